Context: an optimization exercise on an open-source flow, tuned for small area and a short achievable clock period. The choices shown serve that exercise and are no tape-out recipe. RTL that was checked went through simulation tests only; none was proved equivalent to the original. The runs stand in the order in which they began. Some may have run side by side, so a run need not build on the results above it, and the first need not be the original design. Not every run is shown, and edits may drop behaviour that the tests do not exercise. Function not checked in runs 2 to 6, 11, 14, 22 and 27: the RTL went through the layout flow alone.

===== constraint.sdc =====
create_clock -name core_clock -period 8.5 [get_ports {clk}]
set_input_delay 1.7000 -clock core_clock [delete_from_list [all_inputs] [get_ports {clk}]]
set_output_delay 1.7000 -clock core_clock [all_outputs]
set_load 0.01 [all_outputs]

===== run.sh =====
#!/bin/bash
# synth_recipe.tcl (not shown) runs the flow's synth.tcl, then flattens the netlist and writes it again
# the make line also repeats each setting of config.mk as NAME=value (left out here)
make -C /OpenROAD-flow-scripts/flow DESIGN_CONFIG=/design/flow/config.mk WORK_HOME=/design/flow/orfs CLKGATE_MAP_FILE= SYNTH_SCRIPT=/design/flow/synth_recipe.tcl finish

===== design.v =====
`timescale 1ns / 1ps
module decode(instr,opcode,rd_index,rs_index,rt_index,constant,shamt,address);
input [15:0] instr;
output [3:0] opcode;
output [2:0] rd_index,rs_index,rt_index,shamt;
output [5:0] constant;
output [8:0] address;
assign opcode   = instr[15:12];
assign rd_index = instr[11:9];
assign rs_index = instr[8:6];
assign rt_index = instr[5:3];
assign shamt    = instr[2:0];
assign constant = instr[5:0];
assign address  = instr[11:3];
endmodule
`timescale 1ns / 1ps
module control_unit(instr,opcode,rd_index,rs_index,rt_index,shamt,constant,address);
input [15:0] instr;
output  [3:0] opcode;
output  [2:0] rd_index,rs_index,rt_index,shamt;
output [5:0] constant;
output [8:0] address;
decode call(instr,opcode,rd_index,rs_index,rt_index,constant,shamt,address);
endmodule
`timescale 1ns / 1ps
module ALU(clk,reset,op_code,rd,rs,rt,rd_store,shamt,constant,hi,lo);
input clk,reset;
input [3:0] op_code;                   				  
input [15:0]rs,rt;  								        	  
input [15:0]rd_store;                                
input [5:0] constant;										  
input [2:0] shamt;                				        
reg [31:0] TEMP;                                      
wire [15:0] mem_addr;
output reg[15:0] rd;  							            
output reg[15:0] hi,lo;                             
reg [15:0] RAM [0:7];
assign mem_addr = rs + constant;
always @ (*)
	begin
		TEMP = rs * rt;  
		if(op_code== 0)					 
			begin                    
			rd = rs + rt; 
			end
		else if (op_code==1)				 
			begin               
			rd = rs << shamt;
			end
		else if (op_code==2)				 
			begin           
			rd = rs >> shamt; 
			end
		else if (op_code==4) 			 
			begin           
			rd = lo; 
			end
		else if (op_code==5) 			 
			begin           
			rd = hi;   
			end
		else if (op_code==6) 			 
			begin           
			rd = rs | rt; 
			end
		else if (op_code==7) 			 
			begin 
			rd = rs & rt; 
			end
		else if (op_code==8) 			 
			begin 
			rd = rs + constant; 
			end
		else if (op_code==9) 			 
			begin          
			rd = constant; 
			end         
		else if (op_code==10) 			 
			begin             
			rd = (mem_addr < 8) ? RAM [mem_addr[2:0]] : 16'd0;  
			end
		else   							 
			begin 
			rd = 0; 
			end
	end
always @ (posedge clk, posedge reset)
	begin
	if (reset)
		begin
		hi <= 0;
		lo <= 0;
		RAM[0] <= 16'b 0000000000000001;
		RAM[1] <= 16'b 0000000000000101;                      
		RAM[2] <= 16'b 0000000000000000;
		RAM[3] <= 16'b 0000000000000000;
		RAM[4] <= 16'b 0000000000000011;
		RAM[5] <= 16'b 0000000000000001;
		RAM[6] <= 16'b 0000000000000001;
		RAM[7] <= 16'b 0000000000000001;
		end
	else
		begin
		if (op_code == 3)
			begin
			hi <= TEMP[31:16];     			  
			lo <= TEMP[15:0];					 
			end
		if (op_code == 11 && mem_addr < 8)
			RAM[mem_addr[2:0]] <= rd_store;
		end
	end
endmodule
`timescale 1ns / 1ps
module data_path(clk,reset,op_code,rd_index,rs_index,rt_index,shamt,constant,rd_value,rs_value,rt_value,low,high,SR);
input clk,reset;
input [3:0] op_code;
input [2:0] rd_index, rs_index, rt_index, shamt;
input [5:0] constant;
output [15:0] rd_value;
output reg [15:0] rs_value,rt_value;
output [15:0] low,high;
output reg [15:0] SR;	
wire [15:0] hi,lo;
reg [3:0] flags;
reg wr_en;
reg [15:0] regfile[0:7];
always@(*)
	begin
     if (op_code>=0 && op_code<=7)		 
			begin
			rs_value=regfile[rs_index];
			rt_value=regfile[rt_index];
			end
    else if (op_code>=8 && op_code<=11)  
			begin
			rs_value=regfile[rs_index]; 
			rt_value=0;
			end
    else 
			begin 								 
			rs_value=0;
			rt_value=0; 
			end
	end
always @(*)
	begin	
	flags = 4'b0000;
	if(rs_value==rt_value)
			flags[3]=1;                                	    
	else if(rs_value<rt_value)
			flags[2]=1;                           		   	 
	else if(rs_value[15]==1 && rt_value[15]==1)
			flags[0]=1;                          			   
	else if(rs_value[15]==0 && rt_value[15]==0)
			flags[0]=1;                                 	  
	else if(rs_value[15:0] || rt_value[15:0])
			flags[1]=1;                          			  
	end
always @(*)
	begin
	wr_en = !(op_code == 3 || op_code >= 11);
	end
always @(posedge clk, posedge reset)
	begin
	if (reset)
		begin
		regfile[0] <= 7;
		regfile[1] <= 6;
		regfile[2] <= 5;
		regfile[3] <= 4;
		regfile[4] <= 3;
		regfile[5] <= 2;
		regfile[6] <= 1;
		regfile[7] <= 0;
		SR <= 16'b0000000000000000;
		end
	else
		begin
		if (wr_en)
			regfile[rd_index] <= rd_value;
		SR <= {12'b000000000000, flags};
		end
	end
assign low = lo;
assign high = hi;
ALU call(clk,reset,op_code,rd_value,rs_value,rt_value,regfile[rd_index],shamt,constant,hi,lo);
endmodule
`timescale 1ns / 1ps
module processor(clk,reset,instr,PC,opcode,rd_index,rs_index,rt_index,shamt,constant,address,rd_value,rs_value,rt_value,low_out,high_out,SR);
input clk,reset;
input [15:0] instr;							 
reg [7:0] pc;
output [7:0] PC;
output [3:0] opcode;
output [2:0] rd_index, rs_index, rt_index, shamt;
output [5:0] constant;
output [8:0] address;
output [15:0] rd_value,rs_value,rt_value,low_out,high_out,SR;
always @ (posedge clk,posedge reset)
begin
	if(reset==1)
		begin
		pc<=0;
		end
	else if (pc>14)								 
		begin
		pc <= 0;
		end
	else if(opcode>=12 && opcode<=14) 		 
		begin
		pc <= pc + address; 
		end
	else 
		begin
		pc <= pc + 1; 								 
		end
end
assign PC = pc;
wire [3:0] opcode;
wire [2:0] rd_index,rs_index,rt_index,shamt;
wire [5:0] constant;
wire [8:0] address;
control_unit cal1(instr,opcode,rd_index,rs_index,rt_index,shamt,constant,address);
data_path cal2(clk,reset,opcode,rd_index,rs_index,rt_index,shamt,constant,rd_value,rs_value,rt_value,low_out,high_out,SR);
endmodule 

===== config.mk =====
export PLATFORM = sky130hd
export DESIGN_NAME = processor
export DESIGN_NICKNAME = processor
export VERILOG_FILES = /design/flow/design.v
export SDC_FILE = /design/flow/constraint.sdc
export NUM_CORES = 4
export LEC_CHECK = 0
export CAP_MARGIN = 20
export CORE_MARGIN = 2
export CORE_UTILIZATION = 40
export SLEW_MARGIN = 20

==> summary.md, run 1 <==
| Metric | Value |
|---|---|
| Hold path endpoint | cal2.call.RAM[7][15] |
| Max-cap violations | 0 |
| DP Wirelength | 92.85 mm |
| DRC | 0 |
| Fmax | 119.9 MHz |
| R2R cell count | 26 |
| # hold bufs at CTS | 0 |
| Final hold violation count | 0 |
| Layout cells sized above 1 | 29.93% |
| Pins Over Slew Limit | 0 |
| Distinct cell type count after synthesis | 92 |
| Met1 GRT Util | 43.50% |
| Final Setup Violations | 0 |
| Synth warnings | 6 |
| Drt via density | 5.879 |
| Detailed Route WL | 118.1 mm |
| Worst Setup SP | instr[7] |
| Worst-skew pair later-pin latency | 0.59 ns |
| Number of synthesized register bits | 300 |
| Layout Cells excl Fill | 4,416 |
| Layout Nets | 3,828 |
| Die area | 73,020 um2 |
| Area Growth Syn to Fin | 26.28% |
| # IOs | 153 |
| Wire length per cell | 26.75 um |
| Final Cycle Share | 98.13% |
| Initial drt markers | 2,741 |
| Worst Setup Path Type | primary input to output port |
| GPL Wtd Cong | 1.037 |
| First-pass GRT wire length | 175.9 mm |
| RSZ-0062 raised after global routing | no |
| CTS clk-pin slew, worst paths | 0.05 ns |
| TritonRoute pass-1 iters | 7 |
| CTS tree | built |
| R2R setup slack | 1.37 ns |
| CORE AREA | 70,150 um2 |
| Pre-CTS WS | -0.6676 ns |
| CTS H-tree depth | 2 |
| Final WS setup | 0.1589 ns |
| DIE HEIGHT | 270.2 um |
| Period minus WS final | 8.341 ns |
| Largest net degree at the start of global routing | 168 |
| Mapped cell area | 28,350 um2 |
| Row Count | 97 |
| Fraction of registers with async set/reset | 100.0% |
| Slew Limit Headroom | 30.28% |
| Final setup TNS | 0 ns |
| Root Driver | clkbuf_16 |
| Syn_area_per_cell | 9.546 um2 |
| Register area share after synthesis | 26.57% |
| Vias | 25,960 |
| Post-route ant nets | 0 |
| Initial Utilization | 40.41% |
| Top_reg_cell synth | dfrtp_1 |
| Crit Path Max Fanout | 19 |
| Clock net sink count | 300 |
| CP Capture Type | output port |
| TritonCTS Buffers | 36 |
| Crit path required time | 6.80 ns |
| Placed Cells | 4,328 |
| FF-to-FF Start | cal2.regfile[0][9] |
| Chip Width | 270.2 um |
| Critical path arrival | 6.64 ns |
| Worst Max-Slew Pin Slew | 1.019 ns |
| Mapped Cells | 2,970 |
| Routing usage on met2 | 48.87% |
| Total track usage | 32.04% |
| Vias in the first global route | 26,534 |
| Initial antenna violation count | 2 |
| Clk buf depth | 3 |
| Top Usage Layer GRT | met2 |
| Outcome | no timing/DRC/antenna violations |
| Total grt overflow | 0 |
| Skew final | 0.01623 ns |
| Tightest Hold Check Type | flop to flop |
| Crit path launch type | primary input |
| Met3 Use GR | 6.908% |
| Port Buffers | 140 |
| Worst reg2reg endpoint | cal2.call.hi[10] |
| Hold Startpoint | cal2.call.RAM[7][15] |
| Post-synth EDFFs | 0 |
| Hold path depth | 1 |
-- kinds of logic after synthesis --
logic type | share of synthesized area, %
XOR/XNOR | 1.761
AO/OA/AOI/OAI | 13.56
multiplexers | 17.32
flip-flops | 26.57
adder cells (fa/ha/maj) | 21.24
buffers and inverters | 7.432
AND/OR/NAND/NOR | 12.11
other | 0.01323
-- how the worst max path moves through the flow --
stage / to / slack, ns / depth (start not counted)
after CTS: rd_value[9] / 0.004 / 21
after global routing: cal2.call.hi[10] / 0.006 / 31
final: rd_value[1] / 0.16 / 20
after detailed placement: cal2.call.hi[15] / -0.67 / 29
after floorplan: cal2.call.hi[12] / 0.0005 / 27
after global placement: cal2.call.hi[15] / -0.55 / 29
-- critical path: stages --
cell and delay (ns):
buf_2 0.18, buf_6 0.20, buf_12 0.18, or4bb_1 0.49, nand4_1 0.13, o221a_4 0.23
inv_1 0.09, buf_4 0.16, fa_2 0.35, nor2b_2 0.14, o31a_1 0.15, o21ai_0 0.11
a21o_1 0.25, or4_1 0.51, o211ai_1 0.29, nand2_2 0.14, buf_4 0.17, o31a_1 0.32
o21ai_4 0.23, clkdlybuf4s50_1 0.59
-- through the flow --
step	hold slack (ns)	instance area [um2]	utilization (%)
after floorplan	0.4533	28540	-
after global placement	0.4691	33960	48.42
after detailed placement	0.4800	33980	48.44
after CTS	0.4928	35470	50.56
after global routing	0.5153	35800	51.03
final	0.4893	35800	51.04
-- cell type report --
type	count	area, um2
inverter	274	1040
clock inverter	13	267.8
clock buffer	53	1005
timing repair buffer	648	5509
tap	940	1176
multi-input combinational	2187	19270
fill	6531	34350
antenna	1	2.502
sequential	300	7532
-- per-layer routing --
metal	wire (um)	share of wire, %
met1	49110	42
met2	51730	44
met3	10690	9.0
met4	6570	5.6
met5	12	0.010
-- layout by cell type, fill, tap and decap left out, types with 31 or more instances in the layout --
master / instances
buf_4: 473
nand2_1: 288
mux2_2: 282
dfrtp_1: 280
nor2_1: 267
inv_1: 254
fa_1: 192
ha_1: 161
a21oi_1: 130
clkdlybuf4s50_1: 121
o21ai_0: 111
mux2i_1: 74
mux4_2: 36
clkbuf_16: 36
a221oi_1: 34
nand3_1: 34
nor3_1: 33
xnor2_1: 31
-- synth_stat cells (48+ instances only) --
cell / instances / share of area [%]
clkbuf_1: 125 / 1.7
mux2_2: 282 / 11
mux2i_1: 75 / 2.6
fa_1: 197 / 14
inv_1: 260 / 3.4
nand2_1: 295 / 3.9
nor2_1: 270 / 3.6
dfrtp_1: 280 / 25
buf_4: 48 / 1.3
o21ai_0: 118 / 2.1
ha_1: 166 / 7.3
a21oi_1: 134 / 2.4
-- sequential cells by signal, summed over array words and instances, names as in the netlist --
| register | count |
|---|---|
| cal2.call.RAM | 128 |
| cal2.regfile | 128 |
| cal2.call.hi | 16 |
| cal2.call.lo | 16 |
| pc | 8 |
| cal2.SR | 4 |
-- timing repair --
item / 4_1_cts / 5_1_grt
gates resized for setup: 38 / 62
buffers inserted: 9 / 12
endpoints found under the setup margin: 19 / 27
pin swaps: 15 / 26
Power of run 1 is not shown: the default activity estimate is doubtful for this run.
==> run 2, diff against run 1 <==
==> design.v (replaced) <==
`timescale 1ns / 1ps
module decode(instr,opcode,rd_index,rs_index,rt_index,constant,shamt,address);
input [15:0] instr;
output [3:0] opcode;
output [2:0] rd_index,rs_index,rt_index,shamt;
output [5:0] constant;
output [8:0] address;
assign opcode   = instr[15:12];
assign rd_index = instr[11:9];
assign rs_index = instr[8:6];
assign rt_index = instr[5:3];
assign shamt    = instr[2:0];
assign constant = instr[5:0];
assign address  = instr[11:3];
endmodule
`timescale 1ns / 1ps
module control_unit(instr,opcode,rd_index,rs_index,rt_index,shamt,constant,address);
input [15:0] instr;
output  [3:0] opcode;
output  [2:0] rd_index,rs_index,rt_index,shamt;
output [5:0] constant;
output [8:0] address;
decode call(instr,opcode,rd_index,rs_index,rt_index,constant,shamt,address);
endmodule
module mul16(a, b, p);
input [15:0] a, b;
output [31:0] p;
  wire [15:0] pp [0:15];
  genvar gi;
  generate for (gi = 0; gi < 16; gi = gi + 1) begin : g_pp
    assign pp[gi] = b & {16{a[gi]}};
  end endgenerate
  wire t1 = pp[0][13] ^ pp[1][12];
  wire t2 = pp[0][13] & pp[1][12];
  wire t3 = pp[0][14] ^ pp[1][13] ^ pp[2][12];
  wire t4 = (pp[0][14] & pp[1][13]) | (pp[0][14] & pp[2][12]) | (pp[1][13] & pp[2][12]);
  wire t5 = pp[3][11] ^ pp[4][10];
  wire t6 = pp[3][11] & pp[4][10];
  wire t7 = pp[0][15] ^ pp[1][14] ^ pp[2][13];
  wire t8 = (pp[0][15] & pp[1][14]) | (pp[0][15] & pp[2][13]) | (pp[1][14] & pp[2][13]);
  wire t9 = pp[3][12] ^ pp[4][11] ^ pp[5][10];
  wire t10 = (pp[3][12] & pp[4][11]) | (pp[3][12] & pp[5][10]) | (pp[4][11] & pp[5][10]);
  wire t11 = pp[6][9] ^ pp[7][8];
  wire t12 = pp[6][9] & pp[7][8];
  wire t13 = pp[1][15] ^ pp[2][14] ^ pp[3][13];
  wire t14 = (pp[1][15] & pp[2][14]) | (pp[1][15] & pp[3][13]) | (pp[2][14] & pp[3][13]);
  wire t15 = pp[4][12] ^ pp[5][11] ^ pp[6][10];
  wire t16 = (pp[4][12] & pp[5][11]) | (pp[4][12] & pp[6][10]) | (pp[5][11] & pp[6][10]);
  wire t17 = pp[7][9] ^ pp[8][8];
  wire t18 = pp[7][9] & pp[8][8];
  wire t19 = pp[2][15] ^ pp[3][14] ^ pp[4][13];
  wire t20 = (pp[2][15] & pp[3][14]) | (pp[2][15] & pp[4][13]) | (pp[3][14] & pp[4][13]);
  wire t21 = pp[5][12] ^ pp[6][11] ^ pp[7][10];
  wire t22 = (pp[5][12] & pp[6][11]) | (pp[5][12] & pp[7][10]) | (pp[6][11] & pp[7][10]);
  wire t23 = pp[3][15] ^ pp[4][14] ^ pp[5][13];
  wire t24 = (pp[3][15] & pp[4][14]) | (pp[3][15] & pp[5][13]) | (pp[4][14] & pp[5][13]);
  wire t25 = pp[0][9] ^ pp[1][8];
  wire t26 = pp[0][9] & pp[1][8];
  wire t27 = pp[0][10] ^ pp[1][9] ^ pp[2][8];
  wire t28 = (pp[0][10] & pp[1][9]) | (pp[0][10] & pp[2][8]) | (pp[1][9] & pp[2][8]);
  wire t29 = pp[3][7] ^ pp[4][6];
  wire t30 = pp[3][7] & pp[4][6];
  wire t31 = pp[0][11] ^ pp[1][10] ^ pp[2][9];
  wire t32 = (pp[0][11] & pp[1][10]) | (pp[0][11] & pp[2][9]) | (pp[1][10] & pp[2][9]);
  wire t33 = pp[3][8] ^ pp[4][7] ^ pp[5][6];
  wire t34 = (pp[3][8] & pp[4][7]) | (pp[3][8] & pp[5][6]) | (pp[4][7] & pp[5][6]);
  wire t35 = pp[6][5] ^ pp[7][4];
  wire t36 = pp[6][5] & pp[7][4];
  wire t37 = pp[0][12] ^ pp[1][11] ^ pp[2][10];
  wire t38 = (pp[0][12] & pp[1][11]) | (pp[0][12] & pp[2][10]) | (pp[1][11] & pp[2][10]);
  wire t39 = pp[3][9] ^ pp[4][8] ^ pp[5][7];
  wire t40 = (pp[3][9] & pp[4][8]) | (pp[3][9] & pp[5][7]) | (pp[4][8] & pp[5][7]);
  wire t41 = pp[6][6] ^ pp[7][5] ^ pp[8][4];
  wire t42 = (pp[6][6] & pp[7][5]) | (pp[6][6] & pp[8][4]) | (pp[7][5] & pp[8][4]);
  wire t43 = pp[9][3] ^ pp[10][2];
  wire t44 = pp[9][3] & pp[10][2];
  wire t45 = t1 ^ pp[2][11] ^ pp[3][10];
  wire t46 = (t1 & pp[2][11]) | (t1 & pp[3][10]) | (pp[2][11] & pp[3][10]);
  wire t47 = pp[4][9] ^ pp[5][8] ^ pp[6][7];
  wire t48 = (pp[4][9] & pp[5][8]) | (pp[4][9] & pp[6][7]) | (pp[5][8] & pp[6][7]);
  wire t49 = pp[7][6] ^ pp[8][5] ^ pp[9][4];
  wire t50 = (pp[7][6] & pp[8][5]) | (pp[7][6] & pp[9][4]) | (pp[8][5] & pp[9][4]);
  wire t51 = pp[10][3] ^ pp[11][2] ^ pp[12][1];
  wire t52 = (pp[10][3] & pp[11][2]) | (pp[10][3] & pp[12][1]) | (pp[11][2] & pp[12][1]);
  wire t53 = t2 ^ t3 ^ t5;
  wire t54 = (t2 & t3) | (t2 & t5) | (t3 & t5);
  wire t55 = pp[5][9] ^ pp[6][8] ^ pp[7][7];
  wire t56 = (pp[5][9] & pp[6][8]) | (pp[5][9] & pp[7][7]) | (pp[6][8] & pp[7][7]);
  wire t57 = pp[8][6] ^ pp[9][5] ^ pp[10][4];
  wire t58 = (pp[8][6] & pp[9][5]) | (pp[8][6] & pp[10][4]) | (pp[9][5] & pp[10][4]);
  wire t59 = pp[11][3] ^ pp[12][2] ^ pp[13][1];
  wire t60 = (pp[11][3] & pp[12][2]) | (pp[11][3] & pp[13][1]) | (pp[12][2] & pp[13][1]);
  wire t61 = t4 ^ t6 ^ t7;
  wire t62 = (t4 & t6) | (t4 & t7) | (t6 & t7);
  wire t63 = t9 ^ t11 ^ pp[8][7];
  wire t64 = (t9 & t11) | (t9 & pp[8][7]) | (t11 & pp[8][7]);
  wire t65 = pp[9][6] ^ pp[10][5] ^ pp[11][4];
  wire t66 = (pp[9][6] & pp[10][5]) | (pp[9][6] & pp[11][4]) | (pp[10][5] & pp[11][4]);
  wire t67 = pp[12][3] ^ pp[13][2] ^ pp[14][1];
  wire t68 = (pp[12][3] & pp[13][2]) | (pp[12][3] & pp[14][1]) | (pp[13][2] & pp[14][1]);
  wire t69 = t8 ^ t10 ^ t12;
  wire t70 = (t8 & t10) | (t8 & t12) | (t10 & t12);
  wire t71 = t13 ^ t15 ^ t17;
  wire t72 = (t13 & t15) | (t13 & t17) | (t15 & t17);
  wire t73 = pp[9][7] ^ pp[10][6] ^ pp[11][5];
  wire t74 = (pp[9][7] & pp[10][6]) | (pp[9][7] & pp[11][5]) | (pp[10][6] & pp[11][5]);
  wire t75 = pp[12][4] ^ pp[13][3] ^ pp[14][2];
  wire t76 = (pp[12][4] & pp[13][3]) | (pp[12][4] & pp[14][2]) | (pp[13][3] & pp[14][2]);
  wire t77 = t14 ^ t16 ^ t18;
  wire t78 = (t14 & t16) | (t14 & t18) | (t16 & t18);
  wire t79 = t19 ^ t21 ^ pp[8][9];
  wire t80 = (t19 & t21) | (t19 & pp[8][9]) | (t21 & pp[8][9]);
  wire t81 = pp[9][8] ^ pp[10][7] ^ pp[11][6];
  wire t82 = (pp[9][8] & pp[10][7]) | (pp[9][8] & pp[11][6]) | (pp[10][7] & pp[11][6]);
  wire t83 = pp[12][5] ^ pp[13][4] ^ pp[14][3];
  wire t84 = (pp[12][5] & pp[13][4]) | (pp[12][5] & pp[14][3]) | (pp[13][4] & pp[14][3]);
  wire t85 = t20 ^ t22 ^ t23;
  wire t86 = (t20 & t22) | (t20 & t23) | (t22 & t23);
  wire t87 = pp[6][12] ^ pp[7][11] ^ pp[8][10];
  wire t88 = (pp[6][12] & pp[7][11]) | (pp[6][12] & pp[8][10]) | (pp[7][11] & pp[8][10]);
  wire t89 = pp[9][9] ^ pp[10][8] ^ pp[11][7];
  wire t90 = (pp[9][9] & pp[10][8]) | (pp[9][9] & pp[11][7]) | (pp[10][8] & pp[11][7]);
  wire t91 = pp[12][6] ^ pp[13][5] ^ pp[14][4];
  wire t92 = (pp[12][6] & pp[13][5]) | (pp[12][6] & pp[14][4]) | (pp[13][5] & pp[14][4]);
  wire t93 = t24 ^ pp[4][15] ^ pp[5][14];
  wire t94 = (t24 & pp[4][15]) | (t24 & pp[5][14]) | (pp[4][15] & pp[5][14]);
  wire t95 = pp[6][13] ^ pp[7][12] ^ pp[8][11];
  wire t96 = (pp[6][13] & pp[7][12]) | (pp[6][13] & pp[8][11]) | (pp[7][12] & pp[8][11]);
  wire t97 = pp[9][10] ^ pp[10][9] ^ pp[11][8];
  wire t98 = (pp[9][10] & pp[10][9]) | (pp[9][10] & pp[11][8]) | (pp[10][9] & pp[11][8]);
  wire t99 = pp[12][7] ^ pp[13][6] ^ pp[14][5];
  wire t100 = (pp[12][7] & pp[13][6]) | (pp[12][7] & pp[14][5]) | (pp[13][6] & pp[14][5]);
  wire t101 = pp[5][15] ^ pp[6][14] ^ pp[7][13];
  wire t102 = (pp[5][15] & pp[6][14]) | (pp[5][15] & pp[7][13]) | (pp[6][14] & pp[7][13]);
  wire t103 = pp[8][12] ^ pp[9][11] ^ pp[10][10];
  wire t104 = (pp[8][12] & pp[9][11]) | (pp[8][12] & pp[10][10]) | (pp[9][11] & pp[10][10]);
  wire t105 = pp[11][9] ^ pp[12][8] ^ pp[13][7];
  wire t106 = (pp[11][9] & pp[12][8]) | (pp[11][9] & pp[13][7]) | (pp[12][8] & pp[13][7]);
  wire t107 = pp[6][15] ^ pp[7][14] ^ pp[8][13];
  wire t108 = (pp[6][15] & pp[7][14]) | (pp[6][15] & pp[8][13]) | (pp[7][14] & pp[8][13]);
  wire t109 = pp[9][12] ^ pp[10][11] ^ pp[11][10];
  wire t110 = (pp[9][12] & pp[10][11]) | (pp[9][12] & pp[11][10]) | (pp[10][11] & pp[11][10]);
  wire t111 = pp[7][15] ^ pp[8][14] ^ pp[9][13];
  wire t112 = (pp[7][15] & pp[8][14]) | (pp[7][15] & pp[9][13]) | (pp[8][14] & pp[9][13]);
  wire t113 = pp[0][6] ^ pp[1][5];
  wire t114 = pp[0][6] & pp[1][5];
  wire t115 = pp[0][7] ^ pp[1][6] ^ pp[2][5];
  wire t116 = (pp[0][7] & pp[1][6]) | (pp[0][7] & pp[2][5]) | (pp[1][6] & pp[2][5]);
  wire t117 = pp[3][4] ^ pp[4][3];
  wire t118 = pp[3][4] & pp[4][3];
  wire t119 = pp[0][8] ^ pp[1][7] ^ pp[2][6];
  wire t120 = (pp[0][8] & pp[1][7]) | (pp[0][8] & pp[2][6]) | (pp[1][7] & pp[2][6]);
  wire t121 = pp[3][5] ^ pp[4][4] ^ pp[5][3];
  wire t122 = (pp[3][5] & pp[4][4]) | (pp[3][5] & pp[5][3]) | (pp[4][4] & pp[5][3]);
  wire t123 = pp[6][2] ^ pp[7][1];
  wire t124 = pp[6][2] & pp[7][1];
  wire t125 = t25 ^ pp[2][7] ^ pp[3][6];
  wire t126 = (t25 & pp[2][7]) | (t25 & pp[3][6]) | (pp[2][7] & pp[3][6]);
  wire t127 = pp[4][5] ^ pp[5][4] ^ pp[6][3];
  wire t128 = (pp[4][5] & pp[5][4]) | (pp[4][5] & pp[6][3]) | (pp[5][4] & pp[6][3]);
  wire t129 = pp[7][2] ^ pp[8][1] ^ pp[9][0];
  wire t130 = (pp[7][2] & pp[8][1]) | (pp[7][2] & pp[9][0]) | (pp[8][1] & pp[9][0]);
  wire t131 = t26 ^ t27 ^ t29;
  wire t132 = (t26 & t27) | (t26 & t29) | (t27 & t29);
  wire t133 = pp[5][5] ^ pp[6][4] ^ pp[7][3];
  wire t134 = (pp[5][5] & pp[6][4]) | (pp[5][5] & pp[7][3]) | (pp[6][4] & pp[7][3]);
  wire t135 = pp[8][2] ^ pp[9][1] ^ pp[10][0];
  wire t136 = (pp[8][2] & pp[9][1]) | (pp[8][2] & pp[10][0]) | (pp[9][1] & pp[10][0]);
  wire t137 = t28 ^ t30 ^ t31;
  wire t138 = (t28 & t30) | (t28 & t31) | (t30 & t31);
  wire t139 = t33 ^ t35 ^ pp[8][3];
  wire t140 = (t33 & t35) | (t33 & pp[8][3]) | (t35 & pp[8][3]);
  wire t141 = pp[9][2] ^ pp[10][1] ^ pp[11][0];
  wire t142 = (pp[9][2] & pp[10][1]) | (pp[9][2] & pp[11][0]) | (pp[10][1] & pp[11][0]);
  wire t143 = t32 ^ t34 ^ t36;
  wire t144 = (t32 & t34) | (t32 & t36) | (t34 & t36);
  wire t145 = t37 ^ t39 ^ t41;
  wire t146 = (t37 & t39) | (t37 & t41) | (t39 & t41);
  wire t147 = t43 ^ pp[11][1] ^ pp[12][0];
  wire t148 = (t43 & pp[11][1]) | (t43 & pp[12][0]) | (pp[11][1] & pp[12][0]);
  wire t149 = t38 ^ t40 ^ t42;
  wire t150 = (t38 & t40) | (t38 & t42) | (t40 & t42);
  wire t151 = t44 ^ t45 ^ t47;
  wire t152 = (t44 & t45) | (t44 & t47) | (t45 & t47);
  wire t153 = t49 ^ t51 ^ pp[13][0];
  wire t154 = (t49 & t51) | (t49 & pp[13][0]) | (t51 & pp[13][0]);
  wire t155 = t46 ^ t48 ^ t50;
  wire t156 = (t46 & t48) | (t46 & t50) | (t48 & t50);
  wire t157 = t52 ^ t53 ^ t55;
  wire t158 = (t52 & t53) | (t52 & t55) | (t53 & t55);
  wire t159 = t57 ^ t59 ^ pp[14][0];
  wire t160 = (t57 & t59) | (t57 & pp[14][0]) | (t59 & pp[14][0]);
  wire t161 = t54 ^ t56 ^ t58;
  wire t162 = (t54 & t56) | (t54 & t58) | (t56 & t58);
  wire t163 = t60 ^ t61 ^ t63;
  wire t164 = (t60 & t61) | (t60 & t63) | (t61 & t63);
  wire t165 = t65 ^ t67 ^ pp[15][0];
  wire t166 = (t65 & t67) | (t65 & pp[15][0]) | (t67 & pp[15][0]);
  wire t167 = t62 ^ t64 ^ t66;
  wire t168 = (t62 & t64) | (t62 & t66) | (t64 & t66);
  wire t169 = t68 ^ t69 ^ t71;
  wire t170 = (t68 & t69) | (t68 & t71) | (t69 & t71);
  wire t171 = t73 ^ t75 ^ pp[15][1];
  wire t172 = (t73 & t75) | (t73 & pp[15][1]) | (t75 & pp[15][1]);
  wire t173 = t70 ^ t72 ^ t74;
  wire t174 = (t70 & t72) | (t70 & t74) | (t72 & t74);
  wire t175 = t76 ^ t77 ^ t79;
  wire t176 = (t76 & t77) | (t76 & t79) | (t77 & t79);
  wire t177 = t81 ^ t83 ^ pp[15][2];
  wire t178 = (t81 & t83) | (t81 & pp[15][2]) | (t83 & pp[15][2]);
  wire t179 = t78 ^ t80 ^ t82;
  wire t180 = (t78 & t80) | (t78 & t82) | (t80 & t82);
  wire t181 = t84 ^ t85 ^ t87;
  wire t182 = (t84 & t85) | (t84 & t87) | (t85 & t87);
  wire t183 = t89 ^ t91 ^ pp[15][3];
  wire t184 = (t89 & t91) | (t89 & pp[15][3]) | (t91 & pp[15][3]);
  wire t185 = t86 ^ t88 ^ t90;
  wire t186 = (t86 & t88) | (t86 & t90) | (t88 & t90);
  wire t187 = t92 ^ t93 ^ t95;
  wire t188 = (t92 & t93) | (t92 & t95) | (t93 & t95);
  wire t189 = t97 ^ t99 ^ pp[15][4];
  wire t190 = (t97 & t99) | (t97 & pp[15][4]) | (t99 & pp[15][4]);
  wire t191 = t94 ^ t96 ^ t98;
  wire t192 = (t94 & t96) | (t94 & t98) | (t96 & t98);
  wire t193 = t100 ^ t101 ^ t103;
  wire t194 = (t100 & t101) | (t100 & t103) | (t101 & t103);
  wire t195 = t105 ^ pp[14][6] ^ pp[15][5];
  wire t196 = (t105 & pp[14][6]) | (t105 & pp[15][5]) | (pp[14][6] & pp[15][5]);
  wire t197 = t102 ^ t104 ^ t106;
  wire t198 = (t102 & t104) | (t102 & t106) | (t104 & t106);
  wire t199 = t107 ^ t109 ^ pp[12][9];
  wire t200 = (t107 & t109) | (t107 & pp[12][9]) | (t109 & pp[12][9]);
  wire t201 = pp[13][8] ^ pp[14][7] ^ pp[15][6];
  wire t202 = (pp[13][8] & pp[14][7]) | (pp[13][8] & pp[15][6]) | (pp[14][7] & pp[15][6]);
  wire t203 = t108 ^ t110 ^ t111;
  wire t204 = (t108 & t110) | (t108 & t111) | (t110 & t111);
  wire t205 = pp[10][12] ^ pp[11][11] ^ pp[12][10];
  wire t206 = (pp[10][12] & pp[11][11]) | (pp[10][12] & pp[12][10]) | (pp[11][11] & pp[12][10]);
  wire t207 = pp[13][9] ^ pp[14][8] ^ pp[15][7];
  wire t208 = (pp[13][9] & pp[14][8]) | (pp[13][9] & pp[15][7]) | (pp[14][8] & pp[15][7]);
  wire t209 = t112 ^ pp[8][15] ^ pp[9][14];
  wire t210 = (t112 & pp[8][15]) | (t112 & pp[9][14]) | (pp[8][15] & pp[9][14]);
  wire t211 = pp[10][13] ^ pp[11][12] ^ pp[12][11];
  wire t212 = (pp[10][13] & pp[11][12]) | (pp[10][13] & pp[12][11]) | (pp[11][12] & pp[12][11]);
  wire t213 = pp[13][10] ^ pp[14][9] ^ pp[15][8];
  wire t214 = (pp[13][10] & pp[14][9]) | (pp[13][10] & pp[15][8]) | (pp[14][9] & pp[15][8]);
  wire t215 = pp[9][15] ^ pp[10][14] ^ pp[11][13];
  wire t216 = (pp[9][15] & pp[10][14]) | (pp[9][15] & pp[11][13]) | (pp[10][14] & pp[11][13]);
  wire t217 = pp[12][12] ^ pp[13][11] ^ pp[14][10];
  wire t218 = (pp[12][12] & pp[13][11]) | (pp[12][12] & pp[14][10]) | (pp[13][11] & pp[14][10]);
  wire t219 = pp[10][15] ^ pp[11][14] ^ pp[12][13];
  wire t220 = (pp[10][15] & pp[11][14]) | (pp[10][15] & pp[12][13]) | (pp[11][14] & pp[12][13]);
  wire t221 = pp[0][4] ^ pp[1][3];
  wire t222 = pp[0][4] & pp[1][3];
  wire t223 = pp[0][5] ^ pp[1][4] ^ pp[2][3];
  wire t224 = (pp[0][5] & pp[1][4]) | (pp[0][5] & pp[2][3]) | (pp[1][4] & pp[2][3]);
  wire t225 = pp[3][2] ^ pp[4][1];
  wire t226 = pp[3][2] & pp[4][1];
  wire t227 = t113 ^ pp[2][4] ^ pp[3][3];
  wire t228 = (t113 & pp[2][4]) | (t113 & pp[3][3]) | (pp[2][4] & pp[3][3]);
  wire t229 = pp[4][2] ^ pp[5][1] ^ pp[6][0];
  wire t230 = (pp[4][2] & pp[5][1]) | (pp[4][2] & pp[6][0]) | (pp[5][1] & pp[6][0]);
  wire t231 = t114 ^ t115 ^ t117;
  wire t232 = (t114 & t115) | (t114 & t117) | (t115 & t117);
  wire t233 = pp[5][2] ^ pp[6][1] ^ pp[7][0];
  wire t234 = (pp[5][2] & pp[6][1]) | (pp[5][2] & pp[7][0]) | (pp[6][1] & pp[7][0]);
  wire t235 = t116 ^ t118 ^ t119;
  wire t236 = (t116 & t118) | (t116 & t119) | (t118 & t119);
  wire t237 = t121 ^ t123 ^ pp[8][0];
  wire t238 = (t121 & t123) | (t121 & pp[8][0]) | (t123 & pp[8][0]);
  wire t239 = t120 ^ t122 ^ t124;
  wire t240 = (t120 & t122) | (t120 & t124) | (t122 & t124);
  wire t241 = t125 ^ t127 ^ t129;
  wire t242 = (t125 & t127) | (t125 & t129) | (t127 & t129);
  wire t243 = t126 ^ t128 ^ t130;
  wire t244 = (t126 & t128) | (t126 & t130) | (t128 & t130);
  wire t245 = t131 ^ t133 ^ t135;
  wire t246 = (t131 & t133) | (t131 & t135) | (t133 & t135);
  wire t247 = t132 ^ t134 ^ t136;
  wire t248 = (t132 & t134) | (t132 & t136) | (t134 & t136);
  wire t249 = t137 ^ t139 ^ t141;
  wire t250 = (t137 & t139) | (t137 & t141) | (t139 & t141);
  wire t251 = t138 ^ t140 ^ t142;
  wire t252 = (t138 & t140) | (t138 & t142) | (t140 & t142);
  wire t253 = t143 ^ t145 ^ t147;
  wire t254 = (t143 & t145) | (t143 & t147) | (t145 & t147);
  wire t255 = t144 ^ t146 ^ t148;
  wire t256 = (t144 & t146) | (t144 & t148) | (t146 & t148);
  wire t257 = t149 ^ t151 ^ t153;
  wire t258 = (t149 & t151) | (t149 & t153) | (t151 & t153);
  wire t259 = t150 ^ t152 ^ t154;
  wire t260 = (t150 & t152) | (t150 & t154) | (t152 & t154);
  wire t261 = t155 ^ t157 ^ t159;
  wire t262 = (t155 & t157) | (t155 & t159) | (t157 & t159);
  wire t263 = t156 ^ t158 ^ t160;
  wire t264 = (t156 & t158) | (t156 & t160) | (t158 & t160);
  wire t265 = t161 ^ t163 ^ t165;
  wire t266 = (t161 & t163) | (t161 & t165) | (t163 & t165);
  wire t267 = t162 ^ t164 ^ t166;
  wire t268 = (t162 & t164) | (t162 & t166) | (t164 & t166);
  wire t269 = t167 ^ t169 ^ t171;
  wire t270 = (t167 & t169) | (t167 & t171) | (t169 & t171);
  wire t271 = t168 ^ t170 ^ t172;
  wire t272 = (t168 & t170) | (t168 & t172) | (t170 & t172);
  wire t273 = t173 ^ t175 ^ t177;
  wire t274 = (t173 & t175) | (t173 & t177) | (t175 & t177);
  wire t275 = t174 ^ t176 ^ t178;
  wire t276 = (t174 & t176) | (t174 & t178) | (t176 & t178);
  wire t277 = t179 ^ t181 ^ t183;
  wire t278 = (t179 & t181) | (t179 & t183) | (t181 & t183);
  wire t279 = t180 ^ t182 ^ t184;
  wire t280 = (t180 & t182) | (t180 & t184) | (t182 & t184);
  wire t281 = t185 ^ t187 ^ t189;
  wire t282 = (t185 & t187) | (t185 & t189) | (t187 & t189);
  wire t283 = t186 ^ t188 ^ t190;
  wire t284 = (t186 & t188) | (t186 & t190) | (t188 & t190);
  wire t285 = t191 ^ t193 ^ t195;
  wire t286 = (t191 & t193) | (t191 & t195) | (t193 & t195);
  wire t287 = t192 ^ t194 ^ t196;
  wire t288 = (t192 & t194) | (t192 & t196) | (t194 & t196);
  wire t289 = t197 ^ t199 ^ t201;
  wire t290 = (t197 & t199) | (t197 & t201) | (t199 & t201);
  wire t291 = t198 ^ t200 ^ t202;
  wire t292 = (t198 & t200) | (t198 & t202) | (t200 & t202);
  wire t293 = t203 ^ t205 ^ t207;
  wire t294 = (t203 & t205) | (t203 & t207) | (t205 & t207);
  wire t295 = t204 ^ t206 ^ t208;
  wire t296 = (t204 & t206) | (t204 & t208) | (t206 & t208);
  wire t297 = t209 ^ t211 ^ t213;
  wire t298 = (t209 & t211) | (t209 & t213) | (t211 & t213);
  wire t299 = t210 ^ t212 ^ t214;
  wire t300 = (t210 & t212) | (t210 & t214) | (t212 & t214);
  wire t301 = t215 ^ t217 ^ pp[15][9];
  wire t302 = (t215 & t217) | (t215 & pp[15][9]) | (t217 & pp[15][9]);
  wire t303 = t216 ^ t218 ^ t219;
  wire t304 = (t216 & t218) | (t216 & t219) | (t218 & t219);
  wire t305 = pp[13][12] ^ pp[14][11] ^ pp[15][10];
  wire t306 = (pp[13][12] & pp[14][11]) | (pp[13][12] & pp[15][10]) | (pp[14][11] & pp[15][10]);
  wire t307 = t220 ^ pp[11][15] ^ pp[12][14];
  wire t308 = (t220 & pp[11][15]) | (t220 & pp[12][14]) | (pp[11][15] & pp[12][14]);
  wire t309 = pp[13][13] ^ pp[14][12] ^ pp[15][11];
  wire t310 = (pp[13][13] & pp[14][12]) | (pp[13][13] & pp[15][11]) | (pp[14][12] & pp[15][11]);
  wire t311 = pp[12][15] ^ pp[13][14] ^ pp[14][13];
  wire t312 = (pp[12][15] & pp[13][14]) | (pp[12][15] & pp[14][13]) | (pp[13][14] & pp[14][13]);
  wire t313 = pp[0][3] ^ pp[1][2];
  wire t314 = pp[0][3] & pp[1][2];
  wire t315 = t221 ^ pp[2][2] ^ pp[3][1];
  wire t316 = (t221 & pp[2][2]) | (t221 & pp[3][1]) | (pp[2][2] & pp[3][1]);
  wire t317 = t222 ^ t223 ^ t225;
  wire t318 = (t222 & t223) | (t222 & t225) | (t223 & t225);
  wire t319 = t224 ^ t226 ^ t227;
  wire t320 = (t224 & t226) | (t224 & t227) | (t226 & t227);
  wire t321 = t228 ^ t230 ^ t231;
  wire t322 = (t228 & t230) | (t228 & t231) | (t230 & t231);
  wire t323 = t232 ^ t234 ^ t235;
  wire t324 = (t232 & t234) | (t232 & t235) | (t234 & t235);
  wire t325 = t236 ^ t238 ^ t239;
  wire t326 = (t236 & t238) | (t236 & t239) | (t238 & t239);
  wire t327 = t240 ^ t242 ^ t243;
  wire t328 = (t240 & t242) | (t240 & t243) | (t242 & t243);
  wire t329 = t244 ^ t246 ^ t247;
  wire t330 = (t244 & t246) | (t244 & t247) | (t246 & t247);
  wire t331 = t248 ^ t250 ^ t251;
  wire t332 = (t248 & t250) | (t248 & t251) | (t250 & t251);
  wire t333 = t252 ^ t254 ^ t255;
  wire t334 = (t252 & t254) | (t252 & t255) | (t254 & t255);
  wire t335 = t256 ^ t258 ^ t259;
  wire t336 = (t256 & t258) | (t256 & t259) | (t258 & t259);
  wire t337 = t260 ^ t262 ^ t263;
  wire t338 = (t260 & t262) | (t260 & t263) | (t262 & t263);
  wire t339 = t264 ^ t266 ^ t267;
  wire t340 = (t264 & t266) | (t264 & t267) | (t266 & t267);
  wire t341 = t268 ^ t270 ^ t271;
  wire t342 = (t268 & t270) | (t268 & t271) | (t270 & t271);
  wire t343 = t272 ^ t274 ^ t275;
  wire t344 = (t272 & t274) | (t272 & t275) | (t274 & t275);
  wire t345 = t276 ^ t278 ^ t279;
  wire t346 = (t276 & t278) | (t276 & t279) | (t278 & t279);
  wire t347 = t280 ^ t282 ^ t283;
  wire t348 = (t280 & t282) | (t280 & t283) | (t282 & t283);
  wire t349 = t284 ^ t286 ^ t287;
  wire t350 = (t284 & t286) | (t284 & t287) | (t286 & t287);
  wire t351 = t288 ^ t290 ^ t291;
  wire t352 = (t288 & t290) | (t288 & t291) | (t290 & t291);
  wire t353 = t292 ^ t294 ^ t295;
  wire t354 = (t292 & t294) | (t292 & t295) | (t294 & t295);
  wire t355 = t296 ^ t298 ^ t299;
  wire t356 = (t296 & t298) | (t296 & t299) | (t298 & t299);
  wire t357 = t300 ^ t302 ^ t303;
  wire t358 = (t300 & t302) | (t300 & t303) | (t302 & t303);
  wire t359 = t304 ^ t306 ^ t307;
  wire t360 = (t304 & t306) | (t304 & t307) | (t306 & t307);
  wire t361 = t308 ^ t310 ^ t311;
  wire t362 = (t308 & t310) | (t308 & t311) | (t310 & t311);
  wire t363 = t312 ^ pp[13][15] ^ pp[14][14];
  wire t364 = (t312 & pp[13][15]) | (t312 & pp[14][14]) | (pp[13][15] & pp[14][14]);
  wire t365 = pp[0][2] ^ pp[1][1];
  wire t366 = pp[0][2] & pp[1][1];
  wire t367 = t313 ^ pp[2][1] ^ pp[3][0];
  wire t368 = (t313 & pp[2][1]) | (t313 & pp[3][0]) | (pp[2][1] & pp[3][0]);
  wire t369 = t314 ^ t315 ^ pp[4][0];
  wire t370 = (t314 & t315) | (t314 & pp[4][0]) | (t315 & pp[4][0]);
  wire t371 = t316 ^ t317 ^ pp[5][0];
  wire t372 = (t316 & t317) | (t316 & pp[5][0]) | (t317 & pp[5][0]);
  wire t373 = t318 ^ t319 ^ t229;
  wire t374 = (t318 & t319) | (t318 & t229) | (t319 & t229);
  wire t375 = t320 ^ t321 ^ t233;
  wire t376 = (t320 & t321) | (t320 & t233) | (t321 & t233);
  wire t377 = t322 ^ t323 ^ t237;
  wire t378 = (t322 & t323) | (t322 & t237) | (t323 & t237);
  wire t379 = t324 ^ t325 ^ t241;
  wire t380 = (t324 & t325) | (t324 & t241) | (t325 & t241);
  wire t381 = t326 ^ t327 ^ t245;
  wire t382 = (t326 & t327) | (t326 & t245) | (t327 & t245);
  wire t383 = t328 ^ t329 ^ t249;
  wire t384 = (t328 & t329) | (t328 & t249) | (t329 & t249);
  wire t385 = t330 ^ t331 ^ t253;
  wire t386 = (t330 & t331) | (t330 & t253) | (t331 & t253);
  wire t387 = t332 ^ t333 ^ t257;
  wire t388 = (t332 & t333) | (t332 & t257) | (t333 & t257);
  wire t389 = t334 ^ t335 ^ t261;
  wire t390 = (t334 & t335) | (t334 & t261) | (t335 & t261);
  wire t391 = t336 ^ t337 ^ t265;
  wire t392 = (t336 & t337) | (t336 & t265) | (t337 & t265);
  wire t393 = t338 ^ t339 ^ t269;
  wire t394 = (t338 & t339) | (t338 & t269) | (t339 & t269);
  wire t395 = t340 ^ t341 ^ t273;
  wire t396 = (t340 & t341) | (t340 & t273) | (t341 & t273);
  wire t397 = t342 ^ t343 ^ t277;
  wire t398 = (t342 & t343) | (t342 & t277) | (t343 & t277);
  wire t399 = t344 ^ t345 ^ t281;
  wire t400 = (t344 & t345) | (t344 & t281) | (t345 & t281);
  wire t401 = t346 ^ t347 ^ t285;
  wire t402 = (t346 & t347) | (t346 & t285) | (t347 & t285);
  wire t403 = t348 ^ t349 ^ t289;
  wire t404 = (t348 & t349) | (t348 & t289) | (t349 & t289);
  wire t405 = t350 ^ t351 ^ t293;
  wire t406 = (t350 & t351) | (t350 & t293) | (t351 & t293);
  wire t407 = t352 ^ t353 ^ t297;
  wire t408 = (t352 & t353) | (t352 & t297) | (t353 & t297);
  wire t409 = t354 ^ t355 ^ t301;
  wire t410 = (t354 & t355) | (t354 & t301) | (t355 & t301);
  wire t411 = t356 ^ t357 ^ t305;
  wire t412 = (t356 & t357) | (t356 & t305) | (t357 & t305);
  wire t413 = t358 ^ t359 ^ t309;
  wire t414 = (t358 & t359) | (t358 & t309) | (t359 & t309);
  wire t415 = t360 ^ t361 ^ pp[15][12];
  wire t416 = (t360 & t361) | (t360 & pp[15][12]) | (t361 & pp[15][12]);
  wire t417 = t362 ^ t363 ^ pp[15][13];
  wire t418 = (t362 & t363) | (t362 & pp[15][13]) | (t363 & pp[15][13]);
  wire t419 = t364 ^ pp[14][15] ^ pp[15][14];
  wire t420 = (t364 & pp[14][15]) | (t364 & pp[15][14]) | (pp[14][15] & pp[15][14]);
  wire [31:0] ra = {1'b0, t420, t418, t416, t414, t412, t410, t408, t406, t404, t402, t400, t398, t396, t394, t392, t390, t388, t386, t384, t382, t380, t378, t376, t374, t372, t370, t368, t366, t365, pp[0][1], pp[0][0]};
  wire [31:0] rb = {1'b0, pp[15][15], t419, t417, t415, t413, t411, t409, t407, t405, t403, t401, t399, t397, t395, t393, t391, t389, t387, t385, t383, t381, t379, t377, t375, t373, t371, t369, t367, pp[2][0], pp[1][0], 1'b0};
  assign p = ra + rb;
endmodule
`timescale 1ns / 1ps
`timescale 1ns / 1ps
module processor(clk,reset,instr,PC,opcode,rd_index,rs_index,rt_index,shamt,constant,address,rd_value,rs_value,rt_value,low_out,high_out,SR);
input clk,reset;
input [15:0] instr;
output [7:0] PC;
output [3:0] opcode;
output [2:0] rd_index, rs_index, rt_index, shamt;
output [5:0] constant;
output [8:0] address;
output [15:0] rd_value,rs_value,rt_value,low_out,high_out,SR;
control_unit cal1(instr,opcode,rd_index,rs_index,rt_index,shamt,constant,address);
wire [3:0] op = opcode;
reg [7:0] pc;
reg [15:0] R [0:7];
reg [15:0] RAM [0:7];
reg [15:0] hi, lo;
reg [3:0] flags_q;
wire op_r    = ~op[3];                  
wire op_rs   = ~(op[3] & op[2]);        
wire is_sw   = (op == 4'd11);
wire is_lw   = (op == 4'd10);
wire is_mul  = (op == 4'd3);
wire wr_en   = ~(is_mul | (op[3] & (op[2] | (op[1] & op[0]))));
wire [15:0] rs_v = op_rs ? R[rs_index] : 16'd0;
wire [2:0]  t_idx = is_sw ? rd_index : rt_index;
wire [15:0] t_raw = R[t_idx];
wire [15:0] rt_v = op_r ? t_raw : 16'd0;
assign rs_value = rs_v;
assign rt_value = rt_v;
wire use_c = op[3] & ~op[0] | is_sw;    
wire [15:0] addb = rt_v | (use_c ? {10'd0, constant} : 16'd0);
wire [15:0] sum = rs_v + addb;
wire [6:0] lo_sum = {1'b0, rs_v[5:0]} + {1'b0, constant};
wire ma_ok = (lo_sum[5:3] == 3'd0) & (lo_sum[6] ? (&rs_v[15:6]) : ~(|rs_v[15:6]));
wire [2:0] ma = sum[2:0];
wire [15:0] ram_rd = RAM[ma];
reg [15:0] rdv;
always @(*) begin
	case (op)
	4'd0, 4'd8: rdv = sum;
	4'd1: rdv = rs_v << shamt;
	4'd2: rdv = rs_v >> shamt;
	4'd4: rdv = lo;
	4'd5: rdv = hi;
	4'd6: rdv = rs_v | rt_v;
	4'd7: rdv = rs_v & rt_v;
	4'd9: rdv = {10'd0, constant};
	4'd10: rdv = ma_ok ? ram_rd : 16'd0;
	default: rdv = 16'd0;
	endcase
end
assign rd_value = rdv;
wire [31:0] prod;
mul16 mul(rs_v, rt_v, prod);
wire eq = (rs_v == rt_v);
wire lt = (rs_v < rt_v);
wire sgn_eq = (rs_v[15] == rt_v[15]);
wire [3:0] flags = {eq, ~eq & lt, ~eq & ~lt & ~sgn_eq, ~eq & ~lt & sgn_eq};
assign SR = {12'd0, flags_q};
assign low_out = lo;
assign high_out = hi;
assign PC = pc;
integer k;
always @(posedge clk, posedge reset) begin
	if (reset) begin
		pc <= 8'd0;
		hi <= 16'd0;
		lo <= 16'd0;
		flags_q <= 4'd0;
		for (k = 0; k < 8; k = k + 1) R[k] <= 7 - k;
		RAM[0] <= 16'd1;
		RAM[1] <= 16'd5;
		RAM[2] <= 16'd0;
		RAM[3] <= 16'd0;
		RAM[4] <= 16'd3;
		RAM[5] <= 16'd1;
		RAM[6] <= 16'd1;
		RAM[7] <= 16'd1;
	end else begin
		if (pc > 8'd14) pc <= 8'd0;
		else if (op[3] & op[2] & ~(op[1] & op[0])) pc <= pc + address[7:0];
		else pc <= pc + 8'd1;
		if (is_mul) begin
			hi <= prod[31:16];
			lo <= prod[15:0];
		end
		flags_q <= flags;
		if (wr_en) R[rd_index] <= rdv;
		if (is_sw & ma_ok) RAM[ma] <= t_raw;
	end
end
endmodule
==> run 2 against run 1 <==
Against the previous run:
- synthesized cell count is 0.37% higher
- worst setup slack got worse by 0.060 ns
- core utilization increased by 1.6 points
- sequential cell count is the same
==> summary.md, run 2 <==
| Metric | Value |
|---|---|
| Syn_area_per_cell | 8.751 um2 |
| # IOs | 153 |
| Skew final | 0.03436 ns |
| Synth top area share | 26.86% |
| Vias in the first global route | 25,105 |
| Most common cell after layout, fill and taps aside | nand2_1 |
| CP Capture Type | output port |
| Synth area leader | dfrtp_1 |
| Worst Setup SP | instr[14] |
| R2R setup slack | 1.73 ns |
| # hold bufs at CTS | 0 |
| Row Count | 93 |
| Worst-skew pair later-pin latency | 0.59 ns |
| Total track usage | 30.41% |
| Clk buf depth | 3 |
| Post-route ant nets | 0 |
| Distinct cell type count after synthesis | 87 |
| Crit Path Max Fanout | 7 |
| Initial Utilization | 40.47% |
| Synth warnings | 4 |
| Post-synth EDFFs | 0 |
| Initial drt markers | 2,564 |
| CTS H-tree depth | 2 |
| Layout Nets | 3,796 |
| Mapped Cells | 2,981 |
| CP Buf/Inv Count | 14 |
| DIE HEIGHT | 259.4 um |
| Initial antenna violation count | 0 |
| Crit path launch type | primary input |
| Layout Cells excl Fill | 4,351 |
| Most numerous cell in the Yosys netlist | nand2_1 |
| Commonest cells in the netlist | 489 x nand2_1, 290 x inv_1, 280 x dfrtp_1 |
| Delay of the slowest critical-path stage | 0.53 ns |
| Worst Setup Path Type | primary input to output port |
| Period minus WS final | 8.401 ns |
| Drt via density | 5.710 |
| CORE AREA | 64,460 um2 |
| Area contributors post-synth | dfrtp_1 27%, fa_1 15%, nand2_1 7.0%, ha_1 5.3%, mux2_2 4.5% |
| Placed Cells | 4,219 |
| Slew Limit Headroom | 33.47% |
| TritonCTS Buffers | 36 |
| Regs by FF count | RAM x128, R x128 |
| DP Wirelength | 78.67 mm |
| Critical Path Sink | rd_value[1] |
| Critical path arrival | 6.70 ns |
| Chip Width | 259.4 um |
| Fmax | 119.0 MHz |
| DRC | 0 |
| Hold Startpoint | RAM[7][0] |
| Outcome | no timing/DRC/antenna violations |
| Area Growth Syn to Fin | 30.06% |
| Register area share after synthesis | 28.87% |
| TritonRoute pass-1 iters | 8 |
| Util after Layout | 52.63% |
| Worst reg2reg endpoint | hi[14] |
| RSZ-0062 raised after global routing | yes |
| CP Depth | 29 |
| Die area | 67,280 um2 |
| Number of synthesized register bits | 300 |
| Clock net sink count | 300 |
| Most Frequent Cell on Critical Path | buf_4 |
| Final Setup Violations | 0 |
| Commonest non-fill, non-tap cells in the layout | 486 x nand2_1, 482 x buf_4, 285 x inv_1, 280 x dfrtp_1, 214 x nor2_1 |
| Layout cells sized above 1 | 26.58% |
| First-pass GRT wire length | 154.7 mm |
| Detailed Route WL | 102.2 mm |
| Hold Worst Slack | 0.4640 ns |
| Mapped cell area | 26,090 um2 |
| Max-cap violations | 0 |
| Worst Max-Slew Pin Slew | 0.9980 ns |
| Root Driver | clkbuf_16 |
| Largest net degree at the start of global routing | 167 |
| CP delay by family, top | buffers and inverters |
| Vias | 24,844 |
| Crit path required time | 6.80 ns |
| CTS clk-pin slew, worst paths | 0.06 ns |
| Final hold violation count | 0 |
| CTS tree | built |
| Wire length per cell | 23.49 um |
| Final Cycle Share | 98.83% |
| Top_reg_cell synth | dfrtp_1 |
| Pins Over Slew Limit | 0 |
| GPL Wtd Cong | 1.020 |
| Fraction of registers with async set/reset | 100.0% |
| R2R cell count | 27 |
| FF-to-FF Start | R[2][2] |
| Port Buffers | 140 |
| Critical-path top delay cell | clkdlybuf4s50_1 |
| Tightest Hold Check Type | flop to flop |
| Total grt overflow | 0 |
-- run 2: cell count changes after synthesis, sizes merged, moves of 13 or more --
| cell | before | now |
|---|---|---|
| mux2 | 294 | 104 |
| o21ai | 122 | 238 |
| inv | 269 | 295 |
| a22oi | 26 | 9 |
| a21oi | 134 | 151 |
| nor3 | 49 | 36 |
| ha | 166 | 111 |
| mux4 | 36 | 23 |
| nor2 | 274 | 254 |
| nand2 | 296 | 489 |
-- run 2: logic make-up (layout without fill, tap and decap cells) --
group,after synthesis,in the layout,share of synthesized area (%)
adders and majority gates,309,309,20.52
AOI/OAI and AO/OA,672,672,16.32
xor gates and xnor gates,46,46,1.544
muxes,191,191,8.931
buffers and inverters,529,1032,8.562
other,1,13,0.01438
and+or+nand+nor,933,933,15.23
DFF,300,300,28.87
-- run 2: cell type report --
| class | count | area, um2 |
|---|---|---|
| diodes | 1 | 2.502 |
| clock buffers | 49 | 1020 |
| clock inverters | 15 | 211.5 |
| fillers | 5960 | 30540 |
| inverters | 306 | 1167 |
| multi-input cells | 2163 | 17260 |
| flip-flops and latches | 300 | 7532 |
| well taps | 855 | 1070 |
| repair buffers | 662 | 5665 |
-- run 2: worst min path at each step --
stage,to,slack (ns),cells past startpoint
floorplan,RAM[5][14],0.44,2
global placement,RAM[1][2],0.45,2
detailed placement,RAM[1][2],0.46,2
CTS,RAM[1][2],0.47,2
global route,RAM[7][0],0.48,2
finish,RAM[7][0],0.46,2
-- run 2: timing repair --
action | CTS | global route
pin swaps | 60 | 49
gates resized for setup | 85 | 69
cloned | 3 | 0
buffers inserted | 51 | 14
setup endpoints to repair | 27 | 24
-- run 2: per-stage QoR --
step | TNS, ns | cell area (um2) | setup slack (ns)
2_1_floorplan | -0.09590 | 26580 | -0.05981
3_3_place_gp | -18.73 | 31580 | -0.8405
3_5_place_dp | -22.06 | 31600 | -0.8374
4_1_cts | 0 | 33590 | 0.02899
5_1_grt | -0.05533 | 33930 | -0.02347
6_report | 0 | 33930 | 0.09916
-- run 2: layer usage --
layer	GRT usage (%)	wire, um	up-vias
li1	-	-	11022
met1	41.42	42850	12469
met2	49.13	47650	1100
met3	4.101	7328	253
met4	11.93	4375	0
met5	0	0	-
-- run 2: worst register-to-register path: stages, from the launching register on --
cell	delay [ns]
dfstp_2	0.55
inv_1	0.04
a221oi_1	0.26
a211oi_1	0.12
buf_4	0.15
nor2_1	0.13
inv_1	0.21
buf_4	0.22
buf_4	0.13
nor2_4	0.09
fa_1	0.44
fa_1	0.55
inv_2	0.05
fa_2	0.34
fa_1	0.48
fa_1	0.52
inv_1	0.05
fa_1	0.48
ha_4	0.31
and4_1	0.19
and2_4	0.16
a21oi_1	0.08
a221oi_2	0.23
buf_4	0.18
a21oi_1	0.07
o2111a_1	0.24
a41o_1	0.20
o22a_1	0.17
Power of run 2 is not shown: the default activity estimate is doubtful for this run.
==> run 3, diff against run 2 <==
--- a/config.mk
+++ b/config.mk
@@ -8,4 +8,5 @@
 export CAP_MARGIN = 20
 export CORE_MARGIN = 2
 export CORE_UTILIZATION = 40
+export SETUP_SLACK_MARGIN = 2
 export SLEW_MARGIN = 20
==> run 3 against run 2 <==
Against the previous run:
- still clean
- non-clock buffer count increased by 22
- sequential share of layout area decreased by 0.91 points
- cell count increased by 0.60%
- routed wire length increased by 4.0%
- die area unchanged
- critical endpoint is now hi[11]
==> summary.md, run 3 <==
| Metric | Value |
|---|---|
| Mapped cell area | 26,090 um2 |
| # hold bufs at CTS | 0 |
| GPL Wtd Cong | 0.9799 |
| Port Buffers | 140 |
| Post-route ant nets | 0 |
| Worst-skew pair later-pin latency | 0.58 ns |
| Post-synth EDFFs | 0 |
| Synth Area in XOR/XNOR | 1.544% |
| Wire length per cell | 24.29 um |
| FF-to-FF Start | R[7][0] |
| Vias in the first global route | 25,409 |
| Root Driver | clkbuf_16 |
| Mapped Cells | 2,981 |
| Most common cell after layout, fill and taps aside | nand2_1 |
| DRC | 0 |
| Initial Utilization | 40.47% |
| Crit path launch type | primary input |
| CP Capture Type | flop |
| Distinct cell type count after synthesis | 87 |
| Layout Nets | 3,819 |
| Mux share of post-synthesis cell area | 8.931% |
| CTS H-tree depth | 2 |
| Critical-path top delay cell | fa_1 |
| Pins Over Slew Limit | 0 |
| Post-Synth Adder-Cell Area | 20.52% |
| DIE HEIGHT | 259.4 um |
| Register area share after synthesis | 28.87% |
| Area contributors post-synth | dfrtp_1 27%, fa_1 15%, nand2_1 7.0%, ha_1 5.3%, mux2_2 4.5% |
| Max-cap violations | 0 |
| CTS tree | built |
| Skew final | 0.03441 ns |
| Commonest cells in the netlist | 489 x nand2_1, 290 x inv_1, 280 x dfrtp_1 |
| R2R setup slack | 1.72 ns |
| Final Cycle Share | 96.93% |
| Post-Synth Simple-Gate Area | 15.23% |
| Worst Max-Slew Pin Slew | 1.016 ns |
| Hold path depth | 2 |
| Crit path required time | 8.92 ns |
| # IOs | 153 |
| Clk buf depth | 3 |
| Regs by FF count | RAM x128, R x128 |
| Vias | 24,884 |
| Final WS setup | 0.2613 ns |
| Largest net degree at the start of global routing | 160 |
| Tightest Hold Check Type | flop to flop |
| Layout cells sized above 1 | 31.39% |
| Compound-gate portion of the synthesized area | 16.32% |
| Hold Startpoint | RAM[4][1] |
| Syn_area_per_cell | 8.751 um2 |
| Main combinational cell family by area after synthesis | adder cells |
| Clock net sink count | 300 |
| Hold path endpoint | RAM[4][1] |
| Most numerous cell in the Yosys netlist | nand2_1 |
| RSZ-0062 raised after global routing | yes |
| Row Count | 93 |
| Initial drt markers | 2,209 |
| Fmax | 121.4 MHz |
| Detailed Route WL | 106.3 mm |
| Pre-CTS WS | -0.9667 ns |
| TritonRoute pass-1 iters | 6 |
| Delay of the slowest critical-path stage | 0.55 ns |
| R2R cell count | 22 |
| Drt via density | 5.685 |
| Worst reg2reg endpoint | hi[11] |
| Synth top area share | 26.86% |
| TritonCTS Buffers | 37 |
| Worst Setup Path Type | primary input to flop |
| Number of synthesized register bits | 300 |
| DP Wirelength | 81.06 mm |
| Top_reg_cell synth | dfrtp_1 |
| Final hold violation count | 0 |
| Commonest non-fill, non-tap cells in the layout | 471 x nand2_1, 434 x buf_4, 280 x dfrtp_1, 268 x inv_1, 195 x nor2_1 |
| CTS clk-pin slew, worst paths | 0.05 ns |
| Synth warnings | 4 |
| First-pass GRT wire length | 159.3 mm |
| Die area | 67,280 um2 |
| Total track usage | 31.48% |
| Final Setup Violations | 0 |
| Critical path arrival | 8.66 ns |
| Initial antenna violation count | 2 |
| Most Frequent Cell on Critical Path | fa_1 |
| Total grt overflow | 0 |
| Area Growth Syn to Fin | 35.62% |
| Slew Limit Headroom | 31.76% |
| Outcome | no timing/DRC/antenna violations |
| Synth area leader | dfrtp_1 |
| Period minus WS final | 8.239 ns |
| Chip Width | 259.4 um |
| Crit Path Max Fanout | 8 |
| CORE AREA | 64,460 um2 |
| Fraction of registers with async set/reset | 100.0% |
| Hold Worst Slack | 0.4630 ns |
-- run 3: cell counts after synthesis --
No cell type changed its count.
-- run 3: cells by family after synthesis --
kind of cell | Yosys count
adder cells (fa/ha/maj) | 309
multiplexers | 191
AO/OA/AOI/OAI | 672
AND/OR/NAND/NOR | 933
buffers and inverters | 529
flip-flops | 300
XOR/XNOR | 46
other | 1
-- run 3: per-stage QoR --
step	utilization (%)	setup TNS [ns]	cell area, um2	instances
final	54.88	0	35380	4377
after global routing	54.87	0	35370	4375
after CTS	53.02	0	34180	4325
after detailed placement	49.36	-18.63	31820	4197
after global placement	49.36	-16.80	31820	4197
after floorplan	-	-0.09672	27080	2992
-- run 3: how the worst max path moves through the flow --
stage / startpoint / to / slack (ns)
floorplan: instr[14] / hi[11] / -0.06
global placement: instr[14] / rd_value[15] / -0.95
detailed placement: instr[14] / rd_value[15] / -0.97
CTS: instr[12] / rd_value[15] / 0.33
global route: instr[14] / hi[9] / 0.04
finish: instr[14] / hi[11] / 0.26
-- run 3: routing by layer --
layer	share of wire [%]	global-route usage, %	vias to the layer above
met3	7.1	4.657	196
met1	44	44.81	12622
met5	0	0	-
li1	-	-	11059
met4	3.4	10.30	0
met2	45	49.20	1007
-- run 3: worst max-delay path: cells and delay by family --
family / cells / cell delay (ns)
buffers and inverters: 8 / 0.96
AND/OR/NAND/NOR: 6 / 0.92
XOR/XNOR: 1 / 0.15
multiplexers: 1 / 0.19
AO/OA/AOI/OAI: 8 / 1.69
adder cells (fa/ha/maj): 7 / 3.02
-- run 3: layout make-up --
| cell class | count | area (um2) |
|---|---|---|
| fillers | 5862 | 29090 |
| multi-input cells | 2163 | 18130 |
| flip-flops and latches | 300 | 7532 |
| repair buffers | 684 | 6211 |
| inverters | 306 | 1196 |
| clock buffers | 54 | 1111 |
| well taps | 855 | 1070 |
| clock inverters | 13 | 118.9 |
| diodes | 2 | 5.005 |
-- run 3: timing repair --
item / in CTS / in global routing
setup endpoints to repair: 164 / 61
cloned: 0 / 2
pin swaps: 93 / 98
setup buffers: 61 / 48
resized for setup: 247 / 182
Power of run 3 is not shown: the default activity estimate is doubtful for this run.
==> run 4, diff against run 3 <==
--- a/config.mk
+++ b/config.mk
@@ -5,6 +5,7 @@
 export SDC_FILE = /design/flow/constraint.sdc
 export NUM_CORES = 4
 export LEC_CHECK = 0
+export ABC_CLOCK_PERIOD_IN_PS = 4000
 export CAP_MARGIN = 20
 export CORE_MARGIN = 2
 export CORE_UTILIZATION = 40
==> run 4 against run 3 <==
Against the previous run:
- synthesized cell count did not move
- critical endpoint unchanged
- largest cell class unchanged
- worst hold slack unchanged
- non-clock buffer count did not move
==> summary.md, run 4 <==
| Metric | Value |
|---|---|
| Outcome | no timing/DRC/antenna violations |
| Worst Max-Slew Pin Slew | 1.016 ns |
| DRC | 0 |
| # IOs | 153 |
| Chip Width | 259.4 um |
| CORE AREA | 64,460 um2 |
| Fraction of registers with async set/reset | 100.0% |
| Main combinational cell family by area after synthesis | adder cells |
| Total track usage | 31.48% |
| Worst Setup Path Type | primary input to flop |
| Top_reg_cell synth | dfrtp_1 |
| Register area share after synthesis | 28.87% |
| Slew Limit Headroom | 31.76% |
| Layout Nets | 3,819 |
| GPL Wtd Cong | 0.9799 |
| Total grt overflow | 0 |
| Syn_area_per_cell | 8.751 um2 |
| Final hold violation count | 0 |
| Post-Synth Simple-Gate Area | 15.23% |
| Vias in the first global route | 25,409 |
| Post-synth EDFFs | 0 |
| Tightest Hold Check Type | flop to flop |
| Regs by FF count | RAM x128, R x128 |
| Mapped Cells | 2,981 |
| Area Growth Syn to Fin | 35.62% |
| Fmax | 121.4 MHz |
| Most Frequent Cell on Critical Path | fa_1 |
| Worst-skew pair later-pin latency | 0.58 ns |
| DP Wirelength | 81.06 mm |
| Max Used Layer | met4 |
| Crit Path Max Fanout | 8 |
| Skew final | 0.03441 ns |
| Max-cap violations | 0 |
| Critical path arrival | 8.66 ns |
| Most numerous cell in the Yosys netlist | nand2_1 |
| Synth area leader | dfrtp_1 |
| Period minus WS final | 8.239 ns |
| Distinct cell type count after synthesis | 87 |
| Clk buf depth | 3 |
| Post-route ant nets | 0 |
| Post-Synth Adder-Cell Area | 20.52% |
| Critical-path top delay cell | fa_1 |
| # hold bufs at CTS | 0 |
| CTS tree | built |
| Drt via density | 5.685 |
| Area contributors post-synth | dfrtp_1 27%, fa_1 15%, nand2_1 7.0%, ha_1 5.3%, mux2_2 4.5% |
| Metal2 WL | 48.27 mm |
| Compound-gate portion of the synthesized area | 16.32% |
| Most common cell after layout, fill and taps aside | nand2_1 |
| Synth top area share | 26.86% |
| Number of synthesized register bits | 300 |
| Util after Layout | 54.88% |
| Final Cycle Share | 96.93% |
| Initial Utilization | 40.47% |
| Crit path required time | 8.92 ns |
| Mux share of post-synthesis cell area | 8.931% |
| CP Capture Type | flop |
| RSZ-0062 raised after global routing | yes |
| TritonCTS Buffers | 37 |
| Final Setup Violations | 0 |
| Mapped cell area | 26,090 um2 |
| CTS clk-pin slew, worst paths | 0.05 ns |
| Metal-1 WL | 46.91 mm |
| Dpl cell area | 31,820 um2 |
| Initial drt markers | 2,209 |
| Initial antenna violation count | 2 |
| Die area | 67,280 um2 |
| Layout cells sized above 1 | 31.39% |
| DIE HEIGHT | 259.4 um |
| Hold Worst Slack | 0.4630 ns |
| First-pass GRT wire length | 159.3 mm |
| Wire length per cell | 24.29 um |
| Pins Over Slew Limit | 0 |
| Detailed Route WL | 106.3 mm |
| Placed Cells | 4,197 |
| Crit path launch type | primary input |
| CTS H-tree depth | 2 |
| Root Driver | clkbuf_16 |
| Port Buffers | 140 |
| Delay of the slowest critical-path stage | 0.55 ns |
| Synth Area in XOR/XNOR | 1.544% |
| Clock net sink count | 300 |
| Layout Cells excl Fill | 4,377 |
| Fin area | 35,380 um2 |
| Vias | 24,884 |
| Commonest non-fill, non-tap cells in the layout | 471 x nand2_1, 434 x buf_4, 280 x dfrtp_1, 268 x inv_1, 195 x nor2_1 |
| Synth warnings | 4 |
| Row Count | 93 |
| TritonRoute pass-1 iters | 6 |
| Commonest cells in the netlist | 489 x nand2_1, 290 x inv_1, 280 x dfrtp_1 |
| Detail Route met3 WL | 7.551 mm |
| Largest net degree at the start of global routing | 160 |
## run 4: cell counts after synthesis
No cell type changed its count.
## run 4: kinds of logic after synthesis
| logic type | count (synthesis) |
|---|---|
| mux | 191 |
| fa+ha+maj | 309 |
| buf+inv | 529 |
| compound gates | 672 |
| simple gates | 933 |
| other cells | 1 |
| xor+xnor | 46 |
| flops | 300 |
## run 4: through the flow
stage          worst slack (ns)  setup TNS (ns)
3_5_place_dp            -0.9667          -18.63
6_report                 0.2613               0
2_1_floorplan          -0.05829        -0.09672
4_1_cts                  0.3343               0
5_1_grt                 0.04392               0
3_3_place_gp            -0.9487          -16.80
## run 4: metal layers
metal,GRT usage (%),up-vias
met5,0,-
met4,10.30,0
met3,4.657,196
met2,49.20,1007
met1,44.81,12622
li1,-,11059
## run 4: final timing paths
check / startpoint / endpoint / slack (ns) / depth (start not counted)
setup / recovery: instr[14] / hi[11] / 0.26 / 31
hold / removal: RAM[4][1] / RAM[4][1] / 0.46 / 2
setup reg to reg: R[7][0] / hi[11] / 1.72 / 22
hold reg to reg: RAM[4][1] / RAM[4][1] / 0.46 / 2
max in group asynchronous: reset / hi[9] / 4.97 / 4
min in group asynchronous: reset / RAM[6][6] / 1.54 / 2
## run 4: timing repair
action	CTS	global route
gates resized for setup	247	182
gates cloned	0	2
endpoints found under the setup margin	164	61
buffers inserted	61	48
pin swaps	93	98
## run 4: layout make-up
type	instances	area, um2
Sequential cell	300	7532
Tap cell	855	1070
Clock inverter	13	118.9
Inverter	306	1196
Multi-Input combinational cell	2163	18130
Timing Repair Buffer	684	6211
Fill cell	5862	29090
Antenna cell	2	5.005
Clock buffer	54	1111
## run 4: worst max-delay path: cells and delay by family
family | cells | cell delay, ns
and+or+nand+nor | 6 | 0.92
buffers and inverters | 8 | 0.96
xor gates and xnor gates | 1 | 0.15
AOI/OAI and AO/OA | 8 | 1.69
adders and majority gates | 7 | 3.02
muxes | 1 | 0.19
Power of run 4 is not shown: the default activity estimate is doubtful for this run.
==> run 5, diff against run 4 <==
==> design.v (replaced) <==
`timescale 1ns / 1ps
module decode(instr,opcode,rd_index,rs_index,rt_index,constant,shamt,address);
input [15:0] instr;
output [3:0] opcode;
output [2:0] rd_index,rs_index,rt_index,shamt;
output [5:0] constant;
output [8:0] address;
assign opcode   = instr[15:12];
assign rd_index = instr[11:9];
assign rs_index = instr[8:6];
assign rt_index = instr[5:3];
assign shamt    = instr[2:0];
assign constant = instr[5:0];
assign address  = instr[11:3];
endmodule
`timescale 1ns / 1ps
module control_unit(instr,opcode,rd_index,rs_index,rt_index,shamt,constant,address);
input [15:0] instr;
output  [3:0] opcode;
output  [2:0] rd_index,rs_index,rt_index,shamt;
output [5:0] constant;
output [8:0] address;
decode call(instr,opcode,rd_index,rs_index,rt_index,constant,shamt,address);
endmodule
`timescale 1ns / 1ps
module mul16(a, b, p);
input [15:0] a, b;
output [31:0] p;
  wire [17:0] bx = {2'b00, b};
  wire [18:0] be = {bx, 1'b0};
  wire [16:0] ax = {1'b0, a};
  wire [17:0] ax2 = {1'b0, a, 1'b0};
  wire [7:0] neg, one, two;
  wire [16:0] pp0;
  wire [16:0] pp1;
  wire [16:0] pp2;
  wire [16:0] pp3;
  wire [16:0] pp4;
  wire [16:0] pp5;
  wire [16:0] pp6;
  wire [16:0] pp7;
  genvar gi;
  generate for (gi = 0; gi < 8; gi = gi + 1) begin : g_booth
    wire b0 = be[2*gi], b1 = be[2*gi+1], b2 = be[2*gi+2];
    assign neg[gi] = b2;
    assign one[gi] = b1 ^ b0;
    assign two[gi] = (b2 & ~b1 & ~b0) | (~b2 & b1 & b0);
  end endgenerate
  assign pp0 = (({17{one[0]}} & ax) | ({17{two[0]}} & ax2[16:0])) ^ {17{neg[0]}};
  assign pp1 = (({17{one[1]}} & ax) | ({17{two[1]}} & ax2[16:0])) ^ {17{neg[1]}};
  assign pp2 = (({17{one[2]}} & ax) | ({17{two[2]}} & ax2[16:0])) ^ {17{neg[2]}};
  assign pp3 = (({17{one[3]}} & ax) | ({17{two[3]}} & ax2[16:0])) ^ {17{neg[3]}};
  assign pp4 = (({17{one[4]}} & ax) | ({17{two[4]}} & ax2[16:0])) ^ {17{neg[4]}};
  assign pp5 = (({17{one[5]}} & ax) | ({17{two[5]}} & ax2[16:0])) ^ {17{neg[5]}};
  assign pp6 = (({17{one[6]}} & ax) | ({17{two[6]}} & ax2[16:0])) ^ {17{neg[6]}};
  assign pp7 = (({17{one[7]}} & ax) | ({17{two[7]}} & ax2[16:0])) ^ {17{neg[7]}};
  wire [15:0] pp8 = a & {16{b[15]}};
  wire t1 = pp0[10] ^ pp1[8];
  wire t2 = pp0[10] & pp1[8];
  wire t3 = pp0[11] ^ pp1[9];
  wire t4 = pp0[11] & pp1[9];
  wire t5 = pp0[12] ^ pp1[10] ^ pp2[8];
  wire t6 = (pp0[12] & pp1[10]) | (pp0[12] & pp2[8]) | (pp1[10] & pp2[8]);
  wire t7 = pp3[6] ^ pp4[4];
  wire t8 = pp3[6] & pp4[4];
  wire t9 = pp0[13] ^ pp1[11] ^ pp2[9];
  wire t10 = (pp0[13] & pp1[11]) | (pp0[13] & pp2[9]) | (pp1[11] & pp2[9]);
  wire t11 = pp3[7] ^ pp4[5];
  wire t12 = pp3[7] & pp4[5];
  wire t13 = pp0[14] ^ pp1[12] ^ pp2[10];
  wire t14 = (pp0[14] & pp1[12]) | (pp0[14] & pp2[10]) | (pp1[12] & pp2[10]);
  wire t15 = pp3[8] ^ pp4[6] ^ pp5[4];
  wire t16 = (pp3[8] & pp4[6]) | (pp3[8] & pp5[4]) | (pp4[6] & pp5[4]);
  wire t17 = pp6[2] ^ pp7[0];
  wire t18 = pp6[2] & pp7[0];
  wire t19 = pp0[15] ^ pp1[13] ^ pp2[11];
  wire t20 = (pp0[15] & pp1[13]) | (pp0[15] & pp2[11]) | (pp1[13] & pp2[11]);
  wire t21 = pp3[9] ^ pp4[7] ^ pp5[5];
  wire t22 = (pp3[9] & pp4[7]) | (pp3[9] & pp5[5]) | (pp4[7] & pp5[5]);
  wire t23 = pp6[3] ^ pp7[1];
  wire t24 = pp6[3] & pp7[1];
  wire t25 = pp0[16] ^ pp1[14] ^ pp2[12];
  wire t26 = (pp0[16] & pp1[14]) | (pp0[16] & pp2[12]) | (pp1[14] & pp2[12]);
  wire t27 = pp3[10] ^ pp4[8] ^ pp5[6];
  wire t28 = (pp3[10] & pp4[8]) | (pp3[10] & pp5[6]) | (pp4[8] & pp5[6]);
  wire t29 = pp6[4] ^ pp7[2] ^ pp8[0];
  wire t30 = (pp6[4] & pp7[2]) | (pp6[4] & pp8[0]) | (pp7[2] & pp8[0]);
  wire t31 = neg[0] ^ pp1[15] ^ pp2[13];
  wire t32 = (neg[0] & pp1[15]) | (neg[0] & pp2[13]) | (pp1[15] & pp2[13]);
  wire t33 = pp3[11] ^ pp4[9] ^ pp5[7];
  wire t34 = (pp3[11] & pp4[9]) | (pp3[11] & pp5[7]) | (pp4[9] & pp5[7]);
  wire t35 = pp6[5] ^ pp7[3] ^ pp8[1];
  wire t36 = (pp6[5] & pp7[3]) | (pp6[5] & pp8[1]) | (pp7[3] & pp8[1]);
  wire t37 = neg[0] ^ pp1[16] ^ pp2[14];
  wire t38 = (neg[0] & pp1[16]) | (neg[0] & pp2[14]) | (pp1[16] & pp2[14]);
  wire t39 = pp3[12] ^ pp4[10] ^ pp5[8];
  wire t40 = (pp3[12] & pp4[10]) | (pp3[12] & pp5[8]) | (pp4[10] & pp5[8]);
  wire t41 = pp6[6] ^ pp7[4] ^ pp8[2];
  wire t42 = (pp6[6] & pp7[4]) | (pp6[6] & pp8[2]) | (pp7[4] & pp8[2]);
  wire t43 = ~neg[0] ^ ~neg[1] ^ pp2[15];
  wire t44 = (~neg[0] & ~neg[1]) | (~neg[0] & pp2[15]) | (~neg[1] & pp2[15]);
  wire t45 = pp3[13] ^ pp4[11] ^ pp5[9];
  wire t46 = (pp3[13] & pp4[11]) | (pp3[13] & pp5[9]) | (pp4[11] & pp5[9]);
  wire t47 = pp6[7] ^ pp7[5] ^ pp8[3];
  wire t48 = (pp6[7] & pp7[5]) | (pp6[7] & pp8[3]) | (pp7[5] & pp8[3]);
  wire t49 = pp2[16] ^ pp3[14] ^ pp4[12];
  wire t50 = (pp2[16] & pp3[14]) | (pp2[16] & pp4[12]) | (pp3[14] & pp4[12]);
  wire t51 = pp5[10] ^ pp6[8] ^ pp7[6];
  wire t52 = (pp5[10] & pp6[8]) | (pp5[10] & pp7[6]) | (pp6[8] & pp7[6]);
  wire t53 = pp8[4] ^ 1'b1;
  wire t54 = pp8[4] & 1'b1;
  wire t55 = ~neg[2] ^ pp3[15] ^ pp4[13];
  wire t56 = (~neg[2] & pp3[15]) | (~neg[2] & pp4[13]) | (pp3[15] & pp4[13]);
  wire t57 = pp5[11] ^ pp6[9] ^ pp7[7];
  wire t58 = (pp5[11] & pp6[9]) | (pp5[11] & pp7[7]) | (pp6[9] & pp7[7]);
  wire t59 = pp3[16] ^ pp4[14] ^ pp5[12];
  wire t60 = (pp3[16] & pp4[14]) | (pp3[16] & pp5[12]) | (pp4[14] & pp5[12]);
  wire t61 = pp6[10] ^ pp7[8];
  wire t62 = pp6[10] & pp7[8];
  wire t63 = ~neg[3] ^ pp4[15] ^ pp5[13];
  wire t64 = (~neg[3] & pp4[15]) | (~neg[3] & pp5[13]) | (pp4[15] & pp5[13]);
  wire t65 = pp4[16] ^ pp5[14];
  wire t66 = pp4[16] & pp5[14];
  wire t67 = pp0[6] ^ pp1[4];
  wire t68 = pp0[6] & pp1[4];
  wire t69 = pp0[7] ^ pp1[5];
  wire t70 = pp0[7] & pp1[5];
  wire t71 = pp0[8] ^ pp1[6] ^ pp2[4];
  wire t72 = (pp0[8] & pp1[6]) | (pp0[8] & pp2[4]) | (pp1[6] & pp2[4]);
  wire t73 = pp3[2] ^ pp4[0];
  wire t74 = pp3[2] & pp4[0];
  wire t75 = pp0[9] ^ pp1[7] ^ pp2[5];
  wire t76 = (pp0[9] & pp1[7]) | (pp0[9] & pp2[5]) | (pp1[7] & pp2[5]);
  wire t77 = pp3[3] ^ pp4[1];
  wire t78 = pp3[3] & pp4[1];
  wire t79 = t1 ^ pp2[6] ^ pp3[4];
  wire t80 = (t1 & pp2[6]) | (t1 & pp3[4]) | (pp2[6] & pp3[4]);
  wire t81 = pp4[2] ^ pp5[0] ^ neg[5];
  wire t82 = (pp4[2] & pp5[0]) | (pp4[2] & neg[5]) | (pp5[0] & neg[5]);
  wire t83 = t2 ^ t3 ^ pp2[7];
  wire t84 = (t2 & t3) | (t2 & pp2[7]) | (t3 & pp2[7]);
  wire t85 = pp3[5] ^ pp4[3] ^ pp5[1];
  wire t86 = (pp3[5] & pp4[3]) | (pp3[5] & pp5[1]) | (pp4[3] & pp5[1]);
  wire t87 = t4 ^ t5 ^ t7;
  wire t88 = (t4 & t5) | (t4 & t7) | (t5 & t7);
  wire t89 = pp5[2] ^ pp6[0] ^ neg[6];
  wire t90 = (pp5[2] & pp6[0]) | (pp5[2] & neg[6]) | (pp6[0] & neg[6]);
  wire t91 = t6 ^ t8 ^ t9;
  wire t92 = (t6 & t8) | (t6 & t9) | (t8 & t9);
  wire t93 = t11 ^ pp5[3] ^ pp6[1];
  wire t94 = (t11 & pp5[3]) | (t11 & pp6[1]) | (pp5[3] & pp6[1]);
  wire t95 = t10 ^ t12 ^ t13;
  wire t96 = (t10 & t12) | (t10 & t13) | (t12 & t13);
  wire t97 = t15 ^ t17 ^ neg[7];
  wire t98 = (t15 & t17) | (t15 & neg[7]) | (t17 & neg[7]);
  wire t99 = t14 ^ t16 ^ t18;
  wire t100 = (t14 & t16) | (t14 & t18) | (t16 & t18);
  wire t101 = t19 ^ t21 ^ t23;
  wire t102 = (t19 & t21) | (t19 & t23) | (t21 & t23);
  wire t103 = t20 ^ t22 ^ t24;
  wire t104 = (t20 & t22) | (t20 & t24) | (t22 & t24);
  wire t105 = t25 ^ t27 ^ t29;
  wire t106 = (t25 & t27) | (t25 & t29) | (t27 & t29);
  wire t107 = t26 ^ t28 ^ t30;
  wire t108 = (t26 & t28) | (t26 & t30) | (t28 & t30);
  wire t109 = t31 ^ t33 ^ t35;
  wire t110 = (t31 & t33) | (t31 & t35) | (t33 & t35);
  wire t111 = t32 ^ t34 ^ t36;
  wire t112 = (t32 & t34) | (t32 & t36) | (t34 & t36);
  wire t113 = t37 ^ t39 ^ t41;
  wire t114 = (t37 & t39) | (t37 & t41) | (t39 & t41);
  wire t115 = t38 ^ t40 ^ t42;
  wire t116 = (t38 & t40) | (t38 & t42) | (t40 & t42);
  wire t117 = t43 ^ t45 ^ t47;
  wire t118 = (t43 & t45) | (t43 & t47) | (t45 & t47);
  wire t119 = t44 ^ t46 ^ t48;
  wire t120 = (t44 & t46) | (t44 & t48) | (t46 & t48);
  wire t121 = t49 ^ t51 ^ t53;
  wire t122 = (t49 & t51) | (t49 & t53) | (t51 & t53);
  wire t123 = t50 ^ t52 ^ t54;
  wire t124 = (t50 & t52) | (t50 & t54) | (t52 & t54);
  wire t125 = t55 ^ t57 ^ pp8[5];
  wire t126 = (t55 & t57) | (t55 & pp8[5]) | (t57 & pp8[5]);
  wire t127 = t56 ^ t58 ^ t59;
  wire t128 = (t56 & t58) | (t56 & t59) | (t58 & t59);
  wire t129 = t61 ^ pp8[6] ^ 1'b1;
  wire t130 = (t61 & pp8[6]) | (t61 & 1'b1) | (pp8[6] & 1'b1);
  wire t131 = t60 ^ t62 ^ t63;
  wire t132 = (t60 & t62) | (t60 & t63) | (t62 & t63);
  wire t133 = pp6[11] ^ pp7[9] ^ pp8[7];
  wire t134 = (pp6[11] & pp7[9]) | (pp6[11] & pp8[7]) | (pp7[9] & pp8[7]);
  wire t135 = t64 ^ t65 ^ pp6[12];
  wire t136 = (t64 & t65) | (t64 & pp6[12]) | (t65 & pp6[12]);
  wire t137 = pp7[10] ^ pp8[8] ^ 1'b1;
  wire t138 = (pp7[10] & pp8[8]) | (pp7[10] & 1'b1) | (pp8[8] & 1'b1);
  wire t139 = t66 ^ ~neg[4] ^ pp5[15];
  wire t140 = (t66 & ~neg[4]) | (t66 & pp5[15]) | (~neg[4] & pp5[15]);
  wire t141 = pp6[13] ^ pp7[11] ^ pp8[9];
  wire t142 = (pp6[13] & pp7[11]) | (pp6[13] & pp8[9]) | (pp7[11] & pp8[9]);
  wire t143 = pp5[16] ^ pp6[14] ^ pp7[12];
  wire t144 = (pp5[16] & pp6[14]) | (pp5[16] & pp7[12]) | (pp6[14] & pp7[12]);
  wire t145 = pp8[10] ^ 1'b1;
  wire t146 = pp8[10] & 1'b1;
  wire t147 = ~neg[5] ^ pp6[15] ^ pp7[13];
  wire t148 = (~neg[5] & pp6[15]) | (~neg[5] & pp7[13]) | (pp6[15] & pp7[13]);
  wire t149 = pp6[16] ^ pp7[14];
  wire t150 = pp6[16] & pp7[14];
  wire t151 = pp0[4] ^ pp1[2];
  wire t152 = pp0[4] & pp1[2];
  wire t153 = pp0[5] ^ pp1[3];
  wire t154 = pp0[5] & pp1[3];
  wire t155 = t67 ^ pp2[2] ^ pp3[0];
  wire t156 = (t67 & pp2[2]) | (t67 & pp3[0]) | (pp2[2] & pp3[0]);
  wire t157 = t68 ^ t69 ^ pp2[3];
  wire t158 = (t68 & t69) | (t68 & pp2[3]) | (t69 & pp2[3]);
  wire t159 = t70 ^ t71 ^ t73;
  wire t160 = (t70 & t71) | (t70 & t73) | (t71 & t73);
  wire t161 = t72 ^ t74 ^ t75;
  wire t162 = (t72 & t74) | (t72 & t75) | (t74 & t75);
  wire t163 = t76 ^ t78 ^ t79;
  wire t164 = (t76 & t78) | (t76 & t79) | (t78 & t79);
  wire t165 = t80 ^ t82 ^ t83;
  wire t166 = (t80 & t82) | (t80 & t83) | (t82 & t83);
  wire t167 = t84 ^ t86 ^ t87;
  wire t168 = (t84 & t86) | (t84 & t87) | (t86 & t87);
  wire t169 = t88 ^ t90 ^ t91;
  wire t170 = (t88 & t90) | (t88 & t91) | (t90 & t91);
  wire t171 = t92 ^ t94 ^ t95;
  wire t172 = (t92 & t94) | (t92 & t95) | (t94 & t95);
  wire t173 = t96 ^ t98 ^ t99;
  wire t174 = (t96 & t98) | (t96 & t99) | (t98 & t99);
  wire t175 = t100 ^ t102 ^ t103;
  wire t176 = (t100 & t102) | (t100 & t103) | (t102 & t103);
  wire t177 = t104 ^ t106 ^ t107;
  wire t178 = (t104 & t106) | (t104 & t107) | (t106 & t107);
  wire t179 = t108 ^ t110 ^ t111;
  wire t180 = (t108 & t110) | (t108 & t111) | (t110 & t111);
  wire t181 = t112 ^ t114 ^ t115;
  wire t182 = (t112 & t114) | (t112 & t115) | (t114 & t115);
  wire t183 = t116 ^ t118 ^ t119;
  wire t184 = (t116 & t118) | (t116 & t119) | (t118 & t119);
  wire t185 = t120 ^ t122 ^ t123;
  wire t186 = (t120 & t122) | (t120 & t123) | (t122 & t123);
  wire t187 = t124 ^ t126 ^ t127;
  wire t188 = (t124 & t126) | (t124 & t127) | (t126 & t127);
  wire t189 = t128 ^ t130 ^ t131;
  wire t190 = (t128 & t130) | (t128 & t131) | (t130 & t131);
  wire t191 = t132 ^ t134 ^ t135;
  wire t192 = (t132 & t134) | (t132 & t135) | (t134 & t135);
  wire t193 = t136 ^ t138 ^ t139;
  wire t194 = (t136 & t138) | (t136 & t139) | (t138 & t139);
  wire t195 = t140 ^ t142 ^ t143;
  wire t196 = (t140 & t142) | (t140 & t143) | (t142 & t143);
  wire t197 = t144 ^ t146 ^ t147;
  wire t198 = (t144 & t146) | (t144 & t147) | (t146 & t147);
  wire t199 = t148 ^ t149 ^ pp8[12];
  wire t200 = (t148 & t149) | (t148 & pp8[12]) | (t149 & pp8[12]);
  wire t201 = t150 ^ ~neg[6] ^ pp7[15];
  wire t202 = (t150 & ~neg[6]) | (t150 & pp7[15]) | (~neg[6] & pp7[15]);
  wire t203 = pp7[16] ^ pp8[14];
  wire t204 = pp7[16] & pp8[14];
  wire t205 = pp0[2] ^ pp1[0];
  wire t206 = pp0[2] & pp1[0];
  wire t207 = pp0[3] ^ pp1[1];
  wire t208 = pp0[3] & pp1[1];
  wire t209 = t151 ^ pp2[0] ^ neg[2];
  wire t210 = (t151 & pp2[0]) | (t151 & neg[2]) | (pp2[0] & neg[2]);
  wire t211 = t152 ^ t153 ^ pp2[1];
  wire t212 = (t152 & t153) | (t152 & pp2[1]) | (t153 & pp2[1]);
  wire t213 = t154 ^ t155 ^ neg[3];
  wire t214 = (t154 & t155) | (t154 & neg[3]) | (t155 & neg[3]);
  wire t215 = t156 ^ t157 ^ pp3[1];
  wire t216 = (t156 & t157) | (t156 & pp3[1]) | (t157 & pp3[1]);
  wire t217 = t158 ^ t159 ^ neg[4];
  wire t218 = (t158 & t159) | (t158 & neg[4]) | (t159 & neg[4]);
  wire t219 = t160 ^ t161 ^ t77;
  wire t220 = (t160 & t161) | (t160 & t77) | (t161 & t77);
  wire t221 = t162 ^ t163 ^ t81;
  wire t222 = (t162 & t163) | (t162 & t81) | (t163 & t81);
  wire t223 = t164 ^ t165 ^ t85;
  wire t224 = (t164 & t165) | (t164 & t85) | (t165 & t85);
  wire t225 = t166 ^ t167 ^ t89;
  wire t226 = (t166 & t167) | (t166 & t89) | (t167 & t89);
  wire t227 = t168 ^ t169 ^ t93;
  wire t228 = (t168 & t169) | (t168 & t93) | (t169 & t93);
  wire t229 = t170 ^ t171 ^ t97;
  wire t230 = (t170 & t171) | (t170 & t97) | (t171 & t97);
  wire t231 = t172 ^ t173 ^ t101;
  wire t232 = (t172 & t173) | (t172 & t101) | (t173 & t101);
  wire t233 = t174 ^ t175 ^ t105;
  wire t234 = (t174 & t175) | (t174 & t105) | (t175 & t105);
  wire t235 = t176 ^ t177 ^ t109;
  wire t236 = (t176 & t177) | (t176 & t109) | (t177 & t109);
  wire t237 = t178 ^ t179 ^ t113;
  wire t238 = (t178 & t179) | (t178 & t113) | (t179 & t113);
  wire t239 = t180 ^ t181 ^ t117;
  wire t240 = (t180 & t181) | (t180 & t117) | (t181 & t117);
  wire t241 = t182 ^ t183 ^ t121;
  wire t242 = (t182 & t183) | (t182 & t121) | (t183 & t121);
  wire t243 = t184 ^ t185 ^ t125;
  wire t244 = (t184 & t185) | (t184 & t125) | (t185 & t125);
  wire t245 = t186 ^ t187 ^ t129;
  wire t246 = (t186 & t187) | (t186 & t129) | (t187 & t129);
  wire t247 = t188 ^ t189 ^ t133;
  wire t248 = (t188 & t189) | (t188 & t133) | (t189 & t133);
  wire t249 = t190 ^ t191 ^ t137;
  wire t250 = (t190 & t191) | (t190 & t137) | (t191 & t137);
  wire t251 = t192 ^ t193 ^ t141;
  wire t252 = (t192 & t193) | (t192 & t141) | (t193 & t141);
  wire t253 = t194 ^ t195 ^ t145;
  wire t254 = (t194 & t195) | (t194 & t145) | (t195 & t145);
  wire t255 = t196 ^ t197 ^ pp8[11];
  wire t256 = (t196 & t197) | (t196 & pp8[11]) | (t197 & pp8[11]);
  wire t257 = t198 ^ t199 ^ 1'b1;
  wire t258 = (t198 & t199) | (t198 & 1'b1) | (t199 & 1'b1);
  wire t259 = t200 ^ t201 ^ pp8[13];
  wire t260 = (t200 & t201) | (t200 & pp8[13]) | (t201 & pp8[13]);
  wire t261 = t202 ^ t203 ^ 1'b1;
  wire t262 = (t202 & t203) | (t202 & 1'b1) | (t203 & 1'b1);
  wire t263 = t204 ^ ~neg[7] ^ pp8[15];
  wire t264 = (t204 & ~neg[7]) | (t204 & pp8[15]) | (~neg[7] & pp8[15]);
  wire [31:0] ra = {t262, t260, t258, t256, t254, t252, t250, t248, t246, t244, t242, t240, t238, t236, t234, t232, t230, t228, t226, t224, t222, t220, t218, t216, t214, t212, t210, t208, t206, t205, pp0[1], pp0[0]};
  wire [31:0] rb = {t263, t261, t259, t257, t255, t253, t251, t249, t247, t245, t243, t241, t239, t237, t235, t233, t231, t229, t227, t225, t223, t221, t219, t217, t215, t213, t211, t209, t207, neg[1], 1'b0, neg[0]};
  assign p = ra + rb;
endmodule
`timescale 1ns / 1ps
`timescale 1ns / 1ps
module processor(clk,reset,instr,PC,opcode,rd_index,rs_index,rt_index,shamt,constant,address,rd_value,rs_value,rt_value,low_out,high_out,SR);
input clk,reset;
input [15:0] instr;
output [7:0] PC;
output [3:0] opcode;
output [2:0] rd_index, rs_index, rt_index, shamt;
output [5:0] constant;
output [8:0] address;
output [15:0] rd_value,rs_value,rt_value,low_out,high_out,SR;
control_unit cal1(instr,opcode,rd_index,rs_index,rt_index,shamt,constant,address);
wire [3:0] op = opcode;
reg [7:0] pc;
reg [15:0] R [0:7];
reg [15:0] RAM [0:7];
reg [15:0] hi, lo;
reg [3:0] flags_q;
wire op_r    = ~op[3];                  
wire op_rs   = ~(op[3] & op[2]);        
wire is_sw   = (op == 4'd11);
wire is_lw   = (op == 4'd10);
wire is_mul  = (op == 4'd3);
wire wr_en   = ~(is_mul | (op[3] & (op[2] | (op[1] & op[0]))));
wire [15:0] rs_v = op_rs ? R[rs_index] : 16'd0;
wire [15:0] rt_v = op_r ? R[rt_index] : 16'd0;
wire [15:0] st_v = R[rd_index];
assign rs_value = rs_v;
assign rt_value = rt_v;
wire use_c = op[3] & ~op[0] | is_sw;    
wire [15:0] addb = rt_v | (use_c ? {10'd0, constant} : 16'd0);
wire [15:0] sum = rs_v + addb;
wire [6:0] lo_sum = {1'b0, rs_v[5:0]} + {1'b0, constant};
wire ma_ok = (lo_sum[5:3] == 3'd0) & (lo_sum[6] ? (&rs_v[15:6]) : ~(|rs_v[15:6]));
wire [2:0] ma = sum[2:0];
wire [15:0] ram_rd = RAM[ma];
reg [15:0] rdv;
always @(*) begin
	case (op)
	4'd0, 4'd8: rdv = sum;
	4'd1: rdv = rs_v << shamt;
	4'd2: rdv = rs_v >> shamt;
	4'd4: rdv = lo;
	4'd5: rdv = hi;
	4'd6: rdv = rs_v | rt_v;
	4'd7: rdv = rs_v & rt_v;
	4'd9: rdv = {10'd0, constant};
	4'd10: rdv = ma_ok ? ram_rd : 16'd0;
	default: rdv = 16'd0;
	endcase
end
assign rd_value = rdv;
wire [31:0] prod;
mul16 mul(rs_v, rt_v, prod);
wire eq = (rs_v == rt_v);
wire lt = (rs_v < rt_v);
wire sgn_eq = (rs_v[15] == rt_v[15]);
wire [3:0] flags = {eq, ~eq & lt, ~eq & ~lt & ~sgn_eq, ~eq & ~lt & sgn_eq};
assign SR = {12'd0, flags_q};
assign low_out = lo;
assign high_out = hi;
assign PC = pc;
integer k;
always @(posedge clk, posedge reset) begin
	if (reset) begin
		pc <= 8'd0;
		hi <= 16'd0;
		lo <= 16'd0;
		flags_q <= 4'd0;
		for (k = 0; k < 8; k = k + 1) R[k] <= 7 - k;
		RAM[0] <= 16'd1;
		RAM[1] <= 16'd5;
		RAM[2] <= 16'd0;
		RAM[3] <= 16'd0;
		RAM[4] <= 16'd3;
		RAM[5] <= 16'd1;
		RAM[6] <= 16'd1;
		RAM[7] <= 16'd1;
	end else begin
		if (pc > 8'd14) pc <= 8'd0;
		else if (op[3] & op[2] & ~(op[1] & op[0])) pc <= pc + address[7:0];
		else pc <= pc + 8'd1;
		if (is_mul) begin
			hi <= prod[31:16];
			lo <= prod[15:0];
		end
		flags_q <= flags;
		if (wr_en) R[rd_index] <= rdv;
		if (is_sw & ma_ok) RAM[ma] <= st_v;
	end
end
endmodule
--- a/config.mk
+++ b/config.mk
@@ -5,9 +5,8 @@
 export SDC_FILE = /design/flow/constraint.sdc
 export NUM_CORES = 4
 export LEC_CHECK = 0
-export ABC_CLOCK_PERIOD_IN_PS = 4000
 export CAP_MARGIN = 20
 export CORE_MARGIN = 2
 export CORE_UTILIZATION = 40
-export SETUP_SLACK_MARGIN = 2
+export GPL_TIMING_DRIVEN = 0
 export SLEW_MARGIN = 20
==> run 5 against run 4 <==
Against the previous run:
- routed wire length rose by 34%
- clock skew grew 0.0037 ns
- core utilization is 4.7 points lower
- critical path type is now primary input to output port
- count of clock-buffer cells in the layout fell by 2
- now fails the layout checks on setup timing
- global-route usage up 7.8 points
==> summary.md, run 5 <==
| Metric | Value |
|---|---|
| Worst-skew pair later-pin latency | 0.61 ns |
| Critical path arrival | 6.83 ns |
| Initial antenna violation count | 3 |
| Post-route ant nets | 0 |
| Worst Setup SP | instr[15] |
| DIE HEIGHT | 267.2 um |
| Commonest cells in the netlist | 379 x nand2_1, 350 x o21ai_0, 288 x a21oi_1 |
| Row Count | 96 |
| Outcome | complete, but fails checks |
| Chip Width | 267.2 um |
| Main combinational cell family by area after synthesis | compound AO/OA/AOI/OAI gates |
| Layout Nets | 3,873 |
| R2R setup slack | 1.13 ns |
| Detailed Route WL | 142.2 mm |
| Final Cycle Share | 100.3% |
| Mapped cell area | 27,710 um2 |
| FF/Latch Area | 7532 um2 |
| Final Setup Violations | 6 |
| Worst Setup Path Type | primary input to output port |
| Distinct cell type count after synthesis | 86 |
| Synth Area in XOR/XNOR | 1.833% |
| Total track usage | 39.23% |
| Max-cap violations | 0 |
| Hold Startpoint | RAM[1][6] |
| Synth area leader | dfrtp_1 |
| CP cell instances | clkdlybuf4s50_1 > nand2_2 > clkbuf_4 > buf_4 > o221a_2 > clkbuf_8 > buf_8 > ha_1 > a211oi_1 > a311oi_1 > nand4_1 > or4_4 > o31ai_4 > buf_6 > and2_1 > buf_6 > a311oi_4 > buf_4 > inv_1 > clkdlybuf4s50_1 |
| Commonest non-fill, non-tap cells in the layout | 374 x nand2_1, 330 x o21ai_0, 280 x dfrtp_1, 273 x a21oi_1, 237 x inv_1 |
| DP Wirelength | 104.4 mm |
| CP Capture Type | output port |
| Final setup TNS | -0.08129 ns |
| Mux share of post-synthesis cell area | 10.64% |
| Post-Synth Adder-Cell Area | 12.84% |
| Crit Path Max Fanout | 14 |
| Critical-path top delay cell | or4_4 |
| Initial drt markers | 4,250 |
| Drt via density | 6.458 |
| Vias | 29,667 |
| Multi-input logic area | 18,880 um2 |
| Util after Layout | 50.19% |
| DRC | 0 |
| Post-synth EDFFs | 0 |
| TritonRoute pass-1 iters | 6 |
| Die area | 71,390 um2 |
| Pins Over Slew Limit | 0 |
| Slew Limit Headroom | 23.97% |
| Wire length per cell | 30.95 um |
| Number of synthesized register bits | 300 |
| Worst Max-Slew Pin Slew | 1.132 ns |
| # hold bufs at CTS | 0 |
| Post-Synth Simple-Gate Area | 14.07% |
| Final hold violation count | 0 |
| Period minus WS final | 8.528 ns |
| CTS tree | built |
| Syn_area_per_cell | 8.294 um2 |
| Crit path launch type | primary input |
| Port Buffers | 137 |
| # IOs | 153 |
| Clk buf depth | 3 |
| Skew final | 0.03814 ns |
| Ant. Diodes | 0 |
| Top_reg_cell synth | dfrtp_1 |
| Area contributors post-synth | dfrtp_1 25%, fa_1 7.5%, o21ai_0 6.3%, ha_1 5.3%, a21oi_1 5.2% |
| Initial Utilization | 40.40% |
| Delay of the slowest critical-path stage | 0.59 ns |
| Vias in the first global route | 28,025 |
| Largest net degree at the start of global routing | 35 |
| Root Driver | clkbuf_16 |
| Synth warnings | 3 |
| Fraction of registers with async set/reset | 100.0% |
| Synth top area share | 25.29% |
| Compound-gate portion of the synthesized area | 24.87% |
| Clock net sink count | 300 |
| CTS clk-pin slew, worst paths | 0.06 ns |
| Area Growth Syn to Fin | 24.22% |
| Mapped Cells | 3,341 |
| Tightest Hold Check Type | flop to flop |
| Most numerous cell in the Yosys netlist | nand2_1 |
| Total grt overflow | 0 |
| TritonCTS Buffers | 38 |
| Layout cells sized above 1 | 20.39% |
| FF-to-FF Start | R[7][14] |
| GPL Wtd Cong | 1.022 |
| Register area share after synthesis | 27.18% |
| Regs by FF count | RAM x128, R x128 |
| Final WS setup | -0.02763 ns |
| CORE AREA | 68,590 um2 |
| CTS H-tree depth | 2 |
| Crit path required time | 6.80 ns |
| First-pass GRT wire length | 202.4 mm |
| Layout check faults | setup timing |
| Filler cell count | 6,693 |
| Fmax | 117.3 MHz |
| Most common cell after layout, fill and taps aside | nand2_1 |
[run 5: cell types whose count changed in the layout (fill, tap and decap cells not counted), sizes merged, moves of 24 or more]
cell and change:
buf -307, clkbuf +150, a21oi +138, o21ai +135, nand2 -110, fa -94, inv -48, a221oi +38
a22oi +37, mux2i +27, mux4 +25, clkdlybuf4s50 +24, o22ai +24
[run 5: per-layer routing]
| layer | up-vias | share of wire (%) | GRT usage (%) |
|---|---|---|---|
| li1 | 12457 | - | - |
| met1 | 14542 | 41 | 54.72 |
| met5 | - | 0.047 | 0.4158 |
| met2 | 2150 | 40 | 55.24 |
| met4 | 6 | 5.9 | 19.31 |
| met3 | 512 | 13 | 11.15 |
[run 5: path summary, 6_finish.rpt]
check	endpoint	cells after the start
max	rd_value[12]	20
max reg2reg	hi[12]	23
min in group asynchronous	R[5][8]	2
min	RAM[1][6]	2
max in group asynchronous	hi[1]	7
min reg2reg	RAM[1][6]	2
[run 5: logic make-up (layout without fill, tap and decap cells)]
kind of cell,count (synthesis),in the layout
AOI/OAI and AO/OA,1099,1099
buffers and inverters,562,873
adders and majority gates,222,222
and+or+nand+nor,875,875
xor gates and xnor gates,58,58
other,1,12
DFF,300,300
muxes,224,224
[run 5: worst max-delay path, delay by kind of cell]
| kind | cells | cell delay (ns) |
|---|---|---|
| buffers and inverters | 10 | 2.75 |
| and+or+nand+nor | 4 | 1.08 |
| AOI/OAI and AO/OA | 5 | 1.06 |
| adders and majority gates | 1 | 0.20 |
[run 5: per-stage QoR]
step                cell area, um2  hold WS, ns  instances  setup WS [ns]
floorplan                    27800       0.4422       3352        0.04656
global placement             30340       0.4552       4420         -3.787
detailed placement           30710       0.4573       4439         -3.757
CTS                          33570       0.4770       4553       -0.02532
global route                 34420       0.4896       4594       -0.01159
finish                       34420       0.4758       4594       -0.02763
[run 5: repair_timing]
action | 4_1_cts | 5_1_grt
pin swaps | 32 | 32
gates resized for setup | 355 | 206
endpoints found under the setup margin | 217 | 33
setup buffers | 60 | 44
[run 5: layout make-up]
| class | count | share of cell area (%) |
|---|---|---|
| flip-flops and latches | 300 | 21.88 |
| inverters | 257 | 2.930 |
| well taps | 931 | 3.384 |
| clock inverters | 18 | 0.7961 |
| repair buffers | 261 | 7.386 |
| plain buffers | 285 | 5.580 |
| clock buffers | 52 | 3.177 |
| multi-input cells | 2490 | 54.86 |
Power of run 5 is not shown: the default activity estimate is doubtful for this run.
==> run 6, diff against run 5 <==
--- a/design.v
+++ b/design.v
@@ -23,9 +23,9 @@
 decode call(instr,opcode,rd_index,rs_index,rt_index,constant,shamt,address);
 endmodule
 `timescale 1ns / 1ps
-module mul16(a, b, p);
+module mul16(a, b, s, c);
 input [15:0] a, b;
-output [31:0] p;
+output [31:0] s, c;
   wire [17:0] bx = {2'b00, b};
   wire [18:0] be = {bx, 1'b0};
   wire [16:0] ax = {1'b0, a};
@@ -319,9 +319,8 @@
   wire t262 = (t202 & t203) | (t202 & 1'b1) | (t203 & 1'b1);
   wire t263 = t204 ^ ~neg[7] ^ pp8[15];
   wire t264 = (t204 & ~neg[7]) | (t204 & pp8[15]) | (~neg[7] & pp8[15]);
-  wire [31:0] ra = {t262, t260, t258, t256, t254, t252, t250, t248, t246, t244, t242, t240, t238, t236, t234, t232, t230, t228, t226, t224, t222, t220, t218, t216, t214, t212, t210, t208, t206, t205, pp0[1], pp0[0]};
-  wire [31:0] rb = {t263, t261, t259, t257, t255, t253, t251, t249, t247, t245, t243, t241, t239, t237, t235, t233, t231, t229, t227, t225, t223, t221, t219, t217, t215, t213, t211, t209, t207, neg[1], 1'b0, neg[0]};
-  assign p = ra + rb;
+  assign s = {t262, t260, t258, t256, t254, t252, t250, t248, t246, t244, t242, t240, t238, t236, t234, t232, t230, t228, t226, t224, t222, t220, t218, t216, t214, t212, t210, t208, t206, t205, pp0[1], pp0[0]};
+  assign c = {t263, t261, t259, t257, t255, t253, t251, t249, t247, t245, t243, t241, t239, t237, t235, t233, t231, t229, t227, t225, t223, t221, t219, t217, t215, t213, t211, t209, t207, neg[1], 1'b0, neg[0]};
 endmodule
 `timescale 1ns / 1ps
 `timescale 1ns / 1ps
@@ -339,7 +338,8 @@
 reg [7:0] pc;
 reg [15:0] R [0:7];
 reg [15:0] RAM [0:7];
-reg [15:0] hi, lo;
+reg [31:0] ps, pc2;    
+wire [15:0] hi, lo;
 reg [3:0] flags_q;
 wire op_r    = ~op[3];                  
 wire op_rs   = ~(op[3] & op[2]);        
@@ -375,8 +375,11 @@
 	endcase
 end
 assign rd_value = rdv;
-wire [31:0] prod;
-mul16 mul(rs_v, rt_v, prod);
+wire [31:0] mul_s, mul_c;
+mul16 mul(rs_v, rt_v, mul_s, mul_c);
+wire [31:0] prod = ps + pc2;
+assign lo = prod[15:0];
+assign hi = prod[31:16];
 wire eq = (rs_v == rt_v);
 wire lt = (rs_v < rt_v);
 wire sgn_eq = (rs_v[15] == rt_v[15]);
@@ -389,8 +392,8 @@
 always @(posedge clk, posedge reset) begin
 	if (reset) begin
 		pc <= 8'd0;
-		hi <= 16'd0;
-		lo <= 16'd0;
+		ps <= 32'd0;
+		pc2 <= 32'd0;
 		flags_q <= 4'd0;
 		for (k = 0; k < 8; k = k + 1) R[k] <= 7 - k;
 		RAM[0] <= 16'd1;
@@ -406,8 +409,8 @@
 		else if (op[3] & op[2] & ~(op[1] & op[0])) pc <= pc + address[7:0];
 		else pc <= pc + 8'd1;
 		if (is_mul) begin
-			hi <= prod[31:16];
-			lo <= prod[15:0];
+			ps <= mul_s;
+			pc2 <= mul_c;
 		end
 		flags_q <= flags;
 		if (wr_en) R[rd_index] <= rdv;
--- a/config.mk
+++ b/config.mk
@@ -8,5 +8,4 @@
 export CAP_MARGIN = 20
 export CORE_MARGIN = 2
 export CORE_UTILIZATION = 40
-export GPL_TIMING_DRIVEN = 0
 export SLEW_MARGIN = 20
==> run 6 against run 5 <==
Against the previous run:
- the run now finishes clean
- synthesized cell count grew 8.3%
- first-iteration DRC count shrank 6.9%
- fmax grew 2.0%
- critical path depth shrank 3
- area after synthesis grew 6.2%
- clock skew grew 0.033 ns
- count of clock-buffer cells in the layout grew 1
- via count shrank 0.36%
- cell area shrank 2.6%
- die area grew 6.1%
- sequential share of layout area grew 2.9 points
- critical path type unchanged
- highest routed layer unchanged
==> summary.md, run 6 <==
| Metric | Value |
|---|---|
| Layout Nets | 3,909 |
| Total grt overflow | 0 |
| First-pass GRT wire length | 192.8 mm |
| Regs by FF count | RAM x128, R x128, ps x32 |
| Final Setup Violations | 0 |
| Worst Setup SP | instr[8] |
| TritonRoute pass-1 iters | 6 |
| R2R setup slack | 2.75 ns |
| Fin area | 33,510 um2 |
| CP Capture Type | output port |
| Number of synthesized register bits | 331 |
| Fmax | 119.7 MHz |
| Mapped Cells | 3,617 |
| Drt via density | 6.342 |
| Delay of the slowest critical-path stage | 0.61 ns |
| Pins Over Slew Limit | 0 |
| Post-route ant nets | 0 |
| Most Frequent Cell on Critical Path | buf_4 |
| Chip Width | 275.3 um |
| # IOs | 153 |
| Initial antenna violation count | 6 |
| Syn_area_per_cell | 8.137 um2 |
| CP cell instances | clkdlybuf4s50_1 > buf_12 > nand2_1 > o22ai_1 > o31a_1 > buf_4 > ha_1 > nand3_1 > o31ai_1 > mux2i_1 > nor2_1 > buf_4 > a31o_2 > a211oi_1 > buf_4 > inv_1 > clkdlybuf4s50_1 |
| Clock net sink count | 331 |
| Critical-path top delay cell | mux2i_1 |
| DIE HEIGHT | 275.3 um |
| Post-synth EDFFs | 0 |
| Most numerous cell in the Yosys netlist | nand2_1 |
| Crit path required time | 6.80 ns |
| Critical path arrival | 6.66 ns |
| Total track usage | 34.31% |
| Period minus WS final | 8.357 ns |
| CORE AREA | 72,960 um2 |
| Critical Path Sink | rd_value[13] |
| CP delay by family, top | buffers and inverters |
| Row Count | 99 |
| Distinct cell type count after synthesis | 92 |
| Commonest cells in the netlist | 489 x nand2_1, 327 x nor2_1, 311 x dfrtp_1 |
| Root Driver | clkbuf_16 |
| Tightest Hold Check Type | flop to flop |
| R2R cell count | 19 |
| Register area share after synthesis | 28.23% |
| Mapped cell area | 29,430 um2 |
| Postcts setup bufs | 0 |
| RSZ-0062 raised after global routing | no |
| Filler cell count | 7,255 |
| Vias in the first global route | 27,756 |
| Worst-skew pair later-pin latency | 0.62 ns |
| Hold path depth | 2 |
| Final WS setup | 0.1425 ns |
| TritonCTS Buffers | 39 |
| Final hold violation count | 0 |
| Final setup TNS | 0 ns |
| Outcome | no timing/DRC/antenna violations |
| Synth warnings | 3 |
| Crit path launch type | primary input |
| CP Buf/Inv Count | 7 |
| Max-cap violations | 0 |
| Commonest non-fill, non-tap cells in the layout | 488 x nand2_1, 324 x nor2_1, 311 x dfrtp_1, 302 x o21ai_0, 278 x a21oi_1 |
| Wire length per cell | 28.36 um |
| FF-to-FF Start | R[7][5] |
| Initial Utilization | 40.34% |
| Dpl cell area | 32,130 um2 |
| Final Cycle Share | 98.32% |
| Clk buf depth | 3 |
| Synth area leader | dfrtp_1 |
| Initial drt markers | 3,957 |
| Worst Max-Slew Pin Slew | 1.220 ns |
| Area Growth Syn to Fin | 13.86% |
| GPL Wtd Cong | 1.034 |
| Port Buffers | 140 |
| Skew final | 0.07070 ns |
| DP Wirelength | 97.62 mm |
| Largest net degree at the start of global routing | 169 |
| CP Depth | 17 |
| Vias | 29,559 |
| Area contributors post-synth | dfrtp_1 26%, fa_1 7.1%, nand2_1 6.2%, o21ai_0 5.1%, ha_1 5.0% |
| CTS H-tree depth | 2 |
| CTS clk-pin slew, worst paths | 0.06 ns |
| Die area | 75,770 um2 |
| Slew Limit Headroom | 18.11% |
| Synth top area share | 26.44% |
| Crit Path Max Fanout | 38 |
| Top_reg_cell synth | dfrtp_1 |
| Worst Setup Path Type | primary input to output port |
| Layout cells sized above 1 | 12.41% |
| CTS tree | built |
| Pre-CTS WS | 0.3055 ns |
| DRC | 0 |
| Most common cell after layout, fill and taps aside | nand2_1 |
| Detailed Route WL | 132.2 mm |
| Worst reg2reg endpoint | pc2[19] |
| Fraction of registers with async set/reset | 100.0% |
==> run 6: cell types whose count changed after synthesis, moves of 31 or more <==
cell	before	now
a21o_1	20	95
dfrtp_1	280	311
inv_1	247	175
nand2_1	379	489
nor2_1	246	327
o21ai_0	350	302
==> run 6: per-layer routing <==
metal | routed length, um | GRT usage [%]
met1 | 57670 | 50.50
met2 | 54610 | 49.28
met3 | 14280 | 7.168
met4 | 5580 | 12.63
met5 | 28 | 0
==> run 6: per-stage QoR <==
stage | utilization (%) | cells | hold slack, ns
after floorplan | - | 3628 | 0.4411
after global placement | 44.04 | 4586 | 0.4520
final | 45.93 | 4661 | 0.4654
after global routing | 45.93 | 4660 | 0.4800
after detailed placement | 44.04 | 4586 | 0.4590
after CTS | 45.90 | 4658 | 0.4685
==> run 6: worst min-delay path by stage <==
stage	from	slack, ns	endpoint
after floorplan	RAM[2][3]	0.44	RAM[2][3]
after global placement	RAM[6][7]	0.45	RAM[6][7]
after detailed placement	RAM[6][7]	0.46	RAM[6][7]
after CTS	RAM[5][0]	0.47	RAM[5][0]
after global routing	RAM[1][0]	0.48	RAM[1][0]
final	RAM[1][0]	0.47	RAM[1][0]
==> run 6: final cells by class <==
class | instances | area [um2] | share of cell area [%]
antenna | 2 | 5.005 | 0.01493
multi-input combinational | 2769 | 19040 | 56.81
sequential | 331 | 8308 | 24.79
inverter | 192 | 724.4 | 2.162
tap | 959 | 1200 | 3.580
clock buffer | 53 | 1089 | 3.248
timing repair buffer | 336 | 2883 | 8.602
clock inverter | 19 | 266.5 | 0.7953
==> run 6: cell families (layout without fill, tap and decap cells) <==
family | after synthesis | count (layout) | synth area share [%]
other | 1 | 14 | 0.01274
XOR/XNOR | 68 | 68 | 2.023
flip-flops | 331 | 331 | 28.23
adder cells (fa/ha/maj) | 222 | 222 | 12.09
AND/OR/NAND/NOR | 1096 | 1096 | 16.37
buffers and inverters | 528 | 600 | 7.677
AO/OA/AOI/OAI | 1167 | 1167 | 25.23
multiplexers | 204 | 204 | 8.379
==> run 6: worst register-to-register path, cell delays in order (launching register included) <==
cell	delay [ns]
dfrtp_1	0.41
mux4_2	0.48
a21oi_1	0.28
or3_1	0.22
buf_4	0.21
inv_1	0.14
buf_4	0.23
nor2_1	0.57
buf_4	0.31
nor2_1	0.05
o21ai_0	0.14
o221ai_1	0.14
fa_1	0.53
fa_1	0.54
inv_1	0.06
fa_1	0.54
inv_1	0.05
fa_1	0.62
nand2_1	0.08
nand2_1	0.07
==> run 6: timing repair <==
action | 4_1_cts | 5_1_grt
resized for setup | 0 | 2
endpoints found under the hold margin | 0 | 0
hold buffers | 0 | 0
endpoints found under the setup margin | 0 | 1
Power of run 6 is not shown: the default activity estimate is doubtful for this run.
==> run 7, diff against run 6 <==
==> design.v (replaced) <==
`timescale 1ns / 1ps
module decode(instr,opcode,rd_index,rs_index,rt_index,constant,shamt,address);
input [15:0] instr;
output [3:0] opcode;
output [2:0] rd_index,rs_index,rt_index,shamt;
output [5:0] constant;
output [8:0] address;
assign opcode   = instr[15:12];
assign rd_index = instr[11:9];
assign rs_index = instr[8:6];
assign rt_index = instr[5:3];
assign shamt    = instr[2:0];
assign constant = instr[5:0];
assign address  = instr[11:3];
endmodule
`timescale 1ns / 1ps
module control_unit(instr,opcode,rd_index,rs_index,rt_index,shamt,constant,address);
input [15:0] instr;
output  [3:0] opcode;
output  [2:0] rd_index,rs_index,rt_index,shamt;
output [5:0] constant;
output [8:0] address;
decode call(instr,opcode,rd_index,rs_index,rt_index,constant,shamt,address);
endmodule
`timescale 1ns / 1ps
module mul16(a, b, s, c);
input [15:0] a, b;
output [31:0] s, c;
  wire [15:0] pp [0:15];
  genvar gi;
  generate for (gi = 0; gi < 16; gi = gi + 1) begin : g_pp
    assign pp[gi] = b & {16{a[gi]}};
  end endgenerate
  wire t1 = pp[0][13] ^ pp[1][12];
  wire t2 = pp[0][13] & pp[1][12];
  wire t3 = pp[0][14] ^ pp[1][13] ^ pp[2][12];
  wire t4 = (pp[0][14] & pp[1][13]) | (pp[0][14] & pp[2][12]) | (pp[1][13] & pp[2][12]);
  wire t5 = pp[3][11] ^ pp[4][10];
  wire t6 = pp[3][11] & pp[4][10];
  wire t7 = pp[0][15] ^ pp[1][14] ^ pp[2][13];
  wire t8 = (pp[0][15] & pp[1][14]) | (pp[0][15] & pp[2][13]) | (pp[1][14] & pp[2][13]);
  wire t9 = pp[3][12] ^ pp[4][11] ^ pp[5][10];
  wire t10 = (pp[3][12] & pp[4][11]) | (pp[3][12] & pp[5][10]) | (pp[4][11] & pp[5][10]);
  wire t11 = pp[6][9] ^ pp[7][8];
  wire t12 = pp[6][9] & pp[7][8];
  wire t13 = pp[1][15] ^ pp[2][14] ^ pp[3][13];
  wire t14 = (pp[1][15] & pp[2][14]) | (pp[1][15] & pp[3][13]) | (pp[2][14] & pp[3][13]);
  wire t15 = pp[4][12] ^ pp[5][11] ^ pp[6][10];
  wire t16 = (pp[4][12] & pp[5][11]) | (pp[4][12] & pp[6][10]) | (pp[5][11] & pp[6][10]);
  wire t17 = pp[7][9] ^ pp[8][8];
  wire t18 = pp[7][9] & pp[8][8];
  wire t19 = pp[2][15] ^ pp[3][14] ^ pp[4][13];
  wire t20 = (pp[2][15] & pp[3][14]) | (pp[2][15] & pp[4][13]) | (pp[3][14] & pp[4][13]);
  wire t21 = pp[5][12] ^ pp[6][11] ^ pp[7][10];
  wire t22 = (pp[5][12] & pp[6][11]) | (pp[5][12] & pp[7][10]) | (pp[6][11] & pp[7][10]);
  wire t23 = pp[3][15] ^ pp[4][14] ^ pp[5][13];
  wire t24 = (pp[3][15] & pp[4][14]) | (pp[3][15] & pp[5][13]) | (pp[4][14] & pp[5][13]);
  wire t25 = pp[0][9] ^ pp[1][8];
  wire t26 = pp[0][9] & pp[1][8];
  wire t27 = pp[0][10] ^ pp[1][9] ^ pp[2][8];
  wire t28 = (pp[0][10] & pp[1][9]) | (pp[0][10] & pp[2][8]) | (pp[1][9] & pp[2][8]);
  wire t29 = pp[3][7] ^ pp[4][6];
  wire t30 = pp[3][7] & pp[4][6];
  wire t31 = pp[0][11] ^ pp[1][10] ^ pp[2][9];
  wire t32 = (pp[0][11] & pp[1][10]) | (pp[0][11] & pp[2][9]) | (pp[1][10] & pp[2][9]);
  wire t33 = pp[3][8] ^ pp[4][7] ^ pp[5][6];
  wire t34 = (pp[3][8] & pp[4][7]) | (pp[3][8] & pp[5][6]) | (pp[4][7] & pp[5][6]);
  wire t35 = pp[6][5] ^ pp[7][4];
  wire t36 = pp[6][5] & pp[7][4];
  wire t37 = pp[0][12] ^ pp[1][11] ^ pp[2][10];
  wire t38 = (pp[0][12] & pp[1][11]) | (pp[0][12] & pp[2][10]) | (pp[1][11] & pp[2][10]);
  wire t39 = pp[3][9] ^ pp[4][8] ^ pp[5][7];
  wire t40 = (pp[3][9] & pp[4][8]) | (pp[3][9] & pp[5][7]) | (pp[4][8] & pp[5][7]);
  wire t41 = pp[6][6] ^ pp[7][5] ^ pp[8][4];
  wire t42 = (pp[6][6] & pp[7][5]) | (pp[6][6] & pp[8][4]) | (pp[7][5] & pp[8][4]);
  wire t43 = pp[9][3] ^ pp[10][2];
  wire t44 = pp[9][3] & pp[10][2];
  wire t45 = t1 ^ pp[2][11] ^ pp[3][10];
  wire t46 = (t1 & pp[2][11]) | (t1 & pp[3][10]) | (pp[2][11] & pp[3][10]);
  wire t47 = pp[4][9] ^ pp[5][8] ^ pp[6][7];
  wire t48 = (pp[4][9] & pp[5][8]) | (pp[4][9] & pp[6][7]) | (pp[5][8] & pp[6][7]);
  wire t49 = pp[7][6] ^ pp[8][5] ^ pp[9][4];
  wire t50 = (pp[7][6] & pp[8][5]) | (pp[7][6] & pp[9][4]) | (pp[8][5] & pp[9][4]);
  wire t51 = pp[10][3] ^ pp[11][2] ^ pp[12][1];
  wire t52 = (pp[10][3] & pp[11][2]) | (pp[10][3] & pp[12][1]) | (pp[11][2] & pp[12][1]);
  wire t53 = t2 ^ t3 ^ t5;
  wire t54 = (t2 & t3) | (t2 & t5) | (t3 & t5);
  wire t55 = pp[5][9] ^ pp[6][8] ^ pp[7][7];
  wire t56 = (pp[5][9] & pp[6][8]) | (pp[5][9] & pp[7][7]) | (pp[6][8] & pp[7][7]);
  wire t57 = pp[8][6] ^ pp[9][5] ^ pp[10][4];
  wire t58 = (pp[8][6] & pp[9][5]) | (pp[8][6] & pp[10][4]) | (pp[9][5] & pp[10][4]);
  wire t59 = pp[11][3] ^ pp[12][2] ^ pp[13][1];
  wire t60 = (pp[11][3] & pp[12][2]) | (pp[11][3] & pp[13][1]) | (pp[12][2] & pp[13][1]);
  wire t61 = t4 ^ t6 ^ t7;
  wire t62 = (t4 & t6) | (t4 & t7) | (t6 & t7);
  wire t63 = t9 ^ t11 ^ pp[8][7];
  wire t64 = (t9 & t11) | (t9 & pp[8][7]) | (t11 & pp[8][7]);
  wire t65 = pp[9][6] ^ pp[10][5] ^ pp[11][4];
  wire t66 = (pp[9][6] & pp[10][5]) | (pp[9][6] & pp[11][4]) | (pp[10][5] & pp[11][4]);
  wire t67 = pp[12][3] ^ pp[13][2] ^ pp[14][1];
  wire t68 = (pp[12][3] & pp[13][2]) | (pp[12][3] & pp[14][1]) | (pp[13][2] & pp[14][1]);
  wire t69 = t8 ^ t10 ^ t12;
  wire t70 = (t8 & t10) | (t8 & t12) | (t10 & t12);
  wire t71 = t13 ^ t15 ^ t17;
  wire t72 = (t13 & t15) | (t13 & t17) | (t15 & t17);
  wire t73 = pp[9][7] ^ pp[10][6] ^ pp[11][5];
  wire t74 = (pp[9][7] & pp[10][6]) | (pp[9][7] & pp[11][5]) | (pp[10][6] & pp[11][5]);
  wire t75 = pp[12][4] ^ pp[13][3] ^ pp[14][2];
  wire t76 = (pp[12][4] & pp[13][3]) | (pp[12][4] & pp[14][2]) | (pp[13][3] & pp[14][2]);
  wire t77 = t14 ^ t16 ^ t18;
  wire t78 = (t14 & t16) | (t14 & t18) | (t16 & t18);
  wire t79 = t19 ^ t21 ^ pp[8][9];
  wire t80 = (t19 & t21) | (t19 & pp[8][9]) | (t21 & pp[8][9]);
  wire t81 = pp[9][8] ^ pp[10][7] ^ pp[11][6];
  wire t82 = (pp[9][8] & pp[10][7]) | (pp[9][8] & pp[11][6]) | (pp[10][7] & pp[11][6]);
  wire t83 = pp[12][5] ^ pp[13][4] ^ pp[14][3];
  wire t84 = (pp[12][5] & pp[13][4]) | (pp[12][5] & pp[14][3]) | (pp[13][4] & pp[14][3]);
  wire t85 = t20 ^ t22 ^ t23;
  wire t86 = (t20 & t22) | (t20 & t23) | (t22 & t23);
  wire t87 = pp[6][12] ^ pp[7][11] ^ pp[8][10];
  wire t88 = (pp[6][12] & pp[7][11]) | (pp[6][12] & pp[8][10]) | (pp[7][11] & pp[8][10]);
  wire t89 = pp[9][9] ^ pp[10][8] ^ pp[11][7];
  wire t90 = (pp[9][9] & pp[10][8]) | (pp[9][9] & pp[11][7]) | (pp[10][8] & pp[11][7]);
  wire t91 = pp[12][6] ^ pp[13][5] ^ pp[14][4];
  wire t92 = (pp[12][6] & pp[13][5]) | (pp[12][6] & pp[14][4]) | (pp[13][5] & pp[14][4]);
  wire t93 = t24 ^ pp[4][15] ^ pp[5][14];
  wire t94 = (t24 & pp[4][15]) | (t24 & pp[5][14]) | (pp[4][15] & pp[5][14]);
  wire t95 = pp[6][13] ^ pp[7][12] ^ pp[8][11];
  wire t96 = (pp[6][13] & pp[7][12]) | (pp[6][13] & pp[8][11]) | (pp[7][12] & pp[8][11]);
  wire t97 = pp[9][10] ^ pp[10][9] ^ pp[11][8];
  wire t98 = (pp[9][10] & pp[10][9]) | (pp[9][10] & pp[11][8]) | (pp[10][9] & pp[11][8]);
  wire t99 = pp[12][7] ^ pp[13][6] ^ pp[14][5];
  wire t100 = (pp[12][7] & pp[13][6]) | (pp[12][7] & pp[14][5]) | (pp[13][6] & pp[14][5]);
  wire t101 = pp[5][15] ^ pp[6][14] ^ pp[7][13];
  wire t102 = (pp[5][15] & pp[6][14]) | (pp[5][15] & pp[7][13]) | (pp[6][14] & pp[7][13]);
  wire t103 = pp[8][12] ^ pp[9][11] ^ pp[10][10];
  wire t104 = (pp[8][12] & pp[9][11]) | (pp[8][12] & pp[10][10]) | (pp[9][11] & pp[10][10]);
  wire t105 = pp[11][9] ^ pp[12][8] ^ pp[13][7];
  wire t106 = (pp[11][9] & pp[12][8]) | (pp[11][9] & pp[13][7]) | (pp[12][8] & pp[13][7]);
  wire t107 = pp[6][15] ^ pp[7][14] ^ pp[8][13];
  wire t108 = (pp[6][15] & pp[7][14]) | (pp[6][15] & pp[8][13]) | (pp[7][14] & pp[8][13]);
  wire t109 = pp[9][12] ^ pp[10][11] ^ pp[11][10];
  wire t110 = (pp[9][12] & pp[10][11]) | (pp[9][12] & pp[11][10]) | (pp[10][11] & pp[11][10]);
  wire t111 = pp[7][15] ^ pp[8][14] ^ pp[9][13];
  wire t112 = (pp[7][15] & pp[8][14]) | (pp[7][15] & pp[9][13]) | (pp[8][14] & pp[9][13]);
  wire t113 = pp[0][6] ^ pp[1][5];
  wire t114 = pp[0][6] & pp[1][5];
  wire t115 = pp[0][7] ^ pp[1][6] ^ pp[2][5];
  wire t116 = (pp[0][7] & pp[1][6]) | (pp[0][7] & pp[2][5]) | (pp[1][6] & pp[2][5]);
  wire t117 = pp[3][4] ^ pp[4][3];
  wire t118 = pp[3][4] & pp[4][3];
  wire t119 = pp[0][8] ^ pp[1][7] ^ pp[2][6];
  wire t120 = (pp[0][8] & pp[1][7]) | (pp[0][8] & pp[2][6]) | (pp[1][7] & pp[2][6]);
  wire t121 = pp[3][5] ^ pp[4][4] ^ pp[5][3];
  wire t122 = (pp[3][5] & pp[4][4]) | (pp[3][5] & pp[5][3]) | (pp[4][4] & pp[5][3]);
  wire t123 = pp[6][2] ^ pp[7][1];
  wire t124 = pp[6][2] & pp[7][1];
  wire t125 = t25 ^ pp[2][7] ^ pp[3][6];
  wire t126 = (t25 & pp[2][7]) | (t25 & pp[3][6]) | (pp[2][7] & pp[3][6]);
  wire t127 = pp[4][5] ^ pp[5][4] ^ pp[6][3];
  wire t128 = (pp[4][5] & pp[5][4]) | (pp[4][5] & pp[6][3]) | (pp[5][4] & pp[6][3]);
  wire t129 = pp[7][2] ^ pp[8][1] ^ pp[9][0];
  wire t130 = (pp[7][2] & pp[8][1]) | (pp[7][2] & pp[9][0]) | (pp[8][1] & pp[9][0]);
  wire t131 = t26 ^ t27 ^ t29;
  wire t132 = (t26 & t27) | (t26 & t29) | (t27 & t29);
  wire t133 = pp[5][5] ^ pp[6][4] ^ pp[7][3];
  wire t134 = (pp[5][5] & pp[6][4]) | (pp[5][5] & pp[7][3]) | (pp[6][4] & pp[7][3]);
  wire t135 = pp[8][2] ^ pp[9][1] ^ pp[10][0];
  wire t136 = (pp[8][2] & pp[9][1]) | (pp[8][2] & pp[10][0]) | (pp[9][1] & pp[10][0]);
  wire t137 = t28 ^ t30 ^ t31;
  wire t138 = (t28 & t30) | (t28 & t31) | (t30 & t31);
  wire t139 = t33 ^ t35 ^ pp[8][3];
  wire t140 = (t33 & t35) | (t33 & pp[8][3]) | (t35 & pp[8][3]);
  wire t141 = pp[9][2] ^ pp[10][1] ^ pp[11][0];
  wire t142 = (pp[9][2] & pp[10][1]) | (pp[9][2] & pp[11][0]) | (pp[10][1] & pp[11][0]);
  wire t143 = t32 ^ t34 ^ t36;
  wire t144 = (t32 & t34) | (t32 & t36) | (t34 & t36);
  wire t145 = t37 ^ t39 ^ t41;
  wire t146 = (t37 & t39) | (t37 & t41) | (t39 & t41);
  wire t147 = t43 ^ pp[11][1] ^ pp[12][0];
  wire t148 = (t43 & pp[11][1]) | (t43 & pp[12][0]) | (pp[11][1] & pp[12][0]);
  wire t149 = t38 ^ t40 ^ t42;
  wire t150 = (t38 & t40) | (t38 & t42) | (t40 & t42);
  wire t151 = t44 ^ t45 ^ t47;
  wire t152 = (t44 & t45) | (t44 & t47) | (t45 & t47);
  wire t153 = t49 ^ t51 ^ pp[13][0];
  wire t154 = (t49 & t51) | (t49 & pp[13][0]) | (t51 & pp[13][0]);
  wire t155 = t46 ^ t48 ^ t50;
  wire t156 = (t46 & t48) | (t46 & t50) | (t48 & t50);
  wire t157 = t52 ^ t53 ^ t55;
  wire t158 = (t52 & t53) | (t52 & t55) | (t53 & t55);
  wire t159 = t57 ^ t59 ^ pp[14][0];
  wire t160 = (t57 & t59) | (t57 & pp[14][0]) | (t59 & pp[14][0]);
  wire t161 = t54 ^ t56 ^ t58;
  wire t162 = (t54 & t56) | (t54 & t58) | (t56 & t58);
  wire t163 = t60 ^ t61 ^ t63;
  wire t164 = (t60 & t61) | (t60 & t63) | (t61 & t63);
  wire t165 = t65 ^ t67 ^ pp[15][0];
  wire t166 = (t65 & t67) | (t65 & pp[15][0]) | (t67 & pp[15][0]);
  wire t167 = t62 ^ t64 ^ t66;
  wire t168 = (t62 & t64) | (t62 & t66) | (t64 & t66);
  wire t169 = t68 ^ t69 ^ t71;
  wire t170 = (t68 & t69) | (t68 & t71) | (t69 & t71);
  wire t171 = t73 ^ t75 ^ pp[15][1];
  wire t172 = (t73 & t75) | (t73 & pp[15][1]) | (t75 & pp[15][1]);
  wire t173 = t70 ^ t72 ^ t74;
  wire t174 = (t70 & t72) | (t70 & t74) | (t72 & t74);
  wire t175 = t76 ^ t77 ^ t79;
  wire t176 = (t76 & t77) | (t76 & t79) | (t77 & t79);
  wire t177 = t81 ^ t83 ^ pp[15][2];
  wire t178 = (t81 & t83) | (t81 & pp[15][2]) | (t83 & pp[15][2]);
  wire t179 = t78 ^ t80 ^ t82;
  wire t180 = (t78 & t80) | (t78 & t82) | (t80 & t82);
  wire t181 = t84 ^ t85 ^ t87;
  wire t182 = (t84 & t85) | (t84 & t87) | (t85 & t87);
  wire t183 = t89 ^ t91 ^ pp[15][3];
  wire t184 = (t89 & t91) | (t89 & pp[15][3]) | (t91 & pp[15][3]);
  wire t185 = t86 ^ t88 ^ t90;
  wire t186 = (t86 & t88) | (t86 & t90) | (t88 & t90);
  wire t187 = t92 ^ t93 ^ t95;
  wire t188 = (t92 & t93) | (t92 & t95) | (t93 & t95);
  wire t189 = t97 ^ t99 ^ pp[15][4];
  wire t190 = (t97 & t99) | (t97 & pp[15][4]) | (t99 & pp[15][4]);
  wire t191 = t94 ^ t96 ^ t98;
  wire t192 = (t94 & t96) | (t94 & t98) | (t96 & t98);
  wire t193 = t100 ^ t101 ^ t103;
  wire t194 = (t100 & t101) | (t100 & t103) | (t101 & t103);
  wire t195 = t105 ^ pp[14][6] ^ pp[15][5];
  wire t196 = (t105 & pp[14][6]) | (t105 & pp[15][5]) | (pp[14][6] & pp[15][5]);
  wire t197 = t102 ^ t104 ^ t106;
  wire t198 = (t102 & t104) | (t102 & t106) | (t104 & t106);
  wire t199 = t107 ^ t109 ^ pp[12][9];
  wire t200 = (t107 & t109) | (t107 & pp[12][9]) | (t109 & pp[12][9]);
  wire t201 = pp[13][8] ^ pp[14][7] ^ pp[15][6];
  wire t202 = (pp[13][8] & pp[14][7]) | (pp[13][8] & pp[15][6]) | (pp[14][7] & pp[15][6]);
  wire t203 = t108 ^ t110 ^ t111;
  wire t204 = (t108 & t110) | (t108 & t111) | (t110 & t111);
  wire t205 = pp[10][12] ^ pp[11][11] ^ pp[12][10];
  wire t206 = (pp[10][12] & pp[11][11]) | (pp[10][12] & pp[12][10]) | (pp[11][11] & pp[12][10]);
  wire t207 = pp[13][9] ^ pp[14][8] ^ pp[15][7];
  wire t208 = (pp[13][9] & pp[14][8]) | (pp[13][9] & pp[15][7]) | (pp[14][8] & pp[15][7]);
  wire t209 = t112 ^ pp[8][15] ^ pp[9][14];
  wire t210 = (t112 & pp[8][15]) | (t112 & pp[9][14]) | (pp[8][15] & pp[9][14]);
  wire t211 = pp[10][13] ^ pp[11][12] ^ pp[12][11];
  wire t212 = (pp[10][13] & pp[11][12]) | (pp[10][13] & pp[12][11]) | (pp[11][12] & pp[12][11]);
  wire t213 = pp[13][10] ^ pp[14][9] ^ pp[15][8];
  wire t214 = (pp[13][10] & pp[14][9]) | (pp[13][10] & pp[15][8]) | (pp[14][9] & pp[15][8]);
  wire t215 = pp[9][15] ^ pp[10][14] ^ pp[11][13];
  wire t216 = (pp[9][15] & pp[10][14]) | (pp[9][15] & pp[11][13]) | (pp[10][14] & pp[11][13]);
  wire t217 = pp[12][12] ^ pp[13][11] ^ pp[14][10];
  wire t218 = (pp[12][12] & pp[13][11]) | (pp[12][12] & pp[14][10]) | (pp[13][11] & pp[14][10]);
  wire t219 = pp[10][15] ^ pp[11][14] ^ pp[12][13];
  wire t220 = (pp[10][15] & pp[11][14]) | (pp[10][15] & pp[12][13]) | (pp[11][14] & pp[12][13]);
  wire t221 = pp[0][4] ^ pp[1][3];
  wire t222 = pp[0][4] & pp[1][3];
  wire t223 = pp[0][5] ^ pp[1][4] ^ pp[2][3];
  wire t224 = (pp[0][5] & pp[1][4]) | (pp[0][5] & pp[2][3]) | (pp[1][4] & pp[2][3]);
  wire t225 = pp[3][2] ^ pp[4][1];
  wire t226 = pp[3][2] & pp[4][1];
  wire t227 = t113 ^ pp[2][4] ^ pp[3][3];
  wire t228 = (t113 & pp[2][4]) | (t113 & pp[3][3]) | (pp[2][4] & pp[3][3]);
  wire t229 = pp[4][2] ^ pp[5][1] ^ pp[6][0];
  wire t230 = (pp[4][2] & pp[5][1]) | (pp[4][2] & pp[6][0]) | (pp[5][1] & pp[6][0]);
  wire t231 = t114 ^ t115 ^ t117;
  wire t232 = (t114 & t115) | (t114 & t117) | (t115 & t117);
  wire t233 = pp[5][2] ^ pp[6][1] ^ pp[7][0];
  wire t234 = (pp[5][2] & pp[6][1]) | (pp[5][2] & pp[7][0]) | (pp[6][1] & pp[7][0]);
  wire t235 = t116 ^ t118 ^ t119;
  wire t236 = (t116 & t118) | (t116 & t119) | (t118 & t119);
  wire t237 = t121 ^ t123 ^ pp[8][0];
  wire t238 = (t121 & t123) | (t121 & pp[8][0]) | (t123 & pp[8][0]);
  wire t239 = t120 ^ t122 ^ t124;
  wire t240 = (t120 & t122) | (t120 & t124) | (t122 & t124);
  wire t241 = t125 ^ t127 ^ t129;
  wire t242 = (t125 & t127) | (t125 & t129) | (t127 & t129);
  wire t243 = t126 ^ t128 ^ t130;
  wire t244 = (t126 & t128) | (t126 & t130) | (t128 & t130);
  wire t245 = t131 ^ t133 ^ t135;
  wire t246 = (t131 & t133) | (t131 & t135) | (t133 & t135);
  wire t247 = t132 ^ t134 ^ t136;
  wire t248 = (t132 & t134) | (t132 & t136) | (t134 & t136);
  wire t249 = t137 ^ t139 ^ t141;
  wire t250 = (t137 & t139) | (t137 & t141) | (t139 & t141);
  wire t251 = t138 ^ t140 ^ t142;
  wire t252 = (t138 & t140) | (t138 & t142) | (t140 & t142);
  wire t253 = t143 ^ t145 ^ t147;
  wire t254 = (t143 & t145) | (t143 & t147) | (t145 & t147);
  wire t255 = t144 ^ t146 ^ t148;
  wire t256 = (t144 & t146) | (t144 & t148) | (t146 & t148);
  wire t257 = t149 ^ t151 ^ t153;
  wire t258 = (t149 & t151) | (t149 & t153) | (t151 & t153);
  wire t259 = t150 ^ t152 ^ t154;
  wire t260 = (t150 & t152) | (t150 & t154) | (t152 & t154);
  wire t261 = t155 ^ t157 ^ t159;
  wire t262 = (t155 & t157) | (t155 & t159) | (t157 & t159);
  wire t263 = t156 ^ t158 ^ t160;
  wire t264 = (t156 & t158) | (t156 & t160) | (t158 & t160);
  wire t265 = t161 ^ t163 ^ t165;
  wire t266 = (t161 & t163) | (t161 & t165) | (t163 & t165);
  wire t267 = t162 ^ t164 ^ t166;
  wire t268 = (t162 & t164) | (t162 & t166) | (t164 & t166);
  wire t269 = t167 ^ t169 ^ t171;
  wire t270 = (t167 & t169) | (t167 & t171) | (t169 & t171);
  wire t271 = t168 ^ t170 ^ t172;
  wire t272 = (t168 & t170) | (t168 & t172) | (t170 & t172);
  wire t273 = t173 ^ t175 ^ t177;
  wire t274 = (t173 & t175) | (t173 & t177) | (t175 & t177);
  wire t275 = t174 ^ t176 ^ t178;
  wire t276 = (t174 & t176) | (t174 & t178) | (t176 & t178);
  wire t277 = t179 ^ t181 ^ t183;
  wire t278 = (t179 & t181) | (t179 & t183) | (t181 & t183);
  wire t279 = t180 ^ t182 ^ t184;
  wire t280 = (t180 & t182) | (t180 & t184) | (t182 & t184);
  wire t281 = t185 ^ t187 ^ t189;
  wire t282 = (t185 & t187) | (t185 & t189) | (t187 & t189);
  wire t283 = t186 ^ t188 ^ t190;
  wire t284 = (t186 & t188) | (t186 & t190) | (t188 & t190);
  wire t285 = t191 ^ t193 ^ t195;
  wire t286 = (t191 & t193) | (t191 & t195) | (t193 & t195);
  wire t287 = t192 ^ t194 ^ t196;
  wire t288 = (t192 & t194) | (t192 & t196) | (t194 & t196);
  wire t289 = t197 ^ t199 ^ t201;
  wire t290 = (t197 & t199) | (t197 & t201) | (t199 & t201);
  wire t291 = t198 ^ t200 ^ t202;
  wire t292 = (t198 & t200) | (t198 & t202) | (t200 & t202);
  wire t293 = t203 ^ t205 ^ t207;
  wire t294 = (t203 & t205) | (t203 & t207) | (t205 & t207);
  wire t295 = t204 ^ t206 ^ t208;
  wire t296 = (t204 & t206) | (t204 & t208) | (t206 & t208);
  wire t297 = t209 ^ t211 ^ t213;
  wire t298 = (t209 & t211) | (t209 & t213) | (t211 & t213);
  wire t299 = t210 ^ t212 ^ t214;
  wire t300 = (t210 & t212) | (t210 & t214) | (t212 & t214);
  wire t301 = t215 ^ t217 ^ pp[15][9];
  wire t302 = (t215 & t217) | (t215 & pp[15][9]) | (t217 & pp[15][9]);
  wire t303 = t216 ^ t218 ^ t219;
  wire t304 = (t216 & t218) | (t216 & t219) | (t218 & t219);
  wire t305 = pp[13][12] ^ pp[14][11] ^ pp[15][10];
  wire t306 = (pp[13][12] & pp[14][11]) | (pp[13][12] & pp[15][10]) | (pp[14][11] & pp[15][10]);
  wire t307 = t220 ^ pp[11][15] ^ pp[12][14];
  wire t308 = (t220 & pp[11][15]) | (t220 & pp[12][14]) | (pp[11][15] & pp[12][14]);
  wire t309 = pp[13][13] ^ pp[14][12] ^ pp[15][11];
  wire t310 = (pp[13][13] & pp[14][12]) | (pp[13][13] & pp[15][11]) | (pp[14][12] & pp[15][11]);
  wire t311 = pp[12][15] ^ pp[13][14] ^ pp[14][13];
  wire t312 = (pp[12][15] & pp[13][14]) | (pp[12][15] & pp[14][13]) | (pp[13][14] & pp[14][13]);
  wire t313 = pp[0][3] ^ pp[1][2];
  wire t314 = pp[0][3] & pp[1][2];
  wire t315 = t221 ^ pp[2][2] ^ pp[3][1];
  wire t316 = (t221 & pp[2][2]) | (t221 & pp[3][1]) | (pp[2][2] & pp[3][1]);
  wire t317 = t222 ^ t223 ^ t225;
  wire t318 = (t222 & t223) | (t222 & t225) | (t223 & t225);
  wire t319 = t224 ^ t226 ^ t227;
  wire t320 = (t224 & t226) | (t224 & t227) | (t226 & t227);
  wire t321 = t228 ^ t230 ^ t231;
  wire t322 = (t228 & t230) | (t228 & t231) | (t230 & t231);
  wire t323 = t232 ^ t234 ^ t235;
  wire t324 = (t232 & t234) | (t232 & t235) | (t234 & t235);
  wire t325 = t236 ^ t238 ^ t239;
  wire t326 = (t236 & t238) | (t236 & t239) | (t238 & t239);
  wire t327 = t240 ^ t242 ^ t243;
  wire t328 = (t240 & t242) | (t240 & t243) | (t242 & t243);
  wire t329 = t244 ^ t246 ^ t247;
  wire t330 = (t244 & t246) | (t244 & t247) | (t246 & t247);
  wire t331 = t248 ^ t250 ^ t251;
  wire t332 = (t248 & t250) | (t248 & t251) | (t250 & t251);
  wire t333 = t252 ^ t254 ^ t255;
  wire t334 = (t252 & t254) | (t252 & t255) | (t254 & t255);
  wire t335 = t256 ^ t258 ^ t259;
  wire t336 = (t256 & t258) | (t256 & t259) | (t258 & t259);
  wire t337 = t260 ^ t262 ^ t263;
  wire t338 = (t260 & t262) | (t260 & t263) | (t262 & t263);
  wire t339 = t264 ^ t266 ^ t267;
  wire t340 = (t264 & t266) | (t264 & t267) | (t266 & t267);
  wire t341 = t268 ^ t270 ^ t271;
  wire t342 = (t268 & t270) | (t268 & t271) | (t270 & t271);
  wire t343 = t272 ^ t274 ^ t275;
  wire t344 = (t272 & t274) | (t272 & t275) | (t274 & t275);
  wire t345 = t276 ^ t278 ^ t279;
  wire t346 = (t276 & t278) | (t276 & t279) | (t278 & t279);
  wire t347 = t280 ^ t282 ^ t283;
  wire t348 = (t280 & t282) | (t280 & t283) | (t282 & t283);
  wire t349 = t284 ^ t286 ^ t287;
  wire t350 = (t284 & t286) | (t284 & t287) | (t286 & t287);
  wire t351 = t288 ^ t290 ^ t291;
  wire t352 = (t288 & t290) | (t288 & t291) | (t290 & t291);
  wire t353 = t292 ^ t294 ^ t295;
  wire t354 = (t292 & t294) | (t292 & t295) | (t294 & t295);
  wire t355 = t296 ^ t298 ^ t299;
  wire t356 = (t296 & t298) | (t296 & t299) | (t298 & t299);
  wire t357 = t300 ^ t302 ^ t303;
  wire t358 = (t300 & t302) | (t300 & t303) | (t302 & t303);
  wire t359 = t304 ^ t306 ^ t307;
  wire t360 = (t304 & t306) | (t304 & t307) | (t306 & t307);
  wire t361 = t308 ^ t310 ^ t311;
  wire t362 = (t308 & t310) | (t308 & t311) | (t310 & t311);
  wire t363 = t312 ^ pp[13][15] ^ pp[14][14];
  wire t364 = (t312 & pp[13][15]) | (t312 & pp[14][14]) | (pp[13][15] & pp[14][14]);
  wire t365 = pp[0][2] ^ pp[1][1];
  wire t366 = pp[0][2] & pp[1][1];
  wire t367 = t313 ^ pp[2][1] ^ pp[3][0];
  wire t368 = (t313 & pp[2][1]) | (t313 & pp[3][0]) | (pp[2][1] & pp[3][0]);
  wire t369 = t314 ^ t315 ^ pp[4][0];
  wire t370 = (t314 & t315) | (t314 & pp[4][0]) | (t315 & pp[4][0]);
  wire t371 = t316 ^ t317 ^ pp[5][0];
  wire t372 = (t316 & t317) | (t316 & pp[5][0]) | (t317 & pp[5][0]);
  wire t373 = t318 ^ t319 ^ t229;
  wire t374 = (t318 & t319) | (t318 & t229) | (t319 & t229);
  wire t375 = t320 ^ t321 ^ t233;
  wire t376 = (t320 & t321) | (t320 & t233) | (t321 & t233);
  wire t377 = t322 ^ t323 ^ t237;
  wire t378 = (t322 & t323) | (t322 & t237) | (t323 & t237);
  wire t379 = t324 ^ t325 ^ t241;
  wire t380 = (t324 & t325) | (t324 & t241) | (t325 & t241);
  wire t381 = t326 ^ t327 ^ t245;
  wire t382 = (t326 & t327) | (t326 & t245) | (t327 & t245);
  wire t383 = t328 ^ t329 ^ t249;
  wire t384 = (t328 & t329) | (t328 & t249) | (t329 & t249);
  wire t385 = t330 ^ t331 ^ t253;
  wire t386 = (t330 & t331) | (t330 & t253) | (t331 & t253);
  wire t387 = t332 ^ t333 ^ t257;
  wire t388 = (t332 & t333) | (t332 & t257) | (t333 & t257);
  wire t389 = t334 ^ t335 ^ t261;
  wire t390 = (t334 & t335) | (t334 & t261) | (t335 & t261);
  wire t391 = t336 ^ t337 ^ t265;
  wire t392 = (t336 & t337) | (t336 & t265) | (t337 & t265);
  wire t393 = t338 ^ t339 ^ t269;
  wire t394 = (t338 & t339) | (t338 & t269) | (t339 & t269);
  wire t395 = t340 ^ t341 ^ t273;
  wire t396 = (t340 & t341) | (t340 & t273) | (t341 & t273);
  wire t397 = t342 ^ t343 ^ t277;
  wire t398 = (t342 & t343) | (t342 & t277) | (t343 & t277);
  wire t399 = t344 ^ t345 ^ t281;
  wire t400 = (t344 & t345) | (t344 & t281) | (t345 & t281);
  wire t401 = t346 ^ t347 ^ t285;
  wire t402 = (t346 & t347) | (t346 & t285) | (t347 & t285);
  wire t403 = t348 ^ t349 ^ t289;
  wire t404 = (t348 & t349) | (t348 & t289) | (t349 & t289);
  wire t405 = t350 ^ t351 ^ t293;
  wire t406 = (t350 & t351) | (t350 & t293) | (t351 & t293);
  wire t407 = t352 ^ t353 ^ t297;
  wire t408 = (t352 & t353) | (t352 & t297) | (t353 & t297);
  wire t409 = t354 ^ t355 ^ t301;
  wire t410 = (t354 & t355) | (t354 & t301) | (t355 & t301);
  wire t411 = t356 ^ t357 ^ t305;
  wire t412 = (t356 & t357) | (t356 & t305) | (t357 & t305);
  wire t413 = t358 ^ t359 ^ t309;
  wire t414 = (t358 & t359) | (t358 & t309) | (t359 & t309);
  wire t415 = t360 ^ t361 ^ pp[15][12];
  wire t416 = (t360 & t361) | (t360 & pp[15][12]) | (t361 & pp[15][12]);
  wire t417 = t362 ^ t363 ^ pp[15][13];
  wire t418 = (t362 & t363) | (t362 & pp[15][13]) | (t363 & pp[15][13]);
  wire t419 = t364 ^ pp[14][15] ^ pp[15][14];
  wire t420 = (t364 & pp[14][15]) | (t364 & pp[15][14]) | (pp[14][15] & pp[15][14]);
  assign s = {1'b0, t420, t418, t416, t414, t412, t410, t408, t406, t404, t402, t400, t398, t396, t394, t392, t390, t388, t386, t384, t382, t380, t378, t376, t374, t372, t370, t368, t366, t365, pp[0][1], pp[0][0]};
  assign c = {1'b0, pp[15][15], t419, t417, t415, t413, t411, t409, t407, t405, t403, t401, t399, t397, t395, t393, t391, t389, t387, t385, t383, t381, t379, t377, t375, t373, t371, t369, t367, pp[2][0], pp[1][0], 1'b0};
endmodule
`timescale 1ns / 1ps
`timescale 1ns / 1ps
module processor(clk,reset,instr,PC,opcode,rd_index,rs_index,rt_index,shamt,constant,address,rd_value,rs_value,rt_value,low_out,high_out,SR);
input clk,reset;
input [15:0] instr;
output [7:0] PC;
output [3:0] opcode;
output [2:0] rd_index, rs_index, rt_index, shamt;
output [5:0] constant;
output [8:0] address;
output [15:0] rd_value,rs_value,rt_value,low_out,high_out,SR;
control_unit cal1(instr,opcode,rd_index,rs_index,rt_index,shamt,constant,address);
wire [3:0] op = opcode;
reg [7:0] pc;
reg [15:0] R [0:7];
reg [15:0] RAM [0:7];
reg [31:0] ps, pc2;    
reg [3:0] flags_q;
wire op_r    = ~op[3];                  
wire op_rs   = ~(op[3] & op[2]);        
wire is_sw   = (op == 4'd11);
wire is_mul  = (op == 4'd3);
wire wr_en   = ~(is_mul | (op[3] & (op[2] | (op[1] & op[0]))));
reg [15:0] rs_v, rt_v, st_v;
integer i;
always @(*) begin
	rs_v = 16'd0;
	rt_v = 16'd0;
	st_v = 16'd0;
	for (i = 0; i < 8; i = i + 1) begin
		rs_v = rs_v | (R[i] & {16{op_rs & (rs_index == i)}});
		rt_v = rt_v | (R[i] & {16{op_r & (rt_index == i)}});
		st_v = st_v | (R[i] & {16{rd_index == i}});
	end
end
assign rs_value = rs_v;
assign rt_value = rt_v;
wire [15:0] sum = rs_v + (rt_v | (op[3] ? {10'd0, constant} : 16'd0));
reg [7:0] cl, ch, r02, r35;
reg carry3, eq_n1, eq_n0x;
reg [15:0] ram_rd;
reg [7:0] ma_hot;
integer v, j;
always @(*) begin
	for (v = 0; v < 8; v = v + 1) begin
		cl[v]  = (constant[2:0] == v);
		ch[v]  = (constant[5:3] == v);
		r02[v] = (rs_v[2:0] == v);
		r35[v] = (rs_v[5:3] == v);
	end
	carry3 = 1'b0;
	eq_n1 = 1'b0;
	eq_n0x = 1'b0;
	for (v = 0; v < 8; v = v + 1) begin
		carry3 = carry3 | (cl[v] & (rs_v[2:0] > 7 - v));
		eq_n1 = eq_n1 | (r35[v] & ch[7 - v]);
		if (v != 0) eq_n0x = eq_n0x | (r35[v] & ch[8 - v]);
	end
	ram_rd = 16'd0;
	for (j = 0; j < 8; j = j + 1) begin
		ma_hot[j] = 1'b0;
		for (v = 0; v < 8; v = v + 1)
			ma_hot[j] = ma_hot[j] | (cl[v] & r02[(j - v) & 7]);
		ram_rd = ram_rd | (RAM[j] & {16{ma_hot[j]}});
	end
end
wire ones_hi = &rs_v[15:6];
wire ma_ok = carry3 ? (ones_hi & eq_n1)
                    : (ch[0] ? ~(|rs_v[15:3]) : (ones_hi & eq_n0x));
wire [31:0] mul_s, mul_c;
mul16 mul(rs_v, rt_v, mul_s, mul_c);
wire [31:0] prod = ps + pc2;
wire [15:0] lo = prod[15:0];
wire [15:0] hi = prod[31:16];
reg [15:0] rdv;
always @(*) begin
	case (op)
	4'd0, 4'd8: rdv = sum;
	4'd1: rdv = rs_v << shamt;
	4'd2: rdv = rs_v >> shamt;
	4'd4: rdv = lo;
	4'd5: rdv = hi;
	4'd6: rdv = rs_v | rt_v;
	4'd7: rdv = rs_v & rt_v;
	4'd9: rdv = {10'd0, constant};
	4'd10: rdv = ma_ok ? ram_rd : 16'd0;
	default: rdv = 16'd0;
	endcase
end
assign rd_value = rdv;
wire eq = (rs_v == rt_v);
wire lt = (rs_v < rt_v);
wire sgn_eq = (rs_v[15] == rt_v[15]);
wire [3:0] flags = {eq, ~eq & lt, ~eq & ~lt & ~sgn_eq, ~eq & ~lt & sgn_eq};
assign SR = {12'd0, flags_q};
assign low_out = lo;
assign high_out = hi;
assign PC = pc;
integer k;
always @(posedge clk, posedge reset) begin
	if (reset) begin
		pc <= 8'd0;
		ps <= 32'd0;
		pc2 <= 32'd0;
		flags_q <= 4'd0;
		for (k = 0; k < 8; k = k + 1) R[k] <= 7 - k;
		RAM[0] <= 16'd1;
		RAM[1] <= 16'd5;
		RAM[2] <= 16'd0;
		RAM[3] <= 16'd0;
		RAM[4] <= 16'd3;
		RAM[5] <= 16'd1;
		RAM[6] <= 16'd1;
		RAM[7] <= 16'd1;
	end else begin
		if (pc > 8'd14) pc <= 8'd0;
		else if (op[3] & op[2] & ~(op[1] & op[0])) pc <= pc + address[7:0];
		else pc <= pc + 8'd1;
		if (is_mul) begin
			ps <= mul_s;
			pc2 <= mul_c;
		end
		flags_q <= flags;
		if (wr_en) R[rd_index] <= rdv;
		for (k = 0; k < 8; k = k + 1)
			if (is_sw & ma_ok & ma_hot[k]) RAM[k] <= st_v;
	end
end
endmodule
==> flow/run.sh (new file) <==
#!/bin/bash
# The standard layout (standard.sh), with two changes: buf_4 port buffers,
# and no adder-cell mapping (extract_fa) in synthesis, so ABC maps adders.
set -euo pipefail
export BUFFER_PORTS_ARGS="-buffer_cell sky130_fd_sc_hd__buf_4"
export ADDER_MAP_FILE=
bash standard.sh > standard.log 2>&1
==> standard.sh (new file) <==
#!/bin/bash
# synth_recipe.tcl (not shown) runs the flow's synth.tcl, then flattens the netlist and writes it again
# the make line also repeats each setting of config.mk as NAME=value (left out here)
make -C /OpenROAD-flow-scripts/flow DESIGN_CONFIG=/design/flow/config.mk WORK_HOME=/design/flow/orfs CLKGATE_MAP_FILE= SYNTH_SCRIPT=/design/flow/synth_recipe.tcl "${@:-finish}"
removed: run.sh
==> run 7 against run 6 <==
Against the previous run:
- non-clock buffer count fell by 74
- cell count fell by 4.7%
- die area fell by 1.7%
- via count fell by 8.9%
- synthesized cell count fell by 5.0%
- clock skew fell by 0.033 ns
- largest cell class unchanged
- still clean on timing, DRC and antenna
- area after synthesis fell by 1.8%
- critical path type unchanged
- cell area fell by 4.1%
- core utilization fell by 0.97 points
- worst setup slack improved by 0.21 ns
- worst hold slack improved by 0.013 ns
- routed wire length fell by 10%
==> summary.md, run 7 <==
| Metric | Value |
|---|---|
| Outcome | no timing/DRC/antenna violations |
| Metal-1 WL | 50.97 mm |
| Drt via density | 6.063 |
| Detailed Route WL | 118.9 mm |
| Die area | 74,450 um2 |
| Final setup TNS | 0 ns |
| Critical path arrival | 6.44 ns |
| # resized after CTS | 0 |
| DIE HEIGHT | 272.9 um |
| First-pass GRT wire length | 174.7 mm |
| Row Count | 98 |
| # hold bufs at CTS | 0 |
| Layout Nets | 3,480 |
| Initial Utilization | 40.45% |
| Max-cap violations | 0 |
| Top_reg_cell synth | dfrtp_1 |
| CP Capture Type | output port |
| Postcts setup bufs | 0 |
| Skew final | 0.03752 ns |
| Regs by FF count | RAM x128, R x128, ps x31 |
| Initial drt markers | 3,070 |
| Chip Width | 272.9 um |
| Tightest Hold Check Type | flop to flop |
| Commonest non-fill, non-tap cells in the layout | 523 x nand2_1, 328 x xnor2_1, 309 x dfrtp_1, 267 x nor2_1, 258 x buf_4 |
| GPL Wtd Cong | 1.083 |
| DRC | 0 |
| Post-synth EDFFs | 0 |
| Max Used Layer | met5 |
| Synth top area share | 26.74% |
| Crit Path Max Fanout | 36 |
| Final Cycle Share | 95.80% |
| Period minus WS final | 8.143 ns |
| Area Growth Syn to Fin | 11.17% |
| Worst Setup Path Type | primary input to output port |
| Number of synthesized register bits | 329 |
| CORE AREA | 71,490 um2 |
| Vias | 26,938 |
| RSZ-0062 raised after global routing | no |
| CTS H-tree depth | 2 |
| Area contributors post-synth | dfrtp_1 27%, xnor2_1 10%, nand2_1 6.8%, maj3_1 5.0%, o21ai_0 4.5% |
| Filler cell count | 7,074 |
| Final Setup Violations | 0 |
| Worst-skew pair later-pin latency | 0.59 ns |
| Crit path launch type | primary input |
| Distinct cell type count after synthesis | 117 |
| Hold path depth | 2 |
| Total grt overflow | 0 |
| Most common cell after layout, fill and taps aside | nand2_1 |
| Fmax | 122.8 MHz |
| Worst Max-Slew Pin Slew | 1.122 ns |
| Slew Limit Headroom | 24.67% |
| DP Wirelength | 88.89 mm |
| Pins Over Slew Limit | 0 |
| CTS tree | built |
| Vias in the first global route | 25,323 |
| Root Driver | clkbuf_16 |
| Wire length per cell | 26.76 um |
| Final hold violation count | 0 |
| R2R cell count | 16 |
| CTS clk-pin slew, worst paths | 0.06 ns |
| TritonRoute pass-1 iters | 6 |
| Synth warnings | 4 |
| Total track usage | 31.44% |
| Synth area leader | dfrtp_1 |
| Post-route ant nets | 0 |
| R2R setup slack | 3.10 ns |
| Initial antenna violation count | 5 |
| Clk buf depth | 3 |
| Most numerous cell in the Yosys netlist | nand2_1 |
| Metal2 WL | 50.49 mm |
| Syn_area_per_cell | 8.413 um2 |
| Fraction of registers with async set/reset | 100.0% |
| Mapped Cells | 3,437 |
| Crit path required time | 6.80 ns |
| Layout cells sized above 1 | 17.89% |
| Largest net degree at the start of global routing | 165 |
| Detail Route met3 WL | 11.27 mm |
| # IOs | 153 |
| Clock net sink count | 329 |
| Port Buffers | 140 |
| Ant. Diodes | 0 |
| Mapped cell area | 28,910 um2 |
| Register area share after synthesis | 28.56% |
| TritonCTS Buffers | 41 |
| Commonest cells in the netlist | 524 x nand2_1, 329 x xnor2_1, 309 x dfrtp_1 |
## run 7: cell types whose count changed in the layout (fill, tap and decap cells not counted), moves of 103 or more
cell,previous run,this run
clkdlybuf4s50_1,132,0
fa_1,103,0
ha_1,117,0
inv_1,174,52
maj3_1,0,143
xnor2_1,50,328
## run 7: kinds of logic (layout without fill, tap and decap cells)
kind of cell,count (synthesis),in the layout,synth area share (%)
compound gates,863,863,20.05
xor+xnor,465,465,15.35
fa+ha+maj,187,187,6.664
buf+inv,370,415,6.275
flops,329,329,28.56
mux,173,173,6.989
other cells,1,12,0.01297
simple gates,1049,1049,16.10
## run 7: worst max-delay path, cell delays in order
cell	delay, ns
buf_4	0.35
nor2b_1	0.55
and2_1	0.32
a221oi_4	0.12
and2_1	0.29
maj3_2	0.41
maj3_2	0.37
a21oi_1	0.39
o21ai_0	0.25
a22oi_1	0.31
nand2_1	0.16
nor4b_2	0.33
mux2i_1	0.26
nand3_2	0.31
buf_4	0.27
## run 7: final cells by class
type	instances	area (um2)	share of cell area, %
inverter	79	304.0	0.9459
clock inverter	15	234.0	0.7279
tap	950	1189	3.698
timing repair buffer	262	2014	6.267
sequential	329	8258	25.69
clock buffer	59	1174	3.651
multi-input combinational	2749	18970	59.02
## run 7: per-stage QoR
stage / worst slack, ns / std cells / util (%) / hold slack (ns) / cell area [um2]
floorplan: 1.741 / 3448 / - / 0.4422 / 28960
global placement: 0.5230 / 4366 / 42.91 / 0.4618 / 30680
detailed placement: 0.4496 / 4366 / 42.91 / 0.4698 / 30680
CTS: 0.4394 / 4440 / 44.88 / 0.4837 / 32080
global route: 0.2008 / 4443 / 44.97 / 0.5025 / 32140
finish: 0.3567 / 4443 / 44.97 / 0.4783 / 32140
## run 7: final timing paths
| path | startpoint | end |
|---|---|---|
| max | instr[7] | rd_value[15] |
| max in group asynchronous | reset | RAM[5][3] |
| min reg2reg | RAM[0][4] | RAM[0][4] |
| min in group asynchronous | reset | R[3][3] |
| min | RAM[0][4] | RAM[0][4] |
| max reg2reg | ps[2] | R[0][14] |
## run 7: per-layer routing
metal | global-route usage [%] | up-vias
li1 | - | 12138
met1 | 43.79 | 13132
met2 | 46.73 | 1340
met3 | 6.291 | 322
met4 | 14.53 | 6
met5 | 0 | -
Power of run 7 is not shown: the default activity estimate is doubtful for this run.
==> run 8, diff against run 7 <==
==> flow/run.sh (replaced) <==
#!/bin/bash
# The standard layout (standard.sh), with one change: the port buffers that
# global placement inserts on every input and output are buf_4 cells instead
# of the resizer's default pick (clkdlybuf4s50_1, a delay cell).
set -euo pipefail
export BUFFER_PORTS_ARGS="-buffer_cell sky130_fd_sc_hd__buf_4"
bash standard.sh > standard.log 2>&1
==> run 8 against run 7 <==
Against the previous run:
- still clean
- core utilization grew 0.81 points
- first-iteration DRC count shrank 11%
- register-to-register slack lost 0.50 ns
- sequential cell count is the same
- clock skew grew 0.0062 ns
- sequential share of layout area grew 1.2 points
- critical path type unchanged
- largest cell class unchanged
==> summary.md, run 8 <==
| Metric | Value |
|---|---|
| Fmax | 120.2 MHz |
| Total grt overflow | 0 |
| Root Driver | clkbuf_16 |
| Tightest Hold Check Type | flop to flop |
| Post-Synth Adder-Cell Area | 19.55% |
| Commonest non-fill, non-tap cells in the layout | 393 x nand2_1, 309 x dfrtp_1, 281 x nor2_1, 279 x buf_4, 265 x inv_1 |
| DP Wirelength | 83.62 mm |
| Initial drt markers | 2,724 |
| Worst reg2reg endpoint | pc2[16] |
| Regs by FF count | RAM x128, R x128, ps x31 |
| Crit path required time | 6.80 ns |
| Final setup TNS | 0 ns |
| Synth warnings | 4 |
| Post-route ant nets | 0 |
| Register area share after synthesis | 30.51% |
| Commonest cells in the netlist | 393 x nand2_1, 309 x dfrtp_1, 281 x nor2_1 |
| Critical Path Sink | rd_value[13] |
| Post-Synth Simple-Gate Area | 15.50% |
| Initial Utilization | 40.37% |
| Largest net degree at the start of global routing | 203 |
| Crit path launch type | primary input |
| CORE AREA | 67,040 um2 |
| Area Growth Syn to Fin | 13.40% |
| Synth area leader | dfrtp_1 |
| Vias | 24,648 |
| Compound-gate portion of the synthesized area | 18.53% |
| Detailed Route WL | 110.6 mm |
| R2R setup slack | 2.60 ns |
| Total track usage | 31.46% |
| Critical path arrival | 6.62 ns |
| Util after Layout | 45.78% |
| Final Cycle Share | 97.84% |
| Worst-skew pair later-pin latency | 0.61 ns |
| Distinct cell type count after synthesis | 106 |
| # IOs | 153 |
| Outcome | no timing/DRC/antenna violations |
| Final hold violation count | 0 |
| TritonCTS Buffers | 39 |
| Synth top area share | 28.57% |
| CTS clk-pin slew, worst paths | 0.06 ns |
| DIE HEIGHT | 264.1 um |
| FF-to-FF Start | R[0][3] |
| Mux share of post-synthesis cell area | 6.236% |
| Die area | 69,760 um2 |
| Mapped cell area | 27,060 um2 |
| Syn_area_per_cell | 8.956 um2 |
| Mapped Cells | 3,022 |
| Max-cap violations | 0 |
| Number of synthesized register bits | 329 |
| CTS tree | built |
| Area contributors post-synth | dfrtp_1 29%, fa_1 15%, nand2_1 5.5%, ha_1 4.9%, mux2_2 4.7% |
| Main combinational cell family by area after synthesis | adder cells |
| Row Count | 95 |
| Chip Width | 264.1 um |
| Metal-1 WL | 43.82 mm |
| Synth Area in XOR/XNOR | 1.489% |
| Postcts setup bufs | 0 |
| Layout Nets | 3,436 |
| Layout cells sized above 1 | 17.59% |
| Crit Path Max Fanout | 18 |
| Final Setup Violations | 0 |
| Metal2 WL | 49.63 mm |
| Port Buffers | 140 |
| Most common cell after layout, fill and taps aside | nand2_1 |
| DRC | 0 |
| Worst Setup SP | instr[14] |
| Clk buf depth | 3 |
| CTS H-tree depth | 2 |
| Max Used Layer | met4 |
| First-pass GRT wire length | 163.7 mm |
| R2R cell count | 17 |
| Clock net sink count | 329 |
| CP Capture Type | output port |
| Vias in the first global route | 24,794 |
| Period minus WS final | 8.317 ns |
| Top_reg_cell synth | dfrtp_1 |
| Post-synth EDFFs | 0 |
| Skew final | 0.04373 ns |
| Initial antenna violation count | 0 |
| Worst Max-Slew Pin Slew | 1.096 ns |
| Ant. Diodes | 0 |
| Fraction of registers with async set/reset | 100.0% |
| Slew Limit Headroom | 26.86% |
| Hold Startpoint | RAM[2][12] |
| Hold path depth | 2 |
| RSZ-0062 raised after global routing | no |
| GPL Wtd Cong | 1.040 |
| Drt via density | 6.136 |
| Pins Over Slew Limit | 0 |
| Most numerous cell in the Yosys netlist | nand2_1 |
| Worst Setup Path Type | primary input to output port |
| Detail Route met3 WL | 9.806 mm |
| TritonRoute pass-1 iters | 9 |
| Wire length per cell | 27.52 um |
[run 8: kinds of logic after synthesis]
family,Yosys count
multiplexers,146
other,1
buffers and inverters,518
AND/OR/NAND/NOR,931
XOR/XNOR,46
flip-flops,329
AO/OA/AOI/OAI,747
adder cells (fa/ha/maj),304
[run 8: how the worst min path moves through the flow]
stage | slack (ns) | endpoint
after global routing | 0.50 | RAM[2][6]
final | 0.48 | RAM[2][12]
after CTS | 0.48 | RAM[2][12]
after floorplan | 0.44 | RAM[2][15]
after global placement | 0.45 | RAM[2][15]
after detailed placement | 0.46 | RAM[2][12]
[run 8: worst max-delay path, cell delays in order]
cell and delay (ns):
buf_4 0.23, and2_1 0.41, nor3_1 0.15, nor4_2 0.41
nand2b_1 0.18, buf_4 0.26, ha_1 0.31, a211oi_1 0.37
o21ai_0 0.20, a2111oi_0 0.63, o31ai_1 0.24, a21o_1 0.24
a21oi_1 0.19, nand2_1 0.07, nor3b_1 0.16, a2111oi_4 0.56
inv_1 0.10, buf_4 0.16
[run 8: layer usage]
layer | global-route usage [%] | up-vias
met5 | 0 | -
met4 | 18.43 | 0
met2 | 49.05 | 1358
li1 | - | 10583
met1 | 40.45 | 12359
met3 | 6.646 | 348
[run 8: per-stage QoR]
| step | worst slack (ns) | instance area (um2) | hold slack, ns | std cells |
|---|---|---|---|---|
| after floorplan | 0.3374 | 27110 | 0.4418 | 3033 |
| after global placement | 0.04884 | 29240 | 0.4529 | 3944 |
| after detailed placement | 0.07073 | 29240 | 0.4637 | 3944 |
| after CTS | 0.06726 | 30610 | 0.4794 | 4015 |
| after global routing | 0.003736 | 30690 | 0.4977 | 4017 |
| final | 0.1835 | 30690 | 0.4755 | 4017 |
[run 8: final cells by class]
class | count | area, um2
clock inverters | 16 | 206.4
multi-input cells | 2186 | 16770
flip-flops and latches | 329 | 8258
clock buffers | 55 | 1156
fillers | 6500 | 36350
inverters | 276 | 1041
repair buffers | 282 | 2170
well taps | 873 | 1092
[run 8: what timing repair did]
action,4_1_cts,5_1_grt
hold endpoints to repair,0,0
gates resized for setup,0,5
hold buffers,0,0
setup endpoints to repair,0,4
Power of run 8 is not shown: the default activity estimate is doubtful for this run.
==> run 9, diff against run 8 <==
--- a/config.mk
+++ b/config.mk
@@ -5,6 +5,7 @@
 export SDC_FILE = /design/flow/constraint.sdc
 export NUM_CORES = 4
 export LEC_CHECK = 0
+export ABC_AREA = 1
 export CAP_MARGIN = 20
 export CORE_MARGIN = 2
 export CORE_UTILIZATION = 40
==> run 9 against run 8 <==
Against the previous run:
- sequential cell count stayed put
- cell count is 32% higher
- register-to-register slack better by 0.35 ns
- non-clock buffer count is 24 lower
- routed wire length is 6.6% higher
- critical path type unchanged
- critical endpoint is now rd_value[12]
- highest routed layer unchanged
==> summary.md, run 9 <==
| Metric | Value |
|---|---|
| Outcome | no timing/DRC/antenna violations |
| Hold path depth | 2 |
| Number of synthesized register bits | 329 |
| Detailed Route WL | 117.9 mm |
| Max-cap violations | 0 |
| Vias in the first global route | 27,694 |
| First-pass GRT wire length | 176.4 mm |
| Fmax | 124.5 MHz |
| CTS H-tree depth | 2 |
| Layout Nets | 4,661 |
| CTS tree | built |
| Crit path required time | 6.80 ns |
| Port Buffers | 140 |
| Vias | 28,573 |
| DRC | 0 |
| Register area share after synthesis | 28.43% |
| FF/Latch Area | 8258 um2 |
| Final hold violation count | 0 |
| Wire length per cell | 22.16 um |
| Slew Limit Headroom | 21.13% |
| Dpl cell area | 31,270 um2 |
| Row Count | 98 |
| Synth top area share | 26.62% |
| Initial Utilization | 40.50% |
| Fraction of registers with async set/reset | 100.0% |
| Drt via density | 5.371 |
| Clk buf depth | 3 |
| Commonest non-fill, non-tap cells in the layout | 1,720 x nand2_1, 627 x inv_1, 309 x dfrtp_1, 256 x buf_4, 243 x o21ai_0 |
| CORE AREA | 71,730 um2 |
| Post-route ant nets | 0 |
| Ant. Diodes | 0 |
| Mapped Cells | 4,222 |
| Filler cell count | 7,472 |
| Layout cells sized above 1 | 9.451% |
| TritonCTS Buffers | 41 |
| Synth area leader | dfrtp_1 |
| Worst Setup Path Type | primary input to output port |
| CTS clk-pin slew, worst paths | 0.05 ns |
| Final setup TNS | 0 ns |
| Synth warnings | 4 |
| Commonest cells in the netlist | 1,720 x nand2_1, 628 x inv_1, 309 x dfrtp_1 |
| Skew final | 0.02315 ns |
| Final Cycle Share | 94.49% |
| DIE HEIGHT | 273.5 um |
| Distinct cell type count after synthesis | 54 |
| DP Wirelength | 89.09 mm |
| GPL Wtd Cong | 1.025 |
| Area Growth Syn to Fin | 12.21% |
| Total track usage | 31.41% |
| Clock net sink count | 329 |
| # IOs | 153 |
| Pins Over Slew Limit | 0 |
| Chip Width | 273.5 um |
| TritonRoute pass-1 iters | 7 |
| Most common cell after layout, fill and taps aside | nand2_1 |
| Fin area | 32,600 um2 |
| Largest net degree at the start of global routing | 149 |
| Crit path launch type | primary input |
| Post-synth EDFFs | 0 |
| Syn_area_per_cell | 6.881 um2 |
| Area contributors post-synth | dfrtp_1 27%, nand2_1 22%, fa_1 14%, inv_1 8.1%, ha_1 4.6% |
| Worst Max-Slew Pin Slew | 1.179 ns |
| Critical path arrival | 6.33 ns |
| Initial drt markers | 3,140 |
| Multi-input logic area | 17,430 um2 |
| Crit Path Max Fanout | 11 |
| Worst-skew pair later-pin latency | 0.60 ns |
| Final Setup Violations | 0 |
| Period minus WS final | 8.032 ns |
| Top_reg_cell synth | dfrtp_1 |
| Initial antenna violation count | 0 |
| Tightest Hold Check Type | flop to flop |
| Hold Worst Slack | 0.4738 ns |
| Root Driver | clkbuf_16 |
| R2R cell count | 16 |
| RSZ-0062 raised after global routing | no |
| Total grt overflow | 0 |
| Mapped cell area | 29,050 um2 |
| Die area | 74,800 um2 |
| Regs by FF count | RAM x128, R x128, ps x31 |
| Most numerous cell in the Yosys netlist | nand2_1 |
| CP Capture Type | output port |
## run 9: final timing paths
kind,start,endpoint,slack (ns)
max,instr[15],rd_value[12],0.47
min,pc2[5],pc2[5],0.47
max reg2reg,R[0][13],pc2[15],2.95
min reg2reg,pc2[5],pc2[5],0.47
max in group asynchronous,reset,RAM[2][7],5.88
min in group asynchronous,reset,R[2][10],1.05
## run 9: worst max-delay path, cell delays in order
cell,delay (ns)
buf_4,0.16
clkinv_1,0.23
nand2_1,0.30
inv_1,0.31
a22o_1,0.29
nor4_1,0.27
buf_4,0.20
o21ai_0,0.09
ha_1,0.27
fa_1,0.47
nand3_1,0.12
a31oi_1,0.09
nor2_1,0.17
o21ai_0,0.14
a21oi_1,0.24
o21ai_0,0.13
or2_2,0.29
nand2_1,0.07
nand2_1,0.05
nor2_1,0.14
nand3_2,0.30
buf_4,0.27
## run 9: final cells by class
| type | instances | area share [%] |
|---|---|---|
| Multi-Input combinational cell | 3062 | 53.47 |
| Sequential cell | 329 | 25.33 |
| Inverter | 647 | 7.462 |
| Timing Repair Buffer | 258 | 6.019 |
| Clock buffer | 66 | 3.685 |
| Tap cell | 950 | 3.647 |
| Clock inverter | 8 | 0.3800 |
## run 9: cell families after synthesis
group                      after synthesis  synth area share, %
xor gates and xnor gates                31               0.9346
adders and majority gates              304                18.21
AOI/OAI and AO/OA                      517                10.30
buffers and inverters                  842                11.81
other                                    1              0.01291
and+or+nand+nor                       2198                30.31
DFF                                    329                28.43
## run 9: stage by stage
step / std cells / setup slack (ns) / utilization (%)
after global placement: 5246 / 0.6208 / 43.60
after CTS: 5320 / 0.5281 / 45.44
after floorplan: 4233 / 1.372 / -
after detailed placement: 5246 / 0.5420 / 43.60
final: 5320 / 0.4683 / 45.44
after global routing: 5320 / 0.004456 / 45.44
## run 9: layer usage
layer  share of wire (%)  wire length [um]  track usage (%)  vias to the layer above
li1                    -                 -                -                    13207
met1                  43             50170            42.44                    13863
met2                  45             52860            49.97                     1248
met3                 7.8              9253            5.026                      255
met4                 4.8              5620            13.33                        0
met5                   0                 0                0                        -
## run 9: timing repair
| item | 4_1_cts | 5_1_grt |
|---|---|---|
| endpoints found under the setup margin | 0 | 1 |
| hold buffers | 0 | 0 |
| setup buffers | 0 | 0 |
| resized for setup | 0 | 1 |
Power of run 9 is not shown: the default activity estimate is doubtful for this run.
==> run 10, diff against run 9 <==
--- a/config.mk
+++ b/config.mk
@@ -5,8 +5,8 @@
 export SDC_FILE = /design/flow/constraint.sdc
 export NUM_CORES = 4
 export LEC_CHECK = 0
-export ABC_AREA = 1
 export CAP_MARGIN = 20
 export CORE_MARGIN = 2
 export CORE_UTILIZATION = 40
+export CTS_BUF_LIST = sky130_fd_sc_hd__clkbuf_4 sky130_fd_sc_hd__clkbuf_8
 export SLEW_MARGIN = 20
==> run 10 against run 9 <==
Against the previous run:
- routed wire length down 6.1%
- area after synthesis down 6.8%
- critical path depth down 4
- synthesized cell count down 28%
- count of clock-buffer cells in the layout rose by 30
- core utilization increased by 0.34 points
- still clean on timing, DRC and antenna
- die area decreased by 6.7%
- critical endpoint is now rd_value[13]
- cell count shrank 24%
- sequential share of layout area up 1.6 points
- via count is 14% lower
- worst hold slack gained 0.0046 ns
==> summary.md, run 10 <==
| Metric | Value |
|---|---|
| Outcome | no timing/DRC/antenna violations |
| Slew Limit Headroom | 24.14% |
| Top_reg_cell synth | dfrtp_1 |
| Commonest cells in the netlist | 393 x nand2_1, 309 x dfrtp_1, 281 x nor2_1 |
| Crit Path Max Fanout | 18 |
| Post-Synth Adder-Cell Area | 19.55% |
| First-pass GRT wire length | 164.0 mm |
| Layout cells sized above 1 | 18.67% |
| TritonCTS Buffers | 58 |
| Max-cap violations | 0 |
| Chip Width | 264.1 um |
| Root Driver | clkbuf_8 |
| Most common cell after layout, fill and taps aside | nand2_1 |
| Regs by FF count | RAM x128, R x128, ps x31 |
| Final Cycle Share | 97.95% |
| Period minus WS final | 8.326 ns |
| Row Count | 95 |
| TritonRoute pass-1 iters | 6 |
| Fraction of registers with async set/reset | 100.0% |
| Filler cell count | 6,548 |
| Most numerous cell in the Yosys netlist | nand2_1 |
| Post-Synth Simple-Gate Area | 15.50% |
| CP Capture Type | output port |
| Compound-gate portion of the synthesized area | 18.53% |
| Port Buffers | 140 |
| Wire length per cell | 27.28 um |
| Crit path launch type | primary input |
| Mux share of post-synthesis cell area | 6.236% |
| Die area | 69,760 um2 |
| Clk buf depth | 3 |
| Critical path arrival | 6.63 ns |
| CORE AREA | 67,040 um2 |
| Synth top area share | 28.57% |
| Synth Area in XOR/XNOR | 1.489% |
| Commonest non-fill, non-tap cells in the layout | 393 x nand2_1, 309 x dfrtp_1, 281 x nor2_1, 279 x buf_4, 265 x inv_1 |
| RSZ-0062 raised after global routing | no |
| CTS tree | built |
| Mapped Cells | 3,022 |
| Vias | 24,686 |
| CTS H-tree depth | 2 |
| Initial drt markers | 2,728 |
| Crit path required time | 6.80 ns |
| Largest net degree at the start of global routing | 203 |
| Layout Nets | 3,455 |
| CTS clk-pin slew, worst paths | 0.06 ns |
| Post-route ant nets | 0 |
| Worst-skew pair later-pin latency | 0.73 ns |
| DRC | 0 |
| Final hold violation count | 0 |
| DP Wirelength | 83.62 mm |
| Worst Setup Path Type | primary input to output port |
| Final Setup Violations | 0 |
| Pins Over Slew Limit | 0 |
| Final setup TNS | 0 ns |
| Worst Max-Slew Pin Slew | 1.137 ns |
| # IOs | 153 |
| Number of synthesized register bits | 329 |
| Postcts setup bufs | 0 |
| Post-synth EDFFs | 0 |
| Total grt overflow | 0 |
| Main combinational cell family by area after synthesis | adder cells |
| Tightest Hold Check Type | flop to flop |
| Area contributors post-synth | dfrtp_1 29%, fa_1 15%, nand2_1 5.5%, ha_1 4.9%, mux2_2 4.7% |
| Syn_area_per_cell | 8.956 um2 |
| Distinct cell type count after synthesis | 106 |
| Drt via density | 6.086 |
| Synth area leader | dfrtp_1 |
| Area Growth Syn to Fin | 13.39% |
| # hold bufs at CTS | 0 |
| Synth warnings | 4 |
| GPL Wtd Cong | 1.040 |
| Mapped cell area | 27,060 um2 |
| Skew final | 0.04800 ns |
| Initial antenna violation count | 2 |
| Detailed Route WL | 110.7 mm |
| Fmax | 120.1 MHz |
| Total track usage | 31.46% |
| Clock net sink count | 329 |
| Register area share after synthesis | 30.51% |
| Initial Utilization | 40.37% |
| DIE HEIGHT | 264.1 um |
| Vias in the first global route | 25,043 |
==> run 10: logic make-up (layout without fill, tap and decap cells) <==
logic type	Yosys count	count (layout)
DFF	329	329
xor gates and xnor gates	46	46
adders and majority gates	304	304
muxes	146	146
and+or+nand+nor	931	931
AOI/OAI and AO/OA	747	747
buffers and inverters	518	666
other	1	14
==> run 10: final cells by class <==
class / count / area, um2 / area share (%)
clock buffers: 96 / 1196 / 3.898
repair buffers: 282 / 2170 / 7.069
multi-input cells: 2186 / 16770 / 54.64
well taps: 873 / 1092 / 3.559
clock inverters: 12 / 160.2 / 0.5219
diodes: 2 / 5.005 / 0.01631
inverters: 276 / 1041 / 3.392
flip-flops and latches: 329 / 8258 / 26.91
==> run 10: what timing repair did <==
action,CTS,global route
gates resized for setup,0,5
endpoints found under the setup margin,0,4
hold endpoints to repair,0,0
==> run 10: final timing paths <==
kind	depth (start not counted)	from	end	slack, ns
max	18	instr[14]	rd_value[13]	0.17
min reg2reg	2	RAM[7][11]	RAM[7][11]	0.48
min in group asynchronous	2	reset	R[3][3]	1.12
max in group asynchronous	5	reset	ps[25]	5.55
min	2	RAM[7][11]	RAM[7][11]	0.48
max reg2reg	17	R[0][3]	pc2[16]	2.62
==> run 10: layer usage <==
| metal | part of all wire, % | track usage [%] | up-vias |
|---|---|---|---|
| li1 | - | - | 10623 |
| met1 | 39 | 40.21 | 12317 |
| met5 | 0 | 0 | - |
| met2 | 45 | 49.25 | 1377 |
| met4 | 6.8 | 18.87 | 0 |
| met3 | 9.1 | 6.488 | 369 |
==> run 10: critical path, cell delays in order <==
cell	delay (ns)
buf_4	0.22
and2_1	0.40
nor3_1	0.15
nor4_2	0.41
nand2b_1	0.20
buf_4	0.26
ha_1	0.31
a211oi_1	0.38
o21ai_0	0.21
a2111oi_0	0.62
o31ai_1	0.24
a21o_1	0.24
a21oi_1	0.19
nand2_1	0.07
nor3b_1	0.17
a2111oi_4	0.57
inv_1	0.10
buf_4	0.16
==> run 10: stage by stage <==
stage,setup WS [ns],instance area [um2],instances,hold slack [ns],util (%)
after CTS,0.06729,30600,4052,0.4790,45.65
final,0.1740,30690,4056,0.4785,45.78
after floorplan,0.3374,27110,3033,0.4418,-
after detailed placement,0.07073,29240,3944,0.4637,43.62
after global routing,0.003134,30690,4055,0.4991,45.77
after global placement,0.04884,29240,3944,0.4529,43.62
Power of run 10 is not shown: the default activity estimate is doubtful for this run.
==> run 11, diff against run 10 <==
--- a/design.v
+++ b/design.v
@@ -23,9 +23,9 @@
 decode call(instr,opcode,rd_index,rs_index,rt_index,constant,shamt,address);
 endmodule
 `timescale 1ns / 1ps
-module mul16(a, b, s, c);
+module mul16(a, b, p);
 input [15:0] a, b;
-output [31:0] s, c;
+output [31:0] p;
   wire [15:0] pp [0:15];
   genvar gi;
   generate for (gi = 0; gi < 16; gi = gi + 1) begin : g_pp
@@ -451,8 +451,9 @@
   wire t418 = (t362 & t363) | (t362 & pp[15][13]) | (t363 & pp[15][13]);
   wire t419 = t364 ^ pp[14][15] ^ pp[15][14];
   wire t420 = (t364 & pp[14][15]) | (t364 & pp[15][14]) | (pp[14][15] & pp[15][14]);
-  assign s = {1'b0, t420, t418, t416, t414, t412, t410, t408, t406, t404, t402, t400, t398, t396, t394, t392, t390, t388, t386, t384, t382, t380, t378, t376, t374, t372, t370, t368, t366, t365, pp[0][1], pp[0][0]};
-  assign c = {1'b0, pp[15][15], t419, t417, t415, t413, t411, t409, t407, t405, t403, t401, t399, t397, t395, t393, t391, t389, t387, t385, t383, t381, t379, t377, t375, t373, t371, t369, t367, pp[2][0], pp[1][0], 1'b0};
+  wire [31:0] ra = {1'b0, t420, t418, t416, t414, t412, t410, t408, t406, t404, t402, t400, t398, t396, t394, t392, t390, t388, t386, t384, t382, t380, t378, t376, t374, t372, t370, t368, t366, t365, pp[0][1], pp[0][0]};
+  wire [31:0] rb = {1'b0, pp[15][15], t419, t417, t415, t413, t411, t409, t407, t405, t403, t401, t399, t397, t395, t393, t391, t389, t387, t385, t383, t381, t379, t377, t375, t373, t371, t369, t367, pp[2][0], pp[1][0], 1'b0};
+  assign p = ra + rb;
 endmodule
 `timescale 1ns / 1ps
 `timescale 1ns / 1ps
@@ -470,7 +471,7 @@
 reg [7:0] pc;
 reg [15:0] R [0:7];
 reg [15:0] RAM [0:7];
-reg [31:0] ps, pc2;    
+reg [15:0] mul_a, mul_b;    
 reg [3:0] flags_q;
 wire op_r    = ~op[3];                  
 wire op_rs   = ~(op[3] & op[2]);        
@@ -523,9 +524,8 @@
 wire ones_hi = &rs_v[15:6];
 wire ma_ok = carry3 ? (ones_hi & eq_n1)
                     : (ch[0] ? ~(|rs_v[15:3]) : (ones_hi & eq_n0x));
-wire [31:0] mul_s, mul_c;
-mul16 mul(rs_v, rt_v, mul_s, mul_c);
-wire [31:0] prod = ps + pc2;
+wire [31:0] prod;
+mul16 mul(mul_a, mul_b, prod);
 wire [15:0] lo = prod[15:0];
 wire [15:0] hi = prod[31:16];
 reg [15:0] rdv;
@@ -556,8 +556,8 @@
 always @(posedge clk, posedge reset) begin
 	if (reset) begin
 		pc <= 8'd0;
-		ps <= 32'd0;
-		pc2 <= 32'd0;
+		mul_a <= 16'd0;
+		mul_b <= 16'd0;
 		flags_q <= 4'd0;
 		for (k = 0; k < 8; k = k + 1) R[k] <= 7 - k;
 		RAM[0] <= 16'd1;
@@ -573,8 +573,8 @@
 		else if (op[3] & op[2] & ~(op[1] & op[0])) pc <= pc + address[7:0];
 		else pc <= pc + 8'd1;
 		if (is_mul) begin
-			ps <= mul_s;
-			pc2 <= mul_c;
+			mul_a <= rs_v;
+			mul_b <= rt_v;
 		end
 		flags_q <= flags;
 		if (wr_en) R[rd_index] <= rdv;
--- a/config.mk
+++ b/config.mk
@@ -8,5 +8,4 @@
 export CAP_MARGIN = 20
 export CORE_MARGIN = 2
 export CORE_UTILIZATION = 40
-export CTS_BUF_LIST = sky130_fd_sc_hd__clkbuf_4 sky130_fd_sc_hd__clkbuf_8
 export SLEW_MARGIN = 20
==> run 11 against run 10 <==
Against the previous run:
- highest routed layer is now met5
- core utilization rose by 1.2 points
- clock skew fell by 0.028 ns
- still clean
- cell count fell by 3.2%
- die area fell by 0.15%
- fmax fell by 0.46%
==> summary.md, run 11 <==
| Metric | Value |
|---|---|
| Syn_area_per_cell | 9.542 um2 |
| Initial Utilization | 40.31% |
| Fmax | 119.6 MHz |
| CP Buf/Inv Count | 5 |
| Initial antenna violation count | 5 |
| Post-synth EDFFs | 0 |
| Crit path launch type | flop |
| Drt via density | 6.101 |
| Compound-gate portion of the synthesized area | 15.96% |
| Most Frequent Cell on Critical Path | fa_1 |
| Max Used Layer | met5 |
| Slew Limit Headroom | 24.00% |
| Worst Max-Slew Pin Slew | 1.136 ns |
| Skew final | 0.01998 ns |
| Number of synthesized register bits | 300 |
| Pins Over Slew Limit | 0 |
| Mapped cell area | 27,020 um2 |
| Synth top area share | 25.93% |
| Hold Worst Slack | 0.4815 ns |
| Final Cycle Share | 98.40% |
| Main combinational cell family by area after synthesis | adder cells |
| First-pass GRT wire length | 159.9 mm |
| Commonest cells in the netlist | 313 x inv_1, 280 x dfrtp_1, 256 x nand2_1 |
| Tightest Hold Check Type | flop to flop |
| Chip Width | 263.9 um |
| CP Capture Type | output port |
| Fin area | 31,490 um2 |
| Vias in the first global route | 24,067 |
| Vias | 23,945 |
| TritonCTS Buffers | 37 |
| Final hold violation count | 0 |
| TritonRoute pass-1 iters | 7 |
| DIE HEIGHT | 263.9 um |
| Crit path required time | 6.80 ns |
| Regs by FF count | RAM x128, R x128 |
| Commonest non-fill, non-tap cells in the layout | 341 x buf_4, 309 x inv_1, 261 x dfrtp_1, 250 x nand2_1, 193 x fa_1 |
| Delay of the slowest critical-path stage | 0.56 ns |
| Synth area leader | dfrtp_1 |
| CTS tree | built |
| GPL Wtd Cong | 1.009 |
| Mux share of post-synthesis cell area | 11.85% |
| Layout cells sized above 1 | 25.66% |
| DP Wirelength | 82.29 mm |
| Final Setup Violations | 0 |
| CTS H-tree depth | 2 |
| Detail Route met3 WL | 10.81 mm |
| Area contributors post-synth | dfrtp_1 26%, fa_1 15%, mux2_2 7.0%, ha_1 4.9%, inv_1 4.3% |
| Worst Setup Path Type | flop to output port |
| Post-route ant nets | 0 |
| Final setup TNS | 0 ns |
| Total grt overflow | 0 |
| Register area share after synthesis | 27.87% |
| Period minus WS final | 8.364 ns |
| # hold bufs at CTS | 0 |
| Fraction of registers with async set/reset | 100.0% |
| Root Driver | clkbuf_16 |
| Ant. Diodes | 0 |
| Row Count | 95 |
| Crit Path Max Fanout | 5 |
| Total track usage | 30.72% |
| CTS clk-pin slew, worst paths | 0.06 ns |
| Wire length per cell | 27.74 um |
| Util after Layout | 46.97% |
| Top_reg_cell synth | dfrtp_1 |
| Distinct cell type count after synthesis | 97 |
| Port Buffers | 140 |
| Metal-1 WL | 43.51 mm |
| Filler cell count | 6,348 |
| Worst-skew pair later-pin latency | 0.56 ns |
| # IOs | 153 |
| DRC | 0 |
| Die area | 69,650 um2 |
| Area Growth Syn to Fin | 16.52% |
| Clk buf depth | 3 |
| Max-cap violations | 0 |
| Largest net degree at the start of global routing | 146 |
| Layout Nets | 3,349 |
| Post-Synth Adder-Cell Area | 19.58% |
| Dpl cell area | 29,630 um2 |
| CP delay by family, top | adder cells |
| Mapped Cells | 2,832 |
| Initial drt markers | 2,847 |
| Outcome | no timing/DRC/antenna violations |
| Synth Area in XOR/XNOR | 1.556% |
| Most numerous cell in the Yosys netlist | inv_1 |
| RSZ-0062 raised after global routing | yes |
| Critical-path top delay cell | fa_1 |
| Critical path arrival | 6.66 ns |
| Post-Synth Simple-Gate Area | 14.66% |
| Clock net sink count | 300 |
| Metal2 WL | 48.37 mm |
| CP cell instances | and2_1 > fa_1 > fa_1 > fa_1 > inv_1 > fa_1 > fa_1 > inv_1 > fa_1 > ha_4 > buf_4 > nand2_1 > o211ai_1 > a221oi_4 > a21oi_2 > o21ai_2 > a311oi_2 > buf_4 > a21oi_4 > mux2i_1 > o211ai_2 > buf_6 |
| Detailed Route WL | 108.9 mm |
| CORE AREA | 67,040 um2 |
| Most common cell after layout, fill and taps aside | buf_4 |
| Synth warnings | 4 |
==> run 11: worst register-to-register path, delay by kind of cell (launching register included) <==
family	cells	cell delay (ns)
DFF	1	0.45
muxes	2	0.52
adders and majority gates	7	3.15
and+or+nand+nor	2	0.30
AOI/OAI and AO/OA	7	1.34
buffers and inverters	5	0.66
==> run 11: final timing paths <==
path,from,cells past startpoint,slack (ns),endpoint
worst max-delay path,mul_a[2],22,0.14,rd_value[12]
worst min-delay path,RAM[3][5],1,0.48,RAM[3][5]
worst max register to register,mul_a[2],23,1.98,R[2][12]
worst min register to register,RAM[3][5],1,0.48,RAM[3][5]
max in group asynchronous,reset,4,5.53,pc[7]
min in group asynchronous,reset,3,1.37,RAM[3][5]
==> run 11: repair_timing <==
item                                    4_1_cts  5_1_grt
pin swaps                                     4       38
gates resized for setup                      29       75
endpoints found under the setup margin       21       23
buffers inserted                              6       19
==> run 11: cell type report <==
class                           count  area (um2)  share of cell area [%]
Clock buffer                       50        1087                   3.453
Clock inverter                     14       170.2                  0.5404
Inverter                          326        1227                   3.898
Multi-Input combinational cell   2009       17630                   56.00
Sequential cell                   300        7556                   24.00
Tap cell                          873        1092                   3.469
Timing Repair Buffer              353        2721                   8.642
==> run 11: metal layers <==
metal	track usage, %	vias to the layer above
li1	-	10173
met1	40.34	12111
met2	47.50	1338
met3	7.681	319
met4	14.63	4
met5	0	-
==> run 11: metrics by stage <==
stage                     worst slack [ns]  cells
after floorplan                     0.2570   2843
after global placement              0.3106   3836
after detailed placement            0.2051   3836
after CTS                         -0.01025   3906
after global routing              -0.09054   3925
final                               0.1360   3925
==> run 11: logic make-up (layout without fill, tap and decap cells) <==
| group | Yosys count | count (layout) |
|---|---|---|
| compound gates | 607 | 607 |
| simple gates | 782 | 782 |
| fa+ha+maj | 304 | 304 |
| mux | 256 | 256 |
| xor+xnor | 48 | 48 |
| other cells | 1 | 12 |
| buf+inv | 534 | 743 |
| flops | 300 | 300 |
Power of run 11 is left out: the tool's default activity adds up to more than one toggle a clock period on the data nets, which glitch-free logic cannot reach.
==> run 12, diff against run 11 <==
==> design.v: back to that of run 7 <==
==> flow/run.sh (replaced) <==
#!/bin/bash
# The standard layout (standard.sh), with one change: the port buffers that
# global placement inserts on every input and output are buf_2 cells instead
# of the resizer's default pick (clkdlybuf4s50_1, a delay cell).
set -euo pipefail
export BUFFER_PORTS_ARGS="-buffer_cell sky130_fd_sc_hd__buf_2"
bash standard.sh > standard.log 2>&1
--- a/config.mk
+++ b/config.mk
@@ -7,5 +7,5 @@
 export LEC_CHECK = 0
 export CAP_MARGIN = 20
 export CORE_MARGIN = 2
-export CORE_UTILIZATION = 40
+export CORE_UTILIZATION = 50
 export SLEW_MARGIN = 20
==> run 12 against run 11 <==
Against the previous run:
- sequential cell count rose by 29
- die area shrank 20%
- cell count is 2.1% lower
- clock skew rose by 0.0035 ns
- fmax up 0.52%
- synthesized cell count grew 6.7%
- core utilization rose by 9.0 points
- via count rose by 2.6%
- highest routed layer unchanged
- register-to-register slack better by 0.88 ns
- worst hold slack worse by 0.0056 ns
- count of clock-buffer cells in the layout increased by 5
- routed wire length shrank 2.1%
- still clean on timing, DRC and antenna
==> summary.md, run 12 <==
| Metric | Value |
|---|---|
| DRC | 0 |
| Most common cell after layout, fill and taps aside | nand2_1 |
| Most numerous cell in the Yosys netlist | nand2_1 |
| Filler cell count | 4,839 |
| Skew final | 0.02343 ns |
| GPL Wtd Cong | 1.009 |
| Worst Max-Slew Pin Slew | 1.094 ns |
| Chip Width | 236.7 um |
| # IOs | 153 |
| Clock net sink count | 329 |
| Worst Setup Path Type | primary input to output port |
| Mapped cell area | 27,060 um2 |
| Pre-CTS WS | 0.01255 ns |
| CORE AREA | 53,710 um2 |
| Crit path launch type | primary input |
| Util after Layout | 55.95% |
| Layout Nets | 3,441 |
| Vias | 24,565 |
| Slew Limit Headroom | 26.88% |
| CP Capture Type | output port |
| Layout cells sized above 1 | 17.47% |
| Port Buffers | 140 |
| Dpl cell area | 28,720 um2 |
| Period minus WS final | 8.321 ns |
| R2R setup slack | 2.86 ns |
| TritonRoute pass-1 iters | 6 |
| Final Setup Violations | 0 |
| Tightest Hold Check Type | flop to flop |
| Synth top area share | 28.57% |
| Hold Startpoint | RAM[2][14] |
| Worst-skew pair later-pin latency | 0.59 ns |
| Total grt overflow | 0 |
| Register area share after synthesis | 30.51% |
| Critical path arrival | 6.62 ns |
| Initial antenna violation count | 4 |
| Regs by FF count | RAM x128, R x128, ps x31 |
| Clk buf depth | 3 |
| Post-synth EDFFs | 0 |
| Final WS setup | 0.1790 ns |
| Area contributors post-synth | dfrtp_1 29%, fa_1 15%, nand2_1 5.5%, ha_1 4.9%, mux2_2 4.7% |
| Synth area leader | dfrtp_1 |
| TritonCTS Buffers | 39 |
| Worst Setup SP | instr[15] |
| Post-route ant nets | 0 |
| Synth warnings | 4 |
| Row Count | 85 |
| Largest net degree at the start of global routing | 135 |
| DIE HEIGHT | 236.7 um |
| RSZ-0062 raised after global routing | no |
| Pins Over Slew Limit | 0 |
| Outcome | no timing/DRC/antenna violations |
| Commonest non-fill, non-tap cells in the layout | 393 x nand2_1, 309 x dfrtp_1, 281 x nor2_1, 265 x inv_1, 219 x o21ai_0 |
| Final hold violation count | 0 |
| CTS clk-pin slew, worst paths | 0.06 ns |
| Syn_area_per_cell | 8.956 um2 |
| FF-to-FF Start | R[5][5] |
| Total track usage | 38.20% |
| Mapped Cells | 3,022 |
| Die area | 56,010 um2 |
| DP Wirelength | 81.27 mm |
| Initial drt markers | 2,732 |
| Distinct cell type count after synthesis | 106 |
| # hold bufs at CTS | 0 |
| Fraction of registers with async set/reset | 100.0% |
| Ant. Diodes | 0 |
| CTS tree | built |
| Final Cycle Share | 97.89% |
| Top_reg_cell synth | dfrtp_1 |
| Root Driver | clkbuf_16 |
| Commonest cells in the netlist | 393 x nand2_1, 309 x dfrtp_1, 281 x nor2_1 |
| Crit Path Max Fanout | 15 |
| Postcts setup bufs | 0 |
| Initial Utilization | 50.39% |
| Number of synthesized register bits | 329 |
| Drt via density | 6.390 |
| Hold path depth | 2 |
| Area Growth Syn to Fin | 11.03% |
| CTS H-tree depth | 2 |
| Wire length per cell | 27.72 um |
| Detailed Route WL | 106.6 mm |
| Vias in the first global route | 24,415 |
| Final setup TNS | 0 ns |
| Fin area | 30,050 um2 |
| Max-cap violations | 0 |
| Crit path required time | 6.80 ns |
| First-pass GRT wire length | 159.5 mm |
| Fmax | 120.2 MHz |
| R2R cell count | 18 |
==> run 12: final cells by class <==
cell class	count	area, um2	area share (%)
clock buffers	55	1086	3.614
clock inverters	15	230.2	0.7661
inverters	276	1041	3.464
multi-input cells	2186	16750	55.73
flip-flops and latches	329	8258	27.48
well taps	696	870.8	2.898
repair buffers	287	1817	6.046
==> run 12: final timing paths <==
path,end
hold reg to reg,RAM[2][14]
setup / recovery,rd_value[14]
hold / removal,RAM[2][14]
setup reg to reg,pc2[17]
max in group asynchronous,ps[22]
min in group asynchronous,R[4][4]
==> run 12: routing by layer <==
metal / vias to the layer above / share of wire, % / GRT usage, %
li1: 10593 / - / -
met1: 12424 / 41 / 50.86
met2: 1273 / 45 / 59.58
met3: 269 / 8.9 / 8.242
met4: 6 / 5.7 / 18.26
met5: - / 0.035 / 0
==> run 12: critical path, cell delays in order <==
cell       delay (ns)
buf_2            0.26
buf_4            0.28
a2111oi_2        0.11
a221o_1          0.37
or2_1            0.27
ha_1             0.24
fa_1             0.49
a211oi_1         0.32
o21bai_1         0.16
a2111oi_2        0.45
buf_4            0.18
nor4b_1          0.07
o21a_1           0.22
o41ai_2          0.29
o21ai_0          0.18
xnor2_1          0.17
nor2_1           0.05
or3b_1           0.57
buf_2            0.22
==> run 12: timing repair <==
| action | 4_1_cts | 5_1_grt |
|---|---|---|
| setup endpoints to repair | 1 | 1 |
| resized for setup | 1 | 2 |
| hold endpoints to repair | 0 | 0 |
==> run 12: logic make-up after synthesis <==
family / share of synthesized area [%]
fa+ha+maj: 19.55
xor+xnor: 1.489
buf+inv: 8.173
mux: 6.236
other cells: 0.01386
simple gates: 15.50
compound gates: 18.53
flops: 30.51
==> run 12: through the flow <==
stage | hold slack (ns) | cells
floorplan | 0.4418 | 3033
global placement | 0.4559 | 3774
detailed placement | 0.4642 | 3774
CTS | 0.4766 | 3844
global route | 0.4942 | 3844
finish | 0.4759 | 3844
Power of run 12 is not shown: the default activity estimate is doubtful for this run.
==> run 13, diff against run 12 <==
==> flow/run.sh (replaced) <==
#!/bin/bash
# The standard layout (standard.sh), with one change: the port buffers that
# global placement inserts on every input and output are buf_4 cells instead
# of the resizer's default pick (clkdlybuf4s50_1, a delay cell).
set -euo pipefail
export BUFFER_PORTS_ARGS="-buffer_cell sky130_fd_sc_hd__buf_4"
bash standard.sh > standard.log 2>&1
--- a/config.mk
+++ b/config.mk
@@ -7,5 +7,6 @@
 export LEC_CHECK = 0
 export CAP_MARGIN = 20
 export CORE_MARGIN = 2
-export CORE_UTILIZATION = 50
+export CORE_UTILIZATION = 40
+export CTS_BUF_LIST = sky130_fd_sc_hd__clkbuf_4
 export SLEW_MARGIN = 20
==> run 13 against run 12 <==
Against the previous run:
- synthesized cell count unchanged
- via count up 1.6%
- cell area up 1.6%
- fmax about the same
- highest routed layer is now met4
- critical path depth down 1
- count of clock-buffer cells in the layout up 85
- first-iteration DRC count down 4.8%
- non-clock buffer count down 6
- global-route usage down 6.6 points
==> summary.md, run 13 <==
| Metric | Value |
|---|---|
| Total grt overflow | 0 |
| Fraction of registers with async set/reset | 100.0% |
| Crit path launch type | primary input |
| Tightest Hold Check Type | flop to flop |
| Row Count | 95 |
| Layout cells sized above 1 | 19.64% |
| Final Cycle Share | 97.90% |
| Crit path required time | 6.80 ns |
| Critical-path top delay cell | nor3_2 |
| Worst Max-Slew Pin Slew | 1.125 ns |
| TritonCTS Buffers | 92 |
| Detailed Route WL | 110.9 mm |
| Synth top area share | 28.57% |
| Pins Over Slew Limit | 0 |
| Commonest cells in the netlist | 393 x nand2_1, 309 x dfrtp_1, 281 x nor2_1 |
| Vias in the first global route | 25,228 |
| Delay of the slowest critical-path stage | 0.76 ns |
| Drt via density | 6.067 |
| Hold path depth | 2 |
| Initial Utilization | 40.37% |
| Most numerous cell in the Yosys netlist | nand2_1 |
| Mux share of post-synthesis cell area | 6.236% |
| # IOs | 153 |
| Initial antenna violation count | 4 |
| TritonRoute pass-1 iters | 8 |
| Max-cap violations | 0 |
| Final hold violation count | 0 |
| CTS tree | built |
| Synth area leader | dfrtp_1 |
| Wire length per cell | 26.95 um |
| Period minus WS final | 8.322 ns |
| Fmax | 120.2 MHz |
| DIE HEIGHT | 264.1 um |
| Crit Path Max Fanout | 14 |
| CORE AREA | 67,040 um2 |
| Commonest non-fill, non-tap cells in the layout | 393 x nand2_1, 309 x dfrtp_1, 281 x nor2_1, 279 x buf_4, 265 x inv_1 |
| Synth warnings | 4 |
| CTS H-tree depth | 3 |
| Area contributors post-synth | dfrtp_1 29%, fa_1 15%, nand2_1 5.5%, ha_1 4.9%, mux2_2 4.7% |
| Post-Synth Simple-Gate Area | 15.50% |
| Regs by FF count | RAM x128, R x128, ps x31 |
| CP cell instances | buf_4 > buf_4 > nor3_2 > a22oi_1 > nand4_1 > inv_1 > nand2_1 > ha_1 > a211oi_1 > o21ai_0 > a2111oi_0 > o31ai_1 > a21o_1 > a21oi_1 > nor2_1 > a41o_1 > nand4bb_1 > buf_4 |
| First-pass GRT wire length | 164.3 mm |
| Most common cell after layout, fill and taps aside | nand2_1 |
| Compound-gate portion of the synthesized area | 18.53% |
| CTS clk-pin slew, worst paths | 0.07 ns |
| Number of synthesized register bits | 329 |
| CP Capture Type | output port |
| Initial drt markers | 2,600 |
| Root Driver | clkbuf_4 |
| Area Growth Syn to Fin | 12.76% |
| Worst Setup Path Type | primary input to output port |
| Post-synth EDFFs | 0 |
| Mapped Cells | 3,022 |
| Synth Area in XOR/XNOR | 1.489% |
| Final Setup Violations | 0 |
| Outcome | no timing/DRC/antenna violations |
| Die area | 69,760 um2 |
| Final setup TNS | 0 ns |
| RSZ-0062 raised after global routing | no |
| Total track usage | 31.64% |
| Most Frequent Cell on Critical Path | buf_4 |
| Register area share after synthesis | 30.51% |
| R2R cell count | 17 |
| DP Wirelength | 83.62 mm |
| Top_reg_cell synth | dfrtp_1 |
| Vias | 24,954 |
| Post-Synth Adder-Cell Area | 19.55% |
| Main combinational cell family by area after synthesis | adder cells |
| Mapped cell area | 27,060 um2 |
| Worst-skew pair later-pin latency | 0.93 ns |
| DRC | 0 |
| GPL Wtd Cong | 1.040 |
| Skew final | 0.08160 ns |
| Clk buf depth | 3 |
| Post-route ant nets | 0 |
| Slew Limit Headroom | 24.94% |
| Layout Nets | 3,488 |
| Distinct cell type count after synthesis | 106 |
| Clock net sink count | 329 |
| Largest net degree at the start of global routing | 203 |
| Critical path arrival | 6.62 ns |
| Port Buffers | 140 |
| Chip Width | 264.1 um |
| Syn_area_per_cell | 8.956 um2 |
==> run 13: per-stage QoR <==
stage	hold slack (ns)	instance area [um2]	worst slack, ns	util, %	std cells
4_1_cts	0.4798	30440	0.06175	45.41	4105
3_3_place_gp	0.4529	29240	0.04884	43.62	3944
2_1_floorplan	0.4418	27110	0.3374	-	3033
6_report	0.4807	30520	0.1782	45.52	4113
5_1_grt	0.5014	30510	0.03710	45.52	4111
3_5_place_dp	0.4637	29240	0.07073	43.62	3944
==> run 13: critical path: cells and delay by family <==
| kind | cells | cell delay, ns |
|---|---|---|
| and+or+nand+nor | 5 | 1.60 |
| adders and majority gates | 1 | 0.25 |
| buffers and inverters | 4 | 0.75 |
| AOI/OAI and AO/OA | 8 | 2.29 |
==> run 13: final timing paths <==
check                      startpoint      endpoint  slack [ns]
max                         instr[15]  rd_value[15]        0.18
min                        RAM[7][11]    RAM[7][11]        0.48
max reg2reg                   R[0][3]       pc2[16]        2.64
min reg2reg                RAM[7][11]    RAM[7][11]        0.48
max in group asynchronous       reset        ps[25]        5.65
min in group asynchronous       reset       R[7][1]        0.93
==> run 13: what timing repair did <==
action / 4_1_cts / 5_1_grt
hold buffers: 0 / 0
endpoints found under the setup margin: 0 / 4
gates resized for setup: 0 / 6
setup buffers: 0 / 0
==> run 13: per-layer routing <==
metal	GRT usage, %	wire length [um]	vias up
li1	-	-	10764
met1	40.55	43640	12428
met2	49.43	49880	1401
met3	6.516	10200	361
met4	18.86	7142	0
met5	0	0	-
==> run 13: cells by family after synthesis <==
family | after synthesis
xor+xnor | 46
fa+ha+maj | 304
compound gates | 747
flops | 329
simple gates | 931
mux | 146
other cells | 1
buf+inv | 518
==> run 13: area by class of cell <==
class / instances / area (um2)
timing repair buffer: 281 / 2142
multi-input combinational: 2186 / 16770
clock buffer: 140 / 1051
tap: 873 / 1092
fill: 6605 / 36520
sequential: 329 / 8258
clock inverter: 21 / 146.4
inverter: 276 / 1041
antenna: 7 / 17.52
Power of run 13 is not shown: the default activity estimate is doubtful for this run.
==> run 14, diff against run 13 <==
==> design.v: back to that of run 11 <==
==> flow/run.sh (replaced) <==
#!/bin/bash
# The standard layout (standard.sh), with one change: the port buffers that
# global placement inserts on every input and output are buf_2 cells instead
# of the resizer's default pick (clkdlybuf4s50_1, a delay cell).
set -euo pipefail
export BUFFER_PORTS_ARGS="-buffer_cell sky130_fd_sc_hd__buf_2"
bash standard.sh > standard.log 2>&1
--- a/config.mk
+++ b/config.mk
@@ -7,6 +7,5 @@
 export LEC_CHECK = 0
 export CAP_MARGIN = 20
 export CORE_MARGIN = 2
-export CORE_UTILIZATION = 40
-export CTS_BUF_LIST = sky130_fd_sc_hd__clkbuf_4
+export CORE_UTILIZATION = 50
 export SLEW_MARGIN = 20
==> run 14 against run 13 <==
Against the previous run:
- still clean on timing, DRC and antenna
- count of clock-buffer cells in the layout shrank 87
- synthesized cell count shrank 6.3%
- core utilization grew 12 points
- routed wire length shrank 8.4%
- sequential cell count shrank 29
- via count shrank 5.1%
- non-clock buffer count grew 70
- largest cell class unchanged
==> summary.md, run 14 <==
| Metric | Value |
|---|---|
| CORE AREA | 53,600 um2 |
| Post-Synth Adder-Cell Area | 19.58% |
| Layout Cells excl Fill | 3,744 |
| Synth warnings | 4 |
| Ant. Diodes | 0 |
| Largest net degree at the start of global routing | 128 |
| Crit Path Max Fanout | 7 |
| First-pass GRT wire length | 152.3 mm |
| Detailed Route WL | 101.5 mm |
| Row Count | 85 |
| CTS H-tree depth | 2 |
| Skew final | 0.02436 ns |
| CP Capture Type | output port |
| Mux share of post-synthesis cell area | 11.85% |
| Commonest non-fill, non-tap cells in the layout | 309 x inv_1, 262 x dfrtp_1, 248 x nand2_1, 195 x buf_4, 191 x fa_1 |
| Syn_area_per_cell | 9.542 um2 |
| Multi-input logic area | 17,620 um2 |
| Fraction of registers with async set/reset | 100.0% |
| Regs by FF count | RAM x128, R x128 |
| Outcome | no timing/DRC/antenna violations |
| Number of synthesized register bits | 300 |
| Wire length per cell | 27.11 um |
| Post-synth EDFFs | 0 |
| Post-Synth Simple-Gate Area | 14.66% |
| Port Buffers | 140 |
| Slew Limit Headroom | 19.99% |
| Layout cells sized above 1 | 25.13% |
| Mapped Cells | 2,832 |
| Initial drt markers | 2,255 |
| Pins Over Slew Limit | 0 |
| Commonest cells in the netlist | 313 x inv_1, 280 x dfrtp_1, 256 x nand2_1 |
| Top_reg_cell synth | dfrtp_1 |
| Mapped cell area | 27,020 um2 |
| # hold bufs at CTS | 0 |
| Area Growth Syn to Fin | 14.07% |
| Worst-skew pair later-pin latency | 0.57 ns |
| Vias | 23,685 |
| RSZ-0062 raised after global routing | yes |
| Most numerous cell in the Yosys netlist | inv_1 |
| Fmax | 119.7 MHz |
| FF/Latch Area | 7555 um2 |
| Clock net sink count | 300 |
| CTS tree | built |
| DP Wirelength | 75.89 mm |
| Register area share after synthesis | 27.87% |
| Tightest Hold Check Type | flop to flop |
| Crit path launch type | flop |
| Filler cell count | 4,796 |
| Distinct cell type count after synthesis | 97 |
| CTS clk-pin slew, worst paths | 0.06 ns |
| Die area | 55,920 um2 |
| DIE HEIGHT | 236.5 um |
| Initial antenna violation count | 0 |
| Final Cycle Share | 98.29% |
| Worst Setup Path Type | flop to output port |
| Chip Width | 236.5 um |
| Synth top area share | 25.93% |
| Root Driver | clkbuf_16 |
| DRC | 0 |
| TritonCTS Buffers | 35 |
| Total track usage | 36.32% |
| Compound-gate portion of the synthesized area | 15.96% |
| Final Setup Violations | 0 |
| Initial Utilization | 50.42% |
| Vias in the first global route | 23,750 |
| Most common cell after layout, fill and taps aside | inv_1 |
| Main combinational cell family by area after synthesis | adder cells |
| Final hold violation count | 0 |
| Area contributors post-synth | dfrtp_1 26%, fa_1 15%, mux2_2 7.0%, ha_1 4.9%, inv_1 4.3% |
| Synth Area in XOR/XNOR | 1.556% |
| Drt via density | 6.326 |
| Critical path arrival | 6.65 ns |
| Period minus WS final | 8.354 ns |
| Synth area leader | dfrtp_1 |
| # IOs | 153 |
| Max-cap violations | 0 |
| Layout Nets | 3,345 |
| Crit path required time | 6.80 ns |
| Placed Cells | 3,652 |
| Post-route ant nets | 0 |
| GPL Wtd Cong | 0.9892 |
| TritonRoute pass-1 iters | 8 |
| Total grt overflow | 0 |
| Util after Layout | 57.51% |
| Worst Max-Slew Pin Slew | 1.200 ns |
| Clk buf depth | 3 |
-- run 14: changes by cell type after synthesis, sizes merged, moves of 16 or more --
cell | before | now
a22o | 24 | 7
nand2 | 394 | 257
inv | 273 | 324
mux4 | 6 | 22
and2 | 9 | 173
o21ai | 236 | 106
nor2 | 282 | 127
mux2 | 115 | 216
dfrtp | 309 | 280
clkbuf | 142 | 113
-- run 14: worst max-delay path, stage by stage (launching register included) --
cell and delay (ns):
dfrtp_1 0.43, buf_4 0.19, and2_1 0.15, ha_1 0.27, inv_1 0.05, fa_1 0.54
inv_1 0.06, fa_1 0.38, inv_1 0.08, fa_1 0.47, fa_1 0.55, inv_1 0.05
fa_2 0.56, ha_4 0.22, and4_1 0.19, o2111a_2 0.18, a221oi_4 0.28, a21oi_2 0.11
o21ai_2 0.24, and2_4 0.21, a21oi_1 0.07, xnor2_1 0.18, a221oi_2 0.42, inv_1 0.07
buf_2 0.15
-- run 14: stage by stage --
| step | setup WS, ns | cell area, um2 | hold slack, ns | setup TNS (ns) |
|---|---|---|---|---|
| floorplan | 0.2570 | 27070 | 0.4503 | 0 |
| global placement | 0.1583 | 29040 | 0.4611 | 0 |
| detailed placement | 0.1250 | 29040 | 0.4692 | 0 |
| CTS | -0.007390 | 30310 | 0.4831 | -0.007390 |
| global route | -0.07698 | 30830 | 0.4922 | -0.2175 |
| finish | 0.1456 | 30830 | 0.4783 | 0 |
-- run 14: cells by family after synthesis --
| group | after synthesis |
|---|---|
| buf+inv | 534 |
| flops | 300 |
| compound gates | 607 |
| simple gates | 782 |
| other cells | 1 |
| xor+xnor | 48 |
| fa+ha+maj | 304 |
| mux | 256 |
-- run 14: path summary, 6_finish.rpt --
kind / start / endpoint / slack [ns] / cells after the start
max in group asynchronous: reset / mul_b[11] / 5.86 / 3
min in group asynchronous: reset / RAM[1][7] / 1.23 / 2
min reg2reg: RAM[3][8] / RAM[3][8] / 0.48 / 1
min: RAM[3][8] / RAM[3][8] / 0.48 / 1
max: mul_b[10] / rd_value[10] / 0.15 / 24
max reg2reg: mul_b[10] / R[2][14] / 1.93 / 25
-- run 14: layout make-up --
class	instances	area share [%]
multi-input cells	2009	57.16
flip-flops and latches	300	24.51
repair buffers	351	7.813
inverters	326	3.982
clock buffers	53	3.190
well taps	696	2.825
clock inverters	9	0.5195
-- run 14: metal layers --
layer / vias to the layer above / wire, um / GRT usage, %
li1: 10174 / - / -
met1: 11865 / 38730 / 45.85
met2: 1286 / 47080 / 58.50
met3: 360 / 9505 / 8.464
met4: 0 / 6188 / 18.62
met5: - / 0 / 0
-- run 14: what timing repair did --
item	in CTS	in global routing
endpoints found under the setup margin	18	22
cloned	0	0
setup buffers	3	24
pin swaps	9	34
endpoints found under the hold margin	0	0
gates resized for setup	27	78
Power of run 14 is not shown: default switching activity piles up to over one toggle a cycle in this logic, so the estimate is an artifact.
==> run 15, diff against run 14 <==
==> design.v: back to that of run 7 <==
==> flow/run.sh (replaced) <==
#!/bin/bash
# The standard layout (standard.sh), with one change: the port buffers that
# global placement inserts on every input and output are buf_1 cells instead
# of the resizer's default pick (clkdlybuf4s50_1, a delay cell).
set -euo pipefail
export BUFFER_PORTS_ARGS="-buffer_cell sky130_fd_sc_hd__buf_1"
bash standard.sh > standard.log 2>&1
--- a/config.mk
+++ b/config.mk
@@ -7,5 +7,5 @@
 export LEC_CHECK = 0
 export CAP_MARGIN = 20
 export CORE_MARGIN = 2
-export CORE_UTILIZATION = 50
+export CORE_UTILIZATION = 55
 export SLEW_MARGIN = 20
==> run 15 against run 14 <==
Against the previous run:
- highest routed layer unchanged
- clock skew increased by 0.026 ns
- sequential cell count up 29
- fmax is 2.2% higher
- synthesized cell count increased by 6.7%
- critical path depth fell by 4
- cell count up 1.7%
- routed wire length grew 1.2%
- first-iteration DRC count rose by 32%
- critical endpoint is now rd_value[14]
- global-route usage up 4.4 points
- non-clock buffer count down 67
==> summary.md, run 15 <==
| Metric | Value |
|---|---|
| Outcome | no timing/DRC/antenna violations |
| Dpl cell area | 28,520 um2 |
| # IOs | 153 |
| Worst Setup Path Type | primary input to output port |
| Crit Path Max Fanout | 7 |
| DRC | 0 |
| # hold bufs at CTS | 0 |
| Most Frequent Cell on Critical Path | buf_4 |
| CTS clk-pin slew, worst paths | 0.06 ns |
| CTS tree | built |
| Post-synth EDFFs | 0 |
| First-pass GRT wire length | 154.8 mm |
| Synth warnings | 4 |
| Drt via density | 6.518 |
| Most numerous cell in the Yosys netlist | nand2_1 |
| Pins Over Slew Limit | 0 |
| Top_reg_cell synth | dfrtp_1 |
| Mapped cell area | 27,060 um2 |
| Largest net degree at the start of global routing | 193 |
| Chip Width | 225.8 um |
| CP Capture Type | output port |
| Commonest cells in the netlist | 393 x nand2_1, 309 x dfrtp_1, 281 x nor2_1 |
| Synth area leader | dfrtp_1 |
| Hold Worst Slack | 0.4828 ns |
| Critical-path top delay cell | fa_1 |
| Initial Utilization | 55.52% |
| Initial antenna violation count | 2 |
| Total grt overflow | 0 |
| Skew final | 0.05001 ns |
| Wire length per cell | 26.96 um |
| Final Setup Violations | 0 |
| Postcts setup bufs | 0 |
| Clock net sink count | 329 |
| CTS H-tree depth | 2 |
| Layout cells sized above 1 | 13.20% |
| Tightest Hold Check Type | flop to flop |
| Crit path launch type | primary input |
| DIE HEIGHT | 225.8 um |
| Syn_area_per_cell | 8.956 um2 |
| Fin area | 29,820 um2 |
| Detailed Route WL | 102.7 mm |
| Max-cap violations | 0 |
| Critical path arrival | 6.48 ns |
| Final Cycle Share | 96.18% |
| RSZ-0062 raised after global routing | no |
| Final setup TNS | 0 ns |
| Row Count | 81 |
| CP Buf/Inv Count | 4 |
| Area Growth Syn to Fin | 10.19% |
| Worst-skew pair later-pin latency | 0.59 ns |
| Clk buf depth | 3 |
| CP cell instances | clkbuf_2 > mux2_4 > a32o_1 > a211o_1 > or2_1 > ha_1 > fa_1 > a211oi_2 > o21bai_1 > a2111oi_1 > buf_4 > nor4b_2 > o21a_1 > o41ai_1 > buf_4 > o21ai_0 > xnor2_1 > nor2_1 > or3b_4 > buf_1 |
| Port Buffers | 140 |
| TritonRoute pass-1 iters | 9 |
| Fraction of registers with async set/reset | 100.0% |
| Most common cell after layout, fill and taps aside | nand2_1 |
| Slew Limit Headroom | 27.85% |
| Total track usage | 40.72% |
| Mapped Cells | 3,022 |
| Area contributors post-synth | dfrtp_1 29%, fa_1 15%, nand2_1 5.5%, ha_1 4.9%, mux2_2 4.7% |
| Worst Max-Slew Pin Slew | 1.082 ns |
| Vias in the first global route | 24,841 |
| Regs by FF count | RAM x128, R x128, ps x31 |
| Number of synthesized register bits | 329 |
| DP Wirelength | 77.16 mm |
| CORE AREA | 48,750 um2 |
| Final hold violation count | 0 |
| Die area | 51,000 um2 |
| Layout Nets | 3,436 |
| Period minus WS final | 8.175 ns |
| Register area share after synthesis | 30.51% |
| Crit path required time | 6.80 ns |
| CP delay by family, top | compound AO/OA/AOI/OAI gates |
| Synth top area share | 28.57% |
| Initial drt markers | 2,987 |
| Vias | 24,819 |
| GPL Wtd Cong | 1.040 |
| Post-route ant nets | 0 |
| Delay of the slowest critical-path stage | 0.50 ns |
| Fmax | 122.3 MHz |
| Commonest non-fill, non-tap cells in the layout | 393 x nand2_1, 309 x dfrtp_1, 281 x nor2_1, 265 x inv_1, 219 x o21ai_0 |
| Root Driver | clkbuf_16 |
| Filler cell count | 4,271 |
| Distinct cell type count after synthesis | 106 |
| TritonCTS Buffers | 37 |
==> run 15: layer usage <==
metal	wire (um)	GRT usage, %	vias to the layer above
met1	39000	51.72	12292
met5	0	0	-
met4	7235	24.50	0
li1	-	-	10591
met3	10210	8.574	382
met2	46230	64.15	1554
==> run 15: path summary, 6_finish.rpt <==
| path | slack, ns | cells past startpoint | startpoint | endpoint |
|---|---|---|---|---|
| max in group asynchronous | 5.36 | 4 | reset | ps[24] |
| min in group asynchronous | 1.23 | 2 | reset | R[4][4] |
| min reg2reg | 0.48 | 2 | RAM[5][2] | RAM[5][2] |
| max | 0.32 | 20 | instr[6] | rd_value[14] |
| max reg2reg | 2.69 | 18 | R[5][5] | pc2[17] |
| min | 0.48 | 2 | RAM[5][2] | RAM[5][2] |
==> run 15: area by class of cell <==
| class | instances | area, um2 | share of cell area, % |
|---|---|---|---|
| Antenna cell | 1 | 2.502 | 0.008391 |
| Tap cell | 664 | 830.8 | 2.786 |
| Timing Repair Buffer | 284 | 1662 | 5.572 |
| Multi-Input combinational cell | 2186 | 16760 | 56.19 |
| Inverter | 276 | 1041 | 3.491 |
| Sequential cell | 329 | 8258 | 27.69 |
| Clock buffer | 51 | 1039 | 3.482 |
| Clock inverter | 17 | 231.5 | 0.7762 |
==> run 15: kinds of logic after synthesis <==
logic type,count (synthesis),synth area share [%]
DFF,329,30.51
other,1,0.01386
adders and majority gates,304,19.55
and+or+nand+nor,931,15.50
muxes,146,6.236
xor gates and xnor gates,46,1.489
AOI/OAI and AO/OA,747,18.53
buffers and inverters,518,8.173
==> run 15: metrics by stage <==
step	setup slack, ns	std cells	utilization [%]
3_5_place_dp	0.2344	3739	58.51
6_report	0.3250	3808	61.18
3_3_place_gp	0.1780	3739	58.51
2_1_floorplan	0.3374	3033	-
4_1_cts	0.2073	3807	61.12
5_1_grt	0.05998	3807	61.17
==> run 15: worst reg2reg max path, stage by stage (launching register included) <==
cell and delay [ns]:
dfrtp_1 0.43, mux2i_1 0.20, o32ai_1 0.09, or4_1 0.63, buf_4 0.28, inv_2 0.14, buf_4 0.28, nor2_1 0.10
fa_1 0.51, inv_1 0.05, fa_1 0.51, inv_1 0.06, fa_1 0.45, fa_1 0.53, inv_1 0.06, fa_1 0.54
inv_1 0.06, fa_1 0.47, mux2_2 0.27
==> run 15: timing repair <==
action,in CTS,in global routing
setup endpoints to repair,0,2
resized for setup,0,6
endpoints found under the hold margin,0,0
Power of run 15 is not shown: the default activity estimate is doubtful for this run.
==> run 16, diff against run 15 <==
--- a/config.mk
+++ b/config.mk
@@ -7,5 +7,5 @@
 export LEC_CHECK = 0
 export CAP_MARGIN = 20
 export CORE_MARGIN = 2
-export CORE_UTILIZATION = 55
+export CORE_UTILIZATION = 60
 export SLEW_MARGIN = 20
==> run 16 against run 15 <==
Against the previous run:
- routed wire length rose by 3.4%
- critical path type unchanged
- largest cell class unchanged
- still clean on timing, DRC and antenna
- synthesized cell count did not move
- worst setup slack got worse by 0.16 ns
==> summary.md, run 16 <==
| Metric | Value |
|---|---|
| Commonest cells in the netlist | 393 x nand2_1, 309 x dfrtp_1, 281 x nor2_1 |
| Top_reg_cell synth | dfrtp_1 |
| Fraction of registers with async set/reset | 100.0% |
| Port Buffers | 140 |
| Post-route ant nets | 0 |
| Commonest non-fill, non-tap cells in the layout | 391 x nand2_1, 309 x dfrtp_1, 281 x nor2_1, 265 x inv_1, 219 x o21ai_0 |
| Synth warnings | 4 |
| CTS tree | built |
| Slew Limit Headroom | 27.17% |
| Critical path arrival | 6.64 ns |
| Number of synthesized register bits | 329 |
| Worst Setup Path Type | primary input to output port |
| Initial Utilization | 60.94% |
| Register area share after synthesis | 30.51% |
| Delay of the slowest critical-path stage | 0.49 ns |
| Post-synth EDFFs | 0 |
| Most numerous cell in the Yosys netlist | nand2_1 |
| First-pass GRT wire length | 158.0 mm |
| Period minus WS final | 8.337 ns |
| Final Setup Violations | 0 |
| Filler cell count | 3,507 |
| Layout cells sized above 1 | 12.89% |
| Detailed Route WL | 106.1 mm |
| CTS clk-pin slew, worst paths | 0.06 ns |
| Critical Path Sink | rd_value[14] |
| Initial drt markers | 3,540 |
| Util after Layout | 66.77% |
| CP Capture Type | output port |
| Layout Nets | 3,421 |
| DP Wirelength | 76.92 mm |
| Worst reg2reg endpoint | pc2[16] |
| Total grt overflow | 0 |
| Top Usage Layer GRT | met2 |
| CP Buf/Inv Count | 2 |
| Row Count | 77 |
| TritonRoute pass-1 iters | 9 |
| Fmax | 119.9 MHz |
| Pins Over Slew Limit | 0 |
| Clock net sink count | 329 |
| # hold bufs at CTS | 0 |
| Met1 GRT Util | 56.68% |
| R2R setup slack | 2.70 ns |
| Area contributors post-synth | dfrtp_1 29%, fa_1 15%, nand2_1 5.5%, ha_1 4.9%, mux2_2 4.7% |
| Met3 Use GR | 12.56% |
| CP cell instances | clkbuf_2 > mux2_4 > a32o_1 > a211o_1 > or2_1 > ha_1 > fa_1 > a211oi_1 > o21bai_1 > a2111oi_4 > nor4b_1 > o21a_1 > o41ai_1 > o21ai_0 > xnor2_1 > nor2_1 > or3b_4 > buf_1 |
| Area Growth Syn to Fin | 9.574% |
| Total track usage | 45.18% |
| Wire length per cell | 28.52 um |
| Drt via density | 6.779 |
| Largest net degree at the start of global routing | 200 |
| DIE HEIGHT | 216.4 um |
| Worst Max-Slew Pin Slew | 1.092 ns |
| Worst Setup SP | instr[6] |
| CTS H-tree depth | 2 |
| Postcts setup bufs | 0 |
| RSZ-0062 raised after global routing | no |
| Outcome | no timing/DRC/antenna violations |
| Vias in the first global route | 25,233 |
| # IOs | 153 |
| CP delay by family, top | compound AO/OA/AOI/OAI gates |
| Skew final | 0.02023 ns |
| Crit path required time | 6.80 ns |
| CP Depth | 18 |
| Crit Path Max Fanout | 11 |
| TritonCTS Buffers | 37 |
| Worst-skew pair later-pin latency | 0.60 ns |
| Crit path launch type | primary input |
| CORE AREA | 44,410 um2 |
| Initial antenna violation count | 3 |
| Mapped cell area | 27,060 um2 |
| Final hold violation count | 0 |
| R2R cell count | 16 |
| Most common cell after layout, fill and taps aside | nand2_1 |
| Die area | 46,820 um2 |
| Synth top area share | 28.57% |
| Mapped Cells | 3,022 |
| Syn_area_per_cell | 8.956 um2 |
| Vias | 25,225 |
| Critical-path top delay cell | fa_1 |
| Chip Width | 216.4 um |
| Tightest Hold Check Type | flop to flop |
| Final Cycle Share | 98.08% |
| Root Driver | clkbuf_16 |
| Synth area leader | dfrtp_1 |
| Regs by FF count | RAM x128, R x128, ps x31 |
| Clk buf depth | 3 |
| FF-to-FF Start | R[0][3] |
| Routing usage on met2 | 69.82% |
| GPL Wtd Cong | 1.057 |
| Max-cap violations | 0 |
| Distinct cell type count after synthesis | 106 |
| DRC | 0 |
-- run 16: worst min path at each step --
stage	from	to	slack, ns	cells after the start
3_5_place_dp	RAM[2][14]	RAM[2][14]	0.47	2
3_3_place_gp	RAM[2][14]	RAM[2][14]	0.46	2
4_1_cts	RAM[1][0]	RAM[1][0]	0.48	2
6_report	RAM[3][10]	RAM[3][10]	0.48	2
2_1_floorplan	RAM[2][15]	RAM[2][15]	0.44	2
5_1_grt	ps[1]	ps[1]	0.50	2
-- run 16: final cells by class --
class,count,area (um2),area share (%)
clock buffers,57,1111,3.747
diodes,2,5.005,0.01688
multi-input cells,2186,16780,56.57
inverters,276,1041,3.510
flip-flops and latches,329,8258,27.85
well taps,592,740.7,2.498
repair buffers,269,1564,5.274
clock inverters,10,158.9,0.5358
-- run 16: logic make-up (layout without fill, tap and decap cells) --
logic type	after synthesis	after routing	synth area share, %
buffers and inverters	518	612	8.173
AND/OR/NAND/NOR	931	931	15.50
AO/OA/AOI/OAI	747	747	18.53
flip-flops	329	329	30.51
other	1	14	0.01386
adder cells (fa/ha/maj)	304	304	19.55
multiplexers	146	146	6.236
XOR/XNOR	46	46	1.489
-- run 16: through the flow --
step           area, um2  setup TNS, ns  instances  worst slack (ns)  hold slack [ns]
6_report           29660              0       3721            0.1630           0.4822
3_3_place_gp       28280        -0.1638       3650           -0.1638           0.4578
3_5_place_dp       28290        -0.2663       3650           -0.2385           0.4657
4_1_cts            29560              0       3717           0.04198           0.4821
5_1_grt            29650              0       3719           0.04401           0.5033
2_1_floorplan      27110              0       3033            0.3374           0.4418
-- run 16: worst min-delay path: stages (launching register included) --
cell     delay (ns)
dfrtp_1        0.34
nand2_1        0.04
o21ai_0        0.06
-- run 16: layer usage --
layer  share of wire, %  up-vias
li1                   -    10542
met1                 36    12458
met2                 45     1783
met3                 12      438
met4                7.1        4
met5              0.020        -
-- run 16: what timing repair did --
action	in CTS	in global routing
hold endpoints to repair	0	0
setup endpoints to repair	3	5
resized for setup	2	9
pin swaps	0	0
Power of run 16 is not shown: the default activity estimate is doubtful for this run.
==> run 17, diff against run 16 <==
--- a/config.mk
+++ b/config.mk
@@ -5,7 +5,8 @@
 export SDC_FILE = /design/flow/constraint.sdc
 export NUM_CORES = 4
 export LEC_CHECK = 0
-export CAP_MARGIN = 20
+export CAP_MARGIN = 10
 export CORE_MARGIN = 2
-export CORE_UTILIZATION = 60
-export SLEW_MARGIN = 20
+export CORE_UTILIZATION = 55
+export PLACE_DENSITY = 0.75
+export SLEW_MARGIN = 10
==> run 17 against run 16 <==
Against the previous run:
- still clean
- count of clock-buffer cells in the layout down 3
- sequential cell count did not move
- fmax is 0.68% higher
- worst setup slack better by 0.057 ns
- clock skew increased by 0.0062 ns
- routed wire length about the same
- highest routed layer unchanged
==> summary.md, run 17 <==
| Metric | Value |
|---|---|
| Outcome | no timing/DRC/antenna violations |
| Crit Path Max Fanout | 11 |
| CTS clk-pin slew, worst paths | 0.06 ns |
| Met3 Use GR | 10.17% |
| TritonRoute pass-1 iters | 8 |
| Layout Cells excl Fill | 3,804 |
| CTS H-tree depth | 2 |
| Crit path required time | 6.80 ns |
| Layout Nets | 3,430 |
| R2R setup slack | 2.79 ns |
| Dpl cell area | 28,460 um2 |
| Hold path depth | 2 |
| Met1 GRT Util | 52.69% |
| Area Growth Syn to Fin | 10.11% |
| Critical-path top delay cell | or3b_1 |
| FF/Latch Area | 8258 um2 |
| CTS tree | built |
| Crit path launch type | primary input |
| Worst Setup Path Type | primary input to output port |
| Hold Worst Slack | 0.4821 ns |
| Die area | 51,000 um2 |
| CP Capture Type | output port |
| Commonest cells in the netlist | 393 x nand2_1, 309 x dfrtp_1, 281 x nor2_1 |
| Post-synth EDFFs | 0 |
| Synth warnings | 4 |
| Fmax | 120.8 MHz |
| Postcts setup bufs | 0 |
| Pins Over Slew Limit | 0 |
| Largest net degree at the start of global routing | 171 |
| Initial Utilization | 55.52% |
| Wire length per cell | 27.90 um |
| Clk buf depth | 3 |
| Worst Max-Slew Pin Slew | 1.260 ns |
| Critical path arrival | 6.58 ns |
| GPL Wtd Cong | 1.080 |
| Filler cell count | 4,162 |
| Clock net sink count | 329 |
| Synth top area share | 28.57% |
| Synth area leader | dfrtp_1 |
| Final Setup Violations | 0 |
| Number of synthesized register bits | 329 |
| Fin area | 29,800 um2 |
| Detailed Route WL | 106.1 mm |
| Slew Limit Headroom | 16.03% |
| Period minus WS final | 8.280 ns |
| TritonCTS Buffers | 37 |
| R2R cell count | 18 |
| Port Buffers | 140 |
| Worst-skew pair later-pin latency | 0.59 ns |
| Hold path endpoint | RAM[7][8] |
| Most Frequent Cell on Critical Path | buf_4 |
| Area contributors post-synth | dfrtp_1 29%, fa_1 15%, nand2_1 5.5%, ha_1 4.9%, mux2_2 4.7% |
| Mapped Cells | 3,022 |
| Regs by FF count | RAM x128, R x128, ps x31 |
| Delay of the slowest critical-path stage | 0.52 ns |
| Most numerous cell in the Yosys netlist | nand2_1 |
| CORE AREA | 48,750 um2 |
| Mapped cell area | 27,060 um2 |
| Routing usage on met2 | 65.42% |
| Worst reg2reg endpoint | pc2[17] |
| # IOs | 153 |
| Root Driver | clkbuf_16 |
| Commonest non-fill, non-tap cells in the layout | 393 x nand2_1, 309 x dfrtp_1, 280 x nor2_1, 265 x inv_1, 219 x o21ai_0 |
| Syn_area_per_cell | 8.956 um2 |
| Hold Startpoint | RAM[7][8] |
| Max-cap violations | 0 |
| Multi-input logic area | 16,750 um2 |
| Top_reg_cell synth | dfrtp_1 |
| Most common cell after layout, fill and taps aside | nand2_1 |
| DRC | 0 |
| Placed Cells | 3,733 |
| Initial drt markers | 3,185 |
| Total grt overflow | 0 |
| Initial antenna violation count | 3 |
| First-pass GRT wire length | 157.7 mm |
| CP cell instances | clkbuf_2 > nor2b_1 > a32o_1 > a211o_1 > or2_1 > ha_1 > fa_1 > a211oi_1 > o21bai_1 > a2111oi_2 > buf_4 > nor4b_1 > o21a_1 > o41ai_1 > buf_4 > o21ai_0 > xnor2_1 > nor2_1 > or3b_1 > buf_1 |
| Final Cycle Share | 97.42% |
| Row Count | 81 |
| Distinct cell type count after synthesis | 106 |
| Layout cells sized above 1 | 12.91% |
| Top Usage Layer GRT | met2 |
| Tightest Hold Check Type | flop to flop |
| Post-route ant nets | 0 |
| Chip Width | 225.8 um |
| FF-to-FF Start | R[5][5] |
| Skew final | 0.02643 ns |
| Drt via density | 6.589 |
| Final hold violation count | 0 |
| Total track usage | 41.97% |
| DIE HEIGHT | 225.8 um |
| Vias | 25,063 |
| Vias in the first global route | 25,001 |
| DP Wirelength | 78.28 mm |
| Fraction of registers with async set/reset | 100.0% |
| Register area share after synthesis | 30.51% |
run 17: cell counts after synthesis:
Identical to the previous run, type by type.
run 17: how the worst max path moves through the flow:
| stage | startpoint | to | slack, ns | cells past startpoint |
|---|---|---|---|---|
| finish | instr[7] | rd_value[14] | 0.22 | 20 |
| global route | instr[6] | rd_value[15] | -0.02 | 22 |
| CTS | instr[8] | rd_value[14] | 0.14 | 20 |
| detailed placement | instr[8] | rd_value[14] | 0.16 | 20 |
| global placement | instr[8] | rd_value[14] | 0.21 | 20 |
| floorplan | instr[15] | rd_value[14] | 0.34 | 21 |
run 17: per-layer routing:
metal	share of wire, %	wire, um	up-vias
li1	-	-	10566
met1	37	39200	12374
met2	45	47630	1688
met3	11	11490	431
met4	7.3	7760	4
met5	0.027	29	-
run 17: worst max-delay path: cells and delay by family:
kind	cells	cell delay, ns
xor gates and xnor gates	1	0.18
AOI/OAI and AO/OA	8	2.07
and+or+nand+nor	5	1.12
adders and majority gates	2	0.74
buffers and inverters	4	0.77
run 17: cells by family (layout without fill, tap and decap cells):
family                   Yosys count  after routing  synth area share [%]
buffers and inverters            518            622                 8.173
AO/OA/AOI/OAI                    747            747                 18.53
XOR/XNOR                          46             46                 1.489
flip-flops                       329            329                 30.51
adder cells (fa/ha/maj)          304            304                 19.55
AND/OR/NAND/NOR                  931            931                 15.50
multiplexers                     146            146                 6.236
other                              1             15               0.01386
run 17: final cells by class:
cell class                 count  share of cell area [%]
tap                          664                   2.788
multi-input combinational   2186                   56.20
inverter                     276                   3.493
timing repair buffer         278                   5.344
clock inverter                14                  0.8481
antenna                        3                 0.02519
clock buffer                  54                   3.590
sequential                   329                   27.71
run 17: stage by stage:
step           worst slack, ns  utilization, %  setup TNS, ns
2_1_floorplan           0.3374               -              0
4_1_cts                 0.1413           61.09              0
3_5_place_dp            0.1648           58.38              0
5_1_grt               -0.01602           61.12       -0.01602
6_report                0.2196           61.14              0
3_3_place_gp            0.2121           58.38              0
run 17: repair_timing:
action                     CTS  global route
resized for setup            0             5
hold buffers                 0             0
setup endpoints to repair    0             3
Power of run 17 is not shown: the default activity estimate is doubtful for this run.
==> run 18, diff against run 17 <==
--- a/config.mk
+++ b/config.mk
@@ -5,8 +5,8 @@
 export SDC_FILE = /design/flow/constraint.sdc
 export NUM_CORES = 4
 export LEC_CHECK = 0
-export CAP_MARGIN = 10
+export CAP_MARGIN = 20
 export CORE_MARGIN = 2
 export CORE_UTILIZATION = 55
-export PLACE_DENSITY = 0.75
-export SLEW_MARGIN = 10
+export SETUP_SLACK_MARGIN = 0.4
+export SLEW_MARGIN = 20
==> run 18 against run 17 <==
Against the previous run:
- fmax rose by 3.9%
- sequential share of layout area decreased by 0.10 points
- non-clock buffer count is 2 higher
- worst setup slack improved by 0.31 ns
- count of clock-buffer cells in the layout down 2
- via count decreased by 0.52%
- cell area grew 0.37%
- synthesized cell count unchanged
- global-route usage shrank 0.84 points
- worst hold slack got worse by 0.0034 ns
==> summary.md, run 18 <==
| Metric | Value |
|---|---|
| CP Capture Type | output port |
| # IOs | 153 |
| Commonest cells in the netlist | 393 x nand2_1, 309 x dfrtp_1, 281 x nor2_1 |
| Outcome | no timing/DRC/antenna violations |
| Most numerous cell in the Yosys netlist | nand2_1 |
| Area Growth Syn to Fin | 10.53% |
| Initial antenna violation count | 3 |
| R2R setup slack | 2.96 ns |
| Wire length per cell | 27.42 um |
| R2R cell count | 16 |
| Crit path launch type | primary input |
| Period minus WS final | 7.967 ns |
| Clock net sink count | 329 |
| Critical-path top delay cell | fa_2 |
| Synth warnings | 4 |
| CP Depth | 19 |
| Worst reg2reg endpoint | pc2[18] |
| Worst-skew pair later-pin latency | 0.59 ns |
| Tightest Hold Check Type | flop to flop |
| FF-to-FF Start | R[4][2] |
| CTS clk-pin slew, worst paths | 0.06 ns |
| DIE HEIGHT | 225.8 um |
| Layout Nets | 3,432 |
| Synth area leader | dfrtp_1 |
| Root Driver | clkbuf_16 |
| Final Setup Violations | 0 |
| Post-route ant nets | 0 |
| Port Buffers | 140 |
| Hold Worst Slack | 0.4787 ns |
| DP Wirelength | 77.88 mm |
| Distinct cell type count after synthesis | 106 |
| Hold Startpoint | RAM[3][7] |
| Delay of the slowest critical-path stage | 0.44 ns |
| Total grt overflow | 0 |
| Top_reg_cell synth | dfrtp_1 |
| CORE AREA | 48,750 um2 |
| TritonCTS Buffers | 37 |
| Commonest non-fill, non-tap cells in the layout | 392 x nand2_1, 309 x dfrtp_1, 281 x nor2_1, 265 x inv_1, 218 x o21ai_0 |
| Slew Limit Headroom | 31.12% |
| GPL Wtd Cong | 1.061 |
| CTS tree | built |
| Final Cycle Share | 93.73% |
| Syn_area_per_cell | 8.956 um2 |
| Placed Cells | 3,732 |
| Total track usage | 41.13% |
| Synth top area share | 28.57% |
| Final hold violation count | 0 |
| Skew final | 0.03414 ns |
| TritonRoute pass-1 iters | 7 |
| Crit Path Max Fanout | 9 |
| Drt via density | 6.559 |
| CP Buf/Inv Count | 3 |
| Mapped Cells | 3,022 |
| Chip Width | 225.8 um |
| Most common cell after layout, fill and taps aside | nand2_1 |
| Critical path arrival | 6.27 ns |
| Initial drt markers | 3,091 |
| Util after Layout | 61.36% |
| Regs by FF count | RAM x128, R x128, ps x31 |
| DRC | 0 |
| Row Count | 81 |
| Initial Utilization | 55.52% |
| Register area share after synthesis | 30.51% |
| Worst Setup SP | instr[7] |
| Layout cells sized above 1 | 13.33% |
| CTS H-tree depth | 2 |
| Post-synth EDFFs | 0 |
| Vias in the first global route | 24,718 |
| Largest net degree at the start of global routing | 193 |
| Vias | 24,932 |
| Number of synthesized register bits | 329 |
| Area contributors post-synth | dfrtp_1 29%, fa_1 15%, nand2_1 5.5%, ha_1 4.9%, mux2_2 4.7% |
| CP delay by family, top | compound AO/OA/AOI/OAI gates |
| Max-cap violations | 0 |
| Mapped cell area | 27,060 um2 |
| Critical Path Sink | rd_value[14] |
| Layout Cells excl Fill | 3,801 |
| Fmax | 125.5 MHz |
| Crit path required time | 6.80 ns |
| First-pass GRT wire length | 155.4 mm |
| Die area | 51,000 um2 |
| Fraction of registers with async set/reset | 100.0% |
| Clk buf depth | 3 |
| Worst Setup Path Type | primary input to output port |
| Worst Max-Slew Pin Slew | 1.033 ns |
| CP cell instances | clkbuf_2 > nor2b_2 > a32o_1 > a211o_1 > or2_1 > ha_1 > fa_2 > a211oi_2 > o21bai_1 > a2111oi_4 > nor4b_1 > o21a_1 > o41ai_4 > o21ai_0 > xnor2_1 > nor2_1 > or3b_1 > buf_4 > buf_1 |
| Detailed Route WL | 104.2 mm |
| # hold bufs at CTS | 0 |
| Pins Over Slew Limit | 0 |
| RSZ-0062 raised after global routing | yes |
run 18: cell counts after synthesis:
Identical to the previous run, type by type.
run 18: worst min path at each step:
stage	endpoint	slack [ns]	cells after the start
2_1_floorplan	RAM[2][15]	0.44	2
3_3_place_gp	RAM[2][15]	0.46	2
3_5_place_dp	RAM[2][12]	0.47	2
4_1_cts	RAM[1][13]	0.48	2
5_1_grt	RAM[7][9]	0.49	2
6_report	RAM[3][7]	0.48	2
run 18: layout make-up:
class	count	area, um2
tap	664	830.8
sequential	329	8258
inverter	276	1044
timing repair buffer	280	1639
clock inverter	13	249.0
fill	4234	18830
multi-input combinational	2186	16840
clock buffer	52	1052
antenna	1	2.502
run 18: cell families (layout without fill, tap and decap cells):
group / count (synthesis) / after routing / synth area share, %
AOI/OAI and AO/OA: 747 / 747 / 18.53
DFF: 329 / 329 / 30.51
buffers and inverters: 518 / 621 / 8.173
and+or+nand+nor: 931 / 931 / 15.50
adders and majority gates: 304 / 304 / 19.55
xor gates and xnor gates: 46 / 46 / 1.489
muxes: 146 / 146 / 6.236
other: 1 / 13 / 0.01386
run 18: metrics by stage:
stage	area, um2	setup slack (ns)	TNS (ns)
final	29910	0.5332	0
after global routing	29910	0.3576	0
after CTS	29760	0.3834	0
after detailed placement	28430	-0.02850	-0.02850
after global placement	28430	-0.01687	-0.01687
after floorplan	27110	0.4691	0
run 18: layer usage:
metal / vias up / GRT usage, % / routed length [um]
li1: 10560 / - / -
met1: 12460 / 53.09 / 39500
met2: 1544 / 64.57 / 47460
met3: 364 / 9.680 / 10990
met4: 4 / 21.49 / 6228
met5: - / 0 / 26
run 18: worst register-to-register path, stage by stage, from the launching register on:
cell and delay, ns:
dfrtp_1 0.46, or3b_2 0.47, o22ai_1 0.33, a221oi_1 0.14
nand2_1 0.17, buf_4 0.29, nand2_1 0.13, fa_1 0.56
inv_1 0.06, fa_1 0.49, fa_1 0.54, inv_1 0.05
fa_1 0.44, fa_1 0.52, inv_1 0.06, fa_1 0.45
mux2_2 0.27
run 18: repair_timing:
action,CTS,global route
buffers inserted,0,2
pin swaps,1,2
setup endpoints to repair,4,3
gates resized for setup,6,23
Power of run 18 is not shown: the default activity estimate is doubtful for this run.
==> run 19, diff against run 18 <==
--- a/config.mk
+++ b/config.mk
@@ -8,5 +8,5 @@
 export CAP_MARGIN = 20
 export CORE_MARGIN = 2
 export CORE_UTILIZATION = 55
-export SETUP_SLACK_MARGIN = 0.4
+export SETUP_SLACK_MARGIN = 1.5
 export SLEW_MARGIN = 20
==> run 19 against run 18 <==
Against the previous run:
- cell area is 6.2% higher
- sequential share of layout area down 1.6 points
- critical path depth shrank 2
- via count rose by 2.3%
- sequential cell count did not move
- register-to-register slack improved by 0.10 ns
- count of clock-buffer cells in the layout rose by 1
- worst setup slack better by 0.49 ns
- global-route usage rose by 1.0 points
- cell count rose by 2.5%
- largest cell class unchanged
- highest routed layer unchanged
==> summary.md, run 19 <==
| Metric | Value |
|---|---|
| Most common cell after layout, fill and taps aside | nand2_1 |
| Root Driver | clkbuf_16 |
| # IOs | 153 |
| Clock net sink count | 329 |
| Final Cycle Share | 87.96% |
| Total track usage | 42.17% |
| Port Buffers | 140 |
| Area contributors post-synth | dfrtp_1 29%, fa_1 15%, nand2_1 5.5%, ha_1 4.9%, mux2_2 4.7% |
| Initial antenna violation count | 3 |
| Pins Over Slew Limit | 0 |
| R2R cell count | 16 |
| Layout Nets | 3,525 |
| TritonRoute pass-1 iters | 6 |
| Commonest cells in the netlist | 393 x nand2_1, 309 x dfrtp_1, 281 x nor2_1 |
| Regs by FF count | RAM x128, R x128, ps x31 |
| Hold Startpoint | RAM[2][15] |
| Area Growth Syn to Fin | 17.34% |
| Slew Limit Headroom | 32.59% |
| Tightest Hold Check Type | flop to flop |
| Final Setup Violations | 0 |
| Row Count | 81 |
| Period minus WS final | 7.477 ns |
| Mapped Cells | 3,022 |
| Commonest non-fill, non-tap cells in the layout | 385 x nand2_1, 309 x dfrtp_1, 273 x nor2_1, 259 x inv_1, 211 x o21ai_0 |
| GPL Wtd Cong | 1.027 |
| Number of synthesized register bits | 329 |
| Drt via density | 6.546 |
| Filler cell count | 4,085 |
| Clk buf depth | 3 |
| First-pass GRT wire length | 159.0 mm |
| Hold path endpoint | RAM[2][15] |
| Crit Path Max Fanout | 21 |
| FF-to-FF Start | R[4][2] |
| # hold bufs at CTS | 0 |
| Crit path launch type | primary input |
| Synth top area share | 28.57% |
| Top_reg_cell synth | dfrtp_1 |
| FF/Latch Area | 8258 um2 |
| Mapped cell area | 27,060 um2 |
| TritonCTS Buffers | 37 |
| Final hold violation count | 0 |
| RSZ-0062 raised after global routing | yes |
| Chip Width | 225.8 um |
| Final setup TNS | 0 ns |
| Crit path required time | 6.80 ns |
| Most numerous cell in the Yosys netlist | nand2_1 |
| Worst Max-Slew Pin Slew | 1.011 ns |
| Hold path depth | 2 |
| CTS H-tree depth | 2 |
| Outcome | no timing/DRC/antenna violations |
| Syn_area_per_cell | 8.956 um2 |
| Die area | 51,000 um2 |
| Total grt overflow | 0 |
| Post-synth EDFFs | 0 |
| Worst Setup Path Type | primary input to output port |
| Wire length per cell | 27.56 um |
| CORE AREA | 48,750 um2 |
| Critical path arrival | 5.78 ns |
| Multi-input logic area | 17,570 um2 |
| Detailed Route WL | 107.4 mm |
| Max-cap violations | 0 |
| CP Capture Type | output port |
| Vias in the first global route | 25,053 |
| Vias | 25,510 |
| CTS tree | built |
| Largest net degree at the start of global routing | 196 |
| DIE HEIGHT | 225.8 um |
| Post-route ant nets | 0 |
| Skew final | 0.01774 ns |
| R2R setup slack | 3.06 ns |
| Fraction of registers with async set/reset | 100.0% |
| DP Wirelength | 78.79 mm |
| Synth area leader | dfrtp_1 |
| CTS clk-pin slew, worst paths | 0.06 ns |
| DRC | 0 |
| Synth warnings | 4 |
| Distinct cell type count after synthesis | 106 |
| Fmax | 133.7 MHz |
| Worst reg2reg endpoint | pc2[15] |
| Register area share after synthesis | 30.51% |
| Initial drt markers | 3,009 |
| Initial Utilization | 55.52% |
| Layout cells sized above 1 | 19.12% |
| Worst-skew pair later-pin latency | 0.60 ns |
==> run 19: worst max path at each step <==
| stage | from | endpoint | slack [ns] | cells past startpoint |
|---|---|---|---|---|
| after global routing | instr[4] | rd_value[14] | 0.93 | 21 |
| after detailed placement | instr[15] | rd_value[15] | 0.27 | 20 |
| final | instr[6] | rd_value[15] | 1.02 | 17 |
| after CTS | instr[6] | rd_value[14] | 0.95 | 18 |
| after global placement | instr[15] | rd_value[15] | 0.32 | 20 |
| after floorplan | instr[6] | rd_value[14] | 1.09 | 20 |
==> run 19: layer usage <==
layer	share of wire (%)	vias up	global-route usage (%)
met5	0.012	-	0
met4	6.9	2	25.19
met3	9.7	414	8.899
met2	45	1595	65.81
met1	38	12740	54.18
li1	-	10759	-
==> run 19: critical path, stage by stage <==
cell and delay, ns:
clkbuf_16 0.13, buf_4 0.21, mux2_1 0.37, a32o_1 0.30
nor4_4 0.33, buf_6 0.30, inv_1 0.23, ha_1 0.42
nand2b_1 0.17, o22ai_1 0.10, a221oi_1 0.32, o31ai_1 0.13
a31oi_1 0.21, nand3_1 0.17, nand4bb_1 0.29, buf_6 0.21
buf_1 0.13
==> run 19: cell type report <==
class	count	area share, %
multi-input cells	2186	55.33
flip-flops and latches	329	26.00
repair buffers	373	8.617
clock buffers	53	3.420
inverters	276	3.412
well taps	664	2.616
clock inverters	15	0.5949
diodes	1	0.007880
==> run 19: timing repair <==
action | CTS | global route
hold endpoints to repair | 0 | 0
pin swaps | 33 | 33
gates cloned | 3 | 2
buffers inserted | 46 | 40
endpoints found under the setup margin | 27 | 16
resized for setup | 102 | 116
==> run 19: logic make-up after synthesis <==
family / after synthesis / synth area share (%)
buffers and inverters: 518 / 8.173
multiplexers: 146 / 6.236
AO/OA/AOI/OAI: 747 / 18.53
flip-flops: 329 / 30.51
other: 1 / 0.01386
AND/OR/NAND/NOR: 931 / 15.50
adder cells (fa/ha/maj): 304 / 19.55
XOR/XNOR: 46 / 1.489
==> run 19: metrics by stage <==
step                      hold WS [ns]  std cells  util, %  cell area, um2  setup WS, ns
after CTS                       0.4779       3852    63.22           30820        0.9548
after detailed placement        0.4648       3735    58.72           28620        0.2701
after global routing            0.4981       3896    65.14           31750        0.9336
final                           0.4757       3897    65.14           31760         1.023
after global placement          0.4568       3735    58.72           28620        0.3170
after floorplan                 0.4418       3033        -           27400         1.093
Power of run 19 is not shown: the default activity estimate is doubtful for this run.
==> run 20, diff against run 19 <==
--- a/config.mk
+++ b/config.mk
@@ -8,5 +8,5 @@
 export CAP_MARGIN = 20
 export CORE_MARGIN = 2
 export CORE_UTILIZATION = 55
-export SETUP_SLACK_MARGIN = 1.5
+export SETUP_SLACK_MARGIN = 2.0
 export SLEW_MARGIN = 20
==> run 20 against run 19 <==
Against the previous run:
- still clean on timing, DRC and antenna
- clock skew rose by 0.024 ns
- cell area fell by 0.56%
- sequential cell count did not move
- non-clock buffer count fell by 14
- critical path depth rose by 1
- global-route usage rose by 0.33 points
- area after synthesis did not move
- critical path type unchanged
==> summary.md, run 20 <==
| Metric | Value |
|---|---|
| Final Setup Violations | 0 |
| Crit path required time | 6.80 ns |
| Filler cell count | 4,031 |
| # IOs | 153 |
| CORE AREA | 48,750 um2 |
| Final Cycle Share | 87.38% |
| Outcome | no timing/DRC/antenna violations |
| Area Growth Syn to Fin | 16.68% |
| Crit Path Max Fanout | 5 |
| Crit path launch type | primary input |
| TritonRoute pass-1 iters | 6 |
| Number of synthesized register bits | 329 |
| Area contributors post-synth | dfrtp_1 29%, fa_1 15%, nand2_1 5.5%, ha_1 4.9%, mux2_2 4.7% |
| Initial drt markers | 3,134 |
| Root Driver | clkbuf_16 |
| Port Buffers | 140 |
| Regs by FF count | RAM x128, R x128, ps x31 |
| Mapped Cells | 3,022 |
| Mapped cell area | 27,060 um2 |
| Total grt overflow | 0 |
| Distinct cell type count after synthesis | 106 |
| CTS clk-pin slew, worst paths | 0.05 ns |
| CTS H-tree depth | 2 |
| Worst-skew pair later-pin latency | 0.60 ns |
| Period minus WS final | 7.427 ns |
| Fraction of registers with async set/reset | 100.0% |
| Worst Setup Path Type | primary input to output port |
| Synth warnings | 4 |
| DRC | 0 |
| Clk buf depth | 3 |
| Initial Utilization | 55.52% |
| Largest net degree at the start of global routing | 194 |
| TritonCTS Buffers | 38 |
| Drt via density | 6.531 |
| Clock net sink count | 329 |
| Tightest Hold Check Type | flop to flop |
| CTS tree | built |
| Commonest non-fill, non-tap cells in the layout | 384 x nand2_1, 309 x dfrtp_1, 270 x nor2_1, 252 x inv_1, 211 x o21ai_0 |
| Ant. Diodes | 0 |
| Layout cells sized above 1 | 19.42% |
| Worst Max-Slew Pin Slew | 1.118 ns |
| DP Wirelength | 79.18 mm |
| Skew final | 0.04179 ns |
| Synth top area share | 28.57% |
| Syn_area_per_cell | 8.956 um2 |
| Most numerous cell in the Yosys netlist | nand2_1 |
| Post-synth EDFFs | 0 |
| DIE HEIGHT | 225.8 um |
| Max-cap violations | 0 |
| Critical path arrival | 5.73 ns |
| Total track usage | 42.50% |
| First-pass GRT wire length | 159.6 mm |
| Pins Over Slew Limit | 0 |
| Synth area leader | dfrtp_1 |
| Detailed Route WL | 107.8 mm |
| Layout Nets | 3,512 |
| GPL Wtd Cong | 1.037 |
| Post-route ant nets | 0 |
| Slew Limit Headroom | 25.46% |
| Top_reg_cell synth | dfrtp_1 |
| Initial antenna violation count | 2 |
| Row Count | 81 |
| RSZ-0062 raised after global routing | yes |
| Vias in the first global route | 25,211 |
| Die area | 51,000 um2 |
| Chip Width | 225.8 um |
| Multi-input logic area | 17,520 um2 |
| Final hold violation count | 0 |
| Commonest cells in the netlist | 393 x nand2_1, 309 x dfrtp_1, 281 x nor2_1 |
| FF/Latch Area | 8258 um2 |
| Most common cell after layout, fill and taps aside | nand2_1 |
| Fmax | 134.6 MHz |
| Final setup TNS | 0 ns |
| Register area share after synthesis | 30.51% |
| Vias | 25,358 |
| Wire length per cell | 27.75 um |
| # hold bufs at CTS | 0 |
| CP Capture Type | output port |
-- run 20: cell types whose count changed in the layout (fill, tap and decap cells not counted), moves of 8 or more --
cell	previous run	this run
fa_2	1	19
clkbuf_1	6	17
inv_2	5	13
buf_6	16	32
buf_4	199	172
fa_1	197	179
-- run 20: final timing paths --
kind	from	to	slack [ns]	cells past startpoint
hold reg to reg	RAM[2][15]	RAM[2][15]	0.48	2
max in group asynchronous	reset	pc2[24]	5.55	5
setup reg to reg	R[4][5]	pc2[17]	3.04	20
min in group asynchronous	reset	R[1][3]	1.15	2
hold / removal	RAM[2][15]	RAM[2][15]	0.48	2
setup / recovery	instr[6]	rd_value[14]	1.07	18
-- run 20: cell type report --
class / count / share of cell area (%)
clock buffer: 59 / 3.388
multi-input combinational: 2186 / 55.50
sequential: 329 / 26.15
timing repair buffer: 359 / 8.392
inverter: 276 / 3.400
clock inverter: 10 / 0.5428
tap: 664 / 2.631
-- run 20: routing by layer --
| layer | global-route usage, % | part of all wire, % |
|---|---|---|
| met1 | 53.03 | 37 |
| met2 | 66.32 | 45 |
| met3 | 9.628 | 11 |
| met4 | 28.24 | 7.8 |
| met5 | 0 | 0.017 |
-- run 20: through the flow --
step / setup slack, ns / instance area (um2) / cells / util (%) / hold slack [ns]
3_3_place_gp: 0.4067 / 28690 / 3730 / 58.86 / 0.4555
3_5_place_dp: 0.3713 / 28690 / 3730 / 58.86 / 0.4644
6_report: 1.073 / 31580 / 3883 / 64.78 / 0.4761
4_1_cts: 1.006 / 31060 / 3858 / 63.72 / 0.4764
2_1_floorplan: 1.094 / 27640 / 3033 / - / 0.4418
5_1_grt: 0.9274 / 31580 / 3883 / 64.78 / 0.5006
-- run 20: critical path, stage by stage --
cell,delay [ns]
clkbuf_16,0.14
mux2_4,0.29
a32o_1,0.22
a211o_1,0.29
or2_4,0.25
ha_4,0.17
fa_2,0.39
a211oi_4,0.23
o21bai_2,0.11
a2111oi_4,0.41
nor4b_2,0.10
o21a_1,0.23
o41ai_2,0.25
o21ai_1,0.12
xnor2_1,0.15
nor2_1,0.06
or3b_4,0.44
buf_1,0.15
-- run 20: what timing repair did --
action / in CTS / in global routing
endpoints found under the setup margin: 40 / 30
cloned: 2 / 0
buffers inserted: 57 / 24
pin swaps: 30 / 27
gates resized for setup: 141 / 80
-- run 20: cell families after synthesis --
| kind of cell | after synthesis | synth area share [%] |
|---|---|---|
| and+or+nand+nor | 931 | 15.50 |
| AOI/OAI and AO/OA | 747 | 18.53 |
| buffers and inverters | 518 | 8.173 |
| DFF | 329 | 30.51 |
| adders and majority gates | 304 | 19.55 |
| muxes | 146 | 6.236 |
| xor gates and xnor gates | 46 | 1.489 |
| other | 1 | 0.01386 |
Power of run 20 is not shown: the default activity estimate is doubtful for this run.
==> run 21, diff against run 20 <==
--- a/config.mk
+++ b/config.mk
@@ -8,5 +8,5 @@
 export CAP_MARGIN = 20
 export CORE_MARGIN = 2
 export CORE_UTILIZATION = 55
-export SETUP_SLACK_MARGIN = 2.0
+export SETUP_SLACK_MARGIN = 1.0
 export SLEW_MARGIN = 20
==> run 21 against run 20 <==
Against the previous run:
- still clean
- worst hold slack better by 0.0020 ns
- global-route usage is 0.67 points lower
- sequential cell count stayed put
- cell count is 1.6% lower
- sequential share of layout area is 0.90 points higher
- worst setup slack worse by 0.083 ns
- core utilization is 2.2 points lower
- cell area is 3.3% lower
- via count is 1.4% lower
- first-iteration DRC count is 7.9% lower
==> summary.md, run 21 <==
| Metric | Value |
|---|---|
| Layout cells sized above 1 | 15.69% |
| DP Wirelength | 78.40 mm |
| Crit path required time | 6.80 ns |
| Die area | 51,000 um2 |
| Clock net sink count | 329 |
| Total track usage | 41.83% |
| Worst reg2reg endpoint | pc2[17] |
| TritonRoute pass-1 iters | 9 |
| Initial Utilization | 55.52% |
| Vias in the first global route | 24,884 |
| Synth top area share | 28.57% |
| Pre-CTS WS | 0.3179 ns |
| TritonCTS Buffers | 37 |
| Final Cycle Share | 88.35% |
| Distinct cell type count after synthesis | 106 |
| Critical-path top delay cell | or3b_4 |
| R2R cell count | 18 |
| Chip Width | 225.8 um |
| CORE AREA | 48,750 um2 |
| CP cell instances | clkbuf_16 > mux2_4 > a32o_1 > a211o_1 > or2_4 > ha_4 > fa_2 > a211oi_4 > o21bai_2 > a2111oi_4 > nor4b_4 > o21a_1 > o41ai_4 > o21ai_1 > xnor2_1 > nor2_1 > or3b_4 > buf_6 |
| Outcome | no timing/DRC/antenna violations |
| Period minus WS final | 7.510 ns |
| Worst-skew pair later-pin latency | 0.60 ns |
| Drt via density | 6.548 |
| Critical path arrival | 5.81 ns |
| DRC | 0 |
| Mapped cell area | 27,060 um2 |
| Commonest cells in the netlist | 393 x nand2_1, 309 x dfrtp_1, 281 x nor2_1 |
| Total grt overflow | 0 |
| Max-cap violations | 0 |
| Worst Setup Path Type | primary input to output port |
| Synth warnings | 4 |
| Crit path launch type | primary input |
| # hold bufs at CTS | 0 |
| CTS H-tree depth | 2 |
| First-pass GRT wire length | 157.5 mm |
| Pins Over Slew Limit | 0 |
| Tightest Hold Check Type | flop to flop |
| Fraction of registers with async set/reset | 100.0% |
| Fmax | 133.2 MHz |
| CTS tree | built |
| Skew final | 0.03088 ns |
| Hold path depth | 2 |
| Layout Nets | 3,449 |
| Clk buf depth | 3 |
| Root Driver | clkbuf_16 |
| Top_reg_cell synth | dfrtp_1 |
| Hold Startpoint | RAM[6][0] |
| Regs by FF count | RAM x128, R x128, ps x31 |
| Largest net degree at the start of global routing | 181 |
| Post-synth EDFFs | 0 |
| Vias | 25,015 |
| GPL Wtd Cong | 1.007 |
| Most numerous cell in the Yosys netlist | nand2_1 |
| Final WS setup | 0.9902 ns |
| DIE HEIGHT | 225.8 um |
| CP Capture Type | output port |
| Syn_area_per_cell | 8.956 um2 |
| Detailed Route WL | 105.9 mm |
| Crit Path Max Fanout | 8 |
| Hold path endpoint | RAM[6][0] |
| Wire length per cell | 27.72 um |
| Most common cell after layout, fill and taps aside | nand2_1 |
| Mapped Cells | 3,022 |
| CTS clk-pin slew, worst paths | 0.06 ns |
| Row Count | 81 |
| Final Setup Violations | 0 |
| Delay of the slowest critical-path stage | 0.46 ns |
| Slew Limit Headroom | 24.53% |
| Worst Max-Slew Pin Slew | 1.129 ns |
| Initial drt markers | 2,886 |
| Register area share after synthesis | 30.51% |
| Final setup TNS | 0 ns |
| Post-route ant nets | 0 |
| Commonest non-fill, non-tap cells in the layout | 386 x nand2_1, 309 x dfrtp_1, 275 x nor2_1, 264 x inv_1, 215 x o21ai_0 |
| Final hold violation count | 0 |
| Area contributors post-synth | dfrtp_1 29%, fa_1 15%, nand2_1 5.5%, ha_1 4.9%, mux2_2 4.7% |
| R2R setup slack | 2.77 ns |
| FF-to-FF Start | R[5][6] |
| Initial antenna violation count | 2 |
| # IOs | 153 |
| Port Buffers | 140 |
| Synth area leader | dfrtp_1 |
| Area Growth Syn to Fin | 12.78% |
| RSZ-0062 raised after global routing | yes |
| Number of synthesized register bits | 329 |
## run 21: cell count changes in the layout (fill, tap and decap cells not counted), sizes merged
cell      previous run  this run
clkbuf              66        58
buf                350       290
clkinvlp             5         3
clkinv               9        10
bufbuf               2         0
inv                270       273
bufinv               2         6
diode                0         1
## run 21: worst max-delay path: cells and delay by family
| family | cells | cell delay, ns |
|---|---|---|
| adder cells (fa/ha/maj) | 2 | 0.59 |
| AND/OR/NAND/NOR | 4 | 0.90 |
| AO/OA/AOI/OAI | 8 | 1.86 |
| XOR/XNOR | 1 | 0.15 |
| buffers and inverters | 2 | 0.29 |
| multiplexers | 1 | 0.29 |
## run 21: metrics by stage
step | hold slack [ns] | cells | util (%) | cell area (um2)
detailed placement | 0.4664 | 3724 | 58.29 | 28410
floorplan | 0.4418 | 3033 | - | 27210
global route | 0.5026 | 3819 | 62.61 | 30520
finish | 0.4781 | 3820 | 62.62 | 30520
global placement | 0.4555 | 3724 | 58.28 | 28410
CTS | 0.4801 | 3802 | 61.67 | 30060
## run 21: what timing repair did
action | in CTS | in global routing
gates resized for setup | 45 | 61
pin swaps | 11 | 10
setup endpoints to repair | 16 | 16
setup buffers | 11 | 17
endpoints found under the hold margin | 0 | 0
## run 21: metal layers
metal	vias up	share of wire [%]	GRT usage [%]
met1	12496	38	52.97
met4	0	7.3	26.64
met3	383	10	9.654
met2	1536	45	64.80
li1	10600	-	-
met5	-	0	0
## run 21: cell type report
| class | instances | area (um2) |
|---|---|---|
| Inverter | 276 | 1041 |
| Timing Repair Buffer | 297 | 1872 |
| Tap cell | 664 | 830.8 |
| Multi-Input combinational cell | 2186 | 17160 |
| Clock inverter | 16 | 290.3 |
| Sequential cell | 329 | 8258 |
| Antenna cell | 1 | 2.502 |
| Clock buffer | 51 | 1069 |
| Fill cell | 4118 | 18220 |
## run 21: cell families (layout without fill, tap and decap cells)
group / after synthesis / after routing / synth area share, %
AND/OR/NAND/NOR: 931 / 931 / 15.50
AO/OA/AOI/OAI: 747 / 747 / 18.53
buffers and inverters: 518 / 640 / 8.173
flip-flops: 329 / 329 / 30.51
adder cells (fa/ha/maj): 304 / 304 / 19.55
multiplexers: 146 / 146 / 6.236
XOR/XNOR: 46 / 46 / 1.489
other: 1 / 13 / 0.01386
## run 21: worst max-delay path by stage
stage              endpoint  startpoint  slack (ns)  depth (start not counted)
2_1_floorplan  rd_value[13]    instr[3]        0.97                         21
6_report       rd_value[14]    instr[6]        0.99                         18
5_1_grt        rd_value[14]    instr[8]        0.89                         19
4_1_cts        rd_value[14]    instr[6]        0.95                         18
3_5_place_dp   rd_value[14]   instr[15]        0.32                         20
3_3_place_gp   rd_value[14]   instr[15]        0.35                         20
Power of run 21 is not shown: the default activity estimate is doubtful for this run.
==> run 22, diff against run 21 <==
==> design.v: back to that of run 11 <==
==> run 22 against run 21 <==
Against the previous run:
- still clean on timing, DRC and antenna
- global-route usage down 1.4 points
- core utilization increased by 2.2 points
- via count down 3.9%
- worst setup slack lost 0.75 ns
- worst hold slack gained 0.0079 ns
- cell area rose by 3.4%
- first-iteration DRC count fell by 17%
- die area is 0.15% lower
- critical path type is now flop to output port
==> summary.md, run 22 <==
| Metric | Value |
|---|---|
| Layout cells sized above 1 | 25.02% |
| Chip Width | 225.7 um |
| Crit path launch type | flop |
| Initial drt markers | 2,401 |
| Area contributors post-synth | dfrtp_1 26%, fa_1 15%, mux2_2 7.0%, ha_1 4.9%, inv_1 4.3% |
| Synth warnings | 4 |
| Layout Nets | 3,366 |
| Final Cycle Share | 97.20% |
| CP cell instances | buf_6 > and2_4 > fa_1 > fa_1 > fa_2 > inv_2 > fa_2 > fa_1 > inv_2 > fa_1 > ha_4 > nand3_4 > a31oi_4 > nor3_4 > o41ai_4 > nand2_1 > o221ai_2 > a31oi_1 > xnor2_1 > nand2_2 > nand2_2 > buf_6 |
| Final setup TNS | 0 ns |
| Skew final | 0.02932 ns |
| Largest net degree at the start of global routing | 127 |
| Wire length per cell | 27.39 um |
| Total track usage | 40.42% |
| Most Frequent Cell on Critical Path | fa_1 |
| Register area share after synthesis | 27.87% |
| Crit Path Max Fanout | 4 |
| Crit path required time | 6.80 ns |
| First-pass GRT wire length | 152.5 mm |
| Multi-input logic area | 18,220 um2 |
| Root Driver | clkbuf_16 |
| CP Capture Type | output port |
| Mapped Cells | 2,832 |
| DIE HEIGHT | 225.7 um |
| Worst-skew pair later-pin latency | 0.57 ns |
| Number of synthesized register bits | 300 |
| Outcome | no timing/DRC/antenna violations |
| Fmax | 121.0 MHz |
| DP Wirelength | 75.98 mm |
| Top_reg_cell synth | dfrtp_1 |
| TritonCTS Buffers | 34 |
| Most common cell after layout, fill and taps aside | inv_1 |
| Period minus WS final | 8.262 ns |
| Layout Cells excl Fill | 3,734 |
| Syn_area_per_cell | 9.542 um2 |
| Die area | 50,920 um2 |
| Critical path arrival | 6.56 ns |
| CTS clk-pin slew, worst paths | 0.07 ns |
| Pins Over Slew Limit | 0 |
| Drt via density | 6.436 |
| Dpl cell area | 28,840 um2 |
| Initial Utilization | 55.43% |
| FF/Latch Area | 7572 um2 |
| Vias | 24,033 |
| Detailed Route WL | 102.3 mm |
| Post-route ant nets | 0 |
| Total grt overflow | 0 |
| Tightest Hold Check Type | flop to flop |
| Worst Setup Path Type | flop to output port |
| Filler cell count | 4,035 |
| Clock net sink count | 300 |
| Area Growth Syn to Fin | 16.85% |
| GPL Wtd Cong | 1.052 |
| Fraction of registers with async set/reset | 100.0% |
| Max-cap violations | 0 |
| Commonest cells in the netlist | 313 x inv_1, 280 x dfrtp_1, 256 x nand2_1 |
| Critical-path top delay cell | fa_1 |
| Commonest non-fill, non-tap cells in the layout | 301 x inv_1, 254 x dfrtp_1, 239 x nand2_1, 211 x buf_4, 186 x fa_1 |
| Distinct cell type count after synthesis | 97 |
| Util after Layout | 64.78% |
| CTS H-tree depth | 2 |
| Post-synth EDFFs | 0 |
| Regs by FF count | RAM x128, R x128 |
| Most numerous cell in the Yosys netlist | inv_1 |
| CTS tree | built |
| Delay of the slowest critical-path stage | 0.56 ns |
| Mapped cell area | 27,020 um2 |
| Slew Limit Headroom | 25.32% |
| CORE AREA | 48,750 um2 |
| Synth top area share | 25.93% |
| Placed Cells | 3,610 |
| Row Count | 81 |
| Worst Max-Slew Pin Slew | 1.117 ns |
| Vias in the first global route | 24,179 |
| Fin area | 31,580 um2 |
| Port Buffers | 140 |
| DRC | 0 |
| # hold bufs at CTS | 0 |
| Synth area leader | dfrtp_1 |
| TritonRoute pass-1 iters | 9 |
| RSZ-0062 raised after global routing | yes |
| Initial antenna violation count | 0 |
| # IOs | 153 |
| Final hold violation count | 0 |
| Clk buf depth | 3 |
| Final Setup Violations | 0 |
run 22: cells by family (layout without fill, tap and decap cells):
| logic type | Yosys count | count (layout) | share of synthesized area [%] |
|---|---|---|---|
| AO/OA/AOI/OAI | 607 | 607 | 15.96 |
| XOR/XNOR | 48 | 48 | 1.556 |
| adder cells (fa/ha/maj) | 304 | 304 | 19.58 |
| buffers and inverters | 534 | 760 | 8.510 |
| flip-flops | 300 | 300 | 27.87 |
| multiplexers | 256 | 256 | 11.85 |
| other | 1 | 13 | 0.01388 |
| AND/OR/NAND/NOR | 782 | 782 | 14.66 |
run 22: through the flow:
stage               hold slack, ns  worst slack [ns]
floorplan                   0.4503             1.008
global placement            0.4608            0.3077
detailed placement          0.4729            0.2321
CTS                         0.4864            0.3460
global route                0.5035           0.05287
finish                      0.4860            0.2381
run 22: area by class of cell:
type | instances | share of cell area [%]
Clock inverter | 12 | 0.5230
Sequential cell | 300 | 23.98
Clock buffer | 49 | 3.095
Multi-Input combinational cell | 2009 | 57.70
Tap cell | 664 | 2.631
Antenna cell | 1 | 0.007925
Timing Repair Buffer | 373 | 8.171
Inverter | 326 | 3.887
run 22: metal layers:
layer / share of wire (%) / vias to the layer above / track usage [%]
met4: 7.6 / 0 / 25.87
met3: 8.8 / 406 / 7.976
met1: 38 / 12101 / 50.37
met2: 46 / 1310 / 64.58
met5: 0 / - / 0
li1: - / 10216 / -
run 22: path summary, 6_finish.rpt:
kind                       startpoint            to  slack [ns]  cells past startpoint
min                         RAM[3][8]     RAM[3][8]        0.49                      1
min in group asynchronous       reset      R[1][14]        1.31                      2
min reg2reg                 RAM[3][8]     RAM[3][8]        0.49                      1
max                          mul_a[0]  rd_value[13]        0.24                     22
max in group asynchronous       reset      mul_b[6]        5.72                      3
max reg2reg                 mul_b[13]      R[6][12]        2.02                     23
run 22: critical path: cells and delay by family (launching register included):
family	cells	cell delay (ns)
compound gates	4	1.02
xor+xnor	1	0.25
fa+ha+maj	7	3.18
buf+inv	4	0.31
flops	1	0.45
simple gates	6	0.78
run 22: what timing repair did:
item                                    4_1_cts  5_1_grt
resized for setup                           164      102
endpoints found under the setup margin       35       34
pin swaps                                    65       68
setup buffers                                39       22
gates cloned                                  0        0
Power of run 22 is left out: the tool's default activity adds up to more than one toggle a clock period on the data nets, which glitch-free logic cannot reach.
==> run 23, diff against run 22 <==
==> design.v: back to that of run 7 <==
--- a/config.mk
+++ b/config.mk
@@ -7,6 +7,6 @@
 export LEC_CHECK = 0
 export CAP_MARGIN = 20
 export CORE_MARGIN = 2
-export CORE_UTILIZATION = 55
+export CORE_UTILIZATION = 50
 export SETUP_SLACK_MARGIN = 1.0
 export SLEW_MARGIN = 20
==> run 23 against run 22 <==
Against the previous run:
- still clean
- global-route usage decreased by 1.4 points
- critical path depth is 4 lower
- die area up 10%
- area after synthesis rose by 0.15%
- critical path type is now primary input to output port
- largest cell class unchanged
==> summary.md, run 23 <==
| Metric | Value |
|---|---|
| CTS tree | built |
| Fraction of registers with async set/reset | 100.0% |
| Final hold violation count | 0 |
| Final Setup Violations | 0 |
| Post-route ant nets | 0 |
| Fmax | 132.2 MHz |
| Initial Utilization | 50.39% |
| TritonRoute pass-1 iters | 8 |
| Root Driver | clkbuf_16 |
| Drt via density | 6.401 |
| FF-to-FF Start | R[5][5] |
| CORE AREA | 53,710 um2 |
| Die area | 56,010 um2 |
| Worst Max-Slew Pin Slew | 1.136 ns |
| Synth area leader | dfrtp_1 |
| Vias in the first global route | 24,817 |
| Hold path depth | 2 |
| Total grt overflow | 0 |
| Vias | 24,937 |
| Util after Layout | 57.55% |
| Regs by FF count | RAM x128, R x128, ps x31 |
| Wire length per cell | 28.08 um |
| RSZ-0062 raised after global routing | yes |
| Mapped cell area | 27,060 um2 |
| Top_reg_cell synth | dfrtp_1 |
| Mapped Cells | 3,022 |
| # hold bufs at CTS | 0 |
| CP Capture Type | output port |
| Initial drt markers | 2,740 |
| CTS clk-pin slew, worst paths | 0.06 ns |
| Critical path arrival | 5.86 ns |
| Crit Path Max Fanout | 11 |
| Period minus WS final | 7.562 ns |
| Layout cells sized above 1 | 16.58% |
| R2R cell count | 18 |
| Tightest Hold Check Type | flop to flop |
| Hold path endpoint | RAM[2][12] |
| Worst Setup Path Type | primary input to output port |
| Register area share after synthesis | 30.51% |
| Distinct cell type count after synthesis | 106 |
| Final setup TNS | 0 ns |
| CTS H-tree depth | 2 |
| Worst-skew pair later-pin latency | 0.60 ns |
| Filler cell count | 4,872 |
| Commonest cells in the netlist | 393 x nand2_1, 309 x dfrtp_1, 281 x nor2_1 |
| Skew final | 0.02421 ns |
| Clk buf depth | 3 |
| # IOs | 153 |
| Slew Limit Headroom | 24.19% |
| GPL Wtd Cong | 1.043 |
| Initial antenna violation count | 2 |
| DRC | 0 |
| Total track usage | 38.98% |
| Final Cycle Share | 88.96% |
| Chip Width | 236.7 um |
| Worst reg2reg endpoint | pc2[17] |
| Crit path launch type | primary input |
| Outcome | no timing/DRC/antenna violations |
| Layout Nets | 3,489 |
| TritonCTS Buffers | 38 |
| Max-cap violations | 0 |
| Post-synth EDFFs | 0 |
| Row Count | 85 |
| Commonest non-fill, non-tap cells in the layout | 387 x nand2_1, 309 x dfrtp_1, 276 x nor2_1, 263 x inv_1, 215 x o21ai_0 |
| Most numerous cell in the Yosys netlist | nand2_1 |
| Synth warnings | 4 |
| DP Wirelength | 80.26 mm |
| Detailed Route WL | 109.4 mm |
| Syn_area_per_cell | 8.956 um2 |
| Clock net sink count | 329 |
| Hold Startpoint | RAM[2][12] |
| Pins Over Slew Limit | 0 |
| Largest net degree at the start of global routing | 197 |
| Number of synthesized register bits | 329 |
| Most common cell after layout, fill and taps aside | nand2_1 |
| Port Buffers | 140 |
| Crit path required time | 6.80 ns |
| Area contributors post-synth | dfrtp_1 29%, fa_1 15%, nand2_1 5.5%, ha_1 4.9%, mux2_2 4.7% |
| Area Growth Syn to Fin | 14.20% |
| Synth top area share | 28.57% |
| First-pass GRT wire length | 162.2 mm |
| R2R setup slack | 2.91 ns |
| DIE HEIGHT | 236.7 um |
[run 23: worst max-delay path, stage by stage]
cell       delay (ns)
buf_6            0.13
buf_12           0.13
nand2b_4         0.17
nor2_4           0.06
buf_6            0.15
buf_4            0.18
a22oi_1          0.18
nand4_1          0.80
ha_1             0.68
a21oi_1          0.18
o22ai_1          0.09
a221oi_1         0.37
o31ai_1          0.16
a31oi_1          0.17
nand3_1          0.14
nand4bb_1        0.23
buf_6            0.18
clkbuf_2         0.13
[run 23: how the worst max path moves through the flow]
| stage | slack, ns | start | endpoint | cells past startpoint |
|---|---|---|---|---|
| detailed placement | 0.40 | instr[6] | rd_value[14] | 18 |
| CTS | 0.97 | instr[6] | rd_value[14] | 18 |
| global route | 0.86 | instr[3] | rd_value[13] | 25 |
| floorplan | 0.97 | instr[3] | rd_value[13] | 21 |
| finish | 0.94 | instr[15] | rd_value[15] | 18 |
| global placement | 0.36 | instr[7] | rd_value[14] | 18 |
[run 23: area by class of cell]
cell class                 instances  area, um2  share of cell area [%]
antenna                            3      7.507                 0.02429
clock buffer                      54       1071                   3.465
clock inverter                    16      276.5                  0.8946
inverter                         276       1046                   3.384
multi-input combinational       2186      17160                   55.53
sequential                       329       8258                   26.72
timing repair buffer             336       2215                   7.165
tap                              696      870.8                   2.817
[run 23: repair_timing]
action	in CTS	in global routing
cloned	3	2
pin swaps	20	13
buffers inserted	27	16
gates resized for setup	64	48
setup endpoints to repair	16	15
[run 23: logic make-up after synthesis]
kind of cell               after synthesis  share of synthesized area [%]
xor gates and xnor gates                46                          1.489
AOI/OAI and AO/OA                      747                          18.53
DFF                                    329                          30.51
other                                    1                        0.01386
buffers and inverters                  518                          8.173
muxes                                  146                          6.236
adders and majority gates              304                          19.55
and+or+nand+nor                        931                          15.50
[run 23: per-layer routing]
metal  wire (um)  global-route usage [%]
met5           0                  0.2597
met4        6118                   19.54
met3        9287                   8.533
met1       42850                   49.95
met2       51160                   62.51
[run 23: stage by stage]
step           hold slack, ns  instances  instance area (um2)  worst slack (ns)
2_1_floorplan          0.4418       3033                27210            0.9739
3_3_place_gp           0.4581       3774                28610            0.3553
3_5_place_dp           0.4679       3774                28620            0.3997
4_1_cts                0.4816       3874                30530            0.9676
5_1_grt                0.4972       3894                30900            0.8561
6_report               0.4827       3896                30910            0.9381
Power of run 23 is not shown: the default activity estimate is doubtful for this run.
==> run 24, diff against run 23 <==
--- a/config.mk
+++ b/config.mk
@@ -7,6 +7,6 @@
 export LEC_CHECK = 0
 export CAP_MARGIN = 20
 export CORE_MARGIN = 2
-export CORE_UTILIZATION = 50
-export SETUP_SLACK_MARGIN = 1.0
+export CORE_UTILIZATION = 55
+export SETUP_SLACK_MARGIN = 1.2
 export SLEW_MARGIN = 20
==> run 24 against run 23 <==
Against the previous run:
- worst setup slack lost 0.019 ns
- sequential cell count is the same
- sequential share of layout area shrank 0.061 points
- non-clock buffer count grew 4
- global-route usage grew 3.1 points
- cell area grew 0.23%
- synthesized cell count is the same
- critical path depth grew 1
- via count grew 1.6%
==> summary.md, run 24 <==
| Metric | Value |
|---|---|
| R2R cell count | 18 |
| CTS tree | built |
| Filler cell count | 4,079 |
| Most numerous cell in the Yosys netlist | nand2_1 |
| Outcome | no timing/DRC/antenna violations |
| Commonest non-fill, non-tap cells in the layout | 383 x nand2_1, 309 x dfrtp_1, 273 x nor2_1, 262 x inv_1, 212 x o21ai_0 |
| # hold bufs at CTS | 0 |
| # IOs | 153 |
| Register area share after synthesis | 30.51% |
| DP Wirelength | 80.11 mm |
| CP cell instances | clkbuf_16 > mux2_4 > a32o_2 > a211o_1 > or2_4 > ha_4 > fa_2 > a211oi_4 > o21bai_2 > a2111oi_4 > nor4b_2 > buf_4 > o21a_1 > o41ai_2 > o21ai_1 > xnor2_1 > nor2_1 > or3b_4 > clkbuf_2 |
| Area Growth Syn to Fin | 14.47% |
| Tightest Hold Check Type | flop to flop |
| Distinct cell type count after synthesis | 106 |
| Hold Startpoint | RAM[6][5] |
| Wire length per cell | 27.70 um |
| Layout cells sized above 1 | 17.51% |
| Fraction of registers with async set/reset | 100.0% |
| Layout Nets | 3,492 |
| Final setup TNS | 0 ns |
| TritonCTS Buffers | 37 |
| Crit path launch type | primary input |
| Initial antenna violation count | 3 |
| Initial drt markers | 2,932 |
| Synth warnings | 4 |
| First-pass GRT wire length | 158.4 mm |
| Hold path depth | 2 |
| Vias in the first global route | 25,033 |
| Regs by FF count | RAM x128, R x128, ps x31 |
| Worst Setup Path Type | primary input to output port |
| GPL Wtd Cong | 1.061 |
| DRC | 0 |
| Pins Over Slew Limit | 0 |
| Max-cap violations | 0 |
| Clk buf depth | 3 |
| Worst Setup SP | instr[6] |
| Critical-path top delay cell | or3b_4 |
| Synth area leader | dfrtp_1 |
| Clock net sink count | 329 |
| Worst-skew pair later-pin latency | 0.60 ns |
| Port Buffers | 140 |
| Total grt overflow | 0 |
| Root Driver | clkbuf_16 |
| Skew final | 0.04723 ns |
| Vias | 25,331 |
| Final Setup Violations | 0 |
| Synth top area share | 28.57% |
| RSZ-0062 raised after global routing | yes |
| Commonest cells in the netlist | 393 x nand2_1, 309 x dfrtp_1, 281 x nor2_1 |
| Util after Layout | 63.55% |
| CP Buf/Inv Count | 3 |
| CP delay by family, top | compound AO/OA/AOI/OAI gates |
| Worst reg2reg endpoint | pc2[17] |
| Delay of the slowest critical-path stage | 0.45 ns |
| Largest net degree at the start of global routing | 160 |
| Slew Limit Headroom | 23.48% |
| Post-synth EDFFs | 0 |
| Post-route ant nets | 0 |
| Detailed Route WL | 107.0 mm |
| Drt via density | 6.556 |
| Most common cell after layout, fill and taps aside | nand2_1 |
| TritonRoute pass-1 iters | 6 |
| Crit path required time | 6.80 ns |
| DIE HEIGHT | 225.8 um |
| R2R setup slack | 2.82 ns |
| Chip Width | 225.8 um |
| Hold Worst Slack | 0.4807 ns |
| Die area | 51,000 um2 |
| Worst Max-Slew Pin Slew | 1.145 ns |
| Final Cycle Share | 89.18% |
| Total track usage | 42.03% |
| Initial Utilization | 55.52% |
| Critical path arrival | 5.88 ns |
| Fmax | 131.9 MHz |
| Period minus WS final | 7.580 ns |
| Crit Path Max Fanout | 5 |
| Hold path endpoint | RAM[6][5] |
| Syn_area_per_cell | 8.956 um2 |
| CORE AREA | 48,750 um2 |
| Final hold violation count | 0 |
| Row Count | 81 |
| CTS H-tree depth | 2 |
| CP Capture Type | output port |
| Mapped Cells | 3,022 |
| FF-to-FF Start | R[5][6] |
| Top_reg_cell synth | dfrtp_1 |
| Number of synthesized register bits | 329 |
| Mapped cell area | 27,060 um2 |
| Area contributors post-synth | dfrtp_1 29%, fa_1 15%, nand2_1 5.5%, ha_1 4.9%, mux2_2 4.7% |
| CTS clk-pin slew, worst paths | 0.06 ns |
-- run 24: cell counts after synthesis --
No cell type changed its count.
-- run 24: kinds of logic (layout without fill, tap and decap cells) --
family,Yosys count,after routing,synth area share (%)
AOI/OAI and AO/OA,747,747,18.53
xor gates and xnor gates,46,46,1.489
adders and majority gates,304,304,19.55
buffers and inverters,518,683,8.173
DFF,329,329,30.51
muxes,146,146,6.236
other,1,14,0.01386
and+or+nand+nor,931,931,15.50
-- run 24: worst max path at each step --
stage                         endpoint  depth (start not counted)
after floorplan           rd_value[14]                         21
after global placement    rd_value[14]                         21
after detailed placement  rd_value[14]                         19
after CTS                 rd_value[14]                         19
after global routing      rd_value[14]                         20
final                     rd_value[14]                         19
-- run 24: final cells by class --
class	count	area [um2]	area share, %
clock inverters	19	266.5	0.8603
repair buffers	340	2285	7.375
inverters	276	1052	3.397
multi-input cells	2186	17300	55.83
flip-flops and latches	329	8258	26.66
clock buffers	48	987.2	3.187
diodes	2	5.005	0.01616
well taps	664	830.8	2.682
-- run 24: per-layer routing --
metal / vias to the layer above / GRT usage [%] / wire [um] / share of wire, %
met4: 4 / 24.63 / 7295 / 6.8
met5: - / 1.857 / 141 / 0.13
met1: 12648 / 53.99 / 40560 / 38
met2: 1605 / 64.43 / 47450 / 44
li1: 10691 / - / - / -
met3: 383 / 10.43 / 11580 / 11
-- run 24: stage by stage --
step | std cells | instance area (um2) | worst slack [ns]
4_1_cts | 3830 | 30330 | 0.8976
2_1_floorplan | 3033 | 27280 | 1.060
6_report | 3864 | 30980 | 0.9196
3_3_place_gp | 3736 | 28570 | 0.2767
5_1_grt | 3863 | 30980 | 0.7981
3_5_place_dp | 3737 | 28580 | 0.2278
-- run 24: worst min-delay path: stages (launching register included) --
cell	delay, ns
dfrtp_1	0.34
nand2_1	0.04
o21ai_0	0.06
-- run 24: repair_timing --
action                     4_1_cts  5_1_grt
gates resized for setup         56       86
cloned                           3        1
pin swaps                       12       34
buffers inserted                23       31
setup endpoints to repair       16       16
Power of run 24 is not shown: the default activity estimate is doubtful for this run.
==> run 25, diff against run 24 <==
==> flow/run.sh (replaced) <==
#!/bin/bash
# The standard layout (standard.sh), with two changes: the port buffers
# that global placement inserts on every input and output are buf_1 cells
# instead of the resizer's default pick (clkdlybuf4s50_1, a delay cell); and
# synthesis maps no adder cells (ADDER_MAP_FILE empty, so no extract_fa):
# ABC then maps the adders with the rest of the logic and sees their paths.
set -euo pipefail
export BUFFER_PORTS_ARGS="-buffer_cell sky130_fd_sc_hd__buf_1"
export ADDER_MAP_FILE=
bash standard.sh > standard.log 2>&1
--- a/config.mk
+++ b/config.mk
@@ -8,5 +8,5 @@
 export CAP_MARGIN = 20
 export CORE_MARGIN = 2
 export CORE_UTILIZATION = 55
-export SETUP_SLACK_MARGIN = 1.2
+export SETUP_SLACK_MARGIN = 1.0
 export SLEW_MARGIN = 20
==> run 25 against run 24 <==
Against the previous run:
- still clean on timing, DRC and antenna
- die area increased by 6.7%
- routed wire length increased by 14%
- fmax increased by 1.8%
- first-iteration DRC count increased by 16%
- global-route usage increased by 1.9 points
- critical path depth decreased by 3
- area after synthesis increased by 6.8%
- cell area increased by 3.2%
- count of clock-buffer cells in the layout unchanged
- sequential share of layout area decreased by 0.83 points
- non-clock buffer count decreased by 19
- highest routed layer unchanged
==> summary.md, run 25 <==
| Metric | Value |
|---|---|
| Outcome | no timing/DRC/antenna violations |
| Vias in the first global route | 26,519 |
| Worst Max-Slew Pin Slew | 1.277 ns |
| Fraction of registers with async set/reset | 100.0% |
| Crit path required time | 6.80 ns |
| Mapped Cells | 3,437 |
| Drt via density | 6.639 |
| Clock net sink count | 329 |
| Fmax | 134.3 MHz |
| Root Driver | clkbuf_16 |
| Detailed Route WL | 121.7 mm |
| Distinct cell type count after synthesis | 117 |
| Post-route ant nets | 0 |
| Crit path launch type | primary input |
| CP cell instances | clkbuf_4 > buf_6 > and4b_1 > o31ai_2 > and4_4 > buf_6 > nand2_1 > and2_1 > and2_1 > buf_4 > a221oi_1 > nand3_1 > a221o_1 > a21oi_4 > inv_1 > buf_1 |
| Die area | 54,420 um2 |
| Synth top area share | 26.74% |
| Synth warnings | 4 |
| Post-Synth Simple-Gate Area | 16.10% |
| Most common cell after layout, fill and taps aside | nand2_1 |
| Vias | 28,115 |
| TritonRoute pass-1 iters | 8 |
| Slew Limit Headroom | 14.28% |
| Tightest Hold Check Type | flop to flop |
| Area Growth Syn to Fin | 10.61% |
| TritonCTS Buffers | 36 |
| Row Count | 84 |
| Area contributors post-synth | dfrtp_1 27%, xnor2_1 10%, nand2_1 6.8%, maj3_1 5.0%, o21ai_0 4.5% |
| Synth area leader | dfrtp_1 |
| Critical-path top delay cell | a221o_1 |
| CTS clk-pin slew, worst paths | 0.06 ns |
| Skew final | 0.02317 ns |
| Top_reg_cell synth | dfrtp_1 |
| Register area share after synthesis | 28.56% |
| Worst-skew pair later-pin latency | 0.58 ns |
| GPL Wtd Cong | 1.116 |
| Post-Synth Adder-Cell Area | 6.664% |
| CTS tree | built |
| Commonest cells in the netlist | 524 x nand2_1, 329 x xnor2_1, 309 x dfrtp_1 |
| Final Setup Violations | 0 |
| Critical path arrival | 5.75 ns |
| DRC | 0 |
| Final setup TNS | 0 ns |
| Crit Path Max Fanout | 20 |
| Total grt overflow | 0 |
| Chip Width | 233.3 um |
| Mux share of post-synthesis cell area | 6.989% |
| # IOs | 153 |
| Largest net degree at the start of global routing | 171 |
| Period minus WS final | 7.449 ns |
| CP Capture Type | output port |
| Synth Area in XOR/XNOR | 15.35% |
| Number of synthesized register bits | 329 |
| DP Wirelength | 92.10 mm |
| Post-synth EDFFs | 0 |
| Pins Over Slew Limit | 0 |
| Clk buf depth | 3 |
| First-pass GRT wire length | 175.3 mm |
| Initial Utilization | 55.35% |
| Delay of the slowest critical-path stage | 0.41 ns |
| # hold bufs at CTS | 0 |
| CP Buf/Inv Count | 6 |
| Initial antenna violation count | 4 |
| Compound-gate portion of the synthesized area | 20.05% |
| Wire length per cell | 28.73 um |
| CP delay by family, top | simple AND/OR/NAND/NOR gates |
| Regs by FF count | RAM x128, R x128, ps x31 |
| Initial drt markers | 3,396 |
| Most numerous cell in the Yosys netlist | nand2_1 |
| Syn_area_per_cell | 8.413 um2 |
| CTS H-tree depth | 2 |
| Mapped cell area | 28,910 um2 |
| Final Cycle Share | 87.63% |
| Worst Setup Path Type | primary input to output port |
| Port Buffers | 140 |
| Final hold violation count | 0 |
| CORE AREA | 52,240 um2 |
| Total track usage | 43.94% |
| RSZ-0062 raised after global routing | yes |
| Main combinational cell family by area after synthesis | compound AO/OA/AOI/OAI gates |
| Layout Nets | 3,534 |
| Max-cap violations | 0 |
| Layout cells sized above 1 | 16.62% |
| DIE HEIGHT | 233.3 um |
| Commonest non-fill, non-tap cells in the layout | 521 x nand2_1, 326 x xnor2_1, 309 x dfrtp_1, 264 x nor2_1, 251 x o21ai_0 |
==> run 25: routing by layer <==
layer  up-vias  part of all wire (%)  global-route usage, %  routed length (um)
met2      1752                    43                  66.17               52680
met3       473                    11                  11.79               13450
met1     13656                    39                  56.06               47030
met5         -                 0.011                      0                  13
met4         2                   7.0                  27.21                8506
li1      12232                     -                      -                   -
==> run 25: cells by family after synthesis <==
logic type	count (synthesis)
multiplexers	173
AO/OA/AOI/OAI	863
buffers and inverters	370
XOR/XNOR	465
other	1
adder cells (fa/ha/maj)	187
flip-flops	329
AND/OR/NAND/NOR	1049
==> run 25: final timing paths <==
path	start	to	slack, ns	cells after the start
worst max-delay path	instr[8]	rd_value[11]	1.05	16
worst min-delay path	RAM[6][8]	RAM[6][8]	0.48	2
worst max register to register	pc2[2]	R[5][14]	3.39	15
worst min register to register	RAM[6][8]	RAM[6][8]	0.48	2
max in group asynchronous	reset	ps[14]	5.90	4
min in group asynchronous	reset	R[1][8]	1.09	2
==> run 25: per-stage QoR <==
stage / cells / hold WS, ns / utilization [%] / worst slack (ns) / cell area (um2)
after floorplan: 3448 / 0.4422 / - / 1.741 / 28960
after global placement: 4135 / 0.4613 / 57.57 / 0.5123 / 30070
after detailed placement: 4135 / 0.4704 / 57.57 / 0.3120 / 30070
after CTS: 4211 / 0.4846 / 60.40 / 1.001 / 31550
after global routing: 4232 / 0.5156 / 61.21 / 0.9726 / 31970
final: 4235 / 0.4834 / 61.22 / 1.051 / 31980
==> run 25: final cells by class <==
cell class / instances / area [um2]
Fill cell: 4640 / 20250
Multi-Input combinational cell: 2749 / 19280
Sequential cell: 329 / 8258
Timing Repair Buffer: 321 / 2031
Clock buffer: 48 / 965.9
Tap cell: 688 / 860.8
Inverter: 79 / 317.8
Clock inverter: 18 / 261.5
Antenna cell: 3 / 7.507
==> run 25: what timing repair did <==
action | in CTS | in global routing
gates resized for setup | 45 | 54
gates cloned | 0 | 0
setup endpoints to repair | 16 | 16
buffers inserted | 10 | 19
pin swaps | 7 | 14
==> run 25: worst reg2reg max path: stages, from the launching register on <==
cell       delay, ns
dfrtp_1         0.43
o211ai_1        0.27
a31oi_1         0.27
o211ai_1        0.24
a31oi_1         0.12
buf_4           0.21
a2111oi_0       0.46
o2bb2ai_1       0.21
a21oi_2         0.43
nor3_1          0.13
o32ai_2         0.51
o22ai_1         0.24
maj3_1          0.44
xor2_2          0.23
a211o_2         0.50
mux2_2          0.30
Power of run 25 is not shown: the default activity estimate is doubtful for this run.
==> run 26, diff against run 25 <==
==> flow/run.sh (replaced) <==
#!/bin/bash
# The standard layout (standard.sh), with one change: the port buffers that
# global placement inserts on every input and output are buf_1 cells instead
# of the resizer's default pick (clkdlybuf4s50_1, a delay cell).
set -euo pipefail
export BUFFER_PORTS_ARGS="-buffer_cell sky130_fd_sc_hd__buf_1"
bash standard.sh > standard.log 2>&1
--- a/config.mk
+++ b/config.mk
@@ -8,5 +8,5 @@
 export CAP_MARGIN = 20
 export CORE_MARGIN = 2
 export CORE_UTILIZATION = 55
-export SETUP_SLACK_MARGIN = 1.0
+export SETUP_SLACK_MARGIN = 0.8
 export SLEW_MARGIN = 20
==> run 26 against run 25 <==
Against the previous run:
- die area is 6.3% lower
- critical path depth is 2 higher
- global-route usage shrank 2.3 points
- cell count decreased by 9.9%
- critical endpoint is now rd_value[3]
- highest routed layer unchanged
==> summary.md, run 26 <==
| Metric | Value |
|---|---|
| Outcome | no timing/DRC/antenna violations |
| Mapped cell area | 27,060 um2 |
| TritonRoute pass-1 iters | 7 |
| Area Growth Syn to Fin | 12.52% |
| CP Capture Type | output port |
| RSZ-0062 raised after global routing | yes |
| Vias in the first global route | 24,392 |
| Commonest non-fill, non-tap cells in the layout | 392 x nand2_1, 309 x dfrtp_1, 281 x nor2_1, 265 x inv_1, 215 x o21ai_0 |
| Most Frequent Cell on Critical Path | buf_4 |
| Most numerous cell in the Yosys netlist | nand2_1 |
| Drt via density | 6.494 |
| CTS H-tree depth | 2 |
| Synth area leader | dfrtp_1 |
| CTS tree | built |
| Register area share after synthesis | 30.51% |
| Util after Layout | 62.47% |
| Row Count | 81 |
| Dpl cell area | 28,480 um2 |
| Chip Width | 225.8 um |
| Final Cycle Share | 90.36% |
| Synth warnings | 4 |
| Number of synthesized register bits | 329 |
| DP Wirelength | 77.57 mm |
| DRC | 0 |
| Crit path launch type | primary input |
| Clk buf depth | 3 |
| Root Driver | clkbuf_16 |
| Top_reg_cell synth | dfrtp_1 |
| Detailed Route WL | 105.5 mm |
| Total track usage | 41.66% |
| Crit path required time | 6.80 ns |
| Total grt overflow | 0 |
| Crit Path Max Fanout | 19 |
| Slew Limit Headroom | 30.74% |
| Area contributors post-synth | dfrtp_1 29%, fa_1 15%, nand2_1 5.5%, ha_1 4.9%, mux2_2 4.7% |
| Initial drt markers | 3,219 |
| Post-synth EDFFs | 0 |
| Final Setup Violations | 0 |
| Post-route ant nets | 0 |
| Critical path arrival | 5.98 ns |
| Filler cell count | 4,223 |
| First-pass GRT wire length | 156.7 mm |
| # hold bufs at CTS | 0 |
| Most common cell after layout, fill and taps aside | nand2_1 |
| Synth top area share | 28.57% |
| Layout cells sized above 1 | 14.47% |
| GPL Wtd Cong | 1.037 |
| Initial Utilization | 55.52% |
| CP cell instances | clkbuf_2 > buf_6 > and2_1 > buf_4 > a211oi_2 > a221oi_2 > nand2_1 > buf_4 > inv_2 > ha_1 > nor2_1 > a2111oi_1 > nand3_1 > a21oi_1 > a21boi_1 > buf_4 > inv_1 > buf_1 |
| Mapped Cells | 3,022 |
| Syn_area_per_cell | 8.956 um2 |
| CP delay by family, top | compound AO/OA/AOI/OAI gates |
| # IOs | 153 |
| TritonCTS Buffers | 39 |
| Hold Worst Slack | 0.4754 ns |
| Die area | 51,000 um2 |
| CP Buf/Inv Count | 8 |
| Critical-path top delay cell | a2111oi_1 |
| Commonest cells in the netlist | 393 x nand2_1, 309 x dfrtp_1, 281 x nor2_1 |
| Final hold violation count | 0 |
| DIE HEIGHT | 225.8 um |
| Tightest Hold Check Type | flop to flop |
| Skew final | 0.03597 ns |
| Largest net degree at the start of global routing | 170 |
| Worst-skew pair later-pin latency | 0.60 ns |
| Worst Setup Path Type | primary input to output port |
| Layout Nets | 3,442 |
| Delay of the slowest critical-path stage | 0.69 ns |
| Fin area | 30,450 um2 |
| Distinct cell type count after synthesis | 106 |
| CTS clk-pin slew, worst paths | 0.06 ns |
| Vias | 24,783 |
| Fmax | 130.2 MHz |
| Port Buffers | 140 |
| CORE AREA | 48,750 um2 |
| Fraction of registers with async set/reset | 100.0% |
| Clock net sink count | 329 |
| Final setup TNS | 0 ns |
| Initial antenna violation count | 4 |
| Wire length per cell | 27.66 um |
| Pins Over Slew Limit | 0 |
| Max-cap violations | 0 |
| Worst Max-Slew Pin Slew | 1.039 ns |
| Period minus WS final | 7.681 ns |
| Regs by FF count | RAM x128, R x128, ps x31 |
[run 26: timing repair]
item                                    4_1_cts  5_1_grt
buffers inserted                              2        5
hold endpoints to repair                      0        0
pin swaps                                     3       13
cloned                                        0        3
resized for setup                            22       46
endpoints found under the setup margin        7       15
[run 26: logic make-up (layout without fill, tap and decap cells)]
group | count (synthesis) | in the layout | share of synthesized area [%]
xor gates and xnor gates | 46 | 46 | 1.489
DFF | 329 | 329 | 30.51
adders and majority gates | 304 | 304 | 19.55
other | 1 | 13 | 0.01386
AOI/OAI and AO/OA | 747 | 747 | 18.53
buffers and inverters | 518 | 636 | 8.173
muxes | 146 | 146 | 6.236
and+or+nand+nor | 931 | 931 | 15.50
[run 26: final timing paths]
check	startpoint	end	slack, ns	cells past startpoint
worst max-delay path	instr[14]	rd_value[3]	0.82	18
worst min-delay path	RAM[2][15]	RAM[2][15]	0.48	2
worst max register to register	R[5][5]	pc2[17]	2.86	18
worst min register to register	RAM[2][15]	RAM[2][15]	0.48	2
max in group asynchronous	reset	RAM[1][2]	5.62	4
min in group asynchronous	reset	R[0][3]	1.15	2
[run 26: per-layer routing]
layer / vias to the layer above / part of all wire, % / wire length [um] / GRT usage [%]
met5: - / 0.022 / 23 / 0
li1: 10596 / - / - / -
met1: 12333 / 38 / 40280 / 54.05
met2: 1492 / 45 / 47370 / 64.18
met3: 358 / 10 / 10770 / 9.589
met4: 4 / 6.7 / 7095 / 24.08
[run 26: final cells by class]
| type | count | area [um2] | share of cell area, % |
|---|---|---|---|
| Timing Repair Buffer | 288 | 1789 | 5.875 |
| Antenna cell | 1 | 2.502 | 0.008217 |
| Multi-Input combinational cell | 2186 | 16940 | 55.61 |
| Sequential cell | 329 | 8258 | 27.12 |
| Inverter | 276 | 1041 | 3.418 |
| Clock inverter | 27 | 568.0 | 1.865 |
| Clock buffer | 45 | 1028 | 3.377 |
| Tap cell | 664 | 830.8 | 2.728 |
[run 26: worst min-delay path: cells and delay by family (launching register included)]
| kind | cells | cell delay [ns] |
|---|---|---|
| compound gates | 1 | 0.06 |
| flops | 1 | 0.34 |
| simple gates | 1 | 0.05 |
[run 26: metrics by stage]
stage,instances,setup slack [ns]
final,3816,0.8195
after detailed placement,3733,0.1223
after global routing,3816,0.6906
after global placement,3733,0.2193
after floorplan,3033,0.6851
after CTS,3807,0.7265
Power of run 26 is not shown: the default activity estimate is doubtful for this run.
==> run 27, diff against run 26 <==
--- a/design.v
+++ b/design.v
@@ -477,21 +477,23 @@
 wire is_sw   = (op == 4'd11);
 wire is_mul  = (op == 4'd3);
 wire wr_en   = ~(is_mul | (op[3] & (op[2] | (op[1] & op[0]))));
-reg [15:0] rs_v, rt_v, st_v;
+reg [15:0] rs_r, rt_r, st_v;
 integer i;
 always @(*) begin
-	rs_v = 16'd0;
-	rt_v = 16'd0;
+	rs_r = 16'd0;
+	rt_r = 16'd0;
 	st_v = 16'd0;
 	for (i = 0; i < 8; i = i + 1) begin
-		rs_v = rs_v | (R[i] & {16{op_rs & (rs_index == i)}});
-		rt_v = rt_v | (R[i] & {16{op_r & (rt_index == i)}});
+		rs_r = rs_r | (R[i] & {16{rs_index == i}});
+		rt_r = rt_r | (R[i] & {16{rt_index == i}});
 		st_v = st_v | (R[i] & {16{rd_index == i}});
 	end
 end
+wire [15:0] rs_v = rs_r & {16{op_rs}};
+wire [15:0] rt_v = rt_r & {16{op_r}};
 assign rs_value = rs_v;
 assign rt_value = rt_v;
-wire [15:0] sum = rs_v + (rt_v | (op[3] ? {10'd0, constant} : 16'd0));
+wire [15:0] sum = rs_r + (op[3] ? {10'd0, constant} : rt_r);
 reg [7:0] cl, ch, r02, r35;
 reg carry3, eq_n1, eq_n0x;
 reg [15:0] ram_rd;
@@ -501,14 +503,14 @@
 	for (v = 0; v < 8; v = v + 1) begin
 		cl[v]  = (constant[2:0] == v);
 		ch[v]  = (constant[5:3] == v);
-		r02[v] = (rs_v[2:0] == v);
-		r35[v] = (rs_v[5:3] == v);
+		r02[v] = (rs_r[2:0] == v);
+		r35[v] = (rs_r[5:3] == v);
 	end
 	carry3 = 1'b0;
 	eq_n1 = 1'b0;
 	eq_n0x = 1'b0;
 	for (v = 0; v < 8; v = v + 1) begin
-		carry3 = carry3 | (cl[v] & (rs_v[2:0] > 7 - v));
+		carry3 = carry3 | (cl[v] & (rs_r[2:0] > 7 - v));
 		eq_n1 = eq_n1 | (r35[v] & ch[7 - v]);
 		if (v != 0) eq_n0x = eq_n0x | (r35[v] & ch[8 - v]);
 	end
@@ -520,11 +522,11 @@
 		ram_rd = ram_rd | (RAM[j] & {16{ma_hot[j]}});
 	end
 end
-wire ones_hi = &rs_v[15:6];
+wire ones_hi = &rs_r[15:6];
 wire ma_ok = carry3 ? (ones_hi & eq_n1)
-                    : (ch[0] ? ~(|rs_v[15:3]) : (ones_hi & eq_n0x));
+                    : (ch[0] ? ~(|rs_r[15:3]) : (ones_hi & eq_n0x));
 wire [31:0] mul_s, mul_c;
-mul16 mul(rs_v, rt_v, mul_s, mul_c);
+mul16 mul(rs_r, rt_r, mul_s, mul_c);
 wire [31:0] prod = ps + pc2;
 wire [15:0] lo = prod[15:0];
 wire [15:0] hi = prod[31:16];
@@ -532,12 +534,12 @@
 always @(*) begin
 	case (op)
 	4'd0, 4'd8: rdv = sum;
-	4'd1: rdv = rs_v << shamt;
-	4'd2: rdv = rs_v >> shamt;
+	4'd1: rdv = rs_r << shamt;
+	4'd2: rdv = rs_r >> shamt;
 	4'd4: rdv = lo;
 	4'd5: rdv = hi;
-	4'd6: rdv = rs_v | rt_v;
-	4'd7: rdv = rs_v & rt_v;
+	4'd6: rdv = rs_r | rt_r;
+	4'd7: rdv = rs_r & rt_r;
 	4'd9: rdv = {10'd0, constant};
 	4'd10: rdv = ma_ok ? ram_rd : 16'd0;
 	default: rdv = 16'd0;
--- a/config.mk
+++ b/config.mk
@@ -8,5 +8,5 @@
 export CAP_MARGIN = 20
 export CORE_MARGIN = 2
 export CORE_UTILIZATION = 55
-export SETUP_SLACK_MARGIN = 0.8
+export SETUP_SLACK_MARGIN = 1.0
 export SLEW_MARGIN = 20
==> run 27 against run 26 <==
Against the previous run:
- via count is 6.9% higher
- fmax is 3.7% higher
- area after synthesis is 5.3% higher
- clock skew is 0.0091 ns lower
- register-to-register slack better by 0.21 ns
- largest cell class unchanged
- worst setup slack better by 0.27 ns
- cell area is 3.0% higher
- count of clock-buffer cells in the layout is 11 higher
- sequential cell count stayed put
- critical path type unchanged
- worst hold slack better by 0.0058 ns
==> summary.md, run 27 <==
| Metric | Value |
|---|---|
| Outcome | no timing/DRC/antenna violations |
| Delay of the slowest critical-path stage | 0.47 ns |
| CTS clk-pin slew, worst paths | 0.06 ns |
| Area contributors post-synth | dfrtp_1 27%, fa_1 14%, nor2_1 6.2%, mux2_2 5.9%, nand2_1 4.1% |
| Pre-CTS WS | 0.4501 ns |
| Layout Cells excl Fill | 3,973 |
| CORE AREA | 51,300 um2 |
| Final Cycle Share | 87.13% |
| Clk buf depth | 3 |
| Post-route ant nets | 0 |
| Post-synth EDFFs | 0 |
| Regs by FF count | RAM x128, R x128, ps x31 |
| Commonest non-fill, non-tap cells in the layout | 467 x nor2_1, 309 x dfrtp_1, 309 x nand2_1, 251 x inv_1, 198 x fa_1 |
| Crit path launch type | primary input |
| Critical path arrival | 5.71 ns |
| TritonRoute pass-1 iters | 7 |
| Total track usage | 43.41% |
| Mapped Cells | 3,198 |
| Slew Limit Headroom | 22.61% |
| Final setup TNS | 0 ns |
| Die area | 53,640 um2 |
| Mapped cell area | 28,490 um2 |
| DP Wirelength | 84.77 mm |
| DRC | 0 |
| Synth area leader | dfrtp_1 |
| Largest net degree at the start of global routing | 179 |
| Register area share after synthesis | 28.98% |
| RSZ-0062 raised after global routing | yes |
| Root Driver | clkbuf_16 |
| Layout cells sized above 1 | 15.97% |
| Layout Nets | 3,561 |
| Vias in the first global route | 26,665 |
| Area Growth Syn to Fin | 10.14% |
| Wire length per cell | 29.18 um |
| Row Count | 83 |
| Final hold violation count | 0 |
| Initial antenna violation count | 0 |
| Tightest Hold Check Type | flop to flop |
| Commonest cells in the netlist | 470 x nor2_1, 309 x dfrtp_1, 309 x nand2_1 |
| Period minus WS final | 7.406 ns |
| CTS H-tree depth | 2 |
| CP cell instances | clkbuf_4 > nor2_1 > buf_4 > a221oi_1 > o22a_1 > mux2i_1 > ha_1 > fa_1 > a21o_1 > a21oi_2 > o21ai_0 > a31o_2 > xor2_1 > a22o_1 > a211o_1 > nand2b_1 > buf_1 |
| Syn_area_per_cell | 8.909 um2 |
| Most numerous cell in the Yosys netlist | nor2_1 |
| Number of synthesized register bits | 329 |
| DIE HEIGHT | 231.6 um |
| Ant. Diodes | 0 |
| Fmax | 135.0 MHz |
| Placed Cells | 3,893 |
| Hold path depth | 2 |
| R2R cell count | 17 |
| Max-cap violations | 0 |
| Vias | 26,498 |
| Worst-skew pair later-pin latency | 0.60 ns |
| GPL Wtd Cong | 1.085 |
| Total grt overflow | 0 |
| Clock net sink count | 329 |
| Final Setup Violations | 0 |
| Detailed Route WL | 115.9 mm |
| Crit Path Max Fanout | 19 |
| Final WS setup | 1.094 ns |
| Critical-path top delay cell | fa_1 |
| # IOs | 153 |
| Pins Over Slew Limit | 0 |
| CTS tree | built |
| Top_reg_cell synth | dfrtp_1 |
| Initial drt markers | 3,354 |
| Synth warnings | 4 |
| CP Capture Type | output port |
| Crit path required time | 6.80 ns |
| Distinct cell type count after synthesis | 96 |
| Drt via density | 6.670 |
| TritonCTS Buffers | 39 |
| Worst Setup Path Type | primary input to output port |
| Skew final | 0.02684 ns |
| Fraction of registers with async set/reset | 100.0% |
| Worst Max-Slew Pin Slew | 1.129 ns |
| Port Buffers | 140 |
| Most common cell after layout, fill and taps aside | nor2_1 |
| First-pass GRT wire length | 172.0 mm |
| Chip Width | 231.6 um |
| Initial Utilization | 55.54% |
| Synth top area share | 27.14% |
==> run 27: metrics by stage <==
stage | instance area, um2 | util (%) | hold WS (ns)
floorplan | 28580 | - | 0.4498
global route | 31380 | 61.17 | 0.4984
finish | 31380 | 61.17 | 0.4812
CTS | 31280 | 60.97 | 0.4868
global placement | 29790 | 58.08 | 0.4627
detailed placement | 29790 | 58.08 | 0.4730
==> run 27: critical path, delay by kind of cell <==
family,cells,cell delay [ns]
buffers and inverters,3,0.63
multiplexers,1,0.11
AO/OA/AOI/OAI,8,1.96
AND/OR/NAND/NOR,2,0.34
adder cells (fa/ha/maj),2,0.76
XOR/XNOR,1,0.17
==> run 27: metal layers <==
layer  vias up  part of all wire (%)  GRT usage (%)
met4         0                   8.4          29.31
met1     13136                    36          53.50
met2      1742                    45          68.93
met5         -                     0              0
met3       450                   9.9          8.969
li1      11170                     -              -
==> run 27: cell type report <==
type	count	area, um2
fill	4438	19920
sequential	329	8258
inverter	265	1001
tap	680	850.8
clock buffer	56	1110
timing repair buffer	259	1500
clock inverter	16	279.0
multi-input combinational	2368	18380
==> run 27: cells by family (layout without fill, tap and decap cells) <==
group	after synthesis	count (layout)	share of synthesized area, %
multiplexers	225	225	9.630
buffers and inverters	512	596	7.681
AND/OR/NAND/NOR	1116	1116	17.73
other	1	12	0.01316
XOR/XNOR	42	42	1.291
adder cells (fa/ha/maj)	281	281	17.56
flip-flops	329	329	28.98
AO/OA/AOI/OAI	692	692	17.11
==> run 27: path summary, 6_finish.rpt <==
check | end | slack, ns | start
max reg2reg | ps[18] | 3.07 | R[5][10]
max | rd_value[10] | 1.09 | instr[4]
min reg2reg | ps[8] | 0.48 | ps[8]
max in group asynchronous | pc2[9] | 5.77 | reset
min in group asynchronous | R[3][8] | 1.11 | reset
min | ps[8] | 0.48 | ps[8]
==> run 27: timing repair <==
item | CTS | global route
hold buffers | 0 | 0
hold endpoints to repair | 0 | 0
cloned | 0 | 0
endpoints found under the setup margin | 16 | 14
resized for setup | 22 | 20
pin swaps | 3 | 5
setup buffers | 4 | 3
Power of run 27 is not shown: the default activity estimate is doubtful for this run.
==> run 28, diff against run 27 <==
--- a/design.v
+++ b/design.v
@@ -477,23 +477,21 @@
 wire is_sw   = (op == 4'd11);
 wire is_mul  = (op == 4'd3);
 wire wr_en   = ~(is_mul | (op[3] & (op[2] | (op[1] & op[0]))));
-reg [15:0] rs_r, rt_r, st_v;
+reg [15:0] rs_v, rt_v, st_v;
 integer i;
 always @(*) begin
-	rs_r = 16'd0;
-	rt_r = 16'd0;
+	rs_v = 16'd0;
+	rt_v = 16'd0;
 	st_v = 16'd0;
 	for (i = 0; i < 8; i = i + 1) begin
-		rs_r = rs_r | (R[i] & {16{rs_index == i}});
-		rt_r = rt_r | (R[i] & {16{rt_index == i}});
+		rs_v = rs_v | (R[i] & {16{op_rs & (rs_index == i)}});
+		rt_v = rt_v | (R[i] & {16{op_r & (rt_index == i)}});
 		st_v = st_v | (R[i] & {16{rd_index == i}});
 	end
 end
-wire [15:0] rs_v = rs_r & {16{op_rs}};
-wire [15:0] rt_v = rt_r & {16{op_r}};
 assign rs_value = rs_v;
 assign rt_value = rt_v;
-wire [15:0] sum = rs_r + (op[3] ? {10'd0, constant} : rt_r);
+wire [15:0] sum = rs_v + (rt_v | (op[3] ? {10'd0, constant} : 16'd0));
 reg [7:0] cl, ch, r02, r35;
 reg carry3, eq_n1, eq_n0x;
 reg [15:0] ram_rd;
@@ -503,14 +501,14 @@
 	for (v = 0; v < 8; v = v + 1) begin
 		cl[v]  = (constant[2:0] == v);
 		ch[v]  = (constant[5:3] == v);
-		r02[v] = (rs_r[2:0] == v);
-		r35[v] = (rs_r[5:3] == v);
+		r02[v] = (rs_v[2:0] == v);
+		r35[v] = (rs_v[5:3] == v);
 	end
 	carry3 = 1'b0;
 	eq_n1 = 1'b0;
 	eq_n0x = 1'b0;
 	for (v = 0; v < 8; v = v + 1) begin
-		carry3 = carry3 | (cl[v] & (rs_r[2:0] > 7 - v));
+		carry3 = carry3 | (cl[v] & (rs_v[2:0] > 7 - v));
 		eq_n1 = eq_n1 | (r35[v] & ch[7 - v]);
 		if (v != 0) eq_n0x = eq_n0x | (r35[v] & ch[8 - v]);
 	end
@@ -522,11 +520,11 @@
 		ram_rd = ram_rd | (RAM[j] & {16{ma_hot[j]}});
 	end
 end
-wire ones_hi = &rs_r[15:6];
+wire ones_hi = &rs_v[15:6];
 wire ma_ok = carry3 ? (ones_hi & eq_n1)
-                    : (ch[0] ? ~(|rs_r[15:3]) : (ones_hi & eq_n0x));
+                    : (ch[0] ? ~(|rs_v[15:3]) : (ones_hi & eq_n0x));
 wire [31:0] mul_s, mul_c;
-mul16 mul(rs_r, rt_r, mul_s, mul_c);
+mul16 mul(rs_v, rt_v, mul_s, mul_c);
 wire [31:0] prod = ps + pc2;
 wire [15:0] lo = prod[15:0];
 wire [15:0] hi = prod[31:16];
@@ -534,12 +532,12 @@
 always @(*) begin
 	case (op)
 	4'd0, 4'd8: rdv = sum;
-	4'd1: rdv = rs_r << shamt;
-	4'd2: rdv = rs_r >> shamt;
+	4'd1: rdv = rs_v << shamt;
+	4'd2: rdv = rs_v >> shamt;
 	4'd4: rdv = lo;
 	4'd5: rdv = hi;
-	4'd6: rdv = rs_r | rt_r;
-	4'd7: rdv = rs_r & rt_r;
+	4'd6: rdv = rs_v | rt_v;
+	4'd7: rdv = rs_v & rt_v;
 	4'd9: rdv = {10'd0, constant};
 	4'd10: rdv = ma_ok ? ram_rd : 16'd0;
 	default: rdv = 16'd0;
==> flow/run.sh (replaced) <==
#!/bin/bash
# The standard layout (standard.sh), with one change: the port buffers that
# global placement inserts on every input and output are buf_2 cells instead
# of the resizer's default pick (clkdlybuf4s50_1, a delay cell).
set -euo pipefail
export BUFFER_PORTS_ARGS="-buffer_cell sky130_fd_sc_hd__buf_2"
bash standard.sh > standard.log 2>&1
==> run 28 against run 27 <==
Against the previous run:
- sequential cell count unchanged
- count of clock-buffer cells in the layout fell by 7
- cell count fell by 3.3%
- die area shrank 4.9%
- non-clock buffer count is 55 higher
- fmax decreased by 2.4%
- clock skew is 0.0084 ns higher
- worst hold slack is essentially flat
- sequential share of layout area grew 0.50 points
- critical path depth increased by 1
- via count decreased by 4.6%
- area after synthesis is 5.0% lower
- critical path type unchanged
- critical endpoint is now rd_value[6]
- highest routed layer unchanged
==> summary.md, run 28 <==
| Metric | Value |
|---|---|
| Distinct cell type count after synthesis | 106 |
| Layout Nets | 3,467 |
| # IOs | 153 |
| TritonRoute pass-1 iters | 9 |
| Final Setup Violations | 0 |
| CP Capture Type | output port |
| Layout cells sized above 1 | 19.75% |
| Worst-skew pair later-pin latency | 0.60 ns |
| CTS tree | built |
| Final Cycle Share | 89.31% |
| DRC | 0 |
| Critical-path top delay cell | a211oi_2 |
| Critical path arrival | 5.89 ns |
| Drt via density | 6.580 |
| Commonest cells in the netlist | 393 x nand2_1, 309 x dfrtp_1, 281 x nor2_1 |
| Worst Max-Slew Pin Slew | 1.070 ns |
| GPL Wtd Cong | 1.049 |
| Period minus WS final | 7.591 ns |
| Crit Path Max Fanout | 16 |
| Synth warnings | 4 |
| Synth top area share | 28.57% |
| Detailed Route WL | 106.6 mm |
| Die area | 51,000 um2 |
| Worst Setup Path Type | primary input to output port |
| Largest net degree at the start of global routing | 157 |
| Outcome | no timing/DRC/antenna violations |
| Mapped cell area | 27,060 um2 |
| DP Wirelength | 79.28 mm |
| Wire length per cell | 27.74 um |
| Fraction of registers with async set/reset | 100.0% |
| Port Buffers | 140 |
| Total grt overflow | 0 |
| Number of synthesized register bits | 329 |
| Total track usage | 41.96% |
| Tightest Hold Check Type | flop to flop |
| Commonest non-fill, non-tap cells in the layout | 390 x nand2_1, 309 x dfrtp_1, 276 x nor2_1, 263 x inv_1, 215 x o21ai_0 |
| Final setup TNS | 0 ns |
| # hold bufs at CTS | 0 |
| Mapped Cells | 3,022 |
| DIE HEIGHT | 225.8 um |
| CORE AREA | 48,750 um2 |
| Post-synth EDFFs | 0 |
| Row Count | 81 |
| Vias | 25,273 |
| Syn_area_per_cell | 8.956 um2 |
| Crit path launch type | primary input |
| Regs by FF count | RAM x128, R x128, ps x31 |
| Vias in the first global route | 24,955 |
| Synth area leader | dfrtp_1 |
| Most common cell after layout, fill and taps aside | nand2_1 |
| Pins Over Slew Limit | 0 |
| Initial antenna violation count | 1 |
| RSZ-0062 raised after global routing | yes |
| Fmax | 131.7 MHz |
| Crit path required time | 6.80 ns |
| Skew final | 0.03523 ns |
| Initial Utilization | 55.52% |
| Initial drt markers | 3,120 |
| Clock net sink count | 329 |
| CTS H-tree depth | 2 |
| Chip Width | 225.8 um |
| Delay of the slowest critical-path stage | 0.57 ns |
| Most numerous cell in the Yosys netlist | nand2_1 |
| Final hold violation count | 0 |
| First-pass GRT wire length | 158.8 mm |
| Clk buf depth | 3 |
| Top_reg_cell synth | dfrtp_1 |
| TritonCTS Buffers | 38 |
| CP cell instances | buf_4 > a21boi_4 > buf_4 > a32oi_1 > nand3_1 > or2_2 > buf_4 > inv_1 > buf_4 > ha_1 > nor2_1 > a221oi_1 > o311ai_0 > a21oi_1 > o2111ai_1 > a211oi_2 > inv_1 > buf_2 |
| Post-route ant nets | 0 |
| Register area share after synthesis | 30.51% |
| Max-cap violations | 0 |
| Root Driver | clkbuf_16 |
| CTS clk-pin slew, worst paths | 0.06 ns |
| Slew Limit Headroom | 28.16% |
| Area contributors post-synth | dfrtp_1 29%, fa_1 15%, nand2_1 5.5%, ha_1 4.9%, mux2_2 4.7% |
| Most Frequent Cell on Critical Path | buf_4 |
| Area Growth Syn to Fin | 13.77% |
run 28: cell type report:
cell class,count,area (um2)
sequential,329,8258
fill,4091,17960
multi-input combinational,2186,17080
tap,664,830.8
timing repair buffer,314,2216
clock inverter,21,326.6
clock buffer,49,1032
antenna,2,5.005
inverter,276,1041
run 28: final timing paths:
| check | from | end | slack, ns | cells after the start |
|---|---|---|---|---|
| max | instr[14] | rd_value[6] | 0.91 | 18 |
| min | RAM[6][13] | RAM[6][13] | 0.48 | 2 |
| max reg2reg | R[7][6] | pc2[17] | 2.81 | 18 |
| min reg2reg | RAM[6][13] | RAM[6][13] | 0.48 | 2 |
| max in group asynchronous | reset | RAM[7][1] | 5.75 | 4 |
| min in group asynchronous | reset | R[7][4] | 1.32 | 3 |
run 28: layer usage:
layer / vias up / track usage (%) / share of wire (%)
li1: 10630 / - / -
met1: 12659 / 53.02 / 37
met2: 1607 / 64.99 / 45
met3: 377 / 10.47 / 10
met4: 0 / 25.66 / 7.3
met5: - / 0 / 0
run 28: cell families after synthesis:
family	after synthesis	share of synthesized area (%)
muxes	146	6.236
xor gates and xnor gates	46	1.489
DFF	329	30.51
other	1	0.01386
AOI/OAI and AO/OA	747	18.53
adders and majority gates	304	19.55
and+or+nand+nor	931	15.50
buffers and inverters	518	8.173
run 28: timing repair:
item / in CTS / in global routing
gates resized for setup: 63 / 32
setup buffers: 21 / 6
pin swaps: 19 / 17
cloned: 3 / 0
endpoints found under the setup margin: 15 / 15
run 28: worst max-delay path: cells and delay by family:
kind | cells | cell delay (ns)
AO/OA/AOI/OAI | 7 | 2.12
AND/OR/NAND/NOR | 3 | 0.55
buffers and inverters | 7 | 1.32
adder cells (fa/ha/maj) | 1 | 0.19
run 28: stage by stage:
stage	utilization (%)	instance area, um2	cells	setup WS [ns]	hold WS, ns
after floorplan	-	27210	3033	0.9739	0.4418
after global placement	58.86	28700	3739	0.4067	0.4561
after detailed placement	58.86	28700	3739	0.3587	0.4710
after CTS	62.74	30580	3833	0.9487	0.4825
after global routing	63.15	30790	3839	0.8103	0.4958
final	63.16	30790	3841	0.9087	0.4810
Power of run 28 is not shown: the default activity estimate is doubtful for this run.
==> run 29, diff against run 28 <==
==> flow/run.sh (replaced) <==
#!/bin/bash
# The standard layout (standard.sh), with one change: the port buffers that
# global placement inserts on every input and output are buf_1 cells instead
# of the resizer's default pick (clkdlybuf4s50_1, a delay cell).
set -euo pipefail
export BUFFER_PORTS_ARGS="-buffer_cell sky130_fd_sc_hd__buf_1"
bash standard.sh > standard.log 2>&1
--- a/config.mk
+++ b/config.mk
@@ -8,5 +8,7 @@
 export CAP_MARGIN = 20
 export CORE_MARGIN = 2
 export CORE_UTILIZATION = 55
+export CTS_CLUSTER_DIAMETER = 100
+export CTS_CLUSTER_SIZE = 24
 export SETUP_SLACK_MARGIN = 1.0
 export SLEW_MARGIN = 20
==> run 29 against run 28 <==
Against the previous run:
- die area unchanged
- critical path depth unchanged
- sequential share of layout area increased by 0.83 points
- area after synthesis stayed put
- worst setup slack better by 0.081 ns
- count of clock-buffer cells in the layout fell by 20
- worst hold slack about the same
- register-to-register slack lost 0.07 ns
- via count shrank 0.78%
- synthesized cell count stayed put
- routed wire length is 1.1% lower
- largest cell class unchanged
==> summary.md, run 29 <==
| Metric | Value |
|---|---|
| Outcome | no timing/DRC/antenna violations |
| Critical-path top delay cell | or3b_4 |
| CORE AREA | 48,750 um2 |
| GPL Wtd Cong | 1.007 |
| FF/Latch Area | 8258 um2 |
| Wire length per cell | 27.78 um |
| Port Buffers | 140 |
| Crit Path Max Fanout | 8 |
| Worst Max-Slew Pin Slew | 1.101 ns |
| Final setup TNS | 0 ns |
| CP cell instances | clkbuf_16 > mux2_4 > a32o_1 > a211o_1 > or2_4 > ha_4 > fa_2 > a211oi_4 > o21bai_2 > a2111oi_4 > nor4b_4 > o21a_1 > o41ai_4 > o21ai_1 > xnor2_1 > nor2_1 > or3b_4 > buf_1 |
| # hold bufs at CTS | 0 |
| Pins Over Slew Limit | 0 |
| # IOs | 153 |
| Die area | 51,000 um2 |
| Worst Setup Path Type | primary input to output port |
| Syn_area_per_cell | 8.956 um2 |
| Mapped cell area | 27,060 um2 |
| Slew Limit Headroom | 26.40% |
| Initial antenna violation count | 2 |
| Max-cap violations | 0 |
| Final Setup Violations | 0 |
| Detailed Route WL | 105.4 mm |
| RSZ-0062 raised after global routing | yes |
| Layout Nets | 3,436 |
| Filler cell count | 4,252 |
| Commonest cells in the netlist | 393 x nand2_1, 309 x dfrtp_1, 281 x nor2_1 |
| Mapped Cells | 3,022 |
| Register area share after synthesis | 30.51% |
| Synth warnings | 4 |
| DRC | 0 |
| Layout cells sized above 1 | 14.83% |
| Chip Width | 225.8 um |
| Most common cell after layout, fill and taps aside | nand2_1 |
| Regs by FF count | RAM x128, R x128, ps x31 |
| Post-route ant nets | 0 |
| Delay of the slowest critical-path stage | 0.46 ns |
| DIE HEIGHT | 225.8 um |
| Skew final | 0.03450 ns |
| Root Driver | clkbuf_16 |
| CTS H-tree depth | 1 |
| Initial Utilization | 55.52% |
| Number of synthesized register bits | 329 |
| Post-synth EDFFs | 0 |
| TritonCTS Buffers | 20 |
| R2R setup slack | 2.74 ns |
| Clk buf depth | 3 |
| DP Wirelength | 78.40 mm |
| Total grt overflow | 0 |
| Vias | 25,075 |
| Initial drt markers | 2,937 |
| Hold Startpoint | RAM[6][0] |
| Top_reg_cell synth | dfrtp_1 |
| Largest net degree at the start of global routing | 181 |
| Synth top area share | 28.57% |
| Fmax | 133.1 MHz |
| FF-to-FF Start | R[5][6] |
| CTS clk-pin slew, worst paths | 0.09 ns |
| Tightest Hold Check Type | flop to flop |
| Area contributors post-synth | dfrtp_1 29%, fa_1 15%, nand2_1 5.5%, ha_1 4.9%, mux2_2 4.7% |
| Clock net sink count | 329 |
| Final hold violation count | 0 |
| R2R cell count | 18 |
| Fraction of registers with async set/reset | 100.0% |
| TritonRoute pass-1 iters | 7 |
| Hold path endpoint | RAM[6][0] |
| CTS tree | built |
| Vias in the first global route | 24,512 |
| Row Count | 81 |
| Area Growth Syn to Fin | 10.36% |
| Crit path launch type | primary input |
| Synth area leader | dfrtp_1 |
| Critical path arrival | 5.81 ns |
| Most numerous cell in the Yosys netlist | nand2_1 |
| First-pass GRT wire length | 156.1 mm |
| Worst-skew pair later-pin latency | 0.60 ns |
| Drt via density | 6.611 |
| Hold path depth | 2 |
| Multi-input logic area | 17,160 um2 |
| Period minus WS final | 7.511 ns |
| Commonest non-fill, non-tap cells in the layout | 387 x nand2_1, 309 x dfrtp_1, 275 x nor2_1, 264 x inv_1, 215 x o21ai_0 |
| CP Capture Type | output port |
| Final Cycle Share | 88.36% |
| Crit path required time | 6.80 ns |
| Total track usage | 41.34% |
| Distinct cell type count after synthesis | 106 |
| Worst reg2reg endpoint | pc2[17] |
-- run 29: cell counts after synthesis --
No cell type changed its count.
-- run 29: routing by layer --
metal / wire (um) / global-route usage, % / vias to the layer above
met5: 34 / 0 / -
met4: 7775 / 25.17 / 4
met3: 11060 / 9.199 / 401
met2: 47020 / 64.09 / 1579
met1: 39500 / 52.99 / 12530
li1: - / - / 10561
-- run 29: layout make-up --
class,instances,area share (%)
multi-input combinational,2186,57.47
sequential,329,27.65
timing repair buffer,301,6.401
inverter,276,3.485
tap,664,2.782
clock buffer,29,1.789
clock inverter,7,0.4231
antenna,1,0.008378
-- run 29: timing repair --
| item | in CTS | in global routing |
|---|---|---|
| endpoints found under the setup margin | 16 | 16 |
| resized for setup | 45 | 63 |
| pin swaps | 11 | 13 |
| setup buffers | 11 | 19 |
| gates cloned | 0 | 0 |
-- run 29: worst max-delay path by stage --
stage               depth (start not counted)      endpoint      start  slack [ns]
global route                               19  rd_value[14]   instr[8]        0.89
finish                                     18  rd_value[14]   instr[6]        0.99
floorplan                                  21  rd_value[13]   instr[3]        0.97
CTS                                        18  rd_value[14]   instr[6]        0.95
global placement                           20  rd_value[14]  instr[15]        0.35
detailed placement                         20  rd_value[14]  instr[15]        0.32
-- run 29: cell families after synthesis --
group	Yosys count	synth area share, %
AOI/OAI and AO/OA	747	18.53
xor gates and xnor gates	46	1.489
adders and majority gates	304	19.55
buffers and inverters	518	8.173
DFF	329	30.51
muxes	146	6.236
other	1	0.01386
and+or+nand+nor	931	15.50
-- run 29: per-stage QoR --
step | std cells | util (%) | instance area (um2) | hold slack [ns] | setup WS (ns)
detailed placement | 3724 | 58.29 | 28410 | 0.4664 | 0.3179
global route | 3792 | 61.27 | 29870 | 0.5091 | 0.8888
global placement | 3724 | 58.28 | 28410 | 0.4555 | 0.3546
finish | 3793 | 61.27 | 29870 | 0.4815 | 0.9893
CTS | 3771 | 60.23 | 29360 | 0.4895 | 0.9475
floorplan | 3033 | - | 27210 | 0.4418 | 0.9739
-- run 29: critical path: cells and delay by family --
| kind | cells | cell delay, ns |
|---|---|---|
| fa+ha+maj | 2 | 0.59 |
| simple gates | 4 | 0.90 |
| mux | 1 | 0.29 |
| compound gates | 8 | 1.87 |
| xor+xnor | 1 | 0.15 |
| buf+inv | 2 | 0.30 |
Power of run 29 is not shown: the default activity estimate is doubtful for this run.
==> run 30, diff against run 29 <==
--- a/config.mk
+++ b/config.mk
@@ -8,7 +8,7 @@
 export CAP_MARGIN = 20
 export CORE_MARGIN = 2
 export CORE_UTILIZATION = 55
-export CTS_CLUSTER_DIAMETER = 100
-export CTS_CLUSTER_SIZE = 24
+export CTS_CLUSTER_DIAMETER = 110
+export CTS_CLUSTER_SIZE = 27
 export SETUP_SLACK_MARGIN = 1.0
 export SLEW_MARGIN = 20
==> run 30 against run 29 <==
Against the previous run:
- global-route usage down 0.16 points
- clock skew up 0.0093 ns
- register-to-register slack worse by 0.04 ns
- highest routed layer is now met4
- fmax up 0.32%
- area after synthesis unchanged
- routed wire length down 0.77%
- non-clock buffer count down 10
- synthesized cell count unchanged
- cell area down 0.83%
- largest cell class unchanged
- worst setup slack better by 0.024 ns
==> summary.md, run 30 <==
| Metric | Value |
|---|---|
| TritonCTS Buffers | 18 |
| Largest net degree at the start of global routing | 181 |
| Crit Path Max Fanout | 8 |
| Outcome | no timing/DRC/antenna violations |
| Most common cell after layout, fill and taps aside | nand2_1 |
| CTS tree | built |
| Vias in the first global route | 24,495 |
| Wire length per cell | 27.69 um |
| Commonest cells in the netlist | 393 x nand2_1, 309 x dfrtp_1, 281 x nor2_1 |
| Slew Limit Headroom | 24.61% |
| Pre-CTS WS | 0.3179 ns |
| Pins Over Slew Limit | 0 |
| Routing usage on met2 | 64.26% |
| Mux share of post-synthesis cell area | 6.236% |
| Filler cell count | 4,261 |
| Final hold violation count | 0 |
| Initial antenna violation count | 0 |
| CP cell instances | clkbuf_16 > mux2_4 > a32o_1 > a211o_1 > or2_4 > ha_4 > fa_2 > a211oi_4 > o21bai_2 > a2111oi_4 > nor4b_4 > o21a_1 > o41ai_4 > o21ai_1 > xnor2_1 > nor2_1 > or3b_4 > buf_6 |
| Detailed Route WL | 104.6 mm |
| Post-synth EDFFs | 0 |
| Chip Width | 225.8 um |
| Final Setup Violations | 0 |
| Final setup TNS | 0 ns |
| Drt via density | 6.564 |
| Skew final | 0.04382 ns |
| Met3 Use GR | 9.147% |
| CTS clk-pin slew, worst paths | 0.10 ns |
| Crit path launch type | primary input |
| CTS H-tree depth | 1 |
| Synth warnings | 4 |
| Mapped Cells | 3,022 |
| Worst-skew pair later-pin latency | 0.59 ns |
| Worst reg2reg endpoint | pc2[17] |
| Post-Synth Simple-Gate Area | 15.50% |
| Fmax | 133.6 MHz |
| Met1 GRT Util | 52.59% |
| Critical-path top delay cell | or3b_4 |
| Fraction of registers with async set/reset | 100.0% |
| Post-route ant nets | 0 |
| Most numerous cell in the Yosys netlist | nand2_1 |
| Worst Setup Path Type | primary input to output port |
| Top Usage Layer GRT | met2 |
| Main combinational cell family by area after synthesis | adder cells |
| TritonRoute pass-1 iters | 6 |
| Critical Path Sink | rd_value[14] |
| Critical path arrival | 5.79 ns |
| Tightest Hold Check Type | flop to flop |
| CORE AREA | 48,750 um2 |
| Commonest non-fill, non-tap cells in the layout | 387 x nand2_1, 309 x dfrtp_1, 276 x nor2_1, 264 x inv_1, 215 x o21ai_0 |
| GPL Wtd Cong | 1.007 |
| First-pass GRT wire length | 155.9 mm |
| Final WS setup | 1.013 ns |
| Port Buffers | 140 |
| Initial drt markers | 3,013 |
| Synth top area share | 28.57% |
| Final Cycle Share | 88.08% |
| Mapped cell area | 27,060 um2 |
| Root Driver | clkbuf_16 |
| Vias | 24,794 |
| Post-Synth Adder-Cell Area | 19.55% |
| Layout Nets | 3,424 |
| Top_reg_cell synth | dfrtp_1 |
| DIE HEIGHT | 225.8 um |
| Initial Utilization | 55.52% |
| Number of synthesized register bits | 329 |
| DP Wirelength | 78.40 mm |
| CP Capture Type | output port |
| Register area share after synthesis | 30.51% |
| Synth Area in XOR/XNOR | 1.489% |
| R2R setup slack | 2.70 ns |
| Syn_area_per_cell | 8.956 um2 |
| Total track usage | 41.18% |
| Worst Max-Slew Pin Slew | 1.128 ns |
| Delay of the slowest critical-path stage | 0.46 ns |
| # hold bufs at CTS | 0 |
| Distinct cell type count after synthesis | 106 |
| Regs by FF count | RAM x128, R x128, ps x31 |
| Row Count | 81 |
| Hold Startpoint | RAM[6][0] |
| Worst Setup SP | instr[6] |
| Crit path required time | 6.80 ns |
| FF-to-FF Start | R[5][6] |
| Die area | 51,000 um2 |
| Area Growth Syn to Fin | 9.440% |
| Max-cap violations | 0 |
| Synth area leader | dfrtp_1 |
| Layout cells sized above 1 | 14.24% |
| Compound-gate portion of the synthesized area | 18.53% |
| DRC | 0 |
| Area contributors post-synth | dfrtp_1 29%, fa_1 15%, nand2_1 5.5%, ha_1 4.9%, mux2_2 4.7% |
| Total grt overflow | 0 |
| Clk buf depth | 3 |
| # IOs | 153 |
| R2R cell count | 18 |
| RSZ-0062 raised after global routing | yes |
| Clock net sink count | 329 |
| Period minus WS final | 7.487 ns |
[run 30: routing by layer]
metal / vias to the layer above / part of all wire [%] / wire length [um]
met5: - / 0 / 0
met4: 0 / 7.3 / 7615
met3: 367 / 10 / 10820
met2: 1480 / 45 / 46750
met1: 12409 / 38 / 39390
li1: 10538 / - / -
[run 30: area by class of cell]
type	count	area [um2]	share of cell area [%]
antenna	1	2.502	0.008448
tap	664	830.8	2.805
clock inverter	6	101.3	0.3422
sequential	329	8258	27.88
clock buffer	24	473.0	1.597
inverter	276	1041	3.515
timing repair buffer	291	1797	6.066
multi-input combinational	2186	17120	57.79
[run 30: critical path, delay by kind of cell]
kind	cells	cell delay (ns)
fa+ha+maj	2	0.59
simple gates	4	0.89
buf+inv	2	0.29
compound gates	8	1.85
mux	1	0.29
xor+xnor	1	0.15
[run 30: metrics by stage]
step | hold slack (ns) | cell area, um2 | instances | utilization, %
6_report | 0.4837 | 29620 | 3777 | 60.76
5_1_grt | 0.5101 | 29620 | 3776 | 60.76
2_1_floorplan | 0.4418 | 27210 | 3033 | -
4_1_cts | 0.4912 | 29280 | 3765 | 60.06
3_3_place_gp | 0.4555 | 28410 | 3724 | 58.28
3_5_place_dp | 0.4664 | 28410 | 3724 | 58.29
[run 30: worst min-delay path by stage]
| stage | end | slack, ns | depth (start not counted) |
|---|---|---|---|
| floorplan | RAM[2][15] | 0.44 | 2 |
| CTS | RAM[6][0] | 0.49 | 2 |
| finish | RAM[6][0] | 0.48 | 2 |
| global route | RAM[5][0] | 0.51 | 2 |
| global placement | RAM[2][14] | 0.46 | 2 |
| detailed placement | RAM[2][14] | 0.47 | 2 |
[run 30: logic make-up after synthesis]
family / count (synthesis)
and+or+nand+nor: 931
other: 1
buffers and inverters: 518
adders and majority gates: 304
xor gates and xnor gates: 46
DFF: 329
AOI/OAI and AO/OA: 747
muxes: 146
[run 30: what timing repair did]
action                     4_1_cts  5_1_grt
resized for setup               45       50
pin swaps                       11        6
setup endpoints to repair       16       16
hold endpoints to repair         0        0
setup buffers                   11       10
Power of run 30 is not shown: the default activity estimate is doubtful for this run.

[static timing again, ports no longer ideal]
The flow's constraints put no driver on any port. The routed layouts listed below were extracted and timed again, unchanged, in two steps.
Step 1 sets driving cells, clkbuf_16 on the clock port and buf_2 on the other inputs (assumed; they add their load-dependent delay and slew).
Step 2 also shifts input and output timing later by t, the mid clock arrival at the registers, as if the neighbouring blocks saw the same clock.
Three values: ideal, step 1, step 2; two values: the first two.
| run | shift t [ns] | slack for setup (ns) | hold WS [ns] | worst setup path at the end | worst data-port slew with drivers (ns) |
|---|---|---|---|---|---|
| run 1 | 0.641 | 0.159 / 0.134 / -0.327 | 0.489 / 0.489 / 0.489 | input to register | 0.04 |
| run 2 | 0.634 | 0.099 / 0.081 / -0.389 | 0.464 / 0.464 / 0.464 | input to register | 0.05 |
| run 3 | 0.621 | 0.261 / 0.281 / -0.339 | 0.463 / 0.463 / 0.463 | input to register | 0.05 |
| run 4 | 0.621 | 0.261 / 0.281 / -0.339 | 0.463 / 0.463 / 0.463 | input to register | 0.05 |
| run 5 | 0.663 | -0.028 / -0.054 / -0.614 | 0.476 / 0.476 / 0.476 | input to register | 0.09 |
| run 6 | 0.652 | 0.143 / 0.109 / 0.109 | 0.465 / 0.465 / 0.465 | input to output | 0.08 |
| run 7 | 0.631 | 0.357 / 0.334 / 0.334 | 0.478 / 0.478 / 0.478 | input to output | 0.04 |
| run 8 | 0.654 | 0.183 / 0.161 / 0.161 | 0.475 / 0.475 / 0.475 | input to output | 0.04 |
| run 9 | 0.651 | 0.468 / 0.444 / 0.444 | 0.474 / 0.474 / 0.474 | input to output | 0.04 |
| run 10 | 0.765 | 0.174 / 0.151 / 0.151 | 0.478 / 0.478 / 0.478 | input to output | 0.04 |
| run 11 | 0.609 | 0.136 / 0.078 / 0.245 | 0.482 / 0.482 / 0.482 | input to output | 0.04 |
| run 12 | 0.643 | 0.179 / 0.158 / 0.158 | 0.476 / 0.476 / 0.476 | input to output | 0.03 |
| run 13 | 0.949 | 0.178 / 0.154 / 0.154 | 0.481 / 0.481 / 0.481 | input to output | 0.05 |
| run 14 | 0.617 | 0.146 / 0.085 / 0.246 | 0.478 / 0.478 / 0.478 | input to output | 0.03 |
| run 15 | 0.626 | 0.325 / 0.300 / 0.300 | 0.483 / 0.483 / 0.483 | input to output | 0.03 |
| run 16 | 0.654 | 0.163 / 0.130 / 0.130 | 0.482 / 0.482 / 0.482 | input to output | 0.05 |
| run 17 | 0.640 | 0.220 / 0.196 / 0.196 | 0.482 / 0.482 / 0.482 | input to output | 0.04 |
| run 18 | 0.634 | 0.533 / 0.511 / 0.511 | 0.479 / 0.479 / 0.479 | input to output | 0.06 |
| run 19 | 0.652 | 1.023 / 0.947 / 0.947 | 0.476 / 0.476 / 0.476 | input to output | 0.07 |
| run 20 | 0.645 | 1.073 / 1.013 / 1.013 | 0.476 / 0.476 / 0.476 | input to output | 0.07 |
| run 21 | 0.653 | 0.990 / 0.939 / 0.933 | 0.478 / 0.478 / 0.478 | input to register | 0.06 |
| run 22 | 0.615 | 0.238 / 0.180 / 0.235 | 0.486 / 0.486 / 0.486 | input to output | 0.08 |
| run 23 | 0.645 | 0.938 / 0.900 / 0.900 | 0.483 / 0.483 / 0.483 | input to output | 0.10 |
| run 24 | 0.637 | 0.920 / 0.873 / 0.873 | 0.481 / 0.481 / 0.481 | input to output | 0.07 |
| run 25 | 0.627 | 1.051 / 1.026 / 1.026 | 0.483 / 0.483 / 0.483 | input to output | 0.04 |
| run 26 | 0.643 | 0.819 / 0.798 / 0.798 | 0.475 / 0.475 / 0.475 | input to output | 0.07 |
| run 27 | 0.657 | 1.094 / 1.048 / 1.048 | 0.481 / 0.481 / 0.481 | input to output | 0.05 |
| run 28 | 0.639 | 0.909 / 0.788 / 0.788 | 0.481 / 0.481 / 0.481 | input to output | 0.13 |
| run 29 | 0.644 | 0.989 / 0.932 / 0.925 | 0.482 / 0.482 / 0.482 | input to register | 0.06 |
| run 30 | 0.630 | 1.013 / 0.953 / 0.896 | 0.484 / 0.484 / 0.484 | input to register | 0.06 |
With both steps, setup timing fails in run 1, run 2, run 3 and run 4, where it was met with ideal ports.
